From an optimization exercise on the open Yosys and OpenROAD flow, aimed at small area, a short achievable clock period and few clock cycles; shortcuts taken in it are not production practice.
Where RTL was checked, it was by simulation tests only, not by an equivalence proof against the original.
The runs stand in the order in which they began. Some may have run side by side, so a run need not build on the results above it, and the first need not be the original design.
Some runs may be left out. An edit can pass the tests and still lose a function that they never use.
For runs 2 to 13 and 16, only the layout was checked, not whether the RTL still works.
No activity file was given, so power comes from the tool's default toggle rates.

==> flow/design.v <==
`timescale 1ns / 1ps
module ControlUnit (
    input  logic        clk,
    input  logic        reset,
    input  logic [31:0] instrCode,
    output logic        regFileWe,
    output logic [ 3:0] aluControl,
    output logic        aluSrcMuxSel,
    output logic        dataWe,
    output logic [ 2:0] RFWDSrcMuxSel,
    output logic        branch,
    output logic        jal,
    output logic        jalr,
    output logic        PCEn,
    output logic        transfer,
    input  logic        ready
);
    wire [6:0] opcode = instrCode[6:0];
    wire [3:0] operators = {
        instrCode[30], instrCode[14:12]
    };   
    logic [10:0] signals;
    assign {PCEn, regFileWe, aluSrcMuxSel, dataWe, RFWDSrcMuxSel, branch, jal, jalr,transfer} = signals;
    typedef enum {
        FETCH,
        DECODE,
        R_EXE,
        I_EXE,
        B_EXE,
        LU_EXE,
        AU_EXE,
        J_EXE,
        JL_EXE,
        S_EXE,
        S_MEM,
        L_EXE,
        L_MEM,
        L_WB
    } state_e;
    state_e state, state_next;
    always_ff @(posedge clk, posedge reset) begin
        if (reset) state <= FETCH;
        else state <= state_next;
    end
    always_comb begin
        state_next = state;
        case (state)
            FETCH:  state_next = DECODE;
            DECODE: begin
                case (opcode)
                    7'b0110011:  state_next = R_EXE;
                    7'b0100011:  state_next = S_EXE;
                    7'b0000011:  state_next = L_EXE;
                    7'b0010011:  state_next = I_EXE;
                    7'b1100011:  state_next = B_EXE;
                    7'b0110111: state_next = LU_EXE;
                    7'b0010111: state_next = AU_EXE;
                    7'b1101111:  state_next = J_EXE;
                    7'b1100111: state_next = JL_EXE;
                endcase
            end
            R_EXE:  state_next = FETCH;
            S_EXE:  state_next = S_MEM;
            S_MEM:  if (ready) state_next = FETCH;
            L_EXE:  state_next = L_MEM;
            L_MEM:  if (ready) state_next = L_WB;
            L_WB:   state_next = FETCH;
            I_EXE:  state_next = FETCH;
            B_EXE:  state_next = FETCH;
            LU_EXE: state_next = FETCH;
            AU_EXE: state_next = FETCH;
            J_EXE:  state_next = FETCH;
            JL_EXE: state_next = FETCH;
        endcase
    end
    always_comb begin
        signals = 11'b0_0_0_0_000_0_0_0_0;
        aluControl = operators;
        case (state)
            FETCH:  signals = 11'b1_0_0_0_000_0_0_0_0;
            DECODE: signals = 11'b0_0_0_0_000_0_0_0_0;
            R_EXE:  signals = 11'b0_1_0_0_000_0_0_0_0;
            S_EXE: begin
                signals    = 11'b0_0_1_0_000_0_0_0_0;
                aluControl = 4'b0000;
            end
            S_MEM:  signals = 11'b0_0_1_1_000_0_0_0_1;
            L_EXE: begin
                signals = 11'b0_0_1_0_001_0_0_0_0;
                aluControl = 4'b0000;
            end
            L_MEM:  signals = 11'b0_0_1_0_001_0_0_0_1;
            L_WB:   signals = 11'b0_1_1_0_001_0_0_0_0;
            I_EXE: begin
                signals = 11'b0_1_1_0_000_0_0_0_0;
                if (operators == 4'b1101)
                    aluControl = operators;   
                else aluControl = {1'b0, operators[2:0]};   
            end
            B_EXE:  signals = 11'b0_0_0_0_000_1_0_0_0;
            LU_EXE: signals = 11'b0_1_0_0_010_0_0_0_0;
            AU_EXE: signals = 11'b0_1_0_0_011_0_0_0_0;
            J_EXE:  signals = 11'b0_1_0_0_100_0_1_0_0;
            JL_EXE: begin
                signals    = 11'b0_1_0_0_100_0_1_1_0;
                aluControl = 4'b0000;
            end
        endcase
    end
endmodule
`timescale 1ns / 1ps
module DataPath (
    input  logic        clk,
    input  logic        reset,
    input  logic        regFileWe,
    input  logic [ 3:0] aluControl,
    input  logic        aluSrcMuxSel,
    input  logic [ 2:0] RFWDSrcMuxSel,
    input  logic        branch,
    input  logic        jal,
    input  logic        jalr,
    input  logic        PCEn,
    output logic [31:0] instrMemAddr,
    input  logic [31:0] instrCode,
    output logic [31:0] dataAddr,
    output logic [31:0] dataWData,
    input  logic [31:0] dataRData
);
    logic [31:0] aluResult, RFData1, RFData2;
    logic [31:0] PCSrcData, PCOutData, PC_Imm_Adder_SrcMuxOut;
    logic [31:0] immExt, aluSrcMuxOut, RFWDSrcMuxOut;
    logic btaken, PCSrcMuxSel;
    logic [31:0] PC_Imm_AdderResult, PC_4_AdderResult, PCSrcMuxOut;
    logic [31:0] DecReg_RFData1, DecReg_RFData2, DecReg_immExt;
    logic [31:0] ExeReg_aluResult, ExeReg_RFData2, ExeReg_PCSrcMuxOut, MemAccReg_dataRData;
    assign instrMemAddr = PCOutData;
    assign dataAddr     = ExeReg_aluResult;
    assign dataWData    = ExeReg_RFData2;
    assign PCSrcMuxSel  = jal | (btaken & branch);
    RegisterFile U_RegFile (
        .clk(clk),
        .we(regFileWe),
        .RAddr1(instrCode[19:15]),
        .RAddr2(instrCode[24:20]),
        .WAddr(instrCode[11:7]),
        .WData(RFWDSrcMuxOut),
        .RData1(RFData1),
        .RData2(RFData2)
    );
    register U_DecReg_RFRD1 (
        .clk  (clk),
        .reset(reset),
        .d    (RFData1),
        .q    (DecReg_RFData1)
    );
    register U_DecReg_RFRD2 (
        .clk  (clk),
        .reset(reset),
        .d    (RFData2),
        .q    (DecReg_RFData2)
    );
    register U_ExeReg_RFRD2 (
        .clk  (clk),
        .reset(reset),
        .d    (DecReg_RFData2),
        .q    (ExeReg_RFData2)
    );
    mux_2x1 U_ALUSrcMux (
        .sel(aluSrcMuxSel),
        .x0 (DecReg_RFData2),
        .x1 (DecReg_immExt),
        .y  (aluSrcMuxOut)
    );
    register U_MemAccReg_dataRData (
        .clk  (clk),
        .reset(reset),
        .d    (dataRData),
        .q    (MemAccReg_dataRData)
    );
    mux_5x1 U_RFWDSrcMux (
        .sel(RFWDSrcMuxSel),
        .x0 (aluResult),
        .x1 (MemAccReg_dataRData),
        .x2 (DecReg_immExt),
        .x3 (PC_Imm_AdderResult),
        .x4 (PC_4_AdderResult),
        .y  (RFWDSrcMuxOut)
    );
    alu U_ALU (
        .aluControl(aluControl),
        .a(DecReg_RFData1),
        .b(aluSrcMuxOut),
        .btaken(btaken),
        .result(aluResult)
    );
    register U_ExeReg_ALU (
        .clk  (clk),
        .reset(reset),
        .d    (aluResult),
        .q    (ExeReg_aluResult)
    );
    extend U_ImmExtend (
        .instrCode(instrCode),
        .immExt(immExt)
    );
    register U_DecReg_ImmExtend (
        .clk  (clk),
        .reset(reset),
        .d    (immExt),
        .q    (DecReg_immExt)
    );
    mux_2x1 U_PC_Imm_Adder_SrcMux (
        .sel(jalr),
        .x0 (PCOutData),
        .x1 (RFData1),
        .y  (PC_Imm_Adder_SrcMuxOut)
    );
    adder U_PC_Imm_Adder (
        .a(DecReg_immExt),
        .b(PC_Imm_Adder_SrcMuxOut),
        .y(PC_Imm_AdderResult)
    );
    adder U_PC_4_Adder (
        .a(32'd4),
        .b(PCOutData),
        .y(PC_4_AdderResult)
    );
    mux_2x1 U_PCSrcMux (
        .sel(PCSrcMuxSel),
        .x0 (PC_4_AdderResult),
        .x1 (PC_Imm_AdderResult),
        .y  (PCSrcMuxOut)
    );
    register U_ExeReg_PCSrcMux (
        .clk  (clk),
        .reset(reset),
        .d    (PCSrcMuxOut),
        .q    (ExeReg_PCSrcMuxOut)
    );
    registerEn U_PC (
        .clk  (clk),
        .reset(reset),
        .en   (PCEn),
        .d    (ExeReg_PCSrcMuxOut),
        .q    (PCOutData)
    );
endmodule
module alu (
    input  logic [ 3:0] aluControl,
    input  logic [31:0] a,
    input  logic [31:0] b,
    output logic        btaken,
    output logic [31:0] result
);
    always_comb begin
        case (aluControl)
            4'b0000:    result = a + b;
            4'b1000:    result = a - b;
            4'b0001:    result = a << b;
            4'b0101:    result = a >> b;
            4'b1101:    result = $signed(a) >>> b[4:0];
            4'b0010:    result = ($signed(a) < $signed(b)) ? 1 : 0;
            4'b0011:   result = (a < b) ? 1 : 0;
            4'b0100:    result = a ^ b;
            4'b0110:     result = a | b;
            4'b0111:    result = a & b;
            default: result = 32'b0;
        endcase
    end
    always_comb begin : branch_processor
        btaken = 1'b0;
        case (aluControl[2:0])
            3'b000:    btaken = (a == b);
            3'b001:    btaken = (a != b);
            3'b100:    btaken = ($signed(a) < $signed(b));
            3'b101:    btaken = ($signed(a) >= $signed(b));
            3'b110:   btaken = (a < b);
            3'b111:   btaken = (a >= b);
            default: btaken = 1'b0;
        endcase
    end
endmodule
module register (
    input  logic        clk,
    input  logic        reset,
    input  logic [31:0] d,
    output logic [31:0] q
);
    always_ff @(posedge clk, posedge reset) begin
        if (reset) q <= 0;
        else q <= d;
    end
endmodule
module registerEn (
    input  logic        clk,
    input  logic        reset,
    input  logic        en,
    input  logic [31:0] d,
    output logic [31:0] q
);
    always_ff @(posedge clk, posedge reset) begin
        if (reset) q <= 0;
        else begin
            if (en) q <= d;
        end
    end
endmodule
module adder (
    input  logic [31:0] a,
    input  logic [31:0] b,
    output logic [31:0] y
);
    assign y = a + b;
endmodule
module RegisterFile (
    input  logic        clk,
    input  logic        we,
    input  logic [ 4:0] RAddr1,
    input  logic [ 4:0] RAddr2,
    input  logic [ 4:0] WAddr,
    input  logic [31:0] WData,
    output logic [31:0] RData1,
    output logic [31:0] RData2
);
    logic [31:0] RegFile[0:2**5-1];
    always_ff @(posedge clk) begin
        if (we) RegFile[WAddr] <= WData;
    end
    assign RData1 = (RAddr1 != 0) ? RegFile[RAddr1] : 32'b0;
    assign RData2 = (RAddr2 != 0) ? RegFile[RAddr2] : 32'b0;
endmodule
module mux_2x1 (
    input  logic        sel,
    input  logic [31:0] x0,
    input  logic [31:0] x1,
    output logic [31:0] y
);
    always_comb begin
        case (sel)
            1'b0:    y = x0;
            1'b1:    y = x1;
            default: y = 32'b0;
        endcase
    end
endmodule
module mux_5x1 (
    input  logic [ 2:0] sel,
    input  logic [31:0] x0,
    input  logic [31:0] x1,
    input  logic [31:0] x2,
    input  logic [31:0] x3,
    input  logic [31:0] x4,
    output logic [31:0] y
);
    always_comb begin
        y = 32'b0;
        case (sel)
            3'd0: y = x0;
            3'd1: y = x1;
            3'd2: y = x2;
            3'd3: y = x3;
            3'd4: y = x4;
        endcase
    end
endmodule
module extend (
    input  logic [31:0] instrCode,
    output logic [31:0] immExt
);
    wire [6:0] opcode = instrCode[6:0];
    wire [2:0] func3 = instrCode[14:12];
    always_comb begin
        immExt = 32'b0;
        case (opcode)
            7'b0110011: immExt = 32'b0;
            7'b0000011: immExt = {{20{instrCode[31]}}, instrCode[31:20]};
            7'b0100011:
            immExt = {{20{instrCode[31]}}, instrCode[31:25], instrCode[11:7]};
            7'b0010011: begin
                case (func3)
                    3'b001:  immExt = {27'b0, instrCode[24:20]};
                    3'b101:  immExt = {27'b0, instrCode[24:20]};
                    3'b011:  immExt = {20'b0, instrCode[31:20]};
                    default: immExt = {{20{instrCode[31]}}, instrCode[31:20]};
                endcase
            end
            7'b1100011:
            immExt = {
                {20{instrCode[31]}},
                instrCode[7],
                instrCode[30:25],
                instrCode[11:8],
                1'b0
            };
            7'b0110111: immExt = {instrCode[31:12], 12'b0};
            7'b0010111: immExt = {instrCode[31:12], 12'b0};
            7'b1101111:
            immExt = {
                {12{instrCode[31]}},
                instrCode[19:12],
                instrCode[20],
                instrCode[30:21],
                1'b0
            };
            7'b1100111: immExt = {{20{instrCode[31]}}, instrCode[31:20]};
            default: immExt = 32'b0;
        endcase
    end
endmodule
`timescale 1ns / 1ps
module RV32I_Core (
    input  logic        clk,
    input  logic        reset,
    input  logic [31:0] instrCode,
    output logic [31:0] instrMemAddr,
    output logic        dataWe,
    output logic [31:0] dataAddr,
    output logic [31:0] dataWData,
    input  logic [31:0] dataRData,
    output logic        transfer,
    input  logic        ready
);
    logic        regFileWe;
    logic [ 3:0] aluControl;
    logic        aluSrcMuxSel;
    logic [ 2:0] RFWDSrcMuxSel;
    logic        branch;
    logic        jal;
    logic        jalr;
    logic        PCEn;
    ControlUnit U_ControlUnit (.*);
    DataPath U_DataPath (.*);
endmodule
==> flow/run.sh <==
#!/bin/bash
# synth_recipe.tcl (not shown) runs the flow's synth.tcl, then flattens the netlist and writes it again
# the make line also repeats each setting of config.mk as NAME=value (left out here)
make -C /OpenROAD-flow-scripts/flow DESIGN_CONFIG=/design/flow/config.mk WORK_HOME=/design/flow/orfs CLKGATE_MAP_FILE= SYNTH_SCRIPT=/design/flow/synth_recipe.tcl finish
==> flow/config.mk <==
export PLATFORM = sky130hd
export DESIGN_NAME = RV32I_Core
export DESIGN_NICKNAME = RV32I_Core
export VERILOG_FILES = /design/flow/design.v
export SDC_FILE = /design/flow/constraint.sdc
export NUM_CORES = 4
export LEC_CHECK = 0
export CAP_MARGIN = 20
export CORE_MARGIN = 2
export CORE_UTILIZATION = 40
export SLEW_MARGIN = 20
==> flow/constraint.sdc <==
create_clock -name core_clock -period 8.0 [get_ports {clk}]
set_input_delay 1.6000 -clock core_clock [delete_from_list [all_inputs] [get_ports {clk}]]
set_output_delay 1.6000 -clock core_clock [all_outputs]
set_load 0.01 [all_outputs]
==> results of run 1 <==
## cell usage after synthesis, types with 9 or more instances
master,number,area [µm²]
nor3_1,46,230.2
nand4_1,21,131.4
buf_4,14,105.1
mux2i_1,209,2092
or2_2,11,68.82
a31oi_1,28,175.2
buf_1,73,274.0
o21ai_0,147,735.7
or3_1,14,87.58
nor2b_1,26,162.7
a21o_1,64,480.5
dfrtp_1,260,6506
o21ai_1,10,50.05
edfxtp_1,1024,30750
o31ai_1,12,90.09
and3_1,21,131.4
o32ai_1,10,87.58
a21oi_1,217,1086
o21a_1,14,105.1
a211oi_1,42,315.3
nor4_1,13,81.33
ha_1,122,1526
inv_1,136,510.5
o22ai_1,25,156.4
mux4_2,647,14570
clkbuf_1,207,777.0
and2_1,9,56.30
mux2_2,71,799.5
a221o_1,17,170.2
nand3_1,50,250.2
xor2_1,30,262.8
a22oi_1,34,255.2
a211o_1,13,113.9
o211ai_1,34,255.2
nand2b_1,54,337.8
nor2_1,255,957.2
a221oi_1,24,210.2
o21bai_1,23,172.7
buf_2,26,130.1
xnor2_1,42,367.9
o221ai_1,37,324.1
nand2_1,228,855.8
## worst reg2reg max path, stage by stage, from the launching register on
cell      delay (ns)
dfrtp_1         0.67
nor2b_1         0.31
o22ai_4         0.76
mux2i_1         0.74
ha_1            0.47
or2_2           0.37
nor2_1          0.55
nand3_1         0.20
nand2_1         0.11
o221ai_1        0.25
a21oi_4         0.46
and2b_4         0.25
nor2_1          0.05
xnor2_1         0.32
o311ai_0        0.21
buf_4           0.23
a221o_1         0.60
buf_6           0.28
## cell type report
type                       count  share of cell area (%)
multi-input combinational   2778                   37.90
clock buffer                 191                   5.009
clock inverter                56                  0.8359
tap                         2218                   3.552
antenna                        6                 0.01922
sequential                  1284                   47.68
timing repair buffer         354                   4.309
inverter                     143                  0.6950
## logic make-up after synthesis
group / Yosys count / synth area share, %
buf+inv: 466 / 2.719
simple gates: 788 / 5.394
fa+ha+maj: 125 / 2.305
compound gates: 865 / 8.623
flops: 1284 / 54.48
xor+xnor: 72 / 0.9221
mux: 928 / 25.56
## path summary, 6_finish.rpt
| kind | startpoint | end | slack, ns | cells past startpoint |
|---|---|---|---|---|
| hold reg to reg | U_DataPath.U_DecReg_RFRD2.q[17] | U_DataPath.U_ExeReg_RFRD2.q[17] | 0.43 | 0 |
| setup reg to reg | U_ControlUnit.state[1] | U_DataPath.U_RegFile.RegFile[3][0] | 0.94 | 17 |
| hold / removal | U_DataPath.U_DecReg_RFRD2.q[17] | U_DataPath.U_ExeReg_RFRD2.q[17] | 0.43 | 0 |
| setup / recovery | U_ControlUnit.state[1] | U_DataPath.U_RegFile.RegFile[3][0] | 0.94 | 17 |
| max in group asynchronous | reset | U_ControlUnit.state[1] | 4.98 | 4 |
| min in group asynchronous | reset | U_DataPath.U_DecReg_RFRD1.q[18] | 1.26 | 2 |
## metrics by stage
step	utilization (%)	cell area (µm²)
2_1_floorplan	-	68390
3_3_place_gp	43.35	73540
3_5_place_dp	43.35	73540
4_1_cts	46.04	78110
5_1_grt	46.05	78130
6_report	46.06	78140
## sequential cells by signal, summed over array words and instances, names as in the netlist
signal                              flops
U_ControlUnit.state                     4
U_DataPath.U_DecReg_ImmExtend.q        32
U_DataPath.U_DecReg_RFRD1.q            32
U_DataPath.U_DecReg_RFRD2.q            32
U_DataPath.U_ExeReg_ALU.q              32
U_DataPath.U_ExeReg_PCSrcMux.q         32
U_DataPath.U_ExeReg_RFRD2.q            32
U_DataPath.U_MemAccReg_dataRData.q     32
U_DataPath.U_PC.q                      32
U_DataPath.U_RegFile.RegFile         1024
## routing by layer
metal / vias up / track usage, % / share of wire, %
met4: 6 / 15.93 / 6.4
met5: - / 0 / 0.016
met2: 2539 / 46.95 / 49
li1: 18710 / - / -
met3: 611 / 4.369 / 7.8
met1: 24190 / 36.11 / 37
## power by group through the flow
stage	registers (mW)	clock network (mW)	logic (mW)
after global routing	8.98	6.82	8.09
final	8.96	6.48	7.71
after detailed placement	9.09	0	7.49
after CTS	8.96	6.56	7.51
after global placement	9.08	0	7.48
after floorplan	8.92	0	4.41
==> flow_summary_export.csv, run 1 <==
group,metric,value,unit
run_status,outcome,"complete, no violations",
clock_network,clockBufferDepth,3,
final_layout,final.fill_count,14630,
final_layout,final_common_cell,"edfxtp_1",
timing,whs,0.4274,ns
power_and_ir_drop,p_per_area,296.2,nW/µm²
clock_network,cts_sinks,1284,
synth,synth.distinct_cells,104,
timing,rsz0062_at_grt,"false",
placed_design,place_inst,6776,
placed_design,place.gp.congestion,0.9885,
timing,timing.final.hold_violations,0,
route,route.detailed.drc,0,
setup_path,crit_buf_inv,2,
final_layout,area_growth,14.26,%
route,drt_wl_total,249.0,mm
floorplan,die_area,174300,µm²
route,drtPass1Iterations,7,
final_layout,layout_common_cells,"edfxtp_1, mux4_2, dfrtp_1",
synth,ys_seq_area_share,54.48,%
clock_network,cts_made_buffers,138,
floorplan,dieHeight,417.5,µm
power_and_ir_drop,internal_power,14.91,mW
clock_network,cts_resized,0,
placed_design,pre_cts_ws,0.4029,ns
global_route,grt_max_degree,135,
synth,ys_ff_latch,1284,
synth,yosys_warnings,8,
setup_path,cp_max_fo,18,
clock_network,cts_setup_buffers,0,
power_and_ir_drop,p_sw,8.240,mW
final_layout,drive_gt1_share,25.45,%
setup_path,worst_setup_path_start_kind,"register",
synth,synth_area,68390,µm²
synth,syn-num-nets,4719,
clock_network,clk_pin_slew_worst_paths,0.06,ns
timing,setup_viol,0,
power_and_ir_drop,power,23.15,mW
timing,post-route-min-period,7.061,ns
timing,setup_tns,0,ns
power_and_ir_drop,p_seq_share,38.7,%
floorplan,core_area,169700,µm²
setup_path,crit_slowest_cell,"o22ai_4",
global_route,grt_overflow,0,
timing,worst_slew_pin_slew,1.132,ns
timing,report.final.slew_viol_count,0,
final_layout,multi_input_area,29610,µm²
timing,timing.final.ws_setup,0.9387,ns
floorplan,io_pins,165,
clock_network,worstSkewPairLatency,0.79,ns
route,drt_iter0_markers,5866,
setup_path,slowest_delay,0.76,ns
final_layout,num-nets-final,4890,
synth,synthCells,4528,
timing,fin_crit_sh,88.27,%
clock_network,hold_buffers,0,
route,vias_per_cell,6.551,
timing,fmax,141.6,MHz
final_layout,layoutNonFillerInstCount,7030,
floorplan,rows,151,
timing,slew_headroom,24.34,%
floorplan,die_w,417.5,µm
global_route,antenna_found_initial,12,
power_and_ir_drop,ir_drop,197.3,µV
setup_path,cp_top_family,"compound AO/OA/AOI/OAI gates",
global_route,grt_pass1_vias,46210,
route,drtAntennaViolNets,0,
power_and_ir_drop,p_leak,27.57,nW
power_and_ir_drop,power_switching_share,35.60,%
synth,syn_avg_cell_area,15.10,µm²
floorplan,start_util,40.31,%
placed_design,port-buffer-count,164,
route,via_count,46060,
synth,async_reset_ff_share,20.25,%
power_and_ir_drop,p_clk_share,28.0,%
setup_path,critPathCaptureType,"register",
clock_network,cts_tree,"done",
final_layout,seq_area,37260,µm²
setup_path,path_common_cell,"nor2_1",
setup_path,worstSetupPathType,"reg -> reg",
global_route,grtUsageTotal,28.48,%
clock_network,h-tree-depth,4,
route,avgRoutedWirePerCell,35.42,µm
synth,yosys_most_used_dff,"edfxtp_1",
worst_hold_path,min_path_type,"reg -> reg",
setup_path,worstPathArrival,7.59,ns
global_route,grt_pass1_wl,351.4,mm
timing,fin_skew,0.03541,ns
synth,synth-edff-count,1024,
setup_path,critPathRequiredTime,8.53,ns
clock_network,cts-root-buf,"clkbuf_16",
setup_path,crit_chain,"nor2b_1 > o22ai_4 > mux2i_1 > ha_1 > or2_2 > nor2_1 > nand3_1 > nand2_1 > o221ai_1 > a21oi_4 > and2b_4 > nor2_1 > xnor2_1 > o311ai_0 > buf_4 > a221o_1 > buf_6",
power_and_ir_drop,combPwrFrac,33.3,%
job,maxCapViolCount,0,
placed_design,hpwl,166.4,mm
Testbench counts, summed over its fixed seeds: cycles 94,057.
==> run 2, diff against run 1 <==
==> flow/design.v (replaced) <==
`timescale 1ns / 1ps
module RV32I_Core (
    input  logic        clk,
    input  logic        reset,
    input  logic [31:0] instrCode,
    output logic [31:0] instrMemAddr,
    output logic        dataWe,
    output logic [31:0] dataAddr,
    output logic [31:0] dataWData,
    input  logic [31:0] dataRData,
    output logic        transfer,
    input  logic        ready
);
    localparam logic [6:0] OP_R = 7'b0110011, OP_L = 7'b0000011, OP_I = 7'b0010011,
        OP_S = 7'b0100011, OP_B = 7'b1100011, OP_LU = 7'b0110111, OP_AU = 7'b0010111,
        OP_J = 7'b1101111, OP_JL = 7'b1100111;
    logic [31:0] pc_f;
    logic        v_e;
    logic [31:0] pc_e, a_e, b_e, imm_e;
    logic [ 4:0] rs1_e, rs2_e, rd_e;
    logic        we_e, ld_e, st_e, br_e, jal_e, jalr_e, link_e, useImm_e;
    logic [ 3:0] aluc_e;
    logic [ 2:0] f3_e;
    logic        v_m, mem_m;
    logic [31:0] res_m, sd_m;
    logic [ 4:0] rd_m;
    logic        we_m, ld_m, st_m;
    wire         m_busy = mem_m & ~ready;
    wire         wb_en = v_m & we_m & (~ld_m | ready);
    wire  [31:0] wb_data = ld_m ? dataRData : res_m;
    assign transfer = mem_m;
    assign dataWe   = st_m;
    assign dataAddr = res_m;
    assign dataWData = sd_m;
    logic [31:0] rf[1:31];
    always_ff @(posedge clk) begin
        if (wb_en) rf[rd_m] <= wb_data;
    end
    assign instrMemAddr = pc_f;
    wire [6:0] op = instrCode[6:0];
    wire [2:0] f3 = instrCode[14:12];
    wire [4:0] rs1 = instrCode[19:15];
    wire [4:0] rs2 = instrCode[24:20];
    wire [4:0] rd = instrCode[11:7];
    logic [31:0] imm;
    always_comb begin
        case (op)
            OP_L, OP_JL: imm = {{20{instrCode[31]}}, instrCode[31:20]};
            OP_S: imm = {{20{instrCode[31]}}, instrCode[31:25], instrCode[11:7]};
            OP_I: begin
                case (f3)
                    3'b001, 3'b101: imm = {27'b0, instrCode[24:20]};
                    3'b011: imm = {20'b0, instrCode[31:20]};
                    default: imm = {{20{instrCode[31]}}, instrCode[31:20]};
                endcase
            end
            OP_B: imm = {{20{instrCode[31]}}, instrCode[7], instrCode[30:25], instrCode[11:8], 1'b0};
            OP_LU, OP_AU: imm = {instrCode[31:12], 12'b0};
            OP_J: imm = {{12{instrCode[31]}}, instrCode[19:12], instrCode[20], instrCode[30:21], 1'b0};
            default: imm = 32'b0;
        endcase
    end
    wire [31:0] rd1_raw = (rs1 == 5'd0) ? 32'b0 : rf[rs1];
    wire [31:0] rd2_raw = (rs2 == 5'd0) ? 32'b0 : rf[rs2];
    wire        byp1 = wb_en & (rd_m == rs1) & (rs1 != 5'd0);
    wire        byp2 = wb_en & (rd_m == rs2) & (rs2 != 5'd0);
    wire [31:0] rd1 = byp1 ? wb_data : rd1_raw;
    wire [31:0] rd2 = byp2 ? wb_data : rd2_raw;
    logic [3:0] aluc;
    logic d_we, d_ld, d_st, d_br, d_jal, d_jalr, d_link, d_useImm, d_zeroA;
    always_comb begin
        aluc = {instrCode[30], f3};
        d_we = 1'b0; d_ld = 1'b0; d_st = 1'b0; d_br = 1'b0; d_jal = 1'b0; d_jalr = 1'b0;
        d_link = 1'b0; d_useImm = 1'b0; d_zeroA = 1'b0;
        case (op)
            OP_R: d_we = 1'b1;
            OP_I: begin
                d_we = 1'b1; d_useImm = 1'b1;
                aluc = ({instrCode[30], f3} == 4'b1101) ? 4'b1101 : {1'b0, f3};
            end
            OP_L: begin d_we = 1'b1; d_ld = 1'b1; d_useImm = 1'b1; aluc = 4'b0000; end
            OP_S: begin d_st = 1'b1; d_useImm = 1'b1; aluc = 4'b0000; end
            OP_B: d_br = 1'b1;
            OP_LU: begin d_we = 1'b1; d_useImm = 1'b1; d_zeroA = 1'b1; aluc = 4'b0000; end
            OP_AU: d_we = 1'b1;
            OP_J: begin d_we = 1'b1; d_jal = 1'b1; d_link = 1'b1; end
            OP_JL: begin d_we = 1'b1; d_jalr = 1'b1; d_link = 1'b1; d_useImm = 1'b1; aluc = 4'b0000; end
            default: ;
        endcase
    end
    wire d_auipc = (op == OP_AU);
    wire fwdA = v_m & we_m & ~ld_m & (rd_m == rs1_e) & (rs1_e != 5'd0);
    wire fwdB = v_m & we_m & ~ld_m & (rd_m == rs2_e) & (rs2_e != 5'd0);
    wire [31:0] a = fwdA ? res_m : a_e;
    wire [31:0] b = fwdB ? res_m : b_e;
    wire [31:0] srcB = useImm_e ? imm_e : b;
    wire [31:0] sum = a + srcB;
    wire [31:0] diff = a - srcB;
    wire        eq = (a == srcB);
    wire        ltu = a < srcB;
    wire        lts = $signed(a) < $signed(srcB);
    logic [31:0] alu;
    always_comb begin
        case (aluc_e)
            4'b0000: alu = sum;
            4'b1000: alu = diff;
            4'b0001: alu = a << srcB;
            4'b0101: alu = a >> srcB;
            4'b1101: alu = $signed(a) >>> srcB[4:0];
            4'b0010: alu = {31'b0, lts};
            4'b0011: alu = {31'b0, ltu};
            4'b0100: alu = a ^ srcB;
            4'b0110: alu = a | srcB;
            4'b0111: alu = a & srcB;
            default: alu = 32'b0;
        endcase
    end
    logic cond;
    always_comb begin
        case (f3_e)
            3'b000: cond = eq;
            3'b001: cond = ~eq;
            3'b100: cond = lts;
            3'b101: cond = ~lts;
            3'b110: cond = ltu;
            3'b111: cond = ~ltu;
            default: cond = 1'b0;
        endcase
    end
    wire [31:0] pc_imm = pc_e + imm_e;
    wire [31:0] pc_4 = pc_e + 32'd4;
    wire taken = v_e & (jal_e | jalr_e | (br_e & cond));
    wire [31:0] target = jalr_e ? sum : pc_imm;
    wire [31:0] res_e = link_e ? pc_4 : (aluc_e == 4'b1111 ? pc_imm : alu);
    wire ld_use = v_m & ld_m & v_e & (rd_m != 5'd0) & ((rd_m == rs1_e) | (rd_m == rs2_e));
    wire stall = m_busy | ld_use;
    wire m_done = ~m_busy;
    wire fillA = wb_en & (rd_m == rs1_e) & (rs1_e != 5'd0);
    wire fillB = wb_en & (rd_m == rs2_e) & (rs2_e != 5'd0);
    always_ff @(posedge clk, posedge reset) begin
        if (reset) begin
            pc_f  <= 32'b0;
            v_e   <= 1'b0;
            v_m   <= 1'b0;
            mem_m <= 1'b0;
        end else begin
            if (taken & ~stall) pc_f <= target;
            else if (~stall) pc_f <= pc_f + 32'd4;
            if (~stall) v_e <= ~taken;
            if (~stall) begin
                v_m   <= v_e;
                mem_m <= v_e & (ld_e | st_e);
            end else if (m_done) begin
                v_m   <= 1'b0;
                mem_m <= 1'b0;
            end
        end
    end
    always_ff @(posedge clk) begin
        if (~stall) begin
            pc_e <= pc_f;
            a_e <= d_zeroA ? 32'b0 : rd1;
            b_e <= rd2;
            imm_e <= imm;
            rs1_e <= d_zeroA ? 5'd0 : rs1;
            rs2_e <= ((d_useImm & ~d_st) | d_auipc | d_jal) ? 5'd0 : rs2;
            rd_e <= rd;
            we_e <= d_we & (rd != 5'd0);
            ld_e <= d_ld;
            st_e <= d_st;
            br_e <= d_br;
            jal_e <= d_jal;
            jalr_e <= d_jalr;
            link_e <= d_link;
            useImm_e <= d_useImm;
            aluc_e <= d_auipc ? 4'b1111 : aluc;
            f3_e <= f3;
        end else begin
            if (fillA) a_e <= wb_data;
            if (fillB) b_e <= wb_data;
        end
        if (~stall) begin
            res_m <= res_e;
            sd_m <= b;
            rd_m <= rd_e;
            we_m <= we_e;
            ld_m <= ld_e;
            st_m <= st_e;
        end
    end
endmodule
==> run 2 against run 1 <==
  * Core utilization decreased by 0.56 points
  * Still clean on timing, DRC and antenna
  * Global-route usage increased by 0.33 points
  * Routed wire length increased by 4.1%
  * Critical path type unchanged
  * Worst hold slack improved by 0.050 ns
==> flow_summary_export.csv, run 2 <==
group,metric,value,unit
run_status,outcome,"complete, no violations",
setup_path,path_common_cell,"o41ai_1",
final_layout,area_growth,13.40,%
synth,synth.largest_area_cell,"edfxtp_1",
clock_network,cts_sinks,1257,
floorplan,rows,153,
floorplan,dieHeight,421.1,µm
placed_design,place.gp.congestion,1.019,
power_and_ir_drop,power_switching_share,42.40,%
power_and_ir_drop,power,29.57,mW
clock_network,cts_made_buffers,139,
route,route.detailed.drc,0,
timing,fmax,142.6,MHz
setup_path,worstPathArrival,7.55,ns
final_layout,final.fill_count,15350,
floorplan,start_util,40.12,%
clock_network,cts_setup_buffers,0,
timing,rsz0062_at_grt,"false",
setup_path,cp_top_family,"compound AO/OA/AOI/OAI gates",
final_layout,largest_reg_flops,992,
job,maxCapViolCount,0,
floorplan,core_area,173400,µm²
timing,timing.final.hold_violations,0,
synth,ys_ff_latch,1257,
global_route,grtUsageTotal,28.81,%
setup_path,cp_max_fo,12,
setup_path,worst_setup_path_start_kind,"register",
synth,synth-edff-count,1222,
timing,worst_slew_pin_slew,1.316,ns
global_route,grt_pass1_vias,46560,
route,drtAntennaViolNets,0,
setup_path,cp_num_cells,18,
timing,timing.final.ws_setup,0.9888,ns
final_layout,multi_input_area,30410,µm²
synth,synth_area,69590,µm²
synth,ys_seq_area_share,53.99,%
clock_network,clockBufferDepth,3,
final_layout,layoutNonFillerInstCount,7370,
power_and_ir_drop,combPwrFrac,43.9,%
global_route,antenna_found_initial,11,
timing,fin_skew,0.04452,ns
synth,syn-num-nets,4994,
clock_network,h-tree-depth,4,
setup_path,critPathRequiredTime,8.54,ns
final_layout,num-nets-final,5126,
setup_path,worstReg2RegEnd,"res_m[26]",
clock_network,cts_resized,0,
route,drt_wl_total,259.3,mm
route,avgRoutedWirePerCell,35.18,µm
timing,whs,0.4777,ns
synth,synth_common_cells,"edfxtp_1, mux4_2, mux2i_1",
clock_network,cts-root-buf,"clkbuf_16",
placed_design,place_inst,7109,
synth,syn_avg_cell_area,14.51,µm²
route,drt_iter0_markers,6005,
final_layout,drive_gt1_share,21.72,%
route,vias_per_cell,6.407,
setup_path,r2r-start,"rd_m[3]",
route,drtPass1Iterations,5,
timing,report.final.slew_viol_count,0,
worst_hold_path,hold_path_end,"rd_m[0]",
global_route,grt_max_degree,82,
timing,slew_headroom,11.15,%
final_layout,seq_area,37570,µm²
placed_design,pre_cts_ws,1.254,ns
synth,async_reset_ff_share,2.784,%
global_route,grt_pass1_wl,363.0,mm
clock_network,clk_pin_slew_worst_paths,0.07,ns
setup_path,rrSetupSlack,0.99,ns
synth,synthCells,4795,
synth,netlist_top_cells_area,"edfxtp_1, mux4_2, mux2i_1, ha_1, a21oi_1",
floorplan,die_w,421.1,µm
power_and_ir_drop,internal_power,17.03,mW
setup_path,critPathCaptureType,"register",
power_and_ir_drop,p_sw,12.54,mW
power_and_ir_drop,ir_drop,189.8,µV
clock_network,cts_tree,"done",
setup_path,worstRegToRegCells,18,
clock_network,hold_buffers,0,
final_layout,top_register,"rf",
route,via_count,47220,
worst_hold_path,min_path_type,"reg -> reg",
worst_hold_path,hp-start,"rd_e[0]",
floorplan,io_pins,165,
synth,synth_top_area_share,52.73,%
setup_path,crit_buf_inv,2,
placed_design,hpwl,173.0,mm
power_and_ir_drop,p_seq_share,34.6,%
final_layout,final_util,45.50,%
timing,setup_tns,0,ns
clock_network,worstSkewPairLatency,0.82,ns
setup_path,crit_slowest_cell,"o41ai_1",
timing,fin_crit_sh,87.64,%
placed_design,port-buffer-count,164,
timing,post-route-min-period,7.011,ns
power_and_ir_drop,p_clk_share,21.6,%
global_route,grt_overflow,0,
placed_design,dpl_cell_area,74410,µm²
synth,yosys_most_used_dff,"edfxtp_1",
timing,setup_viol,0,
final_layout,final_common_cell,"edfxtp_1",
setup_path,crit_chain,"xnor2_1 > nand3_1 > nor3_4 > buf_4 > mux2i_1 > inv_1 > ha_1 > nor3b_1 > nor4b_1 > o41ai_1 > o211ai_1 > a22oi_1 > o41ai_1 > o41ai_1 > xnor2_1 > o221ai_1 > a2111oi_0 > a22oi_1",
setup_path,worstSetupPathType,"reg -> reg",
synth,synth_most_common_cell,"edfxtp_1",
final_layout,layout_common_cells,"edfxtp_1, mux4_2, mux2i_1",
power_and_ir_drop,p_leak,27.11,nW
worst_hold_path,holdPathStages,0,
setup_path,slowest_delay,0.78,ns
synth,synth.distinct_cells,101,
floorplan,die_area,177300,µm²
synth,yosys_warnings,1,
power_and_ir_drop,p_per_area,374.7,nW/µm²
final_layout,fin_area,78910,µm²
run 2: cell type report:
cell class,instances,share of cell area (%)
antenna,8,0.02537
clock buffer,172,4.590
clock inverter,79,1.042
sequential,1257,47.61
timing repair buffer,321,3.759
inverter,153,0.7468
multi-input combinational,3055,38.54
tap,2325,3.686
run 2: power groups by stage:
stage | registers, mW | logic (mW) | clock network [mW]
2_1_floorplan | 9.74 | 7.80 | 0
3_3_place_gp | 10.3 | 12.6 | 0
3_5_place_dp | 10.3 | 12.6 | 0
4_1_cts | 10.2 | 12.7 | 6.46
5_1_grt | 10.2 | 13.7 | 6.72
6_report | 10.2 | 13.0 | 6.38
run 2: worst reg2reg max path, stage by stage (launching register included):
cell and delay [ns]:
edfxtp_1 0.61, xnor2_1 0.26, nand3_1 0.23, nor3_4 0.47, buf_4 0.28, mux2i_1 0.71
inv_1 0.16, ha_1 0.45, nor3b_1 0.37, nor4b_1 0.39, o41ai_1 0.20, o211ai_1 0.44
a22oi_1 0.35, o41ai_1 0.79, o41ai_1 0.18, xnor2_1 0.23, o221ai_1 0.15, a2111oi_0 0.38
a22oi_1 0.12
run 2: cell families after synthesis:
group	share of synthesized area, %
flip-flops	53.99
multiplexers	24.78
AND/OR/NAND/NOR	6.135
AO/OA/AOI/OAI	8.301
buffers and inverters	2.828
adder cells (fa/ha/maj)	2.406
XOR/XNOR	1.561
run 2: routing by layer:
| metal | vias to the layer above | wire length [µm] | track usage [%] |
|---|---|---|---|
| li1 | 19580 | - | - |
| met1 | 24520 | 98390 | 37.33 |
| met2 | 2571 | 123500 | 46.23 |
| met3 | 541 | 22140 | 5.660 |
| met4 | 4 | 15250 | 14.62 |
| met5 | - | 27 | 0 |
run 2: worst max-delay path by stage:
stage             from        end  slack, ns
6_report       rd_m[3]  res_m[26]       0.99
5_1_grt        rd_m[4]  res_m[26]       0.79
4_1_cts        rd_m[3]  res_m[26]       1.23
3_5_place_dp   rd_m[3]  res_m[26]       1.25
3_3_place_gp   rd_m[2]  res_m[26]       1.27
2_1_floorplan    ready   pc_f[13]       0.34
==> run 3, diff against run 2 <==
==> flow/design.v (replaced) <==
`timescale 1ns / 1ps
module RV32I_Core (
    input  logic        clk,
    input  logic        reset,
    input  logic [31:0] instrCode,
    output logic [31:0] instrMemAddr,
    output logic        dataWe,
    output logic [31:0] dataAddr,
    output logic [31:0] dataWData,
    input  logic [31:0] dataRData,
    output logic        transfer,
    input  logic        ready
);
    localparam logic [6:0] OP_R = 7'b0110011, OP_L = 7'b0000011, OP_I = 7'b0010011,
        OP_S = 7'b0100011, OP_B = 7'b1100011, OP_LU = 7'b0110111, OP_AU = 7'b0010111,
        OP_J = 7'b1101111, OP_JL = 7'b1100111;
    logic [31:0] pc_f;
    logic        v_e;
    logic [31:0] a_e, b_e, imm_e;
    logic [ 4:0] rs1_e, rs2_e, rd_e;
    logic        we_e, ld_e, st_e, br_e, pred_e, jalr_e, useImm_e;
    logic        sub_e, uns_e, s_add_e, s_slt_e, s_xor_e, s_or_e, s_and_e, s_sh_e;
    logic        shl_e, sha_e;
    logic [ 2:0] f3_e;
    logic        v_m, mem_m, pend;
    logic [31:0] res_m, sd_m;
    logic [ 4:0] rd_m;
    logic        we_m, ld_m, st_m;
    wire         m_ld = v_m & ld_m;
    wire         wb_en = v_m & we_m & (~ld_m | ready);
    wire  [31:0] wb_data = ld_m ? dataRData : res_m;
    assign transfer  = pend | mem_m;
    assign dataWe    = st_m;
    assign dataAddr  = res_m;
    assign dataWData = sd_m;
    logic [31:0] rf[1:31];
    always_ff @(posedge clk) begin
        if (wb_en) rf[rd_m] <= wb_data;
    end
    assign instrMemAddr = pc_f;
    wire [6:0] op = instrCode[6:0];
    wire [2:0] f3 = instrCode[14:12];
    wire [4:0] rs1 = instrCode[19:15];
    wire [4:0] rs2 = instrCode[24:20];
    wire [4:0] rd = instrCode[11:7];
    wire is_r = (op == OP_R), is_i = (op == OP_I), is_l = (op == OP_L), is_s = (op == OP_S);
    wire is_b = (op == OP_B), is_lu = (op == OP_LU), is_au = (op == OP_AU);
    wire is_j = (op == OP_J), is_jl = (op == OP_JL);
    logic [31:0] imm;
    always_comb begin
        imm = {{20{instrCode[31]}}, instrCode[31:20]};   
        if (is_i & (f3 == 3'b011)) imm = {20'b0, instrCode[31:20]};   
        if (is_s) imm = {{20{instrCode[31]}}, instrCode[31:25], instrCode[11:7]};
        if (is_b) imm = {{20{instrCode[31]}}, instrCode[7], instrCode[30:25], instrCode[11:8], 1'b0};
        if (is_lu | is_au) imm = {instrCode[31:12], 12'b0};
        if (is_j) imm = {{12{instrCode[31]}}, instrCode[19:12], instrCode[20], instrCode[30:21], 1'b0};
    end
    wire        pred = is_j | (is_b & instrCode[31]);
    wire [31:0] pc4_f = pc_f + 32'd4;
    wire [31:0] tgt_f = pc_f + imm;
    wire [31:0] rd1_raw = (rs1 == 5'd0) ? 32'b0 : rf[rs1];
    wire [31:0] rd2_raw = (rs2 == 5'd0) ? 32'b0 : rf[rs2];
    wire        byp1 = wb_en & (rd_m == rs1);
    wire        byp2 = wb_en & (rd_m == rs2);
    wire [31:0] rd1 = byp1 ? wb_data : rd1_raw;
    wire [31:0] rd2 = byp2 ? wb_data : rd2_raw;
    wire fwdA = v_m & we_m & ~ld_m & (rd_m == rs1_e);
    wire fwdB = v_m & we_m & ~ld_m & (rd_m == rs2_e);
    wire [31:0] a = fwdA ? res_m : a_e;
    wire [31:0] b = fwdB ? res_m : b_e;
    wire [31:0] srcB = useImm_e ? imm_e : b;
    wire [32:0] sum33 = {1'b0, a} + {1'b0, srcB ^ {32{sub_e}}} + {32'b0, sub_e};
    wire [31:0] sum = sum33[31:0];
    wire [31:0] x = a ^ srcB;
    wire        eq = (x == 32'b0);
    wire        lt = (a[31] ^ srcB[31]) ? (uns_e ? srcB[31] : a[31]) : sum[31];
    logic [31:0] a_rev, sh_r, sh_rev;
    always_comb for (int i = 0; i < 32; i++) a_rev[i] = a[31-i];
    wire [31:0] sh_in = shl_e ? a_rev : a;
    wire [32:0] sh_ext = {sha_e & a[31], sh_in};
    assign sh_r = 32'($signed(sh_ext) >>> srcB[4:0]);
    always_comb for (int i = 0; i < 32; i++) sh_rev[i] = sh_r[31-i];
    wire        sh_zero = ~sha_e & (srcB[31:5] != 27'b0);
    wire [31:0] sh = sh_zero ? 32'b0 : (shl_e ? sh_rev : sh_r);
    wire [31:0] alu = ({32{s_add_e}} & sum) | ({32{s_xor_e}} & x) | ({32{s_or_e}} & (a | srcB))
                    | ({32{s_and_e}} & (a & srcB)) | ({32{s_sh_e}} & sh) | {31'b0, s_slt_e & lt};
    logic cond;
    always_comb begin
        case ({f3_e[2], f3_e[0]})
            2'b00: cond = eq;
            2'b01: cond = ~eq;
            2'b10: cond = lt;
            default: cond = ~lt;
        endcase
    end
    wire        redirect = v_e & (jalr_e | (br_e & (cond ^ pred_e)));
    wire [31:0] raddr = jalr_e ? sum : imm_e;
    wire [31:0] res_e = jalr_e ? pc_f : alu;
    wire m_ld_wait = m_ld & ~ready;
    wire bus_busy = (pend | mem_m) & ~ready;
    wire e_mem = v_e & (ld_e | st_e);
    wire ld_use = m_ld & v_e & ((rd_m == rs1_e) | (rd_m == rs2_e));
    wire stall = m_ld_wait | ld_use | (e_mem & bus_busy);
    wire fillA = wb_en & (rd_m == rs1_e);
    wire fillB = wb_en & (rd_m == rs2_e);
    always_ff @(posedge clk, posedge reset) begin
        if (reset) begin
            pc_f  <= 32'b0;
            v_e   <= 1'b0;
            v_m   <= 1'b0;
            mem_m <= 1'b0;
            pend  <= 1'b0;
        end else begin
            pend <= (pend | (v_m & st_m)) & ~ready;
            if (~stall) begin
                pc_f  <= redirect ? raddr : (pred ? tgt_f : pc4_f);
                v_e   <= ~redirect;
                v_m   <= v_e;
                mem_m <= e_mem;
            end else if (~m_ld_wait) begin
                v_m   <= 1'b0;
                mem_m <= 1'b0;
            end
        end
    end
    always_ff @(posedge clk) begin
        if (~stall) begin
            a_e <= (is_lu | is_au | is_j) ? 32'b0 : rd1;
            b_e <= rd2;
            imm_e <= (is_b | is_j | is_au) ? (pred ? pc4_f : tgt_f) : imm;
            rs1_e <= (is_lu | is_au | is_j) ? 5'd0 : rs1;
            rs2_e <= (is_r | is_s | is_b) ? rs2 : 5'd0;
            rd_e <= (is_s | is_b) ? 5'd0 : rd;
            we_e <= ~(is_s | is_b) & (rd != 5'd0);
            ld_e <= is_l;
            st_e <= is_s;
            br_e <= is_b;
            pred_e <= pred;
            jalr_e <= is_jl;
            useImm_e <= ~(is_r | is_b);
            sub_e <= is_b | ((is_r | is_i) & (f3[2:1] == 2'b01)) | (is_r & (f3 == 3'b000) & instrCode[30]);
            uns_e <= is_b ? f3[1] : f3[0];
            s_add_e <= ~(is_r | is_i) | (f3 == 3'b000);
            s_slt_e <= (is_r | is_i) & (f3[2:1] == 2'b01);
            s_xor_e <= (is_r | is_i) & (f3 == 3'b100);
            s_or_e <= (is_r | is_i) & (f3 == 3'b110);
            s_and_e <= (is_r | is_i) & (f3 == 3'b111);
            s_sh_e <= (is_r | is_i) & (f3[1:0] == 2'b01);
            shl_e <= ~f3[2];
            sha_e <= instrCode[30] & f3[2];
            f3_e <= f3;
        end else begin
            if (fillA) a_e <= wb_data;
            if (fillB) b_e <= wb_data;
        end
        if (~m_ld_wait) begin
            rd_m <= rd_e;
            we_m <= we_e;
            ld_m <= ld_e;
            st_m <= st_e;
        end
        res_m <= res_e;
        sd_m <= b;
    end
endmodule
--- a/flow/config.mk
+++ b/flow/config.mk
@@ -5,7 +5,9 @@
 export SDC_FILE = /design/flow/constraint.sdc
 export NUM_CORES = 4
 export LEC_CHECK = 0
+export ABC_CLOCK_PERIOD_IN_PS = 5000
 export CAP_MARGIN = 20
 export CORE_MARGIN = 2
 export CORE_UTILIZATION = 40
+export SETUP_SLACK_MARGIN = 3.0
 export SLEW_MARGIN = 20
==> run 3 against run 2 <==
  * Still clean
  * Routed wire length grew 1.7%
  * Via count up 2.8%
  * Fmax is 33% higher
  * Area after synthesis decreased by 3.5%
  * Clock skew grew 0.0088 ns
  * Register-to-register slack better by 1.7 ns
  * Final area up 0.23%
  * Largest cell class unchanged
==> flow_summary_export.csv, run 3 <==
group,metric,value,unit
final_layout,top_register,"rf",
final_layout,final_common_cell,"edfxtp_1",
final_layout,num-nets-final,5257,
final_layout,area_growth,17.78,%
final_layout,seq_area,36120,µm²
power_and_ir_drop,p_leak,27.29,nW
setup_path,critPathCaptureType,"register",
timing,setup_tns,0,ns
placed_design,place.gp.congestion,0.9810,
floorplan,core_area,167000,µm²
synth,synth_area,67160,µm²
synth,ys_ff_latch,1230,
global_route,antenna_found_initial,11,
job,maxCapViolCount,0,
timing,slew_headroom,17.78,%
route,drt_iter0_markers,6790,
synth,synth_most_common_cell,"edfxtp_1",
route,via_count,48540,
timing,post-route-min-period,5.263,ns
clock_network,clockBufferDepth,3,
synth,netlist_top_cells_area,"edfxtp_1, mux4_2, mux2i_1, ha_1, mux2_2",
setup_path,worstSetupPathType,"reg -> reg",
worst_hold_path,min_path_type,"reg -> reg",
floorplan,start_util,40.21,%
placed_design,place_inst,6984,
run_status,outcome,"complete, no violations",
synth,yosys_warnings,1,
synth,synth_top_area_share,50.53,%
clock_network,cts_sinks,1230,
global_route,grt_pass1_vias,47010,
final_layout,largest_reg_flops,992,
clock_network,worstSkewPairLatency,0.81,ns
timing,fin_crit_sh,65.79,%
power_and_ir_drop,p_per_area,317.5,nW/µm²
timing,timing.final.hold_violations,0,
synth,synthCells,4804,
final_layout,multi_input_area,30880,µm²
synth,synth_common_cells,"edfxtp_1, mux4_2, mux2i_1",
synth,yosys_most_used_dff,"edfxtp_1",
final_layout,drive_gt1_share,26.04,%
floorplan,io_pins,165,
clock_network,cts-root-buf,"clkbuf_16",
setup_path,worstPathArrival,5.93,ns
timing,report.final.slew_viol_count,0,
placed_design,port-buffer-count,164,
route,route.detailed.drc,0,
clock_network,cts_made_buffers,140,
synth,synth.largest_area_cell,"edfxtp_1",
timing,rsz0062_at_grt,"true",
global_route,grt_pass1_wl,362.5,mm
synth,synth-edff-count,1130,
route,avgRoutedWirePerCell,35.72,µm
floorplan,die_w,413.8,µm
power_and_ir_drop,ir_drop,195.4,µV
route,drtAntennaViolNets,0,
route,drtPass1Iterations,8,
setup_path,critPathRequiredTime,8.66,ns
clock_network,h-tree-depth,4,
floorplan,rows,150,
route,drt_wl_total,263.7,mm
placed_design,hpwl,174.2,mm
synth,async_reset_ff_share,2.927,%
synth,synth.distinct_cells,97,
timing,worst_slew_pin_slew,1.199,ns
power_and_ir_drop,power,25.11,mW
synth,syn_avg_cell_area,13.98,µm²
global_route,grt_max_degree,81,
timing,setup_viol,0,
placed_design,dpl_cell_area,71970,µm²
timing,fin_skew,0.05333,ns
global_route,grt_overflow,0,
final_layout,layoutNonFillerInstCount,7382,
global_route,grtUsageTotal,30.26,%
clock_network,clk_pin_slew_worst_paths,0.06,ns
synth,syn-num-nets,5000,
route,vias_per_cell,6.575,
final_layout,final.fill_count,14530,
clock_network,cts_tree,"done",
timing,fmax,190.0,MHz
floorplan,dieHeight,413.8,µm
final_layout,final_util,47.35,%
synth,ys_seq_area_share,53.78,%
final_layout,layout_common_cells,"edfxtp_1, mux4_2, mux2i_1",
setup_path,cp_max_fo,23,
setup_path,worst_setup_path_start_kind,"register",
final_layout,fin_area,79100,µm²
floorplan,die_area,171200,µm²
[run 3: cell count changes after synthesis, sizes merged, moves of 21 or more]
cell    previous run  this run
a211oi            53       109
a221oi            27        53
and3              43        15
dfxtp              0        64
edfxtp          1222      1130
mux2              74       118
mux4             571       459
nand2            251       272
nand3             80        50
nor2             312       265
o211ai            33        76
o22ai             60        29
xnor2             72       101
[run 3: cells by family (layout without fill, tap and decap cells)]
logic type      after synthesis  after routing  synth area share, %
compound gates             1022           1022                10.39
xor+xnor                    136            136                1.807
fa+ha+maj                   129            129                2.426
buf+inv                     491            854                2.873
flops                      1230           1230                53.78
mux                         943            944                22.83
other cells                   0              6                    0
simple gates                853            857                5.895
[run 3: area by class of cell]
class                   instances  share of cell area [%]
multi-input cells            3088                   39.04
well taps                    2204                   3.486
diodes                          6                 0.01898
repair buffers                456                   5.453
clock inverters                80                   1.036
flip-flops and latches       1230                   45.66
clock buffers                 173                   4.598
inverters                     145                  0.7055
[run 3: through the flow]
step / worst slack (ns) / hold WS [ns]
CTS: 2.849 / 0.4218
floorplan: 2.614 / 0.4003
global route: 2.666 / 0.4403
finish: 2.737 / 0.4231
global placement: 1.293 / 0.4055
detailed placement: 1.291 / 0.4074
[run 3: report_power, final]
group          switching (mW)  internal (mW)  leakage (nW)
combinational            5.78           3.39          13.7
clock                    2.80           3.51          2.16
sequential               1.00           8.63          11.4
[run 3: repair_timing]
item                       4_1_cts  5_1_grt
hold endpoints to repair         0        0
resized for setup              219      102
pin swaps                       87       64
hold buffers                     0        0
buffers inserted                92       34
cloned                           9        1
setup endpoints to repair       92       75
[run 3: critical path, cell delays in order, from the launching register on]
cell	delay (ns)
edfxtp_1	0.33
buf_4	0.20
clkinvlp_4	0.41
buf_6	0.37
nor2_1	0.44
a31oi_2	0.16
xnor2_1	0.18
ha_1	0.42
nand3_1	0.15
o21ai_2	0.07
a21o_1	0.19
a311oi_4	0.38
a2111oi_4	0.14
o41a_1	0.50
a2111oi_4	0.43
xnor2_2	0.15
mux2_4	0.27
a221o_1	0.31
[run 3: path summary, 6_finish.rpt]
| check | start | end | slack, ns | cells past startpoint |
|---|---|---|---|---|
| setup / recovery | useImm_e | pc_f[30] | 2.74 | 17 |
| hold / removal | rd_e[2] | rd_m[2] | 0.42 | 0 |
| setup reg to reg | useImm_e | pc_f[30] | 2.74 | 17 |
| hold reg to reg | rd_e[2] | rd_m[2] | 0.42 | 0 |
| max in group asynchronous | reset | pend | 6.27 | 3 |
| min in group asynchronous | reset | pc_f[11] | 1.28 | 3 |
[run 3: layer usage]
metal	vias up	routed length, µm	track usage, %
li1	19810	-	-
met1	24810	96860	37.80
met2	3173	121800	48.01
met3	736	26450	7.124
met4	10	18480	17.80
met5	-	96	0
==> run 4, diff against run 3 <==
--- a/flow/config.mk
+++ b/flow/config.mk
@@ -5,9 +5,9 @@
 export SDC_FILE = /design/flow/constraint.sdc
 export NUM_CORES = 4
 export LEC_CHECK = 0
-export ABC_CLOCK_PERIOD_IN_PS = 5000
+export ABC_CLOCK_PERIOD_IN_PS = 4000
 export CAP_MARGIN = 20
 export CORE_MARGIN = 2
 export CORE_UTILIZATION = 40
-export SETUP_SLACK_MARGIN = 3.0
+export SETUP_SLACK_MARGIN = 4.0
 export SLEW_MARGIN = 20
==> run 4 against run 3 <==
  * Flip-flop and latch count is the same
  * Register-to-register slack gained 0.11 ns
  * Sequential share of layout area shrank 2.0 points
  * Power grew 6.0%
  * Worst setup slack gained 0.11 ns
  * Die area is the same
  * Non-clock buffer count grew 128
  * Largest cell class unchanged
==> flow_summary_export.csv, run 4 <==
group,metric,value,unit
run_status,outcome,"complete, no violations",
power_and_ir_drop,p_leak,28.57,nW
power_and_ir_drop,p_seq_share,36.4,%
global_route,grt_overflow,0,
route,drtAntennaViolNets,0,
setup_path,worstSetupPathType,"reg -> reg",
floorplan,dieHeight,413.8,µm
final_layout,area_growth,23.11,%
synth,yosys_most_used_dff,"edfxtp_1",
job,maxCapViolCount,0,
route,vias_per_cell,6.582,
setup_path,cp_max_fo,18,
synth,ys_seq_area_share,53.78,%
power_and_ir_drop,ir_drop,185.2,µV
power_and_ir_drop,p_clk_share,24.0,%
clock_network,worstSkewPairLatency,0.82,ns
setup_path,critPathCaptureType,"register",
final_layout,layout_common_cells,"edfxtp_1, mux4_2, mux2i_1",
setup_path,critPathRequiredTime,8.72,ns
global_route,antenna_found_initial,9,
floorplan,die_w,413.8,µm
final_layout,num-nets-final,5391,
synth,yosys_warnings,1,
synth,synth_top_area_share,50.53,%
synth,netlist_top_cells_area,"edfxtp_1, mux4_2, mux2i_1, ha_1, mux2_2",
floorplan,rows,150,
floorplan,die_area,171200,µm²
global_route,grtUsageTotal,31.33,%
timing,setup_viol,0,
clock_network,hold_buffers,0,
timing,post-route-min-period,5.151,ns
power_and_ir_drop,p_per_area,321.8,nW/µm²
power_and_ir_drop,power_switching_share,38.33,%
route,drt_wl_total,273.8,mm
clock_network,h-tree-depth,4,
worst_hold_path,min_path_type,"reg -> reg",
power_and_ir_drop,p_sw,10.20,mW
power_and_ir_drop,internal_power,16.41,mW
clock_network,cts_made_buffers,137,
route,route.detailed.drc,0,
floorplan,core_area,167000,µm²
timing,rsz0062_at_grt,"true",
synth,synth-edff-count,1130,
timing,report.final.slew_viol_count,0,
clock_network,cts_tree,"done",
placed_design,hpwl,176.9,mm
timing,setup_tns,0,ns
floorplan,start_util,40.21,%
setup_path,worstPathArrival,5.87,ns
route,via_count,49450,
synth,synth.largest_area_cell,"edfxtp_1",
synth,syn_avg_cell_area,13.98,µm²
timing,fin_skew,0.05187,ns
synth,synth.distinct_cells,97,
power_and_ir_drop,combPwrFrac,39.6,%
timing,timing.final.hold_violations,0,
final_layout,final_common_cell,"edfxtp_1",
synth,ys_ff_latch,1230,
final_layout,largest_reg_flops,992,
placed_design,place_inst,6980,
synth,synth_most_common_cell,"edfxtp_1",
clock_network,clockBufferDepth,3,
timing,fin_crit_sh,64.39,%
placed_design,place.gp.congestion,0.9957,
timing,worst_slew_pin_slew,1.224,ns
global_route,grt_pass1_vias,47530,
floorplan,io_pins,165,
final_layout,layoutNonFillerInstCount,7513,
route,drtPass1Iterations,6,
synth,synth_area,67160,µm²
route,avgRoutedWirePerCell,36.44,µm
clock_network,cts_sinks,1230,
synth,syn-num-nets,5000,
final_layout,drive_gt1_share,32.42,%
synth,async_reset_ff_share,2.927,%
global_route,grt_max_degree,76,
setup_path,worst_setup_path_start_kind,"register",
timing,slew_headroom,18.41,%
placed_design,port-buffer-count,164,
global_route,grt_pass1_wl,373.3,mm
clock_network,clk_pin_slew_worst_paths,0.06,ns
clock_network,cts-root-buf,"clkbuf_16",
synth,synth_common_cells,"edfxtp_1, mux4_2, mux2i_1",
timing,fmax,194.1,MHz
route,drt_iter0_markers,7121,
synth,synthCells,4804,
final_layout,top_register,"rf",
-- run 4: cell count changes in the layout (fill, tap and decap cells not counted), sizes merged, moves of 4 or more --
cell	delta
nand2	+5
bufinv	+4
clkbuf	+5
clkinv	-18
buf	+127
bufbuf	+4
inv	+4
-- run 4: through the flow --
step                      hold slack (ns)  setup slack (ns)  power (mW)  utilization (%)  instance area, µm²
after floorplan                    0.4003             2.626       14.05                -               68020
after global placement             0.4503             1.336       17.83            43.21               72180
after detailed placement           0.4553             1.344       17.86            43.34               72390
after CTS                          0.4663             2.998       25.64            48.46               80940
after global routing               0.4664             2.819       27.29            49.49               82670
final                              0.4683             2.849       26.61            49.50               82680
-- run 4: routing by layer --
layer / up-vias / track usage (%) / share of wire (%)
li1: 20090 / - / -
met1: 25230 / 39.22 / 36
met2: 3298 / 48.34 / 45
met3: 825 / 7.155 / 10
met4: 2 / 21.60 / 8.5
met5: - / 0 / 0.0047
-- run 4: final timing paths --
kind	to	slack, ns	from	depth (start not counted)
hold / removal	rd_m[0]	0.47	rd_e[0]	0
min in group asynchronous	pc_f[7]	1.22	reset	3
hold reg to reg	rd_m[0]	0.47	rd_e[0]	0
setup / recovery	pc_f[19]	2.85	rd_m[1]	18
max in group asynchronous	pend	6.35	reset	3
setup reg to reg	pc_f[19]	2.85	rd_m[1]	18
-- run 4: cell type report --
cell class	instances	area (µm²)
multi-input cells	3094	32840
repair buffers	584	5868
repair inverters	3	18.77
clock buffers	181	3675
fillers	14130	84360
inverters	145	600.6
flip-flops and latches	1230	36110
diodes	4	10.01
well taps	2204	2758
clock inverters	68	795.8
-- run 4: power by group through the flow --
stage	logic, mW	registers, mW	clock network (mW)
4_1_cts	9.61	9.59	6.44
6_report	10.5	9.68	6.39
2_1_floorplan	4.87	9.19	0
3_3_place_gp	8.13	9.70	0
5_1_grt	11.0	9.66	6.69
3_5_place_dp	8.16	9.70	0
-- run 4: cells by family (layout without fill, tap and decap cells) --
family,Yosys count,count (layout),share of synthesized area (%)
compound gates,1022,1022,10.39
xor+xnor,136,136,1.807
fa+ha+maj,129,129,2.426
buf+inv,491,981,2.873
flops,1230,1230,53.78
mux,943,944,22.83
other cells,0,4,0
simple gates,853,863,5.895
-- run 4: what timing repair did --
item | CTS | global route
gates resized for setup | 488 | 197
buffers inserted | 188 | 66
endpoints found under the setup margin | 669 | 155
cloned | 16 | 7
pin swaps | 189 | 119
-- run 4: worst max-delay path: stages (launching register included) --
cell       delay, ns
edfxtp_1        0.48
buf_6           0.18
xnor2_4         0.18
and3_4          0.35
nand2_4         0.17
mux2i_1         0.47
inv_1           0.28
ha_4            0.30
nor4_4          0.21
nand4_1         0.24
nor3_4          0.35
nor3_2          0.07
a21o_1          0.18
a21oi_2         0.14
or4b_4          0.52
o31ai_4         0.32
buf_8           0.25
o2111ai_1       0.22
o311ai_1        0.16
==> run 5, diff against run 4 <==
--- a/flow/design.v
+++ b/flow/design.v
@@ -1,3 +1,20 @@
+`timescale 1ns / 1ps
+module rf_dec (
+    input  logic [ 4:0] a,
+    output logic [31:1] s
+);
+    always_comb for (int i = 1; i < 32; i++) s[i] = (a == i);
+endmodule
+module rf_sel (
+    input  logic [31:1]        s,
+    input  logic [32*32-1:32]  d,
+    output logic [31:0]        r
+);
+    always_comb begin
+        r = 32'b0;
+        for (int i = 1; i < 32; i++) r = r | ({32{s[i]}} & d[32*i+:32]);
+    end
+endmodule
 `timescale 1ns / 1ps
 module RV32I_Core (
     input  logic        clk,
@@ -22,6 +39,7 @@
     logic        sub_e, uns_e, s_add_e, s_slt_e, s_xor_e, s_or_e, s_and_e, s_sh_e;
     logic        shl_e, sha_e;
     logic [ 2:0] f3_e;
+    logic [ 4:0] rs1_d, rs2_d;
     logic        v_m, mem_m, pend;
     logic [31:0] res_m, sd_m;
     logic [ 4:0] rd_m;
@@ -33,9 +51,9 @@
     assign dataWe    = st_m;
     assign dataAddr  = res_m;
     assign dataWData = sd_m;
-    logic [31:0] rf[1:31];
+    logic [32*32-1:32] rf;   
     always_ff @(posedge clk) begin
-        if (wb_en) rf[rd_m] <= wb_data;
+        for (int i = 1; i < 32; i++) if (wb_en && rd_m == i) rf[32*i+:32] <= wb_data;
     end
     assign instrMemAddr = pc_f;
     wire [6:0] op = instrCode[6:0];
@@ -55,17 +73,22 @@
         if (is_lu | is_au) imm = {instrCode[31:12], 12'b0};
         if (is_j) imm = {{12{instrCode[31]}}, instrCode[19:12], instrCode[20], instrCode[30:21], 1'b0};
     end
+    assign rs1_d = (is_lu | is_au | is_j) ? 5'd0 : rs1;
+    assign rs2_d = (is_r | is_s | is_b) ? rs2 : 5'd0;
     wire        pred = is_j | (is_b & instrCode[31]);
     wire [31:0] pc4_f = pc_f + 32'd4;
     wire [31:0] tgt_f = pc_f + imm;
-    wire [31:0] rd1_raw = (rs1 == 5'd0) ? 32'b0 : rf[rs1];
-    wire [31:0] rd2_raw = (rs2 == 5'd0) ? 32'b0 : rf[rs2];
+    logic [31:1] sel1, sel2;
+    logic [31:0] rd1_raw, rd2_raw;
+    rf_dec u_dec1 (.a(rs1), .s(sel1));
+    rf_dec u_dec2 (.a(rs2), .s(sel2));
+    rf_sel u_sel1 (.s(sel1), .d(rf), .r(rd1_raw));
+    rf_sel u_sel2 (.s(sel2), .d(rf), .r(rd2_raw));
     wire        byp1 = wb_en & (rd_m == rs1);
     wire        byp2 = wb_en & (rd_m == rs2);
     wire [31:0] rd1 = byp1 ? wb_data : rd1_raw;
     wire [31:0] rd2 = byp2 ? wb_data : rd2_raw;
-    wire fwdA = v_m & we_m & ~ld_m & (rd_m == rs1_e);
-    wire fwdB = v_m & we_m & ~ld_m & (rd_m == rs2_e);
+    logic fwdA, fwdB, lduse_e;
     wire [31:0] a = fwdA ? res_m : a_e;
     wire [31:0] b = fwdB ? res_m : b_e;
     wire [31:0] srcB = useImm_e ? imm_e : b;
@@ -99,7 +122,7 @@
     wire m_ld_wait = m_ld & ~ready;
     wire bus_busy = (pend | mem_m) & ~ready;
     wire e_mem = v_e & (ld_e | st_e);
-    wire ld_use = m_ld & v_e & ((rd_m == rs1_e) | (rd_m == rs2_e));
+    wire ld_use = lduse_e;
     wire stall = m_ld_wait | ld_use | (e_mem & bus_busy);
     wire fillA = wb_en & (rd_m == rs1_e);
     wire fillB = wb_en & (rd_m == rs2_e);
@@ -108,10 +131,22 @@
             pc_f  <= 32'b0;
             v_e   <= 1'b0;
             v_m   <= 1'b0;
+            fwdA  <= 1'b0;
+            fwdB  <= 1'b0;
+            lduse_e <= 1'b0;
             mem_m <= 1'b0;
             pend  <= 1'b0;
         end else begin
             pend <= (pend | (v_m & st_m)) & ~ready;
+            if (~stall) begin
+                fwdA  <= v_e & we_e & ~ld_e & (rd_e == rs1_d);
+                fwdB  <= v_e & we_e & ~ld_e & (rd_e == rs2_d);
+                lduse_e <= v_e & ld_e & ~redirect & ((rd_e == rs1_d) | (rd_e == rs2_d)) & (rd_e != 5'd0);
+            end else begin
+                fwdA  <= 1'b0;
+                fwdB  <= 1'b0;
+                lduse_e <= lduse_e & m_ld_wait;
+            end
             if (~stall) begin
                 pc_f  <= redirect ? raddr : (pred ? tgt_f : pc4_f);
                 v_e   <= ~redirect;
@@ -128,8 +163,8 @@
             a_e <= (is_lu | is_au | is_j) ? 32'b0 : rd1;
             b_e <= rd2;
             imm_e <= (is_b | is_j | is_au) ? (pred ? pc4_f : tgt_f) : imm;
-            rs1_e <= (is_lu | is_au | is_j) ? 5'd0 : rs1;
-            rs2_e <= (is_r | is_s | is_b) ? rs2 : 5'd0;
+            rs1_e <= rs1_d;
+            rs2_e <= rs2_d;
             rd_e <= (is_s | is_b) ? 5'd0 : rd;
             we_e <= ~(is_s | is_b) & (rd != 5'd0);
             ld_e <= is_l;
--- a/flow/config.mk
+++ b/flow/config.mk
@@ -5,9 +5,9 @@
 export SDC_FILE = /design/flow/constraint.sdc
 export NUM_CORES = 4
 export LEC_CHECK = 0
-export ABC_CLOCK_PERIOD_IN_PS = 4000
 export CAP_MARGIN = 20
 export CORE_MARGIN = 2
 export CORE_UTILIZATION = 40
 export SETUP_SLACK_MARGIN = 4.0
 export SLEW_MARGIN = 20
+export SYNTH_HIERARCHICAL = 1
==> run 5 against run 4 <==
  * Still clean on timing, DRC and antenna
  * Count of clock-buffer cells in the layout is 4 lower
  * Critical endpoint is now imm_e[12]
  * Sequential power is 7% higher
  * Critical path depth is 3 higher
  * First-iteration DRC count is 5.1% higher
  * Final area is 8.1% lower
  * Non-clock buffer count is 35 lower
==> flow_summary_export.csv, run 5 <==
group,metric,value,unit
final_layout,drive_gt1_share,23.33,%
setup_path,worstPathArrival,5.04,ns
route,via_count,50170,
route,drtPass1Iterations,9,
clock_network,hold_buffers,0,
setup_path,cp_top_family,"compound AO/OA/AOI/OAI gates",
synth,synth.largest_area_cell,"edfxtp_1",
setup_path,worstSetupPathType,"in -> reg",
synth,yosys_most_used_dff,"edfxtp_1",
timing,fin_crit_sh,56.25,%
final_layout,final_common_cell,"edfxtp_1",
timing,report.final.slew_viol_count,0,
global_route,grtUsageTotal,31.28,%
synth,syn-num-nets,5097,
synth,synth.distinct_cells,87,
synth,netlist_top_cells_area,"edfxtp_1, a22oi_1, mux2i_1, ha_1, mux2_2",
route,drt_iter0_markers,7482,
setup_path,critPathRequiredTime,8.54,ns
setup_path,r2r-start,"fwdB",
timing,post-route-min-period,4.500,ns
setup_path,worst_setup_path_start_kind,"primary input",
setup_path,crit_slowest_cell,"fa_2",
final_layout,num-nets-final,5446,
setup_path,rrSetupSlack,3.54,ns
synth,synthSimpleGateAreaFrac,8.655,%
synth,synth-xor-area-share,2.002,%
global_route,antenna_found_initial,16,
final_layout,largest_reg_flops,992,
synth,synth_common_cells,"edfxtp_1, a22oi_1, clkbuf_1",
timing,rsz0062_at_grt,"true",
synth,synth_most_common_cell,"edfxtp_1",
synth,ys_seq_area_share,58.27,%
final_layout,layoutNonFillerInstCount,7401,
global_route,grt_overflow,0,
setup_path,worstRegToRegCells,21,
clock_network,cts-root-buf,"clkbuf_16",
floorplan,die_w,398.0,µm
synth,synth_top_area_share,54.64,%
floorplan,die_area,158400,µm²
power_and_ir_drop,p_leak,26.02,nW
clock_network,cts_made_buffers,134,
floorplan,dieHeight,398.0,µm
power_and_ir_drop,internal_power,17.40,mW
route,drtAntennaViolNets,0,
synth,synthCells,4901,
route,route.detailed.drc,0,
setup_path,path_common_cell,"a21o_1",
global_route,grt_pass1_wl,355.0,mm
global_route,grt_pass1_vias,47600,
synth,synth_top_family_by_area,"compound AO/OA/AOI/OAI gates",
floorplan,core_area,154000,µm²
timing,worst_slew_pin_slew,1.079,ns
final_layout,area_growth,22.39,%
synth,async_reset_ff_share,3.163,%
placed_design,place_inst,6919,
clock_network,cts_tree,"done",
power_and_ir_drop,power,29.03,mW
setup_path,cp_num_cells,21,
run_status,outcome,"complete, no violations",
power_and_ir_drop,combPwrFrac,43.5,%
power_and_ir_drop,power_switching_share,40.07,%
synth,syn_avg_cell_area,12.67,µm²
placed_design,port-buffer-count,164,
timing,fin_skew,0.03765,ns
job,maxCapViolCount,0,
power_and_ir_drop,ir_drop,244.5,µV
setup_path,critPathCaptureType,"register",
placed_design,dpl_cell_area,67150,µm²
setup_path,crit_chain,"buf_8 > nor2_4 > nand3_4 > nor3b_4 > buf_6 > buf_6 > mux2i_4 > nor2_2 > ha_2 > fa_2 > a211oi_4 > nor2_4 > o211ai_1 > buf_4 > nand2b_1 > a21o_1 > a21o_1 > a21oi_2 > xor2_1 > a21oi_1 > a21o_1",
timing,timing.final.hold_violations,0,
timing,setup_viol,0,
setup_path,slowest_delay,0.39,ns
power_and_ir_drop,p_clk_share,20.7,%
clock_network,worstSkewPairLatency,0.79,ns
setup_path,crit_end,"imm_e[12]",
floorplan,io_pins,165,
synth,synth_area,62110,µm²
setup_path,cp_max_fo,5,
synth,synthAdderAreaFrac,2.623,%
route,vias_per_cell,6.778,
final_layout,final.fill_count,13290,
power_and_ir_drop,p_sw,11.63,mW
clock_network,clk_pin_slew_worst_paths,0.06,ns
synth,synth-edff-count,1130,
clock_network,h-tree-depth,4,
timing,slew_headroom,28.03,%
synth,yosys_warnings,9,
timing,whs,0.4648,ns
clock_network,clockBufferDepth,3,
final_layout,top_register,"rf",
placed_design,hpwl,165.1,mm
power_and_ir_drop,p_per_area,382.0,nW/µm²
power_and_ir_drop,p_seq_share,35.8,%
timing,fmax,222.2,MHz
synth,ys_ff_latch,1233,
timing,setup_tns,0,ns
clock_network,cts_sinks,1233,
route,drt_wl_total,255.8,mm
setup_path,worstReg2RegEnd,"pc_f[2]",
route,avgRoutedWirePerCell,34.56,µm
synth,synth_mux_area_share,6.223,%
placed_design,place.gp.congestion,0.9858,
final_layout,layout_common_cells,"edfxtp_1, a22oi_1, buf_4",
worst_hold_path,min_path_type,"reg -> reg",
setup_path,crit_buf_inv,4,
floorplan,rows,144,
setup_path,worstSetupStartpoint,"instrCode[2]",
global_route,grt_max_degree,70,
final_layout,fin_area,76010,µm²
synth,synth_compound_area_share,19.18,%
floorplan,start_util,40.32,%
[run 5: cell types whose count changed in the layout (fill, tap and decap cells not counted), sizes merged, moves of 46 or more]
cell	change
a211oi	-78
a21oi	-121
a222oi	+66
a22o	+62
a22oi	+737
mux2i	-191
mux4	-424
nand2	-46
nand3	+129
nand4	+120
or4	+62
[run 5: area by class of cell]
| type | instances | area [µm²] | share of cell area (%) |
|---|---|---|---|
| antenna | 4 | 10.01 | 0.01317 |
| clock buffer | 177 | 3576 | 4.704 |
| clock inverter | 62 | 571.8 | 0.7522 |
| inverter | 112 | 430.4 | 0.5662 |
| multi-input combinational | 3219 | 27290 | 35.90 |
| sequential | 1233 | 36200 | 47.62 |
| tap | 2044 | 2557 | 3.364 |
| timing repair buffer | 549 | 5375 | 7.071 |
| timing repair inverter | 1 | 5.005 | 0.006584 |
[run 5: worst min path at each step]
stage / to / cells after the start / slack, ns / from
after floorplan: st_m / 0 / 0.42 / st_e
after global routing: st_m / 0 / 0.47 / st_e
after CTS: st_m / 0 / 0.47 / st_e
after detailed placement: st_m / 0 / 0.46 / st_e
final: st_m / 0 / 0.46 / st_e
after global placement: st_m / 0 / 0.45 / st_e
[run 5: what timing repair did]
item,in CTS,in global routing
endpoints found under the hold margin,0,0
setup endpoints to repair,163,130
cloned,13,3
setup buffers,148,75
pin swaps,139,126
resized for setup,393,209
[run 5: stage by stage]
step / setup slack, ns / util (%)
2_1_floorplan: 2.874 / -
3_3_place_gp: 1.551 / 43.59
3_5_place_dp: 1.494 / 43.59
4_1_cts: 3.503 / 48.31
5_1_grt: 3.332 / 49.34
6_report: 3.500 / 49.34
[run 5: worst register-to-register path, cell delays in order, from the launching register on]
cell and delay [ns]:
dfrtp_4 0.50, buf_12 0.16, mux2_4 0.36, mux2i_4 0.21
xnor2_1 0.10, ha_1 0.40, a21oi_2 0.22, o21ai_1 0.14
a221oi_2 0.33, buf_4 0.17, a31oi_4 0.10, a211oi_4 0.29
buf_4 0.17, nor3_4 0.05, o41ai_4 0.29, buf_6 0.18
buf_4 0.12, buf_6 0.10, buf_16 0.14, nand3_2 0.08
a21oi_2 0.16, a21oi_1 0.06
[run 5: kinds of logic (layout without fill, tap and decap cells)]
group                    count (synthesis)  in the layout
XOR/XNOR                               142            142
multiplexers                           327            327
adder cells (fa/ha/maj)                129            129
other                                    0              4
flip-flops                            1233           1233
buffers and inverters                  452            901
AND/OR/NAND/NOR                       1067           1070
AO/OA/AOI/OAI                         1551           1551
[run 5: per-module statistics from Yosys (local to each module, per instance)]
module,cell area (µm²),copies in the design
rf_dec,217.7,2
RV32I_Core,50980,1
rf_sel,5344,2
[run 5: power groups by stage]
| stage | logic, mW | registers (mW) | clock network (mW) |
|---|---|---|---|
| floorplan | 6.11 | 9.95 | 0 |
| global placement | 10.1 | 10.4 | 0 |
| detailed placement | 10.1 | 10.4 | 0 |
| CTS | 11.5 | 10.3 | 6.05 |
| global route | 13.2 | 10.4 | 6.29 |
| finish | 12.6 | 10.4 | 6.00 |
[run 5: layer usage]
layer | wire length [µm] | global-route usage [%] | vias up
li1 | - | - | 20660
met1 | 92910 | 40.20 | 25130
met2 | 113400 | 47.66 | 3562
met3 | 31460 | 7.937 | 801
met4 | 17950 | 18.63 | 10
met5 | 79 | 0 | -
==> run 6, diff against run 5 <==
--- a/flow/config.mk
+++ b/flow/config.mk
@@ -7,7 +7,7 @@
 export LEC_CHECK = 0
 export CAP_MARGIN = 20
 export CORE_MARGIN = 2
-export CORE_UTILIZATION = 40
-export SETUP_SLACK_MARGIN = 4.0
+export CORE_UTILIZATION = 50
+export SETUP_SLACK_MARGIN = 3.5
 export SLEW_MARGIN = 20
 export SYNTH_HIERARCHICAL = 1
==> run 6 against run 5 <==
  * Still clean on timing, DRC and antenna
  * Core utilization is 10 points higher
  * Critical path depth fell by 12
  * Combinational power decreased by 6%
  * Worst setup slack worse by 0.15 ns
  * Critical path type unchanged
  * Critical endpoint is now a_e[11]
==> flow_summary_export.csv, run 6 <==
group,metric,value,unit
global_route,grt_pass1_wl,355.9,mm
worst_hold_path,holdPathStages,0,
power_and_ir_drop,p_leak,25.22,nW
global_route,grt_overflow,0,
clock_network,clk_pin_slew_worst_paths,0.06,ns
timing,timing.final.hold_violations,0,
route,avgRoutedWirePerCell,37.95,µm
setup_path,cp_max_fo,28,
floorplan,die_area,127000,µm²
clock_network,cts_tree,"done",
worst_hold_path,hold_path_end,"we_m",
job,maxCapViolCount,0,
timing,setup_tns,0,ns
power_and_ir_drop,ir_drop,443.6,µV
timing,fmax,215.2,MHz
synth,netlist_top_cells_area,"edfxtp_1, a22oi_1, mux2i_1, ha_1, mux2_2",
timing,fin_skew,0.05777,ns
route,drt_wl_total,261.4,mm
placed_design,hpwl,172.7,mm
setup_path,worstReg2RegEnd,"pc_f[30]",
worst_hold_path,min_path_type,"reg -> reg",
synth,yosys_warnings,9,
placed_design,port-buffer-count,164,
final_layout,num-nets-final,5339,
setup_path,worstPathArrival,5.14,ns
final_layout,final_common_cell,"edfxtp_1",
floorplan,start_util,50.30,%
clock_network,cts-root-buf,"clkbuf_16",
final_layout,layout_common_cells,"edfxtp_1, a22oi_1, buf_4",
synth,yosys_most_used_dff,"edfxtp_1",
final_layout,largest_reg_flops,992,
timing,timing.final.ws_setup,3.353,ns
synth,ys_seq_area_share,58.27,%
setup_path,worstSetupStartpoint,"instrCode[18]",
setup_path,rrSetupSlack,3.46,ns
timing,worst_slew_pin_slew,1.237,ns
route,drtAntennaViolNets,0,
synth,synth.largest_area_cell,"edfxtp_1",
run_status,outcome,"complete, no violations",
synth,syn-num-nets,5097,
synth,synth_most_common_cell,"edfxtp_1",
setup_path,critPathRequiredTime,8.49,ns
timing,rsz0062_at_grt,"true",
setup_path,worst_setup_path_start_kind,"primary input",
setup_path,worstRegToRegCells,18,
global_route,grtUsageTotal,39.90,%
route,drt_iter0_markers,9152,
synth,async_reset_ff_share,3.163,%
clock_network,cts_made_buffers,134,
synth,synth-edff-count,1130,
floorplan,dieHeight,356.4,µm
synth,synth_top_area_share,54.64,%
worst_hold_path,hp-start,"we_e",
timing,report.final.slew_viol_count,0,
floorplan,die_w,356.4,µm
timing,slew_headroom,17.47,%
global_route,grt_pass1_vias,46500,
route,vias_per_cell,7.351,
synth,synth_area,62110,µm²
clock_network,clockBufferDepth,3,
clock_network,h-tree-depth,4,
final_layout,seq_area,36200,µm²
final_layout,multi_input_area,26480,µm²
synth,ys_ff_latch,1233,
placed_design,pre_cts_ws,1.389,ns
timing,fin_crit_sh,58.09,%
setup_path,worstSetupPathType,"in -> reg",
synth,syn_avg_cell_area,12.67,µm²
route,via_count,50640,
global_route,grt_max_degree,71,
synth,synth_common_cells,"edfxtp_1, a22oi_1, clkbuf_1",
setup_path,r2r-start,"fwdB",
route,route.detailed.drc,0,
power_and_ir_drop,p_per_area,385.4,nW/µm²
synth,synthCells,4901,
final_layout,drive_gt1_share,20.00,%
floorplan,core_area,123500,µm²
setup_path,critPathCaptureType,"register",
global_route,antenna_found_initial,19,
clock_network,cts_sinks,1233,
final_layout,area_growth,18.41,%
timing,post-route-min-period,4.647,ns
floorplan,rows,129,
timing,setup_viol,0,
clock_network,hold_buffers,0,
final_layout,top_register,"rf",
clock_network,worstSkewPairLatency,0.81,ns
final_layout,final.fill_count,9890,
power_and_ir_drop,power,28.34,mW
synth,synth.distinct_cells,87,
placed_design,place.gp.congestion,1.014,
route,drtPass1Iterations,7,
floorplan,io_pins,165,
## run 6: kinds of logic (layout without fill, tap and decap cells)
| kind of cell | Yosys count | in the layout | synth area share [%] |
|---|---|---|---|
| xor gates and xnor gates | 142 | 142 | 2.002 |
| DFF | 1233 | 1233 | 58.27 |
| buffers and inverters | 452 | 796 | 3.044 |
| AOI/OAI and AO/OA | 1551 | 1551 | 19.18 |
| muxes | 327 | 327 | 6.223 |
| and+or+nand+nor | 1067 | 1067 | 8.655 |
| other | 0 | 6 | 0 |
| adders and majority gates | 129 | 129 | 2.623 |
## run 6: how the worst max path moves through the flow
stage | slack (ns) | end | cells after the start
2_1_floorplan | 2.87 | pc_f[31] | 19
3_3_place_gp | 1.46 | pc_f[31] | 19
3_5_place_dp | 1.39 | imm_e[30] | 19
4_1_cts | 3.45 | res_m[30] | 17
5_1_grt | 3.33 | pc_f[30] | 19
6_report | 3.35 | a_e[11] | 9
## run 6: routing by layer
metal / part of all wire, % / vias to the layer above / GRT usage (%)
li1: - / 20450 / -
met1: 37 / 25270 / 53.22
met2: 43 / 4049 / 57.83
met3: 14 / 842 / 12.72
met4: 6.4 / 24 / 21.97
met5: 0.074 / - / 0.1481
## run 6: area by class of cell
cell class	count	share of cell area, %
well taps	1637	2.785
multi-input cells	3216	36.00
repair buffers	445	5.650
flip-flops and latches	1233	49.22
diodes	6	0.02042
inverters	112	0.5785
repair inverters	1	0.006805
clock inverters	66	0.8439
clock buffers	172	4.891
## run 6: what timing repair did
item / 4_1_cts / 5_1_grt
buffers inserted: 72 / 39
cloned: 5 / 6
setup endpoints to repair: 140 / 73
resized for setup: 217 / 168
pin swaps: 44 / 74
endpoints found under the hold margin: 0 / 0
## run 6: per-module statistics from Yosys (local to each module, per instance)
module / cells / copies in the design / flip-flops and latches
RV32I_Core: 3343 / 1 / 1233
rf_sel: 733 / 2 / 0
rf_dec: 46 / 2 / 0
## run 6: critical path: stages
cell and delay (ns):
clkdlybuf4s15_1 0.51, nand2b_2 0.50, nor2_2 0.25, buf_4 0.37
a222oi_1 0.49, nand3_1 0.16, or4_1 0.55, mux2i_1 0.49
nor2_1 0.17
## run 6: metrics by stage
step	cell area, µm²	hold slack (ns)	utilization, %	cells
floorplan	62520	0.4208	-	4901
global placement	66550	0.4341	53.90	6522
detailed placement	66560	0.4375	53.91	6522
CTS	72390	0.4544	58.63	6837
global route	73530	0.4630	59.55	6882
finish	73540	0.4553	59.56	6888
## run 6: power breakdown
part	total [mW]	switching, mW	leakage [nW]	internal (mW)
Combinational	11.9	7.79	11.7	4.15
Sequential	10.4	1.05	11.5	9.30
Clock	6.04	2.72	2.06	3.32
Total	28.3	11.6	25.2	16.8
==> run 7, diff against run 6 <==
--- a/flow/design.v
+++ b/flow/design.v
@@ -61,9 +61,15 @@
     wire [4:0] rs1 = instrCode[19:15];
     wire [4:0] rs2 = instrCode[24:20];
     wire [4:0] rd = instrCode[11:7];
-    wire is_r = (op == OP_R), is_i = (op == OP_I), is_l = (op == OP_L), is_s = (op == OP_S);
-    wire is_b = (op == OP_B), is_lu = (op == OP_LU), is_au = (op == OP_AU);
-    wire is_j = (op == OP_J), is_jl = (op == OP_JL);
+    wire is_r  = ~op[6] & op[5] & op[4] & ~op[2];
+    wire is_i  = ~op[6] & ~op[5] & op[4] & ~op[2];
+    wire is_l  = ~op[6] & ~op[5] & ~op[4] & ~op[2];
+    wire is_s  = ~op[6] & op[5] & ~op[4] & ~op[2];
+    wire is_b  = op[6] & ~op[2];
+    wire is_lu = ~op[6] & op[5] & op[2];
+    wire is_au = ~op[6] & ~op[5] & op[2];
+    wire is_j  = op[6] & op[3];
+    wire is_jl = op[6] & op[2] & ~op[3];
     logic [31:0] imm;
     always_comb begin
         imm = {{20{instrCode[31]}}, instrCode[31:20]};   
@@ -77,7 +83,9 @@
     assign rs2_d = (is_r | is_s | is_b) ? rs2 : 5'd0;
     wire        pred = is_j | (is_b & instrCode[31]);
     wire [31:0] pc4_f = pc_f + 32'd4;
-    wire [31:0] tgt_f = pc_f + imm;
+    wire [31:0] imm_bj = op[3] ? {{12{instrCode[31]}}, instrCode[19:12], instrCode[20], instrCode[30:21], 1'b0}
+                               : {{20{instrCode[31]}}, instrCode[7], instrCode[30:25], instrCode[11:8], 1'b0};
+    wire [31:0] tgt_f = pc_f + imm_bj;
     logic [31:1] sel1, sel2;
     logic [31:0] rd1_raw, rd2_raw;
     rf_dec u_dec1 (.a(rs1), .s(sel1));
@@ -86,11 +94,13 @@
     rf_sel u_sel2 (.s(sel2), .d(rf), .r(rd2_raw));
     wire        byp1 = wb_en & (rd_m == rs1);
     wire        byp2 = wb_en & (rd_m == rs2);
-    wire [31:0] rd1 = byp1 ? wb_data : rd1_raw;
-    wire [31:0] rd2 = byp2 ? wb_data : rd2_raw;
-    logic fwdA, fwdB, lduse_e;
-    wire [31:0] a = fwdA ? res_m : a_e;
-    wire [31:0] b = fwdB ? res_m : b_e;
+    wire        fwd1 = v_e & we_e & ~ld_e & (rd_e == rs1);
+    wire        fwd2 = v_e & we_e & ~ld_e & (rd_e == rs2);
+    wire [31:0] rd1 = fwd1 ? res_e : (byp1 ? wb_data : rd1_raw);
+    wire [31:0] rd2 = fwd2 ? res_e : (byp2 ? wb_data : rd2_raw);
+    logic lduse_e;
+    wire [31:0] a = a_e;
+    wire [31:0] b = b_e;
     wire [31:0] srcB = useImm_e ? imm_e : b;
     wire [32:0] sum33 = {1'b0, a} + {1'b0, srcB ^ {32{sub_e}}} + {32'b0, sub_e};
     wire [31:0] sum = sum33[31:0];
@@ -131,22 +141,13 @@
             pc_f  <= 32'b0;
             v_e   <= 1'b0;
             v_m   <= 1'b0;
-            fwdA  <= 1'b0;
-            fwdB  <= 1'b0;
             lduse_e <= 1'b0;
             mem_m <= 1'b0;
             pend  <= 1'b0;
         end else begin
             pend <= (pend | (v_m & st_m)) & ~ready;
-            if (~stall) begin
-                fwdA  <= v_e & we_e & ~ld_e & (rd_e == rs1_d);
-                fwdB  <= v_e & we_e & ~ld_e & (rd_e == rs2_d);
-                lduse_e <= v_e & ld_e & ~redirect & ((rd_e == rs1_d) | (rd_e == rs2_d)) & (rd_e != 5'd0);
-            end else begin
-                fwdA  <= 1'b0;
-                fwdB  <= 1'b0;
-                lduse_e <= lduse_e & m_ld_wait;
-            end
+            if (~stall) lduse_e <= v_e & ld_e & ((rd_e == rs1_d) | (rd_e == rs2_d)) & (rd_e != 5'd0);
+            else lduse_e <= lduse_e & m_ld_wait;
             if (~stall) begin
                 pc_f  <= redirect ? raddr : (pred ? tgt_f : pc4_f);
                 v_e   <= ~redirect;
@@ -160,9 +161,9 @@
     end
     always_ff @(posedge clk) begin
         if (~stall) begin
-            a_e <= (is_lu | is_au | is_j) ? 32'b0 : rd1;
+            a_e <= (is_lu | is_j) ? 32'b0 : (is_au ? pc_f : rd1);
             b_e <= rd2;
-            imm_e <= (is_b | is_j | is_au) ? (pred ? pc4_f : tgt_f) : imm;
+            imm_e <= (is_b | is_j) ? (pred ? pc4_f : tgt_f) : imm;
             rs1_e <= rs1_d;
             rs2_e <= rs2_d;
             rd_e <= (is_s | is_b) ? 5'd0 : rd;
--- a/flow/config.mk
+++ b/flow/config.mk
@@ -8,6 +8,6 @@
 export CAP_MARGIN = 20
 export CORE_MARGIN = 2
 export CORE_UTILIZATION = 50
-export SETUP_SLACK_MARGIN = 3.5
+export SETUP_SLACK_MARGIN = 4.0
 export SLEW_MARGIN = 20
 export SYNTH_HIERARCHICAL = 1
==> run 7 against run 6 <==
  * Still clean on timing, DRC and antenna
  * Fmax grew 7.7%
  * Count of clock-buffer cells in the layout increased by 2
  * Sequential power barely moved
  * Non-clock buffer count grew 154
  * Sequential share of layout area is 2.4 points lower
  * Clock power is 3% higher
  * Critical endpoint is now pc_f[23]
==> flow_summary_export.csv, run 7 <==
group,metric,value,unit
placed_design,hpwl,175.0,mm
timing,fin_skew,0.04641,ns
placed_design,place.gp.congestion,1.022,
floorplan,die_area,128400,µm²
synth,yosys_most_used_dff,"edfxtp_1",
placed_design,port-buffer-count,162,
setup_path,crit_chain,"buf_4 > bufbuf_16 > mux2i_4 > buf_4 > ha_1 > nor4_2 > nand4_1 > nor3_4 > nor3_1 > a21oi_1 > o21ai_0 > a41o_1 > o21a_2 > buf_12 > buf_16 > buf_4 > a2111oi_2 > a2111o_1",
clock_network,cts_made_buffers,136,
floorplan,core_area,124100,µm²
route,drtAntennaViolNets,0,
clock_network,cts_tree,"done",
final_layout,fin_area,77130,µm²
synth,synth_area,62760,µm²
route,drtPass1Iterations,8,
global_route,antenna_found_initial,20,
timing,rsz0062_at_grt,"true",
global_route,grt_use_met1,52.09,%
route,via_count,53050,
final_layout,num-nets-final,5678,
setup_path,crit_slowest_cell,"mux2i_4",
timing,worst_slew_pin_slew,1.102,ns
global_route,use_met2,62.89,%
synth,synth_most_common_cell,"edfxtp_1",
floorplan,io_pins,165,
power_and_ir_drop,ir_drop,270.9,µV
synth,synth_compound_area_share,21.11,%
timing,report.final.slew_viol_count,0,
global_route,top_usage_layer,"met2",
timing,setup_tns,0,ns
timing,slew_headroom,26.23,%
final_layout,final_common_cell,"edfxtp_1",
placed_design,dpl_cell_area,66800,µm²
floorplan,start_util,50.56,%
global_route,grt_use_met3,10.58,%
synth,syn-num-nets,5321,
synth,synthAdderAreaFrac,2.556,%
synth,synth_top_family_by_area,"compound AO/OA/AOI/OAI gates",
timing,timing.final.ws_setup,3.683,ns
floorplan,rows,129,
worst_hold_path,holdPathStages,0,
route,vias_per_cell,7.331,
setup_path,cp_max_fo,13,
synth,syn_avg_cell_area,12.24,µm²
synth,synthSimpleGateAreaFrac,9.265,%
clock_network,clk_pin_slew_worst_paths,0.06,ns
synth,synth_common_cells,"edfxtp_1, a22oi_1, clkbuf_1",
final_layout,top_register,"rf",
setup_path,slowest_delay,0.43,ns
synth,synth-edff-count,1130,
setup_path,crit_buf_inv,6,
timing,post-route-min-period,4.317,ns
floorplan,die_w,358.3,µm
clock_network,h-tree-depth,4,
route,drt_wl_total,272.9,mm
synth,synth_top_area_share,54.07,%
setup_path,critPathRequiredTime,8.71,ns
global_route,grt_overflow,0,
clock_network,cts_sinks,1231,
setup_path,path_common_cell,"buf_4",
run_status,outcome,"complete, no violations",
synth,async_reset_ff_share,3.006,%
route,route.detailed.drc,0,
placed_design,pre_cts_ws,2.200,ns
synth,synth.distinct_cells,97,
synth,synth-xor-area-share,2.046,%
power_and_ir_drop,p_leak,26.29,nW
setup_path,critPathCaptureType,"register",
global_route,grt_pass1_wl,370.5,mm
setup_path,cp_num_cells,18,
global_route,grt_max_degree,89,
clock_network,cts-root-buf,"clkbuf_16",
final_layout,drive_gt1_share,23.56,%
synth,synth_mux_area_share,4.053,%
floorplan,dieHeight,358.3,µm
synth,ys_seq_area_share,57.59,%
final_layout,area_growth,22.90,%
timing,fmax,231.7,MHz
power_and_ir_drop,p_per_area,430.4,nW/µm²
timing,fin_crit_sh,53.96,%
synth,ys_ff_latch,1231,
route,drt_iter0_markers,8904,
setup_path,cp_top_family,"compound AO/OA/AOI/OAI gates",
global_route,grt_pass1_vias,49210,
synth,synth.largest_area_cell,"edfxtp_1",
clock_network,hold_buffers,0,
final_layout,layout_common_cells,"edfxtp_1, a22oi_1, buf_4",
worst_hold_path,min_path_type,"reg -> reg",
timing,timing.final.hold_violations,0,
synth,netlist_top_cells_area,"edfxtp_1, a22oi_1, ha_1, mux2i_1, dfxtp_1",
synth,synthCells,5127,
global_route,grtUsageTotal,40.98,%
setup_path,worstPathArrival,5.03,ns
final_layout,largest_reg_flops,992,
route,avgRoutedWirePerCell,37.71,µm
setup_path,worstRegToRegCells,18,
setup_path,worstSetupPathType,"reg -> reg",
clock_network,worstSkewPairLatency,0.80,ns
job,maxCapViolCount,0,
synth,yosys_warnings,9,
timing,setup_viol,0,
setup_path,worst_setup_path_start_kind,"register",
clock_network,clockBufferDepth,3,
## run 7: worst paths after layout
path	slack [ns]	to	from
max in group asynchronous	6.00	pc_f[24]	reset
min in group asynchronous	1.37	pend	reset
hold reg to reg	0.44	sd_m[2]	b_e[2]
hold / removal	0.44	sd_m[2]	b_e[2]
setup reg to reg	3.68	pc_f[23]	useImm_e
setup / recovery	3.68	pc_f[23]	useImm_e
## run 7: through the flow
stage,cells,power [mW],util (%),hold slack (ns)
final,7236,33.19,62.14,0.4375
after floorplan,5127,16.95,-,0.3473
after global placement,6701,22.40,53.82,0.3939
after global routing,7227,33.88,62.12,0.4464
after CTS,7108,31.02,60.30,0.4391
after detailed placement,6701,22.50,53.82,0.3955
## run 7: repair_timing
| item | CTS | global route |
|---|---|---|
| endpoints found under the setup margin | 152 | 186 |
| setup buffers | 152 | 112 |
| cloned | 11 | 6 |
| pin swaps | 143 | 131 |
| gates resized for setup | 494 | 263 |
## run 7: Yosys stat by module, one instance, submodules excluded
module / flip-flops and latches / cells inside
RV32I_Core: 1231 / 3569
rf_dec: 0 / 46
rf_sel: 0 / 733
## run 7: final cells by class
class	count	area [µm²]
repair inverters	3	20.02
clock inverters	70	683.2
well taps	1637	2048
multi-input cells	3389	28090
diodes	9	22.52
repair buffers	599	5946
fillers	9731	46990
inverters	124	499.2
clock buffers	174	3680
flip-flops and latches	1231	36140
## run 7: layer usage
layer / wire length [µm] / vias up
met2: 121100 / 4102
met5: 111 / -
met3: 33720 / 950
met4: 20780 / 18
li1: - / 21630
met1: 97170 / 26350
## run 7: power breakdown
group | total (mW) | switching, mW | internal (mW)
Clock | 6.20 | 2.74 | 3.46
Combinational | 16.4 | 10.2 | 6.23
Sequential | 10.5 | 1.40 | 9.14
Total | 33.2 | 14.4 | 18.8
## run 7: cell families after synthesis
kind of cell / count (synthesis)
muxes: 223
and+or+nand+nor: 1147
buffers and inverters: 509
adders and majority gates: 127
xor gates and xnor gates: 145
DFF: 1231
AOI/OAI and AO/OA: 1745
==> run 8, diff against run 7 <==
--- a/flow/config.mk
+++ b/flow/config.mk
@@ -8,6 +8,6 @@
 export CAP_MARGIN = 20
 export CORE_MARGIN = 2
 export CORE_UTILIZATION = 50
-export SETUP_SLACK_MARGIN = 4.0
+export SETUP_SLACK_MARGIN = 3.0
 export SLEW_MARGIN = 20
 export SYNTH_HIERARCHICAL = 1
==> run 8 against run 7 <==
  * Still clean
  * Routed wire length is 5.0% lower
  * Die area did not move
  * Sequential share of layout area up 4.0 points
  * Critical endpoint is now b_e[19]
==> flow_summary_export.csv, run 8 <==
group,metric,value,unit
route,avgRoutedWirePerCell,37.33,µm
floorplan,io_pins,165,
global_route,antenna_found_initial,22,
floorplan,core_area,124100,µm²
synth,synth.distinct_cells,97,
power_and_ir_drop,ir_drop,340.9,µV
timing,post-route-min-period,5.128,ns
route,drtAntennaViolNets,0,
floorplan,start_util,50.56,%
route,drt_iter0_markers,8371,
floorplan,die_w,358.3,µm
final_layout,area_growth,13.26,%
timing,worst_slew_pin_slew,1.187,ns
timing,fin_crit_sh,64.10,%
clock_network,cts-root-buf,"clkbuf_16",
clock_network,cts_tree,"done",
global_route,grtUsageTotal,39.64,%
synth,yosys_most_used_dff,"edfxtp_1",
global_route,grt_use_met1,51.45,%
floorplan,dieHeight,358.3,µm
final_layout,final.fill_count,10170,
synth,synth_area,62760,µm²
route,drtPass1Iterations,11,
global_route,grt_pass1_vias,46970,
final_layout,seq_area,36140,µm²
setup_path,critPathCaptureType,"register",
synth,synthAdderAreaFrac,2.556,%
final_layout,layout_common_cells,"edfxtp_1, a22oi_1, nand2_1",
synth,synth-edff-count,1130,
timing,timing.final.ws_setup,2.872,ns
power_and_ir_drop,p_per_area,411.1,nW/µm²
final_layout,layoutNonFillerInstCount,6945,
synth,synth-xor-area-share,2.046,%
clock_network,cts_sinks,1231,
synth,synth_compound_area_share,21.11,%
synth,netlist_top_cells_area,"edfxtp_1, a22oi_1, ha_1, mux2i_1, dfxtp_1",
setup_path,worst_setup_path_start_kind,"register",
synth,synth_top_area_share,54.07,%
placed_design,port-buffer-count,162,
final_layout,drive_gt1_share,12.75,%
power_and_ir_drop,p_leak,24.03,nW
timing,fin_skew,0.04487,ns
synth,yosys_warnings,9,
run_status,outcome,"complete, no violations",
final_layout,final_common_cell,"edfxtp_1",
route,vias_per_cell,7.284,
timing,rsz0062_at_grt,"false",
synth,async_reset_ff_share,3.006,%
synth,synth_mux_area_share,4.053,%
final_layout,multi_input_area,25270,µm²
placed_design,pre_cts_ws,1.916,ns
timing,setup_tns,0,ns
global_route,top_usage_layer,"met2",
clock_network,worstSkewPairLatency,0.80,ns
route,via_count,50590,
synth,syn_avg_cell_area,12.24,µm²
synth,syn-num-nets,5321,
route,drt_wl_total,259.3,mm
setup_path,critPathRequiredTime,8.47,ns
timing,report.final.slew_viol_count,0,
global_route,grt_max_degree,74,
placed_design,hpwl,172.2,mm
global_route,grt_overflow,0,
synth,synth_most_common_cell,"edfxtp_1",
timing,setup_viol,0,
synth,ys_seq_area_share,57.59,%
route,route.detailed.drc,0,
clock_network,clk_pin_slew_worst_paths,0.06,ns
global_route,grt_use_met3,9.629,%
synth,synth_top_family_by_area,"compound AO/OA/AOI/OAI gates",
setup_path,worstSetupPathType,"reg -> reg",
timing,fmax,195.0,MHz
synth,synthCells,5127,
placed_design,place_inst,6697,
final_layout,num-nets-final,5396,
timing,whs,0.4363,ns
synth,ys_ff_latch,1231,
synth,synthSimpleGateAreaFrac,9.265,%
setup_path,cp_max_fo,27,
synth,synth.largest_area_cell,"edfxtp_1",
setup_path,worstPathArrival,5.60,ns
final_layout,largest_reg_flops,992,
placed_design,place.gp.congestion,1.015,
timing,slew_headroom,20.03,%
floorplan,die_area,128400,µm²
final_layout,top_register,"rf",
global_route,grt_pass1_wl,357.7,mm
clock_network,clockBufferDepth,3,
synth,synth_common_cells,"edfxtp_1, a22oi_1, clkbuf_1",
worst_hold_path,min_path_type,"reg -> reg",
floorplan,rows,129,
timing,timing.final.hold_violations,0,
global_route,use_met2,60.54,%
clock_network,h-tree-depth,4,
clock_network,cts_made_buffers,134,
job,maxCapViolCount,0,
-- run 8: logic make-up after synthesis --
family	after synthesis
simple gates	1147
flops	1231
fa+ha+maj	127
buf+inv	509
compound gates	1745
xor+xnor	145
mux	223
-- run 8: cell type report --
| type | count | share of cell area [%] |
|---|---|---|
| Sequential cell | 1231 | 50.84 |
| Multi-Input combinational cell | 3387 | 35.55 |
| Clock buffer | 180 | 5.214 |
| Timing Repair Buffer | 323 | 4.040 |
| Tap cell | 1637 | 2.881 |
| Clock inverter | 56 | 0.7798 |
| Inverter | 124 | 0.6689 |
| Antenna cell | 6 | 0.02112 |
| Timing Repair inverter | 1 | 0.007041 |
-- run 8: power by group --
part	total, mW	internal (mW)	switching, mW
combinational	12.6	3.94	8.70
clock	6.12	3.46	2.65
sequential	10.5	9.15	1.32
total	29.2	16.6	12.7
-- run 8: stage by stage --
step | total power, mW | util, % | area (µm²)
2_1_floorplan | 16.79 | - | 62770
3_3_place_gp | 22.37 | 53.58 | 66510
3_5_place_dp | 22.46 | 53.58 | 66510
4_1_cts | 28.60 | 57.12 | 70890
5_1_grt | 29.98 | 57.26 | 71070
6_report | 29.22 | 57.27 | 71080
-- run 8: metal layers --
layer	part of all wire (%)	wire length, µm
met1	37	95150
met2	44	115400
met3	12	30870
met4	6.9	17860
met5	0.015	40
-- run 8: worst paths after layout --
| kind | end | startpoint | slack (ns) | cells after the start |
|---|---|---|---|---|
| max | b_e[19] | useImm_e | 2.87 | 13 |
| max in group asynchronous | pc_f[9] | reset | 6.28 | 3 |
| min in group asynchronous | pc_f[21] | reset | 1.26 | 3 |
| min | sd_m[3] | b_e[3] | 0.44 | 0 |
| max reg2reg | b_e[19] | useImm_e | 2.87 | 13 |
| min reg2reg | sd_m[3] | b_e[3] | 0.44 | 0 |
-- run 8: timing repair --
action | 4_1_cts | 5_1_grt
endpoints found under the setup margin | 57 | 80
gates cloned | 1 | 0
pin swaps | 2 | 2
buffers inserted | 2 | 2
hold endpoints to repair | 0 | 0
hold buffers | 0 | 0
gates resized for setup | 24 | 34
-- run 8: per-module statistics from Yosys, one instance, submodules excluded --
module      cells inside  times used  cell area (µm²)
RV32I_Core          3569           1            51630
rf_sel               733           2             5344
rf_dec                46           2            217.7
-- run 8: worst max-delay path: stages (launching register included) --
cell and delay [ns]:
edfxtp_1 0.42, buf_6 0.32, mux2i_4 0.51, buf_6 0.35
inv_2 0.32, mux2i_1 0.27, mux2i_1 0.32, mux2i_1 0.16
mux2i_1 0.27, a21oi_1 0.18, a221oi_1 0.83, a22oi_1 0.44
o22ai_1 0.27, a22oi_1 0.08
==> run 9, diff against run 8 <==
--- a/flow/design.v
+++ b/flow/design.v
@@ -34,8 +34,8 @@
     logic [31:0] pc_f;
     logic        v_e;
     logic [31:0] a_e, b_e, imm_e;
-    logic [ 4:0] rs1_e, rs2_e, rd_e;
-    logic        we_e, ld_e, st_e, br_e, pred_e, jalr_e, useImm_e;
+    logic [ 4:0] rd_e;
+    logic        we_e, ld_e, st_e, br_e, pred_e, jalr_e;
     logic        sub_e, uns_e, s_add_e, s_slt_e, s_xor_e, s_or_e, s_and_e, s_sh_e;
     logic        shl_e, sha_e;
     logic [ 2:0] f3_e;
@@ -98,10 +98,9 @@
     wire        fwd2 = v_e & we_e & ~ld_e & (rd_e == rs2);
     wire [31:0] rd1 = fwd1 ? res_e : (byp1 ? wb_data : rd1_raw);
     wire [31:0] rd2 = fwd2 ? res_e : (byp2 ? wb_data : rd2_raw);
-    logic lduse_e;
     wire [31:0] a = a_e;
     wire [31:0] b = b_e;
-    wire [31:0] srcB = useImm_e ? imm_e : b;
+    wire [31:0] srcB = b;
     wire [32:0] sum33 = {1'b0, a} + {1'b0, srcB ^ {32{sub_e}}} + {32'b0, sub_e};
     wire [31:0] sum = sum33[31:0];
     wire [31:0] x = a ^ srcB;
@@ -116,7 +115,8 @@
     wire        sh_zero = ~sha_e & (srcB[31:5] != 27'b0);
     wire [31:0] sh = sh_zero ? 32'b0 : (shl_e ? sh_rev : sh_r);
     wire [31:0] alu = ({32{s_add_e}} & sum) | ({32{s_xor_e}} & x) | ({32{s_or_e}} & (a | srcB))
-                    | ({32{s_and_e}} & (a & srcB)) | ({32{s_sh_e}} & sh) | {31'b0, s_slt_e & lt};
+                    | ({32{s_and_e}} & (a & srcB)) | ({32{s_sh_e}} & sh) | {31'b0, s_slt_e & lt}
+                    | ({32{jalr_e}} & pc_f);   
     logic cond;
     always_comb begin
         case ({f3_e[2], f3_e[0]})
@@ -128,29 +128,25 @@
     end
     wire        redirect = v_e & (jalr_e | (br_e & (cond ^ pred_e)));
     wire [31:0] raddr = jalr_e ? sum : imm_e;
-    wire [31:0] res_e = jalr_e ? pc_f : alu;
+    wire [31:0] res_e = alu;
     wire m_ld_wait = m_ld & ~ready;
     wire bus_busy = (pend | mem_m) & ~ready;
     wire e_mem = v_e & (ld_e | st_e);
-    wire ld_use = lduse_e;
-    wire stall = m_ld_wait | ld_use | (e_mem & bus_busy);
-    wire fillA = wb_en & (rd_m == rs1_e);
-    wire fillB = wb_en & (rd_m == rs2_e);
+    wire stall = m_ld_wait | (e_mem & bus_busy);
+    wire ld_use = v_e & ld_e & (rd_e != 5'd0) & ((rd_e == rs1_d) | (rd_e == rs2_d));
     always_ff @(posedge clk, posedge reset) begin
         if (reset) begin
             pc_f  <= 32'b0;
             v_e   <= 1'b0;
             v_m   <= 1'b0;
-            lduse_e <= 1'b0;
             mem_m <= 1'b0;
             pend  <= 1'b0;
         end else begin
             pend <= (pend | (v_m & st_m)) & ~ready;
-            if (~stall) lduse_e <= v_e & ld_e & ((rd_e == rs1_d) | (rd_e == rs2_d)) & (rd_e != 5'd0);
-            else lduse_e <= lduse_e & m_ld_wait;
             if (~stall) begin
-                pc_f  <= redirect ? raddr : (pred ? tgt_f : pc4_f);
-                v_e   <= ~redirect;
+                if (redirect) pc_f <= raddr;
+                else if (~ld_use) pc_f <= pred ? tgt_f : pc4_f;
+                v_e   <= ~redirect & ~ld_use;
                 v_m   <= v_e;
                 mem_m <= e_mem;
             end else if (~m_ld_wait) begin
@@ -162,10 +158,8 @@
     always_ff @(posedge clk) begin
         if (~stall) begin
             a_e <= (is_lu | is_j) ? 32'b0 : (is_au ? pc_f : rd1);
-            b_e <= rd2;
-            imm_e <= (is_b | is_j) ? (pred ? pc4_f : tgt_f) : imm;
-            rs1_e <= rs1_d;
-            rs2_e <= rs2_d;
+            b_e <= (is_r | is_b) ? rd2 : (is_j ? pc4_f : imm);
+            imm_e <= is_s ? rd2 : (pred ? pc4_f : tgt_f);
             rd_e <= (is_s | is_b) ? 5'd0 : rd;
             we_e <= ~(is_s | is_b) & (rd != 5'd0);
             ld_e <= is_l;
@@ -173,10 +167,9 @@
             br_e <= is_b;
             pred_e <= pred;
             jalr_e <= is_jl;
-            useImm_e <= ~(is_r | is_b);
             sub_e <= is_b | ((is_r | is_i) & (f3[2:1] == 2'b01)) | (is_r & (f3 == 3'b000) & instrCode[30]);
             uns_e <= is_b ? f3[1] : f3[0];
-            s_add_e <= ~(is_r | is_i) | (f3 == 3'b000);
+            s_add_e <= ((is_r | is_i) & (f3 == 3'b000)) | ~(is_r | is_i | is_jl);
             s_slt_e <= (is_r | is_i) & (f3[2:1] == 2'b01);
             s_xor_e <= (is_r | is_i) & (f3 == 3'b100);
             s_or_e <= (is_r | is_i) & (f3 == 3'b110);
@@ -185,9 +178,6 @@
             shl_e <= ~f3[2];
             sha_e <= instrCode[30] & f3[2];
             f3_e <= f3;
-        end else begin
-            if (fillA) a_e <= wb_data;
-            if (fillB) b_e <= wb_data;
         end
         if (~m_ld_wait) begin
             rd_m <= rd_e;
@@ -196,6 +186,6 @@
             st_m <= st_e;
         end
         res_m <= res_e;
-        sd_m <= b;
+        sd_m <= imm_e;
     end
 endmodule
--- a/flow/config.mk
+++ b/flow/config.mk
@@ -8,6 +8,6 @@
 export CAP_MARGIN = 20
 export CORE_MARGIN = 2
 export CORE_UTILIZATION = 50
-export SETUP_SLACK_MARGIN = 3.0
+export SETUP_SLACK_MARGIN = 4.0
 export SLEW_MARGIN = 20
 export SYNTH_HIERARCHICAL = 1
==> run 9 against run 8 <==
  * Still clean on timing, DRC and antenna
  * Final area rose by 4.6%
  * Final cell count barely moved
  * Worst setup slack improved by 0.77 ns
  * Largest power group unchanged
==> flow_summary_export.csv, run 9 <==
group,metric,value,unit
route,drt_wl_total,253.3,mm
clock_network,clk_pin_slew_worst_paths,0.06,ns
setup_path,critPathCaptureType,"register",
synth,synthCells,4895,
synth,synth-edff-count,1119,
power_and_ir_drop,p_per_area,384.7,nW/µm²
synth,syn_avg_cell_area,12.54,µm²
final_layout,num-nets-final,5402,
clock_network,cts_sinks,1219,
floorplan,start_util,50.42,%
timing,setup_viol,0,
floorplan,dieHeight,354.3,µm
final_layout,area_growth,21.21,%
synth,yosys_most_used_dff,"edfxtp_1",
synth,async_reset_ff_share,2.953,%
setup_path,cp_max_fo,3,
synth,yosys_warnings,9,
final_layout,final_common_cell,"edfxtp_1",
timing,setup_tns,0,ns
power_and_ir_drop,p_leak,25.04,nW
clock_network,hold_buffers,0,
clock_network,cts-root-buf,"clkbuf_16",
clock_network,cts_tree,"done",
synth,netlist_top_cells_area,"edfxtp_1, a22oi_1, ha_1, dfxtp_1, nor2_1",
job,maxCapViolCount,0,
power_and_ir_drop,internal_power,17.12,mW
setup_path,worst_setup_path_start_kind,"register",
global_route,grt_pass1_wl,349.0,mm
placed_design,hpwl,165.9,mm
final_layout,layout_common_cells,"edfxtp_1, a22oi_1, buf_4",
synth,synth.largest_area_cell,"edfxtp_1",
power_and_ir_drop,power,28.61,mW
setup_path,worstSetupPathType,"reg -> reg",
route,drtAntennaViolNets,0,
worst_hold_path,min_path_type,"reg -> reg",
final_layout,top_register,"rf",
route,via_count,49940,
global_route,use_met2,60.18,%
placed_design,port-buffer-count,162,
global_route,grt_pass1_vias,46280,
floorplan,core_area,121700,µm²
synth,synth_area,61370,µm²
synth,ys_ff_latch,1219,
global_route,grt_max_degree,67,
floorplan,rows,128,
setup_path,crit_chain,"buf_12 > buf_12 > buf_6 > xor2_2 > inv_1 > fa_2 > nor2b_4 > o21bai_4 > a2111o_1 > a2111oi_4 > o2111ai_2 > buf_4 > nand2_4 > xor2_4 > a221o_2 > a21oi_4 > a21oi_1",
final_layout,drive_gt1_share,22.02,%
power_and_ir_drop,p_clk_share,22.2,%
power_and_ir_drop,p_sw,11.49,mW
synth,ys_seq_area_share,58.31,%
power_and_ir_drop,ir_drop,326.0,µV
run_status,outcome,"complete, no violations",
route,vias_per_cell,7.192,
timing,slew_headroom,24.01,%
route,route.detailed.drc,0,
setup_path,critPathRequiredTime,8.51,ns
floorplan,die_area,125600,µm²
floorplan,io_pins,165,
setup_path,slowest_delay,0.50,ns
global_route,grt_overflow,0,
setup_path,crit_buf_inv,5,
synth,syn-num-nets,5090,
timing,post-route-min-period,4.359,ns
timing,report.final.slew_viol_count,0,
setup_path,path_common_cell,"buf_12",
synth,synth.distinct_cells,92,
final_layout,multi_input_area,26520,µm²
floorplan,die_w,354.3,µm
route,avgRoutedWirePerCell,36.48,µm
timing,fin_crit_sh,54.49,%
final_layout,seq_area,35780,µm²
synth,synth_common_cells,"edfxtp_1, a22oi_1, nor2_1",
final_layout,largest_reg_flops,992,
timing,rsz0062_at_grt,"true",
timing,timing.final.hold_violations,0,
synth,synth_most_common_cell,"edfxtp_1",
global_route,grtUsageTotal,39.17,%
timing,fmax,229.4,MHz
power_and_ir_drop,p_seq_share,34.5,%
global_route,grt_use_met3,9.409,%
power_and_ir_drop,combPwrFrac,43.3,%
timing,fin_skew,0.05739,ns
clock_network,clockBufferDepth,3,
route,drt_iter0_markers,8059,
timing,worst_slew_pin_slew,1.139,ns
placed_design,place.gp.congestion,1.024,
power_and_ir_drop,power_switching_share,40.17,%
final_layout,final.fill_count,9647,
setup_path,cp_top_family,"compound AO/OA/AOI/OAI gates",
setup_path,crit_slowest_cell,"a2111oi_4",
clock_network,worstSkewPairLatency,0.80,ns
clock_network,h-tree-depth,4,
global_route,antenna_found_initial,14,
global_route,grt_use_met1,51.24,%
global_route,top_usage_layer,"met2",
setup_path,worstPathArrival,4.87,ns
route,drtPass1Iterations,9,
synth,synth_top_area_share,54.76,%
clock_network,cts_made_buffers,133,
run 9: cells by family after synthesis:
| logic type | synth area share [%] |
|---|---|
| mux | 4.514 |
| simple gates | 8.859 |
| xor+xnor | 1.955 |
| flops | 58.31 |
| compound gates | 20.40 |
| buf+inv | 3.325 |
| fa+ha+maj | 2.634 |
run 9: repair_timing:
item	4_1_cts	5_1_grt
gates cloned	11	5
resized for setup	318	243
buffers inserted	134	62
endpoints found under the setup margin	643	297
pin swaps	117	96
run 9: per-stage QoR:
step | worst slack (ns) | cells | hold slack [ns] | instance area (µm²) | utilization, %
6_report | 3.641 | 6943 | 0.3627 | 74380 | 61.11
3_3_place_gp | 1.816 | 6484 | 0.3477 | 65560 | 53.87
2_1_floorplan | 3.197 | 4895 | 0.3399 | 61680 | -
3_5_place_dp | 1.834 | 6485 | 0.3467 | 65570 | 53.87
4_1_cts | 3.668 | 6866 | 0.3618 | 72610 | 59.66
5_1_grt | 3.596 | 6935 | 0.3712 | 74360 | 61.10
run 9: layer usage:
metal / vias to the layer above / share of wire [%] / wire, µm
met3: 706 / 12 / 30560
met1: 24980 / 36 / 92400
met2: 3645 / 45 / 112800
li1: 20600 / - / -
met5: - / 0.0079 / 20
met4: 4 / 6.9 / 17470
run 9: final timing paths:
path / start / end / slack, ns / cells after the start
hold reg to reg: imm_e[19] / sd_m[19] / 0.36 / 0
hold / removal: imm_e[19] / sd_m[19] / 0.36 / 0
min in group asynchronous: reset / pc_f[27] / 1.40 / 2
max in group asynchronous: reset / pc_f[12] / 5.93 / 2
setup / recovery: sub_e / b_e[24] / 3.64 / 17
setup reg to reg: sub_e / b_e[24] / 3.64 / 17
run 9: per-module statistics from Yosys (local to each module, per instance):
module	cells inside	cell area [µm²]	flip-flops and latches
rf_sel	733	5344	0
RV32I_Core	3337	50240	1219
rf_dec	46	217.7	0
run 9: final cells by class:
type                       count  share of cell area, %
tap                         1625                  2.733
clock buffer                 172                  4.870
sequential                  1219                  48.11
timing repair buffer         524                  6.844
timing repair inverter         1               0.006728
clock inverter                64                  1.103
antenna                       10                0.03364
inverter                     122                 0.6426
multi-input combinational   3206                  35.66
run 9: power groups by stage:
stage / logic, mW / clock network [mW] / registers [mW]
floorplan: 5.48 / 0 / 9.52
global placement: 9.55 / 0 / 9.89
detailed placement: 9.62 / 0 / 9.90
CTS: 10.9 / 6.38 / 9.78
global route: 12.8 / 6.62 / 9.88
finish: 12.4 / 6.35 / 9.87
==> run 10, diff against run 9 <==
--- a/flow/config.mk
+++ b/flow/config.mk
@@ -8,6 +8,6 @@
 export CAP_MARGIN = 20
 export CORE_MARGIN = 2
 export CORE_UTILIZATION = 50
-export SETUP_SLACK_MARGIN = 4.0
+export SETUP_SLACK_MARGIN = 5.0
 export SLEW_MARGIN = 20
 export SYNTH_HIERARCHICAL = 1
==> run 10 against run 9 <==
  * Still clean on timing, DRC and antenna
  * Area after synthesis unchanged
  * First-iteration DRC count up 3.8%
  * Power up 5.9%
  * Die area unchanged
  * Final area up 4.4%
  * Via count up 1.8%
  * Routed wire length up 2.8%
  * Core utilization up 2.7 points
  * Highest routed layer unchanged
==> flow_summary_export.csv, run 10 <==
group,metric,value,unit
run_status,outcome,"complete, no violations",
power_and_ir_drop,p_leak,26.51,nW
job,maxCapViolCount,0,
timing,rsz0062_at_grt,"true",
synth,yosys_warnings,9,
timing,setup_tns,0,ns
synth,async_reset_ff_share,2.953,%
final_layout,top_register,"rf",
setup_path,crit_slowest_cell,"edfxtp_1",
setup_path,crit_buf_inv,2,
synth,netlist_top_cells_area,"edfxtp_1, a22oi_1, ha_1, dfxtp_1, nor2_1",
synth,synthCells,4895,
final_layout,layoutNonFillerInstCount,7117,
route,drt_iter0_markers,8366,
synth,ys_seq_area_share,58.31,%
setup_path,cp_max_fo,8,
route,via_count,50820,
route,route.detailed.drc,0,
setup_path,r2r-start,"sub_e",
timing,whs,0.3716,ns
clock_network,clockBufferDepth,3,
final_layout,num-nets-final,5574,
timing,setup_viol,0,
worst_hold_path,min_path_type,"reg -> reg",
synth,synth.distinct_cells,92,
route,drtAntennaViolNets,0,
placed_design,hpwl,162.9,mm
synth,ys_ff_latch,1219,
synth,synth_top_area_share,54.76,%
setup_path,slowest_delay,0.48,ns
floorplan,die_w,354.3,µm
floorplan,dieHeight,354.3,µm
worst_hold_path,hp-start,"imm_e[25]",
setup_path,cp_top_family,"compound AO/OA/AOI/OAI gates",
setup_path,critPathCaptureType,"register",
power_and_ir_drop,power,30.30,mW
clock_network,cts_made_buffers,132,
synth,yosys_most_used_dff,"edfxtp_1",
setup_path,critPathRequiredTime,8.49,ns
synth,syn_avg_cell_area,12.54,µm²
final_layout,largest_reg_flops,992,
power_and_ir_drop,ir_drop,391.8,µV
synth,syn-num-nets,5090,
floorplan,start_util,50.42,%
timing,timing.final.hold_violations,0,
placed_design,place_inst,6490,
final_layout,layout_common_cells,"edfxtp_1, a22oi_1, buf_4",
global_route,antenna_found_initial,19,
final_layout,area_growth,26.50,%
timing,worst_slew_pin_slew,1.243,ns
setup_path,worstPathArrival,4.73,ns
placed_design,port-buffer-count,162,
clock_network,h-tree-depth,4,
route,drt_wl_total,260.4,mm
route,drtPass1Iterations,9,
final_layout,drive_gt1_share,29.10,%
synth,synth-edff-count,1119,
clock_network,cts_sinks,1219,
clock_network,cts_tree,"done",
global_route,grt_pass1_vias,47560,
floorplan,rows,128,
timing,slew_headroom,17.15,%
synth,synth.largest_area_cell,"edfxtp_1",
global_route,grtUsageTotal,40.43,%
clock_network,cts-root-buf,"clkbuf_16",
global_route,grt_pass1_wl,359.7,mm
power_and_ir_drop,p_per_area,390.3,nW/µm²
synth,synth_common_cells,"edfxtp_1, a22oi_1, nor2_1",
timing,fin_crit_sh,52.99,%
setup_path,worstSetupPathType,"reg -> reg",
timing,report.final.slew_viol_count,0,
timing,post-route-min-period,4.239,ns
setup_path,crit_chain,"buf_12 > xor2_4 > inv_2 > fa_2 > nor2b_4 > o21bai_4 > a2111o_1 > a2111oi_4 > o2111ai_2 > a31oi_2 > xnor2_2 > a221o_2 > a21oi_4 > a21oi_1",
clock_network,hold_buffers,0,
final_layout,final_common_cell,"edfxtp_1",
synth,synth_most_common_cell,"edfxtp_1",
synth,synth_area,61370,µm²
placed_design,place.gp.congestion,0.9855,
timing,fmax,235.9,MHz
setup_path,worstSetupStartpoint,"sub_e",
floorplan,die_area,125600,µm²
route,avgRoutedWirePerCell,36.59,µm
route,vias_per_cell,7.140,
setup_path,worst_setup_path_start_kind,"register",
floorplan,io_pins,165,
global_route,grt_max_degree,68,
clock_network,worstSkewPairLatency,0.78,ns
timing,fin_skew,0.04051,ns
global_route,grt_overflow,0,
clock_network,clk_pin_slew_worst_paths,0.06,ns
floorplan,core_area,121700,µm²
run 10: cell counts after synthesis:
Identical to the previous run, type by type.
run 10: metrics by stage:
step                      utilization (%)  worst slack (ns)  area, µm²
after floorplan                         -             3.197      62440
after global placement              53.95             2.086      65660
after detailed placement            53.95             2.053      65660
after CTS                           62.87             3.794      76520
after global routing                63.75             3.733      77600
final                               63.78             3.761      77630
run 10: layout make-up:
class | instances | area [µm²]
diodes | 11 | 27.53
clock buffers | 175 | 3674
clock inverters | 61 | 490.5
fillers | 9202 | 44090
inverters | 122 | 503.0
multi-input cells | 3204 | 27650
flip-flops and latches | 1219 | 35840
well taps | 1625 | 2033
repair buffers | 694 | 7376
repair inverters | 6 | 35.03
run 10: path summary, 6_finish.rpt:
check	slack [ns]	depth (start not counted)	to
worst max-delay path	3.76	14	b_e[26]
worst min-delay path	0.37	0	sd_m[25]
worst max register to register	3.76	14	b_e[26]
worst min register to register	0.37	0	sd_m[25]
max in group asynchronous	6.11	3	pc_f[6]
min in group asynchronous	1.33	3	pc_f[22]
run 10: worst reg2reg max path, delay by kind of cell, from the launching register on:
kind / cells / cell delay [ns]
compound gates: 8 / 2.34
buf+inv: 2 / 0.26
flops: 1 / 0.48
xor+xnor: 2 / 0.32
simple gates: 1 / 0.17
fa+ha+maj: 1 / 0.38
run 10: per-module statistics from Yosys (local to each module, per instance):
module | flip-flops and latches | area [µm²]
RV32I_Core | 1219 | 50240
rf_dec | 0 | 217.7
rf_sel | 0 | 5344
run 10: metal layers:
metal | GRT usage, % | wire, µm | vias to the layer above | part of all wire [%]
met3 | 8.797 | 29230 | 768 | 11
li1 | - | - | 20920 | -
met5 | 0 | 59 | - | 0.023
met1 | 51.65 | 92980 | 25410 | 36
met4 | 24.26 | 19030 | 8 | 7.3
met2 | 63.43 | 119100 | 3712 | 46
run 10: cell families (layout without fill, tap and decap cells):
kind of cell             after synthesis  count (layout)  share of synthesized area [%]
AO/OA/AOI/OAI                       1635            1637                          20.40
flip-flops                          1219            1219                          58.31
AND/OR/NAND/NOR                     1093            1097                          8.859
buffers and inverters                478            1058                          3.325
multiplexers                         205             205                          4.514
XOR/XNOR                             137             137                          1.955
adder cells (fa/ha/maj)              128             128                          2.634
other                                  0              11                              0
run 10: where the power goes:
group	internal [mW]	total, mW	switching [mW]
Sequential	8.88	9.65	0.772
Combinational	5.72	14.7	8.93
Clock	3.47	6.00	2.52
Total	18.1	30.3	12.2
run 10: repair_timing:
action                     in CTS  in global routing
buffers inserted              300                 51
gates cloned                   24                  5
pin swaps                     194                 68
gates resized for setup      1170                150
setup endpoints to repair    1371                782
==> run 11, diff against run 10 <==
==> flow/design.v (replaced) <==
`timescale 1ns / 1ps
module rf_dec (
    input  logic [ 4:0] a,
    output logic [31:1] s
);
    always_comb for (int i = 1; i < 32; i++) s[i] = (a == i);
endmodule
module rf_sel (
    input  logic [31:1]        s,
    input  logic [32*32-1:32]  d,
    output logic [31:0]        r
);
    always_comb begin
        r = 32'b0;
        for (int i = 1; i < 32; i++) r = r | ({32{s[i]}} & d[32*i+:32]);
    end
endmodule
`timescale 1ns / 1ps
module RV32I_Core (
    input  logic        clk,
    input  logic        reset,
    input  logic [31:0] instrCode,
    output logic [31:0] instrMemAddr,
    output logic        dataWe,
    output logic [31:0] dataAddr,
    output logic [31:0] dataWData,
    input  logic [31:0] dataRData,
    output logic        transfer,
    input  logic        ready
);
    logic [31:0] pc_f;
    logic        v_e;
    logic [31:0] a_e, b_e, c_e;   
    logic [ 4:0] rd_e;
    logic        we_e, ld_e, st_e, br_e, pred_e, jalr_e;
    logic        sub_e, uns_e, s_add_e, s_slt_e, s_xor_e, s_or_e, s_and_e, s_sh_e;
    logic        shl_e, sha_e;
    logic [ 2:0] f3_e;
    logic        pend;   
    wire [31:0] a = a_e;
    wire [31:0] b = b_e;
    wire [32:0] sum33 = {1'b0, a} + {1'b0, b ^ {32{sub_e}}} + {32'b0, sub_e};
    wire [31:0] sum = sum33[31:0];
    wire [31:0] x = a ^ b;
    wire        eq = (x == 32'b0);
    wire        lt = (a[31] ^ b[31]) ? (uns_e ? b[31] : a[31]) : sum[31];
    logic [31:0] a_rev, sh_r, sh_rev;
    always_comb for (int i = 0; i < 32; i++) a_rev[i] = a[31-i];
    wire [31:0] sh_in = shl_e ? a_rev : a;
    wire [32:0] sh_ext = {sha_e & a[31], sh_in};
    assign sh_r = 32'($signed(sh_ext) >>> b[4:0]);
    always_comb for (int i = 0; i < 32; i++) sh_rev[i] = sh_r[31-i];
    wire        sh_zero = ~sha_e & (b[31:5] != 27'b0);
    wire [31:0] sh = sh_zero ? 32'b0 : (shl_e ? sh_rev : sh_r);
    wire [31:0] alu = ({32{s_add_e}} & sum) | ({32{s_xor_e}} & x) | ({32{s_or_e}} & (a | b))
                    | ({32{s_and_e}} & (a & b)) | ({32{s_sh_e}} & sh) | {31'b0, s_slt_e & lt}
                    | ({32{jalr_e}} & pc_f);   
    logic cond;
    always_comb begin
        case ({f3_e[2], f3_e[0]})
            2'b00: cond = eq;
            2'b01: cond = ~eq;
            2'b10: cond = lt;
            default: cond = ~lt;
        endcase
    end
    wire        redirect = v_e & (jalr_e | (br_e & (cond ^ pred_e)));
    wire [31:0] raddr = jalr_e ? sum : c_e;
    wire mem_e = v_e & (ld_e | st_e);
    assign transfer  = pend | mem_e;
    assign dataWe    = st_e;
    assign dataAddr  = sum;
    assign dataWData = c_e;
    wire stall = mem_e & (pend | (ld_e & ~ready));
    wire        wb_en = v_e & we_e & (~ld_e | (ready & ~pend));
    wire [31:0] wb_data = ld_e ? dataRData : alu;
    logic [32*32-1:32] rf;   
    always_ff @(posedge clk) begin
        for (int i = 1; i < 32; i++) if (wb_en && rd_e == i) rf[32*i+:32] <= wb_data;
    end
    assign instrMemAddr = pc_f;
    wire [6:0] op = instrCode[6:0];
    wire [2:0] f3 = instrCode[14:12];
    wire [4:0] rs1 = instrCode[19:15];
    wire [4:0] rs2 = instrCode[24:20];
    wire [4:0] rd = instrCode[11:7];
    wire is_r  = ~op[6] & op[5] & op[4] & ~op[2];
    wire is_i  = ~op[6] & ~op[5] & op[4] & ~op[2];
    wire is_l  = ~op[6] & ~op[5] & ~op[4] & ~op[2];
    wire is_s  = ~op[6] & op[5] & ~op[4] & ~op[2];
    wire is_b  = op[6] & ~op[2];
    wire is_lu = ~op[6] & op[5] & op[2];
    wire is_au = ~op[6] & ~op[5] & op[2];
    wire is_j  = op[6] & op[3];
    wire is_jl = op[6] & op[2] & ~op[3];
    logic [31:0] imm;
    always_comb begin
        imm = {{20{instrCode[31]}}, instrCode[31:20]};   
        if (is_i & (f3 == 3'b011)) imm = {20'b0, instrCode[31:20]};   
        if (is_s) imm = {{20{instrCode[31]}}, instrCode[31:25], instrCode[11:7]};
        if (is_lu | is_au) imm = {instrCode[31:12], 12'b0};
    end
    wire        pred = is_j | (is_b & instrCode[31]);
    wire [31:0] pc4_f = pc_f + 32'd4;
    wire [31:0] imm_bj = op[3] ? {{12{instrCode[31]}}, instrCode[19:12], instrCode[20], instrCode[30:21], 1'b0}
                               : {{20{instrCode[31]}}, instrCode[7], instrCode[30:25], instrCode[11:8], 1'b0};
    wire [31:0] tgt_f = pc_f + imm_bj;
    logic [31:1] sel1, sel2;
    logic [31:0] rd1_raw, rd2_raw;
    rf_dec u_dec1 (.a(rs1), .s(sel1));
    rf_dec u_dec2 (.a(rs2), .s(sel2));
    rf_sel u_sel1 (.s(sel1), .d(rf), .r(rd1_raw));
    rf_sel u_sel2 (.s(sel2), .d(rf), .r(rd2_raw));
    wire        fwd1 = wb_en & (rd_e == rs1);
    wire        fwd2 = wb_en & (rd_e == rs2);
    wire [31:0] rd1 = fwd1 ? wb_data : rd1_raw;
    wire [31:0] rd2 = fwd2 ? wb_data : rd2_raw;
    always_ff @(posedge clk, posedge reset) begin
        if (reset) begin
            pc_f <= 32'b0;
            v_e  <= 1'b0;
            pend <= 1'b0;
        end else begin
            pend <= (pend | (v_e & st_e)) & ~ready;
            if (~stall) begin
                pc_f <= redirect ? raddr : (pred ? tgt_f : pc4_f);
                v_e  <= ~redirect;
            end
        end
    end
    always_ff @(posedge clk) begin
        if (~stall) begin
            a_e <= (is_lu | is_j) ? 32'b0 : (is_au ? pc_f : rd1);
            b_e <= (is_r | is_b) ? rd2 : (is_j ? pc4_f : imm);
            c_e <= is_s ? rd2 : (pred ? pc4_f : tgt_f);
            rd_e <= (is_s | is_b) ? 5'd0 : rd;
            we_e <= ~(is_s | is_b) & (rd != 5'd0);
            ld_e <= is_l;
            st_e <= is_s;
            br_e <= is_b;
            pred_e <= pred;
            jalr_e <= is_jl;
            sub_e <= is_b | ((is_r | is_i) & (f3[2:1] == 2'b01)) | (is_r & (f3 == 3'b000) & instrCode[30]);
            uns_e <= is_b ? f3[1] : f3[0];
            s_add_e <= ((is_r | is_i) & (f3 == 3'b000)) | ~(is_r | is_i | is_jl);
            s_slt_e <= (is_r | is_i) & (f3[2:1] == 2'b01);
            s_xor_e <= (is_r | is_i) & (f3 == 3'b100);
            s_or_e <= (is_r | is_i) & (f3 == 3'b110);
            s_and_e <= (is_r | is_i) & (f3 == 3'b111);
            s_sh_e <= (is_r | is_i) & (f3[1:0] == 2'b01);
            shl_e <= ~f3[2];
            sha_e <= instrCode[30] & f3[2];
            f3_e <= f3;
        end
    end
endmodule
--- a/flow/config.mk
+++ b/flow/config.mk
@@ -8,6 +8,6 @@
 export CAP_MARGIN = 20
 export CORE_MARGIN = 2
 export CORE_UTILIZATION = 50
-export SETUP_SLACK_MARGIN = 5.0
+export SETUP_SLACK_MARGIN = 4.0
 export SLEW_MARGIN = 20
 export SYNTH_HIERARCHICAL = 1
==> run 11 against run 10 <==
  * Critical path type is now reg -> out
  * Critical endpoint is now dataAddr[29]
  * Area after synthesis shrank 4.0%
  * Still clean
  * Die area is 3.9% lower
  * Fmax shrank 24%
  * Global-route usage increased by 4.8 points
  * Highest routed layer unchanged
  * Critical path depth shrank 3
==> flow_summary_export.csv, run 11 <==
group,metric,value,unit
placed_design,place.gp.congestion,1.113,
clock_network,worstSkewPairLatency,0.79,ns
synth,synth-edff-count,1111,
synth,synth_area,58920,µm²
synth,synthSimpleGateAreaFrac,8.565,%
clock_network,hold_buffers,0,
timing,timing.final.hold_violations,0,
synth,yosys_warnings,9,
clock_network,cts-root-buf,"clkbuf_16",
synth,synth_common_cells,"edfxtp_1, a22oi_1, clkbuf_1",
synth,syn-num-nets,4900,
floorplan,rows,125,
synth,ys_seq_area_share,58.07,%
final_layout,top_register,"rf",
timing,worst_slew_pin_slew,1.013,ns
route,drtPass1Iterations,10,
setup_path,worstSetupStartpoint,"b_e[9]",
synth,ys_ff_latch,1145,
setup_path,rrSetupSlack,3.54,ns
global_route,grt_max_degree,72,
timing,fin_crit_sh,69.34,%
power_and_ir_drop,power,28.90,mW
setup_path,worstRegToRegCells,14,
floorplan,core_area,116500,µm²
floorplan,start_util,50.56,%
floorplan,dieHeight,347.3,µm
timing,slew_headroom,32.48,%
global_route,grtUsageTotal,45.23,%
power_and_ir_drop,ir_drop,331.2,µV
setup_path,worstReg2RegEnd,"c_e[28]",
synth,synth_mux_area_share,4.695,%
clock_network,h-tree-depth,3,
setup_path,worstSetupPathType,"reg -> out",
clock_network,clk_pin_slew_worst_paths,0.07,ns
synth,async_reset_ff_share,2.969,%
synth,synthAdderAreaFrac,2.723,%
global_route,grt_overflow,0,
clock_network,cts_sinks,1145,
clock_network,clockBufferDepth,3,
global_route,antenna_found_initial,56,
power_and_ir_drop,p_leak,25.84,nW
final_layout,drive_gt1_share,27.54,%
route,drt_wl_total,286.9,mm
worst_hold_path,min_path_type,"reg -> reg",
final_layout,num-nets-final,5437,
synth,synth_compound_area_share,20.64,%
setup_path,cp_max_fo,5,
synth,syn_avg_cell_area,12.52,µm²
synth,synth.largest_area_cell,"edfxtp_1",
timing,report.final.slew_viol_count,0,
setup_path,worst_setup_path_start_kind,"register",
final_layout,final_common_cell,"edfxtp_1",
route,drt_iter0_markers,9772,
power_and_ir_drop,p_per_area,385.4,nW/µm²
final_layout,largest_reg_flops,992,
route,route.detailed.drc,0,
timing,rsz0062_at_grt,"true",
synth,synth_most_common_cell,"edfxtp_1",
floorplan,io_pins,165,
timing,setup_tns,0,ns
synth,synth-xor-area-share,1.873,%
global_route,grt_pass1_vias,46550,
synth,netlist_top_cells_area,"edfxtp_1, a22oi_1, ha_1, mux2i_1, a21oi_1",
floorplan,die_area,120600,µm²
clock_network,cts_made_buffers,118,
synth,yosys_most_used_dff,"edfxtp_1",
timing,setup_viol,0,
final_layout,layout_common_cells,"edfxtp_1, a22oi_1, buf_4",
synth,synth_top_family_by_area,"compound AO/OA/AOI/OAI gates",
synth,synthCells,4706,
synth,synth_top_area_share,56.63,%
setup_path,critPathCaptureType,"output pin",
timing,fin_skew,0.04551,ns
placed_design,port-buffer-count,162,
run_status,outcome,"complete, no violations",
setup_path,critPathRequiredTime,6.40,ns
placed_design,hpwl,172.0,mm
clock_network,cts_tree,"done",
setup_path,crit_end,"dataAddr[29]",
timing,post-route-min-period,5.548,ns
final_layout,area_growth,27.28,%
setup_path,r2r-start,"b_e[0]",
setup_path,worstPathArrival,3.95,ns
job,maxCapViolCount,0,
route,avgRoutedWirePerCell,41.62,µm
route,vias_per_cell,7.531,
floorplan,die_w,347.3,µm
timing,fmax,180.3,MHz
synth,synth.distinct_cells,88,
route,via_count,51910,
route,drtAntennaViolNets,0,
global_route,grt_pass1_wl,375.5,mm
run 11: cell types whose count changed after synthesis, moves of 22 or more:
cell,before,now
dfxtp_1,64,0
a211oi_1,111,60
a221o_1,49,10
nor2_1,310,245
o21ai_0,89,111
a222oi_1,64,96
mux2i_1,105,132
run 11: worst min-delay path by stage:
stage / from / end / slack, ns / cells after the start
global placement: pend / pend / 0.51 / 2
finish: pend / pend / 0.55 / 2
detailed placement: pend / pend / 0.52 / 2
floorplan: pend / pend / 0.49 / 2
CTS: pend / pend / 0.55 / 2
global route: pend / pend / 0.60 / 2
run 11: where the power goes:
group | internal, mW | leakage, nW | switching [mW]
sequential | 8.48 | 10.6 | 0.665
clock | 3.08 | 1.86 | 2.49
combinational | 5.46 | 13.4 | 8.73
total | 17.0 | 25.8 | 11.9
run 11: metrics by stage:
stage          instances  area, µm²  worst slack (ns)  util, %  hold WS [ns]
2_1_floorplan       4706      59490             3.494        -        0.4854
3_3_place_gp        6265      63710             2.059    54.67        0.5120
3_5_place_dp        6266      63730             2.046    54.70        0.5227
4_1_cts             6738      72550             2.464    62.26        0.5464
5_1_grt             6869      74930             2.410    64.31        0.5974
6_report            6893      74990             2.452    64.36        0.5460
run 11: per-module statistics from Yosys, one instance, submodules excluded:
module      flip-flops and latches  times used  area (µm²)
rf_dec                           0           2       217.7
RV32I_Core                    1145           1       47790
rf_sel                           0           2        5344
run 11: cell type report:
type / count / area, µm²
antenna: 25 / 62.56
clock buffer: 142 / 3043
clock inverter: 79 / 797.0
fill: 8762 / 41530
inverter: 136 / 530.5
multi-input combinational: 3087 / 26640
sequential: 1145 / 34210
tap: 1524 / 1907
timing repair buffer: 754 / 7782
timing repair inverter: 1 / 7.507
run 11: what timing repair did:
item	in CTS	in global routing
hold endpoints to repair	0	0
cloned	24	16
setup endpoints to repair	1439	912
buffers inserted	227	114
pin swaps	152	105
resized for setup	695	261
run 11: cell families (layout without fill, tap and decap cells):
family                     after synthesis  in the layout
AOI/OAI and AO/OA                     1605           1614
xor gates and xnor gates               126            126
adders and majority gates              127            127
buffers and inverters                  484           1112
DFF                                   1145           1145
muxes                                  211            211
other                                    0             25
and+or+nand+nor                       1008           1009
run 11: routing by layer:
metal / up-vias / wire (µm) / global-route usage, %
met5: - / 218 / 0
met4: 32 / 29500 / 37.01
met3: 1161 / 42270 / 16.06
met2: 4625 / 121300 / 65.54
met1: 25690 / 93650 / 54.31
li1: 20410 / - / -
run 11: critical path: stages (launching register included):
cell and delay (ns):
edfxtp_1 0.79, xor2_1 0.21, ha_4 0.38, nand4_1 0.14
nor2_1 0.15, o211ai_1 0.10, buf_4 0.16, a211o_4 0.37
buf_4 0.17, a21o_4 0.24, a211oi_4 0.26, buf_2 0.18
==> run 12, diff against run 11 <==
==> flow/design.v (replaced) <==
`timescale 1ns / 1ps
module rf_dec (
    input  logic [ 4:0] a,
    output logic [31:1] s
);
    always_comb for (int i = 1; i < 32; i++) s[i] = (a == i);
endmodule
module rf_sel (
    input  logic [31:1]        s,
    input  logic [32*32-1:32]  d,
    output logic [31:0]        r
);
    always_comb begin
        r = 32'b0;
        for (int i = 1; i < 32; i++) r = r | ({32{s[i]}} & d[32*i+:32]);
    end
endmodule
`timescale 1ns / 1ps
module RV32I_Core (
    input  logic        clk,
    input  logic        reset,
    input  logic [31:0] instrCode,
    output logic [31:0] instrMemAddr,
    output logic        dataWe,
    output logic [31:0] dataAddr,
    output logic [31:0] dataWData,
    input  logic [31:0] dataRData,
    output logic        transfer,
    input  logic        ready
);
    localparam logic [6:0] OP_R = 7'b0110011, OP_L = 7'b0000011, OP_I = 7'b0010011,
        OP_S = 7'b0100011, OP_B = 7'b1100011, OP_LU = 7'b0110111, OP_AU = 7'b0010111,
        OP_J = 7'b1101111, OP_JL = 7'b1100111;
    logic [31:0] pc_f;
    logic        v_e;
    logic [31:0] a_e, b_e, imm_e;
    logic [ 4:0] rd_e;
    logic        we_e, ld_e, st_e, br_e, pred_e, jalr_e;
    logic        sub_e, uns_e, s_add_e, s_slt_e, s_xor_e, s_or_e, s_and_e, s_sh_e;
    logic        shl_e, sha_e;
    logic [ 2:0] f3_e;
    logic [ 4:0] rs1_d, rs2_d;
    logic        v_m, mem_m, pend;
    logic [31:0] res_m, sd_m;
    logic [ 4:0] rd_m;
    logic        we_m, ld_m, st_m;
    wire         m_ld = v_m & ld_m;
    wire         wb_en = v_m & we_m & (~ld_m | ready);
    wire  [31:0] wb_data = ld_m ? dataRData : res_m;
    assign transfer  = pend | mem_m;
    assign dataWe    = st_m;
    assign dataAddr  = res_m;
    assign dataWData = sd_m;
    logic [32*32-1:32] rf;   
    always_ff @(posedge clk) begin
        for (int i = 1; i < 32; i++) if (wb_en && rd_m == i) rf[32*i+:32] <= wb_data;
    end
    assign instrMemAddr = pc_f;
    wire [6:0] op = instrCode[6:0];
    wire [2:0] f3 = instrCode[14:12];
    wire [4:0] rs1 = instrCode[19:15];
    wire [4:0] rs2 = instrCode[24:20];
    wire [4:0] rd = instrCode[11:7];
    wire is_r  = ~op[6] & op[5] & op[4] & ~op[2];
    wire is_i  = ~op[6] & ~op[5] & op[4] & ~op[2];
    wire is_l  = ~op[6] & ~op[5] & ~op[4] & ~op[2];
    wire is_s  = ~op[6] & op[5] & ~op[4] & ~op[2];
    wire is_b  = op[6] & ~op[2];
    wire is_lu = ~op[6] & op[5] & op[2];
    wire is_au = ~op[6] & ~op[5] & op[2];
    wire is_j  = op[6] & op[3];
    wire is_jl = op[6] & op[2] & ~op[3];
    logic [31:0] imm;
    always_comb begin
        imm = {{20{instrCode[31]}}, instrCode[31:20]};   
        if (is_i & (f3 == 3'b011)) imm = {20'b0, instrCode[31:20]};   
        if (is_s) imm = {{20{instrCode[31]}}, instrCode[31:25], instrCode[11:7]};
        if (is_b) imm = {{20{instrCode[31]}}, instrCode[7], instrCode[30:25], instrCode[11:8], 1'b0};
        if (is_lu | is_au) imm = {instrCode[31:12], 12'b0};
        if (is_j) imm = {{12{instrCode[31]}}, instrCode[19:12], instrCode[20], instrCode[30:21], 1'b0};
    end
    assign rs1_d = (is_lu | is_au | is_j) ? 5'd0 : rs1;
    assign rs2_d = (is_r | is_s | is_b) ? rs2 : 5'd0;
    wire        d_sub = is_b | ((is_r | is_i) & (f3[2:1] == 2'b01)) | (is_r & (f3 == 3'b000) & instrCode[30]);
    wire        pred = is_j | (is_b & instrCode[31]);
    wire [31:0] pc4_f = pc_f + 32'd4;
    wire [31:0] imm_bj = op[3] ? {{12{instrCode[31]}}, instrCode[19:12], instrCode[20], instrCode[30:21], 1'b0}
                               : {{20{instrCode[31]}}, instrCode[7], instrCode[30:25], instrCode[11:8], 1'b0};
    wire [31:0] tgt_f = pc_f + imm_bj;
    logic [31:1] sel1, sel2;
    logic [31:0] rd1_raw, rd2_raw;
    rf_dec u_dec1 (.a(rs1), .s(sel1));
    rf_dec u_dec2 (.a(rs2), .s(sel2));
    rf_sel u_sel1 (.s(sel1), .d(rf), .r(rd1_raw));
    rf_sel u_sel2 (.s(sel2), .d(rf), .r(rd2_raw));
    wire        byp1 = wb_en & (rd_m == rs1);
    wire        byp2 = wb_en & (rd_m == rs2);
    wire        fwd1 = v_e & we_e & ~ld_e & (rd_e == rs1);
    wire        fwd2 = v_e & we_e & ~ld_e & (rd_e == rs2);
    wire [31:0] rd1 = fwd1 ? res_e : (byp1 ? wb_data : rd1_raw);
    wire [31:0] rd2 = fwd2 ? res_e : (byp2 ? wb_data : rd2_raw);
    wire [31:0] a = a_e;
    wire [31:0] b = b_e;
    wire [31:0] srcB = b;
    wire [31:0] sum = a + srcB + {31'b0, sub_e};
    wire [31:0] x = a ^ srcB;
    wire        eq = &x;
    wire        lt = (a[31] ^ ~srcB[31]) ? (uns_e ? ~srcB[31] : a[31]) : sum[31];
    logic [31:0] a_rev, sh_r, sh_rev;
    always_comb for (int i = 0; i < 32; i++) a_rev[i] = a[31-i];
    wire [31:0] sh_in = shl_e ? a_rev : a;
    wire [32:0] sh_ext = {sha_e & a[31], sh_in};
    assign sh_r = 32'($signed(sh_ext) >>> srcB[4:0]);
    always_comb for (int i = 0; i < 32; i++) sh_rev[i] = sh_r[31-i];
    wire        sh_zero = ~sha_e & (srcB[31:5] != 27'b0);
    wire [31:0] sh = sh_zero ? 32'b0 : (shl_e ? sh_rev : sh_r);
    wire [31:0] alu = ({32{s_add_e}} & sum) | ({32{s_xor_e}} & x) | ({32{s_or_e}} & (a | srcB))
                    | ({32{s_and_e}} & (a & srcB)) | ({32{s_sh_e}} & sh) | {31'b0, s_slt_e & lt}
                    | ({32{jalr_e}} & pc_f);   
    logic cond;
    always_comb begin
        case ({f3_e[2], f3_e[0]})
            2'b00: cond = eq;
            2'b01: cond = ~eq;
            2'b10: cond = lt;
            default: cond = ~lt;
        endcase
    end
    wire        redirect = v_e & (jalr_e | (br_e & (cond ^ pred_e)));
    wire [31:0] raddr = jalr_e ? sum : imm_e;
    wire [31:0] res_e = alu;
    wire m_ld_wait = m_ld & ~ready;
    wire bus_busy = (pend | mem_m) & ~ready;
    wire e_mem = v_e & (ld_e | st_e);
    wire stall = m_ld_wait | (e_mem & bus_busy);
    wire ld_use = v_e & ld_e & (rd_e != 5'd0) & ((rd_e == rs1_d) | (rd_e == rs2_d));
    always_ff @(posedge clk, posedge reset) begin
        if (reset) begin
            pc_f  <= 32'b0;
            v_e   <= 1'b0;
            v_m   <= 1'b0;
            mem_m <= 1'b0;
            pend  <= 1'b0;
        end else begin
            pend <= (pend | (v_m & st_m)) & ~ready;
            if (~stall) begin
                if (redirect) pc_f <= raddr;
                else if (~ld_use) pc_f <= pred ? tgt_f : pc4_f;
                v_e   <= ~redirect & ~ld_use;
                v_m   <= v_e;
                mem_m <= e_mem;
            end else if (~m_ld_wait) begin
                v_m   <= 1'b0;
                mem_m <= 1'b0;
            end
        end
    end
    always_ff @(posedge clk) begin
        if (~stall) begin
            a_e <= (is_lu | is_j) ? 32'b0 : (is_au ? pc_f : rd1);
            b_e <= ((is_r | is_b) ? rd2 : (is_j ? pc4_f : imm)) ^ {32{d_sub}};
            imm_e <= is_s ? rd2 : (pred ? pc4_f : tgt_f);
            rd_e <= (is_s | is_b) ? 5'd0 : rd;
            we_e <= ~(is_s | is_b) & (rd != 5'd0);
            ld_e <= is_l;
            st_e <= is_s;
            br_e <= is_b;
            pred_e <= pred;
            jalr_e <= is_jl;
            sub_e <= d_sub;
            uns_e <= is_b ? f3[1] : f3[0];
            s_add_e <= ((is_r | is_i) & (f3 == 3'b000)) | ~(is_r | is_i | is_jl);
            s_slt_e <= (is_r | is_i) & (f3[2:1] == 2'b01);
            s_xor_e <= (is_r | is_i) & (f3 == 3'b100);
            s_or_e <= (is_r | is_i) & (f3 == 3'b110);
            s_and_e <= (is_r | is_i) & (f3 == 3'b111);
            s_sh_e <= (is_r | is_i) & (f3[1:0] == 2'b01);
            shl_e <= ~f3[2];
            sha_e <= instrCode[30] & f3[2];
            f3_e <= f3;
        end
        if (~m_ld_wait) begin
            rd_m <= rd_e;
            we_m <= we_e;
            ld_m <= ld_e;
            st_m <= st_e;
        end
        res_m <= res_e;
        sd_m <= imm_e;
    end
endmodule
==> run 12 against run 11 <==
  * Area after synthesis up 4.2%
  * Sequential share of layout area up 3.3 points
  * Die area up 4.2%
  * Combinational power down 18%
  * Routed wire length down 4.2%
  * Core utilization down 4.3 points
  * Largest power group unchanged
  * Fmax up 37%
  * Still clean on timing, DRC and antenna
  * Highest routed layer unchanged
  * Sequential power up 7.9%
==> flow_summary_export.csv, run 12 <==
group,metric,value,unit
run_status,outcome,"complete, no violations",
timing,fin_skew,0.04185,ns
setup_path,worstReg2RegEnd,"pc_f[28]",
synth,syn-num-nets,5144,
worst_hold_path,hold_path_end,"sd_m[28]",
setup_path,critPathCaptureType,"register",
power_and_ir_drop,ir_drop,494.0,µV
power_and_ir_drop,power,27.41,mW
route,via_count,50800,
route,vias_per_cell,7.273,
floorplan,io_pins,165,
timing,worst_slew_pin_slew,1.286,ns
timing,report.final.slew_viol_count,0,
floorplan,dieHeight,354.4,µm
final_layout,top_register,"rf",
floorplan,die_w,354.4,µm
floorplan,rows,128,
power_and_ir_drop,p_leak,24.77,nW
final_layout,area_growth,19.22,%
floorplan,die_area,125600,µm²
floorplan,start_util,50.38,%
final_layout,largest_reg_flops,992,
timing,whs,0.3720,ns
clock_network,clockBufferDepth,3,
job,maxCapViolCount,0,
synth,synth_top_area_share,54.73,%
setup_path,r2r-start,"a_e[31]",
final_layout,layout_common_cells,"edfxtp_1, a22oi_1, buf_4",
route,avgRoutedWirePerCell,39.37,µm
power_and_ir_drop,p_per_area,374.4,nW/µm²
clock_network,h-tree-depth,4,
global_route,grt_max_degree,73,
setup_path,rrSetupSlack,4.00,ns
global_route,grt_pass1_wl,372.7,mm
synth,synth_most_common_cell,"edfxtp_1",
worst_hold_path,min_path_type,"reg -> reg",
final_layout,num-nets-final,5419,
route,drt_iter0_markers,8509,
route,route.detailed.drc,0,
synth,synth.largest_area_cell,"edfxtp_1",
synth,ys_ff_latch,1219,
clock_network,cts_sinks,1219,
setup_path,worstPathArrival,4.60,ns
setup_path,worstSetupPathType,"in -> reg",
timing,setup_tns,0,ns
placed_design,dpl_cell_area,65640,µm²
setup_path,cp_max_fo,8,
timing,timing.final.hold_violations,0,
global_route,antenna_found_initial,16,
worst_hold_path,holdPathStages,0,
synth,synthCells,4979,
placed_design,hpwl,178.8,mm
global_route,grt_overflow,0,
synth,synth_area,61400,µm²
placed_design,port-buffer-count,162,
worst_hold_path,hp-start,"imm_e[28]",
clock_network,worstSkewPairLatency,0.81,ns
timing,fmax,246.1,MHz
placed_design,place.gp.congestion,1.067,
final_layout,drive_gt1_share,20.73,%
final_layout,fin_area,73200,µm²
route,drt_wl_total,274.9,mm
final_layout,final_common_cell,"edfxtp_1",
final_layout,final.fill_count,9789,
timing,slew_headroom,11.83,%
synth,yosys_most_used_dff,"edfxtp_1",
timing,setup_viol,0,
route,drtAntennaViolNets,0,
synth,yosys_warnings,9,
floorplan,core_area,121900,µm²
timing,post-route-min-period,4.064,ns
route,drtPass1Iterations,7,
setup_path,worst_setup_path_start_kind,"primary input",
setup_path,worstRegToRegCells,11,
synth,async_reset_ff_share,2.953,%
clock_network,clk_pin_slew_worst_paths,0.06,ns
clock_network,cts_made_buffers,131,
clock_network,cts-root-buf,"clkbuf_16",
synth,ys_seq_area_share,58.28,%
synth,synth-edff-count,1119,
synth,synth.distinct_cells,85,
timing,fin_crit_sh,50.80,%
global_route,grt_pass1_vias,47450,
clock_network,cts_tree,"done",
synth,netlist_top_cells_area,"edfxtp_1, a22oi_1, dfxtp_1, mux4_2, nor2_1",
timing,rsz0062_at_grt,"true",
synth,synth_common_cells,"edfxtp_1, a22oi_1, nor2_1",
synth,syn_avg_cell_area,12.33,µm²
setup_path,critPathRequiredTime,8.54,ns
global_route,grtUsageTotal,42.75,%
## run 12: cell types whose count changed after synthesis, moves of 25 or more
cell	change
a211oi_1	+26
o211ai_1	+47
a21o_1	+27
mux2_2	+25
a21oi_1	-44
mux2i_1	-37
ha_1	-30
nor2_1	+79
a222oi_1	-31
dfxtp_1	+64
## run 12: how the worst max path moves through the flow
stage / startpoint / end / slack (ns) / cells past startpoint
after floorplan: ready / pc_f[12] / 3.06 / 7
after global placement: instrCode[20] / b_e[27] / 1.67 / 12
after detailed placement: instrCode[21] / b_e[27] / 1.68 / 12
after CTS: instrCode[11] / imm_e[20] / 4.00 / 13
after global routing: instrCode[7] / pc_f[29] / 3.88 / 12
final: instrCode[22] / imm_e[26] / 3.94 / 15
## run 12: what timing repair did
| action | 4_1_cts | 5_1_grt |
|---|---|---|
| hold buffers | 0 | 0 |
| gates resized for setup | 376 | 168 |
| cloned | 8 | 3 |
| setup endpoints to repair | 219 | 171 |
| pin swaps | 75 | 57 |
| buffers inserted | 84 | 61 |
## run 12: critical path: stages
cell and delay, ns:
buf_8 0.12, buf_8 0.13, nand3b_1 0.12, buf_6 0.14, nor2_4 0.04, buf_8 0.13, buf_12 0.15, a22oi_2 0.21
nand4_1 0.62, or4_4 0.74, nor2_2 0.10, or3_4 0.18, o21ai_4 0.09, nor2_4 0.18, nor2_2 0.04
## run 12: metal layers
metal | global-route usage [%] | share of wire (%) | up-vias
li1 | - | - | 20740
met1 | 51.43 | 34 | 25140
met2 | 64.22 | 44 | 3977
met3 | 10.87 | 12 | 919
met4 | 37.01 | 11 | 16
met5 | 0 | 0.041 | -
## run 12: logic make-up (layout without fill, tap and decap cells)
family	Yosys count	count (layout)	synth area share, %
xor+xnor	134	134	1.911
fa+ha+maj	98	98	2.034
other cells	0	4	0
compound gates	1679	1680	20.69
buf+inv	502	875	3.419
simple gates	1144	1146	9.152
mux	203	203	4.520
flops	1219	1219	58.28
## run 12: per-stage QoR
stage / worst slack (ns) / util, % / std cells
after floorplan: 3.055 / - / 4979
after global placement: 1.670 / 53.86 / 6590
after detailed placement: 1.684 / 53.86 / 6590
after CTS: 4.001 / 58.99 / 6916
after global routing: 3.879 / 60.05 / 6980
final: 3.936 / 60.06 / 6984
## run 12: layout make-up
cell class / count / area, µm² / share of cell area [%]
flip-flops and latches: 1219 / 35790 / 48.89
clock buffers: 175 / 3568 / 4.875
inverters: 127 / 496.7 / 0.6786
well taps: 1625 / 2033 / 2.778
multi-input cells: 3261 / 25810 / 35.26
clock inverters: 59 / 550.5 / 0.7521
diodes: 4 / 10.01 / 0.01367
repair buffers: 514 / 4943 / 6.753
## run 12: per-module statistics from Yosys, one instance, submodules excluded
module | flops+latches | times used
rf_dec | 0 | 2
RV32I_Core | 1219 | 1
rf_sel | 0 | 2
## run 12: where the power goes
| group | internal [mW] | total, mW | switching, mW |
|---|---|---|---|
| registers | 8.88 | 9.86 | 0.972 |
| clock network | 3.30 | 5.93 | 2.64 |
| logic | 3.77 | 11.6 | 7.85 |
==> run 13, diff against run 12 <==
--- a/flow/config.mk
+++ b/flow/config.mk
@@ -8,6 +8,8 @@
 export CAP_MARGIN = 20
 export CORE_MARGIN = 2
 export CORE_UTILIZATION = 50
+export CTS_BUF_LIST = sky130_fd_sc_hd__clkbuf_4 sky130_fd_sc_hd__clkbuf_8
+export CTS_CLUSTER_SIZE = 20
 export SETUP_SLACK_MARGIN = 4.0
 export SLEW_MARGIN = 20
 export SYNTH_HIERARCHICAL = 1
==> run 13 against run 12 <==
  * Sequential share of layout area grew 0.77 points
  * Final area shrank 1.5%
  * Area after synthesis is the same
  * Routed wire length shrank 0.26%
  * Still clean
  * Largest cell class unchanged
  * Die area is the same
  * Clock power shrank 8.6%
  * Count of clock-buffer cells in the layout grew 94
==> flow_summary_export.csv, run 13 <==
group,metric,value,unit
run_status,outcome,"complete, no violations",
setup_path,path_common_cell,"buf_4",
synth,ys_seq_area_share,58.28,%
clock_network,cts_sinks,1219,
synth,syn-num-nets,5144,
clock_network,worstSkewPairLatency,0.97,ns
final_layout,area_growth,17.41,%
final_layout,top_register,"rf",
timing,slew_headroom,12.35,%
setup_path,critPathRequiredTime,8.68,ns
job,maxCapViolCount,0,
timing,setup_viol,0,
worst_hold_path,min_path_type,"reg -> reg",
timing,fin_skew,0.04842,ns
floorplan,dieHeight,354.4,µm
synth,yosys_most_used_dff,"edfxtp_1",
timing,report.final.slew_viol_count,0,
setup_path,cp_top_family,"simple AND/OR/NAND/NOR gates",
power_and_ir_drop,p_per_area,371.8,nW/µm²
global_route,grt_pass1_wl,373.8,mm
route,drtAntennaViolNets,0,
synth,synth.largest_area_cell,"edfxtp_1",
floorplan,core_area,121900,µm²
timing,fmax,246.2,MHz
route,vias_per_cell,7.251,
floorplan,start_util,50.38,%
floorplan,rows,128,
synth,synth_most_common_cell,"edfxtp_1",
power_and_ir_drop,p_leak,24.46,nW
synth,synthCells,4979,
clock_network,clk_pin_slew_worst_paths,0.06,ns
placed_design,pre_cts_ws,1.684,ns
setup_path,worstSetupPathType,"in -> reg",
route,drt_wl_total,274.2,mm
clock_network,cts_tree,"done",
setup_path,slowest_delay,0.61,ns
route,drtPass1Iterations,9,
synth,synth_area,61400,µm²
synth,synth_top_area_share,54.73,%
timing,rsz0062_at_grt,"true",
timing,timing.final.hold_violations,0,
global_route,grt_pass1_vias,47930,
synth,netlist_top_cells_area,"edfxtp_1, a22oi_1, dfxtp_1, mux4_2, nor2_1",
timing,worst_slew_pin_slew,1.278,ns
setup_path,critPathCaptureType,"register",
global_route,grt_max_degree,73,
setup_path,worst_setup_path_start_kind,"primary input",
synth,syn_avg_cell_area,12.33,µm²
route,drt_iter0_markers,8530,
synth,synth_common_cells,"edfxtp_1, a22oi_1, nor2_1",
timing,timing.final.ws_setup,3.939,ns
clock_network,cts_made_buffers,197,
final_layout,drive_gt1_share,21.27,%
final_layout,largest_reg_flops,992,
route,avgRoutedWirePerCell,38.77,µm
setup_path,crit_slowest_cell,"or4_4",
timing,post-route-min-period,4.061,ns
floorplan,die_area,125600,µm²
setup_path,cp_max_fo,7,
global_route,grt_overflow,0,
global_route,grtUsageTotal,42.79,%
floorplan,die_w,354.4,µm
global_route,antenna_found_initial,24,
final_layout,layout_common_cells,"edfxtp_1, a22oi_1, buf_4",
route,via_count,51290,
power_and_ir_drop,ir_drop,491.1,µV
timing,fin_crit_sh,50.76,%
placed_design,place.gp.congestion,1.067,
placed_design,hpwl,178.8,mm
clock_network,cts-root-buf,"clkbuf_8",
setup_path,crit_buf_inv,4,
synth,yosys_warnings,9,
synth,ys_ff_latch,1219,
final_layout,final_common_cell,"edfxtp_1",
final_layout,num-nets-final,5440,
clock_network,hold_buffers,0,
synth,async_reset_ff_share,2.953,%
placed_design,port-buffer-count,162,
floorplan,io_pins,165,
timing,setup_tns,0,ns
clock_network,h-tree-depth,4,
setup_path,crit_chain,"dlygate4sd2_1 > buf_6 > or2_4 > nor2_4 > buf_4 > buf_4 > a22o_1 > a221oi_2 > nand3_1 > or4_4 > nor2_1 > a211oi_1 > a21oi_2 > o22ai_1 > xor2_1",
synth,synth-edff-count,1119,
route,route.detailed.drc,0,
setup_path,worstPathArrival,4.74,ns
clock_network,clockBufferDepth,3,
synth,synth.distinct_cells,85,
run 13: area by class of cell:
cell class	instances	area (µm²)
Inverter	127	495.5
Sequential cell	1219	35800
Antenna cell	13	32.53
Tap cell	1625	2033
Clock inverter	90	566.8
Multi-Input combinational cell	3261	25520
Timing Repair Buffer	469	4342
Clock buffer	269	3302
Fill cell	10020	49790
run 13: cell families (layout without fill, tap and decap cells):
| kind of cell | after synthesis | in the layout | share of synthesized area (%) |
|---|---|---|---|
| flops | 1219 | 1219 | 58.28 |
| mux | 203 | 203 | 4.520 |
| buf+inv | 502 | 955 | 3.419 |
| compound gates | 1679 | 1680 | 20.69 |
| simple gates | 1144 | 1146 | 9.152 |
| other cells | 0 | 13 | 0 |
| fa+ha+maj | 98 | 98 | 2.034 |
| xor+xnor | 134 | 134 | 1.911 |
run 13: Yosys stat by module, one instance, submodules excluded:
module      area, µm²  flops+latches
RV32I_Core      50280           1219
rf_sel           5344              0
rf_dec          217.7              0
run 13: path summary, 6_finish.rpt:
kind,start,end,depth (start not counted),slack (ns)
hold reg to reg,imm_e[24],sd_m[24],0,0.37
min in group asynchronous,reset,pc_f[31],3,1.09
hold / removal,imm_e[24],sd_m[24],0,0.37
setup / recovery,instrCode[23],b_e[31],15,3.94
setup reg to reg,shl_e,b_e[31],12,3.99
max in group asynchronous,reset,pc_f[15],3,6.46
run 13: metal layers:
layer / share of wire [%] / wire [µm] / vias up / track usage (%)
li1: - / - / 20840 / -
met1: 34 / 93130 / 25310 / 51.61
met2: 43 / 119000 / 4141 / 64.11
met3: 12 / 32170 / 980 / 10.97
met4: 11 / 29780 / 16 / 36.97
met5: 0.040 / 110 / - / 0
run 13: metrics by stage:
step	power [mW]	std cells	area, µm²	hold slack, ns	utilization (%)
2_1_floorplan	14.82	4979	61720	0.3399	-
3_3_place_gp	19.88	6590	65640	0.3537	53.86
3_5_place_dp	19.95	6590	65640	0.3563	53.86
4_1_cts	25.88	7018	71180	0.3681	58.40
5_1_grt	27.33	7061	72060	0.3734	59.12
6_report	26.80	7073	72090	0.3736	59.15
run 13: power by group:
group          total, mW  switching (mW)  internal [mW]
sequential          9.85           0.957           8.89
clock               5.42            2.63           2.79
combinational       11.5            7.82           3.71
run 13: repair_timing:
item                       4_1_cts  5_1_grt
setup buffers                   62       39
pin swaps                       56       44
setup endpoints to repair      155      164
cloned                           7        3
resized for setup              297      134
==> run 14, diff against run 13 <==
--- a/flow/design.v
+++ b/flow/design.v
@@ -82,7 +82,7 @@
     assign rs1_d = (is_lu | is_au | is_j) ? 5'd0 : rs1;
     assign rs2_d = (is_r | is_s | is_b) ? rs2 : 5'd0;
     wire        d_sub = is_b | ((is_r | is_i) & (f3[2:1] == 2'b01)) | (is_r & (f3 == 3'b000) & instrCode[30]);
-    wire        pred = is_j | (is_b & instrCode[31]);
+    wire        pred = is_j | (is_b & (instrCode[31] | (f3 == 3'b001)));
     wire [31:0] pc4_f = pc_f + 32'd4;
     wire [31:0] imm_bj = op[3] ? {{12{instrCode[31]}}, instrCode[19:12], instrCode[20], instrCode[30:21], 1'b0}
                                : {{20{instrCode[31]}}, instrCode[7], instrCode[30:25], instrCode[11:8], 1'b0};
--- a/flow/config.mk
+++ b/flow/config.mk
@@ -8,8 +8,6 @@
 export CAP_MARGIN = 20
 export CORE_MARGIN = 2
 export CORE_UTILIZATION = 50
-export CTS_BUF_LIST = sky130_fd_sc_hd__clkbuf_4 sky130_fd_sc_hd__clkbuf_8
-export CTS_CLUSTER_SIZE = 20
 export SETUP_SLACK_MARGIN = 4.0
 export SLEW_MARGIN = 20
 export SYNTH_HIERARCHICAL = 1
==> run 14 against run 13 <==
  * Combinational power hardly changed
  * Global-route usage decreased by 0.82 points
  * Register-to-register slack lost 0.03 ns
  * Via count grew 2.9%
  * Synthesized cell count grew 2.9%
  * Core utilization up 0.98 points
  * Count of clock-buffer cells in the layout decreased by 89
  * Power is 3.4% higher
  * Final cell count up 1.1%
  * Critical path type unchanged
  * Critical endpoint is now b_e[26]
  * Largest cell class unchanged
==> flow_summary_export.csv, run 14 <==
group,metric,value,unit
synth,synth-edff-count,1119,
synth,netlist_top_cells_area,"edfxtp_1, a22oi_1, mux4_2, dfxtp_1, ha_1",
synth,ys_seq_area_share,57.26,%
placed_design,port-buffer-count,162,
floorplan,die_area,127800,µm²
clock_network,clk_pin_slew_worst_paths,0.06,ns
synth,syn-num-nets,5290,
synth,syn_avg_cell_area,12.19,µm²
clock_network,cts_sinks,1219,
setup_path,worst_setup_path_start_kind,"primary input",
timing,setup_viol,0,
route,drt_iter0_markers,9348,
power_and_ir_drop,p_leak,25.29,nW
global_route,antenna_found_initial,17,
setup_path,crit_slowest_cell,"or4_4",
setup_path,path_common_cell,"buf_6",
timing,timing.final.ws_setup,3.825,ns
job,maxCapViolCount,0,
route,vias_per_cell,7.383,
floorplan,core_area,123800,µm²
final_layout,layoutNonFillerInstCount,7149,
power_and_ir_drop,combPwrFrac,42.4,%
power_and_ir_drop,internal_power,16.24,mW
floorplan,io_pins,165,
route,drt_wl_total,274.4,mm
final_layout,num-nets-final,5565,
clock_network,worstSkewPairLatency,0.80,ns
global_route,grt_pass1_vias,48840,
setup_path,critPathRequiredTime,8.54,ns
timing,report.final.slew_viol_count,0,
placed_design,dpl_cell_area,66580,µm²
final_layout,largest_reg_flops,992,
setup_path,critPathCaptureType,"register",
timing,slew_headroom,22.48,%
synth,synth_common_cells,"edfxtp_1, a22oi_1, clkbuf_1",
final_layout,area_growth,19.11,%
final_layout,fin_area,74440,µm²
route,avgRoutedWirePerCell,38.39,µm
setup_path,worstSetupPathType,"in -> reg",
final_layout,final_common_cell,"edfxtp_1",
timing,worst_slew_pin_slew,1.162,ns
timing,rsz0062_at_grt,"true",
clock_network,cts-root-buf,"clkbuf_16",
synth,yosys_most_used_dff,"edfxtp_1",
worst_hold_path,min_path_type,"reg -> reg",
global_route,grtUsageTotal,41.97,%
setup_path,cp_max_fo,32,
final_layout,final_util,60.13,%
clock_network,cts_tree,"done",
synth,synth.distinct_cells,94,
synth,synth.largest_area_cell,"edfxtp_1",
timing,timing.final.hold_violations,0,
setup_path,worstPathArrival,4.72,ns
global_route,grt_overflow,0,
placed_design,hpwl,178.4,mm
power_and_ir_drop,p_per_area,372.1,nW/µm²
final_layout,layout_common_cells,"edfxtp_1, a22oi_1, buf_4",
setup_path,slowest_delay,0.65,ns
global_route,grt_pass1_wl,375.0,mm
synth,yosys_warnings,9,
clock_network,cts_made_buffers,134,
timing,setup_tns,0,ns
synth,async_reset_ff_share,2.953,%
power_and_ir_drop,p_clk_share,22.2,%
final_layout,drive_gt1_share,20.47,%
power_and_ir_drop,p_seq_share,35.4,%
route,route.detailed.drc,0,
power_and_ir_drop,ir_drop,254.5,µV
placed_design,pre_cts_ws,1.451,ns
clock_network,clockBufferDepth,3,
power_and_ir_drop,p_sw,11.47,mW
final_layout,top_register,"rf",
placed_design,place_inst,6704,
timing,fmax,239.5,MHz
synth,synthCells,5125,
route,drtPass1Iterations,9,
floorplan,dieHeight,357.5,µm
synth,ys_ff_latch,1219,
timing,fin_crit_sh,52.18,%
synth,synth_area,62490,µm²
timing,fin_skew,0.04230,ns
route,drtAntennaViolNets,0,
setup_path,crit_chain,"buf_6 > nand3b_1 > buf_6 > nor2_2 > buf_12 > a22oi_1 > nand4_1 > or4_4 > mux2i_4 > o21ai_1 > a2111oi_2 > nor3_1 > xor2_1",
timing,post-route-min-period,4.175,ns
placed_design,place.gp.congestion,1.077,
run_status,outcome,"complete, no violations",
synth,synth_top_area_share,53.77,%
power_and_ir_drop,power_switching_share,41.39,%
floorplan,start_util,50.48,%
timing,whs,0.3619,ns
floorplan,rows,129,
clock_network,h-tree-depth,4,
synth,synth_most_common_cell,"edfxtp_1",
power_and_ir_drop,power,27.70,mW
floorplan,die_w,357.5,µm
global_route,grt_max_degree,76,
final_layout,final.fill_count,9899,
route,via_count,52780,
run 14: cell count changes after synthesis, moves of 15 or more:
| cell | before | now |
|---|---|---|
| a21oi_1 | 172 | 201 |
| a211oi_1 | 86 | 58 |
| a21o_1 | 54 | 29 |
| nor2_1 | 324 | 300 |
| o21ai_0 | 127 | 150 |
| nand2_1 | 250 | 231 |
| nor3_1 | 44 | 61 |
| inv_1 | 121 | 137 |
| and3_1 | 14 | 29 |
| o21ai_1 | 3 | 18 |
run 14: area by class of cell:
cell class / instances / area (µm²) / share of cell area [%]
Antenna cell: 7 / 17.52 / 0.02353
Clock inverter: 61 / 624.3 / 0.8388
Multi-Input combinational cell: 3383 / 26720 / 35.90
Clock buffer: 180 / 3694 / 4.962
Timing Repair Buffer: 520 / 4994 / 6.708
Inverter: 141 / 546.8 / 0.7345
Timing Repair inverter: 1 / 5.005 / 0.006723
Sequential cell: 1219 / 35790 / 48.07
Tap cell: 1637 / 2048 / 2.752
run 14: worst paths after layout:
| kind | from | to | slack [ns] | cells past startpoint |
|---|---|---|---|---|
| max in group asynchronous | reset | pc_f[23] | 5.97 | 2 |
| min in group asynchronous | reset | pc_f[3] | 1.36 | 2 |
| setup reg to reg | shl_e | a_e[21] | 3.96 | 12 |
| setup / recovery | instrCode[22] | b_e[26] | 3.83 | 13 |
| hold reg to reg | imm_e[23] | sd_m[23] | 0.36 | 0 |
| hold / removal | imm_e[23] | sd_m[23] | 0.36 | 0 |
run 14: cells by family after synthesis:
family          synth area share (%)
compound gates                 21.05
xor+xnor                       1.724
fa+ha+maj                      1.998
buf+inv                        3.582
flops                          57.26
mux                            4.727
simple gates                   9.658
run 14: modules after synthesis (local to each module, per instance):
module,flops+latches,times used
rf_sel,0,2
rf_dec,0,2
RV32I_Core,1219,1
run 14: worst max-delay path: cells and delay by family:
family          cells  cell delay [ns]
simple gates        5             1.29
mux                 1             0.34
buf+inv             3             0.53
xor+xnor            1             0.15
compound gates      3             0.76
run 14: power groups by stage:
stage,clock network (mW),logic [mW],registers (mW)
3_5_place_dp,0,10.0,9.91
5_1_grt,6.43,12.0,9.80
4_1_cts,6.17,10.7,9.77
2_1_floorplan,0,5.56,9.51
3_3_place_gp,0,9.98,9.89
6_report,6.15,11.8,9.80
run 14: repair_timing:
| action | 4_1_cts | 5_1_grt |
|---|---|---|
| pin swaps | 65 | 75 |
| gates cloned | 15 | 3 |
| setup buffers | 116 | 63 |
| setup endpoints to repair | 415 | 233 |
| resized for setup | 291 | 189 |
| hold buffers | 0 | 0 |
run 14: per-layer routing:
metal,GRT usage (%),routed length [µm],up-vias
li1,-,-,21420
met1,52.58,95170,26080
met2,63.24,121000,4287
met3,13.39,36600,992
met4,26.38,21590,6
met5,0,28,-
Testbench counts for the RTL of run 14, summed over its fixed seeds: cycles 32,567.
==> run 15, diff against run 14 <==
--- a/flow/design.v
+++ b/flow/design.v
@@ -5,14 +5,16 @@
 );
     always_comb for (int i = 1; i < 32; i++) s[i] = (a == i);
 endmodule
-module rf_sel (
-    input  logic [31:1]        s,
-    input  logic [32*32-1:32]  d,
-    output logic [31:0]        r
+module op_sel #(
+    parameter int N = 33
+) (
+    input  logic [N-1:0]    s,
+    input  logic [32*N-1:0] d,
+    output logic [31:0]     r
 );
     always_comb begin
         r = 32'b0;
-        for (int i = 1; i < 32; i++) r = r | ({32{s[i]}} & d[32*i+:32]);
+        for (int i = 0; i < N; i++) r = r | ({32{s[i]}} & d[32*i+:32]);
     end
 endmodule
 `timescale 1ns / 1ps
@@ -84,21 +86,33 @@
     wire        d_sub = is_b | ((is_r | is_i) & (f3[2:1] == 2'b01)) | (is_r & (f3 == 3'b000) & instrCode[30]);
     wire        pred = is_j | (is_b & (instrCode[31] | (f3 == 3'b001)));
     wire [31:0] pc4_f = pc_f + 32'd4;
-    wire [31:0] imm_bj = op[3] ? {{12{instrCode[31]}}, instrCode[19:12], instrCode[20], instrCode[30:21], 1'b0}
-                               : {{20{instrCode[31]}}, instrCode[7], instrCode[30:25], instrCode[11:8], 1'b0};
-    wire [31:0] tgt_f = pc_f + imm_bj;
-    logic [31:1] sel1, sel2;
-    logic [31:0] rd1_raw, rd2_raw;
-    rf_dec u_dec1 (.a(rs1), .s(sel1));
-    rf_dec u_dec2 (.a(rs2), .s(sel2));
-    rf_sel u_sel1 (.s(sel1), .d(rf), .r(rd1_raw));
-    rf_sel u_sel2 (.s(sel2), .d(rf), .r(rd2_raw));
-    wire        byp1 = wb_en & (rd_m == rs1);
-    wire        byp2 = wb_en & (rd_m == rs2);
-    wire        fwd1 = v_e & we_e & ~ld_e & (rd_e == rs1);
-    wire        fwd2 = v_e & we_e & ~ld_e & (rd_e == rs2);
-    wire [31:0] rd1 = fwd1 ? res_e : (byp1 ? wb_data : rd1_raw);
-    wire [31:0] rd2 = fwd2 ? res_e : (byp2 ? wb_data : rd2_raw);
+    wire [31:0] tgt_j = pc_f + {{12{instrCode[31]}}, instrCode[19:12], instrCode[20], instrCode[30:21], 1'b0};
+    wire [31:0] tgt_b = pc_f + {{20{instrCode[31]}}, instrCode[7], instrCode[30:25], instrCode[11:8], 1'b0};
+    logic [31:1] dec1, dec2, decE, decM;
+    rf_dec u_dec1 (.a(rs1), .s(dec1));
+    rf_dec u_dec2 (.a(rs2), .s(dec2));
+    rf_dec u_decE (.a(rd_e), .s(decE));
+    rf_dec u_decM (.a(rd_m), .s(decM));
+    wire        fwd_en = v_e & we_e & ~ld_e;
+    wire [31:1] keep = ~({31{fwd_en}} & decE) & ~({31{wb_en}} & decM);
+    wire        fwd1 = fwd_en & (rd_e == rs1);
+    wire        fwd2 = fwd_en & (rd_e == rs2);
+    wire        byp1 = wb_en & (rd_m == rs1) & ~fwd1;
+    wire        byp2 = wb_en & (rd_m == rs2) & ~fwd2;
+    wire        use1 = ~(is_lu | is_au | is_j);
+    logic [31:0] t1, t2;
+    op_sel #(.N(33)) u_sel1 (
+        .s({is_au, byp1 & use1, dec1 & keep & {31{use1}}}),
+        .d({pc_f, wb_data, rf}),
+        .r(t1)
+    );
+    op_sel #(.N(32)) u_sel2 (
+        .s({byp2, dec2 & keep}),
+        .d({wb_data, rf}),
+        .r(t2)
+    );
+    wire [31:0] rd1 = t1 | ({32{fwd1 & use1}} & res_e);
+    wire [31:0] rd2 = t2 | ({32{fwd2}} & res_e);
     wire [31:0] a = a_e;
     wire [31:0] b = b_e;
     wire [31:0] srcB = b;
@@ -145,7 +159,7 @@
             pend <= (pend | (v_m & st_m)) & ~ready;
             if (~stall) begin
                 if (redirect) pc_f <= raddr;
-                else if (~ld_use) pc_f <= pred ? tgt_f : pc4_f;
+                else if (~ld_use) pc_f <= is_j ? tgt_j : ((is_b & pred) ? tgt_b : pc4_f);
                 v_e   <= ~redirect & ~ld_use;
                 v_m   <= v_e;
                 mem_m <= e_mem;
@@ -157,9 +171,9 @@
     end
     always_ff @(posedge clk) begin
         if (~stall) begin
-            a_e <= (is_lu | is_j) ? 32'b0 : (is_au ? pc_f : rd1);
+            a_e <= rd1;
             b_e <= ((is_r | is_b) ? rd2 : (is_j ? pc4_f : imm)) ^ {32{d_sub}};
-            imm_e <= is_s ? rd2 : (pred ? pc4_f : tgt_f);
+            imm_e <= is_s ? rd2 : (pred ? pc4_f : tgt_b);
             rd_e <= (is_s | is_b) ? 5'd0 : rd;
             we_e <= ~(is_s | is_b) & (rd != 5'd0);
             ld_e <= is_l;
--- a/flow/config.mk
+++ b/flow/config.mk
@@ -8,6 +8,9 @@
 export CAP_MARGIN = 20
 export CORE_MARGIN = 2
 export CORE_UTILIZATION = 50
+export CTS_BUF_LIST = sky130_fd_sc_hd__clkbuf_16
+export CTS_CLUSTER_DIAMETER = 80
+export CTS_CLUSTER_SIZE = 22
 export SETUP_SLACK_MARGIN = 4.0
 export SLEW_MARGIN = 20
 export SYNTH_HIERARCHICAL = 1
==> run 15 against run 14 <==
  * Synthesized cell count rose by 3.4%
  * Area after synthesis rose by 0.90%
  * Critical path type is now reg -> reg
  * Routed wire length rose by 20%
  * Worst hold slack improved by 0.014 ns
  * Largest power group unchanged
  * Flip-flop and latch count did not move
  * Worst setup slack got worse by 0.027 ns
==> flow_summary_export.csv, run 15 <==
group,metric,value,unit
timing,setup_tns,0,ns
floorplan,die_w,359.1,µm
floorplan,dieHeight,359.1,µm
timing,whs,0.3763,ns
route,drt_iter0_markers,12480,
setup_path,crit_chain,"ha_1 > nand2_1 > or3_1 > nor3_1 > xnor2_1 > nor2_1 > a211oi_1 > a21oi_1 > xor2_1",
clock_network,hold_buffers,0,
synth,synth_compound_area_share,21.24,%
setup_path,critPathRequiredTime,8.47,ns
final_layout,final_common_cell,"edfxtp_1",
synth,synth-xor-area-share,2.139,%
final_layout,layout_common_cells,"edfxtp_1, a22oi_1, nor2_1",
synth,async_reset_ff_share,2.953,%
setup_path,rrSetupSlack,3.80,ns
clock_network,cts_tree,"done",
global_route,use_met2,69.62,%
route,route.detailed.drc,0,
power_and_ir_drop,p_seq_share,36.6,%
synth,syn-num-nets,5478,
power_and_ir_drop,p_clk_share,15.7,%
timing,fin_crit_sh,52.52,%
power_and_ir_drop,p_leak,24.24,nW
timing,fin_skew,0.05568,ns
clock_network,cts_made_buffers,73,
final_layout,top_register,"rf",
synth,synth_common_cells,"edfxtp_1, a22oi_1, nor2_1",
power_and_ir_drop,internal_power,14.97,mW
power_and_ir_drop,ir_drop,256.5,µV
setup_path,slowest_delay,1.02,ns
power_and_ir_drop,power,27.13,mW
synth,synth_most_common_cell,"edfxtp_1",
placed_design,place.gp.congestion,1.048,
clock_network,clk_pin_slew_worst_paths,0.09,ns
final_layout,final_util,58.25,%
clock_network,cts_sinks,1219,
placed_design,hpwl,195.8,mm
placed_design,port-buffer-count,162,
power_and_ir_drop,p_per_area,371.4,nW/µm²
timing,timing.final.hold_violations,0,
timing,timing.final.ws_setup,3.798,ns
synth,yosys_warnings,10,
setup_path,worstSetupPathType,"reg -> reg",
synth,synthSimpleGateAreaFrac,10.24,%
synth,synthAdderAreaFrac,2.270,%
final_layout,drive_gt1_share,18.19,%
route,via_count,57750,
setup_path,crit_end,"b_e[22]",
global_route,grt_use_met3,21.29,%
clock_network,cts-root-buf,"clkbuf_16",
synth,synth_mux_area_share,3.768,%
final_layout,layoutNonFillerInstCount,7196,
global_route,grt_pass1_vias,52870,
setup_path,worstPathArrival,4.67,ns
floorplan,start_util,50.28,%
clock_network,h-tree-depth,3,
timing,worst_slew_pin_slew,1.226,ns
global_route,grt_max_degree,76,
synth,synth_top_family_by_area,"compound AO/OA/AOI/OAI gates",
run_status,outcome,"complete, no violations",
synth,synth.distinct_cells,87,
power_and_ir_drop,p_sw,12.15,mW
clock_network,worstSkewPairLatency,0.76,ns
synth,synthCells,5299,
setup_path,worstRegToRegCells,9,
global_route,top_usage_layer,"met2",
setup_path,worstReg2RegEnd,"b_e[22]",
synth,yosys_most_used_dff,"edfxtp_1",
setup_path,worst_setup_path_start_kind,"register",
setup_path,crit_buf_inv,0,
worst_hold_path,min_path_type,"reg -> reg",
final_layout,area_growth,15.84,%
synth,synth-edff-count,1119,
timing,slew_headroom,18.09,%
final_layout,fin_area,73050,µm²
route,drt_wl_total,329.2,mm
placed_design,place_inst,6884,
timing,setup_viol,0,
job,maxCapViolCount,0,
route,drtPass1Iterations,10,
timing,rsz0062_at_grt,"true",
power_and_ir_drop,combPwrFrac,47.7,%
setup_path,crit_slowest_cell,"dfrtp_1",
power_and_ir_drop,power_switching_share,44.80,%
setup_path,critPathCaptureType,"register",
synth,ys_seq_area_share,56.75,%
global_route,antenna_found_initial,30,
route,vias_per_cell,8.025,
setup_path,cp_top_family,"flip-flops",
setup_path,cp_num_cells,9,
setup_path,worstSetupStartpoint,"pc_f[3]",
synth,synth.largest_area_cell,"edfxtp_1",
route,avgRoutedWirePerCell,45.75,µm
global_route,grt_pass1_wl,434.5,mm
timing,post-route-min-period,4.202,ns
floorplan,io_pins,165,
placed_design,pre_cts_ws,1.602,ns
synth,ys_ff_latch,1219,
floorplan,rows,130,
timing,fmax,238.0,MHz
clock_network,clockBufferDepth,3,
global_route,grtUsageTotal,48.83,%
synth,synth_area,63060,µm²
final_layout,num-nets-final,5655,
setup_path,r2r-start,"pc_f[3]",
setup_path,cp_max_fo,10,
floorplan,die_area,129000,µm²
global_route,grt_use_met1,56.91,%
global_route,grt_overflow,0,
synth,synth_top_area_share,53.29,%
synth,netlist_top_cells_area,"edfxtp_1, a22oi_1, nand4_1, ha_1, mux4_2",
final_layout,largest_reg_flops,992,
placed_design,dpl_cell_area,66880,µm²
timing,report.final.slew_viol_count,0,
floorplan,core_area,125400,µm²
synth,syn_avg_cell_area,11.90,µm²
route,drtAntennaViolNets,0,
[run 15: cell count changes in the layout (fill, tap and decap cells not counted), moves of 36 or more]
| cell | delta |
|---|---|
| xor2_1 | +37 |
| clkbuf_1 | -36 |
| a22o_1 | -62 |
| a22oi_1 | +238 |
| nand3_1 | -72 |
| or4_1 | -43 |
| a21o_1 | +42 |
| a221oi_2 | -64 |
| buf_4 | -59 |
| nand4_1 | +95 |
| clkbuf_16 | -62 |
| nor2_4 | -50 |
| nor2_1 | +92 |
[run 15: area by class of cell]
type / count / area, µm²
repair buffers: 491 / 4931
clock buffers: 73 / 1827
inverters: 110 / 449.2
repair inverters: 1 / 7.507
diodes: 16 / 40.04
well taps: 1650 / 2064
fillers: 10340 / 52360
flip-flops and latches: 1219 / 35790
multi-input cells: 3580 / 27370
clock inverters: 56 / 568.0
[run 15: routing by layer]
layer,up-vias,part of all wire (%)
met5,-,0.17
met4,34,11
met3,1904,17
met2,6171,41
met1,27850,31
li1,21790,-
[run 15: worst min-delay path by stage]
stage | endpoint | cells past startpoint | start
floorplan | sd_m[19] | 0 | imm_e[19]
detailed placement | sd_m[24] | 0 | imm_e[24]
CTS | sd_m[24] | 0 | imm_e[24]
global placement | sd_m[30] | 0 | imm_e[30]
finish | sd_m[25] | 0 | imm_e[25]
global route | sd_m[25] | 0 | imm_e[25]
[run 15: power by group through the flow]
| stage | combinational, mW | clock [mW] | sequential [mW] |
|---|---|---|---|
| 4_1_cts | 11.7 | 4.20 | 9.85 |
| 6_report | 13.0 | 4.25 | 9.93 |
| 5_1_grt | 13.2 | 4.42 | 9.92 |
| 3_3_place_gp | 10.7 | 0 | 10.0 |
| 2_1_floorplan | 5.93 | 0 | 9.57 |
| 3_5_place_dp | 10.7 | 0 | 10.0 |
[run 15: cell families (layout without fill, tap and decap cells)]
logic type | count (synthesis) | after routing
AOI/OAI and AO/OA | 1886 | 1886
and+or+nand+nor | 1262 | 1270
DFF | 1219 | 1219
buffers and inverters | 508 | 731
muxes | 158 | 158
xor gates and xnor gates | 154 | 154
adders and majority gates | 112 | 112
other | 0 | 16
[run 15: per-module statistics from Yosys (local to each module, per instance), excerpt]
module	flip-flops and latches	area, µm²
RV32I_Core	1219	51250
rf_dec	0	217.7
[run 15: repair_timing]
| action | CTS | global route |
|---|---|---|
| buffers inserted | 89 | 58 |
| pin swaps | 60 | 51 |
| endpoints found under the setup margin | 1100 | 173 |
| hold endpoints to repair | 0 | 0 |
| gates cloned | 10 | 8 |
| gates resized for setup | 387 | 228 |
[run 15: worst register-to-register path: stages, from the launching register on]
cell      delay, ns
dfrtp_1        1.02
ha_1           0.44
nand2_1        0.12
or3_1          0.51
nor3_1         0.29
xnor2_1        0.32
nor2_1         0.09
a211oi_1       0.83
a21oi_1        0.12
xor2_1         0.18
Testbench counts for the RTL of run 15, summed over its fixed seeds: cycles 32,567.
==> run 16, diff against run 15 <==
--- a/flow/design.v
+++ b/flow/design.v
@@ -88,31 +88,23 @@
     wire [31:0] pc4_f = pc_f + 32'd4;
     wire [31:0] tgt_j = pc_f + {{12{instrCode[31]}}, instrCode[19:12], instrCode[20], instrCode[30:21], 1'b0};
     wire [31:0] tgt_b = pc_f + {{20{instrCode[31]}}, instrCode[7], instrCode[30:25], instrCode[11:8], 1'b0};
-    logic [31:1] dec1, dec2, decE, decM;
+    logic [31:1] dec1, dec2;
     rf_dec u_dec1 (.a(rs1), .s(dec1));
     rf_dec u_dec2 (.a(rs2), .s(dec2));
-    rf_dec u_decE (.a(rd_e), .s(decE));
-    rf_dec u_decM (.a(rd_m), .s(decM));
+    logic [31:0] t1, t2;
+    op_sel #(.N(31)) u_sel1 (.s(dec1), .d(rf), .r(t1));
+    op_sel #(.N(31)) u_sel2 (.s(dec2), .d(rf), .r(t2));
     wire        fwd_en = v_e & we_e & ~ld_e;
-    wire [31:1] keep = ~({31{fwd_en}} & decE) & ~({31{wb_en}} & decM);
     wire        fwd1 = fwd_en & (rd_e == rs1);
     wire        fwd2 = fwd_en & (rd_e == rs2);
     wire        byp1 = wb_en & (rd_m == rs1) & ~fwd1;
     wire        byp2 = wb_en & (rd_m == rs2) & ~fwd2;
     wire        use1 = ~(is_lu | is_au | is_j);
-    logic [31:0] t1, t2;
-    op_sel #(.N(33)) u_sel1 (
-        .s({is_au, byp1 & use1, dec1 & keep & {31{use1}}}),
-        .d({pc_f, wb_data, rf}),
-        .r(t1)
-    );
-    op_sel #(.N(32)) u_sel2 (
-        .s({byp2, dec2 & keep}),
-        .d({wb_data, rf}),
-        .r(t2)
-    );
-    wire [31:0] rd1 = t1 | ({32{fwd1 & use1}} & res_e);
-    wire [31:0] rd2 = t2 | ({32{fwd2}} & res_e);
+    wire        keep1 = use1 & ~fwd1 & ~byp1;
+    wire        keep2 = ~fwd2 & ~byp2;
+    wire [31:0] rd1 = ({32{keep1}} & t1) | ({32{fwd1 & use1}} & res_e) | ({32{byp1 & use1}} & wb_data)
+                    | ({32{is_au}} & pc_f);
+    wire [31:0] rd2 = ({32{keep2}} & t2) | ({32{fwd2}} & res_e) | ({32{byp2}} & wb_data);
     wire [31:0] a = a_e;
     wire [31:0] b = b_e;
     wire [31:0] srcB = b;
--- a/flow/config.mk
+++ b/flow/config.mk
@@ -8,9 +8,9 @@
 export CAP_MARGIN = 20
 export CORE_MARGIN = 2
 export CORE_UTILIZATION = 50
-export CTS_BUF_LIST = sky130_fd_sc_hd__clkbuf_16
-export CTS_CLUSTER_DIAMETER = 80
-export CTS_CLUSTER_SIZE = 22
+export CTS_BUF_LIST = sky130_fd_sc_hd__clkbuf_8
+export CTS_CLUSTER_DIAMETER = 60
+export CTS_CLUSTER_SIZE = 15
 export SETUP_SLACK_MARGIN = 4.0
 export SLEW_MARGIN = 20
 export SYNTH_HIERARCHICAL = 1
==> run 16 against run 15 <==
  * Core utilization decreased by 0.26 points
  * Sequential power decreased by 1%
  * Register-to-register slack improved by 0.02 ns
  * Clock skew increased by 0.053 ns
  * Critical endpoint is now b_e[16]
  * First-iteration DRC count decreased by 23%
  * Synthesized cell count decreased by 2.6%
  * Worst hold slack got worse by 0.0078 ns
  * Routed wire length decreased by 13%
  * Global-route usage decreased by 5.3 points
==> flow_summary_export.csv, run 16 <==
group,metric,value,unit
synth,synth.distinct_cells,92,
final_layout,drive_gt1_share,19.93,%
floorplan,start_util,50.23,%
clock_network,cts_tree,"done",
synth,syn-num-nets,5342,
route,drt_wl_total,286.8,mm
synth,yosys_warnings,9,
synth,ys_ff_latch,1219,
global_route,antenna_found_initial,28,
setup_path,worstSetupPathType,"in -> reg",
clock_network,cts_sinks,1219,
power_and_ir_drop,combPwrFrac,47.3,%
final_layout,layout_common_cells,"edfxtp_1, a22oi_1, buf_4",
route,via_count,53500,
floorplan,die_w,358.7,µm
power_and_ir_drop,ir_drop,276.0,µV
clock_network,clk_pin_slew_worst_paths,0.10,ns
final_layout,largest_reg_flops,992,
placed_design,place.gp.congestion,1.036,
global_route,grt_use_met3,12.91,%
clock_network,worstSkewPairLatency,0.95,ns
global_route,grtUsageTotal,43.49,%
final_layout,area_growth,15.45,%
synth,ys_seq_area_share,56.88,%
clock_network,cts_made_buffers,108,
timing,fin_crit_sh,52.74,%
floorplan,io_pins,165,
setup_path,cp_top_family,"simple AND/OR/NAND/NOR gates",
final_layout,seq_area,35790,µm²
power_and_ir_drop,p_clk_share,14.8,%
global_route,grt_max_degree,69,
power_and_ir_drop,p_leak,24.42,nW
setup_path,critPathRequiredTime,8.60,ns
timing,timing.final.hold_violations,0,
setup_path,worstPathArrival,4.82,ns
global_route,grt_pass1_wl,388.0,mm
setup_path,path_common_cell,"buf_12",
route,route.detailed.drc,0,
timing,fmax,237.0,MHz
timing,worst_slew_pin_slew,1.089,ns
placed_design,pre_cts_ws,1.577,ns
setup_path,critPathCaptureType,"register",
clock_network,cts-root-buf,"clkbuf_8",
floorplan,die_area,128700,µm²
placed_design,hpwl,184.1,mm
route,vias_per_cell,7.510,
final_layout,multi_input_area,27190,µm²
route,drtPass1Iterations,13,
clock_network,h-tree-depth,3,
synth,synth.largest_area_cell,"edfxtp_1",
synth,netlist_top_cells_area,"edfxtp_1, a22oi_1, ha_1, dfxtp_1, clkbuf_1",
floorplan,dieHeight,358.7,µm
floorplan,core_area,125200,µm²
synth,synth_top_area_share,53.42,%
clock_network,clockBufferDepth,3,
setup_path,crit_chain,"buf_6 > buf_12 > or2_4 > buf_12 > buf_12 > nor2_4 > a22o_1 > a221oi_2 > nand3_1 > or4_1 > mux2i_1 > mux2i_1 > a21oi_1 > xnor2_1",
global_route,use_met2,64.40,%
synth,yosys_most_used_dff,"edfxtp_1",
global_route,grt_overflow,0,
setup_path,slowest_delay,0.69,ns
timing,setup_tns,0,ns
setup_path,cp_max_fo,7,
synth,synthCells,5163,
power_and_ir_drop,internal_power,14.26,mW
synth,synth_common_cells,"edfxtp_1, a22oi_1, clkbuf_1",
synth,synth_most_common_cell,"edfxtp_1",
worst_hold_path,min_path_type,"reg -> reg",
timing,rsz0062_at_grt,"true",
global_route,top_usage_layer,"met2",
power_and_ir_drop,p_sw,11.63,mW
job,maxCapViolCount,0,
placed_design,port-buffer-count,162,
final_layout,num-nets-final,5572,
final_layout,top_register,"rf",
final_layout,final.fill_count,10360,
timing,timing.final.ws_setup,3.780,ns
setup_path,crit_buf_inv,4,
power_and_ir_drop,p_per_area,356.4,nW/µm²
synth,synth-edff-count,1119,
synth,async_reset_ff_share,2.953,%
timing,post-route-min-period,4.220,ns
power_and_ir_drop,p_seq_share,37.9,%
timing,setup_viol,0,
synth,syn_avg_cell_area,12.18,µm²
timing,report.final.slew_viol_count,0,
timing,fin_skew,0.1083,ns
timing,slew_headroom,27.18,%
synth,synth_area,62910,µm²
route,drtAntennaViolNets,0,
floorplan,rows,130,
setup_path,crit_slowest_cell,"nor2_4",
run_status,outcome,"complete, no violations",
final_layout,final_common_cell,"edfxtp_1",
route,drt_iter0_markers,9623,
setup_path,worst_setup_path_start_kind,"primary input",
global_route,grt_use_met1,52.75,%
global_route,grt_pass1_vias,49490,
route,avgRoutedWirePerCell,40.25,µm
power_and_ir_drop,power_switching_share,44.92,%
run 16: modules after synthesis, one instance, submodules excluded, a selection:
module	flip-flops and latches	times used	cell area (µm²)
RV32I_Core	1219	1	51780
rf_dec	0	2	217.7
run 16: layout make-up:
cell class              count  share of cell area [%]
flip-flops and latches   1219                   49.29
multi-input cells        3442                   37.43
repair buffers            500                   6.776
well taps                1650                   2.843
clock buffers             109                   2.066
clock inverters            67                  0.8511
inverters                 121                  0.6857
diodes                     15                 0.05168
repair inverters            1                0.006891
run 16: final timing paths:
| path | from | to | slack, ns | cells after the start |
|---|---|---|---|---|
| worst max-delay path | instrCode[23] | b_e[16] | 3.78 | 14 |
| worst min-delay path | imm_e[0] | sd_m[0] | 0.37 | 0 |
| worst max register to register | b_e[10] | b_e[16] | 3.82 | 10 |
| worst min register to register | imm_e[0] | sd_m[0] | 0.37 | 0 |
| max in group asynchronous | reset | pc_f[28] | 6.38 | 3 |
| min in group asynchronous | reset | pc_f[14] | 1.16 | 3 |
run 16: cells by family after synthesis:
family,share of synthesized area [%]
fa+ha+maj,2.275
xor+xnor,1.963
mux,4.461
buf+inv,3.353
simple gates,9.322
flops,56.88
compound gates,21.74
run 16: routing by layer:
layer / part of all wire (%) / vias up
met2: 43 / 4375
met4: 10 / 26
met1: 34 / 26490
met5: 0.058 / -
li1: - / 21550
met3: 13 / 1051
run 16: through the flow:
step	util [%]	total power, mW	std cells	instance area [µm²]	hold slack, ns
6_report	57.99	25.88	7124	72630	0.3685
5_1_grt	57.97	26.39	7113	72600	0.3635
4_1_cts	57.16	24.94	7078	71590	0.3459
3_5_place_dp	53.55	20.56	6785	67070	0.3499
3_3_place_gp	53.55	20.46	6785	67070	0.3510
2_1_floorplan	-	15.36	5163	63100	0.3393
run 16: power by group through the flow:
| stage | Clock (mW) | Sequential [mW] | Combinational [mW] |
|---|---|---|---|
| 2_1_floorplan | 0 | 9.56 | 5.80 |
| 3_3_place_gp | 0 | 9.92 | 10.5 |
| 3_5_place_dp | 0 | 9.94 | 10.6 |
| 4_1_cts | 3.83 | 9.74 | 11.4 |
| 5_1_grt | 4.05 | 9.82 | 12.5 |
| 6_report | 3.83 | 9.80 | 12.2 |
run 16: what timing repair did:
action / 4_1_cts / 5_1_grt
pin swaps: 97 / 77
endpoints found under the setup margin: 234 / 111
setup buffers: 105 / 27
cloned: 12 / 4
resized for setup: 373 / 193
hold buffers: 0 / 0
==> run 17, diff against run 16 <==
--- a/flow/design.v
+++ b/flow/design.v
@@ -88,23 +88,31 @@
     wire [31:0] pc4_f = pc_f + 32'd4;
     wire [31:0] tgt_j = pc_f + {{12{instrCode[31]}}, instrCode[19:12], instrCode[20], instrCode[30:21], 1'b0};
     wire [31:0] tgt_b = pc_f + {{20{instrCode[31]}}, instrCode[7], instrCode[30:25], instrCode[11:8], 1'b0};
-    logic [31:1] dec1, dec2;
+    logic [31:1] dec1, dec2, decE, decM;
     rf_dec u_dec1 (.a(rs1), .s(dec1));
     rf_dec u_dec2 (.a(rs2), .s(dec2));
-    logic [31:0] t1, t2;
-    op_sel #(.N(31)) u_sel1 (.s(dec1), .d(rf), .r(t1));
-    op_sel #(.N(31)) u_sel2 (.s(dec2), .d(rf), .r(t2));
+    rf_dec u_decE (.a(rd_e), .s(decE));
+    rf_dec u_decM (.a(rd_m), .s(decM));
     wire        fwd_en = v_e & we_e & ~ld_e;
+    wire [31:1] keep = ~({31{fwd_en}} & decE) & ~({31{wb_en}} & decM);
     wire        fwd1 = fwd_en & (rd_e == rs1);
     wire        fwd2 = fwd_en & (rd_e == rs2);
     wire        byp1 = wb_en & (rd_m == rs1) & ~fwd1;
     wire        byp2 = wb_en & (rd_m == rs2) & ~fwd2;
     wire        use1 = ~(is_lu | is_au | is_j);
-    wire        keep1 = use1 & ~fwd1 & ~byp1;
-    wire        keep2 = ~fwd2 & ~byp2;
-    wire [31:0] rd1 = ({32{keep1}} & t1) | ({32{fwd1 & use1}} & res_e) | ({32{byp1 & use1}} & wb_data)
-                    | ({32{is_au}} & pc_f);
-    wire [31:0] rd2 = ({32{keep2}} & t2) | ({32{fwd2}} & res_e) | ({32{byp2}} & wb_data);
+    logic [31:0] t1, t2;
+    op_sel #(.N(33)) u_sel1 (
+        .s({is_au, byp1 & use1, dec1 & keep & {31{use1}}}),
+        .d({pc_f, wb_data, rf}),
+        .r(t1)
+    );
+    op_sel #(.N(32)) u_sel2 (
+        .s({byp2, dec2 & keep}),
+        .d({wb_data, rf}),
+        .r(t2)
+    );
+    wire [31:0] rd1 = t1 | ({32{fwd1 & use1}} & res_e);
+    wire [31:0] rd2 = t2 | ({32{fwd2}} & res_e);
     wire [31:0] a = a_e;
     wire [31:0] b = b_e;
     wire [31:0] srcB = b;
==> run 17 against run 16 <==
  * Fmax grew 0.15%
  * Final cell count rose by 1.6%
  * Area after synthesis increased by 0.24%
  * Sequential share of layout area grew 0.26 points
  * Die area grew 0.24%
  * Via count increased by 6.7%
  * Clock skew shrank 0.037 ns
  * Clock power rose by 6.5%
  * Count of clock-buffer cells in the layout is 11 higher
  * Still clean
==> flow_summary_export.csv, run 17 <==
group,metric,value,unit
timing,post-route-min-period,4.213,ns
worst_hold_path,min_path_type,"reg -> reg",
power_and_ir_drop,p_sw,12.15,mW
setup_path,cp_top_family,"simple AND/OR/NAND/NOR gates",
power_and_ir_drop,ir_drop,212.9,µV
global_route,grtUsageTotal,48.00,%
timing,whs,0.3783,ns
synth,synth_top_area_share,53.29,%
timing,setup_viol,0,
synth,yosys_warnings,10,
power_and_ir_drop,power_switching_share,45.26,%
power_and_ir_drop,p_clk_share,15.2,%
timing,timing.final.hold_violations,0,
final_layout,num-nets-final,5661,
clock_network,clk_pin_slew_worst_paths,0.10,ns
route,avgRoutedWirePerCell,44.38,µm
clock_network,worstSkewPairLatency,0.94,ns
setup_path,critPathCaptureType,"register",
route,drt_iter0_markers,11910,
timing,fmax,237.3,MHz
global_route,top_usage_layer,"met2",
floorplan,die_w,359.1,µm
setup_path,cp_max_fo,32,
route,route.detailed.drc,0,
final_layout,top_register,"rf",
final_layout,largest_reg_flops,992,
synth,ys_ff_latch,1219,
power_and_ir_drop,internal_power,14.70,mW
setup_path,critPathRequiredTime,8.77,ns
final_layout,final_util,57.62,%
synth,async_reset_ff_share,2.953,%
synth,ys_seq_area_share,56.75,%
timing,setup_tns,0,ns
synth,syn_avg_cell_area,11.90,µm²
power_and_ir_drop,p_leak,24.01,nW
synth,synth.largest_area_cell,"edfxtp_1",
route,drt_wl_total,321.2,mm
clock_network,h-tree-depth,3,
timing,slew_headroom,10.67,%
global_route,antenna_found_initial,22,
clock_network,cts-root-buf,"clkbuf_8",
floorplan,start_util,50.28,%
setup_path,worstPathArrival,4.98,ns
setup_path,crit_chain,"clkdlybuf4s15_2 > and2_4 > nor2_4 > buf_4 > and3_4 > a22oi_1 > nand4_1 > nor4_1 > nand2_1 > a21o_1",
final_layout,drive_gt1_share,18.18,%
job,maxCapViolCount,0,
global_route,grt_overflow,0,
timing,rsz0062_at_grt,"true",
final_layout,seq_area,35800,µm²
clock_network,cts_made_buffers,113,
timing,fin_skew,0.07131,ns
route,drtPass1Iterations,12,
global_route,grt_use_met3,19.53,%
global_route,grt_max_degree,76,
final_layout,layoutNonFillerInstCount,7238,
floorplan,core_area,125400,µm²
synth,synth_common_cells,"edfxtp_1, a22oi_1, nor2_1",
power_and_ir_drop,combPwrFrac,47.9,%
placed_design,port-buffer-count,162,
route,vias_per_cell,7.889,
final_layout,layout_common_cells,"edfxtp_1, a22oi_1, nor2_1",
final_layout,area_growth,14.60,%
setup_path,crit_slowest_cell,"and3_4",
floorplan,rows,130,
final_layout,final.fill_count,10460,
floorplan,io_pins,165,
setup_path,worst_setup_path_start_kind,"primary input",
placed_design,place.gp.congestion,1.048,
clock_network,cts_sinks,1219,
synth,synth_most_common_cell,"edfxtp_1",
timing,report.final.slew_viol_count,0,
synth,synth_area,63060,µm²
global_route,grt_pass1_vias,52740,
route,drtAntennaViolNets,0,
global_route,grt_use_met1,56.75,%
synth,yosys_most_used_dff,"edfxtp_1",
clock_network,clockBufferDepth,3,
placed_design,place_inst,6884,
clock_network,hold_buffers,0,
route,via_count,57100,
final_layout,final_common_cell,"edfxtp_1",
run_status,outcome,"complete, no violations",
setup_path,worstSetupPathType,"in -> reg",
synth,synth.distinct_cells,87,
final_layout,multi_input_area,27060,µm²
floorplan,dieHeight,359.1,µm
synth,synthCells,5299,
synth,syn-num-nets,5478,
setup_path,crit_buf_inv,2,
timing,worst_slew_pin_slew,1.338,ns
clock_network,cts_tree,"done",
synth,synth-edff-count,1119,
timing,fin_crit_sh,52.67,%
power_and_ir_drop,p_per_area,371.6,nW/µm²
setup_path,slowest_delay,1.01,ns
synth,netlist_top_cells_area,"edfxtp_1, a22oi_1, nand4_1, ha_1, mux4_2",
global_route,grt_pass1_wl,428.8,mm
power_and_ir_drop,p_seq_share,36.9,%
floorplan,die_area,129000,µm²
placed_design,hpwl,195.8,mm
global_route,use_met2,69.40,%
-- run 17: kinds of logic (layout without fill, tap and decap cells) --
logic type | count (synthesis) | after routing | synth area share [%]
buf+inv | 508 | 777 | 3.595
other cells | 0 | 16 | 0
mux | 158 | 158 | 3.768
flops | 1219 | 1219 | 56.75
compound gates | 1886 | 1886 | 21.24
fa+ha+maj | 112 | 112 | 2.270
simple gates | 1262 | 1266 | 10.24
xor+xnor | 154 | 154 | 2.139
-- run 17: final timing paths --
kind | slack, ns | endpoint | from | cells after the start
min | 0.38 | sd_m[22] | imm_e[22] | 0
max in group asynchronous | 6.03 | pc_f[13] | reset | 2
min in group asynchronous | 1.26 | pc_f[14] | reset | 2
max reg2reg | 3.84 | b_e[28] | b_e[0] | 16
min reg2reg | 0.38 | sd_m[22] | imm_e[22] | 0
max | 3.79 | a_e[7] | instrCode[6] | 10
-- run 17: Yosys stat by module, one instance, submodules excluded, a selection --
| module | flip-flops and latches | cells |
|---|---|---|
| RV32I_Core | 1219 | 3544 |
| rf_dec | 0 | 46 |
-- run 17: layout make-up --
| type | count | area share (%) |
|---|---|---|
| sequential | 1219 | 49.54 |
| multi-input combinational | 3576 | 37.45 |
| timing repair buffer | 461 | 6.157 |
| tap | 1650 | 2.857 |
| clock buffer | 120 | 2.286 |
| clock inverter | 85 | 1.022 |
| inverter | 110 | 0.6216 |
| antenna | 16 | 0.05541 |
| timing repair inverter | 1 | 0.01039 |
-- run 17: through the flow --
stage / instance area, µm² / total power [mW] / setup slack (ns)
detailed placement: 66880 / 20.75 / 1.602
finish: 72260 / 26.85 / 3.787
CTS: 70820 / 25.47 / 3.911
global placement: 66820 / 20.67 / 1.656
floorplan: 63420 / 15.50 / 3.519
global route: 72230 / 27.27 / 3.849
-- run 17: per-layer routing --
metal | vias up | wire (µm)
li1 | 21810 | -
met1 | 27650 | 103100
met2 | 5938 | 132900
met3 | 1683 | 52290
met4 | 24 | 32710
met5 | - | 241
-- run 17: timing repair --
item,CTS,global route
endpoints found under the hold margin,0,0
setup buffers,51,71
gates resized for setup,296,208
pin swaps,34,51
cloned,6,2
endpoints found under the setup margin,989,182
-- run 17: power groups by stage --
stage | Sequential (mW) | Combinational, mW | Clock (mW)
5_1_grt | 9.91 | 13.1 | 4.27
3_5_place_dp | 10.0 | 10.7 | 0
3_3_place_gp | 10.0 | 10.7 | 0
4_1_cts | 9.86 | 11.6 | 4.06
6_report | 9.91 | 12.9 | 4.08
2_1_floorplan | 9.57 | 5.93 | 0
Testbench counts for the RTL of run 17, summed over its fixed seeds: cycles 32,567.
==> run 18, diff against run 17 <==
--- a/flow/design.v
+++ b/flow/design.v
@@ -47,7 +47,7 @@
     logic [ 4:0] rd_m;
     logic        we_m, ld_m, st_m;
     wire         m_ld = v_m & ld_m;
-    wire         wb_en = v_m & we_m & (~ld_m | ready);
+    wire         wb_en = v_m & we_m;
     wire  [31:0] wb_data = ld_m ? dataRData : res_m;
     assign transfer  = pend | mem_m;
     assign dataWe    = st_m;
@@ -88,31 +88,23 @@
     wire [31:0] pc4_f = pc_f + 32'd4;
     wire [31:0] tgt_j = pc_f + {{12{instrCode[31]}}, instrCode[19:12], instrCode[20], instrCode[30:21], 1'b0};
     wire [31:0] tgt_b = pc_f + {{20{instrCode[31]}}, instrCode[7], instrCode[30:25], instrCode[11:8], 1'b0};
-    logic [31:1] dec1, dec2, decE, decM;
+    logic [31:1] dec1, dec2;
     rf_dec u_dec1 (.a(rs1), .s(dec1));
     rf_dec u_dec2 (.a(rs2), .s(dec2));
-    rf_dec u_decE (.a(rd_e), .s(decE));
-    rf_dec u_decM (.a(rd_m), .s(decM));
+    logic [31:0] t1, t2;
+    op_sel #(.N(31)) u_sel1 (.s(dec1), .d(rf), .r(t1));
+    op_sel #(.N(31)) u_sel2 (.s(dec2), .d(rf), .r(t2));
     wire        fwd_en = v_e & we_e & ~ld_e;
-    wire [31:1] keep = ~({31{fwd_en}} & decE) & ~({31{wb_en}} & decM);
     wire        fwd1 = fwd_en & (rd_e == rs1);
     wire        fwd2 = fwd_en & (rd_e == rs2);
     wire        byp1 = wb_en & (rd_m == rs1) & ~fwd1;
     wire        byp2 = wb_en & (rd_m == rs2) & ~fwd2;
     wire        use1 = ~(is_lu | is_au | is_j);
-    logic [31:0] t1, t2;
-    op_sel #(.N(33)) u_sel1 (
-        .s({is_au, byp1 & use1, dec1 & keep & {31{use1}}}),
-        .d({pc_f, wb_data, rf}),
-        .r(t1)
-    );
-    op_sel #(.N(32)) u_sel2 (
-        .s({byp2, dec2 & keep}),
-        .d({wb_data, rf}),
-        .r(t2)
-    );
-    wire [31:0] rd1 = t1 | ({32{fwd1 & use1}} & res_e);
-    wire [31:0] rd2 = t2 | ({32{fwd2}} & res_e);
+    wire        keep1 = use1 & ~fwd1 & ~byp1;
+    wire        keep2 = ~fwd2 & ~byp2;
+    wire [31:0] rd1 = ({32{keep1}} & t1) | ({32{fwd1 & use1}} & res_e) | ({32{byp1 & use1}} & wb_data)
+                    | ({32{is_au}} & pc_f);
+    wire [31:0] rd2 = ({32{keep2}} & t2) | ({32{fwd2}} & res_e) | ({32{byp2}} & wb_data);
     wire [31:0] a = a_e;
     wire [31:0] b = b_e;
     wire [31:0] srcB = b;
==> run 18 against run 17 <==
  * Count of clock-buffer cells in the layout decreased by 7
  * Final area increased by 1.9%
  * Sequential power decreased by 1%
  * Critical path type unchanged
  * Non-clock buffer count increased by 133
  * Via count decreased by 8.4%
  * First-iteration DRC count decreased by 27%
  * Worst setup slack improved by 0.071 ns
  * Highest routed layer unchanged
  * Global-route usage decreased by 7.1 points
  * Final cell count decreased by 0.77%
  * Area after synthesis decreased by 0.67%
  * Register-to-register slack improved by 0.06 ns
  * Fmax increased by 1.7%
==> flow_summary_export.csv, run 18 <==
group,metric,value,unit
final_layout,final_common_cell,"edfxtp_1",
setup_path,cp_max_fo,8,
clock_network,worstSkewPairLatency,0.87,ns
route,drt_iter0_markers,8662,
route,avgRoutedWirePerCell,37.57,µm
power_and_ir_drop,p_seq_share,37.1,%
clock_network,cts_made_buffers,109,
timing,slew_headroom,17.72,%
setup_path,critPathCaptureType,"register",
setup_path,crit_slowest_cell,"or4_4",
route,vias_per_cell,7.283,
synth,synth_common_cells,"edfxtp_1, a22oi_1, clkbuf_1",
synth,async_reset_ff_share,2.953,%
setup_path,slowest_delay,0.58,ns
setup_path,critPathRequiredTime,8.62,ns
setup_path,worst_setup_path_start_kind,"primary input",
setup_path,crit_buf_inv,7,
route,drt_wl_total,269.9,mm
power_and_ir_drop,internal_power,14.95,mW
clock_network,clockBufferDepth,3,
global_route,antenna_found_initial,18,
final_layout,layout_common_cells,"edfxtp_1, a22oi_1, buf_4",
setup_path,rrSetupSlack,3.90,ns
placed_design,place.gp.congestion,1.030,
job,maxCapViolCount,0,
global_route,grt_pass1_wl,367.6,mm
floorplan,die_area,128100,µm²
floorplan,io_pins,165,
power_and_ir_drop,combPwrFrac,48.1,%
timing,fin_crit_sh,51.78,%
global_route,grt_overflow,0,
floorplan,dieHeight,357.9,µm
floorplan,start_util,50.53,%
setup_path,r2r-start,"b_e[3]",
timing,post-route-min-period,4.142,ns
clock_network,clk_pin_slew_worst_paths,0.10,ns
synth,yosys_most_used_dff,"edfxtp_1",
setup_path,worstReg2RegEnd,"b_e[29]",
synth,ys_ff_latch,1219,
worst_hold_path,holdPathStages,0,
clock_network,cts_sinks,1219,
power_and_ir_drop,power_switching_share,43.54,%
synth,ys_seq_area_share,57.13,%
power_and_ir_drop,p_leak,25.02,nW
setup_path,worstPathArrival,4.76,ns
setup_path,crit_chain,"clkdlybuf4s15_1 > buf_12 > buf_4 > nand2b_4 > buf_6 > buf_12 > nor2_4 > buf_4 > buf_4 > a22oi_1 > nand3_1 > or4_4 > o211ai_1 > o21ai_2 > a21oi_2 > xnor2_1",
worst_hold_path,hp-start,"imm_e[31]",
timing,fmax,241.4,MHz
floorplan,rows,129,
power_and_ir_drop,p_sw,11.53,mW
clock_network,h-tree-depth,3,
global_route,grt_pass1_vias,48290,
clock_network,hold_buffers,0,
setup_path,worstRegToRegCells,15,
synth,syn_avg_cell_area,12.20,µm²
synth,synth_area,62640,µm²
power_and_ir_drop,ir_drop,208.8,µV
power_and_ir_drop,p_clk_share,14.9,%
synth,synth.distinct_cells,92,
timing,worst_slew_pin_slew,1.233,ns
power_and_ir_drop,power,26.47,mW
timing,fin_skew,0.08525,ns
setup_path,cp_top_family,"buffers and inverters",
worst_hold_path,min_path_type,"reg -> reg",
synth,synthCells,5133,
synth,syn-num-nets,5312,
placed_design,port-buffer-count,162,
floorplan,core_area,124000,µm²
route,via_count,52310,
final_layout,largest_reg_flops,992,
final_layout,drive_gt1_share,21.51,%
global_route,top_usage_layer,"met2",
synth,netlist_top_cells_area,"edfxtp_1, a22oi_1, ha_1, dfxtp_1, clkbuf_1",
setup_path,cp_num_cells,16,
timing,setup_tns,0,ns
timing,timing.final.hold_violations,0,
clock_network,cts-root-buf,"clkbuf_8",
timing,report.final.slew_viol_count,0,
global_route,grt_use_met1,50.76,%
global_route,use_met2,65.08,%
synth,synth_top_area_share,53.65,%
synth,yosys_warnings,9,
placed_design,hpwl,179.4,mm
synth,synth-edff-count,1119,
run_status,outcome,"complete, no violations",
worst_hold_path,hold_path_end,"sd_m[31]",
final_layout,final.fill_count,10080,
power_and_ir_drop,p_per_area,359.5,nW/µm²
global_route,grt_max_degree,67,
clock_network,cts_tree,"done",
timing,setup_viol,0,
route,drtPass1Iterations,10,
global_route,grt_use_met3,9.338,%
route,drtAntennaViolNets,0,
setup_path,worstSetupPathType,"in -> reg",
synth,synth_most_common_cell,"edfxtp_1",
route,route.detailed.drc,0,
final_layout,top_register,"rf",
timing,rsz0062_at_grt,"true",
floorplan,die_w,357.9,µm
synth,synth.largest_area_cell,"edfxtp_1",
final_layout,num-nets-final,5648,
final_layout,area_growth,17.57,%
global_route,grtUsageTotal,40.87,%
setup_path,path_common_cell,"buf_4",
-- run 18: per-stage QoR --
stage	area (µm²)	hold WS [ns]	std cells	utilization, %	setup slack, ns
after global routing	73620	0.3666	7175	59.39	3.792
final	73640	0.3698	7182	59.41	3.858
after floorplan	62800	0.3399	5133	-	2.947
after CTS	72050	0.3517	7097	58.13	3.862
after detailed placement	66730	0.3510	6730	53.83	1.782
after global placement	66730	0.3494	6730	53.83	1.805
-- run 18: what timing repair did --
action,CTS,global route
pin swaps,98,84
buffers inserted,169,63
gates cloned,20,12
gates resized for setup,342,193
setup endpoints to repair,212,133
-- run 18: area by class of cell --
type,instances,area (µm²),share of cell area (%)
Inverter,128,523.0,0.7102
Timing Repair Buffer,594,5861,7.958
Tap cell,1637,2048,2.781
Timing Repair inverter,1,8.758,0.01189
Clock buffer,113,1555,2.112
Sequential cell,1219,35790,48.60
Antenna cell,9,22.52,0.03058
Clock inverter,65,678.2,0.9209
Multi-Input combinational cell,3416,27150,36.87
-- run 18: worst reg2reg max path: stages (launching register included) --
cell and delay (ns):
edfxtp_1 0.55, buf_12 0.20, ha_4 0.15, a21o_1 0.19
or3_4 0.38, o211ai_1 0.17, buf_4 0.16, a311oi_2 0.08
buf_4 0.19, a211oi_4 0.35, o21bai_2 0.12, xor2_2 0.16
a221oi_2 0.26, buf_4 0.19, mux2_4 0.30, or4_4 0.40
-- run 18: how the worst max path moves through the flow --
stage / endpoint / startpoint / slack (ns)
after global routing: b_e[29] / b_e[3] / 3.79
after floorplan: pc_f[7] / ready / 2.95
after CTS: b_e[29] / instrCode[6] / 3.86
after detailed placement: b_e[29] / instrCode[22] / 1.78
final: b_e[30] / instrCode[24] / 3.86
after global placement: b_e[20] / instrCode[23] / 1.80
-- run 18: cell families after synthesis --
kind of cell / count (synthesis) / synth area share, %
multiplexers: 212 / 4.473
AO/OA/AOI/OAI: 1769 / 21.33
adder cells (fa/ha/maj): 112 / 2.285
XOR/XNOR: 152 / 2.125
AND/OR/NAND/NOR: 1158 / 9.205
buffers and inverters: 511 / 3.454
flip-flops: 1219 / 57.13
-- run 18: power groups by stage --
stage	combinational, mW	clock (mW)	sequential [mW]
after floorplan	5.78	0	9.55
after global placement	10.4	0	9.89
after detailed placement	10.4	0	9.91
after CTS	11.5	3.95	9.76
after global routing	13.1	4.18	9.82
final	12.7	3.93	9.81
-- run 18: routing by layer --
layer | routed length, µm | share of wire, % | vias to the layer above
met2 | 122900 | 46 | 3824
met3 | 30990 | 11 | 845
li1 | - | - | 21520
met5 | 44 | 0.016 | -
met4 | 21060 | 7.8 | 8
met1 | 94900 | 35 | 26110
-- run 18: modules after synthesis (local to each module, per instance), excerpt --
module,cells inside,area [µm²],times used,flip-flops and latches
RV32I_Core,3575,51510,1,1219
rf_dec,46,217.7,2,0
Testbench counts for the RTL of run 18, summed over its fixed seeds: cycles 32,567.
==> run 19, diff against run 18 <==
--- a/flow/design.v
+++ b/flow/design.v
@@ -84,7 +84,8 @@
     assign rs1_d = (is_lu | is_au | is_j) ? 5'd0 : rs1;
     assign rs2_d = (is_r | is_s | is_b) ? rs2 : 5'd0;
     wire        d_sub = is_b | ((is_r | is_i) & (f3[2:1] == 2'b01)) | (is_r & (f3 == 3'b000) & instrCode[30]);
-    wire        pred = is_j | (is_b & (instrCode[31] | (f3 == 3'b001)));
+    wire        pred_b = instrCode[31] | (f3 == 3'b001);
+    wire        pred = is_j | (is_b & pred_b);
     wire [31:0] pc4_f = pc_f + 32'd4;
     wire [31:0] tgt_j = pc_f + {{12{instrCode[31]}}, instrCode[19:12], instrCode[20], instrCode[30:21], 1'b0};
     wire [31:0] tgt_b = pc_f + {{20{instrCode[31]}}, instrCode[7], instrCode[30:25], instrCode[11:8], 1'b0};
@@ -104,7 +105,12 @@
     wire        keep2 = ~fwd2 & ~byp2;
     wire [31:0] rd1 = ({32{keep1}} & t1) | ({32{fwd1 & use1}} & res_e) | ({32{byp1 & use1}} & wb_data)
                     | ({32{is_au}} & pc_f);
-    wire [31:0] rd2 = ({32{keep2}} & t2) | ({32{fwd2}} & res_e) | ({32{byp2}} & wb_data);
+    wire        use2 = is_r | is_b;
+    wire [31:0] b_d = ({32{keep2 & use2}} & t2) | ({32{fwd2 & use2}} & res_e) | ({32{byp2 & use2}} & wb_data)
+                    | ({32{is_j}} & pc4_f) | ({32{~use2 & ~is_j}} & imm);
+    wire        pb = ~is_s & (is_j | (is_b & pred_b));
+    wire [31:0] c_d = ({32{keep2 & is_s}} & t2) | ({32{fwd2 & is_s}} & res_e) | ({32{byp2 & is_s}} & wb_data)
+                    | ({32{pb}} & pc4_f) | ({32{~is_s & ~pb}} & tgt_b);
     wire [31:0] a = a_e;
     wire [31:0] b = b_e;
     wire [31:0] srcB = b;
@@ -164,8 +170,8 @@
     always_ff @(posedge clk) begin
         if (~stall) begin
             a_e <= rd1;
-            b_e <= ((is_r | is_b) ? rd2 : (is_j ? pc4_f : imm)) ^ {32{d_sub}};
-            imm_e <= is_s ? rd2 : (pred ? pc4_f : tgt_b);
+            b_e <= b_d ^ {32{d_sub}};
+            imm_e <= c_d;
             rd_e <= (is_s | is_b) ? 5'd0 : rd;
             we_e <= ~(is_s | is_b) & (rd != 5'd0);
             ld_e <= is_l;
==> run 19 against run 18 <==
  * Still clean
  * Worst setup slack worse by 0.13 ns
  * Final area decreased by 1.7%
  * Count of clock-buffer cells in the layout did not move
  * Combinational power rose by about 10%
  * Area after synthesis up 0.52%
  * Power grew 5.0%
  * Sequential share of layout area rose by 0.84 points
  * Fmax is 3.1% lower
  * Critical path depth decreased by 4
  * Final cell count is 1.8% lower
==> flow_summary_export.csv, run 19 <==
group,metric,value,unit
run_status,outcome,"complete, no violations",
clock_network,clockBufferDepth,3,
global_route,grt_max_degree,65,
route,drtAntennaViolNets,0,
placed_design,port-buffer-count,162,
route,avgRoutedWirePerCell,41.10,µm
clock_network,cts_sinks,1219,
synth,synth_area,62960,µm²
final_layout,final_common_cell,"edfxtp_1",
setup_path,cp_max_fo,20,
route,drt_iter0_markers,9220,
final_layout,largest_reg_flops,992,
clock_network,worstSkewPairLatency,0.93,ns
power_and_ir_drop,combPwrFrac,50.4,%
placed_design,hpwl,190.4,mm
final_layout,multi_input_area,27330,µm²
final_layout,seq_area,35790,µm²
route,vias_per_cell,7.483,
synth,synth_most_common_cell,"edfxtp_1",
setup_path,crit_slowest_cell,"or4_4",
job,maxCapViolCount,0,
floorplan,rows,130,
global_route,grt_pass1_wl,390.1,mm
setup_path,rrSetupSlack,3.94,ns
setup_path,worstPathArrival,4.84,ns
setup_path,crit_buf_inv,4,
setup_path,worstSetupStartpoint,"instrCode[15]",
floorplan,io_pins,165,
synth,ys_seq_area_share,56.84,%
final_layout,layout_common_cells,"edfxtp_1, a22oi_1, nand2_1",
setup_path,cp_num_cells,12,
timing,whs,0.3770,ns
setup_path,worstSetupPathType,"in -> reg",
timing,post-route-min-period,4.273,ns
final_layout,area_growth,14.98,%
timing,fin_skew,0.1153,ns
route,drt_wl_total,289.9,mm
setup_path,worstReg2RegEnd,"imm_e[1]",
placed_design,place.gp.congestion,1.056,
route,drtPass1Iterations,8,
floorplan,die_w,358.9,µm
setup_path,r2r-start,"a_e[31]",
synth,yosys_warnings,9,
route,route.detailed.drc,0,
global_route,grtUsageTotal,43.41,%
timing,slew_headroom,19.34,%
clock_network,cts_made_buffers,109,
power_and_ir_drop,power_switching_share,46.54,%
final_layout,final.fill_count,10480,
worst_hold_path,min_path_type,"reg -> reg",
timing,fin_crit_sh,53.41,%
clock_network,clk_pin_slew_worst_paths,0.10,ns
synth,async_reset_ff_share,2.953,%
power_and_ir_drop,internal_power,14.86,mW
global_route,antenna_found_initial,44,
synth,synthCells,5128,
clock_network,cts_tree,"done",
power_and_ir_drop,p_per_area,383.9,nW/µm²
synth,synth_top_area_share,53.37,%
timing,timing.final.hold_violations,0,
final_layout,num-nets-final,5497,
synth,synth_common_cells,"edfxtp_1, a22oi_1, clkbuf_1",
floorplan,die_area,128800,µm²
power_and_ir_drop,p_sw,12.93,mW
setup_path,critPathCaptureType,"register",
synth,ys_ff_latch,1219,
floorplan,dieHeight,358.9,µm
final_layout,top_register,"rf",
setup_path,path_common_cell,"buf_4",
timing,fmax,234.0,MHz
floorplan,core_area,125200,µm²
synth,yosys_most_used_dff,"edfxtp_1",
synth,syn_avg_cell_area,12.28,µm²
setup_path,worst_setup_path_start_kind,"primary input",
setup_path,worstRegToRegCells,8,
synth,netlist_top_cells_area,"edfxtp_1, a22oi_1, ha_1, dfxtp_1, clkbuf_1",
clock_network,h-tree-depth,3,
synth,syn-num-nets,5307,
timing,rsz0062_at_grt,"true",
synth,synth-edff-count,1119,
setup_path,crit_end,"a_e[9]",
final_layout,drive_gt1_share,19.49,%
timing,worst_slew_pin_slew,1.200,ns
power_and_ir_drop,p_seq_share,35.8,%
floorplan,start_util,50.27,%
global_route,grt_overflow,0,
clock_network,cts-root-buf,"clkbuf_8",
power_and_ir_drop,ir_drop,291.4,µV
global_route,grt_pass1_vias,48330,
setup_path,slowest_delay,0.81,ns
power_and_ir_drop,p_leak,24.57,nW
timing,setup_viol,0,
power_and_ir_drop,p_clk_share,13.7,%
synth,synth.largest_area_cell,"edfxtp_1",
setup_path,crit_chain,"buf_4 > buf_6 > nand3b_1 > buf_4 > nor2_4 > buf_12 > a22oi_2 > nand4_1 > or4_4 > mux2i_1 > nor2_1 > a221o_1",
route,via_count,52790,
timing,setup_tns,0,ns
setup_path,critPathRequiredTime,8.57,ns
setup_path,cp_top_family,"simple AND/OR/NAND/NOR gates",
synth,synth.distinct_cells,91,
timing,report.final.slew_viol_count,0,
==> run 19: cell types whose count changed after synthesis, sizes merged, moves of 17 or more <==
cell / change
a211oi: -40
a21oi: -61
a22oi: +18
nor2: -18
o221ai: +17
xnor2: -18
==> run 19: kinds of logic after synthesis <==
| family | share of synthesized area [%] |
|---|---|
| AOI/OAI and AO/OA | 21.63 |
| adders and majority gates | 2.274 |
| buffers and inverters | 3.378 |
| muxes | 4.776 |
| and+or+nand+nor | 9.172 |
| DFF | 56.84 |
| xor gates and xnor gates | 1.934 |
==> run 19: per-stage QoR <==
step | total power, mW | instances | area [µm²] | setup WS [ns] | util (%)
3_5_place_dp | 22.34 | 6756 | 67040 | 1.791 | 53.52
2_1_floorplan | 16.10 | 5128 | 63160 | 3.499 | -
5_1_grt | 28.25 | 7035 | 72350 | 3.783 | 57.76
3_3_place_gp | 22.26 | 6756 | 67040 | 1.809 | 53.52
4_1_cts | 26.67 | 6980 | 71040 | 3.983 | 56.72
6_report | 27.79 | 7054 | 72390 | 3.727 | 57.80
==> run 19: layout make-up <==
| cell class | count | share of cell area (%) |
|---|---|---|
| Sequential cell | 1219 | 49.44 |
| Clock inverter | 61 | 0.7829 |
| Inverter | 137 | 0.7449 |
| Antenna cell | 23 | 0.07950 |
| Multi-Input combinational cell | 3400 | 37.75 |
| Clock buffer | 113 | 2.148 |
| Timing Repair inverter | 1 | 0.01037 |
| Tap cell | 1650 | 2.852 |
| Timing Repair Buffer | 450 | 6.194 |
==> run 19: per-module statistics from Yosys, one instance, submodules excluded, a selection <==
| module | area, µm² | cells | flip-flops and latches |
|---|---|---|---|
| rf_dec | 217.7 | 46 | 0 |
| RV32I_Core | 51840 | 3570 | 1219 |
==> run 19: routing by layer <==
layer	GRT usage [%]	up-vias	part of all wire, %
li1	-	21320	-
met1	52.02	26430	34
met2	66.28	4012	44
met3	11.74	985	12
met4	34.68	36	10
met5	0	-	0.11
==> run 19: how the worst min path moves through the flow <==
stage | start | endpoint | slack, ns | cells after the start
final | imm_e[30] | sd_m[30] | 0.38 | 0
after global routing | imm_e[30] | sd_m[30] | 0.39 | 0
after CTS | imm_e[30] | sd_m[30] | 0.37 | 0
after detailed placement | imm_e[29] | sd_m[29] | 0.36 | 0
after global placement | imm_e[31] | sd_m[31] | 0.35 | 0
after floorplan | imm_e[11] | sd_m[11] | 0.34 | 0
==> run 19: power by group through the flow <==
| stage | combinational [mW] | clock [mW] | sequential, mW |
|---|---|---|---|
| 2_1_floorplan | 6.39 | 0 | 9.70 |
| 3_3_place_gp | 12.3 | 0 | 10.0 |
| 3_5_place_dp | 12.3 | 0 | 10.0 |
| 4_1_cts | 13.0 | 3.82 | 9.89 |
| 5_1_grt | 14.2 | 4.04 | 9.99 |
| 6_report | 14.0 | 3.82 | 9.96 |
==> run 19: timing repair <==
item / in CTS / in global routing
pin swaps: 75 / 69
buffers inserted: 44 / 47
resized for setup: 374 / 182
gates cloned: 6 / 4
setup endpoints to repair: 215 / 110
hold buffers: 0 / 0
Testbench counts for the RTL of run 19, summed over its fixed seeds: cycles 32,567.
==> run 20, diff against run 19 <==
--- a/flow/config.mk
+++ b/flow/config.mk
@@ -11,6 +11,7 @@
 export CTS_BUF_LIST = sky130_fd_sc_hd__clkbuf_8
 export CTS_CLUSTER_DIAMETER = 60
 export CTS_CLUSTER_SIZE = 15
+export PLACE_DENSITY = 0.85
 export SETUP_SLACK_MARGIN = 4.0
 export SLEW_MARGIN = 20
 export SYNTH_HIERARCHICAL = 1
==> run 20 against run 19 <==
  * Still clean on timing, DRC and antenna
  * Clock power down 4%
  * Final area fell by 1.4%
  * Global-route usage down 0.99 points
  * Core utilization is 0.78 points lower
  * Flip-flop and latch count did not move
  * Synthesized cell count unchanged
  * Worst hold slack better by 0.0044 ns
  * Worst setup slack got worse by 0.10 ns
  * Sequential share of layout area grew 0.67 points
  * Critical endpoint is now b_e[8]
  * Highest routed layer unchanged
==> flow_summary_export.csv, run 20 <==
group,metric,value,unit
run_status,outcome,"complete, no violations",
timing,setup_viol,0,
setup_path,worst_setup_path_start_kind,"primary input",
final_layout,layout_common_cells,"edfxtp_1, a22oi_1, nand2_1",
worst_hold_path,hp-start,"imm_e[29]",
placed_design,hpwl,184.1,mm
global_route,grt_pass1_vias,49670,
power_and_ir_drop,power,27.43,mW
route,drt_iter0_markers,11520,
clock_network,clk_pin_slew_worst_paths,0.10,ns
setup_path,critPathRequiredTime,8.65,ns
synth,synth_mux_area_share,4.776,%
setup_path,worstPathArrival,5.03,ns
timing,report.final.slew_viol_count,0,
synth,synth-edff-count,1119,
setup_path,crit_chain,"buf_12 > buf_4 > nand3b_1 > buf_4 > nor2_2 > buf_6 > a22oi_1 > nand4_1 > or4_4 > mux2_4 > a222oi_1 > o21ai_1 > xnor2_1",
final_layout,drive_gt1_share,18.03,%
power_and_ir_drop,p_sw,12.89,mW
synth,netlist_top_cells_area,"edfxtp_1, a22oi_1, ha_1, dfxtp_1, clkbuf_1",
job,maxCapViolCount,0,
synth,synth-xor-area-share,1.934,%
setup_path,worstSetupPathType,"in -> reg",
synth,ys_seq_area_share,56.84,%
placed_design,pre_cts_ws,1.397,ns
worst_hold_path,min_path_type,"reg -> reg",
synth,syn_avg_cell_area,12.28,µm²
setup_path,r2r-start,"b_e[1]",
timing,fin_skew,0.05831,ns
floorplan,core_area,125200,µm²
clock_network,cts_sinks,1219,
power_and_ir_drop,power_switching_share,47.00,%
final_layout,area_growth,13.43,%
route,drtPass1Iterations,12,
synth,synth_compound_area_share,21.63,%
final_layout,top_register,"rf",
synth,syn-num-nets,5307,
power_and_ir_drop,ir_drop,297.7,µV
clock_network,hold_buffers,0,
clock_network,h-tree-depth,3,
timing,timing.final.ws_setup,3.626,ns
power_and_ir_drop,p_clk_share,13.3,%
global_route,antenna_found_initial,47,
synth,synth.distinct_cells,91,
timing,setup_tns,0,ns
power_and_ir_drop,internal_power,14.54,mW
global_route,grtUsageTotal,42.42,%
timing,fin_crit_sh,54.68,%
final_layout,fin_area,71410,µm²
clock_network,cts_made_buffers,104,
route,drtAntennaViolNets,0,
timing,whs,0.3814,ns
synth,synthSimpleGateAreaFrac,9.171,%
clock_network,cts_tree,"done",
setup_path,path_common_cell,"buf_4",
route,via_count,54290,
global_route,grt_max_degree,81,
placed_design,dpl_cell_area,66920,µm²
synth,synth_most_common_cell,"edfxtp_1",
synth,synth_top_area_share,53.37,%
floorplan,die_w,358.9,µm
synth,synth.largest_area_cell,"edfxtp_1",
power_and_ir_drop,p_leak,24.24,nW
floorplan,dieHeight,358.9,µm
timing,slew_headroom,19.12,%
timing,timing.final.hold_violations,0,
setup_path,slowest_delay,0.74,ns
setup_path,critPathCaptureType,"register",
synth,synthAdderAreaFrac,2.273,%
power_and_ir_drop,combPwrFrac,50.2,%
global_route,grt_overflow,0,
synth,async_reset_ff_share,2.953,%
timing,worst_slew_pin_slew,1.213,ns
final_layout,final_common_cell,"edfxtp_1",
power_and_ir_drop,p_seq_share,36.5,%
clock_network,clockBufferDepth,3,
timing,post-route-min-period,4.374,ns
final_layout,num-nets-final,5494,
floorplan,io_pins,165,
synth,synthCells,5128,
setup_path,cp_max_fo,32,
final_layout,final.fill_count,10180,
route,route.detailed.drc,0,
floorplan,start_util,50.27,%
clock_network,cts-root-buf,"clkbuf_8",
floorplan,die_area,128800,µm²
floorplan,rows,130,
synth,synth_common_cells,"edfxtp_1, a22oi_1, clkbuf_1",
power_and_ir_drop,p_per_area,384.1,nW/µm²
timing,rsz0062_at_grt,"true",
clock_network,worstSkewPairLatency,0.95,ns
route,avgRoutedWirePerCell,40.12,µm
final_layout,largest_reg_flops,992,
route,drt_wl_total,282.3,mm
synth,yosys_most_used_dff,"edfxtp_1",
placed_design,place.gp.congestion,1.099,
synth,yosys_warnings,9,
synth,synth_area,62960,µm²
timing,fmax,228.6,MHz
placed_design,port-buffer-count,162,
setup_path,worstSetupStartpoint,"instrCode[21]",
synth,synth_top_family_by_area,"compound AO/OA/AOI/OAI gates",
route,vias_per_cell,7.716,
setup_path,crit_slowest_cell,"a222oi_1",
global_route,grt_pass1_wl,385.9,mm
synth,ys_ff_latch,1219,
-- run 20: cell counts after synthesis --
No cell type changed its count.
-- run 20: layout make-up --
| class | instances | area, µm² | area share, % |
|---|---|---|---|
| Clock buffer | 106 | 1459 | 2.043 |
| Clock inverter | 42 | 451.7 | 0.6325 |
| Tap cell | 1650 | 2064 | 2.891 |
| Inverter | 137 | 543.0 | 0.7604 |
| Timing Repair inverter | 1 | 5.005 | 0.007008 |
| Antenna cell | 29 | 72.57 | 0.1016 |
| Multi-Input combinational cell | 3401 | 26630 | 37.29 |
| Sequential cell | 1219 | 35790 | 50.11 |
| Timing Repair Buffer | 451 | 4399 | 6.160 |
-- run 20: repair_timing --
item                                    4_1_cts  5_1_grt
gates resized for setup                     290      123
pin swaps                                    50       55
endpoints found under the setup margin      229      115
buffers inserted                             75       36
gates cloned                                  7        2
-- run 20: layer usage --
metal | up-vias | part of all wire (%) | GRT usage (%)
li1 | 21250 | - | -
met1 | 26190 | 32 | 50.03
met2 | 5429 | 42 | 62.08
met3 | 1375 | 15 | 15.01
met4 | 40 | 11 | 35.83
met5 | - | 0.10 | 0
-- run 20: logic make-up after synthesis --
group | after synthesis
AOI/OAI and AO/OA | 1769
buffers and inverters | 509
DFF | 1219
xor gates and xnor gates | 139
adders and majority gates | 112
and+or+nand+nor | 1149
muxes | 231
-- run 20: Yosys stat by module, one instance, submodules excluded, excerpt --
module      flops+latches  cell area [µm²]  cells inside  times used
RV32I_Core           1219            51840          3570           1
rf_dec                  0            217.7            46           2
-- run 20: path summary, 6_finish.rpt --
check                      endpoint  slack [ns]  cells past startpoint
setup / recovery             b_e[8]        3.63                     13
hold / removal             sd_m[29]        0.38                      0
setup reg to reg             b_e[9]        3.87                     12
hold reg to reg            sd_m[29]        0.38                      0
max in group asynchronous  pc_f[10]        6.44                      3
min in group asynchronous  pc_f[29]        1.14                      3
-- run 20: worst max-delay path, delay by kind of cell --
| family | cells | cell delay (ns) |
|---|---|---|
| XOR/XNOR | 1 | 0.17 |
| AND/OR/NAND/NOR | 4 | 1.08 |
| multiplexers | 1 | 0.30 |
| buffers and inverters | 4 | 0.61 |
| AO/OA/AOI/OAI | 3 | 1.20 |
-- run 20: power groups by stage --
stage	Clock [mW]	Combinational, mW	Sequential, mW
after floorplan	0	6.39	9.70
after global placement	0	12.1	10.0
after detailed placement	0	12.2	10.1
after CTS	3.60	12.7	9.93
after global routing	3.81	13.9	10.0
final	3.65	13.8	10.0
-- run 20: stage by stage --
stage	util [%]	std cells
after floorplan	-	5128
after global placement	53.43	6738
after detailed placement	53.43	6738
after CTS	56.36	6968
after global routing	56.97	7012
final	57.02	7036
==> run 21, diff against run 20 <==
--- a/flow/design.v
+++ b/flow/design.v
@@ -84,8 +84,7 @@
     assign rs1_d = (is_lu | is_au | is_j) ? 5'd0 : rs1;
     assign rs2_d = (is_r | is_s | is_b) ? rs2 : 5'd0;
     wire        d_sub = is_b | ((is_r | is_i) & (f3[2:1] == 2'b01)) | (is_r & (f3 == 3'b000) & instrCode[30]);
-    wire        pred_b = instrCode[31] | (f3 == 3'b001);
-    wire        pred = is_j | (is_b & pred_b);
+    wire        pred = is_j | (is_b & (instrCode[31] | (f3 == 3'b001)));
     wire [31:0] pc4_f = pc_f + 32'd4;
     wire [31:0] tgt_j = pc_f + {{12{instrCode[31]}}, instrCode[19:12], instrCode[20], instrCode[30:21], 1'b0};
     wire [31:0] tgt_b = pc_f + {{20{instrCode[31]}}, instrCode[7], instrCode[30:25], instrCode[11:8], 1'b0};
@@ -105,12 +104,7 @@
     wire        keep2 = ~fwd2 & ~byp2;
     wire [31:0] rd1 = ({32{keep1}} & t1) | ({32{fwd1 & use1}} & res_e) | ({32{byp1 & use1}} & wb_data)
                     | ({32{is_au}} & pc_f);
-    wire        use2 = is_r | is_b;
-    wire [31:0] b_d = ({32{keep2 & use2}} & t2) | ({32{fwd2 & use2}} & res_e) | ({32{byp2 & use2}} & wb_data)
-                    | ({32{is_j}} & pc4_f) | ({32{~use2 & ~is_j}} & imm);
-    wire        pb = ~is_s & (is_j | (is_b & pred_b));
-    wire [31:0] c_d = ({32{keep2 & is_s}} & t2) | ({32{fwd2 & is_s}} & res_e) | ({32{byp2 & is_s}} & wb_data)
-                    | ({32{pb}} & pc4_f) | ({32{~is_s & ~pb}} & tgt_b);
+    wire [31:0] rd2 = ({32{keep2}} & t2) | ({32{fwd2}} & res_e) | ({32{byp2}} & wb_data);
     wire [31:0] a = a_e;
     wire [31:0] b = b_e;
     wire [31:0] srcB = b;
@@ -170,8 +164,8 @@
     always_ff @(posedge clk) begin
         if (~stall) begin
             a_e <= rd1;
-            b_e <= b_d ^ {32{d_sub}};
-            imm_e <= c_d;
+            b_e <= ((is_r | is_b) ? rd2 : (is_j ? pc4_f : imm)) ^ {32{d_sub}};
+            imm_e <= is_s ? rd2 : (pred ? pc4_f : tgt_b);
             rd_e <= (is_s | is_b) ? 5'd0 : rd;
             we_e <= ~(is_s | is_b) & (rd != 5'd0);
             ld_e <= is_l;
--- a/flow/config.mk
+++ b/flow/config.mk
@@ -11,7 +11,7 @@
 export CTS_BUF_LIST = sky130_fd_sc_hd__clkbuf_8
 export CTS_CLUSTER_DIAMETER = 60
 export CTS_CLUSTER_SIZE = 15
-export PLACE_DENSITY = 0.85
+export PLACE_DENSITY = 0.75
 export SETUP_SLACK_MARGIN = 4.0
 export SLEW_MARGIN = 20
 export SYNTH_HIERARCHICAL = 1
==> run 21 against run 20 <==
  * Area after synthesis is 0.51% lower
  * Global-route usage is 4.6 points lower
  * Routed wire length is 10% lower
  * Worst hold slack hardly changed
  * Count of clock-buffer cells in the layout is 1 lower
  * Synthesized cell count hardly changed
  * Clock power is 2% lower
  * Final cell count is 0.44% higher
  * Clock skew is 0.022 ns higher
  * Highest routed layer unchanged
==> flow_summary_export.csv, run 21 <==
group,metric,value,unit
run_status,outcome,"complete, no violations",
final_layout,area_growth,14.76,%
timing,fin_skew,0.08052,ns
synth,async_reset_ff_share,2.953,%
timing,slew_headroom,25.40,%
worst_hold_path,min_path_type,"reg -> reg",
power_and_ir_drop,power,25.70,mW
timing,report.final.slew_viol_count,0,
clock_network,clk_pin_slew_worst_paths,0.11,ns
power_and_ir_drop,power_switching_share,43.80,%
power_and_ir_drop,p_leak,24.27,nW
synth,synth.distinct_cells,92,
floorplan,io_pins,165,
final_layout,final_common_cell,"edfxtp_1",
placed_design,place.gp.congestion,1.055,
job,maxCapViolCount,0,
synth,synth.largest_area_cell,"edfxtp_1",
global_route,grt_max_degree,68,
clock_network,cts_made_buffers,103,
synth,synth_top_area_share,53.65,%
setup_path,rrSetupSlack,3.88,ns
floorplan,rows,129,
timing,rsz0062_at_grt,"true",
timing,timing.final.hold_violations,0,
setup_path,worstPathArrival,4.74,ns
route,drtAntennaViolNets,0,
placed_design,hpwl,166.4,mm
synth,synth_most_common_cell,"edfxtp_1",
floorplan,core_area,124000,µm²
synth,synthCells,5133,
route,via_count,53100,
global_route,grt_overflow,0,
placed_design,dpl_cell_area,66590,µm²
final_layout,drive_gt1_share,19.07,%
route,drtPass1Iterations,8,
route,drt_wl_total,254.2,mm
clock_network,worstSkewPairLatency,0.86,ns
synth,yosys_most_used_dff,"edfxtp_1",
power_and_ir_drop,ir_drop,269.5,µV
route,drt_iter0_markers,11110,
synth,synth_common_cells,"edfxtp_1, a22oi_1, clkbuf_1",
global_route,grt_pass1_wl,348.8,mm
route,route.detailed.drc,0,
synth,syn_avg_cell_area,12.20,µm²
timing,worst_slew_pin_slew,1.112,ns
power_and_ir_drop,p_per_area,357.5,nW/µm²
floorplan,start_util,50.53,%
clock_network,clockBufferDepth,3,
timing,timing.final.ws_setup,3.867,ns
synth,syn-num-nets,5312,
clock_network,h-tree-depth,3,
power_and_ir_drop,internal_power,14.44,mW
route,avgRoutedWirePerCell,35.96,µm
synth,yosys_warnings,9,
timing,setup_tns,0,ns
setup_path,worst_setup_path_start_kind,"primary input",
synth,synth-edff-count,1119,
setup_path,cp_max_fo,11,
power_and_ir_drop,p_sw,11.26,mW
synth,ys_seq_area_share,57.13,%
route,vias_per_cell,7.513,
power_and_ir_drop,p_clk_share,13.9,%
global_route,grt_pass1_vias,48540,
setup_path,critPathCaptureType,"register",
synth,ys_ff_latch,1219,
floorplan,die_area,128100,µm²
final_layout,top_register,"rf",
clock_network,cts_tree,"done",
timing,fmax,241.9,MHz
clock_network,cts_sinks,1219,
power_and_ir_drop,combPwrFrac,48.1,%
timing,fin_crit_sh,51.67,%
final_layout,num-nets-final,5549,
setup_path,critPathRequiredTime,8.60,ns
synth,synth_area,62640,µm²
global_route,antenna_found_initial,13,
clock_network,cts-root-buf,"clkbuf_8",
power_and_ir_drop,p_seq_share,38.0,%
timing,setup_viol,0,
placed_design,port-buffer-count,162,
placed_design,pre_cts_ws,1.583,ns
global_route,grtUsageTotal,37.84,%
setup_path,worstSetupPathType,"in -> reg",
final_layout,layout_common_cells,"edfxtp_1, a22oi_1, buf_4",
floorplan,dieHeight,357.9,µm
timing,post-route-min-period,4.133,ns
synth,netlist_top_cells_area,"edfxtp_1, a22oi_1, ha_1, dfxtp_1, clkbuf_1",
final_layout,largest_reg_flops,992,
floorplan,die_w,357.9,µm
final_layout,fin_area,71880,µm²
## run 21: cell types whose count changed after synthesis, sizes merged, moves of 16 or more
cell,previous run,this run
o211ai,54,38
xnor2,88,106
a22oi,797,779
a211oi,37,77
a21oi,158,219
o221ai,46,29
nor2,274,292
## run 21: path summary, 6_finish.rpt
path                               start       end  cells past startpoint
max                        instrCode[22]    b_e[7]                     11
min                            imm_e[31]  sd_m[31]                      0
max reg2reg                       b_e[3]   pc_f[7]                     20
min reg2reg                    imm_e[31]  sd_m[31]                      0
max in group asynchronous          reset  pc_f[19]                      3
min in group asynchronous          reset       v_m                      3
## run 21: power by group through the flow
stage	combinational, mW	clock (mW)	sequential, mW
finish	12.4	3.57	9.78
global route	12.6	3.76	9.78
CTS	11.2	3.55	9.69
detailed placement	10.1	0	9.87
global placement	9.98	0	9.84
floorplan	5.78	0	9.55
## run 21: kinds of logic (layout without fill, tap and decap cells)
group | Yosys count | count (layout) | share of synthesized area (%)
AO/OA/AOI/OAI | 1769 | 1769 | 21.33
flip-flops | 1219 | 1219 | 57.13
AND/OR/NAND/NOR | 1158 | 1158 | 9.205
buffers and inverters | 511 | 796 | 3.454
multiplexers | 212 | 212 | 4.473
XOR/XNOR | 152 | 152 | 2.125
adder cells (fa/ha/maj) | 112 | 112 | 2.285
other | 0 | 12 | 0
## run 21: worst max-delay path: stages
cell	delay, ns
clkbuf_4	0.20
or3b_4	0.50
nor2_4	0.47
buf_4	0.32
a222oi_1	0.12
nand3_1	0.14
or4_1	0.23
mux2i_1	0.10
mux2_2	0.34
a21oi_1	0.54
xnor2_1	0.14
## run 21: per-module statistics from Yosys, one instance, submodules excluded, a selection
module / cell area (µm²) / flops+latches
RV32I_Core: 51510 / 1219
rf_dec: 217.7 / 0
## run 21: what timing repair did
item | in CTS | in global routing
hold buffers | 0 | 0
gates resized for setup | 292 | 216
gates cloned | 9 | 6
setup endpoints to repair | 141 | 105
setup buffers | 98 | 53
pin swaps | 55 | 58
## run 21: per-layer routing
| layer | wire length (µm) | up-vias | global-route usage (%) |
|---|---|---|---|
| met4 | 22280 | 10 | 22.59 |
| met3 | 39330 | 1125 | 11.81 |
| met1 | 82960 | 25620 | 47.29 |
| met5 | 61 | - | 0 |
| li1 | - | 21280 | - |
| met2 | 109500 | 5057 | 57.88 |
## run 21: cell type report
class / instances / area (µm²)
clock buffers: 105 / 1445
clock inverters: 48 / 431.7
flip-flops and latches: 1219 / 35790
inverters: 128 / 550.5
repair buffers: 513 / 4951
diodes: 12 / 30.03
repair inverters: 2 / 25.02
multi-input cells: 3403 / 26610
well taps: 1637 / 2048
fillers: 9807 / 52080
## run 21: stage by stage
step	util [%]	instances	hold WS [ns]
global route	57.97	7058	0.3817
finish	57.99	7067	0.3817
floorplan	-	5133	0.3399
detailed placement	53.72	6736	0.3579
global placement	53.72	6736	0.3459
CTS	56.92	6996	0.3766
Testbench counts for the RTL of run 21, summed over its fixed seeds: cycles 32,567.
==> run 22, diff against run 21 <==
--- a/flow/config.mk
+++ b/flow/config.mk
@@ -11,7 +11,7 @@
 export CTS_BUF_LIST = sky130_fd_sc_hd__clkbuf_8
 export CTS_CLUSTER_DIAMETER = 60
 export CTS_CLUSTER_SIZE = 15
-export PLACE_DENSITY = 0.75
-export SETUP_SLACK_MARGIN = 4.0
+export PLACE_DENSITY = 0.7
+export SETUP_SLACK_MARGIN = 4.3
 export SLEW_MARGIN = 20
 export SYNTH_HIERARCHICAL = 1
==> run 22 against run 21 <==
  * Final cell count increased by 1.6%
  * Largest power group unchanged
  * Routed wire length increased by 4.5%
  * Count of clock-buffer cells in the layout decreased by 1
  * Clock power about the same
  * Clock skew decreased by 0.0017 ns
  * Critical path depth increased by 4
  * Fmax increased by 0.21%
  * Still clean on timing, DRC and antenna
  * Largest cell class unchanged
  * Via count increased by 0.14%
==> flow_summary_export.csv, run 22 <==
group,metric,value,unit
setup_path,worstRegToRegCells,15,
setup_path,crit_end,"b_e[29]",
floorplan,rows,129,
setup_path,worst_setup_path_start_kind,"register",
timing,post-route-min-period,4.125,ns
floorplan,dieHeight,357.9,µm
setup_path,worstSetupPathType,"reg -> reg",
synth,synth-edff-count,1119,
final_layout,largest_reg_flops,992,
placed_design,dpl_cell_area,66840,µm²
synth,synth_area,62640,µm²
power_and_ir_drop,ir_drop,213.0,µV
clock_network,hold_buffers,0,
placed_design,port-buffer-count,162,
power_and_ir_drop,power,27.35,mW
setup_path,r2r-start,"a_e[4]",
final_layout,drive_gt1_share,25.21,%
synth,async_reset_ff_share,2.953,%
timing,timing.final.hold_violations,0,
synth,synth_most_common_cell,"edfxtp_1",
final_layout,final_common_cell,"edfxtp_1",
setup_path,critPathRequiredTime,8.56,ns
final_layout,multi_input_area,28250,µm²
timing,worst_slew_pin_slew,1.173,ns
clock_network,cts_sinks,1219,
synth,synth_common_cells,"edfxtp_1, a22oi_1, clkbuf_1",
synth,ys_seq_area_share,57.13,%
setup_path,worstReg2RegEnd,"b_e[29]",
timing,setup_tns,0,ns
job,maxCapViolCount,0,
final_layout,top_register,"rf",
timing,setup_viol,0,
synth,synth_top_area_share,53.65,%
timing,report.final.slew_viol_count,0,
synth,yosys_most_used_dff,"edfxtp_1",
final_layout,layout_common_cells,"edfxtp_1, a22oi_1, buf_4",
final_layout,num-nets-final,5667,
global_route,grt_pass1_vias,49150,
floorplan,io_pins,165,
global_route,grt_overflow,0,
final_layout,final_util,60.70,%
power_and_ir_drop,p_leak,25.54,nW
route,avgRoutedWirePerCell,37.00,µm
worst_hold_path,min_path_type,"reg -> reg",
clock_network,h-tree-depth,3,
clock_network,clockBufferDepth,3,
setup_path,worstSetupStartpoint,"a_e[4]",
synth,syn_avg_cell_area,12.20,µm²
setup_path,cp_max_fo,6,
floorplan,die_w,357.9,µm
clock_network,worstSkewPairLatency,0.85,ns
final_layout,final.fill_count,9616,
synth,synth.distinct_cells,92,
clock_network,cts_tree,"done",
final_layout,fin_area,75240,µm²
timing,slew_headroom,21.06,%
timing,fin_crit_sh,51.56,%
synth,syn-num-nets,5312,
route,drtAntennaViolNets,0,
clock_network,cts-root-buf,"clkbuf_8",
route,vias_per_cell,7.407,
route,drt_wl_total,265.6,mm
floorplan,core_area,124000,µm²
synth,synthCells,5133,
placed_design,hpwl,172.0,mm
route,drtPass1Iterations,10,
global_route,grtUsageTotal,39.82,%
route,route.detailed.drc,0,
floorplan,start_util,50.53,%
synth,yosys_warnings,9,
placed_design,place.gp.congestion,1.010,
global_route,grt_max_degree,68,
timing,fin_skew,0.07884,ns
final_layout,seq_area,35830,µm²
setup_path,critPathCaptureType,"register",
clock_network,clk_pin_slew_worst_paths,0.10,ns
power_and_ir_drop,p_per_area,363.5,nW/µm²
floorplan,die_area,128100,µm²
synth,ys_ff_latch,1219,
global_route,grt_pass1_wl,362.7,mm
final_layout,area_growth,20.13,%
setup_path,rrSetupSlack,3.88,ns
clock_network,cts_made_buffers,102,
timing,rsz0062_at_grt,"true",
global_route,antenna_found_initial,13,
synth,netlist_top_cells_area,"edfxtp_1, a22oi_1, ha_1, dfxtp_1, clkbuf_1",
route,via_count,53170,
synth,synth.largest_area_cell,"edfxtp_1",
timing,fmax,242.4,MHz
run_status,outcome,"complete, no violations",
setup_path,worstPathArrival,4.69,ns
route,drt_iter0_markers,10030,
-- run 22: per-stage QoR --
step                setup WS (ns)  cells  hold slack, ns
floorplan                   2.947   5133          0.3399
global placement            1.659   6740          0.3499
detailed placement          1.631   6740          0.3510
CTS                         3.856   7097          0.3640
global route                3.673   7172          0.3845
finish                      3.875   7178          0.3627
-- run 22: cells by family (layout without fill, tap and decap cells) --
kind of cell	count (synthesis)	in the layout	synth area share, %
AOI/OAI and AO/OA	1769	1770	21.33
DFF	1219	1219	57.13
and+or+nand+nor	1158	1159	9.205
buffers and inverters	511	910	3.454
muxes	212	212	4.473
xor gates and xnor gates	152	152	2.125
adders and majority gates	112	112	2.285
other	0	7	0
-- run 22: per-layer routing --
layer  share of wire, %  track usage [%]
met1                 34            49.94
met2                 44            61.76
met3                 14            11.84
met4                7.6            22.37
met5              0.031                0
-- run 22: worst max-delay path, stage by stage (launching register included) --
cell      delay (ns)
edfxtp_1        0.58
inv_1           0.14
ha_4            0.26
a21o_1          0.19
or3_4           0.37
o211ai_1        0.18
buf_4           0.17
a311oi_2        0.09
buf_4           0.19
a211oi_4        0.28
o21bai_2        0.10
xor2_2          0.16
a221oi_2        0.25
buf_4           0.19
mux2_4          0.31
or4_4           0.42
-- run 22: worst min-delay path by stage --
stage,start,end,slack (ns),cells after the start
after CTS,imm_e[11],sd_m[11],0.36,0
final,imm_e[11],sd_m[11],0.36,0
after floorplan,imm_e[20],sd_m[20],0.34,0
after global routing,imm_e[11],sd_m[11],0.38,0
after global placement,imm_e[23],sd_m[23],0.35,0
after detailed placement,imm_e[21],sd_m[21],0.35,0
-- run 22: modules after synthesis (local to each module, per instance), excerpt --
module,flip-flops and latches,cell area (µm²),copies in the design,cells
RV32I_Core,1219,51510,1,3575
rf_dec,0,217.7,2,46
-- run 22: where the power goes --
group,internal (mW),total (mW),switching [mW]
Combinational,5.20,13.8,8.64
Sequential,8.90,9.92,1.02
Clock,1.40,3.60,2.19
-- run 22: layout make-up --
| cell class | instances | share of cell area, % |
|---|---|---|
| Antenna cell | 7 | 0.02328 |
| Clock buffer | 104 | 1.902 |
| Inverter | 128 | 0.7134 |
| Clock inverter | 46 | 0.6352 |
| Sequential cell | 1219 | 47.62 |
| Multi-Input combinational cell | 3405 | 37.55 |
| Tap cell | 1637 | 2.722 |
| Timing Repair Buffer | 632 | 8.838 |
-- run 22: what timing repair did --
item | CTS | global route
gates resized for setup | 634 | 290
cloned | 20 | 6
endpoints found under the hold margin | 0 | 0
setup endpoints to repair | 229 | 130
setup buffers | 187 | 68
pin swaps | 168 | 162
==> run 23, diff against run 22 <==
--- a/flow/design.v
+++ b/flow/design.v
@@ -84,7 +84,8 @@
     assign rs1_d = (is_lu | is_au | is_j) ? 5'd0 : rs1;
     assign rs2_d = (is_r | is_s | is_b) ? rs2 : 5'd0;
     wire        d_sub = is_b | ((is_r | is_i) & (f3[2:1] == 2'b01)) | (is_r & (f3 == 3'b000) & instrCode[30]);
-    wire        pred = is_j | (is_b & (instrCode[31] | (f3 == 3'b001)));
+    wire        pred_b = instrCode[31] | (f3 == 3'b001);
+    wire        pred = is_j | (is_b & pred_b);
     wire [31:0] pc4_f = pc_f + 32'd4;
     wire [31:0] tgt_j = pc_f + {{12{instrCode[31]}}, instrCode[19:12], instrCode[20], instrCode[30:21], 1'b0};
     wire [31:0] tgt_b = pc_f + {{20{instrCode[31]}}, instrCode[7], instrCode[30:25], instrCode[11:8], 1'b0};
@@ -104,7 +105,12 @@
     wire        keep2 = ~fwd2 & ~byp2;
     wire [31:0] rd1 = ({32{keep1}} & t1) | ({32{fwd1 & use1}} & res_e) | ({32{byp1 & use1}} & wb_data)
                     | ({32{is_au}} & pc_f);
-    wire [31:0] rd2 = ({32{keep2}} & t2) | ({32{fwd2}} & res_e) | ({32{byp2}} & wb_data);
+    wire        use2 = is_r | is_b;
+    wire [31:0] b_d = ({32{keep2 & use2}} & t2) | ({32{fwd2 & use2}} & res_e) | ({32{byp2 & use2}} & wb_data)
+                    | ({32{is_j}} & pc4_f) | ({32{~use2 & ~is_j}} & imm);
+    wire        pb = ~is_s & (is_j | (is_b & pred_b));
+    wire [31:0] c_d = ({32{keep2 & is_s}} & t2) | ({32{fwd2 & is_s}} & res_e) | ({32{byp2 & is_s}} & wb_data)
+                    | ({32{pb}} & pc4_f) | ({32{~is_s & ~pb}} & tgt_b);
     wire [31:0] a = a_e;
     wire [31:0] b = b_e;
     wire [31:0] srcB = b;
@@ -164,8 +170,8 @@
     always_ff @(posedge clk) begin
         if (~stall) begin
             a_e <= rd1;
-            b_e <= ((is_r | is_b) ? rd2 : (is_j ? pc4_f : imm)) ^ {32{d_sub}};
-            imm_e <= is_s ? rd2 : (pred ? pc4_f : tgt_b);
+            b_e <= b_d ^ {32{d_sub}};
+            imm_e <= c_d;
             rd_e <= (is_s | is_b) ? 5'd0 : rd;
             we_e <= ~(is_s | is_b) & (rd != 5'd0);
             ld_e <= is_l;
--- a/flow/config.mk
+++ b/flow/config.mk
@@ -11,7 +11,7 @@
 export CTS_BUF_LIST = sky130_fd_sc_hd__clkbuf_8
 export CTS_CLUSTER_DIAMETER = 60
 export CTS_CLUSTER_SIZE = 15
-export PLACE_DENSITY = 0.7
-export SETUP_SLACK_MARGIN = 4.3
+export PLACE_DENSITY = 0.75
+export SETUP_SLACK_MARGIN = 4.0
 export SLEW_MARGIN = 20
 export SYNTH_HIERARCHICAL = 1
==> run 23 against run 22 <==
  * Core utilization down 3.3 points
  * Clock skew down 0.013 ns
  * Power down 3.3%
  * Clock power about the same
  * Synthesized cell count about the same
  * Flip-flop and latch count unchanged
  * Count of clock-buffer cells in the layout up 2
  * Largest power group unchanged
  * Critical path depth down 3
  * Final cell count down 1.9%
  * Routed wire length about the same
  * Die area up 0.51%
  * Worst setup slack better by 0.022 ns
==> flow_summary_export.csv, run 23 <==
group,metric,value,unit
synth,netlist_top_cells_area,"edfxtp_1, a22oi_1, ha_1, dfxtp_1, clkbuf_1",
floorplan,core_area,125200,µm²
synth,syn_avg_cell_area,12.28,µm²
placed_design,hpwl,172.8,mm
final_layout,final_common_cell,"edfxtp_1",
clock_network,cts_tree,"done",
power_and_ir_drop,p_leak,24.16,nW
power_and_ir_drop,ir_drop,231.9,µV
global_route,grt_use_met1,48.42,%
timing,worst_slew_pin_slew,1.185,ns
floorplan,io_pins,165,
synth,synth_most_common_cell,"edfxtp_1",
timing,fin_skew,0.06588,ns
setup_path,worst_setup_path_start_kind,"primary input",
global_route,grt_pass1_wl,364.6,mm
synth,ys_seq_area_share,56.84,%
synth,synth.largest_area_cell,"edfxtp_1",
global_route,top_usage_layer,"met2",
global_route,grtUsageTotal,39.39,%
route,avgRoutedWirePerCell,37.68,µm
timing,setup_tns,0,ns
timing,whs,0.3804,ns
timing,report.final.slew_viol_count,0,
placed_design,place.gp.congestion,1.062,
floorplan,dieHeight,358.9,µm
setup_path,worstPathArrival,4.76,ns
final_layout,largest_reg_flops,992,
clock_network,cts_made_buffers,105,
worst_hold_path,min_path_type,"reg -> reg",
clock_network,hold_buffers,0,
global_route,antenna_found_initial,34,
synth,yosys_warnings,9,
final_layout,top_register,"rf",
final_layout,final.fill_count,9964,
synth,synth_common_cells,"edfxtp_1, a22oi_1, clkbuf_1",
run_status,outcome,"complete, no violations",
setup_path,critPathCaptureType,"register",
clock_network,clk_pin_slew_worst_paths,0.11,ns
setup_path,worstSetupPathType,"in -> reg",
route,drtPass1Iterations,10,
global_route,use_met2,59.54,%
global_route,grt_max_degree,120,
final_layout,multi_input_area,26990,µm²
final_layout,seq_area,35790,µm²
power_and_ir_drop,p_per_area,367.7,nW/µm²
floorplan,die_area,128800,µm²
synth,yosys_most_used_dff,"edfxtp_1",
synth,async_reset_ff_share,2.953,%
placed_design,pre_cts_ws,1.622,ns
timing,timing.final.hold_violations,0,
route,drt_iter0_markers,10920,
synth,synth_top_area_share,53.37,%
setup_path,cp_max_fo,13,
route,drt_wl_total,265.4,mm
timing,rsz0062_at_grt,"true",
floorplan,die_w,358.9,µm
final_layout,num-nets-final,5505,
timing,fmax,243.7,MHz
clock_network,worstSkewPairLatency,0.90,ns
route,route.detailed.drc,0,
final_layout,area_growth,14.21,%
clock_network,clockBufferDepth,3,
floorplan,start_util,50.27,%
timing,fin_crit_sh,51.29,%
route,via_count,53430,
timing,setup_viol,0,
timing,slew_headroom,20.92,%
placed_design,port-buffer-count,162,
job,maxCapViolCount,0,
clock_network,cts-root-buf,"clkbuf_8",
clock_network,h-tree-depth,3,
synth,synth-edff-count,1119,
synth,ys_ff_latch,1219,
global_route,grt_use_met3,13.80,%
floorplan,rows,130,
final_layout,layoutNonFillerInstCount,7042,
setup_path,critPathRequiredTime,8.66,ns
clock_network,cts_sinks,1219,
final_layout,drive_gt1_share,18.48,%
final_layout,layout_common_cells,"edfxtp_1, a22oi_1, nand2_1",
synth,synth.distinct_cells,91,
synth,syn-num-nets,5307,
worst_hold_path,holdPathStages,0,
synth,synthCells,5128,
route,drtAntennaViolNets,0,
synth,synth_area,62960,µm²
global_route,grt_overflow,0,
global_route,grt_pass1_vias,48870,
placed_design,place_inst,6733,
setup_path,worstRegToRegCells,10,
route,vias_per_cell,7.588,
timing,post-route-min-period,4.103,ns
timing,timing.final.ws_setup,3.897,ns
==> run 23: final timing paths <==
check                              startpoint  endpoint  slack [ns]
worst max-delay path            instrCode[20]   b_e[21]        3.90
worst min-delay path                imm_e[26]  sd_m[26]        0.38
worst max register to register        b_e[10]   b_e[23]        3.90
worst min register to register      imm_e[26]  sd_m[26]        0.38
max in group asynchronous               reset  pc_f[10]        6.38
min in group asynchronous               reset     mem_m        1.14
==> run 23: per-layer routing <==
layer,share of wire [%],vias to the layer above
li1,-,21330
met1,32,25830
met2,43,5076
met3,16,1163
met4,8.5,38
met5,0.13,-
==> run 23: logic make-up after synthesis <==
group / count (synthesis) / synth area share (%)
flops: 1219 / 56.84
compound gates: 1769 / 21.63
xor+xnor: 139 / 1.934
fa+ha+maj: 112 / 2.274
buf+inv: 509 / 3.378
simple gates: 1149 / 9.172
mux: 231 / 4.776
==> run 23: per-module statistics from Yosys, one instance, submodules excluded, excerpt <==
module	flip-flops and latches	cell area, µm²
RV32I_Core	1219	51840
rf_dec	0	217.7
==> run 23: per-stage QoR <==
stage	power [mW]	instance area (µm²)	utilization, %
5_1_grt	26.89	71890	57.40
6_report	26.44	71910	57.41
4_1_cts	25.43	70690	56.44
3_5_place_dp	21.45	66990	53.49
2_1_floorplan	16.10	63160	-
3_3_place_gp	21.30	66990	53.49
==> run 23: area by class of cell <==
cell class | count | area share [%]
diodes | 14 | 0.04872
clock buffers | 106 | 2.029
clock inverters | 53 | 0.6717
inverters | 137 | 0.7500
multi-input cells | 3404 | 37.53
flip-flops and latches | 1219 | 49.77
well taps | 1650 | 2.871
repair buffers | 458 | 6.309
repair inverters | 1 | 0.01044
==> run 23: critical path: stages <==
cell and delay [ns]:
buf_12 0.13, or3b_4 0.32, buf_12 0.15, nor2_4 0.08, buf_4 0.22, a22oi_1 0.19, nand4_1 0.38, or4_1 0.61
mux2i_2 0.35, o221ai_1 0.36, a21oi_1 0.25, xnor2_1 0.08
==> run 23: repair_timing <==
action                     4_1_cts  5_1_grt
setup endpoints to repair      152      119
cloned                           8        5
buffers inserted                71       52
pin swaps                       63       58
gates resized for setup        291      179
==> run 23: where the power goes <==
group | internal (mW) | switching (mW)
registers | 9.01 | 1.04
logic | 4.06 | 8.70
clock network | 1.35 | 2.27
total | 14.4 | 12.0
Testbench counts for the RTL of run 23, summed over its fixed seeds: cycles 32,567.
==> run 24, diff against run 23 <==
--- a/flow/config.mk
+++ b/flow/config.mk
@@ -11,7 +11,7 @@
 export CTS_BUF_LIST = sky130_fd_sc_hd__clkbuf_8
 export CTS_CLUSTER_DIAMETER = 60
 export CTS_CLUSTER_SIZE = 15
-export PLACE_DENSITY = 0.75
-export SETUP_SLACK_MARGIN = 4.0
+export PLACE_DENSITY = 0.8
+export SETUP_SLACK_MARGIN = 3.9
 export SLEW_MARGIN = 20
 export SYNTH_HIERARCHICAL = 1
==> run 24 against run 23 <==
  * Sequential power is essentially flat
  * Area after synthesis unchanged
  * Clock skew rose by 0.026 ns
  * Final area decreased by 1.5%
  * Critical path depth down 3
  * Routed wire length increased by 2.0%
  * Via count decreased by 1.2%
  * Worst hold slack improved by 0.0012 ns
  * Clock power is 1% higher
  * First-iteration DRC count increased by 2.6%
  * Core utilization fell by 0.87 points
  * Critical endpoint is now a_e[26]
==> flow_summary_export.csv, run 24 <==
group,metric,value,unit
run_status,outcome,"complete, no violations",
power_and_ir_drop,p_leak,23.87,nW
setup_path,critPathCaptureType,"register",
setup_path,cp_max_fo,18,
power_and_ir_drop,p_per_area,376.8,nW/µm²
clock_network,clockBufferDepth,3,
timing,worst_slew_pin_slew,1.267,ns
synth,ys_ff_latch,1219,
setup_path,crit_chain,"buf_2 > or3b_4 > nor2_4 > buf_4 > a22oi_1 > nand4_1 > or4_1 > mux2i_4 > o221ai_1",
clock_network,worstSkewPairLatency,0.93,ns
global_route,antenna_found_initial,30,
route,avgRoutedWirePerCell,38.84,µm
placed_design,hpwl,181.8,mm
global_route,grt_pass1_vias,48580,
setup_path,crit_slowest_cell,"nor2_4",
setup_path,r2r-start,"b_e[30]",
clock_network,cts-root-buf,"clkbuf_8",
synth,ys_seq_area_share,56.84,%
setup_path,worstSetupPathType,"in -> reg",
clock_network,clk_pin_slew_worst_paths,0.10,ns
global_route,top_usage_layer,"met2",
route,drtAntennaViolNets,0,
timing,whs,0.3816,ns
global_route,grt_max_degree,62,
synth,synth-edff-count,1119,
final_layout,final_common_cell,"edfxtp_1",
setup_path,worst_setup_path_start_kind,"primary input",
final_layout,layoutNonFillerInstCount,6972,
route,drt_wl_total,270.8,mm
setup_path,critPathRequiredTime,8.63,ns
worst_hold_path,min_path_type,"reg -> reg",
global_route,grt_use_met1,48.80,%
floorplan,die_area,128800,µm²
setup_path,worstPathArrival,4.83,ns
route,drtPass1Iterations,12,
clock_network,cts_sinks,1219,
floorplan,rows,130,
final_layout,largest_reg_flops,992,
clock_network,cts_made_buffers,106,
synth,netlist_top_cells_area,"edfxtp_1, a22oi_1, ha_1, dfxtp_1, clkbuf_1",
global_route,use_met2,59.07,%
synth,synth.distinct_cells,91,
synth,async_reset_ff_share,2.953,%
synth,syn-num-nets,5307,
final_layout,num-nets-final,5437,
setup_path,cp_num_cells,9,
setup_path,cp_top_family,"simple AND/OR/NAND/NOR gates",
setup_path,slowest_delay,0.61,ns
timing,slew_headroom,15.22,%
route,route.detailed.drc,0,
final_layout,area_growth,12.48,%
global_route,grt_use_met3,15.13,%
global_route,grtUsageTotal,40.65,%
final_layout,drive_gt1_share,16.76,%
setup_path,worstRegToRegCells,8,
setup_path,rrSetupSlack,3.82,ns
timing,fin_crit_sh,52.56,%
setup_path,worstSetupStartpoint,"instrCode[15]",
final_layout,top_register,"rf",
timing,post-route-min-period,4.205,ns
floorplan,core_area,125200,µm²
timing,fin_skew,0.09191,ns
route,vias_per_cell,7.571,
synth,synth_area,62960,µm²
floorplan,die_w,358.9,µm
final_layout,layout_common_cells,"edfxtp_1, a22oi_1, nand2_1",
setup_path,worstReg2RegEnd,"b_e[14]",
final_layout,fin_area,70810,µm²
timing,report.final.slew_viol_count,0,
timing,fmax,237.8,MHz
placed_design,place.gp.congestion,1.087,
timing,setup_viol,0,
job,maxCapViolCount,0,
route,via_count,52780,
clock_network,h-tree-depth,3,
placed_design,port-buffer-count,162,
power_and_ir_drop,ir_drop,238.4,µV
setup_path,crit_buf_inv,2,
synth,synth_most_common_cell,"edfxtp_1",
timing,setup_tns,0,ns
synth,yosys_warnings,9,
global_route,grt_overflow,0,
synth,synthCells,5128,
timing,timing.final.hold_violations,0,
setup_path,crit_end,"a_e[26]",
clock_network,cts_tree,"done",
global_route,grt_pass1_wl,372.4,mm
synth,synth_top_area_share,53.37,%
floorplan,io_pins,165,
synth,synth.largest_area_cell,"edfxtp_1",
placed_design,place_inst,6744,
timing,rsz0062_at_grt,"true",
synth,syn_avg_cell_area,12.28,µm²
route,drt_iter0_markers,11210,
placed_design,dpl_cell_area,67000,µm²
floorplan,start_util,50.27,%
floorplan,dieHeight,358.9,µm
synth,synth_common_cells,"edfxtp_1, a22oi_1, clkbuf_1",
synth,yosys_most_used_dff,"edfxtp_1",
## run 24: cell count changes in the layout (fill, tap and decap cells not counted), sizes merged, moves of 4 or more
cell / change
clkbuf: -4
diode: +4
inv: -5
nor2: -4
buf: -63
## run 24: metal layers
metal,vias to the layer above,share of wire [%]
met4,26,10
li1,21170,-
met1,25520,32
met5,-,0.055
met2,4925,42
met3,1147,16
## run 24: metrics by stage
stage / worst slack (ns) / power, mW / util, %
3_5_place_dp: 1.547 / 21.70 / 53.49
6_report: 3.795 / 26.68 / 56.54
5_1_grt: 3.823 / 27.14 / 56.51
4_1_cts: 3.799 / 25.58 / 55.78
2_1_floorplan: 3.499 / 16.08 / -
3_3_place_gp: 1.509 / 21.58 / 53.40
## run 24: how the worst min path moves through the flow
| stage | cells after the start | end | from |
|---|---|---|---|
| after floorplan | 0 | sd_m[11] | imm_e[11] |
| after global placement | 0 | sd_m[0] | imm_e[0] |
| after detailed placement | 0 | sd_m[27] | imm_e[27] |
| after CTS | 0 | sd_m[16] | imm_e[16] |
| after global routing | 0 | sd_m[16] | imm_e[16] |
| final | 0 | sd_m[27] | imm_e[27] |
## run 24: logic make-up after synthesis
kind of cell,count (synthesis),share of synthesized area [%]
AOI/OAI and AO/OA,1769,21.63
xor gates and xnor gates,139,1.934
adders and majority gates,112,2.274
buffers and inverters,509,3.378
DFF,1219,56.84
muxes,231,4.776
and+or+nand+nor,1149,9.172
## run 24: area by class of cell
type / instances / area (µm²)
fill: 10120 / 54430
sequential: 1219 / 35790
multi-input combinational: 3400 / 26690
timing repair buffer: 394 / 3745
tap: 1650 / 2064
clock buffer: 106 / 1459
inverter: 137 / 521.8
clock inverter: 48 / 503.0
antenna: 18 / 45.04
## run 24: per-module statistics from Yosys (local to each module, per instance), excerpt
| module | copies in the design | cells inside | cell area, µm² |
|---|---|---|---|
| RV32I_Core | 1 | 3570 | 51840 |
| rf_dec | 2 | 46 | 217.7 |
## run 24: repair_timing
action	in CTS	in global routing
hold buffers	0	0
cloned	0	3
setup buffers	25	26
endpoints found under the setup margin	133	111
pin swaps	26	41
resized for setup	208	138
## run 24: power by group
group	internal (mW)	switching (mW)	total (mW)
registers	9.02	1.05	10.1
logic	4.05	8.90	12.9
clock network	1.39	2.28	3.67
==> run 25, diff against run 24 <==
--- a/flow/config.mk
+++ b/flow/config.mk
@@ -11,7 +11,7 @@
 export CTS_BUF_LIST = sky130_fd_sc_hd__clkbuf_8
 export CTS_CLUSTER_DIAMETER = 60
 export CTS_CLUSTER_SIZE = 15
-export PLACE_DENSITY = 0.8
-export SETUP_SLACK_MARGIN = 3.9
+export PLACE_DENSITY = 0.75
+export SETUP_SLACK_MARGIN = 4.1
 export SLEW_MARGIN = 20
 export SYNTH_HIERARCHICAL = 1
==> run 25 against run 24 <==
  * Die area did not move
  * Global-route usage is 1.4 points higher
  * Power rose by 2.7%
  * Clock power rose by 1%
  * Worst hold slack worse by 0.0035 ns
  * Largest cell class unchanged
  * First-iteration DRC count increased by 3.1%
  * Still clean on timing, DRC and antenna
==> flow_summary_export.csv, run 25 <==
group,metric,value,unit
run_status,outcome,"complete, no violations",
floorplan,start_util,50.27,%
clock_network,clockBufferDepth,3,
synth,yosys_warnings,9,
setup_path,worstRegToRegCells,9,
route,drt_wl_total,286.3,mm
route,avgRoutedWirePerCell,40.17,µm
global_route,grt_pass1_vias,49560,
synth,syn-num-nets,5307,
setup_path,cp_max_fo,8,
final_layout,drive_gt1_share,21.79,%
floorplan,die_w,358.9,µm
setup_path,crit_buf_inv,4,
setup_path,crit_slowest_cell,"or4_1",
setup_path,rrSetupSlack,3.99,ns
final_layout,num-nets-final,5581,
synth,synth.largest_area_cell,"edfxtp_1",
synth,synthCells,5128,
worst_hold_path,min_path_type,"reg -> reg",
final_layout,final.fill_count,9855,
worst_hold_path,hp-start,"imm_e[25]",
final_layout,largest_reg_flops,992,
setup_path,critPathRequiredTime,8.67,ns
job,maxCapViolCount,0,
clock_network,cts_tree,"done",
setup_path,worstPathArrival,5.04,ns
clock_network,clk_pin_slew_worst_paths,0.09,ns
final_layout,area_growth,17.10,%
synth,synth_area,62960,µm²
placed_design,port-buffer-count,162,
clock_network,cts_sinks,1219,
timing,slew_headroom,9.575,%
synth,synth-edff-count,1119,
power_and_ir_drop,p_leak,24.94,nW
synth,synth_top_area_share,53.37,%
power_and_ir_drop,p_per_area,371.7,nW/µm²
setup_path,r2r-start,"a_e[0]",
setup_path,cp_top_family,"simple AND/OR/NAND/NOR gates",
floorplan,io_pins,165,
synth,async_reset_ff_share,2.953,%
route,drt_iter0_markers,11550,
timing,fin_skew,0.1138,ns
route,via_count,54960,
floorplan,die_area,128800,µm²
setup_path,worstSetupPathType,"in -> reg",
worst_hold_path,hold_path_end,"sd_m[25]",
global_route,grt_overflow,0,
placed_design,place.gp.congestion,1.085,
final_layout,top_register,"rf",
timing,fin_crit_sh,54.63,%
floorplan,dieHeight,358.9,µm
synth,ys_ff_latch,1219,
setup_path,crit_chain,"buf_12 > buf_8 > nand2b_4 > nor2_4 > buf_2 > buf_4 > a22oi_1 > nand4_1 > or4_1 > mux2i_2 > o221ai_1 > a21oi_1 > xnor2_1",
timing,fmax,228.8,MHz
final_layout,final_common_cell,"edfxtp_1",
synth,netlist_top_cells_area,"edfxtp_1, a22oi_1, ha_1, dfxtp_1, clkbuf_1",
synth,synth_common_cells,"edfxtp_1, a22oi_1, clkbuf_1",
synth,synth_most_common_cell,"edfxtp_1",
global_route,antenna_found_initial,34,
power_and_ir_drop,power,27.40,mW
clock_network,hold_buffers,0,
synth,syn_avg_cell_area,12.28,µm²
timing,timing.final.hold_violations,0,
worst_hold_path,holdPathStages,0,
clock_network,worstSkewPairLatency,0.96,ns
synth,synth.distinct_cells,91,
timing,worst_slew_pin_slew,1.351,ns
route,drtPass1Iterations,10,
setup_path,worstReg2RegEnd,"imm_e[6]",
timing,setup_viol,0,
route,drtAntennaViolNets,0,
timing,setup_tns,0,ns
timing,rsz0062_at_grt,"true",
clock_network,cts-root-buf,"clkbuf_8",
global_route,grt_pass1_wl,384.3,mm
power_and_ir_drop,ir_drop,300.8,µV
timing,post-route-min-period,4.370,ns
final_layout,layout_common_cells,"edfxtp_1, a22oi_1, buf_4",
setup_path,worst_setup_path_start_kind,"primary input",
global_route,grtUsageTotal,42.10,%
route,route.detailed.drc,0,
clock_network,h-tree-depth,3,
setup_path,critPathCaptureType,"register",
route,vias_per_cell,7.710,
floorplan,rows,130,
synth,ys_seq_area_share,56.84,%
floorplan,core_area,125200,µm²
timing,report.final.slew_viol_count,0,
setup_path,slowest_delay,0.77,ns
synth,yosys_most_used_dff,"edfxtp_1",
global_route,grt_max_degree,84,
placed_design,hpwl,182.7,mm
clock_network,cts_made_buffers,109,
run 25: cell count changes in the layout (fill, tap and decap cells not counted), sizes merged:
cell / delta
buf: +127
clkbuf: +14
inv: +14
bufbuf: +5
nor2: +4
bufinv: -2
clkdlybuf4s50: -2
clkinv: +2
clkinvlp: -2
dlygate4sd2: -2
clkdlybuf4s15: -1
clkdlybuf4s18: -1
diode: -1
dlymetal6s2s: +1
run 25: through the flow:
| stage | std cells | hold WS, ns | setup slack [ns] | instance area [µm²] | utilization [%] |
|---|---|---|---|---|---|
| global placement | 6740 | 0.3567 | 1.485 | 67060 | 53.54 |
| CTS | 6999 | 0.3763 | 3.954 | 71510 | 57.09 |
| finish | 7128 | 0.3781 | 3.630 | 73720 | 58.86 |
| global route | 7112 | 0.3837 | 3.739 | 73680 | 58.83 |
| floorplan | 5128 | 0.3399 | 3.499 | 63350 | - |
| detailed placement | 6742 | 0.3586 | 1.396 | 67090 | 53.57 |
run 25: kinds of logic (layout without fill, tap and decap cells):
| group | Yosys count | in the layout | share of synthesized area, % |
|---|---|---|---|
| compound gates | 1769 | 1769 | 21.63 |
| fa+ha+maj | 112 | 112 | 2.274 |
| other cells | 0 | 17 | 0 |
| buf+inv | 509 | 838 | 3.378 |
| xor+xnor | 139 | 139 | 1.934 |
| simple gates | 1149 | 1153 | 9.172 |
| flops | 1219 | 1219 | 56.84 |
| mux | 231 | 231 | 4.776 |
run 25: metal layers:
metal	up-vias	global-route usage, %	share of wire, %
met5	-	0.03700	0.090
met3	1478	18.88	17
met1	26340	48.96	31
met2	5606	60.06	41
li1	21500	-	-
met4	34	33.96	11
run 25: worst max path at each step:
stage / startpoint / endpoint / slack [ns] / cells after the start
final: instrCode[24] / b_e[20] / 3.63 / 13
after global routing: instrCode[24] / b_e[20] / 3.74 / 13
after CTS: instrCode[11] / imm_e[24] / 3.95 / 11
after detailed placement: instrCode[23] / imm_e[24] / 1.40 / 10
after global placement: instrCode[23] / imm_e[24] / 1.49 / 10
after floorplan: ready / a_e[0] / 3.50 / 3
run 25: final cells by class:
| type | count | area [µm²] | area share, % |
|---|---|---|---|
| antenna | 17 | 42.54 | 0.05770 |
| clock buffer | 111 | 1528 | 2.072 |
| clock inverter | 59 | 491.7 | 0.6670 |
| inverter | 137 | 538.0 | 0.7298 |
| multi-input combinational | 3404 | 27590 | 37.42 |
| sequential | 1219 | 35800 | 48.55 |
| tap | 1650 | 2064 | 2.800 |
| timing repair buffer | 530 | 5669 | 7.690 |
| timing repair inverter | 1 | 5.005 | 0.006789 |
run 25: Yosys stat by module, one instance, submodules excluded, excerpt:
module	flops+latches	cells	copies in the design
RV32I_Core	1219	3570	1
rf_dec	0	46	2
run 25: power by group:
group / switching (mW) / total, mW / internal [mW] / leakage (nW)
sequential: 1.16 / 10.2 / 9.01 / 11.3
clock: 2.33 / 3.71 / 1.39 / 1.10
combinational: 9.13 / 13.5 / 4.39 / 12.6
run 25: what timing repair did:
action                                 in CTS  in global routing
cloned                                     17                 12
gates resized for setup                   369                261
setup buffers                              70                 97
endpoints found under the hold margin       0                  0
pin swaps                                  85                156
setup endpoints to repair                 275                208
==> run 26, diff against run 25 <==
--- a/flow/config.mk
+++ b/flow/config.mk
@@ -11,7 +11,7 @@
 export CTS_BUF_LIST = sky130_fd_sc_hd__clkbuf_8
 export CTS_CLUSTER_DIAMETER = 60
 export CTS_CLUSTER_SIZE = 15
-export PLACE_DENSITY = 0.75
-export SETUP_SLACK_MARGIN = 4.1
+export PLACE_DENSITY = 0.7
+export SETUP_SLACK_MARGIN = 4.0
 export SLEW_MARGIN = 20
 export SYNTH_HIERARCHICAL = 1
==> run 26 against run 25 <==
  * Still clean
  * Clock power decreased by 3%
  * Count of clock-buffer cells in the layout shrank 7
  * Fmax up 7.8%
  * Sequential power is essentially flat
  * Register-to-register slack hardly changed
  * Highest routed layer unchanged
==> flow_summary_export.csv, run 26 <==
group,metric,value,unit
run_status,outcome,"complete, no violations",
synth,synth_top_area_share,53.37,%
floorplan,rows,130,
power_and_ir_drop,power_switching_share,45.29,%
synth,synthAdderAreaFrac,2.273,%
clock_network,cts_sinks,1219,
synth,synthSimpleGateAreaFrac,9.171,%
route,via_count,52970,
global_route,grt_pass1_vias,48330,
synth,async_reset_ff_share,2.953,%
timing,whs,0.3527,ns
route,route.detailed.drc,0,
clock_network,h-tree-depth,3,
timing,post-route-min-period,4.055,ns
timing,worst_slew_pin_slew,1.121,ns
floorplan,io_pins,165,
synth,ys_seq_area_share,56.84,%
power_and_ir_drop,combPwrFrac,48.7,%
setup_path,worstSetupPathType,"in -> reg",
clock_network,cts-root-buf,"clkbuf_8",
synth,yosys_warnings,9,
synth,synth-edff-count,1119,
setup_path,worst_setup_path_start_kind,"primary input",
power_and_ir_drop,ir_drop,209.9,µV
synth,synth_most_common_cell,"edfxtp_1",
synth,yosys_most_used_dff,"edfxtp_1",
final_layout,largest_reg_flops,992,
timing,slew_headroom,24.70,%
setup_path,critPathRequiredTime,8.64,ns
job,maxCapViolCount,0,
final_layout,layoutNonFillerInstCount,7010,
floorplan,dieHeight,358.9,µm
timing,rsz0062_at_grt,"true",
timing,fin_skew,0.06878,ns
synth,syn-num-nets,5307,
power_and_ir_drop,p_sw,12.04,mW
global_route,antenna_found_initial,20,
placed_design,hpwl,173.8,mm
global_route,grt_pass1_wl,359.3,mm
power_and_ir_drop,p_leak,23.99,nW
timing,fmax,246.6,MHz
final_layout,layout_common_cells,"edfxtp_1, a22oi_1, nand2_1",
placed_design,place_inst,6725,
route,drt_wl_total,262.4,mm
setup_path,critPathCaptureType,"register",
synth,synth_top_family_by_area,"compound AO/OA/AOI/OAI gates",
final_layout,top_register,"rf",
global_route,grt_max_degree,91,
placed_design,place.gp.congestion,1.040,
floorplan,die_area,128800,µm²
route,drtPass1Iterations,10,
global_route,grt_overflow,0,
clock_network,cts_tree,"done",
route,avgRoutedWirePerCell,37.43,µm
worst_hold_path,min_path_type,"reg -> reg",
power_and_ir_drop,p_per_area,372.0,nW/µm²
synth,synth.distinct_cells,91,
timing,setup_viol,0,
clock_network,cts_made_buffers,103,
final_layout,area_growth,13.49,%
placed_design,port-buffer-count,162,
floorplan,core_area,125200,µm²
synth,syn_avg_cell_area,12.28,µm²
power_and_ir_drop,internal_power,14.54,mW
clock_network,worstSkewPairLatency,0.85,ns
clock_network,clk_pin_slew_worst_paths,0.10,ns
final_layout,final_common_cell,"edfxtp_1",
global_route,grtUsageTotal,38.68,%
synth,ys_ff_latch,1219,
power_and_ir_drop,p_seq_share,37.8,%
synth,synthCells,5128,
setup_path,worstPathArrival,4.69,ns
power_and_ir_drop,p_clk_share,13.5,%
clock_network,clockBufferDepth,3,
floorplan,start_util,50.27,%
timing,fin_crit_sh,50.69,%
timing,timing.final.hold_violations,0,
setup_path,cp_max_fo,15,
synth,synth_area,62960,µm²
final_layout,num-nets-final,5481,
synth,synth_compound_area_share,21.63,%
synth,synth-xor-area-share,1.934,%
route,vias_per_cell,7.556,
floorplan,die_w,358.9,µm
route,drt_iter0_markers,9611,
final_layout,drive_gt1_share,17.76,%
synth,synth.largest_area_cell,"edfxtp_1",
timing,setup_tns,0,ns
power_and_ir_drop,power,26.58,mW
route,drtAntennaViolNets,0,
timing,report.final.slew_viol_count,0,
synth,synth_common_cells,"edfxtp_1, a22oi_1, clkbuf_1",
synth,netlist_top_cells_area,"edfxtp_1, a22oi_1, ha_1, dfxtp_1, clkbuf_1",
synth,synth_mux_area_share,4.776,%
==> run 26: worst paths after layout <==
kind	from	endpoint	slack, ns	cells after the start
max	instrCode[6]	a_e[7]	3.94	6
min	imm_e[6]	sd_m[6]	0.35	0
max reg2reg	a_e[0]	imm_e[23]	4.00	10
min reg2reg	imm_e[6]	sd_m[6]	0.35	0
max in group asynchronous	reset	pc_f[12]	6.38	3
min in group asynchronous	reset	pc_f[23]	1.21	3
==> run 26: stage by stage <==
step           setup WS, ns  area (µm²)  util, %
6_report              3.945       71450    57.05
3_3_place_gp          1.700       66830    53.36
2_1_floorplan         3.499       63160        -
4_1_cts               3.962       69860    55.78
5_1_grt               3.944       71430    57.03
3_5_place_dp          1.648       66830    53.36
==> run 26: final cells by class <==
cell class / count / area, µm²
timing repair inverter: 1 / 5.005
sequential: 1219 / 35790
clock inverter: 49 / 462.9
tap: 1650 / 2064
inverter: 137 / 546.8
multi-input combinational: 3401 / 26810
clock buffer: 104 / 1431
antenna: 10 / 25.02
timing repair buffer: 439 / 4323
fill: 10230 / 53790
==> run 26: power by group through the flow <==
stage / sequential [mW] / combinational [mW] / clock, mW
floorplan: 9.70 / 6.39 / 0
global placement: 10.1 / 11.3 / 0
detailed placement: 10.1 / 11.4 / 0
CTS: 9.98 / 11.9 / 3.57
global route: 10.1 / 13.2 / 3.79
finish: 10.0 / 12.9 / 3.59
==> run 26: per-layer routing <==
layer	vias to the layer above	track usage, %	part of all wire [%]
li1	21300	-	-
met1	26000	49.11	34
met2	4704	60.16	45
met3	946	9.803	14
met4	18	22.74	7.5
met5	-	0	0.048
==> run 26: kinds of logic after synthesis <==
group / Yosys count
compound gates: 1769
xor+xnor: 139
fa+ha+maj: 112
flops: 1219
simple gates: 1149
mux: 231
buf+inv: 509
==> run 26: worst max-delay path: stages <==
cell and delay, ns:
dlygate4sd2_1 0.62, nand2b_1 0.29, buf_4 0.28, and2_0 0.40
nand4_1 0.89, o221ai_1 0.59
==> run 26: modules after synthesis, one instance, submodules excluded, a selection <==
module	cell area, µm²	times used	cells	flops+latches
RV32I_Core	51840	1	3570	1219
rf_dec	217.7	2	46	0
==> run 26: repair_timing <==
action                     CTS  global route
gates cloned                 2            11
buffers inserted            34            74
gates resized for setup    248           185
hold buffers                 0             0
pin swaps                   31            44
setup endpoints to repair  234           116
==> run 27, diff against run 26 <==
--- a/flow/config.mk
+++ b/flow/config.mk
@@ -9,9 +9,9 @@
 export CORE_MARGIN = 2
 export CORE_UTILIZATION = 50
 export CTS_BUF_LIST = sky130_fd_sc_hd__clkbuf_8
-export CTS_CLUSTER_DIAMETER = 60
-export CTS_CLUSTER_SIZE = 15
-export PLACE_DENSITY = 0.7
+export CTS_CLUSTER_DIAMETER = 50
+export CTS_CLUSTER_SIZE = 18
+export PLACE_DENSITY = 0.75
 export SETUP_SLACK_MARGIN = 4.0
 export SLEW_MARGIN = 20
 export SYNTH_HIERARCHICAL = 1
==> run 27 against run 26 <==
  * Area after synthesis unchanged
  * Worst hold slack better by 0.017 ns
  * Routed wire length up 2.6%
  * Worst setup slack worse by 0.10 ns
  * Via count up 2.0%
  * Critical path depth up 9
  * Sequential share of layout area down 1.1 points
  * Flip-flop and latch count unchanged
  * Fmax down 2.5%
  * Clock power up 22%
  * First-iteration DRC count up 15%
  * Clock skew up 0.0074 ns
==> flow_summary_export.csv, run 27 <==
group,metric,value,unit
run_status,outcome,"complete, no violations",
synth,synth-edff-count,1119,
setup_path,worstSetupPathType,"in -> reg",
job,maxCapViolCount,0,
route,drtPass1Iterations,14,
global_route,grt_overflow,0,
route,drtAntennaViolNets,0,
synth,synth_area,62960,µm²
timing,rsz0062_at_grt,"true",
timing,timing.final.hold_violations,0,
floorplan,die_w,358.9,µm
setup_path,worstPathArrival,4.71,ns
synth,ys_ff_latch,1219,
power_and_ir_drop,power,27.39,mW
setup_path,critPathRequiredTime,8.55,ns
route,via_count,54030,
setup_path,worst_setup_path_start_kind,"primary input",
final_layout,largest_reg_flops,992,
timing,setup_tns,0,ns
clock_network,hold_buffers,0,
global_route,antenna_found_initial,28,
power_and_ir_drop,p_leak,24.62,nW
clock_network,h-tree-depth,3,
synth,yosys_most_used_dff,"edfxtp_1",
final_layout,area_growth,16.10,%
clock_network,cts_sinks,1219,
clock_network,clockBufferDepth,3,
route,drt_wl_total,269.2,mm
synth,synth_common_cells,"edfxtp_1, a22oi_1, clkbuf_1",
setup_path,rrSetupSlack,4.01,ns
clock_network,cts-root-buf,"clkbuf_8",
synth,synth_most_common_cell,"edfxtp_1",
synth,synth.largest_area_cell,"edfxtp_1",
final_layout,top_register,"rf",
setup_path,cp_max_fo,6,
synth,synthCells,5128,
synth,synth_top_area_share,53.37,%
clock_network,cts_made_buffers,110,
timing,timing.final.ws_setup,3.842,ns
placed_design,place.gp.congestion,1.062,
synth,ys_seq_area_share,56.84,%
floorplan,rows,130,
route,route.detailed.drc,0,
global_route,grt_pass1_vias,49210,
final_layout,layout_common_cells,"edfxtp_1, a22oi_1, nand2_1",
timing,report.final.slew_viol_count,0,
timing,setup_viol,0,
final_layout,num-nets-final,5517,
placed_design,hpwl,172.8,mm
final_layout,drive_gt1_share,19.59,%
floorplan,die_area,128800,µm²
timing,slew_headroom,18.26,%
floorplan,io_pins,165,
synth,synth.distinct_cells,91,
power_and_ir_drop,p_per_area,374.7,nW/µm²
timing,fin_crit_sh,51.98,%
final_layout,final_util,58.36,%
worst_hold_path,hp-start,"imm_e[22]",
synth,netlist_top_cells_area,"edfxtp_1, a22oi_1, ha_1, dfxtp_1, clkbuf_1",
floorplan,dieHeight,358.9,µm
synth,syn-num-nets,5307,
floorplan,core_area,125200,µm²
placed_design,pre_cts_ws,1.622,ns
setup_path,worstReg2RegEnd,"a_e[19]",
worst_hold_path,min_path_type,"reg -> reg",
placed_design,port-buffer-count,162,
floorplan,start_util,50.27,%
setup_path,critPathCaptureType,"register",
global_route,grt_pass1_wl,367.5,mm
setup_path,worstRegToRegCells,9,
timing,worst_slew_pin_slew,1.225,ns
route,drt_iter0_markers,11080,
setup_path,crit_end,"b_e[19]",
route,vias_per_cell,7.617,
setup_path,worstSetupStartpoint,"instrCode[24]",
global_route,grtUsageTotal,39.68,%
power_and_ir_drop,ir_drop,235.6,µV
final_layout,final_common_cell,"edfxtp_1",
timing,fmax,240.5,MHz
clock_network,clk_pin_slew_worst_paths,0.11,ns
synth,yosys_warnings,9,
synth,syn_avg_cell_area,12.28,µm²
clock_network,worstSkewPairLatency,0.90,ns
timing,fin_skew,0.07623,ns
route,avgRoutedWirePerCell,37.95,µm
global_route,grt_max_degree,120,
timing,post-route-min-period,4.158,ns
clock_network,cts_tree,"done",
synth,async_reset_ff_share,2.953,%
setup_path,r2r-start,"shl_e",
[run 27: repair_timing]
action / CTS / global route
endpoints found under the setup margin: 150 / 116
pin swaps: 66 / 62
gates resized for setup: 346 / 177
cloned: 10 / 8
buffers inserted: 84 / 40
[run 27: Yosys stat by module (local to each module, per instance), a selection]
module | flip-flops and latches | copies in the design
RV32I_Core | 1219 | 1
rf_dec | 0 | 2
[run 27: how the worst min path moves through the flow]
stage / endpoint / slack [ns] / cells past startpoint
detailed placement: sd_m[29] / 0.35 / 0
CTS: sd_m[22] / 0.37 / 0
floorplan: sd_m[11] / 0.34 / 0
finish: sd_m[22] / 0.37 / 0
global placement: sd_m[22] / 0.35 / 0
global route: sd_m[22] / 0.39 / 0
[run 27: critical path, cell delays in order]
cell	delay (ns)
buf_6	0.08
buf_12	0.13
nand2b_4	0.15
buf_12	0.14
buf_6	0.10
nor2_4	0.07
buf_12	0.16
a22oi_2	0.17
nand4_1	0.43
or4_4	0.69
mux2_4	0.34
a221oi_4	0.33
nand3_1	0.11
o21ai_1	0.11
a311oi_1	0.07
[run 27: kinds of logic after synthesis]
group                      after synthesis  share of synthesized area (%)
AOI/OAI and AO/OA                     1769                          21.63
DFF                                   1219                          56.84
and+or+nand+nor                       1149                          9.172
buffers and inverters                  509                          3.378
muxes                                  231                          4.776
xor gates and xnor gates               139                          1.934
adders and majority gates              112                          2.274
[run 27: area by class of cell]
cell class | instances | area (µm²)
Antenna cell | 17 | 42.54
Sequential cell | 1219 | 35790
Multi-Input combinational cell | 3405 | 27180
Timing Repair inverter | 1 | 7.507
Tap cell | 1650 | 2064
Clock inverter | 86 | 1100
Timing Repair Buffer | 464 | 4805
Inverter | 137 | 541.8
Clock buffer | 114 | 1569
Fill cell | 9828 | 52150
[run 27: power by group]
group          internal (mW)  total [mW]  leakage, nW  switching [mW]
Clock                   1.89        4.39         1.37            2.50
Sequential              9.01        10.1         11.3            1.05
Combinational           4.17        12.9         12.0            8.76
[run 27: metal layers]
metal,track usage (%),vias up,routed length (µm)
li1,-,21400,-
met3,13.87,1216,42690
met1,49.03,26310,87110
met2,59.14,5076,115300
met5,0,-,151
met4,26.00,22,23940
[run 27: stage by stage]
stage,area [µm²],std cells,hold slack [ns]
final,73100,7093,0.3695
after global routing,73070,7080,0.3858
after CTS,71830,7027,0.3722
after detailed placement,66990,6733,0.3506
after global placement,66990,6733,0.3524
after floorplan,63160,5128,0.3399

-- afterwards: timing with drivers on the ports --
Ports are ideal in the flow. The routed layouts listed here were re-timed in OpenROAD.
Step 1 (the two cells are an assumption about what drives the block):
set clk [get_ports {clk}]
set_driving_cell -lib_cell sky130_fd_sc_hd__clkbuf_16 $clk
set_driving_cell -lib_cell sky130_fd_sc_hd__buf_2 [delete_from_list [all_inputs] $clk]
Step 2 times the ports against the registers' clock, not the clock port: input delays grow and output delays shrink by t, the midpoint of the rising clock arrivals with the driver on.
a / b / c = ideal ports / drivers / drivers and shift; a / b = the first two.
run	t, ns	setup slack, ns	worst hold slack (ns)	clock arrival spread, ns
run 1	0.849	0.939 / 0.939 / 0.308	0.427 / 0.427 / 0.427	0.035 / 0.035
run 2	0.886	0.989 / 0.989 / 0.989	0.478 / 0.478 / 0.478	0.052 / 0.052
run 3	0.859	2.737 / 2.737 / 2.233	0.423 / 0.423 / 0.423	0.060 / 0.059
run 4	0.886	2.849 / 2.849 / 2.314	0.468 / 0.468 / 0.468	0.052 / 0.052
run 5	0.855	3.500 / 3.535 / 2.680	0.465 / 0.465 / 0.465	0.038 / 0.038
run 6	0.864	3.353 / 3.387 / 2.523	0.455 / 0.455 / 0.455	0.060 / 0.060
run 7	0.861	3.683 / 3.683 / 3.002	0.437 / 0.437 / 0.437	0.052 / 0.053
run 8	0.860	2.872 / 2.872 / 2.347	0.436 / 0.436 / 0.436	0.049 / 0.050
run 9	0.856	3.641 / 3.641 / 2.846	0.363 / 0.363 / 0.363	0.058 / 0.058
run 10	0.841	3.761 / 3.761 / 3.100	0.372 / 0.372 / 0.372	0.041 / 0.041
run 11	0.844	2.452 / 2.378 / 2.908	0.546 / 0.546 / 0.546	0.046 / 0.046
run 12	0.862	3.936 / 3.924 / 3.062	0.372 / 0.372 / 0.372	0.044 / 0.044
run 13	1.020	3.939 / 3.990 / 2.969	0.374 / 0.374 / 0.374	0.057 / 0.057
run 14	0.861	3.825 / 3.857 / 2.996	0.362 / 0.362 / 0.362	0.043 / 0.043
run 15	0.809	3.798 / 3.798 / 3.117	0.376 / 0.376 / 0.376	0.060 / 0.061
run 16	0.979	3.780 / 3.786 / 2.808	0.369 / 0.369 / 0.369	0.111 / 0.111
run 17	0.970	3.787 / 3.830 / 2.860	0.378 / 0.378 / 0.378	0.085 / 0.085
run 18	0.912	3.858 / 3.901 / 3.002	0.370 / 0.370 / 0.370	0.088 / 0.088
run 19	0.962	3.727 / 3.789 / 2.827	0.377 / 0.377 / 0.377	0.116 / 0.116
run 20	0.996	3.626 / 3.633 / 2.638	0.381 / 0.381 / 0.381	0.070 / 0.069
run 21	0.902	3.867 / 3.880 / 3.023	0.382 / 0.382 / 0.382	0.082 / 0.081
run 22	0.884	3.875 / 3.875 / 3.066	0.363 / 0.363 / 0.363	0.083 / 0.084
run 23	0.943	3.897 / 3.900 / 2.985	0.380 / 0.380 / 0.380	0.073 / 0.073
run 24	0.957	3.795 / 3.743 / 2.882	0.382 / 0.382 / 0.382	0.100 / 0.099
run 25	0.970	3.630 / 3.634 / 2.664	0.378 / 0.378 / 0.378	0.124 / 0.125
run 26	0.889	3.945 / 3.884 / 2.995	0.353 / 0.353 / 0.353	0.071 / 0.071
run 27	0.927	3.842 / 3.872 / 2.945	0.370 / 0.370 / 0.370	0.076 / 0.077
After both steps every run listed still meets setup and hold. The setup slack of run 20, which loses most, moves by +0.007 ns with the drivers and by -0.988 ns with both steps.
